This design comes from an exercise in tuning for small area and a short achievable clock period on the open sky130 flow, not from production work. RTL that was checked went through simulation tests only; none was proved equivalent to the original. The runs stand in the order in which they began. Some may have run side by side, so a run need not build on the results above it, and the first need not be the original design. Some runs may be left out. An edit can pass the tests and still lose a function that they never use. For runs 2 to 13, 25, 26, 28, 29, 31 to 37, 40, 57 and 61 to 66, only the layout was checked, not whether the RTL still works. No activity file was given, so power comes from the tool's default toggle rates.

===== flow/config.mk =====
export PLATFORM = sky130hd
export DESIGN_NAME = VKSA_256_top
export DESIGN_NICKNAME = VKSA_256_top
export VERILOG_FILES = /design/flow/design.v
export SDC_FILE = /design/flow/constraint.sdc
export NUM_CORES = 4
export LEC_CHECK = 0
export CAP_MARGIN = 20
export CORE_MARGIN = 2
export CORE_UTILIZATION = 40
export SLEW_MARGIN = 20

===== flow/constraint.sdc =====
create_clock -name core_clock -period 5.5 [get_ports {in_clk}]
set_input_delay 1.1000 -clock core_clock [delete_from_list [all_inputs] [get_ports {in_clk}]]
set_output_delay 1.1000 -clock core_clock [all_outputs]
set_load 0.01 [all_outputs]

===== flow/design.v =====
module VKSA_256 (in_A, in_B, in_CI, out_S, out_CO);
  input [255:0] in_A, in_B;
  input in_CI;
  output [255:0] out_S;
  output out_CO;
  assign nG_0_0 = in_A[0] & in_B[0];
  assign nP_0_0 = in_A[0] ^ in_B[0];
  assign nG_1_1 = in_A[1] & in_B[1];
  assign nP_1_1 = in_A[1] ^ in_B[1];
  assign nG_2_2 = in_A[2] & in_B[2];
  assign nP_2_2 = in_A[2] ^ in_B[2];
  assign nG_3_3 = in_A[3] & in_B[3];
  assign nP_3_3 = in_A[3] ^ in_B[3];
  assign nG_4_4 = in_A[4] & in_B[4];
  assign nP_4_4 = in_A[4] ^ in_B[4];
  assign nG_5_5 = in_A[5] & in_B[5];
  assign nP_5_5 = in_A[5] ^ in_B[5];
  assign nG_6_6 = in_A[6] & in_B[6];
  assign nP_6_6 = in_A[6] ^ in_B[6];
  assign nG_7_7 = in_A[7] & in_B[7];
  assign nP_7_7 = in_A[7] ^ in_B[7];
  assign nG_8_8 = in_A[8] & in_B[8];
  assign nP_8_8 = in_A[8] ^ in_B[8];
  assign nG_9_9 = in_A[9] & in_B[9];
  assign nP_9_9 = in_A[9] ^ in_B[9];
  assign nG_10_10 = in_A[10] & in_B[10];
  assign nP_10_10 = in_A[10] ^ in_B[10];
  assign nG_11_11 = in_A[11] & in_B[11];
  assign nP_11_11 = in_A[11] ^ in_B[11];
  assign nG_12_12 = in_A[12] & in_B[12];
  assign nP_12_12 = in_A[12] ^ in_B[12];
  assign nG_13_13 = in_A[13] & in_B[13];
  assign nP_13_13 = in_A[13] ^ in_B[13];
  assign nG_14_14 = in_A[14] & in_B[14];
  assign nP_14_14 = in_A[14] ^ in_B[14];
  assign nG_15_15 = in_A[15] & in_B[15];
  assign nP_15_15 = in_A[15] ^ in_B[15];
  assign nG_16_16 = in_A[16] & in_B[16];
  assign nP_16_16 = in_A[16] ^ in_B[16];
  assign nG_17_17 = in_A[17] & in_B[17];
  assign nP_17_17 = in_A[17] ^ in_B[17];
  assign nG_18_18 = in_A[18] & in_B[18];
  assign nP_18_18 = in_A[18] ^ in_B[18];
  assign nG_19_19 = in_A[19] & in_B[19];
  assign nP_19_19 = in_A[19] ^ in_B[19];
  assign nG_20_20 = in_A[20] & in_B[20];
  assign nP_20_20 = in_A[20] ^ in_B[20];
  assign nG_21_21 = in_A[21] & in_B[21];
  assign nP_21_21 = in_A[21] ^ in_B[21];
  assign nG_22_22 = in_A[22] & in_B[22];
  assign nP_22_22 = in_A[22] ^ in_B[22];
  assign nG_23_23 = in_A[23] & in_B[23];
  assign nP_23_23 = in_A[23] ^ in_B[23];
  assign nG_24_24 = in_A[24] & in_B[24];
  assign nP_24_24 = in_A[24] ^ in_B[24];
  assign nG_25_25 = in_A[25] & in_B[25];
  assign nP_25_25 = in_A[25] ^ in_B[25];
  assign nG_26_26 = in_A[26] & in_B[26];
  assign nP_26_26 = in_A[26] ^ in_B[26];
  assign nG_27_27 = in_A[27] & in_B[27];
  assign nP_27_27 = in_A[27] ^ in_B[27];
  assign nG_28_28 = in_A[28] & in_B[28];
  assign nP_28_28 = in_A[28] ^ in_B[28];
  assign nG_29_29 = in_A[29] & in_B[29];
  assign nP_29_29 = in_A[29] ^ in_B[29];
  assign nG_30_30 = in_A[30] & in_B[30];
  assign nP_30_30 = in_A[30] ^ in_B[30];
  assign nG_31_31 = in_A[31] & in_B[31];
  assign nP_31_31 = in_A[31] ^ in_B[31];
  assign nG_32_32 = in_A[32] & in_B[32];
  assign nP_32_32 = in_A[32] ^ in_B[32];
  assign nG_33_33 = in_A[33] & in_B[33];
  assign nP_33_33 = in_A[33] ^ in_B[33];
  assign nG_34_34 = in_A[34] & in_B[34];
  assign nP_34_34 = in_A[34] ^ in_B[34];
  assign nG_35_35 = in_A[35] & in_B[35];
  assign nP_35_35 = in_A[35] ^ in_B[35];
  assign nG_36_36 = in_A[36] & in_B[36];
  assign nP_36_36 = in_A[36] ^ in_B[36];
  assign nG_37_37 = in_A[37] & in_B[37];
  assign nP_37_37 = in_A[37] ^ in_B[37];
  assign nG_38_38 = in_A[38] & in_B[38];
  assign nP_38_38 = in_A[38] ^ in_B[38];
  assign nG_39_39 = in_A[39] & in_B[39];
  assign nP_39_39 = in_A[39] ^ in_B[39];
  assign nG_40_40 = in_A[40] & in_B[40];
  assign nP_40_40 = in_A[40] ^ in_B[40];
  assign nG_41_41 = in_A[41] & in_B[41];
  assign nP_41_41 = in_A[41] ^ in_B[41];
  assign nG_42_42 = in_A[42] & in_B[42];
  assign nP_42_42 = in_A[42] ^ in_B[42];
  assign nG_43_43 = in_A[43] & in_B[43];
  assign nP_43_43 = in_A[43] ^ in_B[43];
  assign nG_44_44 = in_A[44] & in_B[44];
  assign nP_44_44 = in_A[44] ^ in_B[44];
  assign nG_45_45 = in_A[45] & in_B[45];
  assign nP_45_45 = in_A[45] ^ in_B[45];
  assign nG_46_46 = in_A[46] & in_B[46];
  assign nP_46_46 = in_A[46] ^ in_B[46];
  assign nG_47_47 = in_A[47] & in_B[47];
  assign nP_47_47 = in_A[47] ^ in_B[47];
  assign nG_48_48 = in_A[48] & in_B[48];
  assign nP_48_48 = in_A[48] ^ in_B[48];
  assign nG_49_49 = in_A[49] & in_B[49];
  assign nP_49_49 = in_A[49] ^ in_B[49];
  assign nG_50_50 = in_A[50] & in_B[50];
  assign nP_50_50 = in_A[50] ^ in_B[50];
  assign nG_51_51 = in_A[51] & in_B[51];
  assign nP_51_51 = in_A[51] ^ in_B[51];
  assign nG_52_52 = in_A[52] & in_B[52];
  assign nP_52_52 = in_A[52] ^ in_B[52];
  assign nG_53_53 = in_A[53] & in_B[53];
  assign nP_53_53 = in_A[53] ^ in_B[53];
  assign nG_54_54 = in_A[54] & in_B[54];
  assign nP_54_54 = in_A[54] ^ in_B[54];
  assign nG_55_55 = in_A[55] & in_B[55];
  assign nP_55_55 = in_A[55] ^ in_B[55];
  assign nG_56_56 = in_A[56] & in_B[56];
  assign nP_56_56 = in_A[56] ^ in_B[56];
  assign nG_57_57 = in_A[57] & in_B[57];
  assign nP_57_57 = in_A[57] ^ in_B[57];
  assign nG_58_58 = in_A[58] & in_B[58];
  assign nP_58_58 = in_A[58] ^ in_B[58];
  assign nG_59_59 = in_A[59] & in_B[59];
  assign nP_59_59 = in_A[59] ^ in_B[59];
  assign nG_60_60 = in_A[60] & in_B[60];
  assign nP_60_60 = in_A[60] ^ in_B[60];
  assign nG_61_61 = in_A[61] & in_B[61];
  assign nP_61_61 = in_A[61] ^ in_B[61];
  assign nG_62_62 = in_A[62] & in_B[62];
  assign nP_62_62 = in_A[62] ^ in_B[62];
  assign nG_63_63 = in_A[63] & in_B[63];
  assign nP_63_63 = in_A[63] ^ in_B[63];
  assign nG_64_64 = in_A[64] & in_B[64];
  assign nP_64_64 = in_A[64] ^ in_B[64];
  assign nG_65_65 = in_A[65] & in_B[65];
  assign nP_65_65 = in_A[65] ^ in_B[65];
  assign nG_66_66 = in_A[66] & in_B[66];
  assign nP_66_66 = in_A[66] ^ in_B[66];
  assign nG_67_67 = in_A[67] & in_B[67];
  assign nP_67_67 = in_A[67] ^ in_B[67];
  assign nG_68_68 = in_A[68] & in_B[68];
  assign nP_68_68 = in_A[68] ^ in_B[68];
  assign nG_69_69 = in_A[69] & in_B[69];
  assign nP_69_69 = in_A[69] ^ in_B[69];
  assign nG_70_70 = in_A[70] & in_B[70];
  assign nP_70_70 = in_A[70] ^ in_B[70];
  assign nG_71_71 = in_A[71] & in_B[71];
  assign nP_71_71 = in_A[71] ^ in_B[71];
  assign nG_72_72 = in_A[72] & in_B[72];
  assign nP_72_72 = in_A[72] ^ in_B[72];
  assign nG_73_73 = in_A[73] & in_B[73];
  assign nP_73_73 = in_A[73] ^ in_B[73];
  assign nG_74_74 = in_A[74] & in_B[74];
  assign nP_74_74 = in_A[74] ^ in_B[74];
  assign nG_75_75 = in_A[75] & in_B[75];
  assign nP_75_75 = in_A[75] ^ in_B[75];
  assign nG_76_76 = in_A[76] & in_B[76];
  assign nP_76_76 = in_A[76] ^ in_B[76];
  assign nG_77_77 = in_A[77] & in_B[77];
  assign nP_77_77 = in_A[77] ^ in_B[77];
  assign nG_78_78 = in_A[78] & in_B[78];
  assign nP_78_78 = in_A[78] ^ in_B[78];
  assign nG_79_79 = in_A[79] & in_B[79];
  assign nP_79_79 = in_A[79] ^ in_B[79];
  assign nG_80_80 = in_A[80] & in_B[80];
  assign nP_80_80 = in_A[80] ^ in_B[80];
  assign nG_81_81 = in_A[81] & in_B[81];
  assign nP_81_81 = in_A[81] ^ in_B[81];
  assign nG_82_82 = in_A[82] & in_B[82];
  assign nP_82_82 = in_A[82] ^ in_B[82];
  assign nG_83_83 = in_A[83] & in_B[83];
  assign nP_83_83 = in_A[83] ^ in_B[83];
  assign nG_84_84 = in_A[84] & in_B[84];
  assign nP_84_84 = in_A[84] ^ in_B[84];
  assign nG_85_85 = in_A[85] & in_B[85];
  assign nP_85_85 = in_A[85] ^ in_B[85];
  assign nG_86_86 = in_A[86] & in_B[86];
  assign nP_86_86 = in_A[86] ^ in_B[86];
  assign nG_87_87 = in_A[87] & in_B[87];
  assign nP_87_87 = in_A[87] ^ in_B[87];
  assign nG_88_88 = in_A[88] & in_B[88];
  assign nP_88_88 = in_A[88] ^ in_B[88];
  assign nG_89_89 = in_A[89] & in_B[89];
  assign nP_89_89 = in_A[89] ^ in_B[89];
  assign nG_90_90 = in_A[90] & in_B[90];
  assign nP_90_90 = in_A[90] ^ in_B[90];
  assign nG_91_91 = in_A[91] & in_B[91];
  assign nP_91_91 = in_A[91] ^ in_B[91];
  assign nG_92_92 = in_A[92] & in_B[92];
  assign nP_92_92 = in_A[92] ^ in_B[92];
  assign nG_93_93 = in_A[93] & in_B[93];
  assign nP_93_93 = in_A[93] ^ in_B[93];
  assign nG_94_94 = in_A[94] & in_B[94];
  assign nP_94_94 = in_A[94] ^ in_B[94];
  assign nG_95_95 = in_A[95] & in_B[95];
  assign nP_95_95 = in_A[95] ^ in_B[95];
  assign nG_96_96 = in_A[96] & in_B[96];
  assign nP_96_96 = in_A[96] ^ in_B[96];
  assign nG_97_97 = in_A[97] & in_B[97];
  assign nP_97_97 = in_A[97] ^ in_B[97];
  assign nG_98_98 = in_A[98] & in_B[98];
  assign nP_98_98 = in_A[98] ^ in_B[98];
  assign nG_99_99 = in_A[99] & in_B[99];
  assign nP_99_99 = in_A[99] ^ in_B[99];
  assign nG_100_100 = in_A[100] & in_B[100];
  assign nP_100_100 = in_A[100] ^ in_B[100];
  assign nG_101_101 = in_A[101] & in_B[101];
  assign nP_101_101 = in_A[101] ^ in_B[101];
  assign nG_102_102 = in_A[102] & in_B[102];
  assign nP_102_102 = in_A[102] ^ in_B[102];
  assign nG_103_103 = in_A[103] & in_B[103];
  assign nP_103_103 = in_A[103] ^ in_B[103];
  assign nG_104_104 = in_A[104] & in_B[104];
  assign nP_104_104 = in_A[104] ^ in_B[104];
  assign nG_105_105 = in_A[105] & in_B[105];
  assign nP_105_105 = in_A[105] ^ in_B[105];
  assign nG_106_106 = in_A[106] & in_B[106];
  assign nP_106_106 = in_A[106] ^ in_B[106];
  assign nG_107_107 = in_A[107] & in_B[107];
  assign nP_107_107 = in_A[107] ^ in_B[107];
  assign nG_108_108 = in_A[108] & in_B[108];
  assign nP_108_108 = in_A[108] ^ in_B[108];
  assign nG_109_109 = in_A[109] & in_B[109];
  assign nP_109_109 = in_A[109] ^ in_B[109];
  assign nG_110_110 = in_A[110] & in_B[110];
  assign nP_110_110 = in_A[110] ^ in_B[110];
  assign nG_111_111 = in_A[111] & in_B[111];
  assign nP_111_111 = in_A[111] ^ in_B[111];
  assign nG_112_112 = in_A[112] & in_B[112];
  assign nP_112_112 = in_A[112] ^ in_B[112];
  assign nG_113_113 = in_A[113] & in_B[113];
  assign nP_113_113 = in_A[113] ^ in_B[113];
  assign nG_114_114 = in_A[114] & in_B[114];
  assign nP_114_114 = in_A[114] ^ in_B[114];
  assign nG_115_115 = in_A[115] & in_B[115];
  assign nP_115_115 = in_A[115] ^ in_B[115];
  assign nG_116_116 = in_A[116] & in_B[116];
  assign nP_116_116 = in_A[116] ^ in_B[116];
  assign nG_117_117 = in_A[117] & in_B[117];
  assign nP_117_117 = in_A[117] ^ in_B[117];
  assign nG_118_118 = in_A[118] & in_B[118];
  assign nP_118_118 = in_A[118] ^ in_B[118];
  assign nG_119_119 = in_A[119] & in_B[119];
  assign nP_119_119 = in_A[119] ^ in_B[119];
  assign nG_120_120 = in_A[120] & in_B[120];
  assign nP_120_120 = in_A[120] ^ in_B[120];
  assign nG_121_121 = in_A[121] & in_B[121];
  assign nP_121_121 = in_A[121] ^ in_B[121];
  assign nG_122_122 = in_A[122] & in_B[122];
  assign nP_122_122 = in_A[122] ^ in_B[122];
  assign nG_123_123 = in_A[123] & in_B[123];
  assign nP_123_123 = in_A[123] ^ in_B[123];
  assign nG_124_124 = in_A[124] & in_B[124];
  assign nP_124_124 = in_A[124] ^ in_B[124];
  assign nG_125_125 = in_A[125] & in_B[125];
  assign nP_125_125 = in_A[125] ^ in_B[125];
  assign nG_126_126 = in_A[126] & in_B[126];
  assign nP_126_126 = in_A[126] ^ in_B[126];
  assign nG_127_127 = in_A[127] & in_B[127];
  assign nP_127_127 = in_A[127] ^ in_B[127];
  assign nG_128_128 = in_A[128] & in_B[128];
  assign nP_128_128 = in_A[128] ^ in_B[128];
  assign nG_129_129 = in_A[129] & in_B[129];
  assign nP_129_129 = in_A[129] ^ in_B[129];
  assign nG_130_130 = in_A[130] & in_B[130];
  assign nP_130_130 = in_A[130] ^ in_B[130];
  assign nG_131_131 = in_A[131] & in_B[131];
  assign nP_131_131 = in_A[131] ^ in_B[131];
  assign nG_132_132 = in_A[132] & in_B[132];
  assign nP_132_132 = in_A[132] ^ in_B[132];
  assign nG_133_133 = in_A[133] & in_B[133];
  assign nP_133_133 = in_A[133] ^ in_B[133];
  assign nG_134_134 = in_A[134] & in_B[134];
  assign nP_134_134 = in_A[134] ^ in_B[134];
  assign nG_135_135 = in_A[135] & in_B[135];
  assign nP_135_135 = in_A[135] ^ in_B[135];
  assign nG_136_136 = in_A[136] & in_B[136];
  assign nP_136_136 = in_A[136] ^ in_B[136];
  assign nG_137_137 = in_A[137] & in_B[137];
  assign nP_137_137 = in_A[137] ^ in_B[137];
  assign nG_138_138 = in_A[138] & in_B[138];
  assign nP_138_138 = in_A[138] ^ in_B[138];
  assign nG_139_139 = in_A[139] & in_B[139];
  assign nP_139_139 = in_A[139] ^ in_B[139];
  assign nG_140_140 = in_A[140] & in_B[140];
  assign nP_140_140 = in_A[140] ^ in_B[140];
  assign nG_141_141 = in_A[141] & in_B[141];
  assign nP_141_141 = in_A[141] ^ in_B[141];
  assign nG_142_142 = in_A[142] & in_B[142];
  assign nP_142_142 = in_A[142] ^ in_B[142];
  assign nG_143_143 = in_A[143] & in_B[143];
  assign nP_143_143 = in_A[143] ^ in_B[143];
  assign nG_144_144 = in_A[144] & in_B[144];
  assign nP_144_144 = in_A[144] ^ in_B[144];
  assign nG_145_145 = in_A[145] & in_B[145];
  assign nP_145_145 = in_A[145] ^ in_B[145];
  assign nG_146_146 = in_A[146] & in_B[146];
  assign nP_146_146 = in_A[146] ^ in_B[146];
  assign nG_147_147 = in_A[147] & in_B[147];
  assign nP_147_147 = in_A[147] ^ in_B[147];
  assign nG_148_148 = in_A[148] & in_B[148];
  assign nP_148_148 = in_A[148] ^ in_B[148];
  assign nG_149_149 = in_A[149] & in_B[149];
  assign nP_149_149 = in_A[149] ^ in_B[149];
  assign nG_150_150 = in_A[150] & in_B[150];
  assign nP_150_150 = in_A[150] ^ in_B[150];
  assign nG_151_151 = in_A[151] & in_B[151];
  assign nP_151_151 = in_A[151] ^ in_B[151];
  assign nG_152_152 = in_A[152] & in_B[152];
  assign nP_152_152 = in_A[152] ^ in_B[152];
  assign nG_153_153 = in_A[153] & in_B[153];
  assign nP_153_153 = in_A[153] ^ in_B[153];
  assign nG_154_154 = in_A[154] & in_B[154];
  assign nP_154_154 = in_A[154] ^ in_B[154];
  assign nG_155_155 = in_A[155] & in_B[155];
  assign nP_155_155 = in_A[155] ^ in_B[155];
  assign nG_156_156 = in_A[156] & in_B[156];
  assign nP_156_156 = in_A[156] ^ in_B[156];
  assign nG_157_157 = in_A[157] & in_B[157];
  assign nP_157_157 = in_A[157] ^ in_B[157];
  assign nG_158_158 = in_A[158] & in_B[158];
  assign nP_158_158 = in_A[158] ^ in_B[158];
  assign nG_159_159 = in_A[159] & in_B[159];
  assign nP_159_159 = in_A[159] ^ in_B[159];
  assign nG_160_160 = in_A[160] & in_B[160];
  assign nP_160_160 = in_A[160] ^ in_B[160];
  assign nG_161_161 = in_A[161] & in_B[161];
  assign nP_161_161 = in_A[161] ^ in_B[161];
  assign nG_162_162 = in_A[162] & in_B[162];
  assign nP_162_162 = in_A[162] ^ in_B[162];
  assign nG_163_163 = in_A[163] & in_B[163];
  assign nP_163_163 = in_A[163] ^ in_B[163];
  assign nG_164_164 = in_A[164] & in_B[164];
  assign nP_164_164 = in_A[164] ^ in_B[164];
  assign nG_165_165 = in_A[165] & in_B[165];
  assign nP_165_165 = in_A[165] ^ in_B[165];
  assign nG_166_166 = in_A[166] & in_B[166];
  assign nP_166_166 = in_A[166] ^ in_B[166];
  assign nG_167_167 = in_A[167] & in_B[167];
  assign nP_167_167 = in_A[167] ^ in_B[167];
  assign nG_168_168 = in_A[168] & in_B[168];
  assign nP_168_168 = in_A[168] ^ in_B[168];
  assign nG_169_169 = in_A[169] & in_B[169];
  assign nP_169_169 = in_A[169] ^ in_B[169];
  assign nG_170_170 = in_A[170] & in_B[170];
  assign nP_170_170 = in_A[170] ^ in_B[170];
  assign nG_171_171 = in_A[171] & in_B[171];
  assign nP_171_171 = in_A[171] ^ in_B[171];
  assign nG_172_172 = in_A[172] & in_B[172];
  assign nP_172_172 = in_A[172] ^ in_B[172];
  assign nG_173_173 = in_A[173] & in_B[173];
  assign nP_173_173 = in_A[173] ^ in_B[173];
  assign nG_174_174 = in_A[174] & in_B[174];
  assign nP_174_174 = in_A[174] ^ in_B[174];
  assign nG_175_175 = in_A[175] & in_B[175];
  assign nP_175_175 = in_A[175] ^ in_B[175];
  assign nG_176_176 = in_A[176] & in_B[176];
  assign nP_176_176 = in_A[176] ^ in_B[176];
  assign nG_177_177 = in_A[177] & in_B[177];
  assign nP_177_177 = in_A[177] ^ in_B[177];
  assign nG_178_178 = in_A[178] & in_B[178];
  assign nP_178_178 = in_A[178] ^ in_B[178];
  assign nG_179_179 = in_A[179] & in_B[179];
  assign nP_179_179 = in_A[179] ^ in_B[179];
  assign nG_180_180 = in_A[180] & in_B[180];
  assign nP_180_180 = in_A[180] ^ in_B[180];
  assign nG_181_181 = in_A[181] & in_B[181];
  assign nP_181_181 = in_A[181] ^ in_B[181];
  assign nG_182_182 = in_A[182] & in_B[182];
  assign nP_182_182 = in_A[182] ^ in_B[182];
  assign nG_183_183 = in_A[183] & in_B[183];
  assign nP_183_183 = in_A[183] ^ in_B[183];
  assign nG_184_184 = in_A[184] & in_B[184];
  assign nP_184_184 = in_A[184] ^ in_B[184];
  assign nG_185_185 = in_A[185] & in_B[185];
  assign nP_185_185 = in_A[185] ^ in_B[185];
  assign nG_186_186 = in_A[186] & in_B[186];
  assign nP_186_186 = in_A[186] ^ in_B[186];
  assign nG_187_187 = in_A[187] & in_B[187];
  assign nP_187_187 = in_A[187] ^ in_B[187];
  assign nG_188_188 = in_A[188] & in_B[188];
  assign nP_188_188 = in_A[188] ^ in_B[188];
  assign nG_189_189 = in_A[189] & in_B[189];
  assign nP_189_189 = in_A[189] ^ in_B[189];
  assign nG_190_190 = in_A[190] & in_B[190];
  assign nP_190_190 = in_A[190] ^ in_B[190];
  assign nG_191_191 = in_A[191] & in_B[191];
  assign nP_191_191 = in_A[191] ^ in_B[191];
  assign nG_192_192 = in_A[192] & in_B[192];
  assign nP_192_192 = in_A[192] ^ in_B[192];
  assign nG_193_193 = in_A[193] & in_B[193];
  assign nP_193_193 = in_A[193] ^ in_B[193];
  assign nG_194_194 = in_A[194] & in_B[194];
  assign nP_194_194 = in_A[194] ^ in_B[194];
  assign nG_195_195 = in_A[195] & in_B[195];
  assign nP_195_195 = in_A[195] ^ in_B[195];
  assign nG_196_196 = in_A[196] & in_B[196];
  assign nP_196_196 = in_A[196] ^ in_B[196];
  assign nG_197_197 = in_A[197] & in_B[197];
  assign nP_197_197 = in_A[197] ^ in_B[197];
  assign nG_198_198 = in_A[198] & in_B[198];
  assign nP_198_198 = in_A[198] ^ in_B[198];
  assign nG_199_199 = in_A[199] & in_B[199];
  assign nP_199_199 = in_A[199] ^ in_B[199];
  assign nG_200_200 = in_A[200] & in_B[200];
  assign nP_200_200 = in_A[200] ^ in_B[200];
  assign nG_201_201 = in_A[201] & in_B[201];
  assign nP_201_201 = in_A[201] ^ in_B[201];
  assign nG_202_202 = in_A[202] & in_B[202];
  assign nP_202_202 = in_A[202] ^ in_B[202];
  assign nG_203_203 = in_A[203] & in_B[203];
  assign nP_203_203 = in_A[203] ^ in_B[203];
  assign nG_204_204 = in_A[204] & in_B[204];
  assign nP_204_204 = in_A[204] ^ in_B[204];
  assign nG_205_205 = in_A[205] & in_B[205];
  assign nP_205_205 = in_A[205] ^ in_B[205];
  assign nG_206_206 = in_A[206] & in_B[206];
  assign nP_206_206 = in_A[206] ^ in_B[206];
  assign nG_207_207 = in_A[207] & in_B[207];
  assign nP_207_207 = in_A[207] ^ in_B[207];
  assign nG_208_208 = in_A[208] & in_B[208];
  assign nP_208_208 = in_A[208] ^ in_B[208];
  assign nG_209_209 = in_A[209] & in_B[209];
  assign nP_209_209 = in_A[209] ^ in_B[209];
  assign nG_210_210 = in_A[210] & in_B[210];
  assign nP_210_210 = in_A[210] ^ in_B[210];
  assign nG_211_211 = in_A[211] & in_B[211];
  assign nP_211_211 = in_A[211] ^ in_B[211];
  assign nG_212_212 = in_A[212] & in_B[212];
  assign nP_212_212 = in_A[212] ^ in_B[212];
  assign nG_213_213 = in_A[213] & in_B[213];
  assign nP_213_213 = in_A[213] ^ in_B[213];
  assign nG_214_214 = in_A[214] & in_B[214];
  assign nP_214_214 = in_A[214] ^ in_B[214];
  assign nG_215_215 = in_A[215] & in_B[215];
  assign nP_215_215 = in_A[215] ^ in_B[215];
  assign nG_216_216 = in_A[216] & in_B[216];
  assign nP_216_216 = in_A[216] ^ in_B[216];
  assign nG_217_217 = in_A[217] & in_B[217];
  assign nP_217_217 = in_A[217] ^ in_B[217];
  assign nG_218_218 = in_A[218] & in_B[218];
  assign nP_218_218 = in_A[218] ^ in_B[218];
  assign nG_219_219 = in_A[219] & in_B[219];
  assign nP_219_219 = in_A[219] ^ in_B[219];
  assign nG_220_220 = in_A[220] & in_B[220];
  assign nP_220_220 = in_A[220] ^ in_B[220];
  assign nG_221_221 = in_A[221] & in_B[221];
  assign nP_221_221 = in_A[221] ^ in_B[221];
  assign nG_222_222 = in_A[222] & in_B[222];
  assign nP_222_222 = in_A[222] ^ in_B[222];
  assign nG_223_223 = in_A[223] & in_B[223];
  assign nP_223_223 = in_A[223] ^ in_B[223];
  assign nG_224_224 = in_A[224] & in_B[224];
  assign nP_224_224 = in_A[224] ^ in_B[224];
  assign nG_225_225 = in_A[225] & in_B[225];
  assign nP_225_225 = in_A[225] ^ in_B[225];
  assign nG_226_226 = in_A[226] & in_B[226];
  assign nP_226_226 = in_A[226] ^ in_B[226];
  assign nG_227_227 = in_A[227] & in_B[227];
  assign nP_227_227 = in_A[227] ^ in_B[227];
  assign nG_228_228 = in_A[228] & in_B[228];
  assign nP_228_228 = in_A[228] ^ in_B[228];
  assign nG_229_229 = in_A[229] & in_B[229];
  assign nP_229_229 = in_A[229] ^ in_B[229];
  assign nG_230_230 = in_A[230] & in_B[230];
  assign nP_230_230 = in_A[230] ^ in_B[230];
  assign nG_231_231 = in_A[231] & in_B[231];
  assign nP_231_231 = in_A[231] ^ in_B[231];
  assign nG_232_232 = in_A[232] & in_B[232];
  assign nP_232_232 = in_A[232] ^ in_B[232];
  assign nG_233_233 = in_A[233] & in_B[233];
  assign nP_233_233 = in_A[233] ^ in_B[233];
  assign nG_234_234 = in_A[234] & in_B[234];
  assign nP_234_234 = in_A[234] ^ in_B[234];
  assign nG_235_235 = in_A[235] & in_B[235];
  assign nP_235_235 = in_A[235] ^ in_B[235];
  assign nG_236_236 = in_A[236] & in_B[236];
  assign nP_236_236 = in_A[236] ^ in_B[236];
  assign nG_237_237 = in_A[237] & in_B[237];
  assign nP_237_237 = in_A[237] ^ in_B[237];
  assign nG_238_238 = in_A[238] & in_B[238];
  assign nP_238_238 = in_A[238] ^ in_B[238];
  assign nG_239_239 = in_A[239] & in_B[239];
  assign nP_239_239 = in_A[239] ^ in_B[239];
  assign nG_240_240 = in_A[240] & in_B[240];
  assign nP_240_240 = in_A[240] ^ in_B[240];
  assign nG_241_241 = in_A[241] & in_B[241];
  assign nP_241_241 = in_A[241] ^ in_B[241];
  assign nG_242_242 = in_A[242] & in_B[242];
  assign nP_242_242 = in_A[242] ^ in_B[242];
  assign nG_243_243 = in_A[243] & in_B[243];
  assign nP_243_243 = in_A[243] ^ in_B[243];
  assign nG_244_244 = in_A[244] & in_B[244];
  assign nP_244_244 = in_A[244] ^ in_B[244];
  assign nG_245_245 = in_A[245] & in_B[245];
  assign nP_245_245 = in_A[245] ^ in_B[245];
  assign nG_246_246 = in_A[246] & in_B[246];
  assign nP_246_246 = in_A[246] ^ in_B[246];
  assign nG_247_247 = in_A[247] & in_B[247];
  assign nP_247_247 = in_A[247] ^ in_B[247];
  assign nG_248_248 = in_A[248] & in_B[248];
  assign nP_248_248 = in_A[248] ^ in_B[248];
  assign nG_249_249 = in_A[249] & in_B[249];
  assign nP_249_249 = in_A[249] ^ in_B[249];
  assign nG_250_250 = in_A[250] & in_B[250];
  assign nP_250_250 = in_A[250] ^ in_B[250];
  assign nG_251_251 = in_A[251] & in_B[251];
  assign nP_251_251 = in_A[251] ^ in_B[251];
  assign nG_252_252 = in_A[252] & in_B[252];
  assign nP_252_252 = in_A[252] ^ in_B[252];
  assign nG_253_253 = in_A[253] & in_B[253];
  assign nP_253_253 = in_A[253] ^ in_B[253];
  assign nG_254_254 = in_A[254] & in_B[254];
  assign nP_254_254 = in_A[254] ^ in_B[254];
  assign nG_255_255 = in_A[255] & in_B[255];
  assign nP_255_255 = in_A[255] ^ in_B[255];
  assign nG_255_254 = nG_255_255 | (nP_255_255 & nG_254_254);
  assign nP_255_254 = nP_255_255 & nP_254_254;
  assign nG_254_253 = nG_254_254 | (nP_254_254 & nG_253_253);
  assign nP_254_253 = nP_254_254 & nP_253_253;
  assign nG_253_252 = nG_253_253 | (nP_253_253 & nG_252_252);
  assign nP_253_252 = nP_253_253 & nP_252_252;
  assign nG_252_251 = nG_252_252 | (nP_252_252 & nG_251_251);
  assign nP_252_251 = nP_252_252 & nP_251_251;
  assign nG_251_250 = nG_251_251 | (nP_251_251 & nG_250_250);
  assign nP_251_250 = nP_251_251 & nP_250_250;
  assign nG_250_249 = nG_250_250 | (nP_250_250 & nG_249_249);
  assign nP_250_249 = nP_250_250 & nP_249_249;
  assign nG_249_248 = nG_249_249 | (nP_249_249 & nG_248_248);
  assign nP_249_248 = nP_249_249 & nP_248_248;
  assign nG_248_247 = nG_248_248 | (nP_248_248 & nG_247_247);
  assign nP_248_247 = nP_248_248 & nP_247_247;
  assign nG_247_246 = nG_247_247 | (nP_247_247 & nG_246_246);
  assign nP_247_246 = nP_247_247 & nP_246_246;
  assign nG_246_245 = nG_246_246 | (nP_246_246 & nG_245_245);
  assign nP_246_245 = nP_246_246 & nP_245_245;
  assign nG_245_244 = nG_245_245 | (nP_245_245 & nG_244_244);
  assign nP_245_244 = nP_245_245 & nP_244_244;
  assign nG_244_243 = nG_244_244 | (nP_244_244 & nG_243_243);
  assign nP_244_243 = nP_244_244 & nP_243_243;
  assign nG_243_242 = nG_243_243 | (nP_243_243 & nG_242_242);
  assign nP_243_242 = nP_243_243 & nP_242_242;
  assign nG_242_241 = nG_242_242 | (nP_242_242 & nG_241_241);
  assign nP_242_241 = nP_242_242 & nP_241_241;
  assign nG_241_240 = nG_241_241 | (nP_241_241 & nG_240_240);
  assign nP_241_240 = nP_241_241 & nP_240_240;
  assign nG_240_239 = nG_240_240 | (nP_240_240 & nG_239_239);
  assign nP_240_239 = nP_240_240 & nP_239_239;
  assign nG_239_238 = nG_239_239 | (nP_239_239 & nG_238_238);
  assign nP_239_238 = nP_239_239 & nP_238_238;
  assign nG_238_237 = nG_238_238 | (nP_238_238 & nG_237_237);
  assign nP_238_237 = nP_238_238 & nP_237_237;
  assign nG_237_236 = nG_237_237 | (nP_237_237 & nG_236_236);
  assign nP_237_236 = nP_237_237 & nP_236_236;
  assign nG_236_235 = nG_236_236 | (nP_236_236 & nG_235_235);
  assign nP_236_235 = nP_236_236 & nP_235_235;
  assign nG_235_234 = nG_235_235 | (nP_235_235 & nG_234_234);
  assign nP_235_234 = nP_235_235 & nP_234_234;
  assign nG_234_233 = nG_234_234 | (nP_234_234 & nG_233_233);
  assign nP_234_233 = nP_234_234 & nP_233_233;
  assign nG_233_232 = nG_233_233 | (nP_233_233 & nG_232_232);
  assign nP_233_232 = nP_233_233 & nP_232_232;
  assign nG_232_231 = nG_232_232 | (nP_232_232 & nG_231_231);
  assign nP_232_231 = nP_232_232 & nP_231_231;
  assign nG_231_230 = nG_231_231 | (nP_231_231 & nG_230_230);
  assign nP_231_230 = nP_231_231 & nP_230_230;
  assign nG_230_229 = nG_230_230 | (nP_230_230 & nG_229_229);
  assign nP_230_229 = nP_230_230 & nP_229_229;
  assign nG_229_228 = nG_229_229 | (nP_229_229 & nG_228_228);
  assign nP_229_228 = nP_229_229 & nP_228_228;
  assign nG_228_227 = nG_228_228 | (nP_228_228 & nG_227_227);
  assign nP_228_227 = nP_228_228 & nP_227_227;
  assign nG_227_226 = nG_227_227 | (nP_227_227 & nG_226_226);
  assign nP_227_226 = nP_227_227 & nP_226_226;
  assign nG_226_225 = nG_226_226 | (nP_226_226 & nG_225_225);
  assign nP_226_225 = nP_226_226 & nP_225_225;
  assign nG_225_224 = nG_225_225 | (nP_225_225 & nG_224_224);
  assign nP_225_224 = nP_225_225 & nP_224_224;
  assign nG_224_223 = nG_224_224 | (nP_224_224 & nG_223_223);
  assign nP_224_223 = nP_224_224 & nP_223_223;
  assign nG_223_222 = nG_223_223 | (nP_223_223 & nG_222_222);
  assign nP_223_222 = nP_223_223 & nP_222_222;
  assign nG_222_221 = nG_222_222 | (nP_222_222 & nG_221_221);
  assign nP_222_221 = nP_222_222 & nP_221_221;
  assign nG_221_220 = nG_221_221 | (nP_221_221 & nG_220_220);
  assign nP_221_220 = nP_221_221 & nP_220_220;
  assign nG_220_219 = nG_220_220 | (nP_220_220 & nG_219_219);
  assign nP_220_219 = nP_220_220 & nP_219_219;
  assign nG_219_218 = nG_219_219 | (nP_219_219 & nG_218_218);
  assign nP_219_218 = nP_219_219 & nP_218_218;
  assign nG_218_217 = nG_218_218 | (nP_218_218 & nG_217_217);
  assign nP_218_217 = nP_218_218 & nP_217_217;
  assign nG_217_216 = nG_217_217 | (nP_217_217 & nG_216_216);
  assign nP_217_216 = nP_217_217 & nP_216_216;
  assign nG_216_215 = nG_216_216 | (nP_216_216 & nG_215_215);
  assign nP_216_215 = nP_216_216 & nP_215_215;
  assign nG_215_214 = nG_215_215 | (nP_215_215 & nG_214_214);
  assign nP_215_214 = nP_215_215 & nP_214_214;
  assign nG_214_213 = nG_214_214 | (nP_214_214 & nG_213_213);
  assign nP_214_213 = nP_214_214 & nP_213_213;
  assign nG_213_212 = nG_213_213 | (nP_213_213 & nG_212_212);
  assign nP_213_212 = nP_213_213 & nP_212_212;
  assign nG_212_211 = nG_212_212 | (nP_212_212 & nG_211_211);
  assign nP_212_211 = nP_212_212 & nP_211_211;
  assign nG_211_210 = nG_211_211 | (nP_211_211 & nG_210_210);
  assign nP_211_210 = nP_211_211 & nP_210_210;
  assign nG_210_209 = nG_210_210 | (nP_210_210 & nG_209_209);
  assign nP_210_209 = nP_210_210 & nP_209_209;
  assign nG_209_208 = nG_209_209 | (nP_209_209 & nG_208_208);
  assign nP_209_208 = nP_209_209 & nP_208_208;
  assign nG_208_207 = nG_208_208 | (nP_208_208 & nG_207_207);
  assign nP_208_207 = nP_208_208 & nP_207_207;
  assign nG_207_206 = nG_207_207 | (nP_207_207 & nG_206_206);
  assign nP_207_206 = nP_207_207 & nP_206_206;
  assign nG_206_205 = nG_206_206 | (nP_206_206 & nG_205_205);
  assign nP_206_205 = nP_206_206 & nP_205_205;
  assign nG_205_204 = nG_205_205 | (nP_205_205 & nG_204_204);
  assign nP_205_204 = nP_205_205 & nP_204_204;
  assign nG_204_203 = nG_204_204 | (nP_204_204 & nG_203_203);
  assign nP_204_203 = nP_204_204 & nP_203_203;
  assign nG_203_202 = nG_203_203 | (nP_203_203 & nG_202_202);
  assign nP_203_202 = nP_203_203 & nP_202_202;
  assign nG_202_201 = nG_202_202 | (nP_202_202 & nG_201_201);
  assign nP_202_201 = nP_202_202 & nP_201_201;
  assign nG_201_200 = nG_201_201 | (nP_201_201 & nG_200_200);
  assign nP_201_200 = nP_201_201 & nP_200_200;
  assign nG_200_199 = nG_200_200 | (nP_200_200 & nG_199_199);
  assign nP_200_199 = nP_200_200 & nP_199_199;
  assign nG_199_198 = nG_199_199 | (nP_199_199 & nG_198_198);
  assign nP_199_198 = nP_199_199 & nP_198_198;
  assign nG_198_197 = nG_198_198 | (nP_198_198 & nG_197_197);
  assign nP_198_197 = nP_198_198 & nP_197_197;
  assign nG_197_196 = nG_197_197 | (nP_197_197 & nG_196_196);
  assign nP_197_196 = nP_197_197 & nP_196_196;
  assign nG_196_195 = nG_196_196 | (nP_196_196 & nG_195_195);
  assign nP_196_195 = nP_196_196 & nP_195_195;
  assign nG_195_194 = nG_195_195 | (nP_195_195 & nG_194_194);
  assign nP_195_194 = nP_195_195 & nP_194_194;
  assign nG_194_193 = nG_194_194 | (nP_194_194 & nG_193_193);
  assign nP_194_193 = nP_194_194 & nP_193_193;
  assign nG_193_192 = nG_193_193 | (nP_193_193 & nG_192_192);
  assign nP_193_192 = nP_193_193 & nP_192_192;
  assign nG_192_191 = nG_192_192 | (nP_192_192 & nG_191_191);
  assign nP_192_191 = nP_192_192 & nP_191_191;
  assign nG_191_190 = nG_191_191 | (nP_191_191 & nG_190_190);
  assign nP_191_190 = nP_191_191 & nP_190_190;
  assign nG_190_189 = nG_190_190 | (nP_190_190 & nG_189_189);
  assign nP_190_189 = nP_190_190 & nP_189_189;
  assign nG_189_188 = nG_189_189 | (nP_189_189 & nG_188_188);
  assign nP_189_188 = nP_189_189 & nP_188_188;
  assign nG_188_187 = nG_188_188 | (nP_188_188 & nG_187_187);
  assign nP_188_187 = nP_188_188 & nP_187_187;
  assign nG_187_186 = nG_187_187 | (nP_187_187 & nG_186_186);
  assign nP_187_186 = nP_187_187 & nP_186_186;
  assign nG_186_185 = nG_186_186 | (nP_186_186 & nG_185_185);
  assign nP_186_185 = nP_186_186 & nP_185_185;
  assign nG_185_184 = nG_185_185 | (nP_185_185 & nG_184_184);
  assign nP_185_184 = nP_185_185 & nP_184_184;
  assign nG_184_183 = nG_184_184 | (nP_184_184 & nG_183_183);
  assign nP_184_183 = nP_184_184 & nP_183_183;
  assign nG_183_182 = nG_183_183 | (nP_183_183 & nG_182_182);
  assign nP_183_182 = nP_183_183 & nP_182_182;
  assign nG_182_181 = nG_182_182 | (nP_182_182 & nG_181_181);
  assign nP_182_181 = nP_182_182 & nP_181_181;
  assign nG_181_180 = nG_181_181 | (nP_181_181 & nG_180_180);
  assign nP_181_180 = nP_181_181 & nP_180_180;
  assign nG_180_179 = nG_180_180 | (nP_180_180 & nG_179_179);
  assign nP_180_179 = nP_180_180 & nP_179_179;
  assign nG_179_178 = nG_179_179 | (nP_179_179 & nG_178_178);
  assign nP_179_178 = nP_179_179 & nP_178_178;
  assign nG_178_177 = nG_178_178 | (nP_178_178 & nG_177_177);
  assign nP_178_177 = nP_178_178 & nP_177_177;
  assign nG_177_176 = nG_177_177 | (nP_177_177 & nG_176_176);
  assign nP_177_176 = nP_177_177 & nP_176_176;
  assign nG_176_175 = nG_176_176 | (nP_176_176 & nG_175_175);
  assign nP_176_175 = nP_176_176 & nP_175_175;
  assign nG_175_174 = nG_175_175 | (nP_175_175 & nG_174_174);
  assign nP_175_174 = nP_175_175 & nP_174_174;
  assign nG_174_173 = nG_174_174 | (nP_174_174 & nG_173_173);
  assign nP_174_173 = nP_174_174 & nP_173_173;
  assign nG_173_172 = nG_173_173 | (nP_173_173 & nG_172_172);
  assign nP_173_172 = nP_173_173 & nP_172_172;
  assign nG_172_171 = nG_172_172 | (nP_172_172 & nG_171_171);
  assign nP_172_171 = nP_172_172 & nP_171_171;
  assign nG_171_170 = nG_171_171 | (nP_171_171 & nG_170_170);
  assign nP_171_170 = nP_171_171 & nP_170_170;
  assign nG_170_169 = nG_170_170 | (nP_170_170 & nG_169_169);
  assign nP_170_169 = nP_170_170 & nP_169_169;
  assign nG_169_168 = nG_169_169 | (nP_169_169 & nG_168_168);
  assign nP_169_168 = nP_169_169 & nP_168_168;
  assign nG_168_167 = nG_168_168 | (nP_168_168 & nG_167_167);
  assign nP_168_167 = nP_168_168 & nP_167_167;
  assign nG_167_166 = nG_167_167 | (nP_167_167 & nG_166_166);
  assign nP_167_166 = nP_167_167 & nP_166_166;
  assign nG_166_165 = nG_166_166 | (nP_166_166 & nG_165_165);
  assign nP_166_165 = nP_166_166 & nP_165_165;
  assign nG_165_164 = nG_165_165 | (nP_165_165 & nG_164_164);
  assign nP_165_164 = nP_165_165 & nP_164_164;
  assign nG_164_163 = nG_164_164 | (nP_164_164 & nG_163_163);
  assign nP_164_163 = nP_164_164 & nP_163_163;
  assign nG_163_162 = nG_163_163 | (nP_163_163 & nG_162_162);
  assign nP_163_162 = nP_163_163 & nP_162_162;
  assign nG_162_161 = nG_162_162 | (nP_162_162 & nG_161_161);
  assign nP_162_161 = nP_162_162 & nP_161_161;
  assign nG_161_160 = nG_161_161 | (nP_161_161 & nG_160_160);
  assign nP_161_160 = nP_161_161 & nP_160_160;
  assign nG_160_159 = nG_160_160 | (nP_160_160 & nG_159_159);
  assign nP_160_159 = nP_160_160 & nP_159_159;
  assign nG_159_158 = nG_159_159 | (nP_159_159 & nG_158_158);
  assign nP_159_158 = nP_159_159 & nP_158_158;
  assign nG_158_157 = nG_158_158 | (nP_158_158 & nG_157_157);
  assign nP_158_157 = nP_158_158 & nP_157_157;
  assign nG_157_156 = nG_157_157 | (nP_157_157 & nG_156_156);
  assign nP_157_156 = nP_157_157 & nP_156_156;
  assign nG_156_155 = nG_156_156 | (nP_156_156 & nG_155_155);
  assign nP_156_155 = nP_156_156 & nP_155_155;
  assign nG_155_154 = nG_155_155 | (nP_155_155 & nG_154_154);
  assign nP_155_154 = nP_155_155 & nP_154_154;
  assign nG_154_153 = nG_154_154 | (nP_154_154 & nG_153_153);
  assign nP_154_153 = nP_154_154 & nP_153_153;
  assign nG_153_152 = nG_153_153 | (nP_153_153 & nG_152_152);
  assign nP_153_152 = nP_153_153 & nP_152_152;
  assign nG_152_151 = nG_152_152 | (nP_152_152 & nG_151_151);
  assign nP_152_151 = nP_152_152 & nP_151_151;
  assign nG_151_150 = nG_151_151 | (nP_151_151 & nG_150_150);
  assign nP_151_150 = nP_151_151 & nP_150_150;
  assign nG_150_149 = nG_150_150 | (nP_150_150 & nG_149_149);
  assign nP_150_149 = nP_150_150 & nP_149_149;
  assign nG_149_148 = nG_149_149 | (nP_149_149 & nG_148_148);
  assign nP_149_148 = nP_149_149 & nP_148_148;
  assign nG_148_147 = nG_148_148 | (nP_148_148 & nG_147_147);
  assign nP_148_147 = nP_148_148 & nP_147_147;
  assign nG_147_146 = nG_147_147 | (nP_147_147 & nG_146_146);
  assign nP_147_146 = nP_147_147 & nP_146_146;
  assign nG_146_145 = nG_146_146 | (nP_146_146 & nG_145_145);
  assign nP_146_145 = nP_146_146 & nP_145_145;
  assign nG_145_144 = nG_145_145 | (nP_145_145 & nG_144_144);
  assign nP_145_144 = nP_145_145 & nP_144_144;
  assign nG_144_143 = nG_144_144 | (nP_144_144 & nG_143_143);
  assign nP_144_143 = nP_144_144 & nP_143_143;
  assign nG_143_142 = nG_143_143 | (nP_143_143 & nG_142_142);
  assign nP_143_142 = nP_143_143 & nP_142_142;
  assign nG_142_141 = nG_142_142 | (nP_142_142 & nG_141_141);
  assign nP_142_141 = nP_142_142 & nP_141_141;
  assign nG_141_140 = nG_141_141 | (nP_141_141 & nG_140_140);
  assign nP_141_140 = nP_141_141 & nP_140_140;
  assign nG_140_139 = nG_140_140 | (nP_140_140 & nG_139_139);
  assign nP_140_139 = nP_140_140 & nP_139_139;
  assign nG_139_138 = nG_139_139 | (nP_139_139 & nG_138_138);
  assign nP_139_138 = nP_139_139 & nP_138_138;
  assign nG_138_137 = nG_138_138 | (nP_138_138 & nG_137_137);
  assign nP_138_137 = nP_138_138 & nP_137_137;
  assign nG_137_136 = nG_137_137 | (nP_137_137 & nG_136_136);
  assign nP_137_136 = nP_137_137 & nP_136_136;
  assign nG_136_135 = nG_136_136 | (nP_136_136 & nG_135_135);
  assign nP_136_135 = nP_136_136 & nP_135_135;
  assign nG_135_134 = nG_135_135 | (nP_135_135 & nG_134_134);
  assign nP_135_134 = nP_135_135 & nP_134_134;
  assign nG_134_133 = nG_134_134 | (nP_134_134 & nG_133_133);
  assign nP_134_133 = nP_134_134 & nP_133_133;
  assign nG_133_132 = nG_133_133 | (nP_133_133 & nG_132_132);
  assign nP_133_132 = nP_133_133 & nP_132_132;
  assign nG_132_131 = nG_132_132 | (nP_132_132 & nG_131_131);
  assign nP_132_131 = nP_132_132 & nP_131_131;
  assign nG_131_130 = nG_131_131 | (nP_131_131 & nG_130_130);
  assign nP_131_130 = nP_131_131 & nP_130_130;
  assign nG_130_129 = nG_130_130 | (nP_130_130 & nG_129_129);
  assign nP_130_129 = nP_130_130 & nP_129_129;
  assign nG_129_128 = nG_129_129 | (nP_129_129 & nG_128_128);
  assign nP_129_128 = nP_129_129 & nP_128_128;
  assign nG_128_127 = nG_128_128 | (nP_128_128 & nG_127_127);
  assign nP_128_127 = nP_128_128 & nP_127_127;
  assign nG_127_126 = nG_127_127 | (nP_127_127 & nG_126_126);
  assign nP_127_126 = nP_127_127 & nP_126_126;
  assign nG_126_125 = nG_126_126 | (nP_126_126 & nG_125_125);
  assign nP_126_125 = nP_126_126 & nP_125_125;
  assign nG_125_124 = nG_125_125 | (nP_125_125 & nG_124_124);
  assign nP_125_124 = nP_125_125 & nP_124_124;
  assign nG_124_123 = nG_124_124 | (nP_124_124 & nG_123_123);
  assign nP_124_123 = nP_124_124 & nP_123_123;
  assign nG_123_122 = nG_123_123 | (nP_123_123 & nG_122_122);
  assign nP_123_122 = nP_123_123 & nP_122_122;
  assign nG_122_121 = nG_122_122 | (nP_122_122 & nG_121_121);
  assign nP_122_121 = nP_122_122 & nP_121_121;
  assign nG_121_120 = nG_121_121 | (nP_121_121 & nG_120_120);
  assign nP_121_120 = nP_121_121 & nP_120_120;
  assign nG_120_119 = nG_120_120 | (nP_120_120 & nG_119_119);
  assign nP_120_119 = nP_120_120 & nP_119_119;
  assign nG_119_118 = nG_119_119 | (nP_119_119 & nG_118_118);
  assign nP_119_118 = nP_119_119 & nP_118_118;
  assign nG_118_117 = nG_118_118 | (nP_118_118 & nG_117_117);
  assign nP_118_117 = nP_118_118 & nP_117_117;
  assign nG_117_116 = nG_117_117 | (nP_117_117 & nG_116_116);
  assign nP_117_116 = nP_117_117 & nP_116_116;
  assign nG_116_115 = nG_116_116 | (nP_116_116 & nG_115_115);
  assign nP_116_115 = nP_116_116 & nP_115_115;
  assign nG_115_114 = nG_115_115 | (nP_115_115 & nG_114_114);
  assign nP_115_114 = nP_115_115 & nP_114_114;
  assign nG_114_113 = nG_114_114 | (nP_114_114 & nG_113_113);
  assign nP_114_113 = nP_114_114 & nP_113_113;
  assign nG_113_112 = nG_113_113 | (nP_113_113 & nG_112_112);
  assign nP_113_112 = nP_113_113 & nP_112_112;
  assign nG_112_111 = nG_112_112 | (nP_112_112 & nG_111_111);
  assign nP_112_111 = nP_112_112 & nP_111_111;
  assign nG_111_110 = nG_111_111 | (nP_111_111 & nG_110_110);
  assign nP_111_110 = nP_111_111 & nP_110_110;
  assign nG_110_109 = nG_110_110 | (nP_110_110 & nG_109_109);
  assign nP_110_109 = nP_110_110 & nP_109_109;
  assign nG_109_108 = nG_109_109 | (nP_109_109 & nG_108_108);
  assign nP_109_108 = nP_109_109 & nP_108_108;
  assign nG_108_107 = nG_108_108 | (nP_108_108 & nG_107_107);
  assign nP_108_107 = nP_108_108 & nP_107_107;
  assign nG_107_106 = nG_107_107 | (nP_107_107 & nG_106_106);
  assign nP_107_106 = nP_107_107 & nP_106_106;
  assign nG_106_105 = nG_106_106 | (nP_106_106 & nG_105_105);
  assign nP_106_105 = nP_106_106 & nP_105_105;
  assign nG_105_104 = nG_105_105 | (nP_105_105 & nG_104_104);
  assign nP_105_104 = nP_105_105 & nP_104_104;
  assign nG_104_103 = nG_104_104 | (nP_104_104 & nG_103_103);
  assign nP_104_103 = nP_104_104 & nP_103_103;
  assign nG_103_102 = nG_103_103 | (nP_103_103 & nG_102_102);
  assign nP_103_102 = nP_103_103 & nP_102_102;
  assign nG_102_101 = nG_102_102 | (nP_102_102 & nG_101_101);
  assign nP_102_101 = nP_102_102 & nP_101_101;
  assign nG_101_100 = nG_101_101 | (nP_101_101 & nG_100_100);
  assign nP_101_100 = nP_101_101 & nP_100_100;
  assign nG_100_99 = nG_100_100 | (nP_100_100 & nG_99_99);
  assign nP_100_99 = nP_100_100 & nP_99_99;
  assign nG_99_98 = nG_99_99 | (nP_99_99 & nG_98_98);
  assign nP_99_98 = nP_99_99 & nP_98_98;
  assign nG_98_97 = nG_98_98 | (nP_98_98 & nG_97_97);
  assign nP_98_97 = nP_98_98 & nP_97_97;
  assign nG_97_96 = nG_97_97 | (nP_97_97 & nG_96_96);
  assign nP_97_96 = nP_97_97 & nP_96_96;
  assign nG_96_95 = nG_96_96 | (nP_96_96 & nG_95_95);
  assign nP_96_95 = nP_96_96 & nP_95_95;
  assign nG_95_94 = nG_95_95 | (nP_95_95 & nG_94_94);
  assign nP_95_94 = nP_95_95 & nP_94_94;
  assign nG_94_93 = nG_94_94 | (nP_94_94 & nG_93_93);
  assign nP_94_93 = nP_94_94 & nP_93_93;
  assign nG_93_92 = nG_93_93 | (nP_93_93 & nG_92_92);
  assign nP_93_92 = nP_93_93 & nP_92_92;
  assign nG_92_91 = nG_92_92 | (nP_92_92 & nG_91_91);
  assign nP_92_91 = nP_92_92 & nP_91_91;
  assign nG_91_90 = nG_91_91 | (nP_91_91 & nG_90_90);
  assign nP_91_90 = nP_91_91 & nP_90_90;
  assign nG_90_89 = nG_90_90 | (nP_90_90 & nG_89_89);
  assign nP_90_89 = nP_90_90 & nP_89_89;
  assign nG_89_88 = nG_89_89 | (nP_89_89 & nG_88_88);
  assign nP_89_88 = nP_89_89 & nP_88_88;
  assign nG_88_87 = nG_88_88 | (nP_88_88 & nG_87_87);
  assign nP_88_87 = nP_88_88 & nP_87_87;
  assign nG_87_86 = nG_87_87 | (nP_87_87 & nG_86_86);
  assign nP_87_86 = nP_87_87 & nP_86_86;
  assign nG_86_85 = nG_86_86 | (nP_86_86 & nG_85_85);
  assign nP_86_85 = nP_86_86 & nP_85_85;
  assign nG_85_84 = nG_85_85 | (nP_85_85 & nG_84_84);
  assign nP_85_84 = nP_85_85 & nP_84_84;
  assign nG_84_83 = nG_84_84 | (nP_84_84 & nG_83_83);
  assign nP_84_83 = nP_84_84 & nP_83_83;
  assign nG_83_82 = nG_83_83 | (nP_83_83 & nG_82_82);
  assign nP_83_82 = nP_83_83 & nP_82_82;
  assign nG_82_81 = nG_82_82 | (nP_82_82 & nG_81_81);
  assign nP_82_81 = nP_82_82 & nP_81_81;
  assign nG_81_80 = nG_81_81 | (nP_81_81 & nG_80_80);
  assign nP_81_80 = nP_81_81 & nP_80_80;
  assign nG_80_79 = nG_80_80 | (nP_80_80 & nG_79_79);
  assign nP_80_79 = nP_80_80 & nP_79_79;
  assign nG_79_78 = nG_79_79 | (nP_79_79 & nG_78_78);
  assign nP_79_78 = nP_79_79 & nP_78_78;
  assign nG_78_77 = nG_78_78 | (nP_78_78 & nG_77_77);
  assign nP_78_77 = nP_78_78 & nP_77_77;
  assign nG_77_76 = nG_77_77 | (nP_77_77 & nG_76_76);
  assign nP_77_76 = nP_77_77 & nP_76_76;
  assign nG_76_75 = nG_76_76 | (nP_76_76 & nG_75_75);
  assign nP_76_75 = nP_76_76 & nP_75_75;
  assign nG_75_74 = nG_75_75 | (nP_75_75 & nG_74_74);
  assign nP_75_74 = nP_75_75 & nP_74_74;
  assign nG_74_73 = nG_74_74 | (nP_74_74 & nG_73_73);
  assign nP_74_73 = nP_74_74 & nP_73_73;
  assign nG_73_72 = nG_73_73 | (nP_73_73 & nG_72_72);
  assign nP_73_72 = nP_73_73 & nP_72_72;
  assign nG_72_71 = nG_72_72 | (nP_72_72 & nG_71_71);
  assign nP_72_71 = nP_72_72 & nP_71_71;
  assign nG_71_70 = nG_71_71 | (nP_71_71 & nG_70_70);
  assign nP_71_70 = nP_71_71 & nP_70_70;
  assign nG_70_69 = nG_70_70 | (nP_70_70 & nG_69_69);
  assign nP_70_69 = nP_70_70 & nP_69_69;
  assign nG_69_68 = nG_69_69 | (nP_69_69 & nG_68_68);
  assign nP_69_68 = nP_69_69 & nP_68_68;
  assign nG_68_67 = nG_68_68 | (nP_68_68 & nG_67_67);
  assign nP_68_67 = nP_68_68 & nP_67_67;
  assign nG_67_66 = nG_67_67 | (nP_67_67 & nG_66_66);
  assign nP_67_66 = nP_67_67 & nP_66_66;
  assign nG_66_65 = nG_66_66 | (nP_66_66 & nG_65_65);
  assign nP_66_65 = nP_66_66 & nP_65_65;
  assign nG_65_64 = nG_65_65 | (nP_65_65 & nG_64_64);
  assign nP_65_64 = nP_65_65 & nP_64_64;
  assign nG_64_63 = nG_64_64 | (nP_64_64 & nG_63_63);
  assign nP_64_63 = nP_64_64 & nP_63_63;
  assign nG_63_62 = nG_63_63 | (nP_63_63 & nG_62_62);
  assign nP_63_62 = nP_63_63 & nP_62_62;
  assign nG_62_61 = nG_62_62 | (nP_62_62 & nG_61_61);
  assign nP_62_61 = nP_62_62 & nP_61_61;
  assign nG_61_60 = nG_61_61 | (nP_61_61 & nG_60_60);
  assign nP_61_60 = nP_61_61 & nP_60_60;
  assign nG_60_59 = nG_60_60 | (nP_60_60 & nG_59_59);
  assign nP_60_59 = nP_60_60 & nP_59_59;
  assign nG_59_58 = nG_59_59 | (nP_59_59 & nG_58_58);
  assign nP_59_58 = nP_59_59 & nP_58_58;
  assign nG_58_57 = nG_58_58 | (nP_58_58 & nG_57_57);
  assign nP_58_57 = nP_58_58 & nP_57_57;
  assign nG_57_56 = nG_57_57 | (nP_57_57 & nG_56_56);
  assign nP_57_56 = nP_57_57 & nP_56_56;
  assign nG_56_55 = nG_56_56 | (nP_56_56 & nG_55_55);
  assign nP_56_55 = nP_56_56 & nP_55_55;
  assign nG_55_54 = nG_55_55 | (nP_55_55 & nG_54_54);
  assign nP_55_54 = nP_55_55 & nP_54_54;
  assign nG_54_53 = nG_54_54 | (nP_54_54 & nG_53_53);
  assign nP_54_53 = nP_54_54 & nP_53_53;
  assign nG_53_52 = nG_53_53 | (nP_53_53 & nG_52_52);
  assign nP_53_52 = nP_53_53 & nP_52_52;
  assign nG_52_51 = nG_52_52 | (nP_52_52 & nG_51_51);
  assign nP_52_51 = nP_52_52 & nP_51_51;
  assign nG_51_50 = nG_51_51 | (nP_51_51 & nG_50_50);
  assign nP_51_50 = nP_51_51 & nP_50_50;
  assign nG_50_49 = nG_50_50 | (nP_50_50 & nG_49_49);
  assign nP_50_49 = nP_50_50 & nP_49_49;
  assign nG_49_48 = nG_49_49 | (nP_49_49 & nG_48_48);
  assign nP_49_48 = nP_49_49 & nP_48_48;
  assign nG_48_47 = nG_48_48 | (nP_48_48 & nG_47_47);
  assign nP_48_47 = nP_48_48 & nP_47_47;
  assign nG_47_46 = nG_47_47 | (nP_47_47 & nG_46_46);
  assign nP_47_46 = nP_47_47 & nP_46_46;
  assign nG_46_45 = nG_46_46 | (nP_46_46 & nG_45_45);
  assign nP_46_45 = nP_46_46 & nP_45_45;
  assign nG_45_44 = nG_45_45 | (nP_45_45 & nG_44_44);
  assign nP_45_44 = nP_45_45 & nP_44_44;
  assign nG_44_43 = nG_44_44 | (nP_44_44 & nG_43_43);
  assign nP_44_43 = nP_44_44 & nP_43_43;
  assign nG_43_42 = nG_43_43 | (nP_43_43 & nG_42_42);
  assign nP_43_42 = nP_43_43 & nP_42_42;
  assign nG_42_41 = nG_42_42 | (nP_42_42 & nG_41_41);
  assign nP_42_41 = nP_42_42 & nP_41_41;
  assign nG_41_40 = nG_41_41 | (nP_41_41 & nG_40_40);
  assign nP_41_40 = nP_41_41 & nP_40_40;
  assign nG_40_39 = nG_40_40 | (nP_40_40 & nG_39_39);
  assign nP_40_39 = nP_40_40 & nP_39_39;
  assign nG_39_38 = nG_39_39 | (nP_39_39 & nG_38_38);
  assign nP_39_38 = nP_39_39 & nP_38_38;
  assign nG_38_37 = nG_38_38 | (nP_38_38 & nG_37_37);
  assign nP_38_37 = nP_38_38 & nP_37_37;
  assign nG_37_36 = nG_37_37 | (nP_37_37 & nG_36_36);
  assign nP_37_36 = nP_37_37 & nP_36_36;
  assign nG_36_35 = nG_36_36 | (nP_36_36 & nG_35_35);
  assign nP_36_35 = nP_36_36 & nP_35_35;
  assign nG_35_34 = nG_35_35 | (nP_35_35 & nG_34_34);
  assign nP_35_34 = nP_35_35 & nP_34_34;
  assign nG_34_33 = nG_34_34 | (nP_34_34 & nG_33_33);
  assign nP_34_33 = nP_34_34 & nP_33_33;
  assign nG_33_32 = nG_33_33 | (nP_33_33 & nG_32_32);
  assign nP_33_32 = nP_33_33 & nP_32_32;
  assign nG_32_31 = nG_32_32 | (nP_32_32 & nG_31_31);
  assign nP_32_31 = nP_32_32 & nP_31_31;
  assign nG_31_30 = nG_31_31 | (nP_31_31 & nG_30_30);
  assign nP_31_30 = nP_31_31 & nP_30_30;
  assign nG_30_29 = nG_30_30 | (nP_30_30 & nG_29_29);
  assign nP_30_29 = nP_30_30 & nP_29_29;
  assign nG_29_28 = nG_29_29 | (nP_29_29 & nG_28_28);
  assign nP_29_28 = nP_29_29 & nP_28_28;
  assign nG_28_27 = nG_28_28 | (nP_28_28 & nG_27_27);
  assign nP_28_27 = nP_28_28 & nP_27_27;
  assign nG_27_26 = nG_27_27 | (nP_27_27 & nG_26_26);
  assign nP_27_26 = nP_27_27 & nP_26_26;
  assign nG_26_25 = nG_26_26 | (nP_26_26 & nG_25_25);
  assign nP_26_25 = nP_26_26 & nP_25_25;
  assign nG_25_24 = nG_25_25 | (nP_25_25 & nG_24_24);
  assign nP_25_24 = nP_25_25 & nP_24_24;
  assign nG_24_23 = nG_24_24 | (nP_24_24 & nG_23_23);
  assign nP_24_23 = nP_24_24 & nP_23_23;
  assign nG_23_22 = nG_23_23 | (nP_23_23 & nG_22_22);
  assign nP_23_22 = nP_23_23 & nP_22_22;
  assign nG_22_21 = nG_22_22 | (nP_22_22 & nG_21_21);
  assign nP_22_21 = nP_22_22 & nP_21_21;
  assign nG_21_20 = nG_21_21 | (nP_21_21 & nG_20_20);
  assign nP_21_20 = nP_21_21 & nP_20_20;
  assign nG_20_19 = nG_20_20 | (nP_20_20 & nG_19_19);
  assign nP_20_19 = nP_20_20 & nP_19_19;
  assign nG_19_18 = nG_19_19 | (nP_19_19 & nG_18_18);
  assign nP_19_18 = nP_19_19 & nP_18_18;
  assign nG_18_17 = nG_18_18 | (nP_18_18 & nG_17_17);
  assign nP_18_17 = nP_18_18 & nP_17_17;
  assign nG_17_16 = nG_17_17 | (nP_17_17 & nG_16_16);
  assign nP_17_16 = nP_17_17 & nP_16_16;
  assign nG_16_15 = nG_16_16 | (nP_16_16 & nG_15_15);
  assign nP_16_15 = nP_16_16 & nP_15_15;
  assign nG_15_14 = nG_15_15 | (nP_15_15 & nG_14_14);
  assign nP_15_14 = nP_15_15 & nP_14_14;
  assign nG_14_13 = nG_14_14 | (nP_14_14 & nG_13_13);
  assign nP_14_13 = nP_14_14 & nP_13_13;
  assign nG_13_12 = nG_13_13 | (nP_13_13 & nG_12_12);
  assign nP_13_12 = nP_13_13 & nP_12_12;
  assign nG_12_11 = nG_12_12 | (nP_12_12 & nG_11_11);
  assign nP_12_11 = nP_12_12 & nP_11_11;
  assign nG_11_10 = nG_11_11 | (nP_11_11 & nG_10_10);
  assign nP_11_10 = nP_11_11 & nP_10_10;
  assign nG_10_9 = nG_10_10 | (nP_10_10 & nG_9_9);
  assign nP_10_9 = nP_10_10 & nP_9_9;
  assign nG_9_8 = nG_9_9 | (nP_9_9 & nG_8_8);
  assign nP_9_8 = nP_9_9 & nP_8_8;
  assign nG_8_7 = nG_8_8 | (nP_8_8 & nG_7_7);
  assign nP_8_7 = nP_8_8 & nP_7_7;
  assign nG_7_6 = nG_7_7 | (nP_7_7 & nG_6_6);
  assign nP_7_6 = nP_7_7 & nP_6_6;
  assign nG_6_5 = nG_6_6 | (nP_6_6 & nG_5_5);
  assign nP_6_5 = nP_6_6 & nP_5_5;
  assign nG_5_4 = nG_5_5 | (nP_5_5 & nG_4_4);
  assign nP_5_4 = nP_5_5 & nP_4_4;
  assign nG_4_3 = nG_4_4 | (nP_4_4 & nG_3_3);
  assign nP_4_3 = nP_4_4 & nP_3_3;
  assign nG_3_2 = nG_3_3 | (nP_3_3 & nG_2_2);
  assign nP_3_2 = nP_3_3 & nP_2_2;
  assign nG_2_1 = nG_2_2 | (nP_2_2 & nG_1_1);
  assign nP_2_1 = nP_2_2 & nP_1_1;
  assign nG_1_0 = nG_1_1 | (nP_1_1 & nG_0_0);
  assign nP_1_0 = nP_1_1 & nP_0_0;
  assign nG_255_252 = nG_255_254 | (nP_255_254 & nG_253_252);
  assign nP_255_252 = nP_255_254 & nP_253_252;
  assign nG_254_251 = nG_254_253 | (nP_254_253 & nG_252_251);
  assign nP_254_251 = nP_254_253 & nP_252_251;
  assign nG_253_250 = nG_253_252 | (nP_253_252 & nG_251_250);
  assign nP_253_250 = nP_253_252 & nP_251_250;
  assign nG_252_249 = nG_252_251 | (nP_252_251 & nG_250_249);
  assign nP_252_249 = nP_252_251 & nP_250_249;
  assign nG_251_248 = nG_251_250 | (nP_251_250 & nG_249_248);
  assign nP_251_248 = nP_251_250 & nP_249_248;
  assign nG_250_247 = nG_250_249 | (nP_250_249 & nG_248_247);
  assign nP_250_247 = nP_250_249 & nP_248_247;
  assign nG_249_246 = nG_249_248 | (nP_249_248 & nG_247_246);
  assign nP_249_246 = nP_249_248 & nP_247_246;
  assign nG_248_245 = nG_248_247 | (nP_248_247 & nG_246_245);
  assign nP_248_245 = nP_248_247 & nP_246_245;
  assign nG_247_244 = nG_247_246 | (nP_247_246 & nG_245_244);
  assign nP_247_244 = nP_247_246 & nP_245_244;
  assign nG_246_243 = nG_246_245 | (nP_246_245 & nG_244_243);
  assign nP_246_243 = nP_246_245 & nP_244_243;
  assign nG_245_242 = nG_245_244 | (nP_245_244 & nG_243_242);
  assign nP_245_242 = nP_245_244 & nP_243_242;
  assign nG_244_241 = nG_244_243 | (nP_244_243 & nG_242_241);
  assign nP_244_241 = nP_244_243 & nP_242_241;
  assign nG_243_240 = nG_243_242 | (nP_243_242 & nG_241_240);
  assign nP_243_240 = nP_243_242 & nP_241_240;
  assign nG_242_239 = nG_242_241 | (nP_242_241 & nG_240_239);
  assign nP_242_239 = nP_242_241 & nP_240_239;
  assign nG_241_238 = nG_241_240 | (nP_241_240 & nG_239_238);
  assign nP_241_238 = nP_241_240 & nP_239_238;
  assign nG_240_237 = nG_240_239 | (nP_240_239 & nG_238_237);
  assign nP_240_237 = nP_240_239 & nP_238_237;
  assign nG_239_236 = nG_239_238 | (nP_239_238 & nG_237_236);
  assign nP_239_236 = nP_239_238 & nP_237_236;
  assign nG_238_235 = nG_238_237 | (nP_238_237 & nG_236_235);
  assign nP_238_235 = nP_238_237 & nP_236_235;
  assign nG_237_234 = nG_237_236 | (nP_237_236 & nG_235_234);
  assign nP_237_234 = nP_237_236 & nP_235_234;
  assign nG_236_233 = nG_236_235 | (nP_236_235 & nG_234_233);
  assign nP_236_233 = nP_236_235 & nP_234_233;
  assign nG_235_232 = nG_235_234 | (nP_235_234 & nG_233_232);
  assign nP_235_232 = nP_235_234 & nP_233_232;
  assign nG_234_231 = nG_234_233 | (nP_234_233 & nG_232_231);
  assign nP_234_231 = nP_234_233 & nP_232_231;
  assign nG_233_230 = nG_233_232 | (nP_233_232 & nG_231_230);
  assign nP_233_230 = nP_233_232 & nP_231_230;
  assign nG_232_229 = nG_232_231 | (nP_232_231 & nG_230_229);
  assign nP_232_229 = nP_232_231 & nP_230_229;
  assign nG_231_228 = nG_231_230 | (nP_231_230 & nG_229_228);
  assign nP_231_228 = nP_231_230 & nP_229_228;
  assign nG_230_227 = nG_230_229 | (nP_230_229 & nG_228_227);
  assign nP_230_227 = nP_230_229 & nP_228_227;
  assign nG_229_226 = nG_229_228 | (nP_229_228 & nG_227_226);
  assign nP_229_226 = nP_229_228 & nP_227_226;
  assign nG_228_225 = nG_228_227 | (nP_228_227 & nG_226_225);
  assign nP_228_225 = nP_228_227 & nP_226_225;
  assign nG_227_224 = nG_227_226 | (nP_227_226 & nG_225_224);
  assign nP_227_224 = nP_227_226 & nP_225_224;
  assign nG_226_223 = nG_226_225 | (nP_226_225 & nG_224_223);
  assign nP_226_223 = nP_226_225 & nP_224_223;
  assign nG_225_222 = nG_225_224 | (nP_225_224 & nG_223_222);
  assign nP_225_222 = nP_225_224 & nP_223_222;
  assign nG_224_221 = nG_224_223 | (nP_224_223 & nG_222_221);
  assign nP_224_221 = nP_224_223 & nP_222_221;
  assign nG_223_220 = nG_223_222 | (nP_223_222 & nG_221_220);
  assign nP_223_220 = nP_223_222 & nP_221_220;
  assign nG_222_219 = nG_222_221 | (nP_222_221 & nG_220_219);
  assign nP_222_219 = nP_222_221 & nP_220_219;
  assign nG_221_218 = nG_221_220 | (nP_221_220 & nG_219_218);
  assign nP_221_218 = nP_221_220 & nP_219_218;
  assign nG_220_217 = nG_220_219 | (nP_220_219 & nG_218_217);
  assign nP_220_217 = nP_220_219 & nP_218_217;
  assign nG_219_216 = nG_219_218 | (nP_219_218 & nG_217_216);
  assign nP_219_216 = nP_219_218 & nP_217_216;
  assign nG_218_215 = nG_218_217 | (nP_218_217 & nG_216_215);
  assign nP_218_215 = nP_218_217 & nP_216_215;
  assign nG_217_214 = nG_217_216 | (nP_217_216 & nG_215_214);
  assign nP_217_214 = nP_217_216 & nP_215_214;
  assign nG_216_213 = nG_216_215 | (nP_216_215 & nG_214_213);
  assign nP_216_213 = nP_216_215 & nP_214_213;
  assign nG_215_212 = nG_215_214 | (nP_215_214 & nG_213_212);
  assign nP_215_212 = nP_215_214 & nP_213_212;
  assign nG_214_211 = nG_214_213 | (nP_214_213 & nG_212_211);
  assign nP_214_211 = nP_214_213 & nP_212_211;
  assign nG_213_210 = nG_213_212 | (nP_213_212 & nG_211_210);
  assign nP_213_210 = nP_213_212 & nP_211_210;
  assign nG_212_209 = nG_212_211 | (nP_212_211 & nG_210_209);
  assign nP_212_209 = nP_212_211 & nP_210_209;
  assign nG_211_208 = nG_211_210 | (nP_211_210 & nG_209_208);
  assign nP_211_208 = nP_211_210 & nP_209_208;
  assign nG_210_207 = nG_210_209 | (nP_210_209 & nG_208_207);
  assign nP_210_207 = nP_210_209 & nP_208_207;
  assign nG_209_206 = nG_209_208 | (nP_209_208 & nG_207_206);
  assign nP_209_206 = nP_209_208 & nP_207_206;
  assign nG_208_205 = nG_208_207 | (nP_208_207 & nG_206_205);
  assign nP_208_205 = nP_208_207 & nP_206_205;
  assign nG_207_204 = nG_207_206 | (nP_207_206 & nG_205_204);
  assign nP_207_204 = nP_207_206 & nP_205_204;
  assign nG_206_203 = nG_206_205 | (nP_206_205 & nG_204_203);
  assign nP_206_203 = nP_206_205 & nP_204_203;
  assign nG_205_202 = nG_205_204 | (nP_205_204 & nG_203_202);
  assign nP_205_202 = nP_205_204 & nP_203_202;
  assign nG_204_201 = nG_204_203 | (nP_204_203 & nG_202_201);
  assign nP_204_201 = nP_204_203 & nP_202_201;
  assign nG_203_200 = nG_203_202 | (nP_203_202 & nG_201_200);
  assign nP_203_200 = nP_203_202 & nP_201_200;
  assign nG_202_199 = nG_202_201 | (nP_202_201 & nG_200_199);
  assign nP_202_199 = nP_202_201 & nP_200_199;
  assign nG_201_198 = nG_201_200 | (nP_201_200 & nG_199_198);
  assign nP_201_198 = nP_201_200 & nP_199_198;
  assign nG_200_197 = nG_200_199 | (nP_200_199 & nG_198_197);
  assign nP_200_197 = nP_200_199 & nP_198_197;
  assign nG_199_196 = nG_199_198 | (nP_199_198 & nG_197_196);
  assign nP_199_196 = nP_199_198 & nP_197_196;
  assign nG_198_195 = nG_198_197 | (nP_198_197 & nG_196_195);
  assign nP_198_195 = nP_198_197 & nP_196_195;
  assign nG_197_194 = nG_197_196 | (nP_197_196 & nG_195_194);
  assign nP_197_194 = nP_197_196 & nP_195_194;
  assign nG_196_193 = nG_196_195 | (nP_196_195 & nG_194_193);
  assign nP_196_193 = nP_196_195 & nP_194_193;
  assign nG_195_192 = nG_195_194 | (nP_195_194 & nG_193_192);
  assign nP_195_192 = nP_195_194 & nP_193_192;
  assign nG_194_191 = nG_194_193 | (nP_194_193 & nG_192_191);
  assign nP_194_191 = nP_194_193 & nP_192_191;
  assign nG_193_190 = nG_193_192 | (nP_193_192 & nG_191_190);
  assign nP_193_190 = nP_193_192 & nP_191_190;
  assign nG_192_189 = nG_192_191 | (nP_192_191 & nG_190_189);
  assign nP_192_189 = nP_192_191 & nP_190_189;
  assign nG_191_188 = nG_191_190 | (nP_191_190 & nG_189_188);
  assign nP_191_188 = nP_191_190 & nP_189_188;
  assign nG_190_187 = nG_190_189 | (nP_190_189 & nG_188_187);
  assign nP_190_187 = nP_190_189 & nP_188_187;
  assign nG_189_186 = nG_189_188 | (nP_189_188 & nG_187_186);
  assign nP_189_186 = nP_189_188 & nP_187_186;
  assign nG_188_185 = nG_188_187 | (nP_188_187 & nG_186_185);
  assign nP_188_185 = nP_188_187 & nP_186_185;
  assign nG_187_184 = nG_187_186 | (nP_187_186 & nG_185_184);
  assign nP_187_184 = nP_187_186 & nP_185_184;
  assign nG_186_183 = nG_186_185 | (nP_186_185 & nG_184_183);
  assign nP_186_183 = nP_186_185 & nP_184_183;
  assign nG_185_182 = nG_185_184 | (nP_185_184 & nG_183_182);
  assign nP_185_182 = nP_185_184 & nP_183_182;
  assign nG_184_181 = nG_184_183 | (nP_184_183 & nG_182_181);
  assign nP_184_181 = nP_184_183 & nP_182_181;
  assign nG_183_180 = nG_183_182 | (nP_183_182 & nG_181_180);
  assign nP_183_180 = nP_183_182 & nP_181_180;
  assign nG_182_179 = nG_182_181 | (nP_182_181 & nG_180_179);
  assign nP_182_179 = nP_182_181 & nP_180_179;
  assign nG_181_178 = nG_181_180 | (nP_181_180 & nG_179_178);
  assign nP_181_178 = nP_181_180 & nP_179_178;
  assign nG_180_177 = nG_180_179 | (nP_180_179 & nG_178_177);
  assign nP_180_177 = nP_180_179 & nP_178_177;
  assign nG_179_176 = nG_179_178 | (nP_179_178 & nG_177_176);
  assign nP_179_176 = nP_179_178 & nP_177_176;
  assign nG_178_175 = nG_178_177 | (nP_178_177 & nG_176_175);
  assign nP_178_175 = nP_178_177 & nP_176_175;
  assign nG_177_174 = nG_177_176 | (nP_177_176 & nG_175_174);
  assign nP_177_174 = nP_177_176 & nP_175_174;
  assign nG_176_173 = nG_176_175 | (nP_176_175 & nG_174_173);
  assign nP_176_173 = nP_176_175 & nP_174_173;
  assign nG_175_172 = nG_175_174 | (nP_175_174 & nG_173_172);
  assign nP_175_172 = nP_175_174 & nP_173_172;
  assign nG_174_171 = nG_174_173 | (nP_174_173 & nG_172_171);
  assign nP_174_171 = nP_174_173 & nP_172_171;
  assign nG_173_170 = nG_173_172 | (nP_173_172 & nG_171_170);
  assign nP_173_170 = nP_173_172 & nP_171_170;
  assign nG_172_169 = nG_172_171 | (nP_172_171 & nG_170_169);
  assign nP_172_169 = nP_172_171 & nP_170_169;
  assign nG_171_168 = nG_171_170 | (nP_171_170 & nG_169_168);
  assign nP_171_168 = nP_171_170 & nP_169_168;
  assign nG_170_167 = nG_170_169 | (nP_170_169 & nG_168_167);
  assign nP_170_167 = nP_170_169 & nP_168_167;
  assign nG_169_166 = nG_169_168 | (nP_169_168 & nG_167_166);
  assign nP_169_166 = nP_169_168 & nP_167_166;
  assign nG_168_165 = nG_168_167 | (nP_168_167 & nG_166_165);
  assign nP_168_165 = nP_168_167 & nP_166_165;
  assign nG_167_164 = nG_167_166 | (nP_167_166 & nG_165_164);
  assign nP_167_164 = nP_167_166 & nP_165_164;
  assign nG_166_163 = nG_166_165 | (nP_166_165 & nG_164_163);
  assign nP_166_163 = nP_166_165 & nP_164_163;
  assign nG_165_162 = nG_165_164 | (nP_165_164 & nG_163_162);
  assign nP_165_162 = nP_165_164 & nP_163_162;
  assign nG_164_161 = nG_164_163 | (nP_164_163 & nG_162_161);
  assign nP_164_161 = nP_164_163 & nP_162_161;
  assign nG_163_160 = nG_163_162 | (nP_163_162 & nG_161_160);
  assign nP_163_160 = nP_163_162 & nP_161_160;
  assign nG_162_159 = nG_162_161 | (nP_162_161 & nG_160_159);
  assign nP_162_159 = nP_162_161 & nP_160_159;
  assign nG_161_158 = nG_161_160 | (nP_161_160 & nG_159_158);
  assign nP_161_158 = nP_161_160 & nP_159_158;
  assign nG_160_157 = nG_160_159 | (nP_160_159 & nG_158_157);
  assign nP_160_157 = nP_160_159 & nP_158_157;
  assign nG_159_156 = nG_159_158 | (nP_159_158 & nG_157_156);
  assign nP_159_156 = nP_159_158 & nP_157_156;
  assign nG_158_155 = nG_158_157 | (nP_158_157 & nG_156_155);
  assign nP_158_155 = nP_158_157 & nP_156_155;
  assign nG_157_154 = nG_157_156 | (nP_157_156 & nG_155_154);
  assign nP_157_154 = nP_157_156 & nP_155_154;
  assign nG_156_153 = nG_156_155 | (nP_156_155 & nG_154_153);
  assign nP_156_153 = nP_156_155 & nP_154_153;
  assign nG_155_152 = nG_155_154 | (nP_155_154 & nG_153_152);
  assign nP_155_152 = nP_155_154 & nP_153_152;
  assign nG_154_151 = nG_154_153 | (nP_154_153 & nG_152_151);
  assign nP_154_151 = nP_154_153 & nP_152_151;
  assign nG_153_150 = nG_153_152 | (nP_153_152 & nG_151_150);
  assign nP_153_150 = nP_153_152 & nP_151_150;
  assign nG_152_149 = nG_152_151 | (nP_152_151 & nG_150_149);
  assign nP_152_149 = nP_152_151 & nP_150_149;
  assign nG_151_148 = nG_151_150 | (nP_151_150 & nG_149_148);
  assign nP_151_148 = nP_151_150 & nP_149_148;
  assign nG_150_147 = nG_150_149 | (nP_150_149 & nG_148_147);
  assign nP_150_147 = nP_150_149 & nP_148_147;
  assign nG_149_146 = nG_149_148 | (nP_149_148 & nG_147_146);
  assign nP_149_146 = nP_149_148 & nP_147_146;
  assign nG_148_145 = nG_148_147 | (nP_148_147 & nG_146_145);
  assign nP_148_145 = nP_148_147 & nP_146_145;
  assign nG_147_144 = nG_147_146 | (nP_147_146 & nG_145_144);
  assign nP_147_144 = nP_147_146 & nP_145_144;
  assign nG_146_143 = nG_146_145 | (nP_146_145 & nG_144_143);
  assign nP_146_143 = nP_146_145 & nP_144_143;
  assign nG_145_142 = nG_145_144 | (nP_145_144 & nG_143_142);
  assign nP_145_142 = nP_145_144 & nP_143_142;
  assign nG_144_141 = nG_144_143 | (nP_144_143 & nG_142_141);
  assign nP_144_141 = nP_144_143 & nP_142_141;
  assign nG_143_140 = nG_143_142 | (nP_143_142 & nG_141_140);
  assign nP_143_140 = nP_143_142 & nP_141_140;
  assign nG_142_139 = nG_142_141 | (nP_142_141 & nG_140_139);
  assign nP_142_139 = nP_142_141 & nP_140_139;
  assign nG_141_138 = nG_141_140 | (nP_141_140 & nG_139_138);
  assign nP_141_138 = nP_141_140 & nP_139_138;
  assign nG_140_137 = nG_140_139 | (nP_140_139 & nG_138_137);
  assign nP_140_137 = nP_140_139 & nP_138_137;
  assign nG_139_136 = nG_139_138 | (nP_139_138 & nG_137_136);
  assign nP_139_136 = nP_139_138 & nP_137_136;
  assign nG_138_135 = nG_138_137 | (nP_138_137 & nG_136_135);
  assign nP_138_135 = nP_138_137 & nP_136_135;
  assign nG_137_134 = nG_137_136 | (nP_137_136 & nG_135_134);
  assign nP_137_134 = nP_137_136 & nP_135_134;
  assign nG_136_133 = nG_136_135 | (nP_136_135 & nG_134_133);
  assign nP_136_133 = nP_136_135 & nP_134_133;
  assign nG_135_132 = nG_135_134 | (nP_135_134 & nG_133_132);
  assign nP_135_132 = nP_135_134 & nP_133_132;
  assign nG_134_131 = nG_134_133 | (nP_134_133 & nG_132_131);
  assign nP_134_131 = nP_134_133 & nP_132_131;
  assign nG_133_130 = nG_133_132 | (nP_133_132 & nG_131_130);
  assign nP_133_130 = nP_133_132 & nP_131_130;
  assign nG_132_129 = nG_132_131 | (nP_132_131 & nG_130_129);
  assign nP_132_129 = nP_132_131 & nP_130_129;
  assign nG_131_128 = nG_131_130 | (nP_131_130 & nG_129_128);
  assign nP_131_128 = nP_131_130 & nP_129_128;
  assign nG_130_127 = nG_130_129 | (nP_130_129 & nG_128_127);
  assign nP_130_127 = nP_130_129 & nP_128_127;
  assign nG_129_126 = nG_129_128 | (nP_129_128 & nG_127_126);
  assign nP_129_126 = nP_129_128 & nP_127_126;
  assign nG_128_125 = nG_128_127 | (nP_128_127 & nG_126_125);
  assign nP_128_125 = nP_128_127 & nP_126_125;
  assign nG_127_124 = nG_127_126 | (nP_127_126 & nG_125_124);
  assign nP_127_124 = nP_127_126 & nP_125_124;
  assign nG_126_123 = nG_126_125 | (nP_126_125 & nG_124_123);
  assign nP_126_123 = nP_126_125 & nP_124_123;
  assign nG_125_122 = nG_125_124 | (nP_125_124 & nG_123_122);
  assign nP_125_122 = nP_125_124 & nP_123_122;
  assign nG_124_121 = nG_124_123 | (nP_124_123 & nG_122_121);
  assign nP_124_121 = nP_124_123 & nP_122_121;
  assign nG_123_120 = nG_123_122 | (nP_123_122 & nG_121_120);
  assign nP_123_120 = nP_123_122 & nP_121_120;
  assign nG_122_119 = nG_122_121 | (nP_122_121 & nG_120_119);
  assign nP_122_119 = nP_122_121 & nP_120_119;
  assign nG_121_118 = nG_121_120 | (nP_121_120 & nG_119_118);
  assign nP_121_118 = nP_121_120 & nP_119_118;
  assign nG_120_117 = nG_120_119 | (nP_120_119 & nG_118_117);
  assign nP_120_117 = nP_120_119 & nP_118_117;
  assign nG_119_116 = nG_119_118 | (nP_119_118 & nG_117_116);
  assign nP_119_116 = nP_119_118 & nP_117_116;
  assign nG_118_115 = nG_118_117 | (nP_118_117 & nG_116_115);
  assign nP_118_115 = nP_118_117 & nP_116_115;
  assign nG_117_114 = nG_117_116 | (nP_117_116 & nG_115_114);
  assign nP_117_114 = nP_117_116 & nP_115_114;
  assign nG_116_113 = nG_116_115 | (nP_116_115 & nG_114_113);
  assign nP_116_113 = nP_116_115 & nP_114_113;
  assign nG_115_112 = nG_115_114 | (nP_115_114 & nG_113_112);
  assign nP_115_112 = nP_115_114 & nP_113_112;
  assign nG_114_111 = nG_114_113 | (nP_114_113 & nG_112_111);
  assign nP_114_111 = nP_114_113 & nP_112_111;
  assign nG_113_110 = nG_113_112 | (nP_113_112 & nG_111_110);
  assign nP_113_110 = nP_113_112 & nP_111_110;
  assign nG_112_109 = nG_112_111 | (nP_112_111 & nG_110_109);
  assign nP_112_109 = nP_112_111 & nP_110_109;
  assign nG_111_108 = nG_111_110 | (nP_111_110 & nG_109_108);
  assign nP_111_108 = nP_111_110 & nP_109_108;
  assign nG_110_107 = nG_110_109 | (nP_110_109 & nG_108_107);
  assign nP_110_107 = nP_110_109 & nP_108_107;
  assign nG_109_106 = nG_109_108 | (nP_109_108 & nG_107_106);
  assign nP_109_106 = nP_109_108 & nP_107_106;
  assign nG_108_105 = nG_108_107 | (nP_108_107 & nG_106_105);
  assign nP_108_105 = nP_108_107 & nP_106_105;
  assign nG_107_104 = nG_107_106 | (nP_107_106 & nG_105_104);
  assign nP_107_104 = nP_107_106 & nP_105_104;
  assign nG_106_103 = nG_106_105 | (nP_106_105 & nG_104_103);
  assign nP_106_103 = nP_106_105 & nP_104_103;
  assign nG_105_102 = nG_105_104 | (nP_105_104 & nG_103_102);
  assign nP_105_102 = nP_105_104 & nP_103_102;
  assign nG_104_101 = nG_104_103 | (nP_104_103 & nG_102_101);
  assign nP_104_101 = nP_104_103 & nP_102_101;
  assign nG_103_100 = nG_103_102 | (nP_103_102 & nG_101_100);
  assign nP_103_100 = nP_103_102 & nP_101_100;
  assign nG_102_99 = nG_102_101 | (nP_102_101 & nG_100_99);
  assign nP_102_99 = nP_102_101 & nP_100_99;
  assign nG_101_98 = nG_101_100 | (nP_101_100 & nG_99_98);
  assign nP_101_98 = nP_101_100 & nP_99_98;
  assign nG_100_97 = nG_100_99 | (nP_100_99 & nG_98_97);
  assign nP_100_97 = nP_100_99 & nP_98_97;
  assign nG_99_96 = nG_99_98 | (nP_99_98 & nG_97_96);
  assign nP_99_96 = nP_99_98 & nP_97_96;
  assign nG_98_95 = nG_98_97 | (nP_98_97 & nG_96_95);
  assign nP_98_95 = nP_98_97 & nP_96_95;
  assign nG_97_94 = nG_97_96 | (nP_97_96 & nG_95_94);
  assign nP_97_94 = nP_97_96 & nP_95_94;
  assign nG_96_93 = nG_96_95 | (nP_96_95 & nG_94_93);
  assign nP_96_93 = nP_96_95 & nP_94_93;
  assign nG_95_92 = nG_95_94 | (nP_95_94 & nG_93_92);
  assign nP_95_92 = nP_95_94 & nP_93_92;
  assign nG_94_91 = nG_94_93 | (nP_94_93 & nG_92_91);
  assign nP_94_91 = nP_94_93 & nP_92_91;
  assign nG_93_90 = nG_93_92 | (nP_93_92 & nG_91_90);
  assign nP_93_90 = nP_93_92 & nP_91_90;
  assign nG_92_89 = nG_92_91 | (nP_92_91 & nG_90_89);
  assign nP_92_89 = nP_92_91 & nP_90_89;
  assign nG_91_88 = nG_91_90 | (nP_91_90 & nG_89_88);
  assign nP_91_88 = nP_91_90 & nP_89_88;
  assign nG_90_87 = nG_90_89 | (nP_90_89 & nG_88_87);
  assign nP_90_87 = nP_90_89 & nP_88_87;
  assign nG_89_86 = nG_89_88 | (nP_89_88 & nG_87_86);
  assign nP_89_86 = nP_89_88 & nP_87_86;
  assign nG_88_85 = nG_88_87 | (nP_88_87 & nG_86_85);
  assign nP_88_85 = nP_88_87 & nP_86_85;
  assign nG_87_84 = nG_87_86 | (nP_87_86 & nG_85_84);
  assign nP_87_84 = nP_87_86 & nP_85_84;
  assign nG_86_83 = nG_86_85 | (nP_86_85 & nG_84_83);
  assign nP_86_83 = nP_86_85 & nP_84_83;
  assign nG_85_82 = nG_85_84 | (nP_85_84 & nG_83_82);
  assign nP_85_82 = nP_85_84 & nP_83_82;
  assign nG_84_81 = nG_84_83 | (nP_84_83 & nG_82_81);
  assign nP_84_81 = nP_84_83 & nP_82_81;
  assign nG_83_80 = nG_83_82 | (nP_83_82 & nG_81_80);
  assign nP_83_80 = nP_83_82 & nP_81_80;
  assign nG_82_79 = nG_82_81 | (nP_82_81 & nG_80_79);
  assign nP_82_79 = nP_82_81 & nP_80_79;
  assign nG_81_78 = nG_81_80 | (nP_81_80 & nG_79_78);
  assign nP_81_78 = nP_81_80 & nP_79_78;
  assign nG_80_77 = nG_80_79 | (nP_80_79 & nG_78_77);
  assign nP_80_77 = nP_80_79 & nP_78_77;
  assign nG_79_76 = nG_79_78 | (nP_79_78 & nG_77_76);
  assign nP_79_76 = nP_79_78 & nP_77_76;
  assign nG_78_75 = nG_78_77 | (nP_78_77 & nG_76_75);
  assign nP_78_75 = nP_78_77 & nP_76_75;
  assign nG_77_74 = nG_77_76 | (nP_77_76 & nG_75_74);
  assign nP_77_74 = nP_77_76 & nP_75_74;
  assign nG_76_73 = nG_76_75 | (nP_76_75 & nG_74_73);
  assign nP_76_73 = nP_76_75 & nP_74_73;
  assign nG_75_72 = nG_75_74 | (nP_75_74 & nG_73_72);
  assign nP_75_72 = nP_75_74 & nP_73_72;
  assign nG_74_71 = nG_74_73 | (nP_74_73 & nG_72_71);
  assign nP_74_71 = nP_74_73 & nP_72_71;
  assign nG_73_70 = nG_73_72 | (nP_73_72 & nG_71_70);
  assign nP_73_70 = nP_73_72 & nP_71_70;
  assign nG_72_69 = nG_72_71 | (nP_72_71 & nG_70_69);
  assign nP_72_69 = nP_72_71 & nP_70_69;
  assign nG_71_68 = nG_71_70 | (nP_71_70 & nG_69_68);
  assign nP_71_68 = nP_71_70 & nP_69_68;
  assign nG_70_67 = nG_70_69 | (nP_70_69 & nG_68_67);
  assign nP_70_67 = nP_70_69 & nP_68_67;
  assign nG_69_66 = nG_69_68 | (nP_69_68 & nG_67_66);
  assign nP_69_66 = nP_69_68 & nP_67_66;
  assign nG_68_65 = nG_68_67 | (nP_68_67 & nG_66_65);
  assign nP_68_65 = nP_68_67 & nP_66_65;
  assign nG_67_64 = nG_67_66 | (nP_67_66 & nG_65_64);
  assign nP_67_64 = nP_67_66 & nP_65_64;
  assign nG_66_63 = nG_66_65 | (nP_66_65 & nG_64_63);
  assign nP_66_63 = nP_66_65 & nP_64_63;
  assign nG_65_62 = nG_65_64 | (nP_65_64 & nG_63_62);
  assign nP_65_62 = nP_65_64 & nP_63_62;
  assign nG_64_61 = nG_64_63 | (nP_64_63 & nG_62_61);
  assign nP_64_61 = nP_64_63 & nP_62_61;
  assign nG_63_60 = nG_63_62 | (nP_63_62 & nG_61_60);
  assign nP_63_60 = nP_63_62 & nP_61_60;
  assign nG_62_59 = nG_62_61 | (nP_62_61 & nG_60_59);
  assign nP_62_59 = nP_62_61 & nP_60_59;
  assign nG_61_58 = nG_61_60 | (nP_61_60 & nG_59_58);
  assign nP_61_58 = nP_61_60 & nP_59_58;
  assign nG_60_57 = nG_60_59 | (nP_60_59 & nG_58_57);
  assign nP_60_57 = nP_60_59 & nP_58_57;
  assign nG_59_56 = nG_59_58 | (nP_59_58 & nG_57_56);
  assign nP_59_56 = nP_59_58 & nP_57_56;
  assign nG_58_55 = nG_58_57 | (nP_58_57 & nG_56_55);
  assign nP_58_55 = nP_58_57 & nP_56_55;
  assign nG_57_54 = nG_57_56 | (nP_57_56 & nG_55_54);
  assign nP_57_54 = nP_57_56 & nP_55_54;
  assign nG_56_53 = nG_56_55 | (nP_56_55 & nG_54_53);
  assign nP_56_53 = nP_56_55 & nP_54_53;
  assign nG_55_52 = nG_55_54 | (nP_55_54 & nG_53_52);
  assign nP_55_52 = nP_55_54 & nP_53_52;
  assign nG_54_51 = nG_54_53 | (nP_54_53 & nG_52_51);
  assign nP_54_51 = nP_54_53 & nP_52_51;
  assign nG_53_50 = nG_53_52 | (nP_53_52 & nG_51_50);
  assign nP_53_50 = nP_53_52 & nP_51_50;
  assign nG_52_49 = nG_52_51 | (nP_52_51 & nG_50_49);
  assign nP_52_49 = nP_52_51 & nP_50_49;
  assign nG_51_48 = nG_51_50 | (nP_51_50 & nG_49_48);
  assign nP_51_48 = nP_51_50 & nP_49_48;
  assign nG_50_47 = nG_50_49 | (nP_50_49 & nG_48_47);
  assign nP_50_47 = nP_50_49 & nP_48_47;
  assign nG_49_46 = nG_49_48 | (nP_49_48 & nG_47_46);
  assign nP_49_46 = nP_49_48 & nP_47_46;
  assign nG_48_45 = nG_48_47 | (nP_48_47 & nG_46_45);
  assign nP_48_45 = nP_48_47 & nP_46_45;
  assign nG_47_44 = nG_47_46 | (nP_47_46 & nG_45_44);
  assign nP_47_44 = nP_47_46 & nP_45_44;
  assign nG_46_43 = nG_46_45 | (nP_46_45 & nG_44_43);
  assign nP_46_43 = nP_46_45 & nP_44_43;
  assign nG_45_42 = nG_45_44 | (nP_45_44 & nG_43_42);
  assign nP_45_42 = nP_45_44 & nP_43_42;
  assign nG_44_41 = nG_44_43 | (nP_44_43 & nG_42_41);
  assign nP_44_41 = nP_44_43 & nP_42_41;
  assign nG_43_40 = nG_43_42 | (nP_43_42 & nG_41_40);
  assign nP_43_40 = nP_43_42 & nP_41_40;
  assign nG_42_39 = nG_42_41 | (nP_42_41 & nG_40_39);
  assign nP_42_39 = nP_42_41 & nP_40_39;
  assign nG_41_38 = nG_41_40 | (nP_41_40 & nG_39_38);
  assign nP_41_38 = nP_41_40 & nP_39_38;
  assign nG_40_37 = nG_40_39 | (nP_40_39 & nG_38_37);
  assign nP_40_37 = nP_40_39 & nP_38_37;
  assign nG_39_36 = nG_39_38 | (nP_39_38 & nG_37_36);
  assign nP_39_36 = nP_39_38 & nP_37_36;
  assign nG_38_35 = nG_38_37 | (nP_38_37 & nG_36_35);
  assign nP_38_35 = nP_38_37 & nP_36_35;
  assign nG_37_34 = nG_37_36 | (nP_37_36 & nG_35_34);
  assign nP_37_34 = nP_37_36 & nP_35_34;
  assign nG_36_33 = nG_36_35 | (nP_36_35 & nG_34_33);
  assign nP_36_33 = nP_36_35 & nP_34_33;
  assign nG_35_32 = nG_35_34 | (nP_35_34 & nG_33_32);
  assign nP_35_32 = nP_35_34 & nP_33_32;
  assign nG_34_31 = nG_34_33 | (nP_34_33 & nG_32_31);
  assign nP_34_31 = nP_34_33 & nP_32_31;
  assign nG_33_30 = nG_33_32 | (nP_33_32 & nG_31_30);
  assign nP_33_30 = nP_33_32 & nP_31_30;
  assign nG_32_29 = nG_32_31 | (nP_32_31 & nG_30_29);
  assign nP_32_29 = nP_32_31 & nP_30_29;
  assign nG_31_28 = nG_31_30 | (nP_31_30 & nG_29_28);
  assign nP_31_28 = nP_31_30 & nP_29_28;
  assign nG_30_27 = nG_30_29 | (nP_30_29 & nG_28_27);
  assign nP_30_27 = nP_30_29 & nP_28_27;
  assign nG_29_26 = nG_29_28 | (nP_29_28 & nG_27_26);
  assign nP_29_26 = nP_29_28 & nP_27_26;
  assign nG_28_25 = nG_28_27 | (nP_28_27 & nG_26_25);
  assign nP_28_25 = nP_28_27 & nP_26_25;
  assign nG_27_24 = nG_27_26 | (nP_27_26 & nG_25_24);
  assign nP_27_24 = nP_27_26 & nP_25_24;
  assign nG_26_23 = nG_26_25 | (nP_26_25 & nG_24_23);
  assign nP_26_23 = nP_26_25 & nP_24_23;
  assign nG_25_22 = nG_25_24 | (nP_25_24 & nG_23_22);
  assign nP_25_22 = nP_25_24 & nP_23_22;
  assign nG_24_21 = nG_24_23 | (nP_24_23 & nG_22_21);
  assign nP_24_21 = nP_24_23 & nP_22_21;
  assign nG_23_20 = nG_23_22 | (nP_23_22 & nG_21_20);
  assign nP_23_20 = nP_23_22 & nP_21_20;
  assign nG_22_19 = nG_22_21 | (nP_22_21 & nG_20_19);
  assign nP_22_19 = nP_22_21 & nP_20_19;
  assign nG_21_18 = nG_21_20 | (nP_21_20 & nG_19_18);
  assign nP_21_18 = nP_21_20 & nP_19_18;
  assign nG_20_17 = nG_20_19 | (nP_20_19 & nG_18_17);
  assign nP_20_17 = nP_20_19 & nP_18_17;
  assign nG_19_16 = nG_19_18 | (nP_19_18 & nG_17_16);
  assign nP_19_16 = nP_19_18 & nP_17_16;
  assign nG_18_15 = nG_18_17 | (nP_18_17 & nG_16_15);
  assign nP_18_15 = nP_18_17 & nP_16_15;
  assign nG_17_14 = nG_17_16 | (nP_17_16 & nG_15_14);
  assign nP_17_14 = nP_17_16 & nP_15_14;
  assign nG_16_13 = nG_16_15 | (nP_16_15 & nG_14_13);
  assign nP_16_13 = nP_16_15 & nP_14_13;
  assign nG_15_12 = nG_15_14 | (nP_15_14 & nG_13_12);
  assign nP_15_12 = nP_15_14 & nP_13_12;
  assign nG_14_11 = nG_14_13 | (nP_14_13 & nG_12_11);
  assign nP_14_11 = nP_14_13 & nP_12_11;
  assign nG_13_10 = nG_13_12 | (nP_13_12 & nG_11_10);
  assign nP_13_10 = nP_13_12 & nP_11_10;
  assign nG_12_9 = nG_12_11 | (nP_12_11 & nG_10_9);
  assign nP_12_9 = nP_12_11 & nP_10_9;
  assign nG_11_8 = nG_11_10 | (nP_11_10 & nG_9_8);
  assign nP_11_8 = nP_11_10 & nP_9_8;
  assign nG_10_7 = nG_10_9 | (nP_10_9 & nG_8_7);
  assign nP_10_7 = nP_10_9 & nP_8_7;
  assign nG_9_6 = nG_9_8 | (nP_9_8 & nG_7_6);
  assign nP_9_6 = nP_9_8 & nP_7_6;
  assign nG_8_5 = nG_8_7 | (nP_8_7 & nG_6_5);
  assign nP_8_5 = nP_8_7 & nP_6_5;
  assign nG_7_4 = nG_7_6 | (nP_7_6 & nG_5_4);
  assign nP_7_4 = nP_7_6 & nP_5_4;
  assign nG_6_3 = nG_6_5 | (nP_6_5 & nG_4_3);
  assign nP_6_3 = nP_6_5 & nP_4_3;
  assign nG_5_2 = nG_5_4 | (nP_5_4 & nG_3_2);
  assign nP_5_2 = nP_5_4 & nP_3_2;
  assign nG_4_1 = nG_4_3 | (nP_4_3 & nG_2_1);
  assign nP_4_1 = nP_4_3 & nP_2_1;
  assign nG_3_0 = nG_3_2 | (nP_3_2 & nG_1_0);
  assign nP_3_0 = nP_3_2 & nP_1_0;
  assign nG_2_0 = nG_2_1 | (nP_2_1 & nG_0_0);
  assign nP_2_0 = nP_2_1 & nP_0_0;
  assign nG_255_248 = nG_255_252 | (nP_255_252 & nG_251_248);
  assign nP_255_248 = nP_255_252 & nP_251_248;
  assign nG_254_247 = nG_254_251 | (nP_254_251 & nG_250_247);
  assign nP_254_247 = nP_254_251 & nP_250_247;
  assign nG_253_246 = nG_253_250 | (nP_253_250 & nG_249_246);
  assign nP_253_246 = nP_253_250 & nP_249_246;
  assign nG_252_245 = nG_252_249 | (nP_252_249 & nG_248_245);
  assign nP_252_245 = nP_252_249 & nP_248_245;
  assign nG_251_244 = nG_251_248 | (nP_251_248 & nG_247_244);
  assign nP_251_244 = nP_251_248 & nP_247_244;
  assign nG_250_243 = nG_250_247 | (nP_250_247 & nG_246_243);
  assign nP_250_243 = nP_250_247 & nP_246_243;
  assign nG_249_242 = nG_249_246 | (nP_249_246 & nG_245_242);
  assign nP_249_242 = nP_249_246 & nP_245_242;
  assign nG_248_241 = nG_248_245 | (nP_248_245 & nG_244_241);
  assign nP_248_241 = nP_248_245 & nP_244_241;
  assign nG_247_240 = nG_247_244 | (nP_247_244 & nG_243_240);
  assign nP_247_240 = nP_247_244 & nP_243_240;
  assign nG_246_239 = nG_246_243 | (nP_246_243 & nG_242_239);
  assign nP_246_239 = nP_246_243 & nP_242_239;
  assign nG_245_238 = nG_245_242 | (nP_245_242 & nG_241_238);
  assign nP_245_238 = nP_245_242 & nP_241_238;
  assign nG_244_237 = nG_244_241 | (nP_244_241 & nG_240_237);
  assign nP_244_237 = nP_244_241 & nP_240_237;
  assign nG_243_236 = nG_243_240 | (nP_243_240 & nG_239_236);
  assign nP_243_236 = nP_243_240 & nP_239_236;
  assign nG_242_235 = nG_242_239 | (nP_242_239 & nG_238_235);
  assign nP_242_235 = nP_242_239 & nP_238_235;
  assign nG_241_234 = nG_241_238 | (nP_241_238 & nG_237_234);
  assign nP_241_234 = nP_241_238 & nP_237_234;
  assign nG_240_233 = nG_240_237 | (nP_240_237 & nG_236_233);
  assign nP_240_233 = nP_240_237 & nP_236_233;
  assign nG_239_232 = nG_239_236 | (nP_239_236 & nG_235_232);
  assign nP_239_232 = nP_239_236 & nP_235_232;
  assign nG_238_231 = nG_238_235 | (nP_238_235 & nG_234_231);
  assign nP_238_231 = nP_238_235 & nP_234_231;
  assign nG_237_230 = nG_237_234 | (nP_237_234 & nG_233_230);
  assign nP_237_230 = nP_237_234 & nP_233_230;
  assign nG_236_229 = nG_236_233 | (nP_236_233 & nG_232_229);
  assign nP_236_229 = nP_236_233 & nP_232_229;
  assign nG_235_228 = nG_235_232 | (nP_235_232 & nG_231_228);
  assign nP_235_228 = nP_235_232 & nP_231_228;
  assign nG_234_227 = nG_234_231 | (nP_234_231 & nG_230_227);
  assign nP_234_227 = nP_234_231 & nP_230_227;
  assign nG_233_226 = nG_233_230 | (nP_233_230 & nG_229_226);
  assign nP_233_226 = nP_233_230 & nP_229_226;
  assign nG_232_225 = nG_232_229 | (nP_232_229 & nG_228_225);
  assign nP_232_225 = nP_232_229 & nP_228_225;
  assign nG_231_224 = nG_231_228 | (nP_231_228 & nG_227_224);
  assign nP_231_224 = nP_231_228 & nP_227_224;
  assign nG_230_223 = nG_230_227 | (nP_230_227 & nG_226_223);
  assign nP_230_223 = nP_230_227 & nP_226_223;
  assign nG_229_222 = nG_229_226 | (nP_229_226 & nG_225_222);
  assign nP_229_222 = nP_229_226 & nP_225_222;
  assign nG_228_221 = nG_228_225 | (nP_228_225 & nG_224_221);
  assign nP_228_221 = nP_228_225 & nP_224_221;
  assign nG_227_220 = nG_227_224 | (nP_227_224 & nG_223_220);
  assign nP_227_220 = nP_227_224 & nP_223_220;
  assign nG_226_219 = nG_226_223 | (nP_226_223 & nG_222_219);
  assign nP_226_219 = nP_226_223 & nP_222_219;
  assign nG_225_218 = nG_225_222 | (nP_225_222 & nG_221_218);
  assign nP_225_218 = nP_225_222 & nP_221_218;
  assign nG_224_217 = nG_224_221 | (nP_224_221 & nG_220_217);
  assign nP_224_217 = nP_224_221 & nP_220_217;
  assign nG_223_216 = nG_223_220 | (nP_223_220 & nG_219_216);
  assign nP_223_216 = nP_223_220 & nP_219_216;
  assign nG_222_215 = nG_222_219 | (nP_222_219 & nG_218_215);
  assign nP_222_215 = nP_222_219 & nP_218_215;
  assign nG_221_214 = nG_221_218 | (nP_221_218 & nG_217_214);
  assign nP_221_214 = nP_221_218 & nP_217_214;
  assign nG_220_213 = nG_220_217 | (nP_220_217 & nG_216_213);
  assign nP_220_213 = nP_220_217 & nP_216_213;
  assign nG_219_212 = nG_219_216 | (nP_219_216 & nG_215_212);
  assign nP_219_212 = nP_219_216 & nP_215_212;
  assign nG_218_211 = nG_218_215 | (nP_218_215 & nG_214_211);
  assign nP_218_211 = nP_218_215 & nP_214_211;
  assign nG_217_210 = nG_217_214 | (nP_217_214 & nG_213_210);
  assign nP_217_210 = nP_217_214 & nP_213_210;
  assign nG_216_209 = nG_216_213 | (nP_216_213 & nG_212_209);
  assign nP_216_209 = nP_216_213 & nP_212_209;
  assign nG_215_208 = nG_215_212 | (nP_215_212 & nG_211_208);
  assign nP_215_208 = nP_215_212 & nP_211_208;
  assign nG_214_207 = nG_214_211 | (nP_214_211 & nG_210_207);
  assign nP_214_207 = nP_214_211 & nP_210_207;
  assign nG_213_206 = nG_213_210 | (nP_213_210 & nG_209_206);
  assign nP_213_206 = nP_213_210 & nP_209_206;
  assign nG_212_205 = nG_212_209 | (nP_212_209 & nG_208_205);
  assign nP_212_205 = nP_212_209 & nP_208_205;
  assign nG_211_204 = nG_211_208 | (nP_211_208 & nG_207_204);
  assign nP_211_204 = nP_211_208 & nP_207_204;
  assign nG_210_203 = nG_210_207 | (nP_210_207 & nG_206_203);
  assign nP_210_203 = nP_210_207 & nP_206_203;
  assign nG_209_202 = nG_209_206 | (nP_209_206 & nG_205_202);
  assign nP_209_202 = nP_209_206 & nP_205_202;
  assign nG_208_201 = nG_208_205 | (nP_208_205 & nG_204_201);
  assign nP_208_201 = nP_208_205 & nP_204_201;
  assign nG_207_200 = nG_207_204 | (nP_207_204 & nG_203_200);
  assign nP_207_200 = nP_207_204 & nP_203_200;
  assign nG_206_199 = nG_206_203 | (nP_206_203 & nG_202_199);
  assign nP_206_199 = nP_206_203 & nP_202_199;
  assign nG_205_198 = nG_205_202 | (nP_205_202 & nG_201_198);
  assign nP_205_198 = nP_205_202 & nP_201_198;
  assign nG_204_197 = nG_204_201 | (nP_204_201 & nG_200_197);
  assign nP_204_197 = nP_204_201 & nP_200_197;
  assign nG_203_196 = nG_203_200 | (nP_203_200 & nG_199_196);
  assign nP_203_196 = nP_203_200 & nP_199_196;
  assign nG_202_195 = nG_202_199 | (nP_202_199 & nG_198_195);
  assign nP_202_195 = nP_202_199 & nP_198_195;
  assign nG_201_194 = nG_201_198 | (nP_201_198 & nG_197_194);
  assign nP_201_194 = nP_201_198 & nP_197_194;
  assign nG_200_193 = nG_200_197 | (nP_200_197 & nG_196_193);
  assign nP_200_193 = nP_200_197 & nP_196_193;
  assign nG_199_192 = nG_199_196 | (nP_199_196 & nG_195_192);
  assign nP_199_192 = nP_199_196 & nP_195_192;
  assign nG_198_191 = nG_198_195 | (nP_198_195 & nG_194_191);
  assign nP_198_191 = nP_198_195 & nP_194_191;
  assign nG_197_190 = nG_197_194 | (nP_197_194 & nG_193_190);
  assign nP_197_190 = nP_197_194 & nP_193_190;
  assign nG_196_189 = nG_196_193 | (nP_196_193 & nG_192_189);
  assign nP_196_189 = nP_196_193 & nP_192_189;
  assign nG_195_188 = nG_195_192 | (nP_195_192 & nG_191_188);
  assign nP_195_188 = nP_195_192 & nP_191_188;
  assign nG_194_187 = nG_194_191 | (nP_194_191 & nG_190_187);
  assign nP_194_187 = nP_194_191 & nP_190_187;
  assign nG_193_186 = nG_193_190 | (nP_193_190 & nG_189_186);
  assign nP_193_186 = nP_193_190 & nP_189_186;
  assign nG_192_185 = nG_192_189 | (nP_192_189 & nG_188_185);
  assign nP_192_185 = nP_192_189 & nP_188_185;
  assign nG_191_184 = nG_191_188 | (nP_191_188 & nG_187_184);
  assign nP_191_184 = nP_191_188 & nP_187_184;
  assign nG_190_183 = nG_190_187 | (nP_190_187 & nG_186_183);
  assign nP_190_183 = nP_190_187 & nP_186_183;
  assign nG_189_182 = nG_189_186 | (nP_189_186 & nG_185_182);
  assign nP_189_182 = nP_189_186 & nP_185_182;
  assign nG_188_181 = nG_188_185 | (nP_188_185 & nG_184_181);
  assign nP_188_181 = nP_188_185 & nP_184_181;
  assign nG_187_180 = nG_187_184 | (nP_187_184 & nG_183_180);
  assign nP_187_180 = nP_187_184 & nP_183_180;
  assign nG_186_179 = nG_186_183 | (nP_186_183 & nG_182_179);
  assign nP_186_179 = nP_186_183 & nP_182_179;
  assign nG_185_178 = nG_185_182 | (nP_185_182 & nG_181_178);
  assign nP_185_178 = nP_185_182 & nP_181_178;
  assign nG_184_177 = nG_184_181 | (nP_184_181 & nG_180_177);
  assign nP_184_177 = nP_184_181 & nP_180_177;
  assign nG_183_176 = nG_183_180 | (nP_183_180 & nG_179_176);
  assign nP_183_176 = nP_183_180 & nP_179_176;
  assign nG_182_175 = nG_182_179 | (nP_182_179 & nG_178_175);
  assign nP_182_175 = nP_182_179 & nP_178_175;
  assign nG_181_174 = nG_181_178 | (nP_181_178 & nG_177_174);
  assign nP_181_174 = nP_181_178 & nP_177_174;
  assign nG_180_173 = nG_180_177 | (nP_180_177 & nG_176_173);
  assign nP_180_173 = nP_180_177 & nP_176_173;
  assign nG_179_172 = nG_179_176 | (nP_179_176 & nG_175_172);
  assign nP_179_172 = nP_179_176 & nP_175_172;
  assign nG_178_171 = nG_178_175 | (nP_178_175 & nG_174_171);
  assign nP_178_171 = nP_178_175 & nP_174_171;
  assign nG_177_170 = nG_177_174 | (nP_177_174 & nG_173_170);
  assign nP_177_170 = nP_177_174 & nP_173_170;
  assign nG_176_169 = nG_176_173 | (nP_176_173 & nG_172_169);
  assign nP_176_169 = nP_176_173 & nP_172_169;
  assign nG_175_168 = nG_175_172 | (nP_175_172 & nG_171_168);
  assign nP_175_168 = nP_175_172 & nP_171_168;
  assign nG_174_167 = nG_174_171 | (nP_174_171 & nG_170_167);
  assign nP_174_167 = nP_174_171 & nP_170_167;
  assign nG_173_166 = nG_173_170 | (nP_173_170 & nG_169_166);
  assign nP_173_166 = nP_173_170 & nP_169_166;
  assign nG_172_165 = nG_172_169 | (nP_172_169 & nG_168_165);
  assign nP_172_165 = nP_172_169 & nP_168_165;
  assign nG_171_164 = nG_171_168 | (nP_171_168 & nG_167_164);
  assign nP_171_164 = nP_171_168 & nP_167_164;
  assign nG_170_163 = nG_170_167 | (nP_170_167 & nG_166_163);
  assign nP_170_163 = nP_170_167 & nP_166_163;
  assign nG_169_162 = nG_169_166 | (nP_169_166 & nG_165_162);
  assign nP_169_162 = nP_169_166 & nP_165_162;
  assign nG_168_161 = nG_168_165 | (nP_168_165 & nG_164_161);
  assign nP_168_161 = nP_168_165 & nP_164_161;
  assign nG_167_160 = nG_167_164 | (nP_167_164 & nG_163_160);
  assign nP_167_160 = nP_167_164 & nP_163_160;
  assign nG_166_159 = nG_166_163 | (nP_166_163 & nG_162_159);
  assign nP_166_159 = nP_166_163 & nP_162_159;
  assign nG_165_158 = nG_165_162 | (nP_165_162 & nG_161_158);
  assign nP_165_158 = nP_165_162 & nP_161_158;
  assign nG_164_157 = nG_164_161 | (nP_164_161 & nG_160_157);
  assign nP_164_157 = nP_164_161 & nP_160_157;
  assign nG_163_156 = nG_163_160 | (nP_163_160 & nG_159_156);
  assign nP_163_156 = nP_163_160 & nP_159_156;
  assign nG_162_155 = nG_162_159 | (nP_162_159 & nG_158_155);
  assign nP_162_155 = nP_162_159 & nP_158_155;
  assign nG_161_154 = nG_161_158 | (nP_161_158 & nG_157_154);
  assign nP_161_154 = nP_161_158 & nP_157_154;
  assign nG_160_153 = nG_160_157 | (nP_160_157 & nG_156_153);
  assign nP_160_153 = nP_160_157 & nP_156_153;
  assign nG_159_152 = nG_159_156 | (nP_159_156 & nG_155_152);
  assign nP_159_152 = nP_159_156 & nP_155_152;
  assign nG_158_151 = nG_158_155 | (nP_158_155 & nG_154_151);
  assign nP_158_151 = nP_158_155 & nP_154_151;
  assign nG_157_150 = nG_157_154 | (nP_157_154 & nG_153_150);
  assign nP_157_150 = nP_157_154 & nP_153_150;
  assign nG_156_149 = nG_156_153 | (nP_156_153 & nG_152_149);
  assign nP_156_149 = nP_156_153 & nP_152_149;
  assign nG_155_148 = nG_155_152 | (nP_155_152 & nG_151_148);
  assign nP_155_148 = nP_155_152 & nP_151_148;
  assign nG_154_147 = nG_154_151 | (nP_154_151 & nG_150_147);
  assign nP_154_147 = nP_154_151 & nP_150_147;
  assign nG_153_146 = nG_153_150 | (nP_153_150 & nG_149_146);
  assign nP_153_146 = nP_153_150 & nP_149_146;
  assign nG_152_145 = nG_152_149 | (nP_152_149 & nG_148_145);
  assign nP_152_145 = nP_152_149 & nP_148_145;
  assign nG_151_144 = nG_151_148 | (nP_151_148 & nG_147_144);
  assign nP_151_144 = nP_151_148 & nP_147_144;
  assign nG_150_143 = nG_150_147 | (nP_150_147 & nG_146_143);
  assign nP_150_143 = nP_150_147 & nP_146_143;
  assign nG_149_142 = nG_149_146 | (nP_149_146 & nG_145_142);
  assign nP_149_142 = nP_149_146 & nP_145_142;
  assign nG_148_141 = nG_148_145 | (nP_148_145 & nG_144_141);
  assign nP_148_141 = nP_148_145 & nP_144_141;
  assign nG_147_140 = nG_147_144 | (nP_147_144 & nG_143_140);
  assign nP_147_140 = nP_147_144 & nP_143_140;
  assign nG_146_139 = nG_146_143 | (nP_146_143 & nG_142_139);
  assign nP_146_139 = nP_146_143 & nP_142_139;
  assign nG_145_138 = nG_145_142 | (nP_145_142 & nG_141_138);
  assign nP_145_138 = nP_145_142 & nP_141_138;
  assign nG_144_137 = nG_144_141 | (nP_144_141 & nG_140_137);
  assign nP_144_137 = nP_144_141 & nP_140_137;
  assign nG_143_136 = nG_143_140 | (nP_143_140 & nG_139_136);
  assign nP_143_136 = nP_143_140 & nP_139_136;
  assign nG_142_135 = nG_142_139 | (nP_142_139 & nG_138_135);
  assign nP_142_135 = nP_142_139 & nP_138_135;
  assign nG_141_134 = nG_141_138 | (nP_141_138 & nG_137_134);
  assign nP_141_134 = nP_141_138 & nP_137_134;
  assign nG_140_133 = nG_140_137 | (nP_140_137 & nG_136_133);
  assign nP_140_133 = nP_140_137 & nP_136_133;
  assign nG_139_132 = nG_139_136 | (nP_139_136 & nG_135_132);
  assign nP_139_132 = nP_139_136 & nP_135_132;
  assign nG_138_131 = nG_138_135 | (nP_138_135 & nG_134_131);
  assign nP_138_131 = nP_138_135 & nP_134_131;
  assign nG_137_130 = nG_137_134 | (nP_137_134 & nG_133_130);
  assign nP_137_130 = nP_137_134 & nP_133_130;
  assign nG_136_129 = nG_136_133 | (nP_136_133 & nG_132_129);
  assign nP_136_129 = nP_136_133 & nP_132_129;
  assign nG_135_128 = nG_135_132 | (nP_135_132 & nG_131_128);
  assign nP_135_128 = nP_135_132 & nP_131_128;
  assign nG_134_127 = nG_134_131 | (nP_134_131 & nG_130_127);
  assign nP_134_127 = nP_134_131 & nP_130_127;
  assign nG_133_126 = nG_133_130 | (nP_133_130 & nG_129_126);
  assign nP_133_126 = nP_133_130 & nP_129_126;
  assign nG_132_125 = nG_132_129 | (nP_132_129 & nG_128_125);
  assign nP_132_125 = nP_132_129 & nP_128_125;
  assign nG_131_124 = nG_131_128 | (nP_131_128 & nG_127_124);
  assign nP_131_124 = nP_131_128 & nP_127_124;
  assign nG_130_123 = nG_130_127 | (nP_130_127 & nG_126_123);
  assign nP_130_123 = nP_130_127 & nP_126_123;
  assign nG_129_122 = nG_129_126 | (nP_129_126 & nG_125_122);
  assign nP_129_122 = nP_129_126 & nP_125_122;
  assign nG_128_121 = nG_128_125 | (nP_128_125 & nG_124_121);
  assign nP_128_121 = nP_128_125 & nP_124_121;
  assign nG_127_120 = nG_127_124 | (nP_127_124 & nG_123_120);
  assign nP_127_120 = nP_127_124 & nP_123_120;
  assign nG_126_119 = nG_126_123 | (nP_126_123 & nG_122_119);
  assign nP_126_119 = nP_126_123 & nP_122_119;
  assign nG_125_118 = nG_125_122 | (nP_125_122 & nG_121_118);
  assign nP_125_118 = nP_125_122 & nP_121_118;
  assign nG_124_117 = nG_124_121 | (nP_124_121 & nG_120_117);
  assign nP_124_117 = nP_124_121 & nP_120_117;
  assign nG_123_116 = nG_123_120 | (nP_123_120 & nG_119_116);
  assign nP_123_116 = nP_123_120 & nP_119_116;
  assign nG_122_115 = nG_122_119 | (nP_122_119 & nG_118_115);
  assign nP_122_115 = nP_122_119 & nP_118_115;
  assign nG_121_114 = nG_121_118 | (nP_121_118 & nG_117_114);
  assign nP_121_114 = nP_121_118 & nP_117_114;
  assign nG_120_113 = nG_120_117 | (nP_120_117 & nG_116_113);
  assign nP_120_113 = nP_120_117 & nP_116_113;
  assign nG_119_112 = nG_119_116 | (nP_119_116 & nG_115_112);
  assign nP_119_112 = nP_119_116 & nP_115_112;
  assign nG_118_111 = nG_118_115 | (nP_118_115 & nG_114_111);
  assign nP_118_111 = nP_118_115 & nP_114_111;
  assign nG_117_110 = nG_117_114 | (nP_117_114 & nG_113_110);
  assign nP_117_110 = nP_117_114 & nP_113_110;
  assign nG_116_109 = nG_116_113 | (nP_116_113 & nG_112_109);
  assign nP_116_109 = nP_116_113 & nP_112_109;
  assign nG_115_108 = nG_115_112 | (nP_115_112 & nG_111_108);
  assign nP_115_108 = nP_115_112 & nP_111_108;
  assign nG_114_107 = nG_114_111 | (nP_114_111 & nG_110_107);
  assign nP_114_107 = nP_114_111 & nP_110_107;
  assign nG_113_106 = nG_113_110 | (nP_113_110 & nG_109_106);
  assign nP_113_106 = nP_113_110 & nP_109_106;
  assign nG_112_105 = nG_112_109 | (nP_112_109 & nG_108_105);
  assign nP_112_105 = nP_112_109 & nP_108_105;
  assign nG_111_104 = nG_111_108 | (nP_111_108 & nG_107_104);
  assign nP_111_104 = nP_111_108 & nP_107_104;
  assign nG_110_103 = nG_110_107 | (nP_110_107 & nG_106_103);
  assign nP_110_103 = nP_110_107 & nP_106_103;
  assign nG_109_102 = nG_109_106 | (nP_109_106 & nG_105_102);
  assign nP_109_102 = nP_109_106 & nP_105_102;
  assign nG_108_101 = nG_108_105 | (nP_108_105 & nG_104_101);
  assign nP_108_101 = nP_108_105 & nP_104_101;
  assign nG_107_100 = nG_107_104 | (nP_107_104 & nG_103_100);
  assign nP_107_100 = nP_107_104 & nP_103_100;
  assign nG_106_99 = nG_106_103 | (nP_106_103 & nG_102_99);
  assign nP_106_99 = nP_106_103 & nP_102_99;
  assign nG_105_98 = nG_105_102 | (nP_105_102 & nG_101_98);
  assign nP_105_98 = nP_105_102 & nP_101_98;
  assign nG_104_97 = nG_104_101 | (nP_104_101 & nG_100_97);
  assign nP_104_97 = nP_104_101 & nP_100_97;
  assign nG_103_96 = nG_103_100 | (nP_103_100 & nG_99_96);
  assign nP_103_96 = nP_103_100 & nP_99_96;
  assign nG_102_95 = nG_102_99 | (nP_102_99 & nG_98_95);
  assign nP_102_95 = nP_102_99 & nP_98_95;
  assign nG_101_94 = nG_101_98 | (nP_101_98 & nG_97_94);
  assign nP_101_94 = nP_101_98 & nP_97_94;
  assign nG_100_93 = nG_100_97 | (nP_100_97 & nG_96_93);
  assign nP_100_93 = nP_100_97 & nP_96_93;
  assign nG_99_92 = nG_99_96 | (nP_99_96 & nG_95_92);
  assign nP_99_92 = nP_99_96 & nP_95_92;
  assign nG_98_91 = nG_98_95 | (nP_98_95 & nG_94_91);
  assign nP_98_91 = nP_98_95 & nP_94_91;
  assign nG_97_90 = nG_97_94 | (nP_97_94 & nG_93_90);
  assign nP_97_90 = nP_97_94 & nP_93_90;
  assign nG_96_89 = nG_96_93 | (nP_96_93 & nG_92_89);
  assign nP_96_89 = nP_96_93 & nP_92_89;
  assign nG_95_88 = nG_95_92 | (nP_95_92 & nG_91_88);
  assign nP_95_88 = nP_95_92 & nP_91_88;
  assign nG_94_87 = nG_94_91 | (nP_94_91 & nG_90_87);
  assign nP_94_87 = nP_94_91 & nP_90_87;
  assign nG_93_86 = nG_93_90 | (nP_93_90 & nG_89_86);
  assign nP_93_86 = nP_93_90 & nP_89_86;
  assign nG_92_85 = nG_92_89 | (nP_92_89 & nG_88_85);
  assign nP_92_85 = nP_92_89 & nP_88_85;
  assign nG_91_84 = nG_91_88 | (nP_91_88 & nG_87_84);
  assign nP_91_84 = nP_91_88 & nP_87_84;
  assign nG_90_83 = nG_90_87 | (nP_90_87 & nG_86_83);
  assign nP_90_83 = nP_90_87 & nP_86_83;
  assign nG_89_82 = nG_89_86 | (nP_89_86 & nG_85_82);
  assign nP_89_82 = nP_89_86 & nP_85_82;
  assign nG_88_81 = nG_88_85 | (nP_88_85 & nG_84_81);
  assign nP_88_81 = nP_88_85 & nP_84_81;
  assign nG_87_80 = nG_87_84 | (nP_87_84 & nG_83_80);
  assign nP_87_80 = nP_87_84 & nP_83_80;
  assign nG_86_79 = nG_86_83 | (nP_86_83 & nG_82_79);
  assign nP_86_79 = nP_86_83 & nP_82_79;
  assign nG_85_78 = nG_85_82 | (nP_85_82 & nG_81_78);
  assign nP_85_78 = nP_85_82 & nP_81_78;
  assign nG_84_77 = nG_84_81 | (nP_84_81 & nG_80_77);
  assign nP_84_77 = nP_84_81 & nP_80_77;
  assign nG_83_76 = nG_83_80 | (nP_83_80 & nG_79_76);
  assign nP_83_76 = nP_83_80 & nP_79_76;
  assign nG_82_75 = nG_82_79 | (nP_82_79 & nG_78_75);
  assign nP_82_75 = nP_82_79 & nP_78_75;
  assign nG_81_74 = nG_81_78 | (nP_81_78 & nG_77_74);
  assign nP_81_74 = nP_81_78 & nP_77_74;
  assign nG_80_73 = nG_80_77 | (nP_80_77 & nG_76_73);
  assign nP_80_73 = nP_80_77 & nP_76_73;
  assign nG_79_72 = nG_79_76 | (nP_79_76 & nG_75_72);
  assign nP_79_72 = nP_79_76 & nP_75_72;
  assign nG_78_71 = nG_78_75 | (nP_78_75 & nG_74_71);
  assign nP_78_71 = nP_78_75 & nP_74_71;
  assign nG_77_70 = nG_77_74 | (nP_77_74 & nG_73_70);
  assign nP_77_70 = nP_77_74 & nP_73_70;
  assign nG_76_69 = nG_76_73 | (nP_76_73 & nG_72_69);
  assign nP_76_69 = nP_76_73 & nP_72_69;
  assign nG_75_68 = nG_75_72 | (nP_75_72 & nG_71_68);
  assign nP_75_68 = nP_75_72 & nP_71_68;
  assign nG_74_67 = nG_74_71 | (nP_74_71 & nG_70_67);
  assign nP_74_67 = nP_74_71 & nP_70_67;
  assign nG_73_66 = nG_73_70 | (nP_73_70 & nG_69_66);
  assign nP_73_66 = nP_73_70 & nP_69_66;
  assign nG_72_65 = nG_72_69 | (nP_72_69 & nG_68_65);
  assign nP_72_65 = nP_72_69 & nP_68_65;
  assign nG_71_64 = nG_71_68 | (nP_71_68 & nG_67_64);
  assign nP_71_64 = nP_71_68 & nP_67_64;
  assign nG_70_63 = nG_70_67 | (nP_70_67 & nG_66_63);
  assign nP_70_63 = nP_70_67 & nP_66_63;
  assign nG_69_62 = nG_69_66 | (nP_69_66 & nG_65_62);
  assign nP_69_62 = nP_69_66 & nP_65_62;
  assign nG_68_61 = nG_68_65 | (nP_68_65 & nG_64_61);
  assign nP_68_61 = nP_68_65 & nP_64_61;
  assign nG_67_60 = nG_67_64 | (nP_67_64 & nG_63_60);
  assign nP_67_60 = nP_67_64 & nP_63_60;
  assign nG_66_59 = nG_66_63 | (nP_66_63 & nG_62_59);
  assign nP_66_59 = nP_66_63 & nP_62_59;
  assign nG_65_58 = nG_65_62 | (nP_65_62 & nG_61_58);
  assign nP_65_58 = nP_65_62 & nP_61_58;
  assign nG_64_57 = nG_64_61 | (nP_64_61 & nG_60_57);
  assign nP_64_57 = nP_64_61 & nP_60_57;
  assign nG_63_56 = nG_63_60 | (nP_63_60 & nG_59_56);
  assign nP_63_56 = nP_63_60 & nP_59_56;
  assign nG_62_55 = nG_62_59 | (nP_62_59 & nG_58_55);
  assign nP_62_55 = nP_62_59 & nP_58_55;
  assign nG_61_54 = nG_61_58 | (nP_61_58 & nG_57_54);
  assign nP_61_54 = nP_61_58 & nP_57_54;
  assign nG_60_53 = nG_60_57 | (nP_60_57 & nG_56_53);
  assign nP_60_53 = nP_60_57 & nP_56_53;
  assign nG_59_52 = nG_59_56 | (nP_59_56 & nG_55_52);
  assign nP_59_52 = nP_59_56 & nP_55_52;
  assign nG_58_51 = nG_58_55 | (nP_58_55 & nG_54_51);
  assign nP_58_51 = nP_58_55 & nP_54_51;
  assign nG_57_50 = nG_57_54 | (nP_57_54 & nG_53_50);
  assign nP_57_50 = nP_57_54 & nP_53_50;
  assign nG_56_49 = nG_56_53 | (nP_56_53 & nG_52_49);
  assign nP_56_49 = nP_56_53 & nP_52_49;
  assign nG_55_48 = nG_55_52 | (nP_55_52 & nG_51_48);
  assign nP_55_48 = nP_55_52 & nP_51_48;
  assign nG_54_47 = nG_54_51 | (nP_54_51 & nG_50_47);
  assign nP_54_47 = nP_54_51 & nP_50_47;
  assign nG_53_46 = nG_53_50 | (nP_53_50 & nG_49_46);
  assign nP_53_46 = nP_53_50 & nP_49_46;
  assign nG_52_45 = nG_52_49 | (nP_52_49 & nG_48_45);
  assign nP_52_45 = nP_52_49 & nP_48_45;
  assign nG_51_44 = nG_51_48 | (nP_51_48 & nG_47_44);
  assign nP_51_44 = nP_51_48 & nP_47_44;
  assign nG_50_43 = nG_50_47 | (nP_50_47 & nG_46_43);
  assign nP_50_43 = nP_50_47 & nP_46_43;
  assign nG_49_42 = nG_49_46 | (nP_49_46 & nG_45_42);
  assign nP_49_42 = nP_49_46 & nP_45_42;
  assign nG_48_41 = nG_48_45 | (nP_48_45 & nG_44_41);
  assign nP_48_41 = nP_48_45 & nP_44_41;
  assign nG_47_40 = nG_47_44 | (nP_47_44 & nG_43_40);
  assign nP_47_40 = nP_47_44 & nP_43_40;
  assign nG_46_39 = nG_46_43 | (nP_46_43 & nG_42_39);
  assign nP_46_39 = nP_46_43 & nP_42_39;
  assign nG_45_38 = nG_45_42 | (nP_45_42 & nG_41_38);
  assign nP_45_38 = nP_45_42 & nP_41_38;
  assign nG_44_37 = nG_44_41 | (nP_44_41 & nG_40_37);
  assign nP_44_37 = nP_44_41 & nP_40_37;
  assign nG_43_36 = nG_43_40 | (nP_43_40 & nG_39_36);
  assign nP_43_36 = nP_43_40 & nP_39_36;
  assign nG_42_35 = nG_42_39 | (nP_42_39 & nG_38_35);
  assign nP_42_35 = nP_42_39 & nP_38_35;
  assign nG_41_34 = nG_41_38 | (nP_41_38 & nG_37_34);
  assign nP_41_34 = nP_41_38 & nP_37_34;
  assign nG_40_33 = nG_40_37 | (nP_40_37 & nG_36_33);
  assign nP_40_33 = nP_40_37 & nP_36_33;
  assign nG_39_32 = nG_39_36 | (nP_39_36 & nG_35_32);
  assign nP_39_32 = nP_39_36 & nP_35_32;
  assign nG_38_31 = nG_38_35 | (nP_38_35 & nG_34_31);
  assign nP_38_31 = nP_38_35 & nP_34_31;
  assign nG_37_30 = nG_37_34 | (nP_37_34 & nG_33_30);
  assign nP_37_30 = nP_37_34 & nP_33_30;
  assign nG_36_29 = nG_36_33 | (nP_36_33 & nG_32_29);
  assign nP_36_29 = nP_36_33 & nP_32_29;
  assign nG_35_28 = nG_35_32 | (nP_35_32 & nG_31_28);
  assign nP_35_28 = nP_35_32 & nP_31_28;
  assign nG_34_27 = nG_34_31 | (nP_34_31 & nG_30_27);
  assign nP_34_27 = nP_34_31 & nP_30_27;
  assign nG_33_26 = nG_33_30 | (nP_33_30 & nG_29_26);
  assign nP_33_26 = nP_33_30 & nP_29_26;
  assign nG_32_25 = nG_32_29 | (nP_32_29 & nG_28_25);
  assign nP_32_25 = nP_32_29 & nP_28_25;
  assign nG_31_24 = nG_31_28 | (nP_31_28 & nG_27_24);
  assign nP_31_24 = nP_31_28 & nP_27_24;
  assign nG_30_23 = nG_30_27 | (nP_30_27 & nG_26_23);
  assign nP_30_23 = nP_30_27 & nP_26_23;
  assign nG_29_22 = nG_29_26 | (nP_29_26 & nG_25_22);
  assign nP_29_22 = nP_29_26 & nP_25_22;
  assign nG_28_21 = nG_28_25 | (nP_28_25 & nG_24_21);
  assign nP_28_21 = nP_28_25 & nP_24_21;
  assign nG_27_20 = nG_27_24 | (nP_27_24 & nG_23_20);
  assign nP_27_20 = nP_27_24 & nP_23_20;
  assign nG_26_19 = nG_26_23 | (nP_26_23 & nG_22_19);
  assign nP_26_19 = nP_26_23 & nP_22_19;
  assign nG_25_18 = nG_25_22 | (nP_25_22 & nG_21_18);
  assign nP_25_18 = nP_25_22 & nP_21_18;
  assign nG_24_17 = nG_24_21 | (nP_24_21 & nG_20_17);
  assign nP_24_17 = nP_24_21 & nP_20_17;
  assign nG_23_16 = nG_23_20 | (nP_23_20 & nG_19_16);
  assign nP_23_16 = nP_23_20 & nP_19_16;
  assign nG_22_15 = nG_22_19 | (nP_22_19 & nG_18_15);
  assign nP_22_15 = nP_22_19 & nP_18_15;
  assign nG_21_14 = nG_21_18 | (nP_21_18 & nG_17_14);
  assign nP_21_14 = nP_21_18 & nP_17_14;
  assign nG_20_13 = nG_20_17 | (nP_20_17 & nG_16_13);
  assign nP_20_13 = nP_20_17 & nP_16_13;
  assign nG_19_12 = nG_19_16 | (nP_19_16 & nG_15_12);
  assign nP_19_12 = nP_19_16 & nP_15_12;
  assign nG_18_11 = nG_18_15 | (nP_18_15 & nG_14_11);
  assign nP_18_11 = nP_18_15 & nP_14_11;
  assign nG_17_10 = nG_17_14 | (nP_17_14 & nG_13_10);
  assign nP_17_10 = nP_17_14 & nP_13_10;
  assign nG_16_9 = nG_16_13 | (nP_16_13 & nG_12_9);
  assign nP_16_9 = nP_16_13 & nP_12_9;
  assign nG_15_8 = nG_15_12 | (nP_15_12 & nG_11_8);
  assign nP_15_8 = nP_15_12 & nP_11_8;
  assign nG_14_7 = nG_14_11 | (nP_14_11 & nG_10_7);
  assign nP_14_7 = nP_14_11 & nP_10_7;
  assign nG_13_6 = nG_13_10 | (nP_13_10 & nG_9_6);
  assign nP_13_6 = nP_13_10 & nP_9_6;
  assign nG_12_5 = nG_12_9 | (nP_12_9 & nG_8_5);
  assign nP_12_5 = nP_12_9 & nP_8_5;
  assign nG_11_4 = nG_11_8 | (nP_11_8 & nG_7_4);
  assign nP_11_4 = nP_11_8 & nP_7_4;
  assign nG_10_3 = nG_10_7 | (nP_10_7 & nG_6_3);
  assign nP_10_3 = nP_10_7 & nP_6_3;
  assign nG_9_2 = nG_9_6 | (nP_9_6 & nG_5_2);
  assign nP_9_2 = nP_9_6 & nP_5_2;
  assign nG_8_1 = nG_8_5 | (nP_8_5 & nG_4_1);
  assign nP_8_1 = nP_8_5 & nP_4_1;
  assign nG_7_0 = nG_7_4 | (nP_7_4 & nG_3_0);
  assign nP_7_0 = nP_7_4 & nP_3_0;
  assign nG_6_0 = nG_6_3 | (nP_6_3 & nG_2_0);
  assign nP_6_0 = nP_6_3 & nP_2_0;
  assign nG_5_0 = nG_5_2 | (nP_5_2 & nG_1_0);
  assign nP_5_0 = nP_5_2 & nP_1_0;
  assign nG_4_0 = nG_4_1 | (nP_4_1 & nG_0_0);
  assign nP_4_0 = nP_4_1 & nP_0_0;
  assign nG_255_240 = nG_255_248 | (nP_255_248 & nG_247_240);
  assign nP_255_240 = nP_255_248 & nP_247_240;
  assign nG_254_239 = nG_254_247 | (nP_254_247 & nG_246_239);
  assign nP_254_239 = nP_254_247 & nP_246_239;
  assign nG_253_238 = nG_253_246 | (nP_253_246 & nG_245_238);
  assign nP_253_238 = nP_253_246 & nP_245_238;
  assign nG_252_237 = nG_252_245 | (nP_252_245 & nG_244_237);
  assign nP_252_237 = nP_252_245 & nP_244_237;
  assign nG_251_236 = nG_251_244 | (nP_251_244 & nG_243_236);
  assign nP_251_236 = nP_251_244 & nP_243_236;
  assign nG_250_235 = nG_250_243 | (nP_250_243 & nG_242_235);
  assign nP_250_235 = nP_250_243 & nP_242_235;
  assign nG_249_234 = nG_249_242 | (nP_249_242 & nG_241_234);
  assign nP_249_234 = nP_249_242 & nP_241_234;
  assign nG_248_233 = nG_248_241 | (nP_248_241 & nG_240_233);
  assign nP_248_233 = nP_248_241 & nP_240_233;
  assign nG_247_232 = nG_247_240 | (nP_247_240 & nG_239_232);
  assign nP_247_232 = nP_247_240 & nP_239_232;
  assign nG_246_231 = nG_246_239 | (nP_246_239 & nG_238_231);
  assign nP_246_231 = nP_246_239 & nP_238_231;
  assign nG_245_230 = nG_245_238 | (nP_245_238 & nG_237_230);
  assign nP_245_230 = nP_245_238 & nP_237_230;
  assign nG_244_229 = nG_244_237 | (nP_244_237 & nG_236_229);
  assign nP_244_229 = nP_244_237 & nP_236_229;
  assign nG_243_228 = nG_243_236 | (nP_243_236 & nG_235_228);
  assign nP_243_228 = nP_243_236 & nP_235_228;
  assign nG_242_227 = nG_242_235 | (nP_242_235 & nG_234_227);
  assign nP_242_227 = nP_242_235 & nP_234_227;
  assign nG_241_226 = nG_241_234 | (nP_241_234 & nG_233_226);
  assign nP_241_226 = nP_241_234 & nP_233_226;
  assign nG_240_225 = nG_240_233 | (nP_240_233 & nG_232_225);
  assign nP_240_225 = nP_240_233 & nP_232_225;
  assign nG_239_224 = nG_239_232 | (nP_239_232 & nG_231_224);
  assign nP_239_224 = nP_239_232 & nP_231_224;
  assign nG_238_223 = nG_238_231 | (nP_238_231 & nG_230_223);
  assign nP_238_223 = nP_238_231 & nP_230_223;
  assign nG_237_222 = nG_237_230 | (nP_237_230 & nG_229_222);
  assign nP_237_222 = nP_237_230 & nP_229_222;
  assign nG_236_221 = nG_236_229 | (nP_236_229 & nG_228_221);
  assign nP_236_221 = nP_236_229 & nP_228_221;
  assign nG_235_220 = nG_235_228 | (nP_235_228 & nG_227_220);
  assign nP_235_220 = nP_235_228 & nP_227_220;
  assign nG_234_219 = nG_234_227 | (nP_234_227 & nG_226_219);
  assign nP_234_219 = nP_234_227 & nP_226_219;
  assign nG_233_218 = nG_233_226 | (nP_233_226 & nG_225_218);
  assign nP_233_218 = nP_233_226 & nP_225_218;
  assign nG_232_217 = nG_232_225 | (nP_232_225 & nG_224_217);
  assign nP_232_217 = nP_232_225 & nP_224_217;
  assign nG_231_216 = nG_231_224 | (nP_231_224 & nG_223_216);
  assign nP_231_216 = nP_231_224 & nP_223_216;
  assign nG_230_215 = nG_230_223 | (nP_230_223 & nG_222_215);
  assign nP_230_215 = nP_230_223 & nP_222_215;
  assign nG_229_214 = nG_229_222 | (nP_229_222 & nG_221_214);
  assign nP_229_214 = nP_229_222 & nP_221_214;
  assign nG_228_213 = nG_228_221 | (nP_228_221 & nG_220_213);
  assign nP_228_213 = nP_228_221 & nP_220_213;
  assign nG_227_212 = nG_227_220 | (nP_227_220 & nG_219_212);
  assign nP_227_212 = nP_227_220 & nP_219_212;
  assign nG_226_211 = nG_226_219 | (nP_226_219 & nG_218_211);
  assign nP_226_211 = nP_226_219 & nP_218_211;
  assign nG_225_210 = nG_225_218 | (nP_225_218 & nG_217_210);
  assign nP_225_210 = nP_225_218 & nP_217_210;
  assign nG_224_209 = nG_224_217 | (nP_224_217 & nG_216_209);
  assign nP_224_209 = nP_224_217 & nP_216_209;
  assign nG_223_208 = nG_223_216 | (nP_223_216 & nG_215_208);
  assign nP_223_208 = nP_223_216 & nP_215_208;
  assign nG_222_207 = nG_222_215 | (nP_222_215 & nG_214_207);
  assign nP_222_207 = nP_222_215 & nP_214_207;
  assign nG_221_206 = nG_221_214 | (nP_221_214 & nG_213_206);
  assign nP_221_206 = nP_221_214 & nP_213_206;
  assign nG_220_205 = nG_220_213 | (nP_220_213 & nG_212_205);
  assign nP_220_205 = nP_220_213 & nP_212_205;
  assign nG_219_204 = nG_219_212 | (nP_219_212 & nG_211_204);
  assign nP_219_204 = nP_219_212 & nP_211_204;
  assign nG_218_203 = nG_218_211 | (nP_218_211 & nG_210_203);
  assign nP_218_203 = nP_218_211 & nP_210_203;
  assign nG_217_202 = nG_217_210 | (nP_217_210 & nG_209_202);
  assign nP_217_202 = nP_217_210 & nP_209_202;
  assign nG_216_201 = nG_216_209 | (nP_216_209 & nG_208_201);
  assign nP_216_201 = nP_216_209 & nP_208_201;
  assign nG_215_200 = nG_215_208 | (nP_215_208 & nG_207_200);
  assign nP_215_200 = nP_215_208 & nP_207_200;
  assign nG_214_199 = nG_214_207 | (nP_214_207 & nG_206_199);
  assign nP_214_199 = nP_214_207 & nP_206_199;
  assign nG_213_198 = nG_213_206 | (nP_213_206 & nG_205_198);
  assign nP_213_198 = nP_213_206 & nP_205_198;
  assign nG_212_197 = nG_212_205 | (nP_212_205 & nG_204_197);
  assign nP_212_197 = nP_212_205 & nP_204_197;
  assign nG_211_196 = nG_211_204 | (nP_211_204 & nG_203_196);
  assign nP_211_196 = nP_211_204 & nP_203_196;
  assign nG_210_195 = nG_210_203 | (nP_210_203 & nG_202_195);
  assign nP_210_195 = nP_210_203 & nP_202_195;
  assign nG_209_194 = nG_209_202 | (nP_209_202 & nG_201_194);
  assign nP_209_194 = nP_209_202 & nP_201_194;
  assign nG_208_193 = nG_208_201 | (nP_208_201 & nG_200_193);
  assign nP_208_193 = nP_208_201 & nP_200_193;
  assign nG_207_192 = nG_207_200 | (nP_207_200 & nG_199_192);
  assign nP_207_192 = nP_207_200 & nP_199_192;
  assign nG_206_191 = nG_206_199 | (nP_206_199 & nG_198_191);
  assign nP_206_191 = nP_206_199 & nP_198_191;
  assign nG_205_190 = nG_205_198 | (nP_205_198 & nG_197_190);
  assign nP_205_190 = nP_205_198 & nP_197_190;
  assign nG_204_189 = nG_204_197 | (nP_204_197 & nG_196_189);
  assign nP_204_189 = nP_204_197 & nP_196_189;
  assign nG_203_188 = nG_203_196 | (nP_203_196 & nG_195_188);
  assign nP_203_188 = nP_203_196 & nP_195_188;
  assign nG_202_187 = nG_202_195 | (nP_202_195 & nG_194_187);
  assign nP_202_187 = nP_202_195 & nP_194_187;
  assign nG_201_186 = nG_201_194 | (nP_201_194 & nG_193_186);
  assign nP_201_186 = nP_201_194 & nP_193_186;
  assign nG_200_185 = nG_200_193 | (nP_200_193 & nG_192_185);
  assign nP_200_185 = nP_200_193 & nP_192_185;
  assign nG_199_184 = nG_199_192 | (nP_199_192 & nG_191_184);
  assign nP_199_184 = nP_199_192 & nP_191_184;
  assign nG_198_183 = nG_198_191 | (nP_198_191 & nG_190_183);
  assign nP_198_183 = nP_198_191 & nP_190_183;
  assign nG_197_182 = nG_197_190 | (nP_197_190 & nG_189_182);
  assign nP_197_182 = nP_197_190 & nP_189_182;
  assign nG_196_181 = nG_196_189 | (nP_196_189 & nG_188_181);
  assign nP_196_181 = nP_196_189 & nP_188_181;
  assign nG_195_180 = nG_195_188 | (nP_195_188 & nG_187_180);
  assign nP_195_180 = nP_195_188 & nP_187_180;
  assign nG_194_179 = nG_194_187 | (nP_194_187 & nG_186_179);
  assign nP_194_179 = nP_194_187 & nP_186_179;
  assign nG_193_178 = nG_193_186 | (nP_193_186 & nG_185_178);
  assign nP_193_178 = nP_193_186 & nP_185_178;
  assign nG_192_177 = nG_192_185 | (nP_192_185 & nG_184_177);
  assign nP_192_177 = nP_192_185 & nP_184_177;
  assign nG_191_176 = nG_191_184 | (nP_191_184 & nG_183_176);
  assign nP_191_176 = nP_191_184 & nP_183_176;
  assign nG_190_175 = nG_190_183 | (nP_190_183 & nG_182_175);
  assign nP_190_175 = nP_190_183 & nP_182_175;
  assign nG_189_174 = nG_189_182 | (nP_189_182 & nG_181_174);
  assign nP_189_174 = nP_189_182 & nP_181_174;
  assign nG_188_173 = nG_188_181 | (nP_188_181 & nG_180_173);
  assign nP_188_173 = nP_188_181 & nP_180_173;
  assign nG_187_172 = nG_187_180 | (nP_187_180 & nG_179_172);
  assign nP_187_172 = nP_187_180 & nP_179_172;
  assign nG_186_171 = nG_186_179 | (nP_186_179 & nG_178_171);
  assign nP_186_171 = nP_186_179 & nP_178_171;
  assign nG_185_170 = nG_185_178 | (nP_185_178 & nG_177_170);
  assign nP_185_170 = nP_185_178 & nP_177_170;
  assign nG_184_169 = nG_184_177 | (nP_184_177 & nG_176_169);
  assign nP_184_169 = nP_184_177 & nP_176_169;
  assign nG_183_168 = nG_183_176 | (nP_183_176 & nG_175_168);
  assign nP_183_168 = nP_183_176 & nP_175_168;
  assign nG_182_167 = nG_182_175 | (nP_182_175 & nG_174_167);
  assign nP_182_167 = nP_182_175 & nP_174_167;
  assign nG_181_166 = nG_181_174 | (nP_181_174 & nG_173_166);
  assign nP_181_166 = nP_181_174 & nP_173_166;
  assign nG_180_165 = nG_180_173 | (nP_180_173 & nG_172_165);
  assign nP_180_165 = nP_180_173 & nP_172_165;
  assign nG_179_164 = nG_179_172 | (nP_179_172 & nG_171_164);
  assign nP_179_164 = nP_179_172 & nP_171_164;
  assign nG_178_163 = nG_178_171 | (nP_178_171 & nG_170_163);
  assign nP_178_163 = nP_178_171 & nP_170_163;
  assign nG_177_162 = nG_177_170 | (nP_177_170 & nG_169_162);
  assign nP_177_162 = nP_177_170 & nP_169_162;
  assign nG_176_161 = nG_176_169 | (nP_176_169 & nG_168_161);
  assign nP_176_161 = nP_176_169 & nP_168_161;
  assign nG_175_160 = nG_175_168 | (nP_175_168 & nG_167_160);
  assign nP_175_160 = nP_175_168 & nP_167_160;
  assign nG_174_159 = nG_174_167 | (nP_174_167 & nG_166_159);
  assign nP_174_159 = nP_174_167 & nP_166_159;
  assign nG_173_158 = nG_173_166 | (nP_173_166 & nG_165_158);
  assign nP_173_158 = nP_173_166 & nP_165_158;
  assign nG_172_157 = nG_172_165 | (nP_172_165 & nG_164_157);
  assign nP_172_157 = nP_172_165 & nP_164_157;
  assign nG_171_156 = nG_171_164 | (nP_171_164 & nG_163_156);
  assign nP_171_156 = nP_171_164 & nP_163_156;
  assign nG_170_155 = nG_170_163 | (nP_170_163 & nG_162_155);
  assign nP_170_155 = nP_170_163 & nP_162_155;
  assign nG_169_154 = nG_169_162 | (nP_169_162 & nG_161_154);
  assign nP_169_154 = nP_169_162 & nP_161_154;
  assign nG_168_153 = nG_168_161 | (nP_168_161 & nG_160_153);
  assign nP_168_153 = nP_168_161 & nP_160_153;
  assign nG_167_152 = nG_167_160 | (nP_167_160 & nG_159_152);
  assign nP_167_152 = nP_167_160 & nP_159_152;
  assign nG_166_151 = nG_166_159 | (nP_166_159 & nG_158_151);
  assign nP_166_151 = nP_166_159 & nP_158_151;
  assign nG_165_150 = nG_165_158 | (nP_165_158 & nG_157_150);
  assign nP_165_150 = nP_165_158 & nP_157_150;
  assign nG_164_149 = nG_164_157 | (nP_164_157 & nG_156_149);
  assign nP_164_149 = nP_164_157 & nP_156_149;
  assign nG_163_148 = nG_163_156 | (nP_163_156 & nG_155_148);
  assign nP_163_148 = nP_163_156 & nP_155_148;
  assign nG_162_147 = nG_162_155 | (nP_162_155 & nG_154_147);
  assign nP_162_147 = nP_162_155 & nP_154_147;
  assign nG_161_146 = nG_161_154 | (nP_161_154 & nG_153_146);
  assign nP_161_146 = nP_161_154 & nP_153_146;
  assign nG_160_145 = nG_160_153 | (nP_160_153 & nG_152_145);
  assign nP_160_145 = nP_160_153 & nP_152_145;
  assign nG_159_144 = nG_159_152 | (nP_159_152 & nG_151_144);
  assign nP_159_144 = nP_159_152 & nP_151_144;
  assign nG_158_143 = nG_158_151 | (nP_158_151 & nG_150_143);
  assign nP_158_143 = nP_158_151 & nP_150_143;
  assign nG_157_142 = nG_157_150 | (nP_157_150 & nG_149_142);
  assign nP_157_142 = nP_157_150 & nP_149_142;
  assign nG_156_141 = nG_156_149 | (nP_156_149 & nG_148_141);
  assign nP_156_141 = nP_156_149 & nP_148_141;
  assign nG_155_140 = nG_155_148 | (nP_155_148 & nG_147_140);
  assign nP_155_140 = nP_155_148 & nP_147_140;
  assign nG_154_139 = nG_154_147 | (nP_154_147 & nG_146_139);
  assign nP_154_139 = nP_154_147 & nP_146_139;
  assign nG_153_138 = nG_153_146 | (nP_153_146 & nG_145_138);
  assign nP_153_138 = nP_153_146 & nP_145_138;
  assign nG_152_137 = nG_152_145 | (nP_152_145 & nG_144_137);
  assign nP_152_137 = nP_152_145 & nP_144_137;
  assign nG_151_136 = nG_151_144 | (nP_151_144 & nG_143_136);
  assign nP_151_136 = nP_151_144 & nP_143_136;
  assign nG_150_135 = nG_150_143 | (nP_150_143 & nG_142_135);
  assign nP_150_135 = nP_150_143 & nP_142_135;
  assign nG_149_134 = nG_149_142 | (nP_149_142 & nG_141_134);
  assign nP_149_134 = nP_149_142 & nP_141_134;
  assign nG_148_133 = nG_148_141 | (nP_148_141 & nG_140_133);
  assign nP_148_133 = nP_148_141 & nP_140_133;
  assign nG_147_132 = nG_147_140 | (nP_147_140 & nG_139_132);
  assign nP_147_132 = nP_147_140 & nP_139_132;
  assign nG_146_131 = nG_146_139 | (nP_146_139 & nG_138_131);
  assign nP_146_131 = nP_146_139 & nP_138_131;
  assign nG_145_130 = nG_145_138 | (nP_145_138 & nG_137_130);
  assign nP_145_130 = nP_145_138 & nP_137_130;
  assign nG_144_129 = nG_144_137 | (nP_144_137 & nG_136_129);
  assign nP_144_129 = nP_144_137 & nP_136_129;
  assign nG_143_128 = nG_143_136 | (nP_143_136 & nG_135_128);
  assign nP_143_128 = nP_143_136 & nP_135_128;
  assign nG_142_127 = nG_142_135 | (nP_142_135 & nG_134_127);
  assign nP_142_127 = nP_142_135 & nP_134_127;
  assign nG_141_126 = nG_141_134 | (nP_141_134 & nG_133_126);
  assign nP_141_126 = nP_141_134 & nP_133_126;
  assign nG_140_125 = nG_140_133 | (nP_140_133 & nG_132_125);
  assign nP_140_125 = nP_140_133 & nP_132_125;
  assign nG_139_124 = nG_139_132 | (nP_139_132 & nG_131_124);
  assign nP_139_124 = nP_139_132 & nP_131_124;
  assign nG_138_123 = nG_138_131 | (nP_138_131 & nG_130_123);
  assign nP_138_123 = nP_138_131 & nP_130_123;
  assign nG_137_122 = nG_137_130 | (nP_137_130 & nG_129_122);
  assign nP_137_122 = nP_137_130 & nP_129_122;
  assign nG_136_121 = nG_136_129 | (nP_136_129 & nG_128_121);
  assign nP_136_121 = nP_136_129 & nP_128_121;
  assign nG_135_120 = nG_135_128 | (nP_135_128 & nG_127_120);
  assign nP_135_120 = nP_135_128 & nP_127_120;
  assign nG_134_119 = nG_134_127 | (nP_134_127 & nG_126_119);
  assign nP_134_119 = nP_134_127 & nP_126_119;
  assign nG_133_118 = nG_133_126 | (nP_133_126 & nG_125_118);
  assign nP_133_118 = nP_133_126 & nP_125_118;
  assign nG_132_117 = nG_132_125 | (nP_132_125 & nG_124_117);
  assign nP_132_117 = nP_132_125 & nP_124_117;
  assign nG_131_116 = nG_131_124 | (nP_131_124 & nG_123_116);
  assign nP_131_116 = nP_131_124 & nP_123_116;
  assign nG_130_115 = nG_130_123 | (nP_130_123 & nG_122_115);
  assign nP_130_115 = nP_130_123 & nP_122_115;
  assign nG_129_114 = nG_129_122 | (nP_129_122 & nG_121_114);
  assign nP_129_114 = nP_129_122 & nP_121_114;
  assign nG_128_113 = nG_128_121 | (nP_128_121 & nG_120_113);
  assign nP_128_113 = nP_128_121 & nP_120_113;
  assign nG_127_112 = nG_127_120 | (nP_127_120 & nG_119_112);
  assign nP_127_112 = nP_127_120 & nP_119_112;
  assign nG_126_111 = nG_126_119 | (nP_126_119 & nG_118_111);
  assign nP_126_111 = nP_126_119 & nP_118_111;
  assign nG_125_110 = nG_125_118 | (nP_125_118 & nG_117_110);
  assign nP_125_110 = nP_125_118 & nP_117_110;
  assign nG_124_109 = nG_124_117 | (nP_124_117 & nG_116_109);
  assign nP_124_109 = nP_124_117 & nP_116_109;
  assign nG_123_108 = nG_123_116 | (nP_123_116 & nG_115_108);
  assign nP_123_108 = nP_123_116 & nP_115_108;
  assign nG_122_107 = nG_122_115 | (nP_122_115 & nG_114_107);
  assign nP_122_107 = nP_122_115 & nP_114_107;
  assign nG_121_106 = nG_121_114 | (nP_121_114 & nG_113_106);
  assign nP_121_106 = nP_121_114 & nP_113_106;
  assign nG_120_105 = nG_120_113 | (nP_120_113 & nG_112_105);
  assign nP_120_105 = nP_120_113 & nP_112_105;
  assign nG_119_104 = nG_119_112 | (nP_119_112 & nG_111_104);
  assign nP_119_104 = nP_119_112 & nP_111_104;
  assign nG_118_103 = nG_118_111 | (nP_118_111 & nG_110_103);
  assign nP_118_103 = nP_118_111 & nP_110_103;
  assign nG_117_102 = nG_117_110 | (nP_117_110 & nG_109_102);
  assign nP_117_102 = nP_117_110 & nP_109_102;
  assign nG_116_101 = nG_116_109 | (nP_116_109 & nG_108_101);
  assign nP_116_101 = nP_116_109 & nP_108_101;
  assign nG_115_100 = nG_115_108 | (nP_115_108 & nG_107_100);
  assign nP_115_100 = nP_115_108 & nP_107_100;
  assign nG_114_99 = nG_114_107 | (nP_114_107 & nG_106_99);
  assign nP_114_99 = nP_114_107 & nP_106_99;
  assign nG_113_98 = nG_113_106 | (nP_113_106 & nG_105_98);
  assign nP_113_98 = nP_113_106 & nP_105_98;
  assign nG_112_97 = nG_112_105 | (nP_112_105 & nG_104_97);
  assign nP_112_97 = nP_112_105 & nP_104_97;
  assign nG_111_96 = nG_111_104 | (nP_111_104 & nG_103_96);
  assign nP_111_96 = nP_111_104 & nP_103_96;
  assign nG_110_95 = nG_110_103 | (nP_110_103 & nG_102_95);
  assign nP_110_95 = nP_110_103 & nP_102_95;
  assign nG_109_94 = nG_109_102 | (nP_109_102 & nG_101_94);
  assign nP_109_94 = nP_109_102 & nP_101_94;
  assign nG_108_93 = nG_108_101 | (nP_108_101 & nG_100_93);
  assign nP_108_93 = nP_108_101 & nP_100_93;
  assign nG_107_92 = nG_107_100 | (nP_107_100 & nG_99_92);
  assign nP_107_92 = nP_107_100 & nP_99_92;
  assign nG_106_91 = nG_106_99 | (nP_106_99 & nG_98_91);
  assign nP_106_91 = nP_106_99 & nP_98_91;
  assign nG_105_90 = nG_105_98 | (nP_105_98 & nG_97_90);
  assign nP_105_90 = nP_105_98 & nP_97_90;
  assign nG_104_89 = nG_104_97 | (nP_104_97 & nG_96_89);
  assign nP_104_89 = nP_104_97 & nP_96_89;
  assign nG_103_88 = nG_103_96 | (nP_103_96 & nG_95_88);
  assign nP_103_88 = nP_103_96 & nP_95_88;
  assign nG_102_87 = nG_102_95 | (nP_102_95 & nG_94_87);
  assign nP_102_87 = nP_102_95 & nP_94_87;
  assign nG_101_86 = nG_101_94 | (nP_101_94 & nG_93_86);
  assign nP_101_86 = nP_101_94 & nP_93_86;
  assign nG_100_85 = nG_100_93 | (nP_100_93 & nG_92_85);
  assign nP_100_85 = nP_100_93 & nP_92_85;
  assign nG_99_84 = nG_99_92 | (nP_99_92 & nG_91_84);
  assign nP_99_84 = nP_99_92 & nP_91_84;
  assign nG_98_83 = nG_98_91 | (nP_98_91 & nG_90_83);
  assign nP_98_83 = nP_98_91 & nP_90_83;
  assign nG_97_82 = nG_97_90 | (nP_97_90 & nG_89_82);
  assign nP_97_82 = nP_97_90 & nP_89_82;
  assign nG_96_81 = nG_96_89 | (nP_96_89 & nG_88_81);
  assign nP_96_81 = nP_96_89 & nP_88_81;
  assign nG_95_80 = nG_95_88 | (nP_95_88 & nG_87_80);
  assign nP_95_80 = nP_95_88 & nP_87_80;
  assign nG_94_79 = nG_94_87 | (nP_94_87 & nG_86_79);
  assign nP_94_79 = nP_94_87 & nP_86_79;
  assign nG_93_78 = nG_93_86 | (nP_93_86 & nG_85_78);
  assign nP_93_78 = nP_93_86 & nP_85_78;
  assign nG_92_77 = nG_92_85 | (nP_92_85 & nG_84_77);
  assign nP_92_77 = nP_92_85 & nP_84_77;
  assign nG_91_76 = nG_91_84 | (nP_91_84 & nG_83_76);
  assign nP_91_76 = nP_91_84 & nP_83_76;
  assign nG_90_75 = nG_90_83 | (nP_90_83 & nG_82_75);
  assign nP_90_75 = nP_90_83 & nP_82_75;
  assign nG_89_74 = nG_89_82 | (nP_89_82 & nG_81_74);
  assign nP_89_74 = nP_89_82 & nP_81_74;
  assign nG_88_73 = nG_88_81 | (nP_88_81 & nG_80_73);
  assign nP_88_73 = nP_88_81 & nP_80_73;
  assign nG_87_72 = nG_87_80 | (nP_87_80 & nG_79_72);
  assign nP_87_72 = nP_87_80 & nP_79_72;
  assign nG_86_71 = nG_86_79 | (nP_86_79 & nG_78_71);
  assign nP_86_71 = nP_86_79 & nP_78_71;
  assign nG_85_70 = nG_85_78 | (nP_85_78 & nG_77_70);
  assign nP_85_70 = nP_85_78 & nP_77_70;
  assign nG_84_69 = nG_84_77 | (nP_84_77 & nG_76_69);
  assign nP_84_69 = nP_84_77 & nP_76_69;
  assign nG_83_68 = nG_83_76 | (nP_83_76 & nG_75_68);
  assign nP_83_68 = nP_83_76 & nP_75_68;
  assign nG_82_67 = nG_82_75 | (nP_82_75 & nG_74_67);
  assign nP_82_67 = nP_82_75 & nP_74_67;
  assign nG_81_66 = nG_81_74 | (nP_81_74 & nG_73_66);
  assign nP_81_66 = nP_81_74 & nP_73_66;
  assign nG_80_65 = nG_80_73 | (nP_80_73 & nG_72_65);
  assign nP_80_65 = nP_80_73 & nP_72_65;
  assign nG_79_64 = nG_79_72 | (nP_79_72 & nG_71_64);
  assign nP_79_64 = nP_79_72 & nP_71_64;
  assign nG_78_63 = nG_78_71 | (nP_78_71 & nG_70_63);
  assign nP_78_63 = nP_78_71 & nP_70_63;
  assign nG_77_62 = nG_77_70 | (nP_77_70 & nG_69_62);
  assign nP_77_62 = nP_77_70 & nP_69_62;
  assign nG_76_61 = nG_76_69 | (nP_76_69 & nG_68_61);
  assign nP_76_61 = nP_76_69 & nP_68_61;
  assign nG_75_60 = nG_75_68 | (nP_75_68 & nG_67_60);
  assign nP_75_60 = nP_75_68 & nP_67_60;
  assign nG_74_59 = nG_74_67 | (nP_74_67 & nG_66_59);
  assign nP_74_59 = nP_74_67 & nP_66_59;
  assign nG_73_58 = nG_73_66 | (nP_73_66 & nG_65_58);
  assign nP_73_58 = nP_73_66 & nP_65_58;
  assign nG_72_57 = nG_72_65 | (nP_72_65 & nG_64_57);
  assign nP_72_57 = nP_72_65 & nP_64_57;
  assign nG_71_56 = nG_71_64 | (nP_71_64 & nG_63_56);
  assign nP_71_56 = nP_71_64 & nP_63_56;
  assign nG_70_55 = nG_70_63 | (nP_70_63 & nG_62_55);
  assign nP_70_55 = nP_70_63 & nP_62_55;
  assign nG_69_54 = nG_69_62 | (nP_69_62 & nG_61_54);
  assign nP_69_54 = nP_69_62 & nP_61_54;
  assign nG_68_53 = nG_68_61 | (nP_68_61 & nG_60_53);
  assign nP_68_53 = nP_68_61 & nP_60_53;
  assign nG_67_52 = nG_67_60 | (nP_67_60 & nG_59_52);
  assign nP_67_52 = nP_67_60 & nP_59_52;
  assign nG_66_51 = nG_66_59 | (nP_66_59 & nG_58_51);
  assign nP_66_51 = nP_66_59 & nP_58_51;
  assign nG_65_50 = nG_65_58 | (nP_65_58 & nG_57_50);
  assign nP_65_50 = nP_65_58 & nP_57_50;
  assign nG_64_49 = nG_64_57 | (nP_64_57 & nG_56_49);
  assign nP_64_49 = nP_64_57 & nP_56_49;
  assign nG_63_48 = nG_63_56 | (nP_63_56 & nG_55_48);
  assign nP_63_48 = nP_63_56 & nP_55_48;
  assign nG_62_47 = nG_62_55 | (nP_62_55 & nG_54_47);
  assign nP_62_47 = nP_62_55 & nP_54_47;
  assign nG_61_46 = nG_61_54 | (nP_61_54 & nG_53_46);
  assign nP_61_46 = nP_61_54 & nP_53_46;
  assign nG_60_45 = nG_60_53 | (nP_60_53 & nG_52_45);
  assign nP_60_45 = nP_60_53 & nP_52_45;
  assign nG_59_44 = nG_59_52 | (nP_59_52 & nG_51_44);
  assign nP_59_44 = nP_59_52 & nP_51_44;
  assign nG_58_43 = nG_58_51 | (nP_58_51 & nG_50_43);
  assign nP_58_43 = nP_58_51 & nP_50_43;
  assign nG_57_42 = nG_57_50 | (nP_57_50 & nG_49_42);
  assign nP_57_42 = nP_57_50 & nP_49_42;
  assign nG_56_41 = nG_56_49 | (nP_56_49 & nG_48_41);
  assign nP_56_41 = nP_56_49 & nP_48_41;
  assign nG_55_40 = nG_55_48 | (nP_55_48 & nG_47_40);
  assign nP_55_40 = nP_55_48 & nP_47_40;
  assign nG_54_39 = nG_54_47 | (nP_54_47 & nG_46_39);
  assign nP_54_39 = nP_54_47 & nP_46_39;
  assign nG_53_38 = nG_53_46 | (nP_53_46 & nG_45_38);
  assign nP_53_38 = nP_53_46 & nP_45_38;
  assign nG_52_37 = nG_52_45 | (nP_52_45 & nG_44_37);
  assign nP_52_37 = nP_52_45 & nP_44_37;
  assign nG_51_36 = nG_51_44 | (nP_51_44 & nG_43_36);
  assign nP_51_36 = nP_51_44 & nP_43_36;
  assign nG_50_35 = nG_50_43 | (nP_50_43 & nG_42_35);
  assign nP_50_35 = nP_50_43 & nP_42_35;
  assign nG_49_34 = nG_49_42 | (nP_49_42 & nG_41_34);
  assign nP_49_34 = nP_49_42 & nP_41_34;
  assign nG_48_33 = nG_48_41 | (nP_48_41 & nG_40_33);
  assign nP_48_33 = nP_48_41 & nP_40_33;
  assign nG_47_32 = nG_47_40 | (nP_47_40 & nG_39_32);
  assign nP_47_32 = nP_47_40 & nP_39_32;
  assign nG_46_31 = nG_46_39 | (nP_46_39 & nG_38_31);
  assign nP_46_31 = nP_46_39 & nP_38_31;
  assign nG_45_30 = nG_45_38 | (nP_45_38 & nG_37_30);
  assign nP_45_30 = nP_45_38 & nP_37_30;
  assign nG_44_29 = nG_44_37 | (nP_44_37 & nG_36_29);
  assign nP_44_29 = nP_44_37 & nP_36_29;
  assign nG_43_28 = nG_43_36 | (nP_43_36 & nG_35_28);
  assign nP_43_28 = nP_43_36 & nP_35_28;
  assign nG_42_27 = nG_42_35 | (nP_42_35 & nG_34_27);
  assign nP_42_27 = nP_42_35 & nP_34_27;
  assign nG_41_26 = nG_41_34 | (nP_41_34 & nG_33_26);
  assign nP_41_26 = nP_41_34 & nP_33_26;
  assign nG_40_25 = nG_40_33 | (nP_40_33 & nG_32_25);
  assign nP_40_25 = nP_40_33 & nP_32_25;
  assign nG_39_24 = nG_39_32 | (nP_39_32 & nG_31_24);
  assign nP_39_24 = nP_39_32 & nP_31_24;
  assign nG_38_23 = nG_38_31 | (nP_38_31 & nG_30_23);
  assign nP_38_23 = nP_38_31 & nP_30_23;
  assign nG_37_22 = nG_37_30 | (nP_37_30 & nG_29_22);
  assign nP_37_22 = nP_37_30 & nP_29_22;
  assign nG_36_21 = nG_36_29 | (nP_36_29 & nG_28_21);
  assign nP_36_21 = nP_36_29 & nP_28_21;
  assign nG_35_20 = nG_35_28 | (nP_35_28 & nG_27_20);
  assign nP_35_20 = nP_35_28 & nP_27_20;
  assign nG_34_19 = nG_34_27 | (nP_34_27 & nG_26_19);
  assign nP_34_19 = nP_34_27 & nP_26_19;
  assign nG_33_18 = nG_33_26 | (nP_33_26 & nG_25_18);
  assign nP_33_18 = nP_33_26 & nP_25_18;
  assign nG_32_17 = nG_32_25 | (nP_32_25 & nG_24_17);
  assign nP_32_17 = nP_32_25 & nP_24_17;
  assign nG_31_16 = nG_31_24 | (nP_31_24 & nG_23_16);
  assign nP_31_16 = nP_31_24 & nP_23_16;
  assign nG_30_15 = nG_30_23 | (nP_30_23 & nG_22_15);
  assign nP_30_15 = nP_30_23 & nP_22_15;
  assign nG_29_14 = nG_29_22 | (nP_29_22 & nG_21_14);
  assign nP_29_14 = nP_29_22 & nP_21_14;
  assign nG_28_13 = nG_28_21 | (nP_28_21 & nG_20_13);
  assign nP_28_13 = nP_28_21 & nP_20_13;
  assign nG_27_12 = nG_27_20 | (nP_27_20 & nG_19_12);
  assign nP_27_12 = nP_27_20 & nP_19_12;
  assign nG_26_11 = nG_26_19 | (nP_26_19 & nG_18_11);
  assign nP_26_11 = nP_26_19 & nP_18_11;
  assign nG_25_10 = nG_25_18 | (nP_25_18 & nG_17_10);
  assign nP_25_10 = nP_25_18 & nP_17_10;
  assign nG_24_9 = nG_24_17 | (nP_24_17 & nG_16_9);
  assign nP_24_9 = nP_24_17 & nP_16_9;
  assign nG_23_8 = nG_23_16 | (nP_23_16 & nG_15_8);
  assign nP_23_8 = nP_23_16 & nP_15_8;
  assign nG_22_7 = nG_22_15 | (nP_22_15 & nG_14_7);
  assign nP_22_7 = nP_22_15 & nP_14_7;
  assign nG_21_6 = nG_21_14 | (nP_21_14 & nG_13_6);
  assign nP_21_6 = nP_21_14 & nP_13_6;
  assign nG_20_5 = nG_20_13 | (nP_20_13 & nG_12_5);
  assign nP_20_5 = nP_20_13 & nP_12_5;
  assign nG_19_4 = nG_19_12 | (nP_19_12 & nG_11_4);
  assign nP_19_4 = nP_19_12 & nP_11_4;
  assign nG_18_3 = nG_18_11 | (nP_18_11 & nG_10_3);
  assign nP_18_3 = nP_18_11 & nP_10_3;
  assign nG_17_2 = nG_17_10 | (nP_17_10 & nG_9_2);
  assign nP_17_2 = nP_17_10 & nP_9_2;
  assign nG_16_1 = nG_16_9 | (nP_16_9 & nG_8_1);
  assign nP_16_1 = nP_16_9 & nP_8_1;
  assign nG_15_0 = nG_15_8 | (nP_15_8 & nG_7_0);
  assign nP_15_0 = nP_15_8 & nP_7_0;
  assign nG_14_0 = nG_14_7 | (nP_14_7 & nG_6_0);
  assign nP_14_0 = nP_14_7 & nP_6_0;
  assign nG_13_0 = nG_13_6 | (nP_13_6 & nG_5_0);
  assign nP_13_0 = nP_13_6 & nP_5_0;
  assign nG_12_0 = nG_12_5 | (nP_12_5 & nG_4_0);
  assign nP_12_0 = nP_12_5 & nP_4_0;
  assign nG_11_0 = nG_11_4 | (nP_11_4 & nG_3_0);
  assign nP_11_0 = nP_11_4 & nP_3_0;
  assign nG_10_0 = nG_10_3 | (nP_10_3 & nG_2_0);
  assign nP_10_0 = nP_10_3 & nP_2_0;
  assign nG_9_0 = nG_9_2 | (nP_9_2 & nG_1_0);
  assign nP_9_0 = nP_9_2 & nP_1_0;
  assign nG_8_0 = nG_8_1 | (nP_8_1 & nG_0_0);
  assign nP_8_0 = nP_8_1 & nP_0_0;
  assign nG_255_224 = nG_255_240 | (nP_255_240 & nG_239_224);
  assign nP_255_224 = nP_255_240 & nP_239_224;
  assign nG_254_223 = nG_254_239 | (nP_254_239 & nG_238_223);
  assign nP_254_223 = nP_254_239 & nP_238_223;
  assign nG_253_222 = nG_253_238 | (nP_253_238 & nG_237_222);
  assign nP_253_222 = nP_253_238 & nP_237_222;
  assign nG_252_221 = nG_252_237 | (nP_252_237 & nG_236_221);
  assign nP_252_221 = nP_252_237 & nP_236_221;
  assign nG_251_220 = nG_251_236 | (nP_251_236 & nG_235_220);
  assign nP_251_220 = nP_251_236 & nP_235_220;
  assign nG_250_219 = nG_250_235 | (nP_250_235 & nG_234_219);
  assign nP_250_219 = nP_250_235 & nP_234_219;
  assign nG_249_218 = nG_249_234 | (nP_249_234 & nG_233_218);
  assign nP_249_218 = nP_249_234 & nP_233_218;
  assign nG_248_217 = nG_248_233 | (nP_248_233 & nG_232_217);
  assign nP_248_217 = nP_248_233 & nP_232_217;
  assign nG_247_216 = nG_247_232 | (nP_247_232 & nG_231_216);
  assign nP_247_216 = nP_247_232 & nP_231_216;
  assign nG_246_215 = nG_246_231 | (nP_246_231 & nG_230_215);
  assign nP_246_215 = nP_246_231 & nP_230_215;
  assign nG_245_214 = nG_245_230 | (nP_245_230 & nG_229_214);
  assign nP_245_214 = nP_245_230 & nP_229_214;
  assign nG_244_213 = nG_244_229 | (nP_244_229 & nG_228_213);
  assign nP_244_213 = nP_244_229 & nP_228_213;
  assign nG_243_212 = nG_243_228 | (nP_243_228 & nG_227_212);
  assign nP_243_212 = nP_243_228 & nP_227_212;
  assign nG_242_211 = nG_242_227 | (nP_242_227 & nG_226_211);
  assign nP_242_211 = nP_242_227 & nP_226_211;
  assign nG_241_210 = nG_241_226 | (nP_241_226 & nG_225_210);
  assign nP_241_210 = nP_241_226 & nP_225_210;
  assign nG_240_209 = nG_240_225 | (nP_240_225 & nG_224_209);
  assign nP_240_209 = nP_240_225 & nP_224_209;
  assign nG_239_208 = nG_239_224 | (nP_239_224 & nG_223_208);
  assign nP_239_208 = nP_239_224 & nP_223_208;
  assign nG_238_207 = nG_238_223 | (nP_238_223 & nG_222_207);
  assign nP_238_207 = nP_238_223 & nP_222_207;
  assign nG_237_206 = nG_237_222 | (nP_237_222 & nG_221_206);
  assign nP_237_206 = nP_237_222 & nP_221_206;
  assign nG_236_205 = nG_236_221 | (nP_236_221 & nG_220_205);
  assign nP_236_205 = nP_236_221 & nP_220_205;
  assign nG_235_204 = nG_235_220 | (nP_235_220 & nG_219_204);
  assign nP_235_204 = nP_235_220 & nP_219_204;
  assign nG_234_203 = nG_234_219 | (nP_234_219 & nG_218_203);
  assign nP_234_203 = nP_234_219 & nP_218_203;
  assign nG_233_202 = nG_233_218 | (nP_233_218 & nG_217_202);
  assign nP_233_202 = nP_233_218 & nP_217_202;
  assign nG_232_201 = nG_232_217 | (nP_232_217 & nG_216_201);
  assign nP_232_201 = nP_232_217 & nP_216_201;
  assign nG_231_200 = nG_231_216 | (nP_231_216 & nG_215_200);
  assign nP_231_200 = nP_231_216 & nP_215_200;
  assign nG_230_199 = nG_230_215 | (nP_230_215 & nG_214_199);
  assign nP_230_199 = nP_230_215 & nP_214_199;
  assign nG_229_198 = nG_229_214 | (nP_229_214 & nG_213_198);
  assign nP_229_198 = nP_229_214 & nP_213_198;
  assign nG_228_197 = nG_228_213 | (nP_228_213 & nG_212_197);
  assign nP_228_197 = nP_228_213 & nP_212_197;
  assign nG_227_196 = nG_227_212 | (nP_227_212 & nG_211_196);
  assign nP_227_196 = nP_227_212 & nP_211_196;
  assign nG_226_195 = nG_226_211 | (nP_226_211 & nG_210_195);
  assign nP_226_195 = nP_226_211 & nP_210_195;
  assign nG_225_194 = nG_225_210 | (nP_225_210 & nG_209_194);
  assign nP_225_194 = nP_225_210 & nP_209_194;
  assign nG_224_193 = nG_224_209 | (nP_224_209 & nG_208_193);
  assign nP_224_193 = nP_224_209 & nP_208_193;
  assign nG_223_192 = nG_223_208 | (nP_223_208 & nG_207_192);
  assign nP_223_192 = nP_223_208 & nP_207_192;
  assign nG_222_191 = nG_222_207 | (nP_222_207 & nG_206_191);
  assign nP_222_191 = nP_222_207 & nP_206_191;
  assign nG_221_190 = nG_221_206 | (nP_221_206 & nG_205_190);
  assign nP_221_190 = nP_221_206 & nP_205_190;
  assign nG_220_189 = nG_220_205 | (nP_220_205 & nG_204_189);
  assign nP_220_189 = nP_220_205 & nP_204_189;
  assign nG_219_188 = nG_219_204 | (nP_219_204 & nG_203_188);
  assign nP_219_188 = nP_219_204 & nP_203_188;
  assign nG_218_187 = nG_218_203 | (nP_218_203 & nG_202_187);
  assign nP_218_187 = nP_218_203 & nP_202_187;
  assign nG_217_186 = nG_217_202 | (nP_217_202 & nG_201_186);
  assign nP_217_186 = nP_217_202 & nP_201_186;
  assign nG_216_185 = nG_216_201 | (nP_216_201 & nG_200_185);
  assign nP_216_185 = nP_216_201 & nP_200_185;
  assign nG_215_184 = nG_215_200 | (nP_215_200 & nG_199_184);
  assign nP_215_184 = nP_215_200 & nP_199_184;
  assign nG_214_183 = nG_214_199 | (nP_214_199 & nG_198_183);
  assign nP_214_183 = nP_214_199 & nP_198_183;
  assign nG_213_182 = nG_213_198 | (nP_213_198 & nG_197_182);
  assign nP_213_182 = nP_213_198 & nP_197_182;
  assign nG_212_181 = nG_212_197 | (nP_212_197 & nG_196_181);
  assign nP_212_181 = nP_212_197 & nP_196_181;
  assign nG_211_180 = nG_211_196 | (nP_211_196 & nG_195_180);
  assign nP_211_180 = nP_211_196 & nP_195_180;
  assign nG_210_179 = nG_210_195 | (nP_210_195 & nG_194_179);
  assign nP_210_179 = nP_210_195 & nP_194_179;
  assign nG_209_178 = nG_209_194 | (nP_209_194 & nG_193_178);
  assign nP_209_178 = nP_209_194 & nP_193_178;
  assign nG_208_177 = nG_208_193 | (nP_208_193 & nG_192_177);
  assign nP_208_177 = nP_208_193 & nP_192_177;
  assign nG_207_176 = nG_207_192 | (nP_207_192 & nG_191_176);
  assign nP_207_176 = nP_207_192 & nP_191_176;
  assign nG_206_175 = nG_206_191 | (nP_206_191 & nG_190_175);
  assign nP_206_175 = nP_206_191 & nP_190_175;
  assign nG_205_174 = nG_205_190 | (nP_205_190 & nG_189_174);
  assign nP_205_174 = nP_205_190 & nP_189_174;
  assign nG_204_173 = nG_204_189 | (nP_204_189 & nG_188_173);
  assign nP_204_173 = nP_204_189 & nP_188_173;
  assign nG_203_172 = nG_203_188 | (nP_203_188 & nG_187_172);
  assign nP_203_172 = nP_203_188 & nP_187_172;
  assign nG_202_171 = nG_202_187 | (nP_202_187 & nG_186_171);
  assign nP_202_171 = nP_202_187 & nP_186_171;
  assign nG_201_170 = nG_201_186 | (nP_201_186 & nG_185_170);
  assign nP_201_170 = nP_201_186 & nP_185_170;
  assign nG_200_169 = nG_200_185 | (nP_200_185 & nG_184_169);
  assign nP_200_169 = nP_200_185 & nP_184_169;
  assign nG_199_168 = nG_199_184 | (nP_199_184 & nG_183_168);
  assign nP_199_168 = nP_199_184 & nP_183_168;
  assign nG_198_167 = nG_198_183 | (nP_198_183 & nG_182_167);
  assign nP_198_167 = nP_198_183 & nP_182_167;
  assign nG_197_166 = nG_197_182 | (nP_197_182 & nG_181_166);
  assign nP_197_166 = nP_197_182 & nP_181_166;
  assign nG_196_165 = nG_196_181 | (nP_196_181 & nG_180_165);
  assign nP_196_165 = nP_196_181 & nP_180_165;
  assign nG_195_164 = nG_195_180 | (nP_195_180 & nG_179_164);
  assign nP_195_164 = nP_195_180 & nP_179_164;
  assign nG_194_163 = nG_194_179 | (nP_194_179 & nG_178_163);
  assign nP_194_163 = nP_194_179 & nP_178_163;
  assign nG_193_162 = nG_193_178 | (nP_193_178 & nG_177_162);
  assign nP_193_162 = nP_193_178 & nP_177_162;
  assign nG_192_161 = nG_192_177 | (nP_192_177 & nG_176_161);
  assign nP_192_161 = nP_192_177 & nP_176_161;
  assign nG_191_160 = nG_191_176 | (nP_191_176 & nG_175_160);
  assign nP_191_160 = nP_191_176 & nP_175_160;
  assign nG_190_159 = nG_190_175 | (nP_190_175 & nG_174_159);
  assign nP_190_159 = nP_190_175 & nP_174_159;
  assign nG_189_158 = nG_189_174 | (nP_189_174 & nG_173_158);
  assign nP_189_158 = nP_189_174 & nP_173_158;
  assign nG_188_157 = nG_188_173 | (nP_188_173 & nG_172_157);
  assign nP_188_157 = nP_188_173 & nP_172_157;
  assign nG_187_156 = nG_187_172 | (nP_187_172 & nG_171_156);
  assign nP_187_156 = nP_187_172 & nP_171_156;
  assign nG_186_155 = nG_186_171 | (nP_186_171 & nG_170_155);
  assign nP_186_155 = nP_186_171 & nP_170_155;
  assign nG_185_154 = nG_185_170 | (nP_185_170 & nG_169_154);
  assign nP_185_154 = nP_185_170 & nP_169_154;
  assign nG_184_153 = nG_184_169 | (nP_184_169 & nG_168_153);
  assign nP_184_153 = nP_184_169 & nP_168_153;
  assign nG_183_152 = nG_183_168 | (nP_183_168 & nG_167_152);
  assign nP_183_152 = nP_183_168 & nP_167_152;
  assign nG_182_151 = nG_182_167 | (nP_182_167 & nG_166_151);
  assign nP_182_151 = nP_182_167 & nP_166_151;
  assign nG_181_150 = nG_181_166 | (nP_181_166 & nG_165_150);
  assign nP_181_150 = nP_181_166 & nP_165_150;
  assign nG_180_149 = nG_180_165 | (nP_180_165 & nG_164_149);
  assign nP_180_149 = nP_180_165 & nP_164_149;
  assign nG_179_148 = nG_179_164 | (nP_179_164 & nG_163_148);
  assign nP_179_148 = nP_179_164 & nP_163_148;
  assign nG_178_147 = nG_178_163 | (nP_178_163 & nG_162_147);
  assign nP_178_147 = nP_178_163 & nP_162_147;
  assign nG_177_146 = nG_177_162 | (nP_177_162 & nG_161_146);
  assign nP_177_146 = nP_177_162 & nP_161_146;
  assign nG_176_145 = nG_176_161 | (nP_176_161 & nG_160_145);
  assign nP_176_145 = nP_176_161 & nP_160_145;
  assign nG_175_144 = nG_175_160 | (nP_175_160 & nG_159_144);
  assign nP_175_144 = nP_175_160 & nP_159_144;
  assign nG_174_143 = nG_174_159 | (nP_174_159 & nG_158_143);
  assign nP_174_143 = nP_174_159 & nP_158_143;
  assign nG_173_142 = nG_173_158 | (nP_173_158 & nG_157_142);
  assign nP_173_142 = nP_173_158 & nP_157_142;
  assign nG_172_141 = nG_172_157 | (nP_172_157 & nG_156_141);
  assign nP_172_141 = nP_172_157 & nP_156_141;
  assign nG_171_140 = nG_171_156 | (nP_171_156 & nG_155_140);
  assign nP_171_140 = nP_171_156 & nP_155_140;
  assign nG_170_139 = nG_170_155 | (nP_170_155 & nG_154_139);
  assign nP_170_139 = nP_170_155 & nP_154_139;
  assign nG_169_138 = nG_169_154 | (nP_169_154 & nG_153_138);
  assign nP_169_138 = nP_169_154 & nP_153_138;
  assign nG_168_137 = nG_168_153 | (nP_168_153 & nG_152_137);
  assign nP_168_137 = nP_168_153 & nP_152_137;
  assign nG_167_136 = nG_167_152 | (nP_167_152 & nG_151_136);
  assign nP_167_136 = nP_167_152 & nP_151_136;
  assign nG_166_135 = nG_166_151 | (nP_166_151 & nG_150_135);
  assign nP_166_135 = nP_166_151 & nP_150_135;
  assign nG_165_134 = nG_165_150 | (nP_165_150 & nG_149_134);
  assign nP_165_134 = nP_165_150 & nP_149_134;
  assign nG_164_133 = nG_164_149 | (nP_164_149 & nG_148_133);
  assign nP_164_133 = nP_164_149 & nP_148_133;
  assign nG_163_132 = nG_163_148 | (nP_163_148 & nG_147_132);
  assign nP_163_132 = nP_163_148 & nP_147_132;
  assign nG_162_131 = nG_162_147 | (nP_162_147 & nG_146_131);
  assign nP_162_131 = nP_162_147 & nP_146_131;
  assign nG_161_130 = nG_161_146 | (nP_161_146 & nG_145_130);
  assign nP_161_130 = nP_161_146 & nP_145_130;
  assign nG_160_129 = nG_160_145 | (nP_160_145 & nG_144_129);
  assign nP_160_129 = nP_160_145 & nP_144_129;
  assign nG_159_128 = nG_159_144 | (nP_159_144 & nG_143_128);
  assign nP_159_128 = nP_159_144 & nP_143_128;
  assign nG_158_127 = nG_158_143 | (nP_158_143 & nG_142_127);
  assign nP_158_127 = nP_158_143 & nP_142_127;
  assign nG_157_126 = nG_157_142 | (nP_157_142 & nG_141_126);
  assign nP_157_126 = nP_157_142 & nP_141_126;
  assign nG_156_125 = nG_156_141 | (nP_156_141 & nG_140_125);
  assign nP_156_125 = nP_156_141 & nP_140_125;
  assign nG_155_124 = nG_155_140 | (nP_155_140 & nG_139_124);
  assign nP_155_124 = nP_155_140 & nP_139_124;
  assign nG_154_123 = nG_154_139 | (nP_154_139 & nG_138_123);
  assign nP_154_123 = nP_154_139 & nP_138_123;
  assign nG_153_122 = nG_153_138 | (nP_153_138 & nG_137_122);
  assign nP_153_122 = nP_153_138 & nP_137_122;
  assign nG_152_121 = nG_152_137 | (nP_152_137 & nG_136_121);
  assign nP_152_121 = nP_152_137 & nP_136_121;
  assign nG_151_120 = nG_151_136 | (nP_151_136 & nG_135_120);
  assign nP_151_120 = nP_151_136 & nP_135_120;
  assign nG_150_119 = nG_150_135 | (nP_150_135 & nG_134_119);
  assign nP_150_119 = nP_150_135 & nP_134_119;
  assign nG_149_118 = nG_149_134 | (nP_149_134 & nG_133_118);
  assign nP_149_118 = nP_149_134 & nP_133_118;
  assign nG_148_117 = nG_148_133 | (nP_148_133 & nG_132_117);
  assign nP_148_117 = nP_148_133 & nP_132_117;
  assign nG_147_116 = nG_147_132 | (nP_147_132 & nG_131_116);
  assign nP_147_116 = nP_147_132 & nP_131_116;
  assign nG_146_115 = nG_146_131 | (nP_146_131 & nG_130_115);
  assign nP_146_115 = nP_146_131 & nP_130_115;
  assign nG_145_114 = nG_145_130 | (nP_145_130 & nG_129_114);
  assign nP_145_114 = nP_145_130 & nP_129_114;
  assign nG_144_113 = nG_144_129 | (nP_144_129 & nG_128_113);
  assign nP_144_113 = nP_144_129 & nP_128_113;
  assign nG_143_112 = nG_143_128 | (nP_143_128 & nG_127_112);
  assign nP_143_112 = nP_143_128 & nP_127_112;
  assign nG_142_111 = nG_142_127 | (nP_142_127 & nG_126_111);
  assign nP_142_111 = nP_142_127 & nP_126_111;
  assign nG_141_110 = nG_141_126 | (nP_141_126 & nG_125_110);
  assign nP_141_110 = nP_141_126 & nP_125_110;
  assign nG_140_109 = nG_140_125 | (nP_140_125 & nG_124_109);
  assign nP_140_109 = nP_140_125 & nP_124_109;
  assign nG_139_108 = nG_139_124 | (nP_139_124 & nG_123_108);
  assign nP_139_108 = nP_139_124 & nP_123_108;
  assign nG_138_107 = nG_138_123 | (nP_138_123 & nG_122_107);
  assign nP_138_107 = nP_138_123 & nP_122_107;
  assign nG_137_106 = nG_137_122 | (nP_137_122 & nG_121_106);
  assign nP_137_106 = nP_137_122 & nP_121_106;
  assign nG_136_105 = nG_136_121 | (nP_136_121 & nG_120_105);
  assign nP_136_105 = nP_136_121 & nP_120_105;
  assign nG_135_104 = nG_135_120 | (nP_135_120 & nG_119_104);
  assign nP_135_104 = nP_135_120 & nP_119_104;
  assign nG_134_103 = nG_134_119 | (nP_134_119 & nG_118_103);
  assign nP_134_103 = nP_134_119 & nP_118_103;
  assign nG_133_102 = nG_133_118 | (nP_133_118 & nG_117_102);
  assign nP_133_102 = nP_133_118 & nP_117_102;
  assign nG_132_101 = nG_132_117 | (nP_132_117 & nG_116_101);
  assign nP_132_101 = nP_132_117 & nP_116_101;
  assign nG_131_100 = nG_131_116 | (nP_131_116 & nG_115_100);
  assign nP_131_100 = nP_131_116 & nP_115_100;
  assign nG_130_99 = nG_130_115 | (nP_130_115 & nG_114_99);
  assign nP_130_99 = nP_130_115 & nP_114_99;
  assign nG_129_98 = nG_129_114 | (nP_129_114 & nG_113_98);
  assign nP_129_98 = nP_129_114 & nP_113_98;
  assign nG_128_97 = nG_128_113 | (nP_128_113 & nG_112_97);
  assign nP_128_97 = nP_128_113 & nP_112_97;
  assign nG_127_96 = nG_127_112 | (nP_127_112 & nG_111_96);
  assign nP_127_96 = nP_127_112 & nP_111_96;
  assign nG_126_95 = nG_126_111 | (nP_126_111 & nG_110_95);
  assign nP_126_95 = nP_126_111 & nP_110_95;
  assign nG_125_94 = nG_125_110 | (nP_125_110 & nG_109_94);
  assign nP_125_94 = nP_125_110 & nP_109_94;
  assign nG_124_93 = nG_124_109 | (nP_124_109 & nG_108_93);
  assign nP_124_93 = nP_124_109 & nP_108_93;
  assign nG_123_92 = nG_123_108 | (nP_123_108 & nG_107_92);
  assign nP_123_92 = nP_123_108 & nP_107_92;
  assign nG_122_91 = nG_122_107 | (nP_122_107 & nG_106_91);
  assign nP_122_91 = nP_122_107 & nP_106_91;
  assign nG_121_90 = nG_121_106 | (nP_121_106 & nG_105_90);
  assign nP_121_90 = nP_121_106 & nP_105_90;
  assign nG_120_89 = nG_120_105 | (nP_120_105 & nG_104_89);
  assign nP_120_89 = nP_120_105 & nP_104_89;
  assign nG_119_88 = nG_119_104 | (nP_119_104 & nG_103_88);
  assign nP_119_88 = nP_119_104 & nP_103_88;
  assign nG_118_87 = nG_118_103 | (nP_118_103 & nG_102_87);
  assign nP_118_87 = nP_118_103 & nP_102_87;
  assign nG_117_86 = nG_117_102 | (nP_117_102 & nG_101_86);
  assign nP_117_86 = nP_117_102 & nP_101_86;
  assign nG_116_85 = nG_116_101 | (nP_116_101 & nG_100_85);
  assign nP_116_85 = nP_116_101 & nP_100_85;
  assign nG_115_84 = nG_115_100 | (nP_115_100 & nG_99_84);
  assign nP_115_84 = nP_115_100 & nP_99_84;
  assign nG_114_83 = nG_114_99 | (nP_114_99 & nG_98_83);
  assign nP_114_83 = nP_114_99 & nP_98_83;
  assign nG_113_82 = nG_113_98 | (nP_113_98 & nG_97_82);
  assign nP_113_82 = nP_113_98 & nP_97_82;
  assign nG_112_81 = nG_112_97 | (nP_112_97 & nG_96_81);
  assign nP_112_81 = nP_112_97 & nP_96_81;
  assign nG_111_80 = nG_111_96 | (nP_111_96 & nG_95_80);
  assign nP_111_80 = nP_111_96 & nP_95_80;
  assign nG_110_79 = nG_110_95 | (nP_110_95 & nG_94_79);
  assign nP_110_79 = nP_110_95 & nP_94_79;
  assign nG_109_78 = nG_109_94 | (nP_109_94 & nG_93_78);
  assign nP_109_78 = nP_109_94 & nP_93_78;
  assign nG_108_77 = nG_108_93 | (nP_108_93 & nG_92_77);
  assign nP_108_77 = nP_108_93 & nP_92_77;
  assign nG_107_76 = nG_107_92 | (nP_107_92 & nG_91_76);
  assign nP_107_76 = nP_107_92 & nP_91_76;
  assign nG_106_75 = nG_106_91 | (nP_106_91 & nG_90_75);
  assign nP_106_75 = nP_106_91 & nP_90_75;
  assign nG_105_74 = nG_105_90 | (nP_105_90 & nG_89_74);
  assign nP_105_74 = nP_105_90 & nP_89_74;
  assign nG_104_73 = nG_104_89 | (nP_104_89 & nG_88_73);
  assign nP_104_73 = nP_104_89 & nP_88_73;
  assign nG_103_72 = nG_103_88 | (nP_103_88 & nG_87_72);
  assign nP_103_72 = nP_103_88 & nP_87_72;
  assign nG_102_71 = nG_102_87 | (nP_102_87 & nG_86_71);
  assign nP_102_71 = nP_102_87 & nP_86_71;
  assign nG_101_70 = nG_101_86 | (nP_101_86 & nG_85_70);
  assign nP_101_70 = nP_101_86 & nP_85_70;
  assign nG_100_69 = nG_100_85 | (nP_100_85 & nG_84_69);
  assign nP_100_69 = nP_100_85 & nP_84_69;
  assign nG_99_68 = nG_99_84 | (nP_99_84 & nG_83_68);
  assign nP_99_68 = nP_99_84 & nP_83_68;
  assign nG_98_67 = nG_98_83 | (nP_98_83 & nG_82_67);
  assign nP_98_67 = nP_98_83 & nP_82_67;
  assign nG_97_66 = nG_97_82 | (nP_97_82 & nG_81_66);
  assign nP_97_66 = nP_97_82 & nP_81_66;
  assign nG_96_65 = nG_96_81 | (nP_96_81 & nG_80_65);
  assign nP_96_65 = nP_96_81 & nP_80_65;
  assign nG_95_64 = nG_95_80 | (nP_95_80 & nG_79_64);
  assign nP_95_64 = nP_95_80 & nP_79_64;
  assign nG_94_63 = nG_94_79 | (nP_94_79 & nG_78_63);
  assign nP_94_63 = nP_94_79 & nP_78_63;
  assign nG_93_62 = nG_93_78 | (nP_93_78 & nG_77_62);
  assign nP_93_62 = nP_93_78 & nP_77_62;
  assign nG_92_61 = nG_92_77 | (nP_92_77 & nG_76_61);
  assign nP_92_61 = nP_92_77 & nP_76_61;
  assign nG_91_60 = nG_91_76 | (nP_91_76 & nG_75_60);
  assign nP_91_60 = nP_91_76 & nP_75_60;
  assign nG_90_59 = nG_90_75 | (nP_90_75 & nG_74_59);
  assign nP_90_59 = nP_90_75 & nP_74_59;
  assign nG_89_58 = nG_89_74 | (nP_89_74 & nG_73_58);
  assign nP_89_58 = nP_89_74 & nP_73_58;
  assign nG_88_57 = nG_88_73 | (nP_88_73 & nG_72_57);
  assign nP_88_57 = nP_88_73 & nP_72_57;
  assign nG_87_56 = nG_87_72 | (nP_87_72 & nG_71_56);
  assign nP_87_56 = nP_87_72 & nP_71_56;
  assign nG_86_55 = nG_86_71 | (nP_86_71 & nG_70_55);
  assign nP_86_55 = nP_86_71 & nP_70_55;
  assign nG_85_54 = nG_85_70 | (nP_85_70 & nG_69_54);
  assign nP_85_54 = nP_85_70 & nP_69_54;
  assign nG_84_53 = nG_84_69 | (nP_84_69 & nG_68_53);
  assign nP_84_53 = nP_84_69 & nP_68_53;
  assign nG_83_52 = nG_83_68 | (nP_83_68 & nG_67_52);
  assign nP_83_52 = nP_83_68 & nP_67_52;
  assign nG_82_51 = nG_82_67 | (nP_82_67 & nG_66_51);
  assign nP_82_51 = nP_82_67 & nP_66_51;
  assign nG_81_50 = nG_81_66 | (nP_81_66 & nG_65_50);
  assign nP_81_50 = nP_81_66 & nP_65_50;
  assign nG_80_49 = nG_80_65 | (nP_80_65 & nG_64_49);
  assign nP_80_49 = nP_80_65 & nP_64_49;
  assign nG_79_48 = nG_79_64 | (nP_79_64 & nG_63_48);
  assign nP_79_48 = nP_79_64 & nP_63_48;
  assign nG_78_47 = nG_78_63 | (nP_78_63 & nG_62_47);
  assign nP_78_47 = nP_78_63 & nP_62_47;
  assign nG_77_46 = nG_77_62 | (nP_77_62 & nG_61_46);
  assign nP_77_46 = nP_77_62 & nP_61_46;
  assign nG_76_45 = nG_76_61 | (nP_76_61 & nG_60_45);
  assign nP_76_45 = nP_76_61 & nP_60_45;
  assign nG_75_44 = nG_75_60 | (nP_75_60 & nG_59_44);
  assign nP_75_44 = nP_75_60 & nP_59_44;
  assign nG_74_43 = nG_74_59 | (nP_74_59 & nG_58_43);
  assign nP_74_43 = nP_74_59 & nP_58_43;
  assign nG_73_42 = nG_73_58 | (nP_73_58 & nG_57_42);
  assign nP_73_42 = nP_73_58 & nP_57_42;
  assign nG_72_41 = nG_72_57 | (nP_72_57 & nG_56_41);
  assign nP_72_41 = nP_72_57 & nP_56_41;
  assign nG_71_40 = nG_71_56 | (nP_71_56 & nG_55_40);
  assign nP_71_40 = nP_71_56 & nP_55_40;
  assign nG_70_39 = nG_70_55 | (nP_70_55 & nG_54_39);
  assign nP_70_39 = nP_70_55 & nP_54_39;
  assign nG_69_38 = nG_69_54 | (nP_69_54 & nG_53_38);
  assign nP_69_38 = nP_69_54 & nP_53_38;
  assign nG_68_37 = nG_68_53 | (nP_68_53 & nG_52_37);
  assign nP_68_37 = nP_68_53 & nP_52_37;
  assign nG_67_36 = nG_67_52 | (nP_67_52 & nG_51_36);
  assign nP_67_36 = nP_67_52 & nP_51_36;
  assign nG_66_35 = nG_66_51 | (nP_66_51 & nG_50_35);
  assign nP_66_35 = nP_66_51 & nP_50_35;
  assign nG_65_34 = nG_65_50 | (nP_65_50 & nG_49_34);
  assign nP_65_34 = nP_65_50 & nP_49_34;
  assign nG_64_33 = nG_64_49 | (nP_64_49 & nG_48_33);
  assign nP_64_33 = nP_64_49 & nP_48_33;
  assign nG_63_32 = nG_63_48 | (nP_63_48 & nG_47_32);
  assign nP_63_32 = nP_63_48 & nP_47_32;
  assign nG_62_31 = nG_62_47 | (nP_62_47 & nG_46_31);
  assign nP_62_31 = nP_62_47 & nP_46_31;
  assign nG_61_30 = nG_61_46 | (nP_61_46 & nG_45_30);
  assign nP_61_30 = nP_61_46 & nP_45_30;
  assign nG_60_29 = nG_60_45 | (nP_60_45 & nG_44_29);
  assign nP_60_29 = nP_60_45 & nP_44_29;
  assign nG_59_28 = nG_59_44 | (nP_59_44 & nG_43_28);
  assign nP_59_28 = nP_59_44 & nP_43_28;
  assign nG_58_27 = nG_58_43 | (nP_58_43 & nG_42_27);
  assign nP_58_27 = nP_58_43 & nP_42_27;
  assign nG_57_26 = nG_57_42 | (nP_57_42 & nG_41_26);
  assign nP_57_26 = nP_57_42 & nP_41_26;
  assign nG_56_25 = nG_56_41 | (nP_56_41 & nG_40_25);
  assign nP_56_25 = nP_56_41 & nP_40_25;
  assign nG_55_24 = nG_55_40 | (nP_55_40 & nG_39_24);
  assign nP_55_24 = nP_55_40 & nP_39_24;
  assign nG_54_23 = nG_54_39 | (nP_54_39 & nG_38_23);
  assign nP_54_23 = nP_54_39 & nP_38_23;
  assign nG_53_22 = nG_53_38 | (nP_53_38 & nG_37_22);
  assign nP_53_22 = nP_53_38 & nP_37_22;
  assign nG_52_21 = nG_52_37 | (nP_52_37 & nG_36_21);
  assign nP_52_21 = nP_52_37 & nP_36_21;
  assign nG_51_20 = nG_51_36 | (nP_51_36 & nG_35_20);
  assign nP_51_20 = nP_51_36 & nP_35_20;
  assign nG_50_19 = nG_50_35 | (nP_50_35 & nG_34_19);
  assign nP_50_19 = nP_50_35 & nP_34_19;
  assign nG_49_18 = nG_49_34 | (nP_49_34 & nG_33_18);
  assign nP_49_18 = nP_49_34 & nP_33_18;
  assign nG_48_17 = nG_48_33 | (nP_48_33 & nG_32_17);
  assign nP_48_17 = nP_48_33 & nP_32_17;
  assign nG_47_16 = nG_47_32 | (nP_47_32 & nG_31_16);
  assign nP_47_16 = nP_47_32 & nP_31_16;
  assign nG_46_15 = nG_46_31 | (nP_46_31 & nG_30_15);
  assign nP_46_15 = nP_46_31 & nP_30_15;
  assign nG_45_14 = nG_45_30 | (nP_45_30 & nG_29_14);
  assign nP_45_14 = nP_45_30 & nP_29_14;
  assign nG_44_13 = nG_44_29 | (nP_44_29 & nG_28_13);
  assign nP_44_13 = nP_44_29 & nP_28_13;
  assign nG_43_12 = nG_43_28 | (nP_43_28 & nG_27_12);
  assign nP_43_12 = nP_43_28 & nP_27_12;
  assign nG_42_11 = nG_42_27 | (nP_42_27 & nG_26_11);
  assign nP_42_11 = nP_42_27 & nP_26_11;
  assign nG_41_10 = nG_41_26 | (nP_41_26 & nG_25_10);
  assign nP_41_10 = nP_41_26 & nP_25_10;
  assign nG_40_9 = nG_40_25 | (nP_40_25 & nG_24_9);
  assign nP_40_9 = nP_40_25 & nP_24_9;
  assign nG_39_8 = nG_39_24 | (nP_39_24 & nG_23_8);
  assign nP_39_8 = nP_39_24 & nP_23_8;
  assign nG_38_7 = nG_38_23 | (nP_38_23 & nG_22_7);
  assign nP_38_7 = nP_38_23 & nP_22_7;
  assign nG_37_6 = nG_37_22 | (nP_37_22 & nG_21_6);
  assign nP_37_6 = nP_37_22 & nP_21_6;
  assign nG_36_5 = nG_36_21 | (nP_36_21 & nG_20_5);
  assign nP_36_5 = nP_36_21 & nP_20_5;
  assign nG_35_4 = nG_35_20 | (nP_35_20 & nG_19_4);
  assign nP_35_4 = nP_35_20 & nP_19_4;
  assign nG_34_3 = nG_34_19 | (nP_34_19 & nG_18_3);
  assign nP_34_3 = nP_34_19 & nP_18_3;
  assign nG_33_2 = nG_33_18 | (nP_33_18 & nG_17_2);
  assign nP_33_2 = nP_33_18 & nP_17_2;
  assign nG_32_1 = nG_32_17 | (nP_32_17 & nG_16_1);
  assign nP_32_1 = nP_32_17 & nP_16_1;
  assign nG_31_0 = nG_31_16 | (nP_31_16 & nG_15_0);
  assign nP_31_0 = nP_31_16 & nP_15_0;
  assign nG_30_0 = nG_30_15 | (nP_30_15 & nG_14_0);
  assign nP_30_0 = nP_30_15 & nP_14_0;
  assign nG_29_0 = nG_29_14 | (nP_29_14 & nG_13_0);
  assign nP_29_0 = nP_29_14 & nP_13_0;
  assign nG_28_0 = nG_28_13 | (nP_28_13 & nG_12_0);
  assign nP_28_0 = nP_28_13 & nP_12_0;
  assign nG_27_0 = nG_27_12 | (nP_27_12 & nG_11_0);
  assign nP_27_0 = nP_27_12 & nP_11_0;
  assign nG_26_0 = nG_26_11 | (nP_26_11 & nG_10_0);
  assign nP_26_0 = nP_26_11 & nP_10_0;
  assign nG_25_0 = nG_25_10 | (nP_25_10 & nG_9_0);
  assign nP_25_0 = nP_25_10 & nP_9_0;
  assign nG_24_0 = nG_24_9 | (nP_24_9 & nG_8_0);
  assign nP_24_0 = nP_24_9 & nP_8_0;
  assign nG_23_0 = nG_23_8 | (nP_23_8 & nG_7_0);
  assign nP_23_0 = nP_23_8 & nP_7_0;
  assign nG_22_0 = nG_22_7 | (nP_22_7 & nG_6_0);
  assign nP_22_0 = nP_22_7 & nP_6_0;
  assign nG_21_0 = nG_21_6 | (nP_21_6 & nG_5_0);
  assign nP_21_0 = nP_21_6 & nP_5_0;
  assign nG_20_0 = nG_20_5 | (nP_20_5 & nG_4_0);
  assign nP_20_0 = nP_20_5 & nP_4_0;
  assign nG_19_0 = nG_19_4 | (nP_19_4 & nG_3_0);
  assign nP_19_0 = nP_19_4 & nP_3_0;
  assign nG_18_0 = nG_18_3 | (nP_18_3 & nG_2_0);
  assign nP_18_0 = nP_18_3 & nP_2_0;
  assign nG_17_0 = nG_17_2 | (nP_17_2 & nG_1_0);
  assign nP_17_0 = nP_17_2 & nP_1_0;
  assign nG_16_0 = nG_16_1 | (nP_16_1 & nG_0_0);
  assign nP_16_0 = nP_16_1 & nP_0_0;
  assign nG_255_192 = nG_255_224 | (nP_255_224 & nG_223_192);
  assign nP_255_192 = nP_255_224 & nP_223_192;
  assign nG_254_191 = nG_254_223 | (nP_254_223 & nG_222_191);
  assign nP_254_191 = nP_254_223 & nP_222_191;
  assign nG_253_190 = nG_253_222 | (nP_253_222 & nG_221_190);
  assign nP_253_190 = nP_253_222 & nP_221_190;
  assign nG_252_189 = nG_252_221 | (nP_252_221 & nG_220_189);
  assign nP_252_189 = nP_252_221 & nP_220_189;
  assign nG_251_188 = nG_251_220 | (nP_251_220 & nG_219_188);
  assign nP_251_188 = nP_251_220 & nP_219_188;
  assign nG_250_187 = nG_250_219 | (nP_250_219 & nG_218_187);
  assign nP_250_187 = nP_250_219 & nP_218_187;
  assign nG_249_186 = nG_249_218 | (nP_249_218 & nG_217_186);
  assign nP_249_186 = nP_249_218 & nP_217_186;
  assign nG_248_185 = nG_248_217 | (nP_248_217 & nG_216_185);
  assign nP_248_185 = nP_248_217 & nP_216_185;
  assign nG_247_184 = nG_247_216 | (nP_247_216 & nG_215_184);
  assign nP_247_184 = nP_247_216 & nP_215_184;
  assign nG_246_183 = nG_246_215 | (nP_246_215 & nG_214_183);
  assign nP_246_183 = nP_246_215 & nP_214_183;
  assign nG_245_182 = nG_245_214 | (nP_245_214 & nG_213_182);
  assign nP_245_182 = nP_245_214 & nP_213_182;
  assign nG_244_181 = nG_244_213 | (nP_244_213 & nG_212_181);
  assign nP_244_181 = nP_244_213 & nP_212_181;
  assign nG_243_180 = nG_243_212 | (nP_243_212 & nG_211_180);
  assign nP_243_180 = nP_243_212 & nP_211_180;
  assign nG_242_179 = nG_242_211 | (nP_242_211 & nG_210_179);
  assign nP_242_179 = nP_242_211 & nP_210_179;
  assign nG_241_178 = nG_241_210 | (nP_241_210 & nG_209_178);
  assign nP_241_178 = nP_241_210 & nP_209_178;
  assign nG_240_177 = nG_240_209 | (nP_240_209 & nG_208_177);
  assign nP_240_177 = nP_240_209 & nP_208_177;
  assign nG_239_176 = nG_239_208 | (nP_239_208 & nG_207_176);
  assign nP_239_176 = nP_239_208 & nP_207_176;
  assign nG_238_175 = nG_238_207 | (nP_238_207 & nG_206_175);
  assign nP_238_175 = nP_238_207 & nP_206_175;
  assign nG_237_174 = nG_237_206 | (nP_237_206 & nG_205_174);
  assign nP_237_174 = nP_237_206 & nP_205_174;
  assign nG_236_173 = nG_236_205 | (nP_236_205 & nG_204_173);
  assign nP_236_173 = nP_236_205 & nP_204_173;
  assign nG_235_172 = nG_235_204 | (nP_235_204 & nG_203_172);
  assign nP_235_172 = nP_235_204 & nP_203_172;
  assign nG_234_171 = nG_234_203 | (nP_234_203 & nG_202_171);
  assign nP_234_171 = nP_234_203 & nP_202_171;
  assign nG_233_170 = nG_233_202 | (nP_233_202 & nG_201_170);
  assign nP_233_170 = nP_233_202 & nP_201_170;
  assign nG_232_169 = nG_232_201 | (nP_232_201 & nG_200_169);
  assign nP_232_169 = nP_232_201 & nP_200_169;
  assign nG_231_168 = nG_231_200 | (nP_231_200 & nG_199_168);
  assign nP_231_168 = nP_231_200 & nP_199_168;
  assign nG_230_167 = nG_230_199 | (nP_230_199 & nG_198_167);
  assign nP_230_167 = nP_230_199 & nP_198_167;
  assign nG_229_166 = nG_229_198 | (nP_229_198 & nG_197_166);
  assign nP_229_166 = nP_229_198 & nP_197_166;
  assign nG_228_165 = nG_228_197 | (nP_228_197 & nG_196_165);
  assign nP_228_165 = nP_228_197 & nP_196_165;
  assign nG_227_164 = nG_227_196 | (nP_227_196 & nG_195_164);
  assign nP_227_164 = nP_227_196 & nP_195_164;
  assign nG_226_163 = nG_226_195 | (nP_226_195 & nG_194_163);
  assign nP_226_163 = nP_226_195 & nP_194_163;
  assign nG_225_162 = nG_225_194 | (nP_225_194 & nG_193_162);
  assign nP_225_162 = nP_225_194 & nP_193_162;
  assign nG_224_161 = nG_224_193 | (nP_224_193 & nG_192_161);
  assign nP_224_161 = nP_224_193 & nP_192_161;
  assign nG_223_160 = nG_223_192 | (nP_223_192 & nG_191_160);
  assign nP_223_160 = nP_223_192 & nP_191_160;
  assign nG_222_159 = nG_222_191 | (nP_222_191 & nG_190_159);
  assign nP_222_159 = nP_222_191 & nP_190_159;
  assign nG_221_158 = nG_221_190 | (nP_221_190 & nG_189_158);
  assign nP_221_158 = nP_221_190 & nP_189_158;
  assign nG_220_157 = nG_220_189 | (nP_220_189 & nG_188_157);
  assign nP_220_157 = nP_220_189 & nP_188_157;
  assign nG_219_156 = nG_219_188 | (nP_219_188 & nG_187_156);
  assign nP_219_156 = nP_219_188 & nP_187_156;
  assign nG_218_155 = nG_218_187 | (nP_218_187 & nG_186_155);
  assign nP_218_155 = nP_218_187 & nP_186_155;
  assign nG_217_154 = nG_217_186 | (nP_217_186 & nG_185_154);
  assign nP_217_154 = nP_217_186 & nP_185_154;
  assign nG_216_153 = nG_216_185 | (nP_216_185 & nG_184_153);
  assign nP_216_153 = nP_216_185 & nP_184_153;
  assign nG_215_152 = nG_215_184 | (nP_215_184 & nG_183_152);
  assign nP_215_152 = nP_215_184 & nP_183_152;
  assign nG_214_151 = nG_214_183 | (nP_214_183 & nG_182_151);
  assign nP_214_151 = nP_214_183 & nP_182_151;
  assign nG_213_150 = nG_213_182 | (nP_213_182 & nG_181_150);
  assign nP_213_150 = nP_213_182 & nP_181_150;
  assign nG_212_149 = nG_212_181 | (nP_212_181 & nG_180_149);
  assign nP_212_149 = nP_212_181 & nP_180_149;
  assign nG_211_148 = nG_211_180 | (nP_211_180 & nG_179_148);
  assign nP_211_148 = nP_211_180 & nP_179_148;
  assign nG_210_147 = nG_210_179 | (nP_210_179 & nG_178_147);
  assign nP_210_147 = nP_210_179 & nP_178_147;
  assign nG_209_146 = nG_209_178 | (nP_209_178 & nG_177_146);
  assign nP_209_146 = nP_209_178 & nP_177_146;
  assign nG_208_145 = nG_208_177 | (nP_208_177 & nG_176_145);
  assign nP_208_145 = nP_208_177 & nP_176_145;
  assign nG_207_144 = nG_207_176 | (nP_207_176 & nG_175_144);
  assign nP_207_144 = nP_207_176 & nP_175_144;
  assign nG_206_143 = nG_206_175 | (nP_206_175 & nG_174_143);
  assign nP_206_143 = nP_206_175 & nP_174_143;
  assign nG_205_142 = nG_205_174 | (nP_205_174 & nG_173_142);
  assign nP_205_142 = nP_205_174 & nP_173_142;
  assign nG_204_141 = nG_204_173 | (nP_204_173 & nG_172_141);
  assign nP_204_141 = nP_204_173 & nP_172_141;
  assign nG_203_140 = nG_203_172 | (nP_203_172 & nG_171_140);
  assign nP_203_140 = nP_203_172 & nP_171_140;
  assign nG_202_139 = nG_202_171 | (nP_202_171 & nG_170_139);
  assign nP_202_139 = nP_202_171 & nP_170_139;
  assign nG_201_138 = nG_201_170 | (nP_201_170 & nG_169_138);
  assign nP_201_138 = nP_201_170 & nP_169_138;
  assign nG_200_137 = nG_200_169 | (nP_200_169 & nG_168_137);
  assign nP_200_137 = nP_200_169 & nP_168_137;
  assign nG_199_136 = nG_199_168 | (nP_199_168 & nG_167_136);
  assign nP_199_136 = nP_199_168 & nP_167_136;
  assign nG_198_135 = nG_198_167 | (nP_198_167 & nG_166_135);
  assign nP_198_135 = nP_198_167 & nP_166_135;
  assign nG_197_134 = nG_197_166 | (nP_197_166 & nG_165_134);
  assign nP_197_134 = nP_197_166 & nP_165_134;
  assign nG_196_133 = nG_196_165 | (nP_196_165 & nG_164_133);
  assign nP_196_133 = nP_196_165 & nP_164_133;
  assign nG_195_132 = nG_195_164 | (nP_195_164 & nG_163_132);
  assign nP_195_132 = nP_195_164 & nP_163_132;
  assign nG_194_131 = nG_194_163 | (nP_194_163 & nG_162_131);
  assign nP_194_131 = nP_194_163 & nP_162_131;
  assign nG_193_130 = nG_193_162 | (nP_193_162 & nG_161_130);
  assign nP_193_130 = nP_193_162 & nP_161_130;
  assign nG_192_129 = nG_192_161 | (nP_192_161 & nG_160_129);
  assign nP_192_129 = nP_192_161 & nP_160_129;
  assign nG_191_128 = nG_191_160 | (nP_191_160 & nG_159_128);
  assign nP_191_128 = nP_191_160 & nP_159_128;
  assign nG_190_127 = nG_190_159 | (nP_190_159 & nG_158_127);
  assign nP_190_127 = nP_190_159 & nP_158_127;
  assign nG_189_126 = nG_189_158 | (nP_189_158 & nG_157_126);
  assign nP_189_126 = nP_189_158 & nP_157_126;
  assign nG_188_125 = nG_188_157 | (nP_188_157 & nG_156_125);
  assign nP_188_125 = nP_188_157 & nP_156_125;
  assign nG_187_124 = nG_187_156 | (nP_187_156 & nG_155_124);
  assign nP_187_124 = nP_187_156 & nP_155_124;
  assign nG_186_123 = nG_186_155 | (nP_186_155 & nG_154_123);
  assign nP_186_123 = nP_186_155 & nP_154_123;
  assign nG_185_122 = nG_185_154 | (nP_185_154 & nG_153_122);
  assign nP_185_122 = nP_185_154 & nP_153_122;
  assign nG_184_121 = nG_184_153 | (nP_184_153 & nG_152_121);
  assign nP_184_121 = nP_184_153 & nP_152_121;
  assign nG_183_120 = nG_183_152 | (nP_183_152 & nG_151_120);
  assign nP_183_120 = nP_183_152 & nP_151_120;
  assign nG_182_119 = nG_182_151 | (nP_182_151 & nG_150_119);
  assign nP_182_119 = nP_182_151 & nP_150_119;
  assign nG_181_118 = nG_181_150 | (nP_181_150 & nG_149_118);
  assign nP_181_118 = nP_181_150 & nP_149_118;
  assign nG_180_117 = nG_180_149 | (nP_180_149 & nG_148_117);
  assign nP_180_117 = nP_180_149 & nP_148_117;
  assign nG_179_116 = nG_179_148 | (nP_179_148 & nG_147_116);
  assign nP_179_116 = nP_179_148 & nP_147_116;
  assign nG_178_115 = nG_178_147 | (nP_178_147 & nG_146_115);
  assign nP_178_115 = nP_178_147 & nP_146_115;
  assign nG_177_114 = nG_177_146 | (nP_177_146 & nG_145_114);
  assign nP_177_114 = nP_177_146 & nP_145_114;
  assign nG_176_113 = nG_176_145 | (nP_176_145 & nG_144_113);
  assign nP_176_113 = nP_176_145 & nP_144_113;
  assign nG_175_112 = nG_175_144 | (nP_175_144 & nG_143_112);
  assign nP_175_112 = nP_175_144 & nP_143_112;
  assign nG_174_111 = nG_174_143 | (nP_174_143 & nG_142_111);
  assign nP_174_111 = nP_174_143 & nP_142_111;
  assign nG_173_110 = nG_173_142 | (nP_173_142 & nG_141_110);
  assign nP_173_110 = nP_173_142 & nP_141_110;
  assign nG_172_109 = nG_172_141 | (nP_172_141 & nG_140_109);
  assign nP_172_109 = nP_172_141 & nP_140_109;
  assign nG_171_108 = nG_171_140 | (nP_171_140 & nG_139_108);
  assign nP_171_108 = nP_171_140 & nP_139_108;
  assign nG_170_107 = nG_170_139 | (nP_170_139 & nG_138_107);
  assign nP_170_107 = nP_170_139 & nP_138_107;
  assign nG_169_106 = nG_169_138 | (nP_169_138 & nG_137_106);
  assign nP_169_106 = nP_169_138 & nP_137_106;
  assign nG_168_105 = nG_168_137 | (nP_168_137 & nG_136_105);
  assign nP_168_105 = nP_168_137 & nP_136_105;
  assign nG_167_104 = nG_167_136 | (nP_167_136 & nG_135_104);
  assign nP_167_104 = nP_167_136 & nP_135_104;
  assign nG_166_103 = nG_166_135 | (nP_166_135 & nG_134_103);
  assign nP_166_103 = nP_166_135 & nP_134_103;
  assign nG_165_102 = nG_165_134 | (nP_165_134 & nG_133_102);
  assign nP_165_102 = nP_165_134 & nP_133_102;
  assign nG_164_101 = nG_164_133 | (nP_164_133 & nG_132_101);
  assign nP_164_101 = nP_164_133 & nP_132_101;
  assign nG_163_100 = nG_163_132 | (nP_163_132 & nG_131_100);
  assign nP_163_100 = nP_163_132 & nP_131_100;
  assign nG_162_99 = nG_162_131 | (nP_162_131 & nG_130_99);
  assign nP_162_99 = nP_162_131 & nP_130_99;
  assign nG_161_98 = nG_161_130 | (nP_161_130 & nG_129_98);
  assign nP_161_98 = nP_161_130 & nP_129_98;
  assign nG_160_97 = nG_160_129 | (nP_160_129 & nG_128_97);
  assign nP_160_97 = nP_160_129 & nP_128_97;
  assign nG_159_96 = nG_159_128 | (nP_159_128 & nG_127_96);
  assign nP_159_96 = nP_159_128 & nP_127_96;
  assign nG_158_95 = nG_158_127 | (nP_158_127 & nG_126_95);
  assign nP_158_95 = nP_158_127 & nP_126_95;
  assign nG_157_94 = nG_157_126 | (nP_157_126 & nG_125_94);
  assign nP_157_94 = nP_157_126 & nP_125_94;
  assign nG_156_93 = nG_156_125 | (nP_156_125 & nG_124_93);
  assign nP_156_93 = nP_156_125 & nP_124_93;
  assign nG_155_92 = nG_155_124 | (nP_155_124 & nG_123_92);
  assign nP_155_92 = nP_155_124 & nP_123_92;
  assign nG_154_91 = nG_154_123 | (nP_154_123 & nG_122_91);
  assign nP_154_91 = nP_154_123 & nP_122_91;
  assign nG_153_90 = nG_153_122 | (nP_153_122 & nG_121_90);
  assign nP_153_90 = nP_153_122 & nP_121_90;
  assign nG_152_89 = nG_152_121 | (nP_152_121 & nG_120_89);
  assign nP_152_89 = nP_152_121 & nP_120_89;
  assign nG_151_88 = nG_151_120 | (nP_151_120 & nG_119_88);
  assign nP_151_88 = nP_151_120 & nP_119_88;
  assign nG_150_87 = nG_150_119 | (nP_150_119 & nG_118_87);
  assign nP_150_87 = nP_150_119 & nP_118_87;
  assign nG_149_86 = nG_149_118 | (nP_149_118 & nG_117_86);
  assign nP_149_86 = nP_149_118 & nP_117_86;
  assign nG_148_85 = nG_148_117 | (nP_148_117 & nG_116_85);
  assign nP_148_85 = nP_148_117 & nP_116_85;
  assign nG_147_84 = nG_147_116 | (nP_147_116 & nG_115_84);
  assign nP_147_84 = nP_147_116 & nP_115_84;
  assign nG_146_83 = nG_146_115 | (nP_146_115 & nG_114_83);
  assign nP_146_83 = nP_146_115 & nP_114_83;
  assign nG_145_82 = nG_145_114 | (nP_145_114 & nG_113_82);
  assign nP_145_82 = nP_145_114 & nP_113_82;
  assign nG_144_81 = nG_144_113 | (nP_144_113 & nG_112_81);
  assign nP_144_81 = nP_144_113 & nP_112_81;
  assign nG_143_80 = nG_143_112 | (nP_143_112 & nG_111_80);
  assign nP_143_80 = nP_143_112 & nP_111_80;
  assign nG_142_79 = nG_142_111 | (nP_142_111 & nG_110_79);
  assign nP_142_79 = nP_142_111 & nP_110_79;
  assign nG_141_78 = nG_141_110 | (nP_141_110 & nG_109_78);
  assign nP_141_78 = nP_141_110 & nP_109_78;
  assign nG_140_77 = nG_140_109 | (nP_140_109 & nG_108_77);
  assign nP_140_77 = nP_140_109 & nP_108_77;
  assign nG_139_76 = nG_139_108 | (nP_139_108 & nG_107_76);
  assign nP_139_76 = nP_139_108 & nP_107_76;
  assign nG_138_75 = nG_138_107 | (nP_138_107 & nG_106_75);
  assign nP_138_75 = nP_138_107 & nP_106_75;
  assign nG_137_74 = nG_137_106 | (nP_137_106 & nG_105_74);
  assign nP_137_74 = nP_137_106 & nP_105_74;
  assign nG_136_73 = nG_136_105 | (nP_136_105 & nG_104_73);
  assign nP_136_73 = nP_136_105 & nP_104_73;
  assign nG_135_72 = nG_135_104 | (nP_135_104 & nG_103_72);
  assign nP_135_72 = nP_135_104 & nP_103_72;
  assign nG_134_71 = nG_134_103 | (nP_134_103 & nG_102_71);
  assign nP_134_71 = nP_134_103 & nP_102_71;
  assign nG_133_70 = nG_133_102 | (nP_133_102 & nG_101_70);
  assign nP_133_70 = nP_133_102 & nP_101_70;
  assign nG_132_69 = nG_132_101 | (nP_132_101 & nG_100_69);
  assign nP_132_69 = nP_132_101 & nP_100_69;
  assign nG_131_68 = nG_131_100 | (nP_131_100 & nG_99_68);
  assign nP_131_68 = nP_131_100 & nP_99_68;
  assign nG_130_67 = nG_130_99 | (nP_130_99 & nG_98_67);
  assign nP_130_67 = nP_130_99 & nP_98_67;
  assign nG_129_66 = nG_129_98 | (nP_129_98 & nG_97_66);
  assign nP_129_66 = nP_129_98 & nP_97_66;
  assign nG_128_65 = nG_128_97 | (nP_128_97 & nG_96_65);
  assign nP_128_65 = nP_128_97 & nP_96_65;
  assign nG_127_64 = nG_127_96 | (nP_127_96 & nG_95_64);
  assign nP_127_64 = nP_127_96 & nP_95_64;
  assign nG_126_63 = nG_126_95 | (nP_126_95 & nG_94_63);
  assign nP_126_63 = nP_126_95 & nP_94_63;
  assign nG_125_62 = nG_125_94 | (nP_125_94 & nG_93_62);
  assign nP_125_62 = nP_125_94 & nP_93_62;
  assign nG_124_61 = nG_124_93 | (nP_124_93 & nG_92_61);
  assign nP_124_61 = nP_124_93 & nP_92_61;
  assign nG_123_60 = nG_123_92 | (nP_123_92 & nG_91_60);
  assign nP_123_60 = nP_123_92 & nP_91_60;
  assign nG_122_59 = nG_122_91 | (nP_122_91 & nG_90_59);
  assign nP_122_59 = nP_122_91 & nP_90_59;
  assign nG_121_58 = nG_121_90 | (nP_121_90 & nG_89_58);
  assign nP_121_58 = nP_121_90 & nP_89_58;
  assign nG_120_57 = nG_120_89 | (nP_120_89 & nG_88_57);
  assign nP_120_57 = nP_120_89 & nP_88_57;
  assign nG_119_56 = nG_119_88 | (nP_119_88 & nG_87_56);
  assign nP_119_56 = nP_119_88 & nP_87_56;
  assign nG_118_55 = nG_118_87 | (nP_118_87 & nG_86_55);
  assign nP_118_55 = nP_118_87 & nP_86_55;
  assign nG_117_54 = nG_117_86 | (nP_117_86 & nG_85_54);
  assign nP_117_54 = nP_117_86 & nP_85_54;
  assign nG_116_53 = nG_116_85 | (nP_116_85 & nG_84_53);
  assign nP_116_53 = nP_116_85 & nP_84_53;
  assign nG_115_52 = nG_115_84 | (nP_115_84 & nG_83_52);
  assign nP_115_52 = nP_115_84 & nP_83_52;
  assign nG_114_51 = nG_114_83 | (nP_114_83 & nG_82_51);
  assign nP_114_51 = nP_114_83 & nP_82_51;
  assign nG_113_50 = nG_113_82 | (nP_113_82 & nG_81_50);
  assign nP_113_50 = nP_113_82 & nP_81_50;
  assign nG_112_49 = nG_112_81 | (nP_112_81 & nG_80_49);
  assign nP_112_49 = nP_112_81 & nP_80_49;
  assign nG_111_48 = nG_111_80 | (nP_111_80 & nG_79_48);
  assign nP_111_48 = nP_111_80 & nP_79_48;
  assign nG_110_47 = nG_110_79 | (nP_110_79 & nG_78_47);
  assign nP_110_47 = nP_110_79 & nP_78_47;
  assign nG_109_46 = nG_109_78 | (nP_109_78 & nG_77_46);
  assign nP_109_46 = nP_109_78 & nP_77_46;
  assign nG_108_45 = nG_108_77 | (nP_108_77 & nG_76_45);
  assign nP_108_45 = nP_108_77 & nP_76_45;
  assign nG_107_44 = nG_107_76 | (nP_107_76 & nG_75_44);
  assign nP_107_44 = nP_107_76 & nP_75_44;
  assign nG_106_43 = nG_106_75 | (nP_106_75 & nG_74_43);
  assign nP_106_43 = nP_106_75 & nP_74_43;
  assign nG_105_42 = nG_105_74 | (nP_105_74 & nG_73_42);
  assign nP_105_42 = nP_105_74 & nP_73_42;
  assign nG_104_41 = nG_104_73 | (nP_104_73 & nG_72_41);
  assign nP_104_41 = nP_104_73 & nP_72_41;
  assign nG_103_40 = nG_103_72 | (nP_103_72 & nG_71_40);
  assign nP_103_40 = nP_103_72 & nP_71_40;
  assign nG_102_39 = nG_102_71 | (nP_102_71 & nG_70_39);
  assign nP_102_39 = nP_102_71 & nP_70_39;
  assign nG_101_38 = nG_101_70 | (nP_101_70 & nG_69_38);
  assign nP_101_38 = nP_101_70 & nP_69_38;
  assign nG_100_37 = nG_100_69 | (nP_100_69 & nG_68_37);
  assign nP_100_37 = nP_100_69 & nP_68_37;
  assign nG_99_36 = nG_99_68 | (nP_99_68 & nG_67_36);
  assign nP_99_36 = nP_99_68 & nP_67_36;
  assign nG_98_35 = nG_98_67 | (nP_98_67 & nG_66_35);
  assign nP_98_35 = nP_98_67 & nP_66_35;
  assign nG_97_34 = nG_97_66 | (nP_97_66 & nG_65_34);
  assign nP_97_34 = nP_97_66 & nP_65_34;
  assign nG_96_33 = nG_96_65 | (nP_96_65 & nG_64_33);
  assign nP_96_33 = nP_96_65 & nP_64_33;
  assign nG_95_32 = nG_95_64 | (nP_95_64 & nG_63_32);
  assign nP_95_32 = nP_95_64 & nP_63_32;
  assign nG_94_31 = nG_94_63 | (nP_94_63 & nG_62_31);
  assign nP_94_31 = nP_94_63 & nP_62_31;
  assign nG_93_30 = nG_93_62 | (nP_93_62 & nG_61_30);
  assign nP_93_30 = nP_93_62 & nP_61_30;
  assign nG_92_29 = nG_92_61 | (nP_92_61 & nG_60_29);
  assign nP_92_29 = nP_92_61 & nP_60_29;
  assign nG_91_28 = nG_91_60 | (nP_91_60 & nG_59_28);
  assign nP_91_28 = nP_91_60 & nP_59_28;
  assign nG_90_27 = nG_90_59 | (nP_90_59 & nG_58_27);
  assign nP_90_27 = nP_90_59 & nP_58_27;
  assign nG_89_26 = nG_89_58 | (nP_89_58 & nG_57_26);
  assign nP_89_26 = nP_89_58 & nP_57_26;
  assign nG_88_25 = nG_88_57 | (nP_88_57 & nG_56_25);
  assign nP_88_25 = nP_88_57 & nP_56_25;
  assign nG_87_24 = nG_87_56 | (nP_87_56 & nG_55_24);
  assign nP_87_24 = nP_87_56 & nP_55_24;
  assign nG_86_23 = nG_86_55 | (nP_86_55 & nG_54_23);
  assign nP_86_23 = nP_86_55 & nP_54_23;
  assign nG_85_22 = nG_85_54 | (nP_85_54 & nG_53_22);
  assign nP_85_22 = nP_85_54 & nP_53_22;
  assign nG_84_21 = nG_84_53 | (nP_84_53 & nG_52_21);
  assign nP_84_21 = nP_84_53 & nP_52_21;
  assign nG_83_20 = nG_83_52 | (nP_83_52 & nG_51_20);
  assign nP_83_20 = nP_83_52 & nP_51_20;
  assign nG_82_19 = nG_82_51 | (nP_82_51 & nG_50_19);
  assign nP_82_19 = nP_82_51 & nP_50_19;
  assign nG_81_18 = nG_81_50 | (nP_81_50 & nG_49_18);
  assign nP_81_18 = nP_81_50 & nP_49_18;
  assign nG_80_17 = nG_80_49 | (nP_80_49 & nG_48_17);
  assign nP_80_17 = nP_80_49 & nP_48_17;
  assign nG_79_16 = nG_79_48 | (nP_79_48 & nG_47_16);
  assign nP_79_16 = nP_79_48 & nP_47_16;
  assign nG_78_15 = nG_78_47 | (nP_78_47 & nG_46_15);
  assign nP_78_15 = nP_78_47 & nP_46_15;
  assign nG_77_14 = nG_77_46 | (nP_77_46 & nG_45_14);
  assign nP_77_14 = nP_77_46 & nP_45_14;
  assign nG_76_13 = nG_76_45 | (nP_76_45 & nG_44_13);
  assign nP_76_13 = nP_76_45 & nP_44_13;
  assign nG_75_12 = nG_75_44 | (nP_75_44 & nG_43_12);
  assign nP_75_12 = nP_75_44 & nP_43_12;
  assign nG_74_11 = nG_74_43 | (nP_74_43 & nG_42_11);
  assign nP_74_11 = nP_74_43 & nP_42_11;
  assign nG_73_10 = nG_73_42 | (nP_73_42 & nG_41_10);
  assign nP_73_10 = nP_73_42 & nP_41_10;
  assign nG_72_9 = nG_72_41 | (nP_72_41 & nG_40_9);
  assign nP_72_9 = nP_72_41 & nP_40_9;
  assign nG_71_8 = nG_71_40 | (nP_71_40 & nG_39_8);
  assign nP_71_8 = nP_71_40 & nP_39_8;
  assign nG_70_7 = nG_70_39 | (nP_70_39 & nG_38_7);
  assign nP_70_7 = nP_70_39 & nP_38_7;
  assign nG_69_6 = nG_69_38 | (nP_69_38 & nG_37_6);
  assign nP_69_6 = nP_69_38 & nP_37_6;
  assign nG_68_5 = nG_68_37 | (nP_68_37 & nG_36_5);
  assign nP_68_5 = nP_68_37 & nP_36_5;
  assign nG_67_4 = nG_67_36 | (nP_67_36 & nG_35_4);
  assign nP_67_4 = nP_67_36 & nP_35_4;
  assign nG_66_3 = nG_66_35 | (nP_66_35 & nG_34_3);
  assign nP_66_3 = nP_66_35 & nP_34_3;
  assign nG_65_2 = nG_65_34 | (nP_65_34 & nG_33_2);
  assign nP_65_2 = nP_65_34 & nP_33_2;
  assign nG_64_1 = nG_64_33 | (nP_64_33 & nG_32_1);
  assign nP_64_1 = nP_64_33 & nP_32_1;
  assign nG_63_0 = nG_63_32 | (nP_63_32 & nG_31_0);
  assign nP_63_0 = nP_63_32 & nP_31_0;
  assign nG_62_0 = nG_62_31 | (nP_62_31 & nG_30_0);
  assign nP_62_0 = nP_62_31 & nP_30_0;
  assign nG_61_0 = nG_61_30 | (nP_61_30 & nG_29_0);
  assign nP_61_0 = nP_61_30 & nP_29_0;
  assign nG_60_0 = nG_60_29 | (nP_60_29 & nG_28_0);
  assign nP_60_0 = nP_60_29 & nP_28_0;
  assign nG_59_0 = nG_59_28 | (nP_59_28 & nG_27_0);
  assign nP_59_0 = nP_59_28 & nP_27_0;
  assign nG_58_0 = nG_58_27 | (nP_58_27 & nG_26_0);
  assign nP_58_0 = nP_58_27 & nP_26_0;
  assign nG_57_0 = nG_57_26 | (nP_57_26 & nG_25_0);
  assign nP_57_0 = nP_57_26 & nP_25_0;
  assign nG_56_0 = nG_56_25 | (nP_56_25 & nG_24_0);
  assign nP_56_0 = nP_56_25 & nP_24_0;
  assign nG_55_0 = nG_55_24 | (nP_55_24 & nG_23_0);
  assign nP_55_0 = nP_55_24 & nP_23_0;
  assign nG_54_0 = nG_54_23 | (nP_54_23 & nG_22_0);
  assign nP_54_0 = nP_54_23 & nP_22_0;
  assign nG_53_0 = nG_53_22 | (nP_53_22 & nG_21_0);
  assign nP_53_0 = nP_53_22 & nP_21_0;
  assign nG_52_0 = nG_52_21 | (nP_52_21 & nG_20_0);
  assign nP_52_0 = nP_52_21 & nP_20_0;
  assign nG_51_0 = nG_51_20 | (nP_51_20 & nG_19_0);
  assign nP_51_0 = nP_51_20 & nP_19_0;
  assign nG_50_0 = nG_50_19 | (nP_50_19 & nG_18_0);
  assign nP_50_0 = nP_50_19 & nP_18_0;
  assign nG_49_0 = nG_49_18 | (nP_49_18 & nG_17_0);
  assign nP_49_0 = nP_49_18 & nP_17_0;
  assign nG_48_0 = nG_48_17 | (nP_48_17 & nG_16_0);
  assign nP_48_0 = nP_48_17 & nP_16_0;
  assign nG_47_0 = nG_47_16 | (nP_47_16 & nG_15_0);
  assign nP_47_0 = nP_47_16 & nP_15_0;
  assign nG_46_0 = nG_46_15 | (nP_46_15 & nG_14_0);
  assign nP_46_0 = nP_46_15 & nP_14_0;
  assign nG_45_0 = nG_45_14 | (nP_45_14 & nG_13_0);
  assign nP_45_0 = nP_45_14 & nP_13_0;
  assign nG_44_0 = nG_44_13 | (nP_44_13 & nG_12_0);
  assign nP_44_0 = nP_44_13 & nP_12_0;
  assign nG_43_0 = nG_43_12 | (nP_43_12 & nG_11_0);
  assign nP_43_0 = nP_43_12 & nP_11_0;
  assign nG_42_0 = nG_42_11 | (nP_42_11 & nG_10_0);
  assign nP_42_0 = nP_42_11 & nP_10_0;
  assign nG_41_0 = nG_41_10 | (nP_41_10 & nG_9_0);
  assign nP_41_0 = nP_41_10 & nP_9_0;
  assign nG_40_0 = nG_40_9 | (nP_40_9 & nG_8_0);
  assign nP_40_0 = nP_40_9 & nP_8_0;
  assign nG_39_0 = nG_39_8 | (nP_39_8 & nG_7_0);
  assign nP_39_0 = nP_39_8 & nP_7_0;
  assign nG_38_0 = nG_38_7 | (nP_38_7 & nG_6_0);
  assign nP_38_0 = nP_38_7 & nP_6_0;
  assign nG_37_0 = nG_37_6 | (nP_37_6 & nG_5_0);
  assign nP_37_0 = nP_37_6 & nP_5_0;
  assign nG_36_0 = nG_36_5 | (nP_36_5 & nG_4_0);
  assign nP_36_0 = nP_36_5 & nP_4_0;
  assign nG_35_0 = nG_35_4 | (nP_35_4 & nG_3_0);
  assign nP_35_0 = nP_35_4 & nP_3_0;
  assign nG_34_0 = nG_34_3 | (nP_34_3 & nG_2_0);
  assign nP_34_0 = nP_34_3 & nP_2_0;
  assign nG_33_0 = nG_33_2 | (nP_33_2 & nG_1_0);
  assign nP_33_0 = nP_33_2 & nP_1_0;
  assign nG_32_0 = nG_32_1 | (nP_32_1 & nG_0_0);
  assign nP_32_0 = nP_32_1 & nP_0_0;
  assign nG_255_128 = nG_255_192 | (nP_255_192 & nG_191_128);
  assign nP_255_128 = nP_255_192 & nP_191_128;
  assign nG_254_127 = nG_254_191 | (nP_254_191 & nG_190_127);
  assign nP_254_127 = nP_254_191 & nP_190_127;
  assign nG_253_126 = nG_253_190 | (nP_253_190 & nG_189_126);
  assign nP_253_126 = nP_253_190 & nP_189_126;
  assign nG_252_125 = nG_252_189 | (nP_252_189 & nG_188_125);
  assign nP_252_125 = nP_252_189 & nP_188_125;
  assign nG_251_124 = nG_251_188 | (nP_251_188 & nG_187_124);
  assign nP_251_124 = nP_251_188 & nP_187_124;
  assign nG_250_123 = nG_250_187 | (nP_250_187 & nG_186_123);
  assign nP_250_123 = nP_250_187 & nP_186_123;
  assign nG_249_122 = nG_249_186 | (nP_249_186 & nG_185_122);
  assign nP_249_122 = nP_249_186 & nP_185_122;
  assign nG_248_121 = nG_248_185 | (nP_248_185 & nG_184_121);
  assign nP_248_121 = nP_248_185 & nP_184_121;
  assign nG_247_120 = nG_247_184 | (nP_247_184 & nG_183_120);
  assign nP_247_120 = nP_247_184 & nP_183_120;
  assign nG_246_119 = nG_246_183 | (nP_246_183 & nG_182_119);
  assign nP_246_119 = nP_246_183 & nP_182_119;
  assign nG_245_118 = nG_245_182 | (nP_245_182 & nG_181_118);
  assign nP_245_118 = nP_245_182 & nP_181_118;
  assign nG_244_117 = nG_244_181 | (nP_244_181 & nG_180_117);
  assign nP_244_117 = nP_244_181 & nP_180_117;
  assign nG_243_116 = nG_243_180 | (nP_243_180 & nG_179_116);
  assign nP_243_116 = nP_243_180 & nP_179_116;
  assign nG_242_115 = nG_242_179 | (nP_242_179 & nG_178_115);
  assign nP_242_115 = nP_242_179 & nP_178_115;
  assign nG_241_114 = nG_241_178 | (nP_241_178 & nG_177_114);
  assign nP_241_114 = nP_241_178 & nP_177_114;
  assign nG_240_113 = nG_240_177 | (nP_240_177 & nG_176_113);
  assign nP_240_113 = nP_240_177 & nP_176_113;
  assign nG_239_112 = nG_239_176 | (nP_239_176 & nG_175_112);
  assign nP_239_112 = nP_239_176 & nP_175_112;
  assign nG_238_111 = nG_238_175 | (nP_238_175 & nG_174_111);
  assign nP_238_111 = nP_238_175 & nP_174_111;
  assign nG_237_110 = nG_237_174 | (nP_237_174 & nG_173_110);
  assign nP_237_110 = nP_237_174 & nP_173_110;
  assign nG_236_109 = nG_236_173 | (nP_236_173 & nG_172_109);
  assign nP_236_109 = nP_236_173 & nP_172_109;
  assign nG_235_108 = nG_235_172 | (nP_235_172 & nG_171_108);
  assign nP_235_108 = nP_235_172 & nP_171_108;
  assign nG_234_107 = nG_234_171 | (nP_234_171 & nG_170_107);
  assign nP_234_107 = nP_234_171 & nP_170_107;
  assign nG_233_106 = nG_233_170 | (nP_233_170 & nG_169_106);
  assign nP_233_106 = nP_233_170 & nP_169_106;
  assign nG_232_105 = nG_232_169 | (nP_232_169 & nG_168_105);
  assign nP_232_105 = nP_232_169 & nP_168_105;
  assign nG_231_104 = nG_231_168 | (nP_231_168 & nG_167_104);
  assign nP_231_104 = nP_231_168 & nP_167_104;
  assign nG_230_103 = nG_230_167 | (nP_230_167 & nG_166_103);
  assign nP_230_103 = nP_230_167 & nP_166_103;
  assign nG_229_102 = nG_229_166 | (nP_229_166 & nG_165_102);
  assign nP_229_102 = nP_229_166 & nP_165_102;
  assign nG_228_101 = nG_228_165 | (nP_228_165 & nG_164_101);
  assign nP_228_101 = nP_228_165 & nP_164_101;
  assign nG_227_100 = nG_227_164 | (nP_227_164 & nG_163_100);
  assign nP_227_100 = nP_227_164 & nP_163_100;
  assign nG_226_99 = nG_226_163 | (nP_226_163 & nG_162_99);
  assign nP_226_99 = nP_226_163 & nP_162_99;
  assign nG_225_98 = nG_225_162 | (nP_225_162 & nG_161_98);
  assign nP_225_98 = nP_225_162 & nP_161_98;
  assign nG_224_97 = nG_224_161 | (nP_224_161 & nG_160_97);
  assign nP_224_97 = nP_224_161 & nP_160_97;
  assign nG_223_96 = nG_223_160 | (nP_223_160 & nG_159_96);
  assign nP_223_96 = nP_223_160 & nP_159_96;
  assign nG_222_95 = nG_222_159 | (nP_222_159 & nG_158_95);
  assign nP_222_95 = nP_222_159 & nP_158_95;
  assign nG_221_94 = nG_221_158 | (nP_221_158 & nG_157_94);
  assign nP_221_94 = nP_221_158 & nP_157_94;
  assign nG_220_93 = nG_220_157 | (nP_220_157 & nG_156_93);
  assign nP_220_93 = nP_220_157 & nP_156_93;
  assign nG_219_92 = nG_219_156 | (nP_219_156 & nG_155_92);
  assign nP_219_92 = nP_219_156 & nP_155_92;
  assign nG_218_91 = nG_218_155 | (nP_218_155 & nG_154_91);
  assign nP_218_91 = nP_218_155 & nP_154_91;
  assign nG_217_90 = nG_217_154 | (nP_217_154 & nG_153_90);
  assign nP_217_90 = nP_217_154 & nP_153_90;
  assign nG_216_89 = nG_216_153 | (nP_216_153 & nG_152_89);
  assign nP_216_89 = nP_216_153 & nP_152_89;
  assign nG_215_88 = nG_215_152 | (nP_215_152 & nG_151_88);
  assign nP_215_88 = nP_215_152 & nP_151_88;
  assign nG_214_87 = nG_214_151 | (nP_214_151 & nG_150_87);
  assign nP_214_87 = nP_214_151 & nP_150_87;
  assign nG_213_86 = nG_213_150 | (nP_213_150 & nG_149_86);
  assign nP_213_86 = nP_213_150 & nP_149_86;
  assign nG_212_85 = nG_212_149 | (nP_212_149 & nG_148_85);
  assign nP_212_85 = nP_212_149 & nP_148_85;
  assign nG_211_84 = nG_211_148 | (nP_211_148 & nG_147_84);
  assign nP_211_84 = nP_211_148 & nP_147_84;
  assign nG_210_83 = nG_210_147 | (nP_210_147 & nG_146_83);
  assign nP_210_83 = nP_210_147 & nP_146_83;
  assign nG_209_82 = nG_209_146 | (nP_209_146 & nG_145_82);
  assign nP_209_82 = nP_209_146 & nP_145_82;
  assign nG_208_81 = nG_208_145 | (nP_208_145 & nG_144_81);
  assign nP_208_81 = nP_208_145 & nP_144_81;
  assign nG_207_80 = nG_207_144 | (nP_207_144 & nG_143_80);
  assign nP_207_80 = nP_207_144 & nP_143_80;
  assign nG_206_79 = nG_206_143 | (nP_206_143 & nG_142_79);
  assign nP_206_79 = nP_206_143 & nP_142_79;
  assign nG_205_78 = nG_205_142 | (nP_205_142 & nG_141_78);
  assign nP_205_78 = nP_205_142 & nP_141_78;
  assign nG_204_77 = nG_204_141 | (nP_204_141 & nG_140_77);
  assign nP_204_77 = nP_204_141 & nP_140_77;
  assign nG_203_76 = nG_203_140 | (nP_203_140 & nG_139_76);
  assign nP_203_76 = nP_203_140 & nP_139_76;
  assign nG_202_75 = nG_202_139 | (nP_202_139 & nG_138_75);
  assign nP_202_75 = nP_202_139 & nP_138_75;
  assign nG_201_74 = nG_201_138 | (nP_201_138 & nG_137_74);
  assign nP_201_74 = nP_201_138 & nP_137_74;
  assign nG_200_73 = nG_200_137 | (nP_200_137 & nG_136_73);
  assign nP_200_73 = nP_200_137 & nP_136_73;
  assign nG_199_72 = nG_199_136 | (nP_199_136 & nG_135_72);
  assign nP_199_72 = nP_199_136 & nP_135_72;
  assign nG_198_71 = nG_198_135 | (nP_198_135 & nG_134_71);
  assign nP_198_71 = nP_198_135 & nP_134_71;
  assign nG_197_70 = nG_197_134 | (nP_197_134 & nG_133_70);
  assign nP_197_70 = nP_197_134 & nP_133_70;
  assign nG_196_69 = nG_196_133 | (nP_196_133 & nG_132_69);
  assign nP_196_69 = nP_196_133 & nP_132_69;
  assign nG_195_68 = nG_195_132 | (nP_195_132 & nG_131_68);
  assign nP_195_68 = nP_195_132 & nP_131_68;
  assign nG_194_67 = nG_194_131 | (nP_194_131 & nG_130_67);
  assign nP_194_67 = nP_194_131 & nP_130_67;
  assign nG_193_66 = nG_193_130 | (nP_193_130 & nG_129_66);
  assign nP_193_66 = nP_193_130 & nP_129_66;
  assign nG_192_65 = nG_192_129 | (nP_192_129 & nG_128_65);
  assign nP_192_65 = nP_192_129 & nP_128_65;
  assign nG_191_64 = nG_191_128 | (nP_191_128 & nG_127_64);
  assign nP_191_64 = nP_191_128 & nP_127_64;
  assign nG_190_63 = nG_190_127 | (nP_190_127 & nG_126_63);
  assign nP_190_63 = nP_190_127 & nP_126_63;
  assign nG_189_62 = nG_189_126 | (nP_189_126 & nG_125_62);
  assign nP_189_62 = nP_189_126 & nP_125_62;
  assign nG_188_61 = nG_188_125 | (nP_188_125 & nG_124_61);
  assign nP_188_61 = nP_188_125 & nP_124_61;
  assign nG_187_60 = nG_187_124 | (nP_187_124 & nG_123_60);
  assign nP_187_60 = nP_187_124 & nP_123_60;
  assign nG_186_59 = nG_186_123 | (nP_186_123 & nG_122_59);
  assign nP_186_59 = nP_186_123 & nP_122_59;
  assign nG_185_58 = nG_185_122 | (nP_185_122 & nG_121_58);
  assign nP_185_58 = nP_185_122 & nP_121_58;
  assign nG_184_57 = nG_184_121 | (nP_184_121 & nG_120_57);
  assign nP_184_57 = nP_184_121 & nP_120_57;
  assign nG_183_56 = nG_183_120 | (nP_183_120 & nG_119_56);
  assign nP_183_56 = nP_183_120 & nP_119_56;
  assign nG_182_55 = nG_182_119 | (nP_182_119 & nG_118_55);
  assign nP_182_55 = nP_182_119 & nP_118_55;
  assign nG_181_54 = nG_181_118 | (nP_181_118 & nG_117_54);
  assign nP_181_54 = nP_181_118 & nP_117_54;
  assign nG_180_53 = nG_180_117 | (nP_180_117 & nG_116_53);
  assign nP_180_53 = nP_180_117 & nP_116_53;
  assign nG_179_52 = nG_179_116 | (nP_179_116 & nG_115_52);
  assign nP_179_52 = nP_179_116 & nP_115_52;
  assign nG_178_51 = nG_178_115 | (nP_178_115 & nG_114_51);
  assign nP_178_51 = nP_178_115 & nP_114_51;
  assign nG_177_50 = nG_177_114 | (nP_177_114 & nG_113_50);
  assign nP_177_50 = nP_177_114 & nP_113_50;
  assign nG_176_49 = nG_176_113 | (nP_176_113 & nG_112_49);
  assign nP_176_49 = nP_176_113 & nP_112_49;
  assign nG_175_48 = nG_175_112 | (nP_175_112 & nG_111_48);
  assign nP_175_48 = nP_175_112 & nP_111_48;
  assign nG_174_47 = nG_174_111 | (nP_174_111 & nG_110_47);
  assign nP_174_47 = nP_174_111 & nP_110_47;
  assign nG_173_46 = nG_173_110 | (nP_173_110 & nG_109_46);
  assign nP_173_46 = nP_173_110 & nP_109_46;
  assign nG_172_45 = nG_172_109 | (nP_172_109 & nG_108_45);
  assign nP_172_45 = nP_172_109 & nP_108_45;
  assign nG_171_44 = nG_171_108 | (nP_171_108 & nG_107_44);
  assign nP_171_44 = nP_171_108 & nP_107_44;
  assign nG_170_43 = nG_170_107 | (nP_170_107 & nG_106_43);
  assign nP_170_43 = nP_170_107 & nP_106_43;
  assign nG_169_42 = nG_169_106 | (nP_169_106 & nG_105_42);
  assign nP_169_42 = nP_169_106 & nP_105_42;
  assign nG_168_41 = nG_168_105 | (nP_168_105 & nG_104_41);
  assign nP_168_41 = nP_168_105 & nP_104_41;
  assign nG_167_40 = nG_167_104 | (nP_167_104 & nG_103_40);
  assign nP_167_40 = nP_167_104 & nP_103_40;
  assign nG_166_39 = nG_166_103 | (nP_166_103 & nG_102_39);
  assign nP_166_39 = nP_166_103 & nP_102_39;
  assign nG_165_38 = nG_165_102 | (nP_165_102 & nG_101_38);
  assign nP_165_38 = nP_165_102 & nP_101_38;
  assign nG_164_37 = nG_164_101 | (nP_164_101 & nG_100_37);
  assign nP_164_37 = nP_164_101 & nP_100_37;
  assign nG_163_36 = nG_163_100 | (nP_163_100 & nG_99_36);
  assign nP_163_36 = nP_163_100 & nP_99_36;
  assign nG_162_35 = nG_162_99 | (nP_162_99 & nG_98_35);
  assign nP_162_35 = nP_162_99 & nP_98_35;
  assign nG_161_34 = nG_161_98 | (nP_161_98 & nG_97_34);
  assign nP_161_34 = nP_161_98 & nP_97_34;
  assign nG_160_33 = nG_160_97 | (nP_160_97 & nG_96_33);
  assign nP_160_33 = nP_160_97 & nP_96_33;
  assign nG_159_32 = nG_159_96 | (nP_159_96 & nG_95_32);
  assign nP_159_32 = nP_159_96 & nP_95_32;
  assign nG_158_31 = nG_158_95 | (nP_158_95 & nG_94_31);
  assign nP_158_31 = nP_158_95 & nP_94_31;
  assign nG_157_30 = nG_157_94 | (nP_157_94 & nG_93_30);
  assign nP_157_30 = nP_157_94 & nP_93_30;
  assign nG_156_29 = nG_156_93 | (nP_156_93 & nG_92_29);
  assign nP_156_29 = nP_156_93 & nP_92_29;
  assign nG_155_28 = nG_155_92 | (nP_155_92 & nG_91_28);
  assign nP_155_28 = nP_155_92 & nP_91_28;
  assign nG_154_27 = nG_154_91 | (nP_154_91 & nG_90_27);
  assign nP_154_27 = nP_154_91 & nP_90_27;
  assign nG_153_26 = nG_153_90 | (nP_153_90 & nG_89_26);
  assign nP_153_26 = nP_153_90 & nP_89_26;
  assign nG_152_25 = nG_152_89 | (nP_152_89 & nG_88_25);
  assign nP_152_25 = nP_152_89 & nP_88_25;
  assign nG_151_24 = nG_151_88 | (nP_151_88 & nG_87_24);
  assign nP_151_24 = nP_151_88 & nP_87_24;
  assign nG_150_23 = nG_150_87 | (nP_150_87 & nG_86_23);
  assign nP_150_23 = nP_150_87 & nP_86_23;
  assign nG_149_22 = nG_149_86 | (nP_149_86 & nG_85_22);
  assign nP_149_22 = nP_149_86 & nP_85_22;
  assign nG_148_21 = nG_148_85 | (nP_148_85 & nG_84_21);
  assign nP_148_21 = nP_148_85 & nP_84_21;
  assign nG_147_20 = nG_147_84 | (nP_147_84 & nG_83_20);
  assign nP_147_20 = nP_147_84 & nP_83_20;
  assign nG_146_19 = nG_146_83 | (nP_146_83 & nG_82_19);
  assign nP_146_19 = nP_146_83 & nP_82_19;
  assign nG_145_18 = nG_145_82 | (nP_145_82 & nG_81_18);
  assign nP_145_18 = nP_145_82 & nP_81_18;
  assign nG_144_17 = nG_144_81 | (nP_144_81 & nG_80_17);
  assign nP_144_17 = nP_144_81 & nP_80_17;
  assign nG_143_16 = nG_143_80 | (nP_143_80 & nG_79_16);
  assign nP_143_16 = nP_143_80 & nP_79_16;
  assign nG_142_15 = nG_142_79 | (nP_142_79 & nG_78_15);
  assign nP_142_15 = nP_142_79 & nP_78_15;
  assign nG_141_14 = nG_141_78 | (nP_141_78 & nG_77_14);
  assign nP_141_14 = nP_141_78 & nP_77_14;
  assign nG_140_13 = nG_140_77 | (nP_140_77 & nG_76_13);
  assign nP_140_13 = nP_140_77 & nP_76_13;
  assign nG_139_12 = nG_139_76 | (nP_139_76 & nG_75_12);
  assign nP_139_12 = nP_139_76 & nP_75_12;
  assign nG_138_11 = nG_138_75 | (nP_138_75 & nG_74_11);
  assign nP_138_11 = nP_138_75 & nP_74_11;
  assign nG_137_10 = nG_137_74 | (nP_137_74 & nG_73_10);
  assign nP_137_10 = nP_137_74 & nP_73_10;
  assign nG_136_9 = nG_136_73 | (nP_136_73 & nG_72_9);
  assign nP_136_9 = nP_136_73 & nP_72_9;
  assign nG_135_8 = nG_135_72 | (nP_135_72 & nG_71_8);
  assign nP_135_8 = nP_135_72 & nP_71_8;
  assign nG_134_7 = nG_134_71 | (nP_134_71 & nG_70_7);
  assign nP_134_7 = nP_134_71 & nP_70_7;
  assign nG_133_6 = nG_133_70 | (nP_133_70 & nG_69_6);
  assign nP_133_6 = nP_133_70 & nP_69_6;
  assign nG_132_5 = nG_132_69 | (nP_132_69 & nG_68_5);
  assign nP_132_5 = nP_132_69 & nP_68_5;
  assign nG_131_4 = nG_131_68 | (nP_131_68 & nG_67_4);
  assign nP_131_4 = nP_131_68 & nP_67_4;
  assign nG_130_3 = nG_130_67 | (nP_130_67 & nG_66_3);
  assign nP_130_3 = nP_130_67 & nP_66_3;
  assign nG_129_2 = nG_129_66 | (nP_129_66 & nG_65_2);
  assign nP_129_2 = nP_129_66 & nP_65_2;
  assign nG_128_1 = nG_128_65 | (nP_128_65 & nG_64_1);
  assign nP_128_1 = nP_128_65 & nP_64_1;
  assign nG_127_0 = nG_127_64 | (nP_127_64 & nG_63_0);
  assign nP_127_0 = nP_127_64 & nP_63_0;
  assign nG_126_0 = nG_126_63 | (nP_126_63 & nG_62_0);
  assign nP_126_0 = nP_126_63 & nP_62_0;
  assign nG_125_0 = nG_125_62 | (nP_125_62 & nG_61_0);
  assign nP_125_0 = nP_125_62 & nP_61_0;
  assign nG_124_0 = nG_124_61 | (nP_124_61 & nG_60_0);
  assign nP_124_0 = nP_124_61 & nP_60_0;
  assign nG_123_0 = nG_123_60 | (nP_123_60 & nG_59_0);
  assign nP_123_0 = nP_123_60 & nP_59_0;
  assign nG_122_0 = nG_122_59 | (nP_122_59 & nG_58_0);
  assign nP_122_0 = nP_122_59 & nP_58_0;
  assign nG_121_0 = nG_121_58 | (nP_121_58 & nG_57_0);
  assign nP_121_0 = nP_121_58 & nP_57_0;
  assign nG_120_0 = nG_120_57 | (nP_120_57 & nG_56_0);
  assign nP_120_0 = nP_120_57 & nP_56_0;
  assign nG_119_0 = nG_119_56 | (nP_119_56 & nG_55_0);
  assign nP_119_0 = nP_119_56 & nP_55_0;
  assign nG_118_0 = nG_118_55 | (nP_118_55 & nG_54_0);
  assign nP_118_0 = nP_118_55 & nP_54_0;
  assign nG_117_0 = nG_117_54 | (nP_117_54 & nG_53_0);
  assign nP_117_0 = nP_117_54 & nP_53_0;
  assign nG_116_0 = nG_116_53 | (nP_116_53 & nG_52_0);
  assign nP_116_0 = nP_116_53 & nP_52_0;
  assign nG_115_0 = nG_115_52 | (nP_115_52 & nG_51_0);
  assign nP_115_0 = nP_115_52 & nP_51_0;
  assign nG_114_0 = nG_114_51 | (nP_114_51 & nG_50_0);
  assign nP_114_0 = nP_114_51 & nP_50_0;
  assign nG_113_0 = nG_113_50 | (nP_113_50 & nG_49_0);
  assign nP_113_0 = nP_113_50 & nP_49_0;
  assign nG_112_0 = nG_112_49 | (nP_112_49 & nG_48_0);
  assign nP_112_0 = nP_112_49 & nP_48_0;
  assign nG_111_0 = nG_111_48 | (nP_111_48 & nG_47_0);
  assign nP_111_0 = nP_111_48 & nP_47_0;
  assign nG_110_0 = nG_110_47 | (nP_110_47 & nG_46_0);
  assign nP_110_0 = nP_110_47 & nP_46_0;
  assign nG_109_0 = nG_109_46 | (nP_109_46 & nG_45_0);
  assign nP_109_0 = nP_109_46 & nP_45_0;
  assign nG_108_0 = nG_108_45 | (nP_108_45 & nG_44_0);
  assign nP_108_0 = nP_108_45 & nP_44_0;
  assign nG_107_0 = nG_107_44 | (nP_107_44 & nG_43_0);
  assign nP_107_0 = nP_107_44 & nP_43_0;
  assign nG_106_0 = nG_106_43 | (nP_106_43 & nG_42_0);
  assign nP_106_0 = nP_106_43 & nP_42_0;
  assign nG_105_0 = nG_105_42 | (nP_105_42 & nG_41_0);
  assign nP_105_0 = nP_105_42 & nP_41_0;
  assign nG_104_0 = nG_104_41 | (nP_104_41 & nG_40_0);
  assign nP_104_0 = nP_104_41 & nP_40_0;
  assign nG_103_0 = nG_103_40 | (nP_103_40 & nG_39_0);
  assign nP_103_0 = nP_103_40 & nP_39_0;
  assign nG_102_0 = nG_102_39 | (nP_102_39 & nG_38_0);
  assign nP_102_0 = nP_102_39 & nP_38_0;
  assign nG_101_0 = nG_101_38 | (nP_101_38 & nG_37_0);
  assign nP_101_0 = nP_101_38 & nP_37_0;
  assign nG_100_0 = nG_100_37 | (nP_100_37 & nG_36_0);
  assign nP_100_0 = nP_100_37 & nP_36_0;
  assign nG_99_0 = nG_99_36 | (nP_99_36 & nG_35_0);
  assign nP_99_0 = nP_99_36 & nP_35_0;
  assign nG_98_0 = nG_98_35 | (nP_98_35 & nG_34_0);
  assign nP_98_0 = nP_98_35 & nP_34_0;
  assign nG_97_0 = nG_97_34 | (nP_97_34 & nG_33_0);
  assign nP_97_0 = nP_97_34 & nP_33_0;
  assign nG_96_0 = nG_96_33 | (nP_96_33 & nG_32_0);
  assign nP_96_0 = nP_96_33 & nP_32_0;
  assign nG_95_0 = nG_95_32 | (nP_95_32 & nG_31_0);
  assign nP_95_0 = nP_95_32 & nP_31_0;
  assign nG_94_0 = nG_94_31 | (nP_94_31 & nG_30_0);
  assign nP_94_0 = nP_94_31 & nP_30_0;
  assign nG_93_0 = nG_93_30 | (nP_93_30 & nG_29_0);
  assign nP_93_0 = nP_93_30 & nP_29_0;
  assign nG_92_0 = nG_92_29 | (nP_92_29 & nG_28_0);
  assign nP_92_0 = nP_92_29 & nP_28_0;
  assign nG_91_0 = nG_91_28 | (nP_91_28 & nG_27_0);
  assign nP_91_0 = nP_91_28 & nP_27_0;
  assign nG_90_0 = nG_90_27 | (nP_90_27 & nG_26_0);
  assign nP_90_0 = nP_90_27 & nP_26_0;
  assign nG_89_0 = nG_89_26 | (nP_89_26 & nG_25_0);
  assign nP_89_0 = nP_89_26 & nP_25_0;
  assign nG_88_0 = nG_88_25 | (nP_88_25 & nG_24_0);
  assign nP_88_0 = nP_88_25 & nP_24_0;
  assign nG_87_0 = nG_87_24 | (nP_87_24 & nG_23_0);
  assign nP_87_0 = nP_87_24 & nP_23_0;
  assign nG_86_0 = nG_86_23 | (nP_86_23 & nG_22_0);
  assign nP_86_0 = nP_86_23 & nP_22_0;
  assign nG_85_0 = nG_85_22 | (nP_85_22 & nG_21_0);
  assign nP_85_0 = nP_85_22 & nP_21_0;
  assign nG_84_0 = nG_84_21 | (nP_84_21 & nG_20_0);
  assign nP_84_0 = nP_84_21 & nP_20_0;
  assign nG_83_0 = nG_83_20 | (nP_83_20 & nG_19_0);
  assign nP_83_0 = nP_83_20 & nP_19_0;
  assign nG_82_0 = nG_82_19 | (nP_82_19 & nG_18_0);
  assign nP_82_0 = nP_82_19 & nP_18_0;
  assign nG_81_0 = nG_81_18 | (nP_81_18 & nG_17_0);
  assign nP_81_0 = nP_81_18 & nP_17_0;
  assign nG_80_0 = nG_80_17 | (nP_80_17 & nG_16_0);
  assign nP_80_0 = nP_80_17 & nP_16_0;
  assign nG_79_0 = nG_79_16 | (nP_79_16 & nG_15_0);
  assign nP_79_0 = nP_79_16 & nP_15_0;
  assign nG_78_0 = nG_78_15 | (nP_78_15 & nG_14_0);
  assign nP_78_0 = nP_78_15 & nP_14_0;
  assign nG_77_0 = nG_77_14 | (nP_77_14 & nG_13_0);
  assign nP_77_0 = nP_77_14 & nP_13_0;
  assign nG_76_0 = nG_76_13 | (nP_76_13 & nG_12_0);
  assign nP_76_0 = nP_76_13 & nP_12_0;
  assign nG_75_0 = nG_75_12 | (nP_75_12 & nG_11_0);
  assign nP_75_0 = nP_75_12 & nP_11_0;
  assign nG_74_0 = nG_74_11 | (nP_74_11 & nG_10_0);
  assign nP_74_0 = nP_74_11 & nP_10_0;
  assign nG_73_0 = nG_73_10 | (nP_73_10 & nG_9_0);
  assign nP_73_0 = nP_73_10 & nP_9_0;
  assign nG_72_0 = nG_72_9 | (nP_72_9 & nG_8_0);
  assign nP_72_0 = nP_72_9 & nP_8_0;
  assign nG_71_0 = nG_71_8 | (nP_71_8 & nG_7_0);
  assign nP_71_0 = nP_71_8 & nP_7_0;
  assign nG_70_0 = nG_70_7 | (nP_70_7 & nG_6_0);
  assign nP_70_0 = nP_70_7 & nP_6_0;
  assign nG_69_0 = nG_69_6 | (nP_69_6 & nG_5_0);
  assign nP_69_0 = nP_69_6 & nP_5_0;
  assign nG_68_0 = nG_68_5 | (nP_68_5 & nG_4_0);
  assign nP_68_0 = nP_68_5 & nP_4_0;
  assign nG_67_0 = nG_67_4 | (nP_67_4 & nG_3_0);
  assign nP_67_0 = nP_67_4 & nP_3_0;
  assign nG_66_0 = nG_66_3 | (nP_66_3 & nG_2_0);
  assign nP_66_0 = nP_66_3 & nP_2_0;
  assign nG_65_0 = nG_65_2 | (nP_65_2 & nG_1_0);
  assign nP_65_0 = nP_65_2 & nP_1_0;
  assign nG_64_0 = nG_64_1 | (nP_64_1 & nG_0_0);
  assign nP_64_0 = nP_64_1 & nP_0_0;
  assign nG_255_0 = nG_255_128 | (nP_255_128 & nG_127_0);
  assign nP_255_0 = nP_255_128 & nP_127_0;
  assign nG_254_0 = nG_254_127 | (nP_254_127 & nG_126_0);
  assign nP_254_0 = nP_254_127 & nP_126_0;
  assign nG_253_0 = nG_253_126 | (nP_253_126 & nG_125_0);
  assign nP_253_0 = nP_253_126 & nP_125_0;
  assign nG_252_0 = nG_252_125 | (nP_252_125 & nG_124_0);
  assign nP_252_0 = nP_252_125 & nP_124_0;
  assign nG_251_0 = nG_251_124 | (nP_251_124 & nG_123_0);
  assign nP_251_0 = nP_251_124 & nP_123_0;
  assign nG_250_0 = nG_250_123 | (nP_250_123 & nG_122_0);
  assign nP_250_0 = nP_250_123 & nP_122_0;
  assign nG_249_0 = nG_249_122 | (nP_249_122 & nG_121_0);
  assign nP_249_0 = nP_249_122 & nP_121_0;
  assign nG_248_0 = nG_248_121 | (nP_248_121 & nG_120_0);
  assign nP_248_0 = nP_248_121 & nP_120_0;
  assign nG_247_0 = nG_247_120 | (nP_247_120 & nG_119_0);
  assign nP_247_0 = nP_247_120 & nP_119_0;
  assign nG_246_0 = nG_246_119 | (nP_246_119 & nG_118_0);
  assign nP_246_0 = nP_246_119 & nP_118_0;
  assign nG_245_0 = nG_245_118 | (nP_245_118 & nG_117_0);
  assign nP_245_0 = nP_245_118 & nP_117_0;
  assign nG_244_0 = nG_244_117 | (nP_244_117 & nG_116_0);
  assign nP_244_0 = nP_244_117 & nP_116_0;
  assign nG_243_0 = nG_243_116 | (nP_243_116 & nG_115_0);
  assign nP_243_0 = nP_243_116 & nP_115_0;
  assign nG_242_0 = nG_242_115 | (nP_242_115 & nG_114_0);
  assign nP_242_0 = nP_242_115 & nP_114_0;
  assign nG_241_0 = nG_241_114 | (nP_241_114 & nG_113_0);
  assign nP_241_0 = nP_241_114 & nP_113_0;
  assign nG_240_0 = nG_240_113 | (nP_240_113 & nG_112_0);
  assign nP_240_0 = nP_240_113 & nP_112_0;
  assign nG_239_0 = nG_239_112 | (nP_239_112 & nG_111_0);
  assign nP_239_0 = nP_239_112 & nP_111_0;
  assign nG_238_0 = nG_238_111 | (nP_238_111 & nG_110_0);
  assign nP_238_0 = nP_238_111 & nP_110_0;
  assign nG_237_0 = nG_237_110 | (nP_237_110 & nG_109_0);
  assign nP_237_0 = nP_237_110 & nP_109_0;
  assign nG_236_0 = nG_236_109 | (nP_236_109 & nG_108_0);
  assign nP_236_0 = nP_236_109 & nP_108_0;
  assign nG_235_0 = nG_235_108 | (nP_235_108 & nG_107_0);
  assign nP_235_0 = nP_235_108 & nP_107_0;
  assign nG_234_0 = nG_234_107 | (nP_234_107 & nG_106_0);
  assign nP_234_0 = nP_234_107 & nP_106_0;
  assign nG_233_0 = nG_233_106 | (nP_233_106 & nG_105_0);
  assign nP_233_0 = nP_233_106 & nP_105_0;
  assign nG_232_0 = nG_232_105 | (nP_232_105 & nG_104_0);
  assign nP_232_0 = nP_232_105 & nP_104_0;
  assign nG_231_0 = nG_231_104 | (nP_231_104 & nG_103_0);
  assign nP_231_0 = nP_231_104 & nP_103_0;
  assign nG_230_0 = nG_230_103 | (nP_230_103 & nG_102_0);
  assign nP_230_0 = nP_230_103 & nP_102_0;
  assign nG_229_0 = nG_229_102 | (nP_229_102 & nG_101_0);
  assign nP_229_0 = nP_229_102 & nP_101_0;
  assign nG_228_0 = nG_228_101 | (nP_228_101 & nG_100_0);
  assign nP_228_0 = nP_228_101 & nP_100_0;
  assign nG_227_0 = nG_227_100 | (nP_227_100 & nG_99_0);
  assign nP_227_0 = nP_227_100 & nP_99_0;
  assign nG_226_0 = nG_226_99 | (nP_226_99 & nG_98_0);
  assign nP_226_0 = nP_226_99 & nP_98_0;
  assign nG_225_0 = nG_225_98 | (nP_225_98 & nG_97_0);
  assign nP_225_0 = nP_225_98 & nP_97_0;
  assign nG_224_0 = nG_224_97 | (nP_224_97 & nG_96_0);
  assign nP_224_0 = nP_224_97 & nP_96_0;
  assign nG_223_0 = nG_223_96 | (nP_223_96 & nG_95_0);
  assign nP_223_0 = nP_223_96 & nP_95_0;
  assign nG_222_0 = nG_222_95 | (nP_222_95 & nG_94_0);
  assign nP_222_0 = nP_222_95 & nP_94_0;
  assign nG_221_0 = nG_221_94 | (nP_221_94 & nG_93_0);
  assign nP_221_0 = nP_221_94 & nP_93_0;
  assign nG_220_0 = nG_220_93 | (nP_220_93 & nG_92_0);
  assign nP_220_0 = nP_220_93 & nP_92_0;
  assign nG_219_0 = nG_219_92 | (nP_219_92 & nG_91_0);
  assign nP_219_0 = nP_219_92 & nP_91_0;
  assign nG_218_0 = nG_218_91 | (nP_218_91 & nG_90_0);
  assign nP_218_0 = nP_218_91 & nP_90_0;
  assign nG_217_0 = nG_217_90 | (nP_217_90 & nG_89_0);
  assign nP_217_0 = nP_217_90 & nP_89_0;
  assign nG_216_0 = nG_216_89 | (nP_216_89 & nG_88_0);
  assign nP_216_0 = nP_216_89 & nP_88_0;
  assign nG_215_0 = nG_215_88 | (nP_215_88 & nG_87_0);
  assign nP_215_0 = nP_215_88 & nP_87_0;
  assign nG_214_0 = nG_214_87 | (nP_214_87 & nG_86_0);
  assign nP_214_0 = nP_214_87 & nP_86_0;
  assign nG_213_0 = nG_213_86 | (nP_213_86 & nG_85_0);
  assign nP_213_0 = nP_213_86 & nP_85_0;
  assign nG_212_0 = nG_212_85 | (nP_212_85 & nG_84_0);
  assign nP_212_0 = nP_212_85 & nP_84_0;
  assign nG_211_0 = nG_211_84 | (nP_211_84 & nG_83_0);
  assign nP_211_0 = nP_211_84 & nP_83_0;
  assign nG_210_0 = nG_210_83 | (nP_210_83 & nG_82_0);
  assign nP_210_0 = nP_210_83 & nP_82_0;
  assign nG_209_0 = nG_209_82 | (nP_209_82 & nG_81_0);
  assign nP_209_0 = nP_209_82 & nP_81_0;
  assign nG_208_0 = nG_208_81 | (nP_208_81 & nG_80_0);
  assign nP_208_0 = nP_208_81 & nP_80_0;
  assign nG_207_0 = nG_207_80 | (nP_207_80 & nG_79_0);
  assign nP_207_0 = nP_207_80 & nP_79_0;
  assign nG_206_0 = nG_206_79 | (nP_206_79 & nG_78_0);
  assign nP_206_0 = nP_206_79 & nP_78_0;
  assign nG_205_0 = nG_205_78 | (nP_205_78 & nG_77_0);
  assign nP_205_0 = nP_205_78 & nP_77_0;
  assign nG_204_0 = nG_204_77 | (nP_204_77 & nG_76_0);
  assign nP_204_0 = nP_204_77 & nP_76_0;
  assign nG_203_0 = nG_203_76 | (nP_203_76 & nG_75_0);
  assign nP_203_0 = nP_203_76 & nP_75_0;
  assign nG_202_0 = nG_202_75 | (nP_202_75 & nG_74_0);
  assign nP_202_0 = nP_202_75 & nP_74_0;
  assign nG_201_0 = nG_201_74 | (nP_201_74 & nG_73_0);
  assign nP_201_0 = nP_201_74 & nP_73_0;
  assign nG_200_0 = nG_200_73 | (nP_200_73 & nG_72_0);
  assign nP_200_0 = nP_200_73 & nP_72_0;
  assign nG_199_0 = nG_199_72 | (nP_199_72 & nG_71_0);
  assign nP_199_0 = nP_199_72 & nP_71_0;
  assign nG_198_0 = nG_198_71 | (nP_198_71 & nG_70_0);
  assign nP_198_0 = nP_198_71 & nP_70_0;
  assign nG_197_0 = nG_197_70 | (nP_197_70 & nG_69_0);
  assign nP_197_0 = nP_197_70 & nP_69_0;
  assign nG_196_0 = nG_196_69 | (nP_196_69 & nG_68_0);
  assign nP_196_0 = nP_196_69 & nP_68_0;
  assign nG_195_0 = nG_195_68 | (nP_195_68 & nG_67_0);
  assign nP_195_0 = nP_195_68 & nP_67_0;
  assign nG_194_0 = nG_194_67 | (nP_194_67 & nG_66_0);
  assign nP_194_0 = nP_194_67 & nP_66_0;
  assign nG_193_0 = nG_193_66 | (nP_193_66 & nG_65_0);
  assign nP_193_0 = nP_193_66 & nP_65_0;
  assign nG_192_0 = nG_192_65 | (nP_192_65 & nG_64_0);
  assign nP_192_0 = nP_192_65 & nP_64_0;
  assign nG_191_0 = nG_191_64 | (nP_191_64 & nG_63_0);
  assign nP_191_0 = nP_191_64 & nP_63_0;
  assign nG_190_0 = nG_190_63 | (nP_190_63 & nG_62_0);
  assign nP_190_0 = nP_190_63 & nP_62_0;
  assign nG_189_0 = nG_189_62 | (nP_189_62 & nG_61_0);
  assign nP_189_0 = nP_189_62 & nP_61_0;
  assign nG_188_0 = nG_188_61 | (nP_188_61 & nG_60_0);
  assign nP_188_0 = nP_188_61 & nP_60_0;
  assign nG_187_0 = nG_187_60 | (nP_187_60 & nG_59_0);
  assign nP_187_0 = nP_187_60 & nP_59_0;
  assign nG_186_0 = nG_186_59 | (nP_186_59 & nG_58_0);
  assign nP_186_0 = nP_186_59 & nP_58_0;
  assign nG_185_0 = nG_185_58 | (nP_185_58 & nG_57_0);
  assign nP_185_0 = nP_185_58 & nP_57_0;
  assign nG_184_0 = nG_184_57 | (nP_184_57 & nG_56_0);
  assign nP_184_0 = nP_184_57 & nP_56_0;
  assign nG_183_0 = nG_183_56 | (nP_183_56 & nG_55_0);
  assign nP_183_0 = nP_183_56 & nP_55_0;
  assign nG_182_0 = nG_182_55 | (nP_182_55 & nG_54_0);
  assign nP_182_0 = nP_182_55 & nP_54_0;
  assign nG_181_0 = nG_181_54 | (nP_181_54 & nG_53_0);
  assign nP_181_0 = nP_181_54 & nP_53_0;
  assign nG_180_0 = nG_180_53 | (nP_180_53 & nG_52_0);
  assign nP_180_0 = nP_180_53 & nP_52_0;
  assign nG_179_0 = nG_179_52 | (nP_179_52 & nG_51_0);
  assign nP_179_0 = nP_179_52 & nP_51_0;
  assign nG_178_0 = nG_178_51 | (nP_178_51 & nG_50_0);
  assign nP_178_0 = nP_178_51 & nP_50_0;
  assign nG_177_0 = nG_177_50 | (nP_177_50 & nG_49_0);
  assign nP_177_0 = nP_177_50 & nP_49_0;
  assign nG_176_0 = nG_176_49 | (nP_176_49 & nG_48_0);
  assign nP_176_0 = nP_176_49 & nP_48_0;
  assign nG_175_0 = nG_175_48 | (nP_175_48 & nG_47_0);
  assign nP_175_0 = nP_175_48 & nP_47_0;
  assign nG_174_0 = nG_174_47 | (nP_174_47 & nG_46_0);
  assign nP_174_0 = nP_174_47 & nP_46_0;
  assign nG_173_0 = nG_173_46 | (nP_173_46 & nG_45_0);
  assign nP_173_0 = nP_173_46 & nP_45_0;
  assign nG_172_0 = nG_172_45 | (nP_172_45 & nG_44_0);
  assign nP_172_0 = nP_172_45 & nP_44_0;
  assign nG_171_0 = nG_171_44 | (nP_171_44 & nG_43_0);
  assign nP_171_0 = nP_171_44 & nP_43_0;
  assign nG_170_0 = nG_170_43 | (nP_170_43 & nG_42_0);
  assign nP_170_0 = nP_170_43 & nP_42_0;
  assign nG_169_0 = nG_169_42 | (nP_169_42 & nG_41_0);
  assign nP_169_0 = nP_169_42 & nP_41_0;
  assign nG_168_0 = nG_168_41 | (nP_168_41 & nG_40_0);
  assign nP_168_0 = nP_168_41 & nP_40_0;
  assign nG_167_0 = nG_167_40 | (nP_167_40 & nG_39_0);
  assign nP_167_0 = nP_167_40 & nP_39_0;
  assign nG_166_0 = nG_166_39 | (nP_166_39 & nG_38_0);
  assign nP_166_0 = nP_166_39 & nP_38_0;
  assign nG_165_0 = nG_165_38 | (nP_165_38 & nG_37_0);
  assign nP_165_0 = nP_165_38 & nP_37_0;
  assign nG_164_0 = nG_164_37 | (nP_164_37 & nG_36_0);
  assign nP_164_0 = nP_164_37 & nP_36_0;
  assign nG_163_0 = nG_163_36 | (nP_163_36 & nG_35_0);
  assign nP_163_0 = nP_163_36 & nP_35_0;
  assign nG_162_0 = nG_162_35 | (nP_162_35 & nG_34_0);
  assign nP_162_0 = nP_162_35 & nP_34_0;
  assign nG_161_0 = nG_161_34 | (nP_161_34 & nG_33_0);
  assign nP_161_0 = nP_161_34 & nP_33_0;
  assign nG_160_0 = nG_160_33 | (nP_160_33 & nG_32_0);
  assign nP_160_0 = nP_160_33 & nP_32_0;
  assign nG_159_0 = nG_159_32 | (nP_159_32 & nG_31_0);
  assign nP_159_0 = nP_159_32 & nP_31_0;
  assign nG_158_0 = nG_158_31 | (nP_158_31 & nG_30_0);
  assign nP_158_0 = nP_158_31 & nP_30_0;
  assign nG_157_0 = nG_157_30 | (nP_157_30 & nG_29_0);
  assign nP_157_0 = nP_157_30 & nP_29_0;
  assign nG_156_0 = nG_156_29 | (nP_156_29 & nG_28_0);
  assign nP_156_0 = nP_156_29 & nP_28_0;
  assign nG_155_0 = nG_155_28 | (nP_155_28 & nG_27_0);
  assign nP_155_0 = nP_155_28 & nP_27_0;
  assign nG_154_0 = nG_154_27 | (nP_154_27 & nG_26_0);
  assign nP_154_0 = nP_154_27 & nP_26_0;
  assign nG_153_0 = nG_153_26 | (nP_153_26 & nG_25_0);
  assign nP_153_0 = nP_153_26 & nP_25_0;
  assign nG_152_0 = nG_152_25 | (nP_152_25 & nG_24_0);
  assign nP_152_0 = nP_152_25 & nP_24_0;
  assign nG_151_0 = nG_151_24 | (nP_151_24 & nG_23_0);
  assign nP_151_0 = nP_151_24 & nP_23_0;
  assign nG_150_0 = nG_150_23 | (nP_150_23 & nG_22_0);
  assign nP_150_0 = nP_150_23 & nP_22_0;
  assign nG_149_0 = nG_149_22 | (nP_149_22 & nG_21_0);
  assign nP_149_0 = nP_149_22 & nP_21_0;
  assign nG_148_0 = nG_148_21 | (nP_148_21 & nG_20_0);
  assign nP_148_0 = nP_148_21 & nP_20_0;
  assign nG_147_0 = nG_147_20 | (nP_147_20 & nG_19_0);
  assign nP_147_0 = nP_147_20 & nP_19_0;
  assign nG_146_0 = nG_146_19 | (nP_146_19 & nG_18_0);
  assign nP_146_0 = nP_146_19 & nP_18_0;
  assign nG_145_0 = nG_145_18 | (nP_145_18 & nG_17_0);
  assign nP_145_0 = nP_145_18 & nP_17_0;
  assign nG_144_0 = nG_144_17 | (nP_144_17 & nG_16_0);
  assign nP_144_0 = nP_144_17 & nP_16_0;
  assign nG_143_0 = nG_143_16 | (nP_143_16 & nG_15_0);
  assign nP_143_0 = nP_143_16 & nP_15_0;
  assign nG_142_0 = nG_142_15 | (nP_142_15 & nG_14_0);
  assign nP_142_0 = nP_142_15 & nP_14_0;
  assign nG_141_0 = nG_141_14 | (nP_141_14 & nG_13_0);
  assign nP_141_0 = nP_141_14 & nP_13_0;
  assign nG_140_0 = nG_140_13 | (nP_140_13 & nG_12_0);
  assign nP_140_0 = nP_140_13 & nP_12_0;
  assign nG_139_0 = nG_139_12 | (nP_139_12 & nG_11_0);
  assign nP_139_0 = nP_139_12 & nP_11_0;
  assign nG_138_0 = nG_138_11 | (nP_138_11 & nG_10_0);
  assign nP_138_0 = nP_138_11 & nP_10_0;
  assign nG_137_0 = nG_137_10 | (nP_137_10 & nG_9_0);
  assign nP_137_0 = nP_137_10 & nP_9_0;
  assign nG_136_0 = nG_136_9 | (nP_136_9 & nG_8_0);
  assign nP_136_0 = nP_136_9 & nP_8_0;
  assign nG_135_0 = nG_135_8 | (nP_135_8 & nG_7_0);
  assign nP_135_0 = nP_135_8 & nP_7_0;
  assign nG_134_0 = nG_134_7 | (nP_134_7 & nG_6_0);
  assign nP_134_0 = nP_134_7 & nP_6_0;
  assign nG_133_0 = nG_133_6 | (nP_133_6 & nG_5_0);
  assign nP_133_0 = nP_133_6 & nP_5_0;
  assign nG_132_0 = nG_132_5 | (nP_132_5 & nG_4_0);
  assign nP_132_0 = nP_132_5 & nP_4_0;
  assign nG_131_0 = nG_131_4 | (nP_131_4 & nG_3_0);
  assign nP_131_0 = nP_131_4 & nP_3_0;
  assign nG_130_0 = nG_130_3 | (nP_130_3 & nG_2_0);
  assign nP_130_0 = nP_130_3 & nP_2_0;
  assign nG_129_0 = nG_129_2 | (nP_129_2 & nG_1_0);
  assign nP_129_0 = nP_129_2 & nP_1_0;
  assign nG_128_0 = nG_128_1 | (nP_128_1 & nG_0_0);
  assign nP_128_0 = nP_128_1 & nP_0_0;
  assign nC_0 = in_CI;
  assign nC_1 = nG_0_0 | (nP_0_0 & in_CI);
  assign nC_2 = nG_1_0 | (nP_1_0 & in_CI);
  assign nC_3 = nG_2_0 | (nP_2_0 & in_CI);
  assign nC_4 = nG_3_0 | (nP_3_0 & in_CI);
  assign nC_5 = nG_4_0 | (nP_4_0 & in_CI);
  assign nC_6 = nG_5_0 | (nP_5_0 & in_CI);
  assign nC_7 = nG_6_0 | (nP_6_0 & in_CI);
  assign nC_8 = nG_7_0 | (nP_7_0 & in_CI);
  assign nC_9 = nG_8_0 | (nP_8_0 & in_CI);
  assign nC_10 = nG_9_0 | (nP_9_0 & in_CI);
  assign nC_11 = nG_10_0 | (nP_10_0 & in_CI);
  assign nC_12 = nG_11_0 | (nP_11_0 & in_CI);
  assign nC_13 = nG_12_0 | (nP_12_0 & in_CI);
  assign nC_14 = nG_13_0 | (nP_13_0 & in_CI);
  assign nC_15 = nG_14_0 | (nP_14_0 & in_CI);
  assign nC_16 = nG_15_0 | (nP_15_0 & in_CI);
  assign nC_17 = nG_16_0 | (nP_16_0 & in_CI);
  assign nC_18 = nG_17_0 | (nP_17_0 & in_CI);
  assign nC_19 = nG_18_0 | (nP_18_0 & in_CI);
  assign nC_20 = nG_19_0 | (nP_19_0 & in_CI);
  assign nC_21 = nG_20_0 | (nP_20_0 & in_CI);
  assign nC_22 = nG_21_0 | (nP_21_0 & in_CI);
  assign nC_23 = nG_22_0 | (nP_22_0 & in_CI);
  assign nC_24 = nG_23_0 | (nP_23_0 & in_CI);
  assign nC_25 = nG_24_0 | (nP_24_0 & in_CI);
  assign nC_26 = nG_25_0 | (nP_25_0 & in_CI);
  assign nC_27 = nG_26_0 | (nP_26_0 & in_CI);
  assign nC_28 = nG_27_0 | (nP_27_0 & in_CI);
  assign nC_29 = nG_28_0 | (nP_28_0 & in_CI);
  assign nC_30 = nG_29_0 | (nP_29_0 & in_CI);
  assign nC_31 = nG_30_0 | (nP_30_0 & in_CI);
  assign nC_32 = nG_31_0 | (nP_31_0 & in_CI);
  assign nC_33 = nG_32_0 | (nP_32_0 & in_CI);
  assign nC_34 = nG_33_0 | (nP_33_0 & in_CI);
  assign nC_35 = nG_34_0 | (nP_34_0 & in_CI);
  assign nC_36 = nG_35_0 | (nP_35_0 & in_CI);
  assign nC_37 = nG_36_0 | (nP_36_0 & in_CI);
  assign nC_38 = nG_37_0 | (nP_37_0 & in_CI);
  assign nC_39 = nG_38_0 | (nP_38_0 & in_CI);
  assign nC_40 = nG_39_0 | (nP_39_0 & in_CI);
  assign nC_41 = nG_40_0 | (nP_40_0 & in_CI);
  assign nC_42 = nG_41_0 | (nP_41_0 & in_CI);
  assign nC_43 = nG_42_0 | (nP_42_0 & in_CI);
  assign nC_44 = nG_43_0 | (nP_43_0 & in_CI);
  assign nC_45 = nG_44_0 | (nP_44_0 & in_CI);
  assign nC_46 = nG_45_0 | (nP_45_0 & in_CI);
  assign nC_47 = nG_46_0 | (nP_46_0 & in_CI);
  assign nC_48 = nG_47_0 | (nP_47_0 & in_CI);
  assign nC_49 = nG_48_0 | (nP_48_0 & in_CI);
  assign nC_50 = nG_49_0 | (nP_49_0 & in_CI);
  assign nC_51 = nG_50_0 | (nP_50_0 & in_CI);
  assign nC_52 = nG_51_0 | (nP_51_0 & in_CI);
  assign nC_53 = nG_52_0 | (nP_52_0 & in_CI);
  assign nC_54 = nG_53_0 | (nP_53_0 & in_CI);
  assign nC_55 = nG_54_0 | (nP_54_0 & in_CI);
  assign nC_56 = nG_55_0 | (nP_55_0 & in_CI);
  assign nC_57 = nG_56_0 | (nP_56_0 & in_CI);
  assign nC_58 = nG_57_0 | (nP_57_0 & in_CI);
  assign nC_59 = nG_58_0 | (nP_58_0 & in_CI);
  assign nC_60 = nG_59_0 | (nP_59_0 & in_CI);
  assign nC_61 = nG_60_0 | (nP_60_0 & in_CI);
  assign nC_62 = nG_61_0 | (nP_61_0 & in_CI);
  assign nC_63 = nG_62_0 | (nP_62_0 & in_CI);
  assign nC_64 = nG_63_0 | (nP_63_0 & in_CI);
  assign nC_65 = nG_64_0 | (nP_64_0 & in_CI);
  assign nC_66 = nG_65_0 | (nP_65_0 & in_CI);
  assign nC_67 = nG_66_0 | (nP_66_0 & in_CI);
  assign nC_68 = nG_67_0 | (nP_67_0 & in_CI);
  assign nC_69 = nG_68_0 | (nP_68_0 & in_CI);
  assign nC_70 = nG_69_0 | (nP_69_0 & in_CI);
  assign nC_71 = nG_70_0 | (nP_70_0 & in_CI);
  assign nC_72 = nG_71_0 | (nP_71_0 & in_CI);
  assign nC_73 = nG_72_0 | (nP_72_0 & in_CI);
  assign nC_74 = nG_73_0 | (nP_73_0 & in_CI);
  assign nC_75 = nG_74_0 | (nP_74_0 & in_CI);
  assign nC_76 = nG_75_0 | (nP_75_0 & in_CI);
  assign nC_77 = nG_76_0 | (nP_76_0 & in_CI);
  assign nC_78 = nG_77_0 | (nP_77_0 & in_CI);
  assign nC_79 = nG_78_0 | (nP_78_0 & in_CI);
  assign nC_80 = nG_79_0 | (nP_79_0 & in_CI);
  assign nC_81 = nG_80_0 | (nP_80_0 & in_CI);
  assign nC_82 = nG_81_0 | (nP_81_0 & in_CI);
  assign nC_83 = nG_82_0 | (nP_82_0 & in_CI);
  assign nC_84 = nG_83_0 | (nP_83_0 & in_CI);
  assign nC_85 = nG_84_0 | (nP_84_0 & in_CI);
  assign nC_86 = nG_85_0 | (nP_85_0 & in_CI);
  assign nC_87 = nG_86_0 | (nP_86_0 & in_CI);
  assign nC_88 = nG_87_0 | (nP_87_0 & in_CI);
  assign nC_89 = nG_88_0 | (nP_88_0 & in_CI);
  assign nC_90 = nG_89_0 | (nP_89_0 & in_CI);
  assign nC_91 = nG_90_0 | (nP_90_0 & in_CI);
  assign nC_92 = nG_91_0 | (nP_91_0 & in_CI);
  assign nC_93 = nG_92_0 | (nP_92_0 & in_CI);
  assign nC_94 = nG_93_0 | (nP_93_0 & in_CI);
  assign nC_95 = nG_94_0 | (nP_94_0 & in_CI);
  assign nC_96 = nG_95_0 | (nP_95_0 & in_CI);
  assign nC_97 = nG_96_0 | (nP_96_0 & in_CI);
  assign nC_98 = nG_97_0 | (nP_97_0 & in_CI);
  assign nC_99 = nG_98_0 | (nP_98_0 & in_CI);
  assign nC_100 = nG_99_0 | (nP_99_0 & in_CI);
  assign nC_101 = nG_100_0 | (nP_100_0 & in_CI);
  assign nC_102 = nG_101_0 | (nP_101_0 & in_CI);
  assign nC_103 = nG_102_0 | (nP_102_0 & in_CI);
  assign nC_104 = nG_103_0 | (nP_103_0 & in_CI);
  assign nC_105 = nG_104_0 | (nP_104_0 & in_CI);
  assign nC_106 = nG_105_0 | (nP_105_0 & in_CI);
  assign nC_107 = nG_106_0 | (nP_106_0 & in_CI);
  assign nC_108 = nG_107_0 | (nP_107_0 & in_CI);
  assign nC_109 = nG_108_0 | (nP_108_0 & in_CI);
  assign nC_110 = nG_109_0 | (nP_109_0 & in_CI);
  assign nC_111 = nG_110_0 | (nP_110_0 & in_CI);
  assign nC_112 = nG_111_0 | (nP_111_0 & in_CI);
  assign nC_113 = nG_112_0 | (nP_112_0 & in_CI);
  assign nC_114 = nG_113_0 | (nP_113_0 & in_CI);
  assign nC_115 = nG_114_0 | (nP_114_0 & in_CI);
  assign nC_116 = nG_115_0 | (nP_115_0 & in_CI);
  assign nC_117 = nG_116_0 | (nP_116_0 & in_CI);
  assign nC_118 = nG_117_0 | (nP_117_0 & in_CI);
  assign nC_119 = nG_118_0 | (nP_118_0 & in_CI);
  assign nC_120 = nG_119_0 | (nP_119_0 & in_CI);
  assign nC_121 = nG_120_0 | (nP_120_0 & in_CI);
  assign nC_122 = nG_121_0 | (nP_121_0 & in_CI);
  assign nC_123 = nG_122_0 | (nP_122_0 & in_CI);
  assign nC_124 = nG_123_0 | (nP_123_0 & in_CI);
  assign nC_125 = nG_124_0 | (nP_124_0 & in_CI);
  assign nC_126 = nG_125_0 | (nP_125_0 & in_CI);
  assign nC_127 = nG_126_0 | (nP_126_0 & in_CI);
  assign nC_128 = nG_127_0 | (nP_127_0 & in_CI);
  assign nC_129 = nG_128_0 | (nP_128_0 & in_CI);
  assign nC_130 = nG_129_0 | (nP_129_0 & in_CI);
  assign nC_131 = nG_130_0 | (nP_130_0 & in_CI);
  assign nC_132 = nG_131_0 | (nP_131_0 & in_CI);
  assign nC_133 = nG_132_0 | (nP_132_0 & in_CI);
  assign nC_134 = nG_133_0 | (nP_133_0 & in_CI);
  assign nC_135 = nG_134_0 | (nP_134_0 & in_CI);
  assign nC_136 = nG_135_0 | (nP_135_0 & in_CI);
  assign nC_137 = nG_136_0 | (nP_136_0 & in_CI);
  assign nC_138 = nG_137_0 | (nP_137_0 & in_CI);
  assign nC_139 = nG_138_0 | (nP_138_0 & in_CI);
  assign nC_140 = nG_139_0 | (nP_139_0 & in_CI);
  assign nC_141 = nG_140_0 | (nP_140_0 & in_CI);
  assign nC_142 = nG_141_0 | (nP_141_0 & in_CI);
  assign nC_143 = nG_142_0 | (nP_142_0 & in_CI);
  assign nC_144 = nG_143_0 | (nP_143_0 & in_CI);
  assign nC_145 = nG_144_0 | (nP_144_0 & in_CI);
  assign nC_146 = nG_145_0 | (nP_145_0 & in_CI);
  assign nC_147 = nG_146_0 | (nP_146_0 & in_CI);
  assign nC_148 = nG_147_0 | (nP_147_0 & in_CI);
  assign nC_149 = nG_148_0 | (nP_148_0 & in_CI);
  assign nC_150 = nG_149_0 | (nP_149_0 & in_CI);
  assign nC_151 = nG_150_0 | (nP_150_0 & in_CI);
  assign nC_152 = nG_151_0 | (nP_151_0 & in_CI);
  assign nC_153 = nG_152_0 | (nP_152_0 & in_CI);
  assign nC_154 = nG_153_0 | (nP_153_0 & in_CI);
  assign nC_155 = nG_154_0 | (nP_154_0 & in_CI);
  assign nC_156 = nG_155_0 | (nP_155_0 & in_CI);
  assign nC_157 = nG_156_0 | (nP_156_0 & in_CI);
  assign nC_158 = nG_157_0 | (nP_157_0 & in_CI);
  assign nC_159 = nG_158_0 | (nP_158_0 & in_CI);
  assign nC_160 = nG_159_0 | (nP_159_0 & in_CI);
  assign nC_161 = nG_160_0 | (nP_160_0 & in_CI);
  assign nC_162 = nG_161_0 | (nP_161_0 & in_CI);
  assign nC_163 = nG_162_0 | (nP_162_0 & in_CI);
  assign nC_164 = nG_163_0 | (nP_163_0 & in_CI);
  assign nC_165 = nG_164_0 | (nP_164_0 & in_CI);
  assign nC_166 = nG_165_0 | (nP_165_0 & in_CI);
  assign nC_167 = nG_166_0 | (nP_166_0 & in_CI);
  assign nC_168 = nG_167_0 | (nP_167_0 & in_CI);
  assign nC_169 = nG_168_0 | (nP_168_0 & in_CI);
  assign nC_170 = nG_169_0 | (nP_169_0 & in_CI);
  assign nC_171 = nG_170_0 | (nP_170_0 & in_CI);
  assign nC_172 = nG_171_0 | (nP_171_0 & in_CI);
  assign nC_173 = nG_172_0 | (nP_172_0 & in_CI);
  assign nC_174 = nG_173_0 | (nP_173_0 & in_CI);
  assign nC_175 = nG_174_0 | (nP_174_0 & in_CI);
  assign nC_176 = nG_175_0 | (nP_175_0 & in_CI);
  assign nC_177 = nG_176_0 | (nP_176_0 & in_CI);
  assign nC_178 = nG_177_0 | (nP_177_0 & in_CI);
  assign nC_179 = nG_178_0 | (nP_178_0 & in_CI);
  assign nC_180 = nG_179_0 | (nP_179_0 & in_CI);
  assign nC_181 = nG_180_0 | (nP_180_0 & in_CI);
  assign nC_182 = nG_181_0 | (nP_181_0 & in_CI);
  assign nC_183 = nG_182_0 | (nP_182_0 & in_CI);
  assign nC_184 = nG_183_0 | (nP_183_0 & in_CI);
  assign nC_185 = nG_184_0 | (nP_184_0 & in_CI);
  assign nC_186 = nG_185_0 | (nP_185_0 & in_CI);
  assign nC_187 = nG_186_0 | (nP_186_0 & in_CI);
  assign nC_188 = nG_187_0 | (nP_187_0 & in_CI);
  assign nC_189 = nG_188_0 | (nP_188_0 & in_CI);
  assign nC_190 = nG_189_0 | (nP_189_0 & in_CI);
  assign nC_191 = nG_190_0 | (nP_190_0 & in_CI);
  assign nC_192 = nG_191_0 | (nP_191_0 & in_CI);
  assign nC_193 = nG_192_0 | (nP_192_0 & in_CI);
  assign nC_194 = nG_193_0 | (nP_193_0 & in_CI);
  assign nC_195 = nG_194_0 | (nP_194_0 & in_CI);
  assign nC_196 = nG_195_0 | (nP_195_0 & in_CI);
  assign nC_197 = nG_196_0 | (nP_196_0 & in_CI);
  assign nC_198 = nG_197_0 | (nP_197_0 & in_CI);
  assign nC_199 = nG_198_0 | (nP_198_0 & in_CI);
  assign nC_200 = nG_199_0 | (nP_199_0 & in_CI);
  assign nC_201 = nG_200_0 | (nP_200_0 & in_CI);
  assign nC_202 = nG_201_0 | (nP_201_0 & in_CI);
  assign nC_203 = nG_202_0 | (nP_202_0 & in_CI);
  assign nC_204 = nG_203_0 | (nP_203_0 & in_CI);
  assign nC_205 = nG_204_0 | (nP_204_0 & in_CI);
  assign nC_206 = nG_205_0 | (nP_205_0 & in_CI);
  assign nC_207 = nG_206_0 | (nP_206_0 & in_CI);
  assign nC_208 = nG_207_0 | (nP_207_0 & in_CI);
  assign nC_209 = nG_208_0 | (nP_208_0 & in_CI);
  assign nC_210 = nG_209_0 | (nP_209_0 & in_CI);
  assign nC_211 = nG_210_0 | (nP_210_0 & in_CI);
  assign nC_212 = nG_211_0 | (nP_211_0 & in_CI);
  assign nC_213 = nG_212_0 | (nP_212_0 & in_CI);
  assign nC_214 = nG_213_0 | (nP_213_0 & in_CI);
  assign nC_215 = nG_214_0 | (nP_214_0 & in_CI);
  assign nC_216 = nG_215_0 | (nP_215_0 & in_CI);
  assign nC_217 = nG_216_0 | (nP_216_0 & in_CI);
  assign nC_218 = nG_217_0 | (nP_217_0 & in_CI);
  assign nC_219 = nG_218_0 | (nP_218_0 & in_CI);
  assign nC_220 = nG_219_0 | (nP_219_0 & in_CI);
  assign nC_221 = nG_220_0 | (nP_220_0 & in_CI);
  assign nC_222 = nG_221_0 | (nP_221_0 & in_CI);
  assign nC_223 = nG_222_0 | (nP_222_0 & in_CI);
  assign nC_224 = nG_223_0 | (nP_223_0 & in_CI);
  assign nC_225 = nG_224_0 | (nP_224_0 & in_CI);
  assign nC_226 = nG_225_0 | (nP_225_0 & in_CI);
  assign nC_227 = nG_226_0 | (nP_226_0 & in_CI);
  assign nC_228 = nG_227_0 | (nP_227_0 & in_CI);
  assign nC_229 = nG_228_0 | (nP_228_0 & in_CI);
  assign nC_230 = nG_229_0 | (nP_229_0 & in_CI);
  assign nC_231 = nG_230_0 | (nP_230_0 & in_CI);
  assign nC_232 = nG_231_0 | (nP_231_0 & in_CI);
  assign nC_233 = nG_232_0 | (nP_232_0 & in_CI);
  assign nC_234 = nG_233_0 | (nP_233_0 & in_CI);
  assign nC_235 = nG_234_0 | (nP_234_0 & in_CI);
  assign nC_236 = nG_235_0 | (nP_235_0 & in_CI);
  assign nC_237 = nG_236_0 | (nP_236_0 & in_CI);
  assign nC_238 = nG_237_0 | (nP_237_0 & in_CI);
  assign nC_239 = nG_238_0 | (nP_238_0 & in_CI);
  assign nC_240 = nG_239_0 | (nP_239_0 & in_CI);
  assign nC_241 = nG_240_0 | (nP_240_0 & in_CI);
  assign nC_242 = nG_241_0 | (nP_241_0 & in_CI);
  assign nC_243 = nG_242_0 | (nP_242_0 & in_CI);
  assign nC_244 = nG_243_0 | (nP_243_0 & in_CI);
  assign nC_245 = nG_244_0 | (nP_244_0 & in_CI);
  assign nC_246 = nG_245_0 | (nP_245_0 & in_CI);
  assign nC_247 = nG_246_0 | (nP_246_0 & in_CI);
  assign nC_248 = nG_247_0 | (nP_247_0 & in_CI);
  assign nC_249 = nG_248_0 | (nP_248_0 & in_CI);
  assign nC_250 = nG_249_0 | (nP_249_0 & in_CI);
  assign nC_251 = nG_250_0 | (nP_250_0 & in_CI);
  assign nC_252 = nG_251_0 | (nP_251_0 & in_CI);
  assign nC_253 = nG_252_0 | (nP_252_0 & in_CI);
  assign nC_254 = nG_253_0 | (nP_253_0 & in_CI);
  assign nC_255 = nG_254_0 | (nP_254_0 & in_CI);
  assign out_S[0] = nP_0_0 ^ nC_0;
  assign out_S[1] = nP_1_1 ^ nC_1;
  assign out_S[2] = nP_2_2 ^ nC_2;
  assign out_S[3] = nP_3_3 ^ nC_3;
  assign out_S[4] = nP_4_4 ^ nC_4;
  assign out_S[5] = nP_5_5 ^ nC_5;
  assign out_S[6] = nP_6_6 ^ nC_6;
  assign out_S[7] = nP_7_7 ^ nC_7;
  assign out_S[8] = nP_8_8 ^ nC_8;
  assign out_S[9] = nP_9_9 ^ nC_9;
  assign out_S[10] = nP_10_10 ^ nC_10;
  assign out_S[11] = nP_11_11 ^ nC_11;
  assign out_S[12] = nP_12_12 ^ nC_12;
  assign out_S[13] = nP_13_13 ^ nC_13;
  assign out_S[14] = nP_14_14 ^ nC_14;
  assign out_S[15] = nP_15_15 ^ nC_15;
  assign out_S[16] = nP_16_16 ^ nC_16;
  assign out_S[17] = nP_17_17 ^ nC_17;
  assign out_S[18] = nP_18_18 ^ nC_18;
  assign out_S[19] = nP_19_19 ^ nC_19;
  assign out_S[20] = nP_20_20 ^ nC_20;
  assign out_S[21] = nP_21_21 ^ nC_21;
  assign out_S[22] = nP_22_22 ^ nC_22;
  assign out_S[23] = nP_23_23 ^ nC_23;
  assign out_S[24] = nP_24_24 ^ nC_24;
  assign out_S[25] = nP_25_25 ^ nC_25;
  assign out_S[26] = nP_26_26 ^ nC_26;
  assign out_S[27] = nP_27_27 ^ nC_27;
  assign out_S[28] = nP_28_28 ^ nC_28;
  assign out_S[29] = nP_29_29 ^ nC_29;
  assign out_S[30] = nP_30_30 ^ nC_30;
  assign out_S[31] = nP_31_31 ^ nC_31;
  assign out_S[32] = nP_32_32 ^ nC_32;
  assign out_S[33] = nP_33_33 ^ nC_33;
  assign out_S[34] = nP_34_34 ^ nC_34;
  assign out_S[35] = nP_35_35 ^ nC_35;
  assign out_S[36] = nP_36_36 ^ nC_36;
  assign out_S[37] = nP_37_37 ^ nC_37;
  assign out_S[38] = nP_38_38 ^ nC_38;
  assign out_S[39] = nP_39_39 ^ nC_39;
  assign out_S[40] = nP_40_40 ^ nC_40;
  assign out_S[41] = nP_41_41 ^ nC_41;
  assign out_S[42] = nP_42_42 ^ nC_42;
  assign out_S[43] = nP_43_43 ^ nC_43;
  assign out_S[44] = nP_44_44 ^ nC_44;
  assign out_S[45] = nP_45_45 ^ nC_45;
  assign out_S[46] = nP_46_46 ^ nC_46;
  assign out_S[47] = nP_47_47 ^ nC_47;
  assign out_S[48] = nP_48_48 ^ nC_48;
  assign out_S[49] = nP_49_49 ^ nC_49;
  assign out_S[50] = nP_50_50 ^ nC_50;
  assign out_S[51] = nP_51_51 ^ nC_51;
  assign out_S[52] = nP_52_52 ^ nC_52;
  assign out_S[53] = nP_53_53 ^ nC_53;
  assign out_S[54] = nP_54_54 ^ nC_54;
  assign out_S[55] = nP_55_55 ^ nC_55;
  assign out_S[56] = nP_56_56 ^ nC_56;
  assign out_S[57] = nP_57_57 ^ nC_57;
  assign out_S[58] = nP_58_58 ^ nC_58;
  assign out_S[59] = nP_59_59 ^ nC_59;
  assign out_S[60] = nP_60_60 ^ nC_60;
  assign out_S[61] = nP_61_61 ^ nC_61;
  assign out_S[62] = nP_62_62 ^ nC_62;
  assign out_S[63] = nP_63_63 ^ nC_63;
  assign out_S[64] = nP_64_64 ^ nC_64;
  assign out_S[65] = nP_65_65 ^ nC_65;
  assign out_S[66] = nP_66_66 ^ nC_66;
  assign out_S[67] = nP_67_67 ^ nC_67;
  assign out_S[68] = nP_68_68 ^ nC_68;
  assign out_S[69] = nP_69_69 ^ nC_69;
  assign out_S[70] = nP_70_70 ^ nC_70;
  assign out_S[71] = nP_71_71 ^ nC_71;
  assign out_S[72] = nP_72_72 ^ nC_72;
  assign out_S[73] = nP_73_73 ^ nC_73;
  assign out_S[74] = nP_74_74 ^ nC_74;
  assign out_S[75] = nP_75_75 ^ nC_75;
  assign out_S[76] = nP_76_76 ^ nC_76;
  assign out_S[77] = nP_77_77 ^ nC_77;
  assign out_S[78] = nP_78_78 ^ nC_78;
  assign out_S[79] = nP_79_79 ^ nC_79;
  assign out_S[80] = nP_80_80 ^ nC_80;
  assign out_S[81] = nP_81_81 ^ nC_81;
  assign out_S[82] = nP_82_82 ^ nC_82;
  assign out_S[83] = nP_83_83 ^ nC_83;
  assign out_S[84] = nP_84_84 ^ nC_84;
  assign out_S[85] = nP_85_85 ^ nC_85;
  assign out_S[86] = nP_86_86 ^ nC_86;
  assign out_S[87] = nP_87_87 ^ nC_87;
  assign out_S[88] = nP_88_88 ^ nC_88;
  assign out_S[89] = nP_89_89 ^ nC_89;
  assign out_S[90] = nP_90_90 ^ nC_90;
  assign out_S[91] = nP_91_91 ^ nC_91;
  assign out_S[92] = nP_92_92 ^ nC_92;
  assign out_S[93] = nP_93_93 ^ nC_93;
  assign out_S[94] = nP_94_94 ^ nC_94;
  assign out_S[95] = nP_95_95 ^ nC_95;
  assign out_S[96] = nP_96_96 ^ nC_96;
  assign out_S[97] = nP_97_97 ^ nC_97;
  assign out_S[98] = nP_98_98 ^ nC_98;
  assign out_S[99] = nP_99_99 ^ nC_99;
  assign out_S[100] = nP_100_100 ^ nC_100;
  assign out_S[101] = nP_101_101 ^ nC_101;
  assign out_S[102] = nP_102_102 ^ nC_102;
  assign out_S[103] = nP_103_103 ^ nC_103;
  assign out_S[104] = nP_104_104 ^ nC_104;
  assign out_S[105] = nP_105_105 ^ nC_105;
  assign out_S[106] = nP_106_106 ^ nC_106;
  assign out_S[107] = nP_107_107 ^ nC_107;
  assign out_S[108] = nP_108_108 ^ nC_108;
  assign out_S[109] = nP_109_109 ^ nC_109;
  assign out_S[110] = nP_110_110 ^ nC_110;
  assign out_S[111] = nP_111_111 ^ nC_111;
  assign out_S[112] = nP_112_112 ^ nC_112;
  assign out_S[113] = nP_113_113 ^ nC_113;
  assign out_S[114] = nP_114_114 ^ nC_114;
  assign out_S[115] = nP_115_115 ^ nC_115;
  assign out_S[116] = nP_116_116 ^ nC_116;
  assign out_S[117] = nP_117_117 ^ nC_117;
  assign out_S[118] = nP_118_118 ^ nC_118;
  assign out_S[119] = nP_119_119 ^ nC_119;
  assign out_S[120] = nP_120_120 ^ nC_120;
  assign out_S[121] = nP_121_121 ^ nC_121;
  assign out_S[122] = nP_122_122 ^ nC_122;
  assign out_S[123] = nP_123_123 ^ nC_123;
  assign out_S[124] = nP_124_124 ^ nC_124;
  assign out_S[125] = nP_125_125 ^ nC_125;
  assign out_S[126] = nP_126_126 ^ nC_126;
  assign out_S[127] = nP_127_127 ^ nC_127;
  assign out_S[128] = nP_128_128 ^ nC_128;
  assign out_S[129] = nP_129_129 ^ nC_129;
  assign out_S[130] = nP_130_130 ^ nC_130;
  assign out_S[131] = nP_131_131 ^ nC_131;
  assign out_S[132] = nP_132_132 ^ nC_132;
  assign out_S[133] = nP_133_133 ^ nC_133;
  assign out_S[134] = nP_134_134 ^ nC_134;
  assign out_S[135] = nP_135_135 ^ nC_135;
  assign out_S[136] = nP_136_136 ^ nC_136;
  assign out_S[137] = nP_137_137 ^ nC_137;
  assign out_S[138] = nP_138_138 ^ nC_138;
  assign out_S[139] = nP_139_139 ^ nC_139;
  assign out_S[140] = nP_140_140 ^ nC_140;
  assign out_S[141] = nP_141_141 ^ nC_141;
  assign out_S[142] = nP_142_142 ^ nC_142;
  assign out_S[143] = nP_143_143 ^ nC_143;
  assign out_S[144] = nP_144_144 ^ nC_144;
  assign out_S[145] = nP_145_145 ^ nC_145;
  assign out_S[146] = nP_146_146 ^ nC_146;
  assign out_S[147] = nP_147_147 ^ nC_147;
  assign out_S[148] = nP_148_148 ^ nC_148;
  assign out_S[149] = nP_149_149 ^ nC_149;
  assign out_S[150] = nP_150_150 ^ nC_150;
  assign out_S[151] = nP_151_151 ^ nC_151;
  assign out_S[152] = nP_152_152 ^ nC_152;
  assign out_S[153] = nP_153_153 ^ nC_153;
  assign out_S[154] = nP_154_154 ^ nC_154;
  assign out_S[155] = nP_155_155 ^ nC_155;
  assign out_S[156] = nP_156_156 ^ nC_156;
  assign out_S[157] = nP_157_157 ^ nC_157;
  assign out_S[158] = nP_158_158 ^ nC_158;
  assign out_S[159] = nP_159_159 ^ nC_159;
  assign out_S[160] = nP_160_160 ^ nC_160;
  assign out_S[161] = nP_161_161 ^ nC_161;
  assign out_S[162] = nP_162_162 ^ nC_162;
  assign out_S[163] = nP_163_163 ^ nC_163;
  assign out_S[164] = nP_164_164 ^ nC_164;
  assign out_S[165] = nP_165_165 ^ nC_165;
  assign out_S[166] = nP_166_166 ^ nC_166;
  assign out_S[167] = nP_167_167 ^ nC_167;
  assign out_S[168] = nP_168_168 ^ nC_168;
  assign out_S[169] = nP_169_169 ^ nC_169;
  assign out_S[170] = nP_170_170 ^ nC_170;
  assign out_S[171] = nP_171_171 ^ nC_171;
  assign out_S[172] = nP_172_172 ^ nC_172;
  assign out_S[173] = nP_173_173 ^ nC_173;
  assign out_S[174] = nP_174_174 ^ nC_174;
  assign out_S[175] = nP_175_175 ^ nC_175;
  assign out_S[176] = nP_176_176 ^ nC_176;
  assign out_S[177] = nP_177_177 ^ nC_177;
  assign out_S[178] = nP_178_178 ^ nC_178;
  assign out_S[179] = nP_179_179 ^ nC_179;
  assign out_S[180] = nP_180_180 ^ nC_180;
  assign out_S[181] = nP_181_181 ^ nC_181;
  assign out_S[182] = nP_182_182 ^ nC_182;
  assign out_S[183] = nP_183_183 ^ nC_183;
  assign out_S[184] = nP_184_184 ^ nC_184;
  assign out_S[185] = nP_185_185 ^ nC_185;
  assign out_S[186] = nP_186_186 ^ nC_186;
  assign out_S[187] = nP_187_187 ^ nC_187;
  assign out_S[188] = nP_188_188 ^ nC_188;
  assign out_S[189] = nP_189_189 ^ nC_189;
  assign out_S[190] = nP_190_190 ^ nC_190;
  assign out_S[191] = nP_191_191 ^ nC_191;
  assign out_S[192] = nP_192_192 ^ nC_192;
  assign out_S[193] = nP_193_193 ^ nC_193;
  assign out_S[194] = nP_194_194 ^ nC_194;
  assign out_S[195] = nP_195_195 ^ nC_195;
  assign out_S[196] = nP_196_196 ^ nC_196;
  assign out_S[197] = nP_197_197 ^ nC_197;
  assign out_S[198] = nP_198_198 ^ nC_198;
  assign out_S[199] = nP_199_199 ^ nC_199;
  assign out_S[200] = nP_200_200 ^ nC_200;
  assign out_S[201] = nP_201_201 ^ nC_201;
  assign out_S[202] = nP_202_202 ^ nC_202;
  assign out_S[203] = nP_203_203 ^ nC_203;
  assign out_S[204] = nP_204_204 ^ nC_204;
  assign out_S[205] = nP_205_205 ^ nC_205;
  assign out_S[206] = nP_206_206 ^ nC_206;
  assign out_S[207] = nP_207_207 ^ nC_207;
  assign out_S[208] = nP_208_208 ^ nC_208;
  assign out_S[209] = nP_209_209 ^ nC_209;
  assign out_S[210] = nP_210_210 ^ nC_210;
  assign out_S[211] = nP_211_211 ^ nC_211;
  assign out_S[212] = nP_212_212 ^ nC_212;
  assign out_S[213] = nP_213_213 ^ nC_213;
  assign out_S[214] = nP_214_214 ^ nC_214;
  assign out_S[215] = nP_215_215 ^ nC_215;
  assign out_S[216] = nP_216_216 ^ nC_216;
  assign out_S[217] = nP_217_217 ^ nC_217;
  assign out_S[218] = nP_218_218 ^ nC_218;
  assign out_S[219] = nP_219_219 ^ nC_219;
  assign out_S[220] = nP_220_220 ^ nC_220;
  assign out_S[221] = nP_221_221 ^ nC_221;
  assign out_S[222] = nP_222_222 ^ nC_222;
  assign out_S[223] = nP_223_223 ^ nC_223;
  assign out_S[224] = nP_224_224 ^ nC_224;
  assign out_S[225] = nP_225_225 ^ nC_225;
  assign out_S[226] = nP_226_226 ^ nC_226;
  assign out_S[227] = nP_227_227 ^ nC_227;
  assign out_S[228] = nP_228_228 ^ nC_228;
  assign out_S[229] = nP_229_229 ^ nC_229;
  assign out_S[230] = nP_230_230 ^ nC_230;
  assign out_S[231] = nP_231_231 ^ nC_231;
  assign out_S[232] = nP_232_232 ^ nC_232;
  assign out_S[233] = nP_233_233 ^ nC_233;
  assign out_S[234] = nP_234_234 ^ nC_234;
  assign out_S[235] = nP_235_235 ^ nC_235;
  assign out_S[236] = nP_236_236 ^ nC_236;
  assign out_S[237] = nP_237_237 ^ nC_237;
  assign out_S[238] = nP_238_238 ^ nC_238;
  assign out_S[239] = nP_239_239 ^ nC_239;
  assign out_S[240] = nP_240_240 ^ nC_240;
  assign out_S[241] = nP_241_241 ^ nC_241;
  assign out_S[242] = nP_242_242 ^ nC_242;
  assign out_S[243] = nP_243_243 ^ nC_243;
  assign out_S[244] = nP_244_244 ^ nC_244;
  assign out_S[245] = nP_245_245 ^ nC_245;
  assign out_S[246] = nP_246_246 ^ nC_246;
  assign out_S[247] = nP_247_247 ^ nC_247;
  assign out_S[248] = nP_248_248 ^ nC_248;
  assign out_S[249] = nP_249_249 ^ nC_249;
  assign out_S[250] = nP_250_250 ^ nC_250;
  assign out_S[251] = nP_251_251 ^ nC_251;
  assign out_S[252] = nP_252_252 ^ nC_252;
  assign out_S[253] = nP_253_253 ^ nC_253;
  assign out_S[254] = nP_254_254 ^ nC_254;
  assign out_S[255] = nP_255_255 ^ nC_255;
  assign out_CO = nG_255_0 | (nP_255_0 & in_CI);
endmodule
module VKSA_256_top (in_clk, in_A, in_B, in_CI, out_S, out_CO);
  input in_clk;
  input [255:0] in_A, in_B;
  input in_CI;
  output reg [255:0] out_S;
  output reg out_CO;
  reg [255:0] r_A, r_B;
  reg r_CI;
  wire [255:0] w_S;
  wire w_CO;
  always @(posedge in_clk) begin
    r_A <= in_A;
    r_B <= in_B;
    r_CI <= in_CI;
    out_S <= w_S;
    out_CO <= w_CO;
  end
  VKSA_256 U1 ( .in_A(r_A), .in_B(r_B), .in_CI(r_CI), .out_S(w_S), .out_CO(w_CO) );
endmodule

===== flow/run.sh =====
#!/bin/bash
# synth_recipe.tcl (not shown) runs the flow's synth.tcl, then flattens the netlist and writes it again
# the make line also repeats each setting of config.mk as NAME=value (left out here)
make -C /OpenROAD-flow-scripts/flow DESIGN_CONFIG=/design/flow/config.mk WORK_HOME=/design/flow/orfs CLKGATE_MAP_FILE= SYNTH_SCRIPT=/design/flow/synth_recipe.tcl finish

==> impl_metrics.csv, run 1 <==
group,metric,value,unit
run_status,status,"complete, no violations",
detailed_routing,avgViaCountPerCell,5.66,
yosys,yosysSeqAreaShare,45.7,%
critical_path,setup.worst_path.end_class,"flop",
timing,hold-worst-slack,625,ps
placement,port_buffers,770,
finish,n_fill_cell,7718,
clock_tree,clock_sinks,770,
min_path,holdCritStartpoint,"r_B[0]",
placement,dp_hpwl,127,mm
timing,hold_violations,0,
yosys,yosys_register_bits,770,
timing,worst_pin_slew,1080,ps
timing,fmax,189,MHz
timing,final.setup.tns,0,ps
timing,rsz0062_at_grt,"false",
yosys,yosysUniqueCellTypes,78,
detailed_routing,drt_iter0_drc,2978,
floorplan,fp.coreArea,83600,sq um
detailed_routing,ant_nets,0,
clock_tree,cts_root_buffer,"clkbuf_16",
yosys,async_flop_share,0,%
yosys,ys.flop_type,"dfxtp_1",
clock_tree,numCtsBuffers,84,
critical_path,required,6040,ps
min_path,min_path_cells,3,
clock_tree,cts_tree,"done",
timing,layout_min_cycle_time,5290,ps
critical_path,cp-start-kind,"flop",
critical_path,rr_endpoint,"out_S[249]",
power_and_ir_drop,vdd_drop_max,0.000246,V
yosys,synth.net_count,4500,
min_path,worstHoldEndpoint,"out_S[0]",
global_route,grt_pass1_vias,31600,
finish,stdcell_area,45400,sq um
floorplan,rows,106,
yosys,synthCells,3729,
yosys,syn_area,33700,sq um
floorplan,dieArea,86600,sq um
power_and_ir_drop,power,16.5,mW
detailed_routing,drt-total-wl,150,mm
yosys,synth.avg_cell_area,9.04,sq um
finish,fin_nets,5268,
global_route,grt_antenna_before_repair,32,
critical_path,criticalPathCategory,"flop to flop",
detailed_routing,firstDrtPassIters,7,
floorplan,die_y,294,um
min_path,hp-class,"flop to flop",
critical_path,cp.arrival,5840,ps
clock_tree,clk_pin_slew,60,ps
flow_run,drv_cap,0,
clock_tree,clockBufferDepth,3,
global_route,track_usage,33.4,%
placement,placed_cell_area,42600,sq um
critical_path,ff2ff_setup_slack,210,ps
floorplan,ios,771,
yosys,synth_warnings,4355,
timing,slew-limit-headroom,28.1,%
floorplan,fp.dieW,294,um
finish,final_util,54.3,%
finish,syn_to_final_growth,34.5,%
detailed_routing,drc_errors,0,
detailed_routing,wire_per_inst,26.5,um
power_and_ir_drop,power_per_cell_area,364,nW/um^2
clock_tree,h-tree-depth,3,
timing,finalSetupViolCount,0,
global_route,grt_pass1_wl,213,mm
power_and_ir_drop,p_leak,18.3,nW
global_route,grt_overflow,0,
timing,post-route-period-util,96.3,%
detailed_routing,num_vias,32000,
critical_path,path_max_fanout,8,
critical_path,r2r.worst_path.cells,16,
clock_tree,clk_latency,650,ps
global_route,grt_max_degree,16,
yosys,synth_enable_flop_cells,0,
critical_path,r2r_start,"r_A[100]",
placement,place.gp.congestion,0.982,
floorplan,start_util,40.4,%
timing,maxSlewViolCount,0,
finish,final_layout_size_suffix_gt1_share,4.73,%
timing,fin_worst_skew,31.4,ps
-- power by group --
group	leakage, nW	internal (mW)	switching, mW
Clock	1.33	3.20	2.45
Sequential	6.50	6.23	0.302
Combinational	10.4	1.93	2.40
-- layout make-up --
cell class / instances / area [sq um] / share of cell area, %
Antenna cell: 18 / 45.0 / 0.0993
Clock buffer: 111 / 2280 / 5.03
Clock inverter: 42 / 432 / 0.952
Inverter: 91 / 342 / 0.753
Multi-Input combinational cell: 2739 / 17500 / 38.5
Sequential cell: 770 / 15400 / 34.0
Tap cell: 1080 / 1350 / 2.98
Timing Repair Buffer: 811 / 8020 / 17.7
-- critical path, stage by stage (launching register included) --
cell and delay, ps:
dfxtp_1 320, ha_1 490, nand2_1 230, nor2_1 410
nand2_1 170, nor4_2 590, nand2_1 110, o211a_1 370
nand4b_1 320, o21ai_1 420, nand3_1 290, o211ai_1 240
buf_4 170, a21boi_1 120, o21a_1 280, o41ai_2 430
xnor2_1 210
-- cell usage after synthesis (5+ instances only) --
master | n | area (sq um)
a211o_1 | 7 | 61.3
a211oi_1 | 9 | 67.6
a21boi_0 | 29 | 218
a21o_1 | 103 | 773
a21oi_1 | 483 | 2420
a221o_1 | 10 | 100
a221oi_1 | 9 | 78.8
a31o_2 | 6 | 52.6
a31oi_1 | 30 | 188
a41oi_1 | 7 | 61.3
and2_1 | 10 | 62.6
and3_1 | 13 | 81.3
buf_2 | 6 | 30.0
clkbuf_1 | 123 | 462
dfxtp_1 | 770 | 15400
ha_1 | 256 | 3200
inv_1 | 91 | 342
nand2_1 | 367 | 1380
nand2b_1 | 13 | 81.3
nand3_1 | 33 | 165
nand4_1 | 154 | 963
nor2_1 | 282 | 1060
nor2b_1 | 16 | 100
nor3_1 | 59 | 295
nor4_1 | 27 | 169
o211a_1 | 5 | 50.1
o211ai_1 | 19 | 143
o21a_1 | 33 | 248
o21ai_0 | 278 | 1390
o21ai_1 | 9 | 45.0
o21bai_1 | 92 | 691
o221ai_1 | 9 | 78.8
o31ai_1 | 23 | 173
o41ai_1 | 5 | 43.8
or2_2 | 13 | 81.3
or3_1 | 12 | 75.1
or4_1 | 5 | 37.5
xnor2_1 | 155 | 1360
xor2_1 | 100 | 876
-- per-stage QoR --
step	std cells	setup slack, ps
2_1_floorplan	3729	1670
3_3_place_gp	5489	-1.69
3_5_place_dp	5489	36.8
4_1_cts	5642	90.9
5_1_grt	5657	60.7
6_report	5662	205
-- logic make-up after synthesis --
| logic type | synth area share, % |
|---|---|
| adder cells (fa/ha/maj) | 9.56 |
| flip-flops | 45.7 |
| buffers and inverters | 2.47 |
| AO/OA/AOI/OAI | 21.8 |
| XOR/XNOR | 6.62 |
| AND/OR/NAND/NOR | 13.9 |
-- registers in the layout (all words and copies together) (netlist names) --
register,count
r_A,256
out_S,256
r_CI,1
out_CO,1
r_B,256
-- cell usage in the layout (no fill, tap or decap), types with 33 or more instances in the layout --
| cell type | Yosys | final |
|---|---|---|
| o21a_1 | 33 | 33 |
| nand4_1 | 154 | 154 |
| nand2_1 | 367 | 367 |
| a21oi_1 | 483 | 483 |
| ha_1 | 256 | 256 |
| o21ai_0 | 278 | 278 |
| buf_4 | 0 | 41 |
| clkbuf_16 | 0 | 84 |
| dfxtp_1 | 770 | 770 |
| nand3_1 | 33 | 33 |
| nor3_1 | 59 | 58 |
| a21o_1 | 103 | 103 |
| nor2_1 | 282 | 282 |
| clkdlybuf4s50_1 | 0 | 770 |
| inv_1 | 91 | 91 |
| o21bai_1 | 92 | 92 |
| xor2_1 | 100 | 100 |
| xnor2_1 | 155 | 155 |
-- timing repair --
action                                  CTS  global route
pin swaps                                 0             1
hold buffers                              0             0
gates resized for setup                   1             1
buffers inserted                          0             2
endpoints found under the setup margin    1             3
-- per-layer routing --
layer | track usage [%] | vias up | part of all wire [%] | routed length, um
met4 | 12.8 | 14 | 4.0 | 5970
met3 | 7.71 | 264 | 8.4 | 12600
li1 | - | 14900 | - | -
met5 | 0 | - | 0.061 | 92
met2 | 55.8 | 1445 | 47 | 70600
met1 | 41.7 | 15400 | 41 | 61000
-- how the worst max path moves through the flow --
stage	from	end	slack, ps	cells after the start
final	r_A[100]	out_S[249]	210	16
after global routing	r_B[97]	out_S[249]	60	16
after floorplan	r_B[1]	out_S[253]	1670	15
after CTS	r_B[19]	out_S[244]	90	16
after detailed placement	r_A[100]	out_S[249]	40	15
after global placement	r_B[99]	out_S[249]	-2	15
==> run 2: too many edits to list; what changed since run 1 <==
flow/design.v: 4636 -> 758 lines; modules unchanged: 0
  VKSA_blocks: new, 25 lines, not shown
  VKSA_256: edited, 4617 -> 712 lines, not shown
  VKSA_256_top: edited, 19 -> 21 lines, not shown
--- a/flow/config.mk
+++ b/flow/config.mk
@@ -7,5 +7,6 @@
 export LEC_CHECK = 0
+export ABC_AREA = 1
 export CAP_MARGIN = 20
 export CORE_MARGIN = 2
-export CORE_UTILIZATION = 40
+export CORE_UTILIZATION = 60
 export SLEW_MARGIN = 20
==> impl_metrics.csv, run 2 <==
group,metric,value,unit
floorplan,start_util,60.7,%
run_status,first-error,"[ERROR PPL-0024] Number of IO pins (771) exceeds maximum number of available positions (742). Increase the die perimeter from 828.16um to 1048.56um.",
yosys,synth_enable_flop_cells,0,
yosys,async_flop_share,0,%
yosys,syn_area,24700,sq um
yosys,ys.flop_type,"dfxtp_1",
run_status,haltStage,"3_2_place_iop",
floorplan,rows,74,
yosys,yosysTopAreaCellShare,46.7,%
floorplan,die_y,207,um
yosys,synthCells,2556,
yosys,yosysMostFrequentCell,"dfxtp_1",
yosys,ys_top_cells_by_count,"dfxtp_1 (577), inv_1 (561), nand2_1 (521)",
yosys,synth_warnings,1,
yosys,synth.avg_cell_area,9.68,sq um
yosys,yosysTopAreaCell,"dfxtp_1",
run_status,status,"stopped before the end",
floorplan,fp.dieW,207,um
yosys,yosysSeqAreaShare,46.7,%
yosys,yosys_register_bits,577,
yosys,yosysUniqueCellTypes,38,
yosys,synth.net_count,3389,
yosys,synth_area_leaders,"dfxtp_1 (47%), fa_1 (16%), inv_1 (8.5%)",
[run 2: cell count changes after synthesis, moves of 143 or more]
cell     delta
nand4_1   -143
o21ai_0   -277
nor2_1    -156
nand2_1   +154
dfxtp_1   -193
inv_1     +470
fa_1      +192
a21oi_1   -423
[run 2: cells by family after synthesis]
logic type,after synthesis,share of synthesized area (%)
flip-flops,577,46.7
AO/OA/AOI/OAI,88,2.07
buffers and inverters,573,8.92
XOR/XNOR,97,3.43
AND/OR/NAND/NOR,902,16.9
adder cells (fa/ha/maj),319,22.0
==> run 3: changes to the inputs <==
--- a/flow/config.mk
+++ b/flow/config.mk
@@ -7,6 +7,5 @@
 export LEC_CHECK = 0
-export ABC_AREA = 1
 export CAP_MARGIN = 20
 export CORE_MARGIN = 2
-export CORE_UTILIZATION = 60
+export CORE_UTILIZATION = 40
 export SLEW_MARGIN = 20
==> impl_metrics.csv, run 3 <==
group,metric,value,unit
global_route,grt_util_met3,6.58,%
timing,final.setup.tns,0,ps
run_status,status,"complete, no violations",
critical_path,required,5990,ps
global_route,grtUsageMet1,26.5,%
yosys,yosysSeqAreaShare,49.7,%
yosys,synth.net_count,2830,
finish,stdcell_area,33900,sq um
yosys,syn_area,23200,sq um
finish,reg.largest.list,"out_S: 256 flops, r_bs: 256 flops, r_bg: 64 flops",
global_route,grt_pass1_vias,17900,
global_route,grt_util_met2,46.7,%
yosys,synth-xor-area-share,6.83,%
detailed_routing,wl_met2,39.7,mm
critical_path,ff2ff_setup_slack,1790,ps
floorplan,rows,88,
timing,rsz0062_at_grt,"false",
power_and_ir_drop,intPower,9.22,mW
finish,final_common_cell,"clkdlybuf4s50_1",
floorplan,fp.dieW,245,um
critical_path,crit_top_cell,"nand2_1",
timing,hold_violations,0,
clock_tree,h-tree-depth,2,
global_route,grt_pass1_wl,108,mm
detailed_routing,num_vias,16900,
yosys,yosysTopAreaCellShare,49.7,%
detailed_routing,routed.top_layer,"met5",
floorplan,dieArea,60000,sq um
yosys,ys_top_cells_by_count,"dfxtp_1 (577), inv_1 (370), fa_1 (193)",
critical_path,criticalPathCategory,"flop to flop",
clock_tree,cts_tree,"done",
detailed_routing,drt-total-wl,75.1,mm
detailed_routing,wl_met3,5.55,mm
yosys,synth_warnings,1,
finish,instances_no_fill,3638,
clock_tree,cts_hold_buf,0,
floorplan,die_y,245,um
placement,dp_hpwl,65.1,mm
finish,fin_nets,3658,
clock_tree,post_cts_buffers,0,
power_and_ir_drop,p_switching,3.55,mW
critical_path,path_max_fanout,13,
yosys,synth_enable_flop_cells,0,
power_and_ir_drop,power_per_cell_area,376,nW/um^2
clock_tree,cts-resized-gates,0,
clock_tree,numCtsBuffers,59,
global_route,grt_overflow,0,
power_and_ir_drop,clkPwrFrac,32.3,%
finish,mostFrequentLayoutCells,"clkdlybuf4s50_1 (770), dfxtp_1 (577), inv_1 (370), fa_1 (193), ha_1 (126)",
run 3: final timing paths:
path              startpoint          to  depth (start not counted)
setup / recovery    r_bs[38]  out_S[217]                         13
hold / removal       r_bs[1]    out_S[1]                          0
setup reg to reg    r_bs[38]  out_S[217]                         13
hold reg to reg      r_bs[1]    out_S[1]                          0
run 3: power by group through the flow:
stage                     logic (mW)  registers [mW]  clock network, mW
after floorplan                0.844            5.75                  0
after global placement          3.16            5.59                  0
after detailed placement        3.16            5.61                  0
after CTS                       3.19            5.53               4.20
after global routing            3.37            5.62               4.37
final                           3.13            5.52               4.12
run 3: cell type report:
class | count | area (sq um)
Antenna cell | 2 | 5.00
Clock buffer | 89 | 1810
Clock inverter | 18 | 223
Fill cell | 4795 | 23700
Inverter | 373 | 1400
Multi-Input combinational cell | 1044 | 10300
Sequential cell | 577 | 11600
Tap cell | 765 | 957
Timing Repair Buffer | 770 | 7710
==> run 4: too many edits to list; what changed since run 3 <==
flow/design.v: 758 -> 914 lines; modules unchanged: 0
  VKSA_blocks: edited, 25 -> 25 lines, not shown
  VKSA_256: edited, 712 -> 868 lines, not shown
  VKSA_256_top: edited, 21 -> 21 lines, not shown
removed: flow/run.sh
==> flow/flow/run.sh (new file) <==
#!/bin/bash
# Standard synthesis and layout, but with plain buffers on the ports
# (buffer_ports would otherwise pick clkdlybuf4s50_1, a slow delay cell).
set -euo pipefail
bash standard.sh synth > synth.log 2>&1
bash standard.sh "BUFFER_PORTS_ARGS=-buffer_cell ${PORT_BUF:-sky130_fd_sc_hd__buf_1}" finish > layout.log 2>&1
==> flow/standard.sh (new file) <==
#!/bin/bash
# synth_recipe.tcl (not shown) runs the flow's synth.tcl, then flattens the netlist and writes it again
# the make line also repeats each setting of config.mk as NAME=value (left out here)
make -C /OpenROAD-flow-scripts/flow DESIGN_CONFIG=/design/flow/config.mk WORK_HOME=/design/flow/orfs CLKGATE_MAP_FILE= SYNTH_SCRIPT=/design/flow/synth_recipe.tcl "${@:-finish}"
--- a/flow/config.mk
+++ b/flow/config.mk
@@ -7,2 +7,3 @@
 export LEC_CHECK = 0
+export ABC_CLOCK_PERIOD_IN_PS = 1500
 export CAP_MARGIN = 20
@@ -10,2 +11,3 @@
 export CORE_UTILIZATION = 40
+export SETUP_SLACK_MARGIN = 3.3
 export SLEW_MARGIN = 20
==> impl_metrics.csv, run 4 <==
group,metric,value,unit
detailed_routing,met1_length,28.9,mm
finish,syn_to_final_growth,46.4,%
critical_path,required,5980,ps
yosys,ys_top_cells_by_count,"dfxtp_1 (599), inv_1 (452), fa_1 (171)",
placement,placed_cell_area,28400,sq um
floorplan,ios,771,
detailed_routing,ant_nets,0,
yosys,synth.avg_cell_area,11.6,sq um
timing,rsz0062_at_grt,"true",
timing,maxSlewViolCount,0,
clock_tree,clk_pin_slew,60,ps
yosys,synth_warnings,1,
run_status,status,"complete, no violations",
power_and_ir_drop,pg_comb,3.01,mW
finish,diodes,0,
clock_tree,clockBufferDepth,3,
finish,final_layout_size_suffix_gt1_share,32.9,%
detailed_routing,routed.top_layer,"met5",
detailed_routing,drc_errors,0,
global_route,grt_util_met3,4.27,%
floorplan,start_util,40.4,%
timing,fin_worst_skew,12.7,ps
global_route,grt_pass1_wl,105,mm
finish,reg.largest.list,"out_S: 256 flops, r_bs: 256 flops, r_bg: 86 flops",
critical_path,path_buf_inv,0,
detailed_routing,wire_per_inst,19.0,um
finish,final_util,59.2,%
placement,place.gp.congestion,1.05,
power_and_ir_drop,power_per_cell_area,381,nW/um^2
floorplan,fp.coreArea,59000,sq um
critical_path,path_max_fanout,4,
yosys,yosysMostFrequentCell,"dfxtp_1",
power_and_ir_drop,p_switching,3.86,mW
yosys,async_flop_share,0,%
run 4: changes by cell type after synthesis, sizes merged, moves of 17 or more:
cell / delta
a41o: +25
a41oi: +23
and3: +18
and4: -17
dfxtp: +22
fa: -22
ha: +43
inv: +80
nand2: -20
nand3: +49
nand4: -55
xnor2: -17
run 4: final cells by class:
cell class,count,area (sq um)
clock buffers,83,1760
clock inverters,29,444
fillers,4865,24100
inverters,453,1710
multi-input cells,1005,12800
flip-flops and latches,599,12300
well taps,773,967
repair buffers,926,5010
run 4: repair_timing:
item	4_1_cts	5_1_grt
hold buffers	0	0
setup buffers	108	48
gates cloned	0	0
resized for setup	658	282
endpoints found under the setup margin	458	313
pin swaps	135	105
run 4: cells by family after synthesis:
group | after synthesis | share of synthesized area, %
adders and majority gates | 340 | 23.2
AOI/OAI and AO/OA | 193 | 6.49
xor gates and xnor gates | 166 | 6.09
DFF | 599 | 50.2
muxes | 1 | 0.0419
and+or+nand+nor | 305 | 6.80
buffers and inverters | 454 | 7.14
==> run 5: changes to the inputs <==
--- a/flow/config.mk
+++ b/flow/config.mk
@@ -7,3 +7,2 @@
 export LEC_CHECK = 0
-export ABC_CLOCK_PERIOD_IN_PS = 1500
 export CAP_MARGIN = 20
@@ -11,3 +10,2 @@
 export CORE_UTILIZATION = 40
-export SETUP_SLACK_MARGIN = 3.3
 export SLEW_MARGIN = 20
==> impl_metrics.csv, run 5 <==
group,metric,value,unit
detailed_routing,drc_errors,0,
critical_path,cp.arrival,4000,ps
detailed_routing,drt-total-wl,70.7,mm
timing,fin_worst_skew,32.4,ps
flow_run,drv_cap,0,
timing,final.setup.tns,0,ps
timing,finalSetupViolCount,0,
power_and_ir_drop,clkPwrFrac,34.7,%
power_and_ir_drop,intPower,8.51,mW
min_path,min_path_cells,0,
clock_tree,clk_latency,620,ps
detailed_routing,ant_nets,0,
yosys,ys.flop_type,"dfxtp_1",
power_and_ir_drop,power,12.1,mW
critical_path,r2r_start,"r_bs[159]",
clock_tree,cts_tree,"done",
power_and_ir_drop,switching_share,29.6,%
finish,final_layout_size_suffix_gt1_share,4.66,%
floorplan,fp.dieW,248,um
global_route,grt_max_degree,16,
timing,slew-limit-headroom,45.4,%
floorplan,ios,771,
finish,mostFrequentLayoutCells,"buf_1 (770), dfxtp_1 (599), inv_1 (452), fa_1 (171), ha_1 (169)",
floorplan,dieArea,61600,sq um
finish,stdcell_area,29800,sq um
clock_tree,cts_root_buffer,"clkbuf_16",
power_and_ir_drop,power_per_cell_area,406,nW/um^2
critical_path,crit_start,"r_bs[159]",
critical_path,path_max_fanout,5,
run_status,status,"complete, no violations",
critical_path,setup.worst_path.end_class,"flop",
finish,fin_nets,3744,
finish,final_common_cell,"buf_1",
yosys,synth_top_family_by_area,"adder cells",
## run 5: metal layers
metal	track usage (%)	vias to the layer above	part of all wire, %	wire (um)
li1	-	8235	-	-
met1	25.1	8224	38	27000
met2	39.2	604	50	35300
met3	5.47	136	7.1	5030
met4	10.3	10	4.6	3270
met5	0	-	0.098	69
## run 5: power by group through the flow
stage	registers [mW]	clock network [mW]	logic, mW
global route	5.76	4.47	2.47
global placement	5.73	0	2.25
floorplan	5.89	0	0.854
detailed placement	5.76	0	2.25
finish	5.67	4.19	2.23
CTS	5.67	4.29	2.27
## run 5: area by class of cell
| class | count | area (sq um) | share of cell area [%] |
|---|---|---|---|
| clock inverter | 28 | 325 | 1.09 |
| clock buffer | 85 | 1730 | 5.80 |
| inverter | 453 | 1700 | 5.71 |
| multi-input combinational | 1005 | 10200 | 34.2 |
| tap | 773 | 967 | 3.25 |
| sequential | 599 | 12000 | 40.3 |
| antenna | 1 | 2.50 | 0.00840 |
| timing repair buffer | 770 | 2890 | 9.71 |
==> run 6: too many edits to list; what changed since run 5 <==
flow/design.v: 914 -> 759 lines; modules unchanged: 0
  VKSA_blocks: edited, 25 -> 26 lines, not shown
  VKSA_256: edited, 868 -> 712 lines, not shown
  VKSA_256_top: edited, 21 -> 21 lines
==> module VKSA_256_top, changes in run 6 <==
@@ -7,5 +7,5 @@
   wire [255:0] w_bs;
-  wire [85:0] w_bg;
+  wire [63:0] w_bg;
   reg [255:0] r_bs;
-  reg [85:0] r_bg;
+  reg [63:0] r_bg;
   wire [255:0] w_S;
--- a/flow/config.mk
+++ b/flow/config.mk
@@ -7,2 +7,3 @@
 export LEC_CHECK = 0
+export ABC_AREA = 1
 export CAP_MARGIN = 20
==> impl_metrics.csv, run 6 <==
group,metric,value,unit
run_status,status,"complete, no violations",
yosys,yosysMostFrequentCell,"dfxtp_1",
finish,syn_to_final_growth,24.7,%
timing,fmax,370,MHz
yosys,synth.avg_cell_area,10.5,sq um
yosys,async_flop_share,0,%
yosys,yosys_register_bits,577,
critical_path,setup.worst_path.end_class,"flop",
detailed_routing,avgViaCountPerCell,4.56,
critical_path,rr_endpoint,"out_S[217]",
detailed_routing,ant_nets,0,
critical_path,crit_start,"r_bs[32]",
timing,hold-worst-slack,327,ps
finish,fin_nets,3897,
clock_tree,post_cts_buffers,0,
yosys,yosysTopAreaCellShare,49.3,%
clock_tree,clk_latency,610,ps
yosys,synth_mux_area_share,0,%
yosys,syn_area,23400,sq um
detailed_routing,drt-total-wl,68.1,mm
power_and_ir_drop,p_switching,3.51,mW
detailed_routing,drt_iter0_drc,607,
detailed_routing,num_vias,17700,
min_path,min_path_cells,0,
clock_tree,cts_hold_buf,0,
power_and_ir_drop,p_seq,5.41,mW
clock_tree,numCtsBuffers,58,
clock_tree,clockBufferDepth,3,
floorplan,start_util,40.6,%
placement,place.gp.congestion,0.946,
power_and_ir_drop,power,11.8,mW
global_route,grt_overflow,0,
yosys,ys_top_cells_by_count,"dfxtp_1 (577), nand2_1 (530), inv_1 (211)",
finish,mostFrequentLayoutCells,"buf_1 (770), dfxtp_1 (577), nand2_1 (530), inv_1 (211), fa_1 (193)",
[run 6: changes by cell type after synthesis, sizes merged, moves of 25 or more]
cell | previous run | this run
ha | 169 | 126
nor2 | 38 | 156
a41o | 25 | 0
and3 | 39 | 1
nand2 | 55 | 582
a21oi | 39 | 67
inv | 453 | 257
xnor2 | 51 | 18
xor2 | 115 | 81
[run 6: metal layers]
metal  share of wire (%)  up-vias  GRT usage, %
met5               0.019        -             0
met4                 2.8        2          7.17
li1                    -     8598             -
met3                 6.3      108          4.29
met1                  37     8434          24.3
met2                  53      557          42.0
[run 6: cell type report]
class / instances / area share (%)
inverter: 257 / 3.30
clock inverter: 25 / 1.08
antenna: 3 / 0.0257
sequential: 577 / 39.5
timing repair buffer: 770 / 9.88
tap: 765 / 3.27
multi-input combinational: 1400 / 37.1
clock buffer: 83 / 5.84
## Run 7: large edit since run 6, in outline
flow/design.v: 759 -> 915 lines; modules unchanged: 0
  VKSA_blocks: edited, 26 -> 26 lines, not shown
  VKSA_256: edited, 712 -> 868 lines, not shown
  VKSA_256_top: edited, 21 -> 21 lines
==> module VKSA_256_top, changes in run 7 <==
@@ -7,5 +7,5 @@
   wire [255:0] w_bs;
-  wire [63:0] w_bg;
+  wire [85:0] w_bg;
   reg [255:0] r_bs;
-  reg [63:0] r_bg;
+  reg [85:0] r_bg;
   wire [255:0] w_S;
==> impl_metrics.csv, run 7 <==
group,metric,value,unit
yosys,synthSimpleGateAreaFrac,14.7,%
clock_tree,cts_root_buffer,"clkbuf_16",
critical_path,r2r.worst_path.cells,15,
floorplan,rows,89,
timing,finalSetupViolCount,0,
finish,instances_no_fill,3770,
finish,final_util,50.6,%
power_and_ir_drop,p_clk,4.67,mW
floorplan,ios,771,
detailed_routing,routed.top_layer,"met5",
timing,slew-limit-headroom,55.9,%
clock_tree,clock_sinks,599,
detailed_routing,firstDrtPassIters,5,
power_and_ir_drop,p_switching,3.63,mW
critical_path,r2r_start,"r_bs[21]",
clock_tree,clk_latency,590,ps
critical_path,cp-start-kind,"flop",
floorplan,start_util,40.2,%
timing,rsz0062_at_grt,"false",
detailed_routing,num_vias,17100,
power_and_ir_drop,p_leak,13.4,nW
yosys,synthCells,2113,
timing,final.setup.tns,0,ps
yosys,synth_top_family_by_area,"adder cells",
finish,fin_nets,3800,
finish,final_common_cell,"buf_1",
clock_tree,cts_tree,"done",
floorplan,fp.dieW,247,um
clock_tree,post_cts_buffers,0,
yosys,synthAdderAreaFrac,23.4,%
global_route,grt_pass1_wl,98.8,mm
critical_path,crit_top_cell,"nand2_2",
floorplan,dieArea,61100,sq um
detailed_routing,wl_met2,33.5,mm
power_and_ir_drop,power,12.5,mW
timing,layout_min_cycle_time,2880,ps
power_and_ir_drop,switching_share,29.1,%
detailed_routing,wl_met3,4.91,mm
detailed_routing,drc_errors,0,
critical_path,crit_start,"r_bs[21]",
run_status,status,"complete, no violations",
detailed_routing,ant_nets,0,
clock_tree,cts-resized-gates,0,
min_path,holdCritStartpoint,"r_bs[0]",
detailed_routing,drt_iter0_drc,556,
power_and_ir_drop,power_frac_comb,17.8,%
power_and_ir_drop,sequentialPowerShare,44.8,%
detailed_routing,met1_length,27.6,mm
timing,fin_worst_skew,23.7,ps
## run 7: changes by cell type in the layout (fill, tap and decap cells not counted), sizes merged, moves of 9 or more
cell    before  now
nand3      119  137
a21oi       67   56
inv        261  236
a31oi        5   14
nand2      582  422
dfxtp      577  599
clkbuf      83   94
xor2        81   92
o21ai        2   15
fa         193  171
nor2       156  111
ha         126  169
o21bai       7   22
## run 7: layout make-up
cell class,instances,share of cell area (%)
Timing Repair Buffer,770,9.71
Sequential cell,599,40.3
Antenna cell,1,0.00840
Clock buffer,94,6.58
Multi-Input combinational cell,1278,36.0
Tap cell,773,3.25
Inverter,231,2.91
Clock inverter,24,1.26
## run 7: layer usage
| metal | vias up | track usage [%] |
|---|---|---|
| li1 | 8366 | - |
| met3 | 153 | 6.27 |
| met5 | - | 0 |
| met1 | 8043 | 25.7 |
| met4 | 16 | 9.86 |
| met2 | 540 | 37.4 |
## Run 8: large edit since run 7, in outline
flow/design.v: 915 -> 1017 lines; modules unchanged: 0
  VKSA_blocks: edited, 26 -> 26 lines, not shown
  VKSA_256: edited, 868 -> 970 lines, not shown
  VKSA_256_top: edited, 21 -> 21 lines
==> module VKSA_256_top, changes in run 8 <==
@@ -7,5 +7,5 @@
   wire [255:0] w_bs;
-  wire [85:0] w_bg;
+  wire [63:0] w_bg;
   reg [255:0] r_bs;
-  reg [85:0] r_bg;
+  reg [63:0] r_bg;
   wire [255:0] w_S;
==> impl_metrics.csv, run 8 <==
group,metric,value,unit
run_status,status,"complete, no violations",
critical_path,required,6020,ps
critical_path,cp-start-kind,"flop",
finish,final_layout_size_suffix_gt1_share,7.56,%
global_route,busiest_layer,"met2",
yosys,synth_enable_flop_cells,0,
timing,finalSetupViolCount,0,
finish,instances_no_fill,4500,
clock_tree,cts_root_buffer,"clkbuf_16",
critical_path,criticalPathCategory,"flop to flop",
power_and_ir_drop,power,11.7,mW
power_and_ir_drop,p_leak,15.0,nW
yosys,synth_area_leaders,"dfxtp_1 (45%), fa_1 (15%), nand2_1 (12%)",
detailed_routing,wl_met2,38.1,mm
yosys,yosysUniqueCellTypes,34,
yosys,yosysTopAreaCell,"dfxtp_1",
yosys,synth-xor-area-share,3.73,%
finish,final_common_cell,"nand2_1",
power_and_ir_drop,sequentialPowerShare,46.2,%
yosys,synth_compound_area_share,1.65,%
yosys,synth.avg_cell_area,9.22,sq um
timing,slew-limit-headroom,63.8,%
power_and_ir_drop,switching_share,30.6,%
detailed_routing,met1_length,33.7,mm
detailed_routing,firstDrtPassIters,5,
detailed_routing,drt_iter0_drc,935,
clock_tree,cts-resized-gates,0,
finish,syn_to_final_growth,22.8,%
flow_run,drv_cap,0,
global_route,track_usage,23.5,%
timing,fin_worst_skew,20.4,ps
critical_path,ff2ff_setup_slack,2960,ps
global_route,grt_pass1_wl,116,mm
floorplan,rows,92,
yosys,synth_warnings,1,
global_route,grtUsageMet1,29.6,%
clock_tree,clockBufferDepth,3,
yosys,synth_top_family_by_area,"simple AND/OR/NAND/NOR gates",
global_route,grt_overflow,0,
detailed_routing,wire_per_inst,17.5,um
critical_path,crit_family,"simple AND/OR/NAND/NOR gates",
timing,hold-worst-slack,329,ps
min_path,hp-class,"flop to flop",
power_and_ir_drop,p_clk,3.90,mW
floorplan,die_y,257,um
yosys,yosysMostFrequentCell,"nand2_1",
detailed_routing,drt-total-wl,78.5,mm
yosys,synth.net_count,3612,
yosys,synthAdderAreaFrac,21.2,%
[run 8: worst paths after layout]
| check | cells after the start | startpoint | to |
|---|---|---|---|
| max | 12 | r_bs[109] | out_S[253] |
| min | 0 | r_bs[2] | out_S[2] |
| max reg2reg | 12 | r_bs[109] | out_S[253] |
| min reg2reg | 0 | r_bs[2] | out_S[2] |
[run 8: cells by family after synthesis]
group | count (synthesis)
AOI/OAI and AO/OA | 77
xor gates and xnor gates | 109
adders and majority gates | 319
buffers and inverters | 434
DFF | 577
and+or+nand+nor | 1263
[run 8: area by class of cell]
| type | count | area (sq um) | share of cell area (%) |
|---|---|---|---|
| clock inverters | 28 | 289 | 0.919 |
| well taps | 846 | 1060 | 3.36 |
| flip-flops and latches | 577 | 11600 | 36.7 |
| diodes | 1 | 2.50 | 0.00795 |
| inverters | 434 | 1630 | 5.18 |
| clock buffers | 76 | 1600 | 5.08 |
| repair buffers | 770 | 2890 | 9.19 |
| multi-input cells | 1768 | 12400 | 39.6 |
--- run 9: outline of the changes from run 8 ---
flow/design.v: 1017 -> 2731 lines; modules unchanged: 1
  ksa_inv: new, 5 lines, not shown
  ksa_nand2: new, 5 lines, not shown
  ksa_nor2: new, 5 lines, not shown
  ksa_nand3: new, 5 lines, not shown
  ksa_nand4: new, 5 lines, not shown
  ksa_and2: new, 5 lines, not shown
  ksa_and3: new, 5 lines, not shown
  ksa_xor2: new, 5 lines, not shown
  ksa_xnor2: new, 5 lines, not shown
  ksa_aoi21: new, 5 lines, not shown
  ksa_oai21: new, 5 lines, not shown
  ksa_fa: new, 7 lines, not shown
  ksa_ha: new, 6 lines, not shown
  VKSA_blocks: edited, 26 -> 263 lines, not shown
  and 1 more new or edited module, 0 of them shown
--- a/flow/config.mk
+++ b/flow/config.mk
@@ -7,3 +7,2 @@
 export LEC_CHECK = 0
-export ABC_AREA = 1
 export CAP_MARGIN = 20
@@ -12 +11,2 @@
 export SLEW_MARGIN = 20
+export SYNTH_HIERARCHICAL = 1
==> impl_metrics.csv, run 9 <==
group,metric,value,unit
yosys,synth_enable_flop_cells,0,
critical_path,crit_start,"r_bs[8]",
detailed_routing,routed.top_layer,"met5",
finish,final_common_cell,"buf_1",
power_and_ir_drop,p_seq,5.54,mW
min_path,holdCritStartpoint,"r_bs[1]",
finish,reg.largest.list,"out_S: 256 flops, r_bs: 256 flops, r_bg: 64 flops",
power_and_ir_drop,p_clk,3.84,mW
timing,slew-limit-headroom,29.2,%
global_route,grt_util_met2,45.8,%
finish,mostFrequentLayoutCells,"buf_1 (770), dfxtp_1 (577), nand2_1 (297), fa_1 (193)",
critical_path,critical_path.slowest_cell,"o21ai_1",
run_status,status,"complete, no violations",
yosys,synth.avg_cell_area,11.1,sq um
detailed_routing,wl_met2,41.5,mm
global_route,grt_pass1_vias,18600,
power_and_ir_drop,switching_share,30.6,%
detailed_routing,wire_per_inst,21.3,um
yosys,ys_top_cells_by_count,"dfxtp_1 (577), nand2_1 (297), fa_1 (193)",
critical_path,slowest_delay,680,ps
min_path,worstHoldEndpoint,"out_S[1]",
min_path,hp-class,"flop to flop",
finish,fin_nets,3744,
power_and_ir_drop,vdd_drop_max,0.000230,V
yosys,synthAdderAreaFrac,19.5,%
timing,fin_worst_skew,17.3,ps
detailed_routing,avgViaCountPerCell,4.78,
yosys,synth_compound_area_share,9.43,%
timing,final.setup.tns,0,ps
timing,fmax,300,MHz
detailed_routing,met1_length,31.8,mm
placement,dp_hpwl,70.5,mm
critical_path,cp.arrival,3820,ps
floorplan,fp.dieW,248,um
run 9: cell types whose count changed after synthesis, sizes merged, moves of 51 or more:
cell	before	now
a21oi	63	171
nor2	230	171
nand3	87	21
inv	432	100
ha	126	63
xnor2	33	147
nand4	12	63
o21ai	4	150
nand2	892	297
run 9: through the flow:
| step | utilization, % | instances | setup slack [ps] | area [sq um] | hold WS (ps) |
|---|---|---|---|---|---|
| after floorplan | - | 2146 | 2680 | 23800 | 400 |
| after global placement | 46.9 | 3686 | 2210 | 27700 | 313 |
| after detailed placement | 46.9 | 3686 | 2150 | 27700 | 312 |
| after CTS | 50.1 | 3793 | 2120 | 29600 | 326 |
| after global routing | 50.1 | 3794 | 1930 | 29600 | 345 |
| final | 50.1 | 3795 | 2160 | 29600 | 326 |
run 9: cell type report:
cell class                 count  share of cell area (%)
clock buffer                  87                    5.90
inverter                     100                    1.27
clock inverter                20                   0.478
tap                          773                    3.27
multi-input combinational   1465                    40.2
antenna                        2                  0.0169
timing repair buffer         771                    9.80
sequential                   577                    39.1
--- run 10: outline of the changes from run 9 ---
flow/design.v: 2731 -> 2257 lines; modules unchanged: 15
  VKSA_256: edited, 2379 -> 1905 lines, not shown
==> impl_metrics.csv, run 10 <==
group,metric,value,unit
floorplan,tap-cell-count,748,
timing,maxSlewViolCount,0,
floorplan,fp.coreArea,55400,sq um
finish,multi_input_area,10500,sq um
finish,reg.largest.list,"out_S: 256 flops, r_bs: 256 flops, r_bg: 64 flops",
detailed_routing,avgViaCountPerCell,4.62,
critical_path,r2r.worst_path.cells,11,
finish,fin_nets,3506,
critical_path,path_buf_inv,2,
floorplan,ios,771,
detailed_routing,drt_iter0_drc,637,
power_and_ir_drop,power_per_cell_area,419,nW/um^2
finish,nFlopsAndLatches,577,
yosys,synthCells,1909,
clock_tree,post_cts_buffers,0,
clock_tree,clk_latency,600,ps
power_and_ir_drop,power,11.9,mW
timing,layout_min_cycle_time,3690,ps
run_status,status,"complete, no violations",
critical_path,rr_endpoint,"out_S[245]",
finish,final_common_cell,"buf_1",
finish,nNonClkInverters,121,
power_and_ir_drop,p_switching,3.54,mW
yosys,yosysTopAreaCell,"dfxtp_1",
yosys,yosys_register_bits,577,
detailed_routing,wire_per_inst,19.9,um
placement,port_buffers,770,
floorplan,rows,86,
yosys,yosysUniqueCellTypes,15,
timing,final.setup.tns,0,ps
critical_path,r2r_start,"r_bs[4]",
global_route,grt_overflow,0,
finish,buf_share,10.2,%
power_and_ir_drop,p_seq,5.56,mW
-- run 10: cell types whose count changed after synthesis, sizes merged --
cell	before	now
nand2	297	180
o21ai	150	75
nor2	171	180
xor2	105	147
a21oi	171	117
xnor2	147	105
and3	42	21
inv	100	121
and2	42	21
nand3	21	42
-- run 10: per-module statistics from Yosys (local to each module, per instance), a selection --
module        area, sq um  cells inside
ksa_nand2            3.75             1
ksa_xnor2            8.76             1
ksa_nand3            5.00             1
ksa_and3             6.26             1
ksa_ha               12.5             1
VKSA_256_top        11600           577
ksa_nor2             3.75             1
ksa_and2             6.26             1
VKSA_256             30.0             4
ksa_xor2             8.76             1
ksa_inv              3.75             1
ksa_oai21            5.00             1
ksa_nand4            6.26             1
ksa_aoi21            8.76             1
-- run 10: per-layer routing --
layer | share of wire (%) | up-vias | track usage [%]
met5 | 0.038 | - | 0
met4 | 4.0 | 4 | 9.69
met3 | 7.0 | 134 | 6.10
met2 | 51 | 582 | 42.5
met1 | 38 | 7795 | 26.5
li1 | - | 7804 | -
==> run 11: changes to the inputs <==
==> flow/design.v: back to that of run 9 <==
--- a/flow/config.mk
+++ b/flow/config.mk
@@ -10,2 +10,3 @@
 export CORE_UTILIZATION = 40
+export SETUP_SLACK_MARGIN = 3.2
 export SLEW_MARGIN = 20
==> impl_metrics.csv, run 11 <==
group,metric,value,unit
global_route,grt_pass1_vias,19300,
critical_path,cp_cell_sequence,"nand4_1 -> inv_2 -> nand2_2 -> nor2_4 -> nand2_1 -> o21ai_4 -> a21oi_4 -> o21ai_4 -> buf_12 -> nand2_1 -> xnor2_1",
timing,finalSetupViolCount,0,
run_status,status,"complete, no violations",
finish,final_layout_size_suffix_gt1_share,29.4,%
yosys,yosys_register_bits,577,
power_and_ir_drop,power_frac_comb,22.0,%
detailed_routing,drt_iter0_drc,660,
critical_path,criticalPathCategory,"flop to flop",
timing,post-route-period-util,41.8,%
clock_tree,numCtsBuffers,59,
timing,hold_violations,0,
power_and_ir_drop,power_leader,"registers",
clock_tree,clk_pin_slew,60,ps
finish,mostFrequentLayoutCells,"buf_1 (760), dfxtp_1 (549), nand2_1 (228), fa_2 (193), a21oi_2 (151)",
yosys,synth_warnings,7,
yosys,synth_top_family_by_area,"adder cells",
clock_tree,clk_latency,610,ps
floorplan,fp.dieW,248,um
clock_tree,cts_tree,"done",
detailed_routing,drt-total-wl,82.3,mm
yosys,ys.flop_type,"dfxtp_1",
power_and_ir_drop,clkPwrFrac,33.4,%
yosys,synth_enable_flop_cells,0,
power_and_ir_drop,switching_share,30.4,%
timing,layout_min_cycle_time,2300,ps
detailed_routing,wl_met2,42.8,mm
power_and_ir_drop,pg_comb,2.74,mW
yosys,yosysMostFrequentCell,"dfxtp_1",
critical_path,path_buf_inv,2,
timing,fmax,435,MHz
floorplan,die_y,248,um
placement,dp.cells,3686,
floorplan,start_util,40.4,%
[run 11: changes by cell type in the layout (fill, tap and decap cells not counted), sizes merged, moves of 3 or more]
| cell | previous run | this run |
|---|---|---|
| nand2 | 180 | 297 |
| o21ai | 75 | 150 |
| a21oi | 117 | 171 |
| buf | 771 | 813 |
| xnor2 | 105 | 147 |
| xor2 | 147 | 105 |
| inv | 124 | 101 |
| and2 | 21 | 42 |
| and3 | 21 | 42 |
| nand3 | 42 | 21 |
| clkbuf | 75 | 84 |
| nor2 | 180 | 171 |
| clkinv | 17 | 14 |
[run 11: layout make-up]
class	count	area [sq um]	share of cell area, %
clock buffer	79	1670	5.05
clock inverter	28	364	1.10
inverter	100	375	1.13
multi-input combinational	1465	14900	44.9
sequential	577	11600	35.0
tap	773	967	2.92
timing repair buffer	818	3300	9.97
[run 11: cell families after synthesis]
family	after synthesis
xor gates and xnor gates	252
buffers and inverters	104
AOI/OAI and AO/OA	321
adders and majority gates	256
DFF	577
and+or+nand+nor	636
==> run 12: changes to the inputs <==
==> flow/design.v: back to that of run 10 <==
==> impl_metrics.csv, run 12 <==
group,metric,value,unit
floorplan,fp.dieW,241,um
global_route,grt_max_degree,15,
timing,setup_slack,3220,ps
timing,hold_violations,0,
run_status,status,"complete, no violations",
critical_path,ff2ff_setup_slack,3220,ps
power_and_ir_drop,power_per_cell_area,393,nW/um^2
detailed_routing,num_vias,16500,
power_and_ir_drop,clkPwrFrac,34.3,%
critical_path,path_buf_inv,3,
yosys,syn_area,22500,sq um
global_route,grt_pass1_vias,17600,
clock_tree,numCtsBuffers,58,
timing,fmax,439,MHz
timing,final.setup.tns,0,ps
finish,largest_cell_class,"multi-input gates",
power_and_ir_drop,power,12.4,mW
yosys,yosysSeqAreaShare,51.3,%
yosys,async_flop_share,0,%
placement,dpl_worst_slack,2240,ps
finish,nNonClkBuffers,830,
critical_path,criticalPathCategory,"flop to flop",
min_path,holdCritStartpoint,"r_bs[2]",
finish,diodes,0,
yosys,yosysMostFrequentCell,"dfxtp_1",
power_and_ir_drop,power_frac_comb,21.1,%
floorplan,fp.coreArea,55400,sq um
finish,clk_share,6.65,%
critical_path,rr_endpoint,"out_S[166]",
critical_path,cp.depth,13,
power_and_ir_drop,p_leak,12.3,nW
yosys,synth_enable_flop_cells,0,
detailed_routing,drt_iter0_drc,455,
clock_tree,clockBufferDepth,3,
yosys,yosysTopAreaCellShare,51.3,%
finish,clkbuf_count,77,
yosys,synthAdderAreaFrac,20.7,%
power_and_ir_drop,pg_comb,2.62,mW
finish,final_layout_size_suffix_gt1_share,28.4,%
global_route,grt_pass1_wl,103,mm
finish,multi_input_area_share,41.3,%
finish,regArea,11600,sq um
timing,fin_worst_skew,12.5,ps
timing,rsz0062_at_grt,"true",
critical_path,required,5990,ps
finish,mostFrequentLayoutCells,"buf_1 (727), dfxtp_1 (527), fa_2 (192), xor2_1 (147), nand2_1 (137)",
power_and_ir_drop,p_seq,5.55,mW
yosys,ys_top_cells_by_count,"dfxtp_1 (577), fa_1 (193), nand2_1 (180), nor2_1 (180), xor2_1 (147)",
finish,nNonClkInverters,121,
-- run 12: per-layer routing --
| layer | vias to the layer above | GRT usage [%] | wire length, um |
|---|---|---|---|
| li1 | 7919 | - | - |
| met4 | 0 | 7.54 | 2100 |
| met2 | 503 | 46.3 | 39400 |
| met1 | 7995 | 27.1 | 27800 |
| met3 | 106 | 5.21 | 4310 |
| met5 | - | 0 | 0 |
-- run 12: worst max-delay path by stage --
stage | slack, ps | to | start
after global placement | 2360 | out_S[239] | r_bs[12]
after global routing | 3080 | out_S[191] | r_bs[68]
after detailed placement | 2240 | out_S[239] | r_bs[8]
after CTS | 3140 | out_S[245] | r_bs[80]
after floorplan | 2780 | r_bs[3] | in_A[0]
final | 3220 | out_S[166] | r_bs[68]
-- run 12: what timing repair did --
item	in CTS	in global routing
pin swaps	30	55
resized for setup	162	244
setup buffers	38	22
endpoints found under the setup margin	215	168
gates cloned	0	0
==> run 13: changes to the inputs <==
==> flow/design.v: back to that of run 8 <==
--- a/flow/config.mk
+++ b/flow/config.mk
@@ -7,2 +7,3 @@
 export LEC_CHECK = 0
+export ABC_AREA = 1
 export CAP_MARGIN = 20
@@ -12,2 +13 @@
 export SLEW_MARGIN = 20
-export SYNTH_HIERARCHICAL = 1
==> impl_metrics.csv, run 13 <==
group,metric,value,unit
run_status,status,"complete, no violations",
min_path,hp-class,"flop to flop",
timing,maxSlewViolCount,0,
min_path,holdCritStartpoint,"r_bs[1]",
placement,placed_cell_area,30800,sq um
power_and_ir_drop,power,12.3,mW
critical_path,criticalPathCategory,"flop to output port",
floorplan,ios,771,
yosys,yosysTopAreaCell,"dfxtp_1",
power_and_ir_drop,p_leak,15.1,nW
finish,stdcell_area,33700,sq um
detailed_routing,drt-total-wl,81.2,mm
detailed_routing,ant_nets,0,
power_and_ir_drop,pg_comb,2.65,mW
placement,dp.cells,4395,
yosys,synth_warnings,1,
global_route,grt_overflow,0,
global_route,grt_antenna_before_repair,7,
yosys,synth_area_leaders,"dfxtp_1 (45%), fa_1 (15%), nand2_1 (12%)",
yosys,synth.net_count,3612,
timing,hold-worst-slack,329,ps
power_and_ir_drop,switching_share,30.6,%
power_and_ir_drop,vdd_drop_max,0.000237,V
clock_tree,clockBufferDepth,3,
critical_path,required,4400,ps
yosys,async_flop_share,0,%
floorplan,start_util,40.6,%
yosys,syn_area,25600,sq um
critical_path,setup.worst_path.end_class,"output port",
finish,regArea,11600,sq um
critical_path,r2r_start,"r_bs[75]",
power_and_ir_drop,p_switching,3.78,mW
timing,setup_slack,3250,ps
critical_path,slowest_delay,310,ps
clock_tree,cts_tree,"done",
detailed_routing,drt_iter0_drc,897,
clock_tree,h-tree-depth,2,
floorplan,fp.coreArea,63200,sq um
global_route,grt_pass1_vias,20400,
global_route,grt_pass1_wl,119,mm
flow_run,drv_cap,0,
floorplan,rows,92,
clock_tree,cts_root_buffer,"clkbuf_16",
finish,final_common_cell,"nand2_1",
detailed_routing,wire_per_inst,18.0,um
timing,post-route-period-util,41.0,%
finish,multi_input_area,14300,sq um
power_and_ir_drop,sequentialPowerShare,43.8,%
critical_path,crit_end,"out_S[93]",
-- run 13: kinds of logic (layout without fill, tap and decap cells) --
logic type	after synthesis	in the layout	synth area share, %
fa+ha+maj	319	319	21.2
compound gates	77	77	1.65
xor+xnor	109	109	3.73
other cells	0	4	0
simple gates	1263	1263	22.0
flops	577	577	45.1
buf+inv	434	1326	6.36
-- run 13: timing repair --
item | in CTS | in global routing
resized for setup | 38 | 132
endpoints found under the setup margin | 105 | 117
setup buffers | 2 | 8
pin swaps | 1 | 18
-- run 13: layout make-up --
class                      instances  share of cell area (%)
sequential                       577                    34.3
inverter                         434                    4.84
clock buffer                      79                    4.97
multi-input combinational       1768                    42.5
clock inverter                    33                    1.33
timing repair buffer             780                    8.87
tap                              846                    3.14
antenna                            4                  0.0297
-- run 13: metal layers --
metal / global-route usage (%) / share of wire (%) / vias to the layer above
li1: - / - / 10100
met1: 30.1 / 43 / 9241
met2: 41.4 / 48 / 579
met3: 5.05 / 6.0 / 145
met4: 9.38 / 3.8 / 2
met5: 0 / 0.016 / -
--- run 14: outline of the changes from run 13 ---
flow/design.v: 1017 -> 2358 lines; modules unchanged: 0
  ksa_inv: new, 5 lines, not shown
  ksa_nand2: new, 5 lines, not shown
  ksa_nor2: new, 5 lines, not shown
  ksa_nand3: new, 5 lines, not shown
  ksa_nand4: new, 5 lines, not shown
  ksa_and2: new, 5 lines, not shown
  ksa_and3: new, 5 lines, not shown
  ksa_xor2: new, 5 lines, not shown
  ksa_xnor2: new, 5 lines, not shown
  ksa_aoi21: new, 5 lines, not shown
  ksa_a21boi: new, 5 lines, not shown
  ksa_oai21: new, 5 lines, not shown
  ksa_fa: new, 7 lines, not shown
  ksa_ha: new, 6 lines, not shown
  and 3 more new or edited modules, 0 of them shown
--- a/flow/config.mk
+++ b/flow/config.mk
@@ -7,3 +7,2 @@
 export LEC_CHECK = 0
-export ABC_AREA = 1
 export CAP_MARGIN = 20
@@ -13 +12,2 @@
 export SLEW_MARGIN = 20
+export SYNTH_HIERARCHICAL = 1
==> impl_metrics.csv, run 14 <==
group,metric,value,unit
power_and_ir_drop,p_seq,5.60,mW
floorplan,fp.dieW,244,um
clock_tree,clk_latency,600,ps
global_route,grt_pass1_vias,18100,
finish,instances_no_fill,3742,
timing,fin_worst_skew,16.5,ps
power_and_ir_drop,p_switching,3.75,mW
critical_path,required,6010,ps
power_and_ir_drop,power_per_cell_area,391,nW/um^2
run_status,status,"complete, no violations",
placement,dp_hpwl,62.5,mm
critical_path,critical_path.slowest_cell,"dfxtp_2",
placement,place.gp.congestion,1.02,
yosys,synthSimpleGateAreaFrac,11.1,%
placement,port_buffers,770,
timing,post-route-period-util,42.1,%
timing,worst_pin_slew,573,ps
timing,slew-limit-headroom,61.5,%
detailed_routing,num_vias,17600,
critical_path,cp.arrival,2820,ps
finish,mostFrequentLayoutCells,"buf_1 (745), dfxtp_1 (471), xor2_1 (232), nand2_1 (217), xnor2_1 (143)",
critical_path,slowest_delay,370,ps
power_and_ir_drop,p_leak,12.3,nW
power_and_ir_drop,intPower,8.66,mW
yosys,yosysTopAreaCell,"dfxtp_1",
global_route,grt_antenna_before_repair,2,
detailed_routing,avgViaCountPerCell,4.71,
min_path,hp-class,"flop to flop",
timing,setup_slack,3180,ps
critical_path,r2r.worst_path.cells,12,
global_route,track_usage,23.9,%
yosys,synth.net_count,2729,
yosys,ys_top_cells_by_count,"dfxtp_1 (578), nand2_1 (265), xor2_1 (233)",
power_and_ir_drop,pg_comb,2.71,mW
yosys,synthAdderAreaFrac,14.7,%
yosys,synth.avg_cell_area,11.3,sq um
floorplan,fp.coreArea,56600,sq um
critical_path,path_buf_inv,3,
timing,final.setup.tns,0,ps
timing,hold_violations,0,
yosys,synth_warnings,7,
power_and_ir_drop,p_clk,4.10,mW
timing,layout_min_cycle_time,2320,ps
clock_tree,clock_sinks,578,
yosys,synth_top_family_by_area,"adder cells",
critical_path,path_max_fanout,6,
placement,dp.cells,3546,
yosys,async_flop_share,0,%
timing,fmax,432,MHz
[run 14: changes by cell type after synthesis, moves of 64 or more]
cell	before	now
a21boi_2	0	64
a21oi_2	0	76
fa_1	193	128
inv_1	424	41
nand2_1	813	265
o21ai_1	0	117
xnor2_1	33	148
xor2_1	76	233
[run 14: path summary, 6_finish.rpt]
path	slack [ps]	endpoint	startpoint
min reg2reg	330	out_S[2]	r_bs[2]
max	3180	out_S[102]	r_bs[51]
max reg2reg	3180	out_S[102]	r_bs[51]
min	330	out_S[2]	r_bs[2]
[run 14: cell type report]
type / instances / area [sq um]
diodes: 2 / 5.00
repair buffers: 860 / 3680
inverters: 41 / 156
clock buffers: 78 / 1690
flip-flops and latches: 578 / 11700
clock inverters: 26 / 320
well taps: 756 / 946
fillers: 4966 / 24900
multi-input cells: 1401 / 13200
[run 14: routing by layer]
layer  wire (um)  up-vias  GRT usage (%)
li1            -     8488              -
met1       28600     8475           26.8
met2       39700      553           45.2
met3        4610      112           5.39
met4        1960        0           6.24
met5           0        -              0
==> run 15: changes to the inputs <==
--- a/flow/config.mk
+++ b/flow/config.mk
@@ -10,3 +10,4 @@
 export CORE_UTILIZATION = 40
-export SETUP_SLACK_MARGIN = 3.2
+export CTS_BUF_LIST = sky130_fd_sc_hd__clkbuf_8
+export SETUP_SLACK_MARGIN = 3.3
 export SLEW_MARGIN = 20
==> impl_metrics.csv, run 15 <==
group,metric,value,unit
clock_tree,cts_tree,"done",
clock_tree,cts_root_buffer,"clkbuf_8",
yosys,syn_area,23000,sq um
critical_path,crit_end,"out_S[94]",
critical_path,r2r.worst_path.cells,12,
floorplan,dieArea,59300,sq um
global_route,grt_pass1_wl,111,mm
power_and_ir_drop,power_leader,"registers",
detailed_routing,met1_length,29.3,mm
detailed_routing,drt_iter0_drc,599,
clock_tree,clk_pin_slew,70,ps
run_status,status,"complete, no violations",
clock_tree,cts_hold_buf,0,
timing,maxSlewViolCount,0,
clock_tree,numCtsBuffers,93,
yosys,ys.flop_type,"dfxtp_1",
placement,dp_hpwl,63.8,mm
power_and_ir_drop,power_frac_comb,26.9,%
critical_path,path_buf_inv,3,
finish,multi_input_area,14100,sq um
floorplan,rows,87,
yosys,synth_compound_area_share,8.59,%
floorplan,fp.coreArea,56600,sq um
critical_path,setup.worst_path.end_class,"flop",
critical_path,critical_path.slowest_cell,"dfxtp_1",
finish,n_fill_cell,4562,
critical_path,cp.depth,12,
finish,syn_to_final_growth,52.0,%
critical_path,cp.arrival,2870,ps
flow_run,drv_cap,0,
power_and_ir_drop,clkPwrFrac,28.2,%
power_and_ir_drop,pg_comb,3.47,mW
clock_tree,post_cts_buffers,61,
placement,dp.cells,3546,
timing,layout_min_cycle_time,2290,ps
power_and_ir_drop,vdd_drop_max,0.000210,V
finish,clkbuf_count,119,
yosys,synth-xor-area-share,14.5,%
timing,post-route-period-util,41.6,%
placement,port_buffers,770,
clock_tree,clk_latency,690,ps
timing,setup_slack,3210,ps
finish,buf_share,16.6,%
global_route,busiest_layer,"met2",
finish,final_util,61.6,%
timing,final.setup.tns,0,ps
timing,rsz0062_at_grt,"true",
finish,nNonClkBuffers,904,
finish,regArea,12000,sq um
## run 15: cell counts after synthesis
No cell type changed its count.
## run 15: modules after synthesis, one instance, submodules excluded, excerpt
module / times used / cells inside / cell area, sq um / flops+latches
VKSA_256: 1 / 3 / 22.5 / 0
ksa_a21boi: 64 / 1 / 11.3 / 0
ksa_and2: 42 / 1 / 6.26 / 0
ksa_and3: 42 / 1 / 6.26 / 0
ksa_aoi21: 76 / 1 / 8.76 / 0
ksa_fa: 128 / 1 / 20.0 / 0
ksa_ha: 64 / 1 / 12.5 / 0
ksa_nand2: 265 / 1 / 3.75 / 0
ksa_nand3: 21 / 1 / 5.00 / 0
ksa_nor2: 138 / 1 / 3.75 / 0
ksa_oai21: 117 / 1 / 5.00 / 0
ksa_xnor2: 148 / 1 / 8.76 / 0
ksa_xor2: 233 / 1 / 8.76 / 0
==> run 16: changes to the inputs <==
--- a/flow/config.mk
+++ b/flow/config.mk
@@ -10,4 +10,3 @@
 export CORE_UTILIZATION = 40
-export CTS_BUF_LIST = sky130_fd_sc_hd__clkbuf_8
-export SETUP_SLACK_MARGIN = 3.3
+export SETUP_SLACK_MARGIN = 2.9
 export SLEW_MARGIN = 20
==> impl_metrics.csv, run 16 <==
group,metric,value,unit
clock_tree,clk_latency,600,ps
clock_tree,cts_tree,"done",
finish,multi_input_cells,1401,
finish,fin_nets,3578,
timing,hold_violations,0,
run_status,status,"complete, no violations",
global_route,grt_overflow,0,
global_route,grt_max_degree,15,
critical_path,crit_end,"out_S[198]",
finish,seq_share,39.2,%
finish,multi_input_area_share,39.8,%
power_and_ir_drop,p_clk,4.11,mW
placement,place.gp.congestion,0.990,
power_and_ir_drop,power_frac_comb,20.2,%
yosys,yosysTopAreaCellShare,50.4,%
power_and_ir_drop,intPower,8.48,mW
critical_path,criticalPathCategory,"flop to flop",
power_and_ir_drop,pg_comb,2.45,mW
clock_tree,clockBufferDepth,3,
floorplan,ios,771,
floorplan,start_util,40.6,%
clock_tree,numCtsBuffers,58,
critical_path,cp-start-kind,"flop",
critical_path,crit_family,"simple AND/OR/NAND/NOR gates",
power_and_ir_drop,vdd_drop_max,0.000237,V
yosys,yosysMostFrequentCell,"dfxtp_1",
critical_path,crit_top_cell,"nand2_1",
finish,nNonClkBuffers,792,
finish,multi_input_area,11700,sq um
global_route,grt_pass1_vias,17800,
yosys,synthSimpleGateAreaFrac,11.1,%
yosys,synth_warnings,7,
finish,mostFrequentLayoutCells,"buf_1 (770), dfxtp_1 (576), nand2_1 (265), xor2_1 (233), xnor2_1 (148)",
critical_path,crit_start,"r_bs[67]",
run 16: per-module statistics from Yosys (local to each module, per instance), a selection:
module	cell area [sq um]	times used	cells inside
ksa_aoi21	8.76	76	1
ksa_nand3	5.00	21	1
ksa_inv	3.75	41	1
VKSA_256	22.5	1	3
ksa_and2	6.26	42	1
ksa_oai21	5.00	117	1
ksa_ha	12.5	64	1
ksa_nand2	3.75	265	1
ksa_a21boi	11.3	64	1
run 16: per-layer routing:
metal / up-vias / global-route usage, % / part of all wire [%]
met5: - / 0 / 0
met4: 0 / 6.78 / 2.5
met3: 89 / 4.73 / 5.6
met2: 523 / 45.2 / 53
met1: 8250 / 27.5 / 39
li1: 8354 / - / -
run 16: stage by stage:
step	hold WS, ps	cell area, sq um	power, mW	setup WS (ps)	cells
finish	328	29500	12.1	2980	3679
global route	339	29500	12.7	2810	3678
CTS	329	29100	12.2	2860	3658
detailed placement	314	26800	8.02	2020	3546
global placement	312	26800	7.99	2150	3546
floorplan	392	23000	6.76	2910	2023
==> run 17: changes to the inputs <==
--- a/flow/config.mk
+++ b/flow/config.mk
@@ -10,4 +10,5 @@
 export CORE_UTILIZATION = 40
-export SETUP_SLACK_MARGIN = 2.9
+export SETUP_SLACK_MARGIN = 3.1
 export SLEW_MARGIN = 20
 export SYNTH_HIERARCHICAL = 1
+export TNS_END_PERCENT = 5
==> impl_metrics.csv, run 17 <==
group,metric,value,unit
detailed_routing,firstDrtPassIters,5,
finish,multi_input_area,12200,sq um
timing,maxSlewViolCount,0,
timing,layout_min_cycle_time,2410,ps
floorplan,ios,771,
flow_run,drv_cap,0,
run_status,status,"complete, no violations",
min_path,min_path_cells,0,
critical_path,cp.arrival,2930,ps
finish,instances_no_fill,3710,
critical_path,crit_start,"r_bs[91]",
timing,fin_worst_skew,25.7,ps
detailed_routing,drt_iter0_drc,669,
floorplan,fp.dieW,244,um
detailed_routing,ant_nets,0,
placement,placed_cell_area,26800,sq um
global_route,grt_pass1_wl,104,mm
critical_path,crit_end,"out_S[182]",
finish,n_fill_cell,5148,
clock_tree,cts_hold_buf,0,
detailed_routing,wire_per_inst,19.8,um
global_route,grt_max_degree,15,
floorplan,rows,87,
clock_tree,h-tree-depth,2,
clock_tree,clock_sinks,578,
timing,hold_violations,0,
placement,dp_hpwl,62.7,mm
power_and_ir_drop,vdd_drop_max,0.000248,V
finish,regArea,11600,sq um
timing,fmax,414,MHz
timing,rsz0062_at_grt,"true",
critical_path,setup.worst_path.end_class,"flop",
detailed_routing,drc_errors,0,
global_route,grt_antenna_before_repair,5,
run 17: cell counts after synthesis:
No cell type changed its count.
run 17: cell type report:
cell class	instances	area share (%)
Timing Repair Buffer	822	10.9
Inverter	41	0.510
Sequential cell	578	38.4
Antenna cell	4	0.0332
Multi-Input combinational cell	1401	40.6
Clock inverter	20	0.701
Clock buffer	88	5.73
Tap cell	756	3.14
run 17: layer usage:
layer  routed length, um  share of wire (%)  vias up
met1               28000                 38     8209
met5                   0                  0        -
met2               38100                 52      557
met3                4530                6.2      129
met4                2800                3.8        0
li1                    -                  -     8428
run 17: where the power goes:
| group | internal [mW] | total, mW | switching (mW) |
|---|---|---|---|
| logic | 0.987 | 2.51 | 1.52 |
| registers | 5.06 | 5.57 | 0.513 |
| clock network | 2.35 | 3.95 | 1.61 |
run 17: cells by family after synthesis:
family | count (synthesis) | synth area share [%]
compound gates | 257 | 8.59
xor+xnor | 381 | 14.5
fa+ha+maj | 192 | 14.7
buf+inv | 44 | 0.768
flops | 578 | 50.4
simple gates | 571 | 11.1
==> run 18: changes to the inputs <==
--- a/flow/config.mk
+++ b/flow/config.mk
@@ -10,3 +10,3 @@
 export CORE_UTILIZATION = 40
-export SETUP_SLACK_MARGIN = 3.1
+export SETUP_SLACK_MARGIN = 3.25
 export SLEW_MARGIN = 20
==> impl_metrics.csv, run 18 <==
group,metric,value,unit
timing,hold_violations,0,
yosys,ys_top_cells_by_count,"dfxtp_1 (578), nand2_1 (265), xor2_1 (233)",
placement,place.gp.congestion,1.04,
yosys,synth_top_family_by_area,"adder cells",
power_and_ir_drop,p_leak,12.1,nW
detailed_routing,ant_nets,0,
global_route,track_usage,24.2,%
floorplan,start_util,40.6,%
run_status,status,"complete, no violations",
floorplan,ios,771,
power_and_ir_drop,pg_comb,2.59,mW
floorplan,dieArea,59300,sq um
power_and_ir_drop,switching_share,30.5,%
power_and_ir_drop,power_leader,"registers",
timing,rsz0062_at_grt,"true",
power_and_ir_drop,p_switching,3.69,mW
global_route,grt_pass1_vias,18300,
timing,fin_worst_skew,17.7,ps
critical_path,criticalPathCategory,"flop to flop",
critical_path,crit_family,"compound AO/OA/AOI/OAI gates",
power_and_ir_drop,power_per_cell_area,392,nW/um^2
critical_path,rr_endpoint,"out_S[230]",
critical_path,required,6020,ps
clock_tree,clk_pin_slew,60,ps
yosys,yosysSeqAreaShare,50.4,%
yosys,yosysTopAreaCell,"dfxtp_1",
timing,finalSetupViolCount,0,
timing,post-route-period-util,41.9,%
critical_path,cp.arrival,2820,ps
timing,setup_slack,3200,ps
detailed_routing,routed.top_layer,"met5",
clock_tree,numCtsBuffers,58,
detailed_routing,wl_met3,4.37,mm
finish,syn_to_final_growth,34.3,%
global_route,grtUsageMet1,27.6,%
power_and_ir_drop,intPower,8.41,mW
detailed_routing,met1_length,28.9,mm
timing,fmax,434,MHz
global_route,grt_antenna_before_repair,6,
global_route,busiest_layer,"met2",
yosys,synth.net_count,2729,
critical_path,path_buf_inv,2,
placement,port_buffers,770,
clock_tree,cts_root_buffer,"clkbuf_16",
clock_tree,cts-resized-gates,228,
power_and_ir_drop,power_frac_comb,21.4,%
critical_path,critical_path.slowest_cell,"dfxtp_4",
clock_tree,h-tree-depth,2,
power_and_ir_drop,power,12.1,mW
[run 18: cell counts after synthesis]
No cell type changed its count.
[run 18: layout make-up]
class                           instances  area (sq um)  share of cell area, %
Tap cell                              756           946                   3.07
Antenna cell                            3          7.51                 0.0244
Timing Repair Buffer                  845          3510                   11.4
Multi-Input combinational cell       1401         12600                   41.0
Sequential cell                       578         11700                   37.8
Clock inverter                         24           245                  0.796
Inverter                               41           156                  0.507
Clock buffer                           81          1670                   5.41
[run 18: worst min path at each step]
stage / start / to / slack [ps] / cells past startpoint
4_1_cts: r_bs[2] / out_S[2] / 330 / 0
2_1_floorplan: r_bg[64] / out_CO / 390 / 2
3_5_place_dp: r_bs[0] / out_S[0] / 320 / 0
5_1_grt: r_bs[0] / out_S[0] / 330 / 0
6_report: r_bs[2] / out_S[2] / 330 / 0
3_3_place_gp: r_bs[2] / out_S[2] / 310 / 0
--- run 19: outline of the changes from run 18 ---
flow/design.v: 2358 -> 2096 lines; modules unchanged: 16
  VKSA_256: edited, 1745 -> 1483 lines, not shown
==> impl_metrics.csv, run 19 <==
group,metric,value,unit
yosys,synthCells,1892,
power_and_ir_drop,power_leader,"registers",
floorplan,dieArea,58100,sq um
yosys,async_flop_share,0,%
power_and_ir_drop,p_leak,11.6,nW
critical_path,rr_endpoint,"out_S[251]",
timing,setup_slack,3120,ps
yosys,synth-xor-area-share,14.9,%
detailed_routing,drt-total-wl,75.9,mm
finish,final_util,55.4,%
placement,dpl_worst_slack,2420,ps
global_route,track_usage,24.8,%
timing,layout_min_cycle_time,2380,ps
yosys,ys.flop_type,"dfxtp_1",
global_route,grt_antenna_before_repair,2,
yosys,synth_area_leaders,"dfxtp_1 (52%), fa_1 (11%), xnor2_1 (8.2%)",
power_and_ir_drop,p_seq,5.61,mW
detailed_routing,num_vias,17200,
clock_tree,clk_pin_slew,60,ps
power_and_ir_drop,power_frac_comb,21.5,%
yosys,yosysMostFrequentCell,"dfxtp_1",
critical_path,setup.worst_path.end_class,"flop",
yosys,yosysUniqueCellTypes,14,
global_route,grt_pass1_wl,105,mm
run_status,status,"complete, no violations",
finish,stdcell_area,30600,sq um
power_and_ir_drop,power,12.2,mW
timing,rsz0062_at_grt,"true",
placement,placed_cell_area,26300,sq um
timing,worst_pin_slew,523,ps
finish,fin_nets,3521,
timing,hold_violations,0,
floorplan,start_util,40.6,%
clock_tree,clock_sinks,578,
==> run 19: layout make-up <==
| type | instances | area, sq um | share of cell area [%] |
|---|---|---|---|
| Inverter | 36 | 143 | 0.466 |
| Multi-Input combinational cell | 1275 | 12200 | 39.8 |
| Clock inverter | 28 | 313 | 1.02 |
| Antenna cell | 2 | 5.00 | 0.0163 |
| Tap cell | 748 | 936 | 3.05 |
| Timing Repair Buffer | 868 | 3710 | 12.1 |
| Clock buffer | 78 | 1660 | 5.40 |
| Sequential cell | 578 | 11700 | 38.1 |
==> run 19: routing by layer <==
metal,routed length (um),up-vias,track usage (%)
li1,-,8241,-
met1,29000,8234,27.8
met2,39800,566,46.5
met3,4620,115,5.49
met4,2420,2,7.65
met5,11,-,0
==> run 19: worst max-delay path, stage by stage (launching register included) <==
cell and delay (ps):
dfxtp_4 350, nand4_1 210, nor2_4 80, buf_6 140
a21oi_2 260, o21ai_4 120, a21oi_4 300, o21ai_4 150
a21oi_4 260, o21ai_4 90, buf_4 140, xor2_1 150
==> run 20: changes to the inputs <==
--- a/flow/config.mk
+++ b/flow/config.mk
@@ -10,2 +10,4 @@
 export CORE_UTILIZATION = 40
+export CTS_CLUSTER_DIAMETER = 150
+export CTS_CLUSTER_SIZE = 30
 export SETUP_SLACK_MARGIN = 3.25
==> impl_metrics.csv, run 20 <==
group,metric,value,unit
clock_tree,cts_hold_buf,0,
global_route,grtUsageMet1,27.7,%
power_and_ir_drop,p_leak,10.8,nW
yosys,synth.net_count,2598,
power_and_ir_drop,vdd_drop_max,0.000218,V
timing,slew-limit-headroom,67.5,%
detailed_routing,drt-total-wl,74.6,mm
clock_tree,cts_tree,"done",
finish,multi_input_area_share,41.4,%
placement,dp.cells,3407,
yosys,synth_warnings,7,
finish,seq_share,40.1,%
finish,fin_nets,3486,
power_and_ir_drop,power_per_cell_area,350,nW/um^2
finish,clkbuf_count,23,
yosys,syn_area,22500,sq um
timing,fin_worst_skew,32.7,ps
power_and_ir_drop,clkPwrFrac,19.8,%
power_and_ir_drop,p_clk,2.02,mW
placement,dpl_worst_slack,2420,ps
detailed_routing,ant_nets,0,
finish,diodes,1,
clock_tree,clock_sinks,578,
floorplan,start_util,40.6,%
timing,worst_pin_slew,485,ps
timing,post-route-period-util,43.6,%
min_path,hp-class,"flop to flop",
global_route,busiest_layer,"met2",
yosys,yosysSeqAreaShare,51.5,%
placement,place.gp.congestion,1.06,
critical_path,cp_cell_sequence,"nand4_1 -> o21ai_2 -> a21oi_4 -> o21ai_4 -> a21oi_4 -> o21ai_4 -> inv_1 -> o21ai_2 -> nand4_1 -> xnor2_1",
clock_tree,cts-resized-gates,285,
yosys,yosysTopAreaCellShare,51.5,%
timing,rsz0062_at_grt,"true",
finish,n_fill_cell,4980,
global_route,grt_util_met3,4.66,%
clock_tree,clk_pin_slew,110,ps
global_route,grt_util_met2,46.0,%
critical_path,setup.worst_path.end_class,"flop",
timing,setup_slack,3100,ps
global_route,grt_pass1_wl,104,mm
critical_path,critical_path.slowest_cell,"dfxtp_2",
floorplan,tap-cell-count,748,
detailed_routing,firstDrtPassIters,5,
run_status,status,"complete, no violations",
finish,nNonClkBuffers,866,
global_route,grt_max_degree,31,
finish,instances_no_fill,3529,
timing,fmax,417,MHz
-- run 20: cell counts after synthesis --
No cell type changed its count.
-- run 20: path summary, 6_finish.rpt --
| check | startpoint | end | slack [ps] | cells after the start |
|---|---|---|---|---|
| max reg2reg | r_bs[28] | out_S[126] | 3100 | 10 |
| min | r_bs[2] | out_S[2] | 340 | 0 |
| max | r_bs[28] | out_S[126] | 3100 | 10 |
| min reg2reg | r_bs[2] | out_S[2] | 340 | 0 |
-- run 20: cells by family after synthesis --
family	after synthesis	synth area share, %
xor gates and xnor gates	381	14.9
DFF	578	51.5
and+or+nand+nor	445	9.19
buffers and inverters	39	0.702
AOI/OAI and AO/OA	257	8.78
adders and majority gates	192	15.0
-- run 20: worst register-to-register path: stages (launching register included) --
cell and delay [ps]:
dfxtp_2 360, nand4_1 230, o21ai_2 340, a21oi_4 130, o21ai_4 220, a21oi_4 90, o21ai_4 280, inv_1 110
o21ai_2 230, nand4_1 150, xnor2_1 150
==> run 21: changes to the inputs <==
--- a/flow/config.mk
+++ b/flow/config.mk
@@ -8,6 +8,4 @@
 export CAP_MARGIN = 20
-export CORE_MARGIN = 2
-export CORE_UTILIZATION = 40
-export CTS_CLUSTER_DIAMETER = 150
-export CTS_CLUSTER_SIZE = 30
+export CORE_AREA = 17 17 227 227
+export DIE_AREA = 0 0 244 244
 export SETUP_SLACK_MARGIN = 3.25
==> impl_metrics.csv, run 21 <==
group,metric,value,unit
yosys,synth_enable_flop_cells,0,
timing,finalSetupViolCount,0,
yosys,synth.net_count,2598,
finish,reg.largest.list,"out_S: 256 flops, r_bs: 256 flops, r_bg: 65 flops",
finish,final_util,68.4,%
min_path,holdCritStartpoint,"r_bs[1]",
finish,fin_nets,3492,
clock_tree,clockBufferDepth,3,
placement,port_buffers,770,
min_path,hp-class,"flop to flop",
global_route,busiest_layer,"met2",
clock_tree,numCtsBuffers,56,
floorplan,ios,771,
clock_tree,clock_sinks,578,
detailed_routing,wl_met2,43.5,mm
power_and_ir_drop,power,12.0,mW
critical_path,r2r.worst_path.cells,11,
power_and_ir_drop,clkPwrFrac,31.4,%
floorplan,dieArea,59500,sq um
detailed_routing,met1_length,30.9,mm
power_and_ir_drop,p_leak,11.2,nW
finish,final_layout_size_suffix_gt1_share,19.0,%
critical_path,criticalPathCategory,"flop to flop",
global_route,grt_max_degree,15,
floorplan,fp.dieW,244,um
finish,nNonClkInverters,36,
power_and_ir_drop,power_leader,"registers",
power_and_ir_drop,power_frac_comb,21.2,%
finish,buf_share,11.6,%
finish,clkbuf_count,85,
yosys,yosysUniqueCellTypes,14,
finish,mostFrequentLayoutCells,"buf_1 (764), dfxtp_1 (529), xnor2_1 (211), xor2_1 (170), nand2_1 (154)",
power_and_ir_drop,power_per_cell_area,404,nW/um^2
finish,final_common_cell,"buf_1",
placement,place.gp.congestion,0.926,
yosys,synth.avg_cell_area,11.9,sq um
yosys,synthCells,1892,
detailed_routing,routed.top_layer,"met5",
yosys,yosysMostFrequentCell,"dfxtp_1",
global_route,grt_util_met3,8.01,%
yosys,yosysSeqAreaShare,51.5,%
global_route,grt_pass1_vias,17700,
critical_path,cp-start-kind,"flop",
detailed_routing,num_vias,17100,
power_and_ir_drop,switching_share,30.9,%
run_status,status,"complete, no violations",
timing,final.setup.tns,0,ps
floorplan,fp.coreArea,43400,sq um
timing,post-route-period-util,43.0,%
==> run 21: cell counts after synthesis <==
Identical to the previous run, type by type.
==> run 21: kinds of logic (layout without fill, tap and decap cells) <==
logic type	Yosys count	after routing	synth area share [%]
xor gates and xnor gates	381	381	14.9
and+or+nand+nor	445	445	9.19
adders and majority gates	192	192	15.0
other	0	6	0
DFF	578	578	51.5
AOI/OAI and AO/OA	257	257	8.78
buffers and inverters	39	977	0.702
==> run 21: timing repair <==
item / 4_1_cts / 5_1_grt
gates cloned: 0 / 0
endpoints found under the setup margin: 323 / 318
pin swaps: 45 / 91
setup buffers: 25 / 44
resized for setup: 169 / 151
==> run 21: worst max-delay path by stage <==
stage / slack (ps) / to / cells past startpoint
global route: 3060 / out_S[222] / 11
CTS: 3150 / out_S[84] / 1
detailed placement: 2480 / out_S[246] / 10
floorplan: 3140 / r_bs[106] / 4
global placement: 2640 / out_S[246] / 10
finish: 3130 / out_S[222] / 11
==> run 22: changes to the inputs <==
--- a/flow/config.mk
+++ b/flow/config.mk
@@ -9,2 +9,4 @@
 export CORE_AREA = 17 17 227 227
+export CTS_CLUSTER_DIAMETER = 150
+export CTS_CLUSTER_SIZE = 30
 export DIE_AREA = 0 0 244 244
==> impl_metrics.csv, run 22 <==
group,metric,value,unit
yosys,synth.avg_cell_area,11.9,sq um
power_and_ir_drop,p_clk,2.00,mW
floorplan,ios,771,
critical_path,crit_family,"compound AO/OA/AOI/OAI gates",
clock_tree,cts_root_buffer,"clkbuf_16",
global_route,grt_antenna_before_repair,5,
timing,hold_violations,0,
power_and_ir_drop,p_seq,5.66,mW
yosys,synth_warnings,7,
global_route,grt_max_degree,31,
detailed_routing,ant_nets,0,
critical_path,r2r.worst_path.cells,10,
timing,hold-worst-slack,335,ps
floorplan,die_y,244,um
placement,place.gp.congestion,0.926,
power_and_ir_drop,intPower,6.84,mW
power_and_ir_drop,power_per_cell_area,359,nW/um^2
critical_path,criticalPathCategory,"flop to flop",
min_path,min_path_cells,0,
detailed_routing,wire_per_inst,24.7,um
timing,finalSetupViolCount,0,
global_route,grt_overflow,0,
placement,dpl_worst_slack,2480,ps
clock_tree,cts-resized-gates,185,
clock_tree,h-tree-depth,1,
clock_tree,cts_tree,"done",
timing,rsz0062_at_grt,"true",
clock_tree,clk_pin_slew,110,ps
finish,stdcell_area,28400,sq um
floorplan,fp.dieW,244,um
placement,port_buffers,770,
power_and_ir_drop,power,10.2,mW
power_and_ir_drop,power_leader,"registers",
critical_path,ff2ff_setup_slack,3150,ps
finish,n_fill_cell,3701,
detailed_routing,firstDrtPassIters,5,
critical_path,slowest_delay,370,ps
yosys,async_flop_share,0,%
yosys,synth_mux_area_share,0,%
critical_path,crit_start,"r_bs[94]",
timing,fmax,426,MHz
detailed_routing,drc_errors,0,
run_status,status,"complete, no violations",
clock_tree,cts_hold_buf,0,
finish,instances_no_fill,3329,
power_and_ir_drop,power_frac_comb,24.8,%
global_route,grt_pass1_vias,17400,
critical_path,cp.depth,10,
finish,final_layout_size_suffix_gt1_share,17.8,%
## run 22: cell types whose count changed in the layout (fill, tap and decap cells not counted), sizes merged
| cell | previous run | this run |
|---|---|---|
| clkinvlp | 3 | 1 |
| inv | 36 | 35 |
| buf | 839 | 829 |
| bufinv | 1 | 0 |
| clkinv | 13 | 1 |
| diode | 6 | 2 |
| clkbuf | 85 | 23 |
## run 22: layer usage
metal | wire, um | vias to the layer above | GRT usage, %
met4 | 1700 | 6 | 5.31
met2 | 44600 | 481 | 48.9
met1 | 31300 | 8105 | 28.4
li1 | - | 8060 | -
met3 | 4800 | 82 | 5.76
met5 | 42 | - | 0
## run 22: area by class of cell
type                       instances  share of cell area (%)
clock inverter                     1                   0.106
antenna                            2                  0.0176
clock buffer                      23                    2.03
timing repair buffer             829                    11.8
tap                              585                    2.58
sequential                       578                    41.2
inverter                          36                   0.507
multi-input combinational       1275                    41.8
==> run 23: changes to the inputs <==
==> flow/flow/run.sh (replaced) <==
#!/bin/bash
# Standard synthesis and layout, with plain buffers on the ports (buffer_ports
# would otherwise pick clkdlybuf4s50_1, a slow delay cell): minimum-size
# buffers on the inputs, and larger ones on the outputs, which drive the
# output load.
set -euo pipefail
bash standard.sh synth > synth.log 2>&1
bash standard.sh "BUFFER_PORTS_ARGS=-buffer_cell sky130_fd_sc_hd__buf_1" \
  "POST_GLOBAL_PLACE_TCL=$PWD/flow/outbuf.tcl" \
  "OUT_BUF_CELL=${OUT_BUF_CELL:-sky130_fd_sc_hd__buf_4}" finish > layout.log 2>&1
==> flow/flow/outbuf.tcl (new file) <==
# Upsize the output-port buffers that buffer_ports inserted (all outputs get
# the cell named in OUT_BUF_CELL); the input-port buffers stay minimum size.
set block [ord::get_db_block]
set n 0
foreach bterm [$block getBTerms] {
  if {[$bterm getIoType] ne "OUTPUT"} { continue }
  set net [$bterm getNet]
  foreach iterm [$net getITerms] {
    if {[$iterm isOutputSignal]} {
      set inst [$iterm getInst]
      if {[string match "*buf*" [[$inst getMaster] getName]]} {
        replace_cell $inst $::env(OUT_BUF_CELL)
        incr n
      }
    }
  }
}
puts "outbuf.tcl: resized $n output buffers to $::env(OUT_BUF_CELL)"
--- a/flow/config.mk
+++ b/flow/config.mk
@@ -9,4 +9,4 @@
 export CORE_AREA = 17 17 227 227
-export CTS_CLUSTER_DIAMETER = 150
-export CTS_CLUSTER_SIZE = 30
+export CTS_CLUSTER_DIAMETER = 120
+export CTS_CLUSTER_SIZE = 24
 export DIE_AREA = 0 0 244 244
==> impl_metrics.csv, run 23 <==
group,metric,value,unit
yosys,ys_top_cells_by_count,"dfxtp_1 (578), xnor2_1 (211), nand2_1 (181)",
run_status,status,"stopped before the end",
yosys,synth_enable_flop_cells,0,
floorplan,die_y,244,um
yosys,yosysSeqAreaShare,51.5,%
run_status,first-error,"[ERROR STA-0124] instance type 'odb__dbInst' is not an instance.",
yosys,synth_warnings,7,
yosys,synthCells,1892,
floorplan,start_util,51.8,%
yosys,yosys_register_bits,578,
floorplan,fp.dieW,244,um
yosys,synth_area_leaders,"dfxtp_1 (52%), fa_1 (11%), xnor2_1 (8.2%)",
yosys,yosysTopAreaCellShare,51.5,%
yosys,syn_area,22500,sq um
yosys,yosysMostFrequentCell,"dfxtp_1",
placement,port_buffers,770,
yosys,yosysUniqueCellTypes,14,
run_status,haltStage,"3_3_place_gp",
floorplan,rows,76,
yosys,ys.flop_type,"dfxtp_1",
yosys,synth.net_count,2598,
yosys,synth.avg_cell_area,11.9,sq um
yosys,async_flop_share,0,%
floorplan,ios,771,
yosys,yosysTopAreaCell,"dfxtp_1",
-- run 23: cell counts after synthesis --
No cell type changed its count.
-- run 23: kinds of logic after synthesis --
family / share of synthesized area [%]
DFF: 51.5
and+or+nand+nor: 9.19
xor gates and xnor gates: 14.9
AOI/OAI and AO/OA: 8.78
adders and majority gates: 15.0
buffers and inverters: 0.702
==> run 24: changes to the inputs <==
--- a/flow/flow/run.sh
+++ b/flow/flow/run.sh
@@ -9,2 +9,2 @@
   "POST_GLOBAL_PLACE_TCL=$PWD/flow/outbuf.tcl" \
-  "OUT_BUF_CELL=${OUT_BUF_CELL:-sky130_fd_sc_hd__buf_4}" finish > layout.log 2>&1
+  "OUT_BUF_CELL=${OUT_BUF_CELL:-sky130_fd_sc_hd__buf_2}" finish > layout.log 2>&1
==> impl_metrics.csv, run 24 <==
group,metric,value,unit
yosys,synth_enable_flop_cells,0,
run_status,haltStage,"3_3_place_gp",
yosys,async_flop_share,0,%
yosys,synth_warnings,7,
floorplan,start_util,51.8,%
yosys,yosysSeqAreaShare,51.5,%
floorplan,ios,771,
yosys,yosysTopAreaCell,"dfxtp_1",
yosys,ys.flop_type,"dfxtp_1",
run_status,status,"stopped before the end",
placement,port_buffers,770,
yosys,synth_area_leaders,"dfxtp_1 (52%), fa_1 (11%), xnor2_1 (8.2%)",
yosys,yosys_register_bits,578,
floorplan,die_y,244,um
yosys,synth.avg_cell_area,11.9,sq um
yosys,yosysUniqueCellTypes,14,
floorplan,rows,76,
yosys,synth.net_count,2598,
yosys,syn_area,22500,sq um
yosys,synthCells,1892,
yosys,yosysMostFrequentCell,"dfxtp_1",
yosys,ys_top_cells_by_count,"dfxtp_1 (578), xnor2_1 (211), nand2_1 (181)",
run_status,first-error,"[ERROR STA-0124] instance type 'odb__dbInst' is not an instance.",
yosys,yosysTopAreaCellShare,51.5,%
floorplan,fp.dieW,244,um
-- run 24: modules after synthesis, one instance, submodules excluded, excerpt --
| module | area, sq um | times used |
|---|---|---|
| ksa_nor2 | 3.75 | 75 |
| ksa_nand2 | 3.75 | 181 |
| ksa_a21boi | 11.3 | 64 |
| ksa_oai21 | 5.00 | 117 |
| ksa_xor2 | 8.76 | 170 |
| VKSA_256_top | 11600 | 1 |
| ksa_inv | 3.75 | 36 |
| ksa_aoi21 | 8.76 | 76 |
| ksa_nand4 | 6.26 | 126 |
| ksa_ha | 12.5 | 64 |
| VKSA_256 | 22.5 | 1 |
| ksa_fa | 20.0 | 128 |
| ksa_xnor2 | 8.76 | 211 |
| ksa_nand3 | 5.00 | 63 |
-- run 24: logic make-up after synthesis --
kind of cell,share of synthesized area (%)
xor+xnor,14.9
simple gates,9.19
fa+ha+maj,15.0
flops,51.5
compound gates,8.78
buf+inv,0.702
## Run 25: large edit since run 24, in outline
flow/design.v: 2096 -> 2190 lines; modules unchanged: 16
  VKSA_256: edited, 1483 -> 1577 lines, not shown
--- a/flow/flow/run.sh
+++ b/flow/flow/run.sh
@@ -9,2 +9,2 @@
   "POST_GLOBAL_PLACE_TCL=$PWD/flow/outbuf.tcl" \
-  "OUT_BUF_CELL=${OUT_BUF_CELL:-sky130_fd_sc_hd__buf_2}" finish > layout.log 2>&1
+  "OUT_BUF_CELL=${OUT_BUF_CELL:-sky130_fd_sc_hd__buf_4}" finish > layout.log 2>&1
--- a/flow/flow/outbuf.tcl
+++ b/flow/flow/outbuf.tcl
@@ -11,3 +11,3 @@
       if {[string match "*buf*" [[$inst getMaster] getName]]} {
-        replace_cell $inst $::env(OUT_BUF_CELL)
+        replace_cell [get_cells [$inst getName]] [get_lib_cells $::env(OUT_BUF_CELL)]
         incr n
==> impl_metrics.csv, run 25 <==
group,metric,value,unit
run_status,status,"complete, no violations",
yosys,synthCells,1939,
power_and_ir_drop,p_switching,3.45,mW
timing,post-route-period-util,42.0,%
detailed_routing,drt-total-wl,83.4,mm
timing,slew-limit-headroom,69.9,%
finish,final_layout_size_suffix_gt1_share,28.7,%
critical_path,critical_path.slowest_cell,"dfxtp_1",
finish,syn_to_final_growth,33.7,%
floorplan,rows,76,
clock_tree,clockBufferDepth,3,
yosys,yosysTopAreaCellShare,51.2,%
placement,port_buffers,770,
critical_path,rr_endpoint,"out_S[230]",
finish,fin_nets,3535,
finish,regArea,11700,sq um
global_route,grt_max_degree,25,
critical_path,crit_end,"out_S[72]",
critical_path,cp.depth,1,
power_and_ir_drop,vdd_drop_max,0.000248,V
yosys,yosysMostFrequentCell,"dfxtp_1",
power_and_ir_drop,power_leader,"registers",
clock_tree,clock_sinks,578,
placement,dp_hpwl,72.0,mm
global_route,grtUsageMet1,27.3,%
critical_path,cp.arrival,1210,ps
finish,instances_no_fill,3424,
detailed_routing,firstDrtPassIters,5,
power_and_ir_drop,sequentialPowerShare,52.2,%
yosys,ys.flop_type,"dfxtp_1",
detailed_routing,avgViaCountPerCell,5.02,
global_route,grt_antenna_before_repair,11,
critical_path,cp_cell_sequence,"buf_4",
clock_tree,clk_latency,590,ps
timing,worst_pin_slew,448,ps
timing,fin_worst_skew,20.5,ps
timing,finalSetupViolCount,0,
critical_path,ff2ff_setup_slack,3210,ps
yosys,yosysUniqueCellTypes,14,
clock_tree,cts_hold_buf,0,
min_path,worstHoldEndpoint,"out_S[1]",
detailed_routing,wire_per_inst,24.3,um
global_route,grt_util_met2,47.0,%
clock_tree,cts_tree,"done",
clock_tree,clk_pin_slew,100,ps
min_path,holdCritStartpoint,"r_bs[1]",
global_route,grt_pass1_vias,17900,
floorplan,fp.coreArea,43400,sq um
finish,n_fill_cell,3417,
-- run 25: per-layer routing --
| layer | wire length (um) | up-vias |
|---|---|---|
| li1 | - | 8232 |
| met1 | 30100 | 8276 |
| met2 | 43700 | 544 |
| met3 | 6310 | 122 |
| met4 | 3250 | 2 |
| met5 | 20 | - |
-- run 25: cell type report --
cell class,count,share of cell area (%)
sequential,578,38.9
inverter,41,0.518
clock inverter,1,0.0994
antenna,10,0.0828
multi-input combinational,1317,40.4
timing repair buffer,863,15.2
tap,585,2.42
clock buffer,29,2.40
-- run 25: kinds of logic after synthesis --
kind of cell | synth area share, %
adders and majority gates | 14.9
AOI/OAI and AO/OA | 8.73
DFF | 51.2
buffers and inverters | 0.781
xor gates and xnor gates | 14.8
and+or+nand+nor | 9.60
-- run 25: stage by stage --
stage               util [%]  setup slack [ps]  cell area, sq um
finish                  69.7              3190             30200
global route            69.6              3120             30200
CTS                     66.7              3180             28900
detailed placement      62.8              2490             27200
global placement        60.5              2580             26300
floorplan                  -              3140             22700
==> run 26: changes to the inputs <==
--- a/flow/flow/run.sh
+++ b/flow/flow/run.sh
@@ -9,2 +9,2 @@
   "POST_GLOBAL_PLACE_TCL=$PWD/flow/outbuf.tcl" \
-  "OUT_BUF_CELL=${OUT_BUF_CELL:-sky130_fd_sc_hd__buf_4}" finish > layout.log 2>&1
+  "OUT_BUF_CELL=${OUT_BUF_CELL:-sky130_fd_sc_hd__buf_2}" finish > layout.log 2>&1
==> impl_metrics.csv, run 26 <==
group,metric,value,unit
flow_run,drv_cap,0,
yosys,yosysTopAreaCell,"dfxtp_1",
power_and_ir_drop,power_per_cell_area,360,nW/um^2
global_route,grt_max_degree,25,
timing,setup_slack,3190,ps
clock_tree,numCtsBuffers,28,
yosys,synth.net_count,2645,
finish,final_util,67.7,%
placement,port_buffers,770,
yosys,async_flop_share,0,%
timing,post-route-period-util,42.0,%
floorplan,fp.coreArea,43400,sq um
clock_tree,cts_root_buffer,"clkbuf_16",
global_route,grtUsageMet1,27.6,%
finish,nFlopsAndLatches,578,
detailed_routing,avgViaCountPerCell,4.99,
clock_tree,h-tree-depth,1,
critical_path,path_max_fanout,5,
yosys,synth.avg_cell_area,11.6,sq um
critical_path,ff2ff_setup_slack,3190,ps
yosys,yosysMostFrequentCell,"dfxtp_1",
yosys,synth_area_leaders,"dfxtp_1 (51%), fa_1 (11%), xor2_1 (9.0%)",
timing,maxSlewViolCount,0,
placement,dp_hpwl,72.0,mm
floorplan,start_util,52.1,%
floorplan,tap-cell-count,585,
finish,buf_share,13.1,%
global_route,busiest_layer,"met2",
critical_path,required,5980,ps
timing,fmax,433,MHz
yosys,synth_top_family_by_area,"adder cells",
clock_tree,clock_sinks,578,
global_route,track_usage,25.5,%
finish,syn_to_final_growth,29.9,%
clock_tree,clk_pin_slew,90,ps
finish,n_fill_cell,3493,
critical_path,critical_path.slowest_cell,"dfxtp_2",
critical_path,criticalPathCategory,"flop to flop",
run_status,status,"complete, no violations",
finish,multi_input_area,12100,sq um
power_and_ir_drop,vdd_drop_max,0.000262,V
timing,fin_worst_skew,28.1,ps
critical_path,cp.arrival,2790,ps
yosys,synth_compound_area_share,8.73,%
global_route,grt_antenna_before_repair,10,
finish,multi_input_cells,1317,
timing,final.setup.tns,0,ps
critical_path,crit_family,"simple AND/OR/NAND/NOR gates",
yosys,syn_area,22600,sq um
[run 26: report_power, final]
group | internal, mW | switching (mW)
logic | 1.14 | 1.55
registers | 5.07 | 0.587
clock network | 0.949 | 1.28
[run 26: worst paths after layout]
kind                               start          to  depth (start not counted)
worst min register to register   r_bs[1]    out_S[1]                          0
worst max-delay path            r_bs[29]  out_S[238]                         11
worst max register to register  r_bs[29]  out_S[238]                         11
worst min-delay path             r_bs[1]    out_S[1]                          0
[run 26: routing by layer]
metal  vias to the layer above  wire length [um]  part of all wire (%)
li1                       8201                 -                     -
met1                      8146             30500                    37
met2                       535             43300                    52
met3                       116              5870                   7.1
met4                         4              2870                   3.5
met5                         -                27                 0.033
[run 26: cell families after synthesis]
kind of cell,Yosys count
buf+inv,44
flops,578
simple gates,487
fa+ha+maj,192
xor+xnor,381
compound gates,257
[run 26: repair_timing]
item                                    in CTS  in global routing
endpoints found under the setup margin     219                193
pin swaps                                   57                130
setup buffers                               27                 53
gates resized for setup                    199                189
==> run 27: changes to the inputs <==
==> flow/design.v: back to that of run 19 <==
==> flow/flow/run.sh (replaced) <==
#!/bin/bash
# Standard synthesis and layout, but with plain buffers on the ports
# (buffer_ports would otherwise pick clkdlybuf4s50_1, a slow delay cell).
set -euo pipefail
bash standard.sh synth > synth.log 2>&1
bash standard.sh "BUFFER_PORTS_ARGS=-buffer_cell ${PORT_BUF:-sky130_fd_sc_hd__buf_1}" finish > layout.log 2>&1
removed: flow/flow/outbuf.tcl
==> impl_metrics.csv, run 27 <==
group,metric,value,unit
critical_path,setup.worst_path.end_class,"flop",
detailed_routing,wl_met2,43.2,mm
clock_tree,h-tree-depth,1,
placement,dp_hpwl,72.7,mm
detailed_routing,firstDrtPassIters,5,
min_path,min_path_cells,0,
timing,slew-limit-headroom,71.8,%
yosys,synth.avg_cell_area,11.9,sq um
detailed_routing,ant_nets,0,
timing,setup_slack,3170,ps
detailed_routing,routed.top_layer,"met5",
placement,place.gp.congestion,0.926,
finish,clkbuf_count,29,
clock_tree,cts-resized-gates,171,
critical_path,r2r.worst_path.cells,11,
critical_path,criticalPathCategory,"flop to flop",
finish,regArea,11700,sq um
yosys,yosysMostFrequentCell,"dfxtp_1",
flow_run,drv_cap,0,
yosys,synth_area_leaders,"dfxtp_1 (52%), fa_1 (11%), xnor2_1 (8.2%)",
global_route,grt_antenna_before_repair,12,
finish,multi_input_area,11900,sq um
run_status,status,"complete, no violations",
detailed_routing,drt_iter0_drc,817,
critical_path,cp.depth,11,
detailed_routing,num_vias,16800,
critical_path,ff2ff_setup_slack,3170,ps
clock_tree,clk_latency,590,ps
finish,buf_share,11.6,%
power_and_ir_drop,vdd_drop_max,0.000262,V
finish,multi_input_cells,1275,
global_route,grt_pass1_vias,17500,
power_and_ir_drop,intPower,7.01,mW
timing,final.setup.tns,0,ps
min_path,hp-class,"flop to flop",
floorplan,fp.coreArea,43400,sq um
global_route,grt_pass1_wl,116,mm
floorplan,rows,76,
power_and_ir_drop,p_switching,3.39,mW
clock_tree,clockBufferDepth,3,
finish,syn_to_final_growth,26.8,%
global_route,grt_util_met3,6.81,%
placement,port_buffers,770,
critical_path,cp-start-kind,"flop",
detailed_routing,drt-total-wl,82.7,mm
finish,clk_share,2.65,%
finish,instances_no_fill,3334,
finish,diodes,8,
critical_path,crit_start,"r_bs[75]",
-- run 27: cell count changes in the layout (fill, tap and decap cells not counted), sizes merged --
| cell | change |
|---|---|
| buf | -28 |
| clkinvlp | +1 |
| inv | -6 |
| nand4 | +21 |
| nor2 | -63 |
| xnor2 | +63 |
| xor2 | -63 |
-- run 27: power by group through the flow --
| stage | logic [mW] | registers, mW | clock network [mW] |
|---|---|---|---|
| 6_report | 2.53 | 5.66 | 2.22 |
| 5_1_grt | 2.73 | 5.74 | 2.43 |
| 4_1_cts | 2.50 | 5.64 | 2.27 |
| 3_5_place_dp | 2.38 | 5.72 | 0 |
| 3_3_place_gp | 2.37 | 5.70 | 0 |
| 2_1_floorplan | 0.977 | 5.78 | 0 |
-- run 27: logic make-up after synthesis --
kind of cell,count (synthesis),share of synthesized area [%]
AO/OA/AOI/OAI,257,8.78
XOR/XNOR,381,14.9
adder cells (fa/ha/maj),192,15.0
buffers and inverters,39,0.702
flip-flops,578,51.5
AND/OR/NAND/NOR,445,9.19
==> run 28: changes to the inputs <==
==> flow/design.v: back to that of run 25 <==
--- a/flow/config.mk
+++ b/flow/config.mk
@@ -8,3 +8,3 @@
 export CAP_MARGIN = 20
-export CORE_AREA = 17 17 227 227
+export CORE_AREA = 22 22 222 222
 export CTS_CLUSTER_DIAMETER = 120
==> impl_metrics.csv, run 28 <==
group,metric,value,unit
timing,rsz0062_at_grt,"true",
run_status,status,"complete, no violations",
power_and_ir_drop,power_per_cell_area,365,nW/um^2
placement,place.gp.congestion,0.879,
yosys,synth.net_count,2645,
finish,final_layout_size_suffix_gt1_share,16.0,%
clock_tree,post_cts_buffers,30,
global_route,grt_pass1_wl,120,mm
critical_path,setup.worst_path.end_class,"flop",
critical_path,cp-start-kind,"flop",
yosys,yosysMostFrequentCell,"dfxtp_1",
floorplan,start_util,57.8,%
yosys,synth_warnings,7,
clock_tree,clk_latency,570,ps
critical_path,cp.depth,11,
timing,layout_min_cycle_time,2360,ps
yosys,async_flop_share,0,%
power_and_ir_drop,power_leader,"registers",
timing,finalSetupViolCount,0,
critical_path,r2r_start,"r_bs[155]",
clock_tree,clock_sinks,578,
timing,fmax,424,MHz
critical_path,crit_start,"r_bs[155]",
clock_tree,cts_tree,"done",
min_path,hp-class,"flop to flop",
detailed_routing,drt-total-wl,86.6,mm
power_and_ir_drop,intPower,6.99,mW
critical_path,path_buf_inv,1,
power_and_ir_drop,power,10.4,mW
power_and_ir_drop,power_frac_comb,25.1,%
floorplan,dieArea,59500,sq um
finish,regArea,11600,sq um
yosys,yosysTopAreaCell,"dfxtp_1",
detailed_routing,wire_per_inst,26.1,um
timing,maxSlewViolCount,0,
yosys,syn_area,22600,sq um
clock_tree,cts-resized-gates,165,
power_and_ir_drop,p_seq,5.58,mW
finish,final_common_cell,"buf_1",
floorplan,die_y,244,um
floorplan,fp.coreArea,39100,sq um
clock_tree,numCtsBuffers,28,
yosys,yosysSeqAreaShare,51.2,%
global_route,grt_max_degree,25,
timing,fin_worst_skew,18.3,ps
detailed_routing,drt_iter0_drc,864,
critical_path,r2r.worst_path.cells,11,
finish,stdcell_area,28500,sq um
finish,reg.largest.list,"out_S: 256 flops, r_bs: 256 flops, r_bg: 65 flops",
run 28: per-layer routing:
metal,wire length [um],up-vias,GRT usage [%]
li1,-,8157,-
met1,31000,8384,27.2
met2,46800,574,50.9
met3,6320,115,7.76
met4,2440,2,6.38
met5,20,-,0
run 28: cell families (layout without fill, tap and decap cells):
family	Yosys count	after routing	synth area share, %
simple gates	487	487	9.60
other cells	0	3	0
flops	578	578	51.2
fa+ha+maj	192	192	14.9
compound gates	257	257	8.73
buf+inv	44	906	0.781
xor+xnor	381	381	14.8
run 28: cell type report:
type / instances / share of cell area [%]
clock inverter: 1 / 0.105
multi-input combinational: 1317 / 41.8
clock buffer: 29 / 2.55
tap: 518 / 2.28
inverter: 41 / 0.549
antenna: 3 / 0.0264
timing repair buffer: 835 / 11.9
sequential: 578 / 40.8
run 28: per-stage QoR:
stage	utilization (%)	setup slack (ps)	hold WS, ps
floorplan	-	3140	392
global placement	66.9	2650	311
global route	72.8	3000	350
detailed placement	66.9	2470	312
finish	72.8	3140	333
CTS	71.0	3140	334
## Run 29: large edit since run 28, in outline
flow/design.v: 2190 -> 2878 lines; modules unchanged: 16
  VKSA_256: edited, 1577 -> 2265 lines, not shown
--- a/flow/config.mk
+++ b/flow/config.mk
@@ -8,3 +8,3 @@
 export CAP_MARGIN = 20
-export CORE_AREA = 22 22 222 222
+export CORE_AREA = 17 17 227 227
 export CTS_CLUSTER_DIAMETER = 120
==> impl_metrics.csv, run 29 <==
group,metric,value,unit
run_status,status,"complete, no violations",
yosys,synth.net_count,2989,
timing,hold_violations,0,
yosys,synthSimpleGateAreaFrac,11.5,%
clock_tree,h-tree-depth,1,
min_path,holdCritStartpoint,"r_bs[0]",
flow_run,drv_cap,0,
timing,finalSetupViolCount,0,
detailed_routing,avgViaCountPerCell,5.15,
min_path,min_path_cells,0,
power_and_ir_drop,intPower,7.03,mW
timing,post-route-period-util,41.7,%
yosys,yosysTopAreaCellShare,47.6,%
yosys,ys_top_cells_by_count,"dfxtp_1 (578), nor2_1 (279), xor2_1 (275)",
power_and_ir_drop,power_frac_comb,25.9,%
finish,reg.largest.list,"out_S: 256 flops, r_bs: 256 flops, r_bg: 65 flops",
critical_path,critical_path.slowest_cell,"dfxtp_1",
finish,final_common_cell,"buf_1",
critical_path,rr_endpoint,"out_S[110]",
global_route,grt_overflow,0,
clock_tree,numCtsBuffers,28,
critical_path,required,4400,ps
power_and_ir_drop,p_switching,3.49,mW
finish,syn_to_final_growth,24.7,%
power_and_ir_drop,p_leak,11.6,nW
finish,final_util,69.8,%
floorplan,start_util,56.0,%
critical_path,crit_end,"out_S[69]",
timing,final.setup.tns,0,ps
power_and_ir_drop,sequentialPowerShare,53.2,%
yosys,yosysMostFrequentCell,"dfxtp_1",
floorplan,die_y,244,um
yosys,syn_area,24300,sq um
detailed_routing,num_vias,19300,
floorplan,fp.coreArea,43400,sq um
global_route,grt_max_degree,25,
detailed_routing,firstDrtPassIters,7,
power_and_ir_drop,clkPwrFrac,20.9,%
power_and_ir_drop,switching_share,33.2,%
yosys,yosysUniqueCellTypes,14,
clock_tree,cts_root_buffer,"clkbuf_16",
critical_path,r2r_start,"r_bs[55]",
power_and_ir_drop,p_seq,5.59,mW
critical_path,setup.worst_path.end_class,"output port",
timing,hold-worst-slack,333,ps
critical_path,ff2ff_setup_slack,3240,ps
yosys,synthAdderAreaFrac,13.8,%
yosys,synth_top_family_by_area,"adder cells",
timing,fmax,436,MHz
==> run 29: stage by stage <==
step           area, sq um  setup WS, ps  cells
5_1_grt              30300          3150   3737
6_report             30300          3210   3738
4_1_cts              29400          3170   3696
2_1_floorplan        24300          3140   2283
3_5_place_dp         27900          2470   3635
3_3_place_gp         27900          2580   3635
==> run 29: cell type report <==
cell class,instances,area (sq um)
diodes,1,2.50
clock buffers,29,726
clock inverters,1,30.0
fillers,3460,13100
inverters,73,274
multi-input cells,1629,13400
flip-flops and latches,578,11600
well taps,585,732
repair buffers,842,3500
==> run 29: what timing repair did <==
action,CTS,global route
gates cloned,0,0
hold endpoints to repair,0,0
resized for setup,112,157
pin swaps,31,67
hold buffers,0,0
buffers inserted,31,41
endpoints found under the setup margin,262,301
==> run 29: metal layers <==
metal,up-vias,routed length [um],GRT usage (%)
li1,9281,-,-
met1,9189,32100,29.2
met3,146,6120,7.43
met4,6,2960,8.33
met5,-,48,0.318
met2,637,46500,51.7
--- run 30: outline of the changes from run 29 ---
flow/design.v: 2878 -> 2184 lines; modules unchanged: 15
  VKSA_blocks: edited, 519 -> 263 lines, not shown
  VKSA_256: edited, 2265 -> 1827 lines, not shown
==> impl_metrics.csv, run 30 <==
group,metric,value,unit
timing,fmax,427,MHz
power_and_ir_drop,clkPwrFrac,21.6,%
timing,finalSetupViolCount,0,
placement,port_buffers,770,
critical_path,cp.depth,13,
timing,maxSlewViolCount,0,
critical_path,r2r.worst_path.cells,13,
yosys,synth_mux_area_share,0,%
yosys,synthSimpleGateAreaFrac,9.10,%
detailed_routing,avgViaCountPerCell,4.90,
clock_tree,cts_tree,"done",
power_and_ir_drop,power_leader,"registers",
clock_tree,numCtsBuffers,28,
finish,n_fill_cell,3595,
timing,layout_min_cycle_time,2340,ps
yosys,synth-xor-area-share,9.91,%
min_path,min_path_cells,0,
finish,fin_nets,3493,
yosys,yosys_register_bits,578,
yosys,synth_top_family_by_area,"adder cells",
critical_path,ff2ff_setup_slack,3160,ps
global_route,grt_antenna_before_repair,3,
yosys,synth_area_leaders,"dfxtp_1 (52%), fa_1 (17%), xor2_1 (5.8%)",
critical_path,crit_family,"compound AO/OA/AOI/OAI gates",
global_route,grt_max_degree,25,
yosys,ys.flop_type,"dfxtp_1",
critical_path,cp.arrival,2820,ps
run_status,status,"complete, no violations",
min_path,hp-class,"flop to flop",
clock_tree,post_cts_buffers,33,
detailed_routing,ant_nets,0,
clock_tree,clock_sinks,578,
power_and_ir_drop,p_clk,2.22,mW
clock_tree,clk_pin_slew,90,ps
critical_path,slowest_delay,370,ps
timing,setup_slack,3160,ps
yosys,yosysMostFrequentCell,"dfxtp_1",
placement,placed_cell_area,26100,sq um
floorplan,fp.coreArea,43400,sq um
critical_path,crit_top_cell,"a21oi_4",
clock_tree,cts_root_buffer,"clkbuf_16",
placement,dpl_worst_slack,1820,ps
power_and_ir_drop,sequentialPowerShare,54.6,%
finish,final_util,65.7,%
yosys,yosysSeqAreaShare,51.7,%
power_and_ir_drop,vdd_drop_max,0.000220,V
floorplan,start_util,51.6,%
yosys,yosysTopAreaCellShare,51.7,%
critical_path,required,5970,ps
run 30: cell count changes in the layout (fill, tap and decap cells not counted), moves of 20 or more:
| cell | delta |
|---|---|
| dfxtp_1 | -47 |
| nand2_1 | -123 |
| xor2_1 | -127 |
| nor2_1 | -48 |
| dfxtp_2 | +46 |
| inv_1 | +43 |
| nor2_2 | -59 |
| a21oi_2 | -50 |
| o21ai_1 | -80 |
| fa_1 | +49 |
| buf_4 | -20 |
| o21ai_2 | -25 |
| a21boi_2 | -64 |
run 30: layout make-up:
class                           instances  area [sq um]  area share (%)
Clock inverter                          1          30.0           0.105
Timing Repair Buffer                  824          3350            11.8
Tap cell                              585           732            2.57
Multi-Input combinational cell       1167         11500            40.5
Sequential cell                       578         11600            40.9
Inverter                              124           470            1.65
Clock buffer                           29           726            2.55
Antenna cell                            4          10.0          0.0351
run 30: per-layer routing:
layer / track usage [%] / routed length, um
met5: 0 / 0
met4: 8.53 / 3060
met3: 8.28 / 6290
met2: 47.5 / 43000
met1: 27.4 / 29700
==> run 31: changes to the inputs <==
==> flow/design.v: back to that of run 25 <==
--- a/flow/config.mk
+++ b/flow/config.mk
@@ -12,3 +12,3 @@
 export DIE_AREA = 0 0 244 244
-export SETUP_SLACK_MARGIN = 3.25
+export SETUP_SLACK_MARGIN = 3.35
 export SLEW_MARGIN = 20
==> impl_metrics.csv, run 31 <==
group,metric,value,unit
clock_tree,post_cts_buffers,94,
timing,setup_slack,3200,ps
critical_path,r2r_start,"r_bs[83]",
placement,dp.cells,3291,
detailed_routing,firstDrtPassIters,5,
finish,nNonClkInverters,41,
floorplan,rows,76,
power_and_ir_drop,vdd_drop_max,0.000242,V
finish,nNonClkBuffers,900,
finish,instances_no_fill,3463,
timing,maxSlewViolCount,0,
finish,diodes,12,
yosys,synth_warnings,7,
timing,worst_pin_slew,446,ps
power_and_ir_drop,power,10.7,mW
detailed_routing,routed.top_layer,"met5",
critical_path,crit_end,"out_S[219]",
detailed_routing,drc_errors,0,
yosys,yosysTopAreaCell,"dfxtp_1",
global_route,grt_util_met3,7.88,%
power_and_ir_drop,pg_comb,2.79,mW
critical_path,criticalPathCategory,"flop to flop",
finish,mostFrequentLayoutCells,"buf_1 (574), dfxtp_1 (402), xor2_1 (233), buf_2 (176), dfxtp_2 (165)",
placement,placed_cell_area,26300,sq um
power_and_ir_drop,p_clk,2.21,mW
yosys,syn_area,22600,sq um
flow_run,drv_cap,0,
power_and_ir_drop,p_switching,3.44,mW
critical_path,r2r.worst_path.cells,12,
critical_path,required,5960,ps
timing,slew-limit-headroom,70.1,%
critical_path,crit_family,"compound AO/OA/AOI/OAI gates",
timing,finalSetupViolCount,0,
floorplan,tap-cell-count,585,
timing,rsz0062_at_grt,"true",
power_and_ir_drop,switching_share,32.2,%
finish,largest_cell_class,"multi-input gates",
yosys,yosys_register_bits,578,
detailed_routing,avgViaCountPerCell,5.02,
placement,port_buffers,770,
finish,multi_input_area,12200,sq um
critical_path,slowest_delay,330,ps
floorplan,fp.coreArea,43400,sq um
clock_tree,cts_hold_buf,0,
floorplan,ios,771,
clock_tree,clock_sinks,578,
run_status,status,"complete, no violations",
yosys,ys.flop_type,"dfxtp_1",
yosys,synthCells,1939,
==> run 31: cell count changes after synthesis, sizes merged <==
cell	before	now
a21oi	118	76
fa	192	128
nor2	180	138
nand2	138	181
inv	124	41
nand4	84	105
o21ai	75	117
xor2	148	233
a21boi	0	64
xnor2	105	148
==> run 31: Yosys stat by module, one instance, submodules excluded, excerpt <==
module	cell area [sq um]	cells	flops+latches
VKSA_256	22.5	3	0
ksa_a21boi	11.3	1	0
ksa_ha	12.5	1	0
ksa_inv	3.75	1	0
ksa_nand3	5.00	1	0
ksa_xnor2	8.76	1	0
==> run 31: logic make-up (layout without fill, tap and decap cells) <==
family	Yosys count	after routing	synth area share [%]
and+or+nand+nor	487	487	9.60
AOI/OAI and AO/OA	257	257	8.73
xor gates and xnor gates	381	381	14.8
buffers and inverters	44	971	0.781
other	0	12	0
adders and majority gates	192	192	14.9
DFF	578	578	51.2
==> run 32: changes to the inputs <==
--- a/flow/config.mk
+++ b/flow/config.mk
@@ -12,3 +12,4 @@
 export DIE_AREA = 0 0 244 244
-export SETUP_SLACK_MARGIN = 3.35
+export PLACE_DENSITY = 0.75
+export SETUP_SLACK_MARGIN = 3.25
 export SLEW_MARGIN = 20
==> impl_metrics.csv, run 32 <==
group,metric,value,unit
floorplan,fp.dieW,244,um
global_route,grt_util_met2,50.6,%
critical_path,slowest_delay,380,ps
detailed_routing,wire_per_inst,25.0,um
detailed_routing,ant_nets,0,
finish,n_fill_cell,3324,
finish,diodes,4,
yosys,ys_top_cells_by_count,"dfxtp_1 (578), xor2_1 (233), nand2_1 (181)",
critical_path,setup.worst_path.end_class,"flop",
detailed_routing,met1_length,30.4,mm
clock_tree,clockBufferDepth,3,
floorplan,dieArea,59500,sq um
timing,fmax,419,MHz
finish,reg.largest.list,"out_S: 256 flops, r_bs: 256 flops, r_bg: 65 flops",
critical_path,crit_end,"out_S[77]",
finish,nFlopsAndLatches,578,
critical_path,rr_endpoint,"out_S[77]",
timing,fin_worst_skew,22.8,ps
yosys,synthCells,1939,
finish,multi_input_area_share,41.9,%
global_route,grt_pass1_vias,18700,
timing,hold_violations,0,
finish,regArea,11700,sq um
floorplan,rows,76,
timing,post-route-period-util,43.4,%
global_route,busiest_layer,"met2",
floorplan,ios,771,
global_route,grt_antenna_before_repair,4,
finish,buf_share,12.2,%
floorplan,tap-cell-count,585,
yosys,synth.net_count,2645,
finish,final_layout_size_suffix_gt1_share,18.3,%
critical_path,crit_family,"simple AND/OR/NAND/NOR gates",
detailed_routing,avgViaCountPerCell,5.12,
power_and_ir_drop,p_clk,2.22,mW
yosys,synth_area_leaders,"dfxtp_1 (51%), fa_1 (11%), xor2_1 (9.0%)",
detailed_routing,drt_iter0_drc,945,
finish,final_common_cell,"buf_1",
yosys,synth_warnings,7,
clock_tree,cts_tree,"done",
clock_tree,clk_pin_slew,100,ps
critical_path,criticalPathCategory,"flop to flop",
finish,syn_to_final_growth,28.3,%
yosys,yosysMostFrequentCell,"dfxtp_1",
timing,layout_min_cycle_time,2380,ps
run_status,status,"complete, no violations",
min_path,min_path_cells,0,
power_and_ir_drop,power_per_cell_area,361,nW/um^2
min_path,holdCritStartpoint,"r_bs[1]",
-- run 32: cell counts after synthesis --
No cell type changed its count.
-- run 32: cell families after synthesis --
kind of cell	share of synthesized area (%)
AOI/OAI and AO/OA	8.73
xor gates and xnor gates	14.8
adders and majority gates	14.9
buffers and inverters	0.781
DFF	51.2
and+or+nand+nor	9.60
-- run 32: timing repair --
action                                  4_1_cts  5_1_grt
endpoints found under the setup margin      298      321
gates resized for setup                     234      135
setup buffers                                33       46
pin swaps                                    67      104
-- run 32: metrics by stage --
stage | hold WS, ps | total power [mW] | std cells | setup WS (ps) | util, %
2_1_floorplan | 392 | 6.74 | 1939 | 3140 | -
3_3_place_gp | 311 | 8.02 | 3291 | 2560 | 60.5
3_5_place_dp | 316 | 8.08 | 3291 | 2440 | 60.5
4_1_cts | 338 | 10.4 | 3354 | 3180 | 64.9
5_1_grt | 343 | 10.9 | 3401 | 3010 | 66.8
6_report | 338 | 10.5 | 3404 | 3120 | 66.8
==> run 33: changes to the inputs <==
--- a/flow/config.mk
+++ b/flow/config.mk
@@ -12,3 +12,2 @@
 export DIE_AREA = 0 0 244 244
-export PLACE_DENSITY = 0.75
 export SETUP_SLACK_MARGIN = 3.25
@@ -16,2 +15,2 @@
 export SYNTH_HIERARCHICAL = 1
-export TNS_END_PERCENT = 5
+export TNS_END_PERCENT = 20
==> impl_metrics.csv, run 33 <==
group,metric,value,unit
run_status,status,"complete, no violations",
clock_tree,post_cts_buffers,41,
yosys,synth.avg_cell_area,11.6,sq um
yosys,synthCells,1939,
clock_tree,numCtsBuffers,28,
critical_path,path_max_fanout,4,
power_and_ir_drop,p_switching,3.43,mW
global_route,grt_util_met3,7.68,%
power_and_ir_drop,power_per_cell_area,357,nW/um^2
yosys,synth-xor-area-share,14.8,%
timing,final.setup.tns,0,ps
finish,reg.largest.list,"out_S: 256 flops, r_bs: 256 flops, r_bg: 65 flops",
detailed_routing,routed.top_layer,"met5",
power_and_ir_drop,sequentialPowerShare,54.0,%
floorplan,fp.coreArea,43400,sq um
clock_tree,clk_latency,590,ps
detailed_routing,drt_iter0_drc,885,
floorplan,die_y,244,um
floorplan,dieArea,59500,sq um
detailed_routing,drt-total-wl,84.4,mm
global_route,grt_pass1_vias,18100,
finish,syn_to_final_growth,30.1,%
floorplan,ios,771,
yosys,yosysSeqAreaShare,51.2,%
yosys,synth_top_family_by_area,"adder cells",
power_and_ir_drop,power_leader,"registers",
finish,stdcell_area,29400,sq um
floorplan,start_util,52.1,%
min_path,hp-class,"flop to flop",
power_and_ir_drop,vdd_drop_max,0.000245,V
global_route,grt_util_met2,48.7,%
yosys,synth_enable_flop_cells,0,
yosys,yosys_register_bits,578,
yosys,ys.flop_type,"dfxtp_1",
timing,rsz0062_at_grt,"true",
yosys,yosysMostFrequentCell,"dfxtp_1",
global_route,busiest_layer,"met2",
yosys,yosysUniqueCellTypes,14,
detailed_routing,wl_met3,5.87,mm
detailed_routing,drc_errors,0,
placement,dp_hpwl,73.0,mm
yosys,synth.net_count,2645,
yosys,yosysTopAreaCellShare,51.2,%
power_and_ir_drop,p_clk,2.20,mW
timing,layout_min_cycle_time,2330,ps
timing,hold-worst-slack,335,ps
global_route,track_usage,25.8,%
critical_path,cp.arrival,2800,ps
detailed_routing,num_vias,17200,
[run 33: cell counts after synthesis]
No cell type changed its count.
[run 33: final timing paths]
| check | slack [ps] | cells after the start | from | end |
|---|---|---|---|---|
| setup / recovery | 3170 | 12 | r_bs[79] | out_S[235] |
| setup reg to reg | 3170 | 12 | r_bs[79] | out_S[235] |
| hold reg to reg | 330 | 0 | r_bs[2] | out_S[2] |
| hold / removal | 330 | 0 | r_bs[2] | out_S[2] |
[run 33: final cells by class]
type                            count  area [sq um]  share of cell area (%)
Clock buffer                       29           726                    2.47
Sequential cell                   578         11700                    39.8
Tap cell                          585           732                    2.49
Timing Repair Buffer              878          3740                    12.7
Multi-Input combinational cell   1317         12300                    41.8
Inverter                           41           154                   0.524
Antenna cell                        9          22.5                  0.0766
Clock inverter                      1          30.0                   0.102
## Run 34: large edit since run 33, in outline
flow/design.v: 2190 -> 2244 lines; modules unchanged: 16
  VKSA_256: edited, 1577 -> 1631 lines, not shown
--- a/flow/config.mk
+++ b/flow/config.mk
@@ -15,2 +15,2 @@
 export SYNTH_HIERARCHICAL = 1
-export TNS_END_PERCENT = 20
+export TNS_END_PERCENT = 5
==> impl_metrics.csv, run 34 <==
group,metric,value,unit
yosys,yosysMostFrequentCell,"dfxtp_1",
finish,reg.largest.list,"out_S: 256 flops, r_bs: 256 flops, r_bg: 65 flops",
finish,nNonClkInverters,84,
yosys,yosysUniqueCellTypes,14,
critical_path,cp.arrival,2830,ps
power_and_ir_drop,p_clk,2.22,mW
critical_path,r2r.worst_path.cells,12,
detailed_routing,drt-total-wl,82.4,mm
clock_tree,cts_hold_buf,0,
yosys,synth_area_leaders,"dfxtp_1 (51%), fa_1 (11%), xor2_1 (9.5%)",
run_status,status,"complete, no violations",
timing,setup_slack,3140,ps
power_and_ir_drop,switching_share,32.6,%
critical_path,setup.worst_path.end_class,"flop",
power_and_ir_drop,power_frac_comb,24.6,%
yosys,syn_area,22600,sq um
placement,dp_hpwl,71.6,mm
critical_path,cp.depth,12,
power_and_ir_drop,p_switching,3.40,mW
finish,largest_cell_class,"registers",
finish,multi_input_area,11600,sq um
yosys,ys.flop_type,"dfxtp_1",
clock_tree,h-tree-depth,1,
global_route,grt_pass1_vias,17700,
global_route,track_usage,25.4,%
power_and_ir_drop,clkPwrFrac,21.3,%
power_and_ir_drop,p_leak,11.5,nW
flow_run,drv_cap,0,
finish,n_fill_cell,3624,
finish,syn_to_final_growth,27.4,%
floorplan,start_util,52.2,%
power_and_ir_drop,vdd_drop_max,0.000222,V
finish,instances_no_fill,3466,
timing,finalSetupViolCount,0,
critical_path,required,5980,ps
clock_tree,cts_tree,"done",
finish,final_common_cell,"buf_1",
clock_tree,numCtsBuffers,28,
finish,clkbuf_count,29,
finish,clk_share,2.62,%
critical_path,slowest_delay,370,ps
timing,hold-worst-slack,336,ps
timing,layout_min_cycle_time,2360,ps
yosys,ys_top_cells_by_count,"dfxtp_1 (578), xor2_1 (245), nand2_1 (171)",
timing,fin_worst_skew,30.7,ps
floorplan,die_y,244,um
detailed_routing,drc_errors,0,
yosys,synth.avg_cell_area,11.5,sq um
clock_tree,cts-resized-gates,108,
==> run 34: path summary, 6_finish.rpt <==
kind / from / to / slack, ps
setup / recovery: r_bs[43] / out_S[249] / 3140
setup reg to reg: r_bs[43] / out_S[249] / 3140
hold reg to reg: r_bs[2] / out_S[2] / 340
hold / removal: r_bs[2] / out_S[2] / 340
==> run 34: metal layers <==
| metal | track usage [%] | share of wire [%] | vias to the layer above |
|---|---|---|---|
| li1 | - | - | 8263 |
| met3 | 9.01 | 8.3 | 150 |
| met1 | 26.2 | 35 | 8151 |
| met5 | 0 | 0.056 | - |
| met2 | 46.4 | 52 | 556 |
| met4 | 10.3 | 4.5 | 8 |
==> run 34: cells by family after synthesis <==
kind of cell | count (synthesis) | synth area share [%]
flip-flops | 578 | 51.1
AND/OR/NAND/NOR | 485 | 9.48
XOR/XNOR | 381 | 14.7
AO/OA/AOI/OAI | 243 | 8.33
adder cells (fa/ha/maj) | 192 | 14.9
buffers and inverters | 87 | 1.49
==> run 35: too many edits to list; what changed since run 34 <==
flow/design.v: 2244 -> 2366 lines; modules unchanged: 16
  VKSA_256: edited, 1631 -> 1753 lines, not shown
==> impl_metrics.csv, run 35 <==
group,metric,value,unit
clock_tree,clock_sinks,578,
finish,nNonClkBuffers,882,
min_path,hp-class,"flop to flop",
finish,multi_input_area_share,40.5,%
finish,instances_no_fill,3526,
timing,setup_slack,3130,ps
flow_run,drv_cap,0,
global_route,track_usage,25.8,%
timing,slew-limit-headroom,70.6,%
floorplan,start_util,52.9,%
clock_tree,clk_latency,590,ps
global_route,grt_antenna_before_repair,9,
timing,worst_pin_slew,439,ps
power_and_ir_drop,p_leak,11.5,nW
run_status,status,"complete, no violations",
power_and_ir_drop,intPower,7.02,mW
finish,fin_nets,3641,
clock_tree,clockBufferDepth,3,
yosys,async_flop_share,0,%
finish,nNonClkInverters,74,
timing,final.setup.tns,0,ps
finish,reg.largest.list,"out_S: 256 flops, r_bs: 256 flops, r_bg: 65 flops",
finish,clk_share,2.60,%
yosys,synth.net_count,2732,
yosys,synth_warnings,7,
critical_path,cp.arrival,2850,ps
floorplan,dieArea,59500,sq um
critical_path,path_buf_inv,1,
detailed_routing,drt_iter0_drc,825,
finish,nFlopsAndLatches,578,
yosys,synth_enable_flop_cells,0,
yosys,synth.avg_cell_area,11.3,sq um
critical_path,setup.worst_path.end_class,"flop",
clock_tree,numCtsBuffers,28,
finish,multi_input_cells,1371,
yosys,ys.flop_type,"dfxtp_1",
critical_path,cp_cell_sequence,"nand4_1 -> nor2_2 -> nand2_2 -> nor2_4 -> nand2_1 -> nor2_2 -> a21oi_4 -> buf_6 -> o21ai_4 -> nand4_1 -> xnor2_1",
floorplan,tap-cell-count,585,
detailed_routing,wl_met2,44.6,mm
timing,post-route-period-util,43.1,%
finish,syn_to_final_growth,26.5,%
finish,regArea,11700,sq um
detailed_routing,num_vias,17600,
floorplan,die_y,244,um
finish,clkbuf_count,29,
floorplan,rows,76,
finish,seq_share,40.2,%
global_route,grt_max_degree,25,
detailed_routing,routed.top_layer,"met5",
run 35: changes by cell type after synthesis, sizes merged:
cell / change
nand4: -8
nor2: +41
inv: -10
xnor2: -16
xor2: +16
o21ai: +10
nand2: +10
a21oi: +17
run 35: repair_timing:
item                                    in CTS  in global routing
gates cloned                                 0                  0
endpoints found under the setup margin     333                361
pin swaps                                   56                101
hold buffers                                 0                  0
setup buffers                               54                 58
gates resized for setup                    117                102
run 35: worst paths after layout:
path / startpoint / end / slack, ps / cells after the start
worst min-delay path: r_bs[1] / out_S[1] / 340 / 0
worst max register to register: r_bs[141] / out_S[238] / 3130 / 11
worst min register to register: r_bs[1] / out_S[1] / 340 / 0
worst max-delay path: r_bs[141] / out_S[238] / 3130 / 11
run 35: cells by family (layout without fill, tap and decap cells):
logic type      count (synthesis)  count (layout)  synth area share [%]
compound gates                270             270                  9.09
simple gates                  528             528                  9.97
fa+ha+maj                     192             192                  14.7
other cells                     0               6                     0
flops                         578             578                  50.4
buf+inv                        77             986                  1.31
xor+xnor                      381             381                  14.5
==> run 36: changes to the inputs <==
==> flow/design.v: back to that of run 25 <==
==> flow/flow/run.sh (replaced) <==
#!/bin/bash
# Standard synthesis and layout, with plain minimum-size buffers on the ports
# (buffer_ports would otherwise pick clkdlybuf4s50_1, a slow delay cell), and
# power/area recovery (downsizing gates off the critical paths) after global
# routing.
set -euo pipefail
bash standard.sh synth > synth.log 2>&1
bash standard.sh "BUFFER_PORTS_ARGS=-buffer_cell sky130_fd_sc_hd__buf_1" \
  "RECOVER_POWER=${RECOVER_POWER:-100}" finish > layout.log 2>&1
==> impl_metrics.csv, run 36 <==
group,metric,value,unit
run_status,status,"complete, no violations",
timing,fin_worst_skew,26.9,ps
floorplan,die_y,244,um
clock_tree,clockBufferDepth,3,
finish,final_common_cell,"buf_1",
timing,setup_slack,1820,ps
clock_tree,post_cts_buffers,21,
yosys,synth_mux_area_share,0,%
yosys,synth_top_family_by_area,"adder cells",
yosys,yosys_register_bits,578,
global_route,grt_antenna_before_repair,7,
finish,seq_share,41.7,%
placement,place.gp.congestion,0.928,
finish,final_util,64.5,%
clock_tree,cts_root_buffer,"clkbuf_16",
floorplan,start_util,52.1,%
critical_path,cp.arrival,4200,ps
power_and_ir_drop,power,10.3,mW
detailed_routing,drc_errors,0,
clock_tree,clk_latency,590,ps
placement,placed_cell_area,26300,sq um
yosys,synth_warnings,7,
timing,rsz0062_at_grt,"true",
finish,stdcell_area,28000,sq um
finish,buf_share,11.9,%
finish,multi_input_area_share,40.5,%
detailed_routing,ant_nets,0,
yosys,syn_area,22600,sq um
power_and_ir_drop,sequentialPowerShare,55.1,%
placement,port_buffers,770,
finish,fin_nets,3510,
power_and_ir_drop,power_per_cell_area,367,nW/um^2
power_and_ir_drop,intPower,6.92,mW
detailed_routing,firstDrtPassIters,5,
detailed_routing,drt_iter0_drc,809,
critical_path,cp_cell_sequence,"nand4_1 -> o21ai_0 -> a21oi_1 -> o21ai_0 -> a21oi_1 -> o21ai_0 -> a21oi_1 -> o21ai_0 -> nand4_1 -> xnor2_1",
yosys,yosysSeqAreaShare,51.2,%
clock_tree,cts_hold_buf,0,
yosys,yosysTopAreaCellShare,51.2,%
clock_tree,h-tree-depth,1,
finish,syn_to_final_growth,23.8,%
critical_path,path_max_fanout,7,
timing,post-route-period-util,66.9,%
yosys,synth-xor-area-share,14.8,%
floorplan,ios,771,
critical_path,path_buf_inv,0,
flow_run,drv_cap,0,
critical_path,setup.worst_path.end_class,"flop",
global_route,grt_pass1_vias,17800,
-- run 36: changes by cell type in the layout (fill, tap and decap cells not counted), sizes merged, moves of 13 or more --
cell / delta
nand4: +14
inv: -35
a21oi: -13
clkbuf: +45
buf: -90
xnor2: +28
xor2: -28
nor2: -55
-- run 36: power groups by stage --
stage,Sequential (mW),Combinational [mW],Clock [mW]
6_report,5.65,2.39,2.23
5_1_grt,5.74,2.60,2.43
4_1_cts,5.64,2.48,2.27
3_5_place_dp,5.71,2.37,0
3_3_place_gp,5.70,2.36,0
2_1_floorplan,5.78,0.962,0
-- run 36: final timing paths --
kind,startpoint,to,slack (ps),depth (start not counted)
setup / recovery,r_bs[27],out_S[238],1820,10
hold / removal,r_bs[1],out_S[1],340,0
hold reg to reg,r_bs[1],out_S[1],340,0
setup reg to reg,r_bs[27],out_S[238],1820,10
-- run 36: layer usage --
layer | vias up | GRT usage, %
li1 | 8160 | -
met1 | 8251 | 28.6
met2 | 521 | 48.9
met3 | 92 | 6.04
met4 | 2 | 5.86
met5 | - | 0
==> run 37: changes to the inputs <==
==> flow/flow/run.sh (replaced) <==
#!/bin/bash
# Standard synthesis and layout, with plain minimum-size buffers on the ports
# (buffer_ports would otherwise pick clkdlybuf4s50_1, a slow delay cell), and
# with every gate reset to its smallest drive strength after global placement
# (flow/downsize.tcl), so that timing repair upsizes only what it needs.
set -euo pipefail
bash standard.sh synth > synth.log 2>&1
bash standard.sh "BUFFER_PORTS_ARGS=-buffer_cell sky130_fd_sc_hd__buf_1" \
  "POST_GLOBAL_PLACE_TCL=$PWD/flow/downsize.tcl" finish > layout.log 2>&1
==> flow/flow/downsize.tcl (new file) <==
# Start timing repair from minimum-size gates: every combinational cell that
# synthesis mapped to a larger drive strength is swapped for the smallest cell
# of the same function (same name but for the drive-strength suffix). The
# resizer then upsizes only the gates that timing needs.
set n 0
set saved 0.0
foreach inst [get_cells *] {
  set lc [get_lib_cells -of_objects $inst]
  if {$lc eq "" || $lc eq "NULL"} { continue }
  set name [get_name $lc]
  if {![regexp {^(sky130_fd_sc_hd__[a-z0-9]+)_([0-9]+)$} $name -> base drive]} { continue }
  if {[string match "*df*" $base] || [string match "*clk*" $base] || [string match "*tap*" $base]} { continue }
  set best $name
  set best_area [get_property $lc area]
  foreach cand [get_lib_cells ${base}_*] {
    set cname [get_name $cand]
    if {![regexp "^${base}_\[0-9\]+\$" $cname]} { continue }
    if {[get_property $cand dont_use]} { continue }
    set a [get_property $cand area]
    if {$a < $best_area} { set best $cname; set best_area $a }
  }
  if {$best ne $name} {
    set saved [expr {$saved + [get_property $lc area] - $best_area}]
    replace_cell $inst [get_lib_cells $best]
    incr n
  }
}
puts "downsize.tcl: downsized $n cells, [format %.1f $saved] um2"
==> impl_metrics.csv, run 37 <==
group,metric,value,unit
critical_path,cp_cell_sequence,"buf_1",
detailed_routing,drt-total-wl,81.9,mm
yosys,synth_area_leaders,"dfxtp_1 (51%), fa_1 (11%), xor2_1 (9.0%)",
finish,final_util,65.2,%
finish,reg.largest.list,"out_S: 256 flops, r_bs: 256 flops, r_bg: 65 flops",
critical_path,critical_path.slowest_cell,"dfxtp_1",
power_and_ir_drop,power_leader,"registers",
power_and_ir_drop,power,10.3,mW
placement,dp.cells,3291,
floorplan,fp.dieW,244,um
yosys,yosysTopAreaCell,"dfxtp_1",
yosys,yosysUniqueCellTypes,14,
clock_tree,clockBufferDepth,3,
global_route,grt_max_degree,25,
critical_path,setup.worst_path.end_class,"output port",
detailed_routing,firstDrtPassIters,5,
clock_tree,cts_root_buffer,"clkbuf_16",
yosys,synth.net_count,2645,
timing,maxSlewViolCount,0,
finish,mostFrequentLayoutCells,"buf_1 (766), dfxtp_1 (508), xor2_1 (233), nand2_1 (156), xnor2_1 (147)",
run_status,status,"complete, no violations",
placement,dpl_worst_slack,306,ps
clock_tree,clk_pin_slew,90,ps
power_and_ir_drop,p_switching,3.34,mW
critical_path,rr_endpoint,"out_S[238]",
detailed_routing,met1_length,30.7,mm
timing,rsz0062_at_grt,"true",
placement,port_buffers,770,
clock_tree,numCtsBuffers,28,
yosys,synthCells,1939,
yosys,syn_area,22600,sq um
clock_tree,cts_hold_buf,0,
critical_path,path_buf_inv,1,
clock_tree,clock_sinks,578,
detailed_routing,wl_met3,5.33,mm
critical_path,crit_family,"flip-flops",
critical_path,cp.arrival,1220,ps
critical_path,path_max_fanout,1,
power_and_ir_drop,vdd_drop_max,0.000234,V
yosys,async_flop_share,0,%
clock_tree,post_cts_buffers,26,
clock_tree,h-tree-depth,1,
global_route,grt_pass1_vias,17900,
timing,setup_slack,3180,ps
power_and_ir_drop,power_frac_comb,23.7,%
finish,instances_no_fill,3381,
clock_tree,cts_tree,"done",
min_path,hp-class,"flop to flop",
detailed_routing,routed.top_layer,"met5",
[run 37: how the worst max path moves through the flow]
| stage | startpoint | endpoint | slack (ps) |
|---|---|---|---|
| floorplan | in_A[103] | r_bs[106] | 3140 |
| global placement | r_bs[63] | out_S[214] | 2580 |
| detailed placement | r_bs[3] | out_S[229] | 310 |
| CTS | out_S[111] | out_S[111] | 3130 |
| global route | r_bs[84] | out_S[221] | 3080 |
| finish | out_S[161] | out_S[161] | 3180 |
[run 37: kinds of logic after synthesis]
logic type	after synthesis	synth area share (%)
simple gates	487	9.60
compound gates	257	8.73
buf+inv	44	0.781
xor+xnor	381	14.8
fa+ha+maj	192	14.9
flops	578	51.2
[run 37: area by class of cell]
class	instances	area, sq um
antenna	6	15.0
inverter	41	156
sequential	578	11700
tap	585	732
clock inverter	1	30.0
timing repair buffer	824	3340
clock buffer	29	726
multi-input combinational	1317	11600
fill	3662	15100
==> run 38: changes to the inputs <==
==> flow/design.v: back to that of run 30 <==
==> impl_metrics.csv, run 38 <==
group,metric,value,unit
run_status,status,"complete, no violations",
global_route,grt_overflow,0,
yosys,async_flop_share,0,%
yosys,yosysSeqAreaShare,51.7,%
detailed_routing,firstDrtPassIters,7,
detailed_routing,wire_per_inst,24.9,um
critical_path,slowest_delay,420,ps
detailed_routing,num_vias,16400,
global_route,grt_util_met3,6.72,%
yosys,yosysTopAreaCellShare,51.7,%
yosys,synth_mux_area_share,0,%
yosys,synth_enable_flop_cells,0,
yosys,synth_warnings,7,
power_and_ir_drop,power,10.3,mW
critical_path,ff2ff_setup_slack,3200,ps
yosys,syn_area,22400,sq um
power_and_ir_drop,power_leader,"registers",
critical_path,setup.worst_path.end_class,"output port",
power_and_ir_drop,power_frac_comb,23.5,%
detailed_routing,drc_errors,0,
floorplan,start_util,51.6,%
critical_path,crit_family,"flip-flops",
power_and_ir_drop,p_switching,3.34,mW
floorplan,die_y,244,um
critical_path,path_max_fanout,1,
min_path,holdCritStartpoint,"r_bs[1]",
finish,instances_no_fill,3310,
global_route,track_usage,25.7,%
critical_path,rr_endpoint,"out_S[210]",
critical_path,cp.arrival,1210,ps
floorplan,dieArea,59500,sq um
timing,hold_violations,0,
floorplan,fp.dieW,244,um
floorplan,fp.coreArea,43400,sq um
## run 38: cell types whose count changed in the layout (fill, tap and decap cells not counted), sizes merged, moves of 43 or more
cell	before	now
xor2	233	148
xnor2	148	105
inv	41	124
a21boi	64	0
fa	128	192
nand2	181	138
## run 38: final cells by class
cell class / instances / area, sq um / share of cell area, %
Sequential cell: 578 / 11700 / 41.2
Multi-Input combinational cell: 1167 / 11300 / 40.1
Inverter: 124 / 465 / 1.65
Clock buffer: 29 / 726 / 2.57
Tap cell: 585 / 732 / 2.59
Clock inverter: 1 / 30.0 / 0.106
Timing Repair Buffer: 826 / 3340 / 11.8
## run 38: routing by layer
metal	routed length [um]	part of all wire [%]
met5	0	0
met4	1620	2.0
met3	5470	6.7
met2	44500	54
met1	30700	37
## run 38: what timing repair did
action | CTS | global route
gates resized for setup | 181 | 248
setup buffers | 32 | 23
pin swaps | 26 | 45
hold buffers | 0 | 0
setup endpoints to repair | 361 | 345
==> run 39: changes to the inputs <==
==> flow/flow/run.sh (replaced) <==
#!/bin/bash
# Standard synthesis and layout, with:
# - plain minimum-size buffers on the ports (buffer_ports would otherwise pick
#   clkdlybuf4s50_1, a slow delay cell);
# - the pins in bit order around the die (flow/pins.tcl);
# - every gate reset to its smallest drive strength after global placement
#   (flow/downsize.tcl), so that timing repair upsizes only what it needs.
set -euo pipefail
bash standard.sh synth > synth.log 2>&1
bash standard.sh "BUFFER_PORTS_ARGS=-buffer_cell sky130_fd_sc_hd__buf_1" \
  "PRE_IO_PLACEMENT_TCL=$PWD/flow/pins.tcl" \
  "POST_GLOBAL_PLACE_TCL=$PWD/flow/downsize.tcl" finish > layout.log 2>&1
==> flow/flow/pins.tcl (new file) <==
# Pin order: the adder's bit slices follow each other around the die, each
# bit's in_A, in_B and out_S pins side by side, so that the carry network runs
# around a ring of bit slices: bits 0-79 on the bottom edge, 80-127 on the
# right, 128-207 on the top and 208-255 on the left (the top and bottom edges
# have the finer pin pitch).
set edges {bottom right top left}
set bounds {0 80 128 208 256}
for {set q 0} {$q < 4} {incr q} {
  set names {}
  if {$q == 0} { lappend names in_CI }
  for {set i [lindex $bounds $q]} {$i < [lindex $bounds [expr {$q + 1}]]} {incr i} {
    lappend names "in_A\[$i\]" "in_B\[$i\]" "out_S\[$i\]"
  }
  if {$q == 3} { lappend names out_CO }
  if {$q >= 2} { set names [lreverse $names] }
  set_io_pin_constraint -pin_names $names -region [lindex $edges $q]:* -group -order
}
==> impl_metrics.csv, run 39 <==
group,metric,value,unit
flow_run,drv_cap,0,
clock_tree,clock_sinks,578,
critical_path,path_buf_inv,1,
critical_path,crit_end,"out_S[215]",
timing,setup_slack,3130,ps
min_path,holdCritStartpoint,"r_bs[0]",
run_status,status,"complete, no violations",
yosys,synth_enable_flop_cells,0,
critical_path,cp.depth,1,
finish,clk_share,2.67,%
detailed_routing,wl_met3,4.72,mm
clock_tree,clockBufferDepth,3,
finish,final_layout_size_suffix_gt1_share,14.7,%
finish,buf_share,11.9,%
timing,post-route-period-util,43.1,%
finish,syn_to_final_growth,26.3,%
yosys,synthCells,1872,
clock_tree,cts_tree,"done",
detailed_routing,drt_iter0_drc,786,
detailed_routing,wire_per_inst,24.1,um
detailed_routing,wl_met2,43.5,mm
timing,worst_pin_slew,503,ps
detailed_routing,num_vias,16400,
floorplan,fp.dieW,244,um
finish,instances_no_fill,3306,
global_route,track_usage,24.8,%
global_route,grt_pass1_wl,114,mm
detailed_routing,firstDrtPassIters,5,
critical_path,ff2ff_setup_slack,3150,ps
clock_tree,cts-resized-gates,134,
critical_path,crit_start,"out_S[215]",
timing,slew-limit-headroom,66.4,%
critical_path,required,4400,ps
floorplan,fp.coreArea,43400,sq um
timing,finalSetupViolCount,0,
floorplan,ios,771,
clock_tree,numCtsBuffers,28,
power_and_ir_drop,sequentialPowerShare,54.6,%
yosys,ys_top_cells_by_count,"dfxtp_1 (578), fa_1 (192), nor2_1 (180)",
timing,hold-worst-slack,337,ps
timing,final.setup.tns,0,ps
floorplan,die_y,244,um
yosys,yosysMostFrequentCell,"dfxtp_1",
critical_path,r2r.worst_path.cells,13,
global_route,grt_util_met3,5.52,%
finish,stdcell_area,28300,sq um
detailed_routing,ant_nets,0,
yosys,yosysUniqueCellTypes,13,
clock_tree,clk_latency,590,ps
## run 39: cell count changes in the layout (fill, tap and decap cells not counted), sizes merged
cell	change
clkbuf	-3
buf	-1
## run 39: cell families after synthesis
family | Yosys count | share of synthesized area [%]
compound gates | 193 | 6.30
xor+xnor | 253 | 9.91
flops | 578 | 51.7
simple gates | 465 | 9.10
fa+ha+maj | 256 | 20.8
buf+inv | 127 | 2.18
## run 39: per-module statistics from Yosys (local to each module, per instance), a selection
module	cells	flops+latches
VKSA_256	3	0
ksa_ha	1	0
ksa_nand2	1	0
ksa_nand4	1	0
ksa_nor2	1	0
ksa_xor2	1	0
## run 39: power groups by stage
stage | Combinational (mW) | Sequential [mW] | Clock (mW)
after detailed placement | 2.29 | 5.68 | 0
after global routing | 2.69 | 5.72 | 2.41
after global placement | 2.36 | 5.68 | 0
after CTS | 2.43 | 5.60 | 2.26
after floorplan | 0.831 | 5.78 | 0
final | 2.48 | 5.63 | 2.21
==> run 40: changes to the inputs <==
==> flow/design.v: back to that of run 25 <==
==> impl_metrics.csv, run 40 <==
group,metric,value,unit
placement,placed_cell_area,25700,sq um
power_and_ir_drop,p_clk,2.21,mW
power_and_ir_drop,switching_share,33.0,%
finish,fin_nets,3511,
yosys,synth_enable_flop_cells,0,
min_path,holdCritStartpoint,"r_bs[1]",
yosys,synth.net_count,2645,
clock_tree,clk_pin_slew,90,ps
clock_tree,clockBufferDepth,3,
min_path,worstHoldEndpoint,"out_S[1]",
global_route,grt_pass1_vias,18200,
power_and_ir_drop,power_leader,"registers",
finish,stdcell_area,28400,sq um
yosys,synth_warnings,7,
finish,reg.largest.list,"out_S: 256 flops, r_bs: 256 flops, r_bg: 65 flops",
detailed_routing,avgViaCountPerCell,5.05,
min_path,min_path_cells,0,
global_route,grt_antenna_before_repair,1,
floorplan,start_util,52.1,%
critical_path,required,4400,ps
placement,port_buffers,770,
timing,rsz0062_at_grt,"true",
floorplan,ios,771,
timing,layout_min_cycle_time,2350,ps
global_route,busiest_layer,"met2",
yosys,syn_area,22600,sq um
yosys,yosysMostFrequentCell,"dfxtp_1",
detailed_routing,routed.top_layer,"met5",
critical_path,path_buf_inv,1,
clock_tree,numCtsBuffers,28,
finish,diodes,0,
global_route,track_usage,25.4,%
timing,hold-worst-slack,308,ps
clock_tree,cts_tree,"done",
critical_path,cp-start-kind,"flop",
placement,dp_hpwl,71.0,mm
finish,final_layout_size_suffix_gt1_share,13.7,%
timing,finalSetupViolCount,0,
critical_path,critical_path.slowest_cell,"buf_1",
placement,dp.cells,3291,
run_status,status,"complete, no violations",
clock_tree,h-tree-depth,1,
floorplan,die_y,244,um
min_path,hp-class,"flop to flop",
timing,setup_slack,3150,ps
global_route,grt_max_degree,25,
timing,post-route-period-util,42.8,%
global_route,grtUsageMet1,26.7,%
detailed_routing,wl_met2,45.0,mm
run 40: changes by cell type after synthesis, sizes merged, moves of 43 or more:
cell	change
a21boi	+64
fa	-64
inv	-83
nand2	+43
xnor2	+43
xor2	+85
run 40: final cells by class:
class / count / area [sq um] / share of cell area, %
Clock buffer: 29 / 726 / 2.55
Multi-Input combinational cell: 1317 / 11600 / 41.0
Clock inverter: 1 / 30.0 / 0.106
Inverter: 41 / 156 / 0.551
Tap cell: 585 / 732 / 2.58
Timing Repair Buffer: 839 / 3460 / 12.2
Sequential cell: 578 / 11700 / 41.1
run 40: kinds of logic (layout without fill, tap and decap cells):
family	after synthesis	in the layout	share of synthesized area (%)
compound gates	257	257	8.73
flops	578	578	51.2
xor+xnor	381	381	14.8
fa+ha+maj	192	192	14.9
simple gates	487	487	9.60
buf+inv	44	910	0.781
run 40: repair_timing:
item	CTS	global route
setup endpoints to repair	373	358
setup buffers	27	42
pin swaps	45	121
gates resized for setup	164	236
==> run 41: changes to the inputs <==
==> flow/design.v: back to that of run 30 <==
==> flow/flow/run.sh (replaced) <==
#!/bin/bash
# Standard synthesis and layout, with plain minimum-size buffers on the ports
# (buffer_ports would otherwise pick clkdlybuf4s50_1, a slow delay cell), and
# with every gate reset to its smallest drive strength after global placement
# (flow/downsize.tcl), so that timing repair upsizes only what it needs.
set -euo pipefail
bash standard.sh synth > synth.log 2>&1
bash standard.sh "BUFFER_PORTS_ARGS=-buffer_cell sky130_fd_sc_hd__buf_1" \
  "POST_GLOBAL_PLACE_TCL=$PWD/flow/downsize.tcl" finish > layout.log 2>&1
--- a/flow/config.mk
+++ b/flow/config.mk
@@ -12,3 +12,3 @@
 export DIE_AREA = 0 0 244 244
-export SETUP_SLACK_MARGIN = 3.25
+export SETUP_SLACK_MARGIN = 3.3
 export SLEW_MARGIN = 20
removed: flow/flow/pins.tcl
==> impl_metrics.csv, run 41 <==
group,metric,value,unit
floorplan,fp.coreArea,43400,sq um
finish,instances_no_fill,3320,
critical_path,ff2ff_setup_slack,3250,ps
detailed_routing,firstDrtPassIters,5,
yosys,synth-xor-area-share,9.91,%
placement,dpl_worst_slack,1320,ps
critical_path,critical_path.slowest_cell,"fa_1",
run_status,status,"complete, no violations",
min_path,holdCritStartpoint,"r_bs[2]",
critical_path,path_buf_inv,1,
yosys,syn_area,22400,sq um
critical_path,slowest_delay,470,ps
critical_path,crit_start,"in_A[131]",
placement,port_buffers,770,
critical_path,criticalPathCategory,"input pin to flop",
flow_run,drv_cap,0,
yosys,ys.flop_type,"dfxtp_1",
critical_path,path_max_fanout,1,
finish,final_util,65.9,%
timing,fmax,439,MHz
finish,buf_share,12.2,%
floorplan,die_y,244,um
timing,fin_worst_skew,26.2,ps
finish,multi_input_area,11400,sq um
clock_tree,cts_root_buffer,"clkbuf_16",
clock_tree,clk_latency,590,ps
min_path,worstHoldEndpoint,"out_S[2]",
clock_tree,cts_tree,"done",
finish,multi_input_area_share,40.0,%
critical_path,crit_top_cell,"fa_1",
floorplan,rows,76,
timing,hold-worst-slack,344,ps
power_and_ir_drop,p_leak,11.7,nW
placement,placed_cell_area,25500,sq um
yosys,synth_mux_area_share,0,%
global_route,track_usage,25.7,%
detailed_routing,wire_per_inst,25.0,um
timing,hold_violations,0,
floorplan,dieArea,59500,sq um
detailed_routing,routed.top_layer,"met5",
critical_path,cp-start-kind,"input pin",
global_route,grt_overflow,0,
detailed_routing,avgViaCountPerCell,4.95,
power_and_ir_drop,power,10.3,mW
finish,regArea,11700,sq um
yosys,synth_warnings,7,
yosys,synthSimpleGateAreaFrac,9.10,%
detailed_routing,drc_errors,0,
yosys,yosys_register_bits,578,
run 41: cell count changes after synthesis, sizes merged:
cell,delta
xor2,-85
inv,+83
a21boi,-64
fa,+64
nand2,-43
xnor2,-43
a21oi,+42
nor2,+42
o21ai,-42
nand4,-21
run 41: cells by family after synthesis:
| family | after synthesis |
|---|---|
| flip-flops | 578 |
| AND/OR/NAND/NOR | 465 |
| adder cells (fa/ha/maj) | 256 |
| XOR/XNOR | 253 |
| AO/OA/AOI/OAI | 193 |
| buffers and inverters | 127 |
run 41: what timing repair did:
action	4_1_cts	5_1_grt
endpoints found under the hold margin	0	0
pin swaps	24	59
buffers inserted	27	37
gates resized for setup	289	268
setup endpoints to repair	497	463
run 41: power by group through the flow:
stage	clock, mW	combinational, mW	sequential [mW]
CTS	2.27	2.40	5.63
global placement	0	2.28	5.71
detailed placement	0	2.22	5.70
floorplan	0	0.835	5.78
finish	2.21	2.48	5.65
global route	2.42	2.68	5.74
==> run 42: changes to the inputs <==
--- a/flow/config.mk
+++ b/flow/config.mk
@@ -12,3 +12,4 @@
 export DIE_AREA = 0 0 244 244
-export SETUP_SLACK_MARGIN = 3.3
+export GPL_ROUTABILITY_DRIVEN = 0
+export SETUP_SLACK_MARGIN = 3.25
 export SLEW_MARGIN = 20
==> impl_metrics.csv, run 42 <==
group,metric,value,unit
global_route,grt_pass1_vias,17300,
clock_tree,numCtsBuffers,28,
detailed_routing,wire_per_inst,24.8,um
floorplan,ios,771,
yosys,synth_warnings,7,
run_status,status,"complete, no violations",
global_route,track_usage,25.6,%
global_route,grt_max_degree,25,
clock_tree,clockBufferDepth,3,
placement,dp.cells,3225,
floorplan,dieArea,59500,sq um
timing,post-route-period-util,42.5,%
critical_path,setup.worst_path.end_class,"flop",
detailed_routing,routed.top_layer,"met4",
yosys,synth_mux_area_share,0,%
finish,n_fill_cell,3654,
floorplan,fp.coreArea,43400,sq um
finish,instances_no_fill,3303,
floorplan,rows,76,
yosys,synth_compound_area_share,6.30,%
finish,fin_nets,3488,
finish,clkbuf_count,29,
critical_path,cp.arrival,2820,ps
global_route,grt_overflow,0,
clock_tree,post_cts_buffers,28,
floorplan,die_y,244,um
detailed_routing,drc_errors,0,
power_and_ir_drop,intPower,6.92,mW
critical_path,r2r.worst_path.cells,11,
timing,finalSetupViolCount,0,
finish,final_common_cell,"buf_1",
finish,largest_cell_class,"registers",
timing,hold_violations,0,
critical_path,required,5980,ps
finish,diodes,0,
placement,placed_cell_area,25500,sq um
timing,worst_pin_slew,488,ps
yosys,synth.net_count,2642,
critical_path,ff2ff_setup_slack,3160,ps
yosys,synthCells,1872,
finish,regArea,11600,sq um
detailed_routing,drt-total-wl,81.8,mm
timing,slew-limit-headroom,67.4,%
global_route,busiest_layer,"met2",
yosys,yosysTopAreaCellShare,51.7,%
power_and_ir_drop,power,10.2,mW
flow_run,drv_cap,0,
critical_path,cp-start-kind,"flop",
yosys,yosysUniqueCellTypes,13,
## run 42: critical path, cell delays in order (launching register included)
cell and delay, ps:
dfxtp_4 380, nand4_1 240, inv_2 180, nand2_4 100, nor2_4 210, nand2_4 110, o21ai_4 210, a21oi_4 90
o21ai_4 310, buf_6 160, nand3_1 90, xnor2_1 140
## run 42: worst min-delay path by stage
stage | to | start | cells past startpoint
2_1_floorplan | out_CO | r_bg[64] | 2
3_3_place_gp | out_S[0] | r_bs[0] | 0
3_5_place_dp | out_S[2] | r_bs[2] | 0
4_1_cts | out_S[2] | r_bs[2] | 0
5_1_grt | out_S[2] | r_bs[2] | 0
6_report | out_S[2] | r_bs[2] | 0
## run 42: power groups by stage
stage	sequential [mW]	clock [mW]	combinational (mW)
detailed placement	5.68	0	2.22
CTS	5.60	2.27	2.37
finish	5.62	2.23	2.40
global route	5.70	2.42	2.61
floorplan	5.78	0	0.831
global placement	5.68	0	2.28
==> run 43: changes to the inputs <==
--- a/flow/config.mk
+++ b/flow/config.mk
@@ -12,4 +12,4 @@
 export DIE_AREA = 0 0 244 244
-export GPL_ROUTABILITY_DRIVEN = 0
-export SETUP_SLACK_MARGIN = 3.25
+export PLACE_DENSITY = 0.5
+export SETUP_SLACK_MARGIN = 3.3
 export SLEW_MARGIN = 20
==> impl_metrics.csv, run 43 <==
group,metric,value,unit
run_status,status,"complete, no violations",
critical_path,cp-start-kind,"input pin",
power_and_ir_drop,vdd_drop_max,0.000204,V
timing,setup_slack,3200,ps
yosys,ys.flop_type,"dfxtp_1",
timing,finalSetupViolCount,0,
timing,rsz0062_at_grt,"true",
clock_tree,clk_latency,590,ps
global_route,grtUsageMet1,27.9,%
placement,dpl_worst_slack,1550,ps
finish,diodes,2,
critical_path,r2r.worst_path.cells,12,
finish,clk_share,2.65,%
power_and_ir_drop,p_switching,3.33,mW
yosys,yosysMostFrequentCell,"dfxtp_1",
floorplan,ios,771,
global_route,grt_overflow,0,
placement,dp_hpwl,71.7,mm
floorplan,rows,76,
critical_path,criticalPathCategory,"input pin to flop",
finish,fin_nets,3496,
yosys,yosysTopAreaCell,"dfxtp_1",
finish,multi_input_area_share,40.3,%
detailed_routing,avgViaCountPerCell,4.96,
finish,stdcell_area,28500,sq um
global_route,grt_util_met2,49.0,%
detailed_routing,met1_length,30.1,mm
placement,dp.cells,3224,
clock_tree,cts_root_buffer,"clkbuf_16",
yosys,synth_compound_area_share,6.30,%
detailed_routing,drt_iter0_drc,803,
critical_path,cp.arrival,2750,ps
power_and_ir_drop,p_leak,11.6,nW
min_path,hp-class,"flop to flop",
critical_path,required,5950,ps
global_route,grt_max_degree,25,
clock_tree,numCtsBuffers,28,
detailed_routing,drt-total-wl,81.9,mm
finish,nNonClkInverters,124,
floorplan,dieArea,59500,sq um
global_route,track_usage,25.6,%
finish,nNonClkBuffers,827,
yosys,yosysUniqueCellTypes,13,
timing,hold_violations,0,
critical_path,path_max_fanout,1,
yosys,synth_enable_flop_cells,0,
finish,reg.largest.list,"out_S: 256 flops, r_bs: 256 flops, r_bg: 65 flops",
critical_path,crit_end,"r_bs[114]",
critical_path,rr_endpoint,"out_S[86]",
[run 43: how the worst min path moves through the flow]
stage	slack (ps)	start	cells past startpoint	to
after global placement	310	r_bs[0]	0	out_S[0]
after global routing	340	r_bs[0]	0	out_S[0]
after floorplan	390	r_bg[64]	2	out_CO
final	330	r_bs[1]	0	out_S[1]
after detailed placement	310	r_bs[1]	0	out_S[1]
after CTS	340	r_bs[1]	0	out_S[1]
[run 43: power by group through the flow]
stage	registers, mW	logic [mW]	clock network, mW
floorplan	5.78	0.835	0
detailed placement	5.68	2.21	0
global route	5.72	2.66	2.40
CTS	5.61	2.37	2.24
finish	5.63	2.44	2.21
global placement	5.69	2.27	0
[run 43: critical path, stage by stage]
cell	delay [ps]
buf_1	80
ha_1	210
fa_1	410
fa_1	420
fa_1	520
[run 43: timing repair]
action / in CTS / in global routing
setup buffers: 27 / 30
setup endpoints to repair: 467 / 482
gates resized for setup: 237 / 275
pin swaps: 28 / 73
==> run 44: changes to the inputs <==
--- a/flow/config.mk
+++ b/flow/config.mk
@@ -12,4 +12,4 @@
 export DIE_AREA = 0 0 244 244
-export PLACE_DENSITY = 0.5
-export SETUP_SLACK_MARGIN = 3.3
+export PLACE_DENSITY = 0.4
+export SETUP_SLACK_MARGIN = 3.25
 export SLEW_MARGIN = 20
==> impl_metrics.csv, run 44 <==
group,metric,value,unit
run_status,status,"complete, no violations",
finish,syn_to_final_growth,24.9,%
detailed_routing,firstDrtPassIters,5,
power_and_ir_drop,vdd_drop_max,0.000250,V
clock_tree,cts-resized-gates,142,
critical_path,required,4400,ps
finish,clkbuf_count,29,
global_route,grt_pass1_vias,17200,
critical_path,crit_family,"flip-flops",
yosys,synth_enable_flop_cells,0,
global_route,grt_pass1_wl,113,mm
yosys,ys.flop_type,"dfxtp_1",
yosys,yosysSeqAreaShare,51.7,%
finish,nNonClkInverters,124,
yosys,synth_top_family_by_area,"adder cells",
clock_tree,clk_pin_slew,90,ps
yosys,synth.avg_cell_area,11.9,sq um
finish,mostFrequentLayoutCells,"buf_1 (764), dfxtp_1 (514), fa_1 (192), xor2_1 (148), nor2_1 (132)",
finish,multi_input_area_share,39.6,%
timing,fin_worst_skew,24.6,ps
finish,multi_input_cells,1167,
finish,clk_share,2.70,%
critical_path,criticalPathCategory,"flop to output port",
floorplan,start_util,51.6,%
finish,reg.largest.list,"out_S: 256 flops, r_bs: 256 flops, r_bg: 65 flops",
power_and_ir_drop,power_per_cell_area,364,nW/um^2
critical_path,path_buf_inv,1,
clock_tree,numCtsBuffers,28,
floorplan,ios,771,
yosys,yosys_register_bits,578,
yosys,synth_warnings,7,
yosys,synth.net_count,2642,
floorplan,tap-cell-count,585,
detailed_routing,num_vias,16200,
finish,largest_cell_class,"registers",
detailed_routing,avgViaCountPerCell,4.91,
yosys,async_flop_share,0,%
global_route,grt_overflow,0,
finish,n_fill_cell,3667,
detailed_routing,met1_length,29.1,mm
timing,worst_pin_slew,404,ps
clock_tree,h-tree-depth,1,
placement,dp.cells,3225,
critical_path,slowest_delay,320,ps
timing,post-route-period-util,42.0,%
yosys,syn_area,22400,sq um
critical_path,cp-start-kind,"flop",
yosys,synthSimpleGateAreaFrac,9.10,%
yosys,ys_top_cells_by_count,"dfxtp_1 (578), fa_1 (192), nor2_1 (180)",
[run 44: cell counts after synthesis]
No cell type changed its count.
[run 44: power by group]
part	internal, mW	switching (mW)
Clock	0.949	1.26
Sequential	5.05	0.544
Combinational	0.913	1.45
[run 44: per-module statistics from Yosys (local to each module, per instance), excerpt]
module     cells  flip-flops and latches  times used
ksa_aoi21      1                       0         118
ksa_inv        1                       0         124
ksa_nand2      1                       0         138
ksa_xnor2      1                       0         105
ksa_xor2       1                       0         148
ksa_fa         1                       0         192
ksa_ha         1                       0          64
[run 44: final timing paths]
| kind | to | slack, ps | cells after the start |
|---|---|---|---|
| max | out_S[52] | 3190 | 1 |
| min | out_S[2] | 330 | 0 |
| max reg2reg | out_S[142] | 3220 | 11 |
| min reg2reg | out_S[2] | 330 | 0 |
[run 44: through the flow]
step / hold WS [ps] / cell area, sq um
3_3_place_gp: 311 / 26100
2_1_floorplan: 392 / 22500
4_1_cts: 334 / 27100
3_5_place_dp: 312 / 25500
5_1_grt: 352 / 27900
6_report: 334 / 27900
==> run 45: changes to the inputs <==
--- a/flow/config.mk
+++ b/flow/config.mk
@@ -12,3 +12,3 @@
 export DIE_AREA = 0 0 244 244
-export PLACE_DENSITY = 0.4
+export PLACE_DENSITY = 0.45
 export SETUP_SLACK_MARGIN = 3.25
==> impl_metrics.csv, run 45 <==
group,metric,value,unit
detailed_routing,drt-total-wl,79.4,mm
yosys,yosysTopAreaCell,"dfxtp_1",
placement,dpl_worst_slack,1350,ps
power_and_ir_drop,p_switching,3.25,mW
yosys,synthCells,1872,
timing,hold-worst-slack,334,ps
power_and_ir_drop,vdd_drop_max,0.000250,V
run_status,status,"complete, no violations",
yosys,async_flop_share,0,%
power_and_ir_drop,sequentialPowerShare,55.1,%
critical_path,required,4400,ps
global_route,grt_util_met2,47.4,%
timing,layout_min_cycle_time,2310,ps
power_and_ir_drop,pg_comb,2.36,mW
clock_tree,cts_hold_buf,0,
yosys,synth_enable_flop_cells,0,
power_and_ir_drop,p_leak,11.3,nW
yosys,yosysSeqAreaShare,51.7,%
timing,rsz0062_at_grt,"true",
critical_path,criticalPathCategory,"flop to output port",
detailed_routing,ant_nets,0,
detailed_routing,num_vias,16200,
floorplan,ios,771,
finish,instances_no_fill,3302,
detailed_routing,drc_errors,0,
yosys,synth_warnings,7,
placement,placed_cell_area,25500,sq um
global_route,busiest_layer,"met2",
clock_tree,numCtsBuffers,28,
power_and_ir_drop,intPower,6.92,mW
clock_tree,h-tree-depth,1,
detailed_routing,drt_iter0_drc,761,
critical_path,setup.worst_path.end_class,"output port",
power_and_ir_drop,p_seq,5.60,mW
detailed_routing,met1_length,29.1,mm
timing,final.setup.tns,0,ps
clock_tree,cts-resized-gates,142,
timing,maxSlewViolCount,0,
global_route,grt_pass1_wl,113,mm
critical_path,path_buf_inv,1,
floorplan,die_y,244,um
critical_path,cp.arrival,1210,ps
yosys,syn_area,22400,sq um
yosys,ys_top_cells_by_count,"dfxtp_1 (578), fa_1 (192), nor2_1 (180)",
global_route,grt_util_met3,7.08,%
timing,slew-limit-headroom,73.1,%
yosys,yosys_register_bits,578,
yosys,yosysUniqueCellTypes,13,
timing,fmax,433,MHz
## run 45: cell counts after synthesis
Identical to the previous run, type by type.
## run 45: cell families after synthesis
family | count (synthesis) | synth area share (%)
fa+ha+maj | 256 | 20.8
flops | 578 | 51.7
compound gates | 193 | 6.30
simple gates | 465 | 9.10
buf+inv | 127 | 2.18
xor+xnor | 253 | 9.91
## run 45: worst paths after layout
| kind | startpoint | endpoint | slack, ps | cells after the start |
|---|---|---|---|---|
| worst max-delay path | out_S[52] | out_S[52] | 3190 | 1 |
| worst min-delay path | r_bs[2] | out_S[2] | 330 | 0 |
| worst max register to register | r_bs[69] | out_S[142] | 3220 | 11 |
| worst min register to register | r_bs[2] | out_S[2] | 330 | 0 |
## run 45: cell type report
type	count	area, sq um
Inverter	124	465
Clock inverter	1	30.0
Antenna cell	2	5.00
Sequential cell	578	11700
Fill cell	3667	15400
Multi-Input combinational cell	1167	11100
Tap cell	585	732
Clock buffer	29	726
Timing Repair Buffer	816	3280
==> run 46: changes to the inputs <==
--- a/flow/config.mk
+++ b/flow/config.mk
@@ -12,3 +12,3 @@
 export DIE_AREA = 0 0 244 244
-export PLACE_DENSITY = 0.45
+export PLACE_DENSITY = 0.5
 export SETUP_SLACK_MARGIN = 3.25
==> impl_metrics.csv, run 46 <==
group,metric,value,unit
yosys,synth.net_count,2642,
placement,placed_cell_area,25500,sq um
global_route,grt_max_degree,25,
global_route,grt_util_met3,7.08,%
critical_path,r2r.worst_path.cells,11,
clock_tree,cts-resized-gates,142,
placement,port_buffers,770,
timing,maxSlewViolCount,0,
run_status,status,"complete, no violations",
critical_path,rr_endpoint,"out_S[142]",
global_route,grt_util_met2,47.4,%
global_route,grt_pass1_vias,17200,
critical_path,criticalPathCategory,"flop to output port",
detailed_routing,num_vias,16200,
power_and_ir_drop,p_leak,11.3,nW
detailed_routing,drc_errors,0,
critical_path,cp.depth,1,
yosys,synth_enable_flop_cells,0,
detailed_routing,wire_per_inst,24.0,um
timing,rsz0062_at_grt,"true",
yosys,yosysMostFrequentCell,"dfxtp_1",
min_path,worstHoldEndpoint,"out_S[2]",
yosys,synthAdderAreaFrac,20.8,%
timing,fmax,433,MHz
power_and_ir_drop,p_clk,2.21,mW
yosys,yosysTopAreaCell,"dfxtp_1",
global_route,grt_overflow,0,
timing,layout_min_cycle_time,2310,ps
yosys,synth_top_family_by_area,"adder cells",
yosys,yosysTopAreaCellShare,51.7,%
power_and_ir_drop,sequentialPowerShare,55.1,%
timing,hold-worst-slack,334,ps
power_and_ir_drop,vdd_drop_max,0.000250,V
yosys,ys.flop_type,"dfxtp_1",
min_path,holdCritStartpoint,"r_bs[2]",
critical_path,slowest_delay,320,ps
floorplan,dieArea,59500,sq um
yosys,synthCells,1872,
global_route,grt_pass1_wl,113,mm
yosys,synth-xor-area-share,9.91,%
yosys,yosysSeqAreaShare,51.7,%
yosys,syn_area,22400,sq um
critical_path,cp.arrival,1210,ps
power_and_ir_drop,clkPwrFrac,21.7,%
power_and_ir_drop,power_per_cell_area,364,nW/um^2
detailed_routing,met1_length,29.1,mm
clock_tree,cts_root_buffer,"clkbuf_16",
finish,instances_no_fill,3302,
floorplan,fp.coreArea,43400,sq um
-- run 46: cell type report --
cell class              count  area [sq um]
flip-flops and latches    578         11700
fillers                  3667         15400
well taps                 585           732
multi-input cells        1167         11100
clock buffers              29           726
clock inverters             1          30.0
inverters                 124           465
diodes                      2          5.00
repair buffers            816          3280
-- run 46: worst max-delay path by stage --
stage                      end       from
CTS                 out_S[149]   r_bs[20]
global placement    out_S[246]    r_bs[3]
floorplan            r_bs[130]  in_A[127]
global route        out_S[205]  r_bs[107]
finish               out_S[52]  out_S[52]
detailed placement  out_S[254]    r_bs[3]
-- run 46: Yosys stat by module, one instance, submodules excluded, excerpt --
module	copies in the design	flops+latches	cells
VKSA_256_top	1	578	578
VKSA_256	1	0	3
ksa_ha	64	0	1
ksa_xor2	148	0	1
ksa_aoi21	118	0	1
ksa_xnor2	105	0	1
ksa_nand4	84	0	1
ksa_oai21	75	0	1
ksa_nand3	63	0	1
ksa_inv	124	0	1
ksa_nor2	180	0	1
==> run 47: changes to the inputs <==
--- a/flow/config.mk
+++ b/flow/config.mk
@@ -16,2 +16,2 @@
 export SYNTH_HIERARCHICAL = 1
-export TNS_END_PERCENT = 5
+export TNS_END_PERCENT = 10
==> impl_metrics.csv, run 47 <==
group,metric,value,unit
clock_tree,numCtsBuffers,28,
detailed_routing,wl_met3,5.98,mm
timing,rsz0062_at_grt,"true",
detailed_routing,wire_per_inst,24.8,um
clock_tree,cts-resized-gates,161,
timing,fin_worst_skew,28.5,ps
min_path,worstHoldEndpoint,"out_S[1]",
critical_path,required,5960,ps
yosys,synth_top_family_by_area,"adder cells",
yosys,synthSimpleGateAreaFrac,9.10,%
finish,fin_nets,3483,
run_status,status,"complete, no violations",
clock_tree,clockBufferDepth,3,
timing,layout_min_cycle_time,2330,ps
detailed_routing,drt_iter0_drc,786,
critical_path,criticalPathCategory,"input pin to flop",
yosys,synth_enable_flop_cells,0,
critical_path,r2r.worst_path.cells,12,
timing,finalSetupViolCount,0,
critical_path,cp-start-kind,"input pin",
critical_path,rr_endpoint,"out_S[141]",
yosys,yosysUniqueCellTypes,13,
placement,dp.cells,3224,
yosys,synthAdderAreaFrac,20.8,%
critical_path,path_max_fanout,1,
global_route,grtUsageMet1,28.2,%
yosys,synth_warnings,7,
floorplan,ios,771,
global_route,track_usage,25.5,%
yosys,synth.net_count,2642,
finish,stdcell_area,28400,sq um
clock_tree,clock_sinks,578,
critical_path,cp.arrival,2790,ps
placement,dpl_worst_slack,1560,ps
power_and_ir_drop,power,10.3,mW
timing,slew-limit-headroom,65.7,%
power_and_ir_drop,p_leak,11.6,nW
yosys,synth.avg_cell_area,11.9,sq um
min_path,holdCritStartpoint,"r_bs[1]",
min_path,hp-class,"flop to flop",
critical_path,crit_family,"adder cells",
critical_path,crit_start,"in_A[119]",
power_and_ir_drop,vdd_drop_max,0.000359,V
finish,final_layout_size_suffix_gt1_share,17.4,%
critical_path,slowest_delay,460,ps
global_route,busiest_layer,"met2",
detailed_routing,avgViaCountPerCell,4.95,
detailed_routing,num_vias,16300,
yosys,yosysTopAreaCellShare,51.7,%
[run 47: cell counts after synthesis]
Identical to the previous run, type by type.
[run 47: final cells by class]
class | instances | area share [%]
Sequential cell | 578 | 41.3
Multi-Input combinational cell | 1167 | 40.4
Timing Repair Buffer | 814 | 11.4
Tap cell | 585 | 2.57
Clock buffer | 29 | 2.55
Inverter | 124 | 1.64
Clock inverter | 1 | 0.106
Antenna cell | 1 | 0.00880
[run 47: per-module statistics from Yosys (local to each module, per instance), a selection]
module	cell area, sq um	copies in the design	flops+latches
ksa_nand4	6.26	84	0
ksa_nand3	5.00	63	0
ksa_oai21	5.00	75	0
ksa_nand2	3.75	138	0
ksa_fa	20.0	192	0
ksa_xor2	8.76	148	0
VKSA_256	22.5	1	0
VKSA_256_top	11600	1	578
ksa_inv	3.75	124	0
[run 47: where the power goes]
part           internal (mW)  switching (mW)
logic                  0.926            1.48
registers               5.07           0.569
clock network          0.949            1.26
total                   6.94            3.31
==> run 48: changes to the inputs <==
--- a/flow/config.mk
+++ b/flow/config.mk
@@ -8,3 +8,3 @@
 export CAP_MARGIN = 20
-export CORE_AREA = 17 17 227 227
+export CORE_AREA = 10 10 234 234
 export CTS_CLUSTER_DIAMETER = 120
@@ -16,2 +16,2 @@
 export SYNTH_HIERARCHICAL = 1
-export TNS_END_PERCENT = 10
+export TNS_END_PERCENT = 5
==> impl_metrics.csv, run 48 <==
group,metric,value,unit
detailed_routing,firstDrtPassIters,4,
detailed_routing,wl_met3,4.58,mm
clock_tree,cts_tree,"done",
critical_path,setup.worst_path.end_class,"flop",
detailed_routing,met1_length,28.8,mm
detailed_routing,drt-total-wl,75.1,mm
critical_path,cp-start-kind,"flop",
timing,rsz0062_at_grt,"true",
power_and_ir_drop,switching_share,32.1,%
placement,dpl_worst_slack,1020,ps
yosys,ys.flop_type,"dfxtp_1",
run_status,status,"complete, no violations",
yosys,syn_area,22400,sq um
finish,nNonClkBuffers,822,
power_and_ir_drop,p_switching,3.28,mW
timing,finalSetupViolCount,0,
power_and_ir_drop,intPower,6.94,mW
timing,final.setup.tns,0,ps
critical_path,slowest_delay,370,ps
timing,fmax,425,MHz
floorplan,fp.dieW,244,um
critical_path,criticalPathCategory,"flop to flop",
finish,clk_share,2.66,%
detailed_routing,wire_per_inst,22.1,um
critical_path,crit_top_cell,"a21oi_4",
clock_tree,numCtsBuffers,28,
critical_path,path_buf_inv,4,
timing,worst_pin_slew,438,ps
yosys,yosysUniqueCellTypes,13,
global_route,grt_pass1_vias,17200,
power_and_ir_drop,power,10.2,mW
critical_path,required,5990,ps
finish,nNonClkInverters,124,
finish,multi_input_area,11300,sq um
yosys,synth_enable_flop_cells,0,
global_route,busiest_layer,"met2",
finish,multi_input_area_share,39.8,%
global_route,grt_overflow,0,
critical_path,crit_start,"r_bs[11]",
timing,hold-worst-slack,335,ps
yosys,synth.avg_cell_area,11.9,sq um
clock_tree,h-tree-depth,1,
clock_tree,cts_root_buffer,"clkbuf_16",
timing,fin_worst_skew,27.7,ps
finish,buf_share,11.7,%
finish,final_layout_size_suffix_gt1_share,15.6,%
detailed_routing,wl_met2,38.9,mm
placement,dp_hpwl,65.0,mm
critical_path,cp.arrival,2840,ps
-- run 48: cell counts after synthesis --
No cell type changed its count.
-- run 48: path summary, 6_finish.rpt --
check / end / slack [ps]
setup / recovery: out_S[228] / 3150
hold / removal: out_S[2] / 330
setup reg to reg: out_S[228] / 3150
hold reg to reg: out_S[2] / 330
-- run 48: what timing repair did --
item,4_1_cts,5_1_grt
gates resized for setup,182,282
endpoints found under the setup margin,349,330
pin swaps,24,60
setup buffers,27,24
-- run 48: power by group through the flow --
stage | clock, mW | sequential [mW] | combinational [mW]
global placement | 0 | 5.67 | 2.25
CTS | 2.30 | 5.59 | 2.33
global route | 2.46 | 5.71 | 2.59
floorplan | 0 | 5.78 | 0.831
detailed placement | 0 | 5.67 | 2.19
finish | 2.24 | 5.61 | 2.37
-- run 48: cell families after synthesis --
family	synth area share, %
AO/OA/AOI/OAI	6.30
XOR/XNOR	9.91
adder cells (fa/ha/maj)	20.8
buffers and inverters	2.18
flip-flops	51.7
AND/OR/NAND/NOR	9.10
==> run 49: changes to the inputs <==
--- a/flow/config.mk
+++ b/flow/config.mk
@@ -8,3 +8,3 @@
 export CAP_MARGIN = 20
-export CORE_AREA = 10 10 234 234
+export CORE_AREA = 17 17 227 227
 export CTS_CLUSTER_DIAMETER = 120
@@ -13,3 +13,3 @@
 export PLACE_DENSITY = 0.5
-export SETUP_SLACK_MARGIN = 3.25
+export SETUP_SLACK_MARGIN = 3.1
 export SLEW_MARGIN = 20
==> impl_metrics.csv, run 49 <==
group,metric,value,unit
clock_tree,clk_pin_slew,90,ps
finish,regArea,11600,sq um
yosys,yosysMostFrequentCell,"dfxtp_1",
yosys,synth_mux_area_share,0,%
timing,fmax,419,MHz
clock_tree,clockBufferDepth,3,
clock_tree,cts-resized-gates,93,
min_path,hp-class,"flop to flop",
finish,final_common_cell,"buf_1",
timing,finalSetupViolCount,0,
finish,multi_input_area,10800,sq um
power_and_ir_drop,power_leader,"registers",
placement,dp_hpwl,71.1,mm
detailed_routing,wl_met2,41.8,mm
power_and_ir_drop,pg_comb,2.35,mW
power_and_ir_drop,intPower,6.88,mW
global_route,track_usage,25.2,%
clock_tree,cts_tree,"done",
yosys,synth-xor-area-share,9.91,%
finish,final_layout_size_suffix_gt1_share,8.84,%
floorplan,ios,771,
finish,final_util,63.6,%
yosys,synth_top_family_by_area,"adder cells",
global_route,grt_antenna_before_repair,6,
yosys,syn_area,22400,sq um
timing,final.setup.tns,0,ps
detailed_routing,ant_nets,0,
floorplan,dieArea,59500,sq um
global_route,grtUsageMet1,26.6,%
power_and_ir_drop,power_per_cell_area,368,nW/um^2
yosys,yosysSeqAreaShare,51.7,%
critical_path,required,4400,ps
yosys,yosysTopAreaCell,"dfxtp_1",
finish,syn_to_final_growth,23.2,%
yosys,synth.avg_cell_area,11.9,sq um
timing,setup_slack,3110,ps
yosys,synth_compound_area_share,6.30,%
yosys,synthCells,1872,
finish,instances_no_fill,3293,
timing,maxSlewViolCount,0,
yosys,synth_area_leaders,"dfxtp_1 (52%), fa_1 (17%), xor2_1 (5.8%)",
timing,hold_violations,0,
power_and_ir_drop,clkPwrFrac,21.7,%
run_status,status,"complete, no violations",
clock_tree,cts_root_buffer,"clkbuf_16",
timing,post-route-period-util,43.4,%
power_and_ir_drop,p_switching,3.24,mW
detailed_routing,met1_length,28.7,mm
power_and_ir_drop,power,10.1,mW
## run 49: modules after synthesis, one instance, submodules excluded, a selection
module / flip-flops and latches / copies in the design
VKSA_256: 0 / 1
ksa_fa: 0 / 192
ksa_ha: 0 / 64
ksa_nand2: 0 / 138
ksa_nand4: 0 / 84
ksa_oai21: 0 / 75
ksa_xor2: 0 / 148
VKSA_256_top: 578 / 1
## run 49: cell type report
class,instances,share of cell area [%]
Sequential cell,578,42.0
Multi-Input combinational cell,1167,39.2
Timing Repair Buffer,805,11.6
Tap cell,585,2.66
Clock buffer,29,2.63
Inverter,124,1.69
Clock inverter,1,0.109
Antenna cell,4,0.0363
## run 49: worst paths after layout
| check | from | end | slack (ps) | depth (start not counted) |
|---|---|---|---|---|
| worst max-delay path | out_S[81] | out_S[81] | 3110 | 1 |
| worst min-delay path | r_bs[2] | out_S[2] | 330 | 0 |
| worst max register to register | r_bs[59] | out_S[202] | 3130 | 11 |
| worst min register to register | r_bs[2] | out_S[2] | 330 | 0 |
==> run 50: changes to the inputs <==
--- a/flow/config.mk
+++ b/flow/config.mk
@@ -13,3 +13,3 @@
 export PLACE_DENSITY = 0.5
-export SETUP_SLACK_MARGIN = 3.1
+export SETUP_SLACK_MARGIN = 3.15
 export SLEW_MARGIN = 20
==> impl_metrics.csv, run 50 <==
group,metric,value,unit
min_path,worstHoldEndpoint,"out_S[2]",
finish,clkbuf_count,29,
floorplan,dieArea,59500,sq um
run_status,status,"complete, no violations",
finish,final_util,63.8,%
global_route,track_usage,25.3,%
placement,port_buffers,770,
timing,hold_violations,0,
floorplan,start_util,51.6,%
min_path,min_path_cells,0,
yosys,syn_area,22400,sq um
finish,clk_share,2.73,%
finish,n_fill_cell,3671,
yosys,ys.flop_type,"dfxtp_1",
global_route,grt_pass1_vias,17200,
power_and_ir_drop,intPower,6.89,mW
finish,syn_to_final_growth,23.7,%
power_and_ir_drop,pg_comb,2.36,mW
yosys,ys_top_cells_by_count,"dfxtp_1 (578), fa_1 (192), nor2_1 (180)",
clock_tree,cts_tree,"done",
finish,seq_share,41.9,%
finish,final_layout_size_suffix_gt1_share,10.2,%
clock_tree,clk_latency,590,ps
floorplan,ios,771,
yosys,yosysUniqueCellTypes,13,
yosys,synth.avg_cell_area,11.9,sq um
finish,multi_input_area_share,39.3,%
yosys,yosys_register_bits,578,
detailed_routing,avgViaCountPerCell,4.87,
yosys,yosysTopAreaCellShare,51.7,%
critical_path,path_max_fanout,1,
min_path,hp-class,"flop to flop",
finish,instances_no_fill,3296,
critical_path,r2r_start,"r_bs[59]",
floorplan,tap-cell-count,585,
timing,fmax,419,MHz
yosys,async_flop_share,0,%
timing,hold-worst-slack,334,ps
critical_path,crit_family,"flip-flops",
global_route,grt_overflow,0,
yosys,synth_area_leaders,"dfxtp_1 (52%), fa_1 (17%), xor2_1 (5.8%)",
power_and_ir_drop,switching_share,32.1,%
finish,fin_nets,3477,
global_route,grt_antenna_before_repair,6,
critical_path,required,4400,ps
critical_path,cp.depth,1,
yosys,synthCells,1872,
floorplan,fp.dieW,244,um
critical_path,cp_cell_sequence,"buf_1",
## run 50: cell counts after synthesis
Identical to the previous run, type by type.
## run 50: layer usage
| layer | wire length (um) | part of all wire (%) | vias up | track usage [%] |
|---|---|---|---|---|
| met4 | 3010 | 3.8 | 4 | 8.65 |
| li1 | - | - | 7712 | - |
| met2 | 41900 | 52 | 522 | 46.6 |
| met5 | 22 | 0.027 | - | 0 |
| met1 | 28500 | 36 | 7710 | 26.5 |
| met3 | 6740 | 8.4 | 115 | 8.70 |
## run 50: cells by family after synthesis
| group | Yosys count | synth area share (%) |
|---|---|---|
| adders and majority gates | 256 | 20.8 |
| DFF | 578 | 51.7 |
| buffers and inverters | 127 | 2.18 |
| xor gates and xnor gates | 253 | 9.91 |
| and+or+nand+nor | 465 | 9.10 |
| AOI/OAI and AO/OA | 193 | 6.30 |
## run 50: timing repair
item | 4_1_cts | 5_1_grt
setup buffers | 18 | 20
endpoints found under the setup margin | 228 | 169
pin swaps | 9 | 21
hold buffers | 0 | 0
gates resized for setup | 114 | 160
==> run 51: changes to the inputs <==
--- a/flow/config.mk
+++ b/flow/config.mk
@@ -13,5 +13,5 @@
 export PLACE_DENSITY = 0.5
-export SETUP_SLACK_MARGIN = 3.15
+export SETUP_SLACK_MARGIN = 3.2
 export SLEW_MARGIN = 20
 export SYNTH_HIERARCHICAL = 1
-export TNS_END_PERCENT = 5
+export TNS_END_PERCENT = 2
==> impl_metrics.csv, run 51 <==
group,metric,value,unit
yosys,async_flop_share,0,%
run_status,status,"complete, no violations",
global_route,busiest_layer,"met2",
finish,seq_share,41.7,%
floorplan,ios,771,
timing,layout_min_cycle_time,2340,ps
detailed_routing,drc_errors,0,
detailed_routing,wl_met3,5.73,mm
detailed_routing,met1_length,29.4,mm
yosys,yosys_register_bits,578,
floorplan,die_y,244,um
yosys,ys_top_cells_by_count,"dfxtp_1 (578), fa_1 (192), nor2_1 (180)",
timing,fmax,428,MHz
floorplan,dieArea,59500,sq um
yosys,ys.flop_type,"dfxtp_1",
detailed_routing,wire_per_inst,24.2,um
detailed_routing,routed.top_layer,"met4",
timing,hold_violations,0,
clock_tree,clock_sinks,578,
finish,syn_to_final_growth,24.6,%
finish,final_layout_size_suffix_gt1_share,11.2,%
finish,regArea,11600,sq um
critical_path,setup.worst_path.end_class,"output port",
critical_path,slowest_delay,390,ps
clock_tree,clk_pin_slew,90,ps
finish,multi_input_cells,1167,
finish,diodes,1,
power_and_ir_drop,vdd_drop_max,0.000299,V
detailed_routing,wl_met2,43.0,mm
min_path,holdCritStartpoint,"r_bs[2]",
finish,mostFrequentLayoutCells,"buf_1 (769), dfxtp_1 (547), fa_1 (192), xor2_1 (148), nor2_1 (131)",
placement,dp_hpwl,70.6,mm
timing,finalSetupViolCount,0,
floorplan,fp.coreArea,43400,sq um
detailed_routing,avgViaCountPerCell,4.91,
power_and_ir_drop,p_seq,5.58,mW
critical_path,cp_cell_sequence,"buf_1",
power_and_ir_drop,sequentialPowerShare,54.9,%
finish,nNonClkBuffers,816,
min_path,min_path_cells,0,
power_and_ir_drop,power_frac_comb,23.3,%
detailed_routing,ant_nets,0,
global_route,track_usage,25.0,%
timing,final.setup.tns,0,ps
power_and_ir_drop,switching_share,32.0,%
critical_path,criticalPathCategory,"flop to output port",
power_and_ir_drop,p_leak,11.3,nW
floorplan,fp.dieW,244,um
min_path,hp-class,"flop to flop",
## run 51: cells by family after synthesis
family,after synthesis,share of synthesized area [%]
flops,578,51.7
simple gates,465,9.10
fa+ha+maj,256,20.8
xor+xnor,253,9.91
compound gates,193,6.30
buf+inv,127,2.18
## run 51: worst max path at each step
stage,to,start
after CTS,out_S[157],r_bs[131]
after global routing,out_S[181],r_bs[36]
after detailed placement,out_S[252],r_bs[3]
after floorplan,r_bs[110],in_A[107]
final,out_S[177],out_S[177]
after global placement,out_S[196],r_bs[3]
## run 51: metrics by stage
step	worst slack (ps)	cell area (sq um)	cells	power, mW
2_1_floorplan	2920	22400	1872	6.61
3_3_place_gp	2050	26000	3224	7.93
3_5_place_dp	1390	25500	3224	7.89
4_1_cts	3120	27000	3276	10.2
5_1_grt	3100	27900	3300	10.7
6_report	3160	27900	3301	10.2
==> run 52: changes to the inputs <==
--- a/flow/config.mk
+++ b/flow/config.mk
@@ -16,2 +16,2 @@
 export SYNTH_HIERARCHICAL = 1
-export TNS_END_PERCENT = 2
+export TNS_END_PERCENT = 5
==> impl_metrics.csv, run 52 <==
group,metric,value,unit
clock_tree,h-tree-depth,1,
finish,stdcell_area,27700,sq um
detailed_routing,wl_met3,5.58,mm
floorplan,fp.coreArea,43400,sq um
min_path,min_path_cells,0,
placement,dp.cells,3225,
finish,regArea,11600,sq um
critical_path,crit_end,"out_S[104]",
timing,layout_min_cycle_time,2310,ps
power_and_ir_drop,intPower,6.90,mW
flow_run,drv_cap,0,
power_and_ir_drop,power,10.1,mW
clock_tree,clock_sinks,578,
detailed_routing,ant_nets,0,
finish,multi_input_area,10900,sq um
detailed_routing,drt_iter0_drc,749,
finish,syn_to_final_growth,23.7,%
min_path,holdCritStartpoint,"r_bs[2]",
timing,maxSlewViolCount,0,
detailed_routing,firstDrtPassIters,5,
yosys,synth_warnings,7,
yosys,async_flop_share,0,%
yosys,yosysMostFrequentCell,"dfxtp_1",
yosys,yosysUniqueCellTypes,13,
floorplan,ios,771,
timing,setup_slack,3190,ps
finish,instances_no_fill,3293,
detailed_routing,avgViaCountPerCell,4.90,
yosys,yosysTopAreaCellShare,51.7,%
run_status,status,"complete, no violations",
power_and_ir_drop,p_leak,11.2,nW
power_and_ir_drop,p_clk,2.20,mW
detailed_routing,met1_length,29.4,mm
power_and_ir_drop,p_switching,3.23,mW
placement,dpl_worst_slack,1350,ps
clock_tree,cts_tree,"done",
finish,mostFrequentLayoutCells,"buf_1 (767), dfxtp_1 (535), fa_1 (192), xor2_1 (148), nor2_1 (136)",
yosys,ys.flop_type,"dfxtp_1",
power_and_ir_drop,vdd_drop_max,0.000250,V
critical_path,cp-start-kind,"flop",
floorplan,start_util,51.6,%
finish,final_common_cell,"buf_1",
finish,final_util,63.8,%
clock_tree,numCtsBuffers,28,
detailed_routing,routed.top_layer,"met4",
global_route,grt_pass1_vias,17100,
timing,hold_violations,0,
detailed_routing,num_vias,16100,
critical_path,path_max_fanout,1,
[run 52: Yosys stat by module (local to each module, per instance), a selection]
module        copies in the design  cell area, sq um
VKSA_256_top                     1             11600
ksa_ha                          64              12.5
ksa_xor2                       148              8.76
ksa_inv                        124              3.75
ksa_aoi21                      118              8.76
ksa_nand2                      138              3.75
ksa_nand4                       84              6.26
ksa_nand3                       63              5.00
ksa_nor2                       180              3.75
[run 52: cell type report]
type,count,area share (%)
antenna,2,0.0181
clock buffer,29,2.62
clock inverter,1,0.109
inverter,124,1.68
multi-input combinational,1167,39.3
sequential,578,42.0
tap,585,2.65
timing repair buffer,807,11.6
[run 52: cell families after synthesis]
kind of cell | synth area share, %
flops | 51.7
buf+inv | 2.18
xor+xnor | 9.91
compound gates | 6.30
simple gates | 9.10
fa+ha+maj | 20.8
[run 52: per-layer routing]
layer	vias to the layer above	GRT usage (%)
met3	75	7.08
li1	7688	-
met5	-	0
met1	7893	27.0
met4	0	4.66
met2	486	47.3
==> run 53: changes to the inputs <==
==> flow/flow/run.sh (replaced) <==
#!/bin/bash
# Standard synthesis and layout, with:
# - plain buffers on the ports (buffer_ports would otherwise pick
#   clkdlybuf4s50_1, a slow delay cell): minimum size on the inputs, and
#   OUT_BUF_CELL on the outputs, which drive the output load;
# - every gate reset to its smallest drive strength after global placement
#   (flow/downsize.tcl), so that timing repair upsizes only what it needs.
set -euo pipefail
bash standard.sh synth > synth.log 2>&1
bash standard.sh "BUFFER_PORTS_ARGS=-buffer_cell sky130_fd_sc_hd__buf_1" \
  "POST_GLOBAL_PLACE_TCL=$PWD/flow/downsize.tcl" \
  "OUT_BUF_CELL=${OUT_BUF_CELL:-sky130_fd_sc_hd__buf_2}" finish > layout.log 2>&1
--- a/flow/flow/downsize.tcl
+++ b/flow/flow/downsize.tcl
@@ -28 +28,19 @@
 puts "downsize.tcl: downsized $n cells, [format %.1f $saved] um2"
+# The output-port buffers drive the output load and the wire to the pin: give
+# them the cell named in OUT_BUF_CELL.
+if {[info exists ::env(OUT_BUF_CELL)]} {
+  set n 0
+  foreach bterm [[ord::get_db_block] getBTerms] {
+    if {[$bterm getIoType] ne "OUTPUT"} { continue }
+    foreach iterm [[$bterm getNet] getITerms] {
+      if {[$iterm isOutputSignal]} {
+        set inst [$iterm getInst]
+        if {[string match "*buf*" [[$inst getMaster] getName]]} {
+          replace_cell [get_cells [$inst getName]] [get_lib_cells $::env(OUT_BUF_CELL)]
+          incr n
+        }
+      }
+    }
+  }
+  puts "downsize.tcl: set $n output buffers to $::env(OUT_BUF_CELL)"
+}
==> impl_metrics.csv, run 53 <==
group,metric,value,unit
run_status,status,"complete, no violations",
finish,diodes,8,
critical_path,r2r_start,"r_bs[67]",
critical_path,crit_end,"out_S[165]",
floorplan,tap-cell-count,585,
flow_run,drv_cap,0,
clock_tree,cts-resized-gates,160,
finish,nNonClkBuffers,809,
power_and_ir_drop,p_leak,11.9,nW
detailed_routing,avgViaCountPerCell,4.88,
yosys,yosysTopAreaCell,"dfxtp_1",
yosys,yosysUniqueCellTypes,13,
placement,port_buffers,770,
finish,stdcell_area,27900,sq um
placement,dp_hpwl,70.0,mm
finish,clkbuf_count,29,
global_route,grt_pass1_vias,17300,
critical_path,cp-start-kind,"flop",
timing,fmax,423,MHz
global_route,grt_antenna_before_repair,8,
floorplan,start_util,51.6,%
power_and_ir_drop,p_switching,3.21,mW
finish,final_layout_size_suffix_gt1_share,18.9,%
floorplan,rows,76,
timing,rsz0062_at_grt,"true",
finish,buf_share,12.7,%
yosys,yosysTopAreaCellShare,51.7,%
power_and_ir_drop,sequentialPowerShare,54.5,%
clock_tree,clockBufferDepth,3,
clock_tree,h-tree-depth,1,
placement,dpl_worst_slack,1350,ps
detailed_routing,firstDrtPassIters,5,
min_path,worstHoldEndpoint,"out_S[2]",
critical_path,r2r.worst_path.cells,13,
timing,hold_violations,0,
finish,final_common_cell,"dfxtp_1",
finish,nFlopsAndLatches,578,
yosys,synth.avg_cell_area,11.9,sq um
detailed_routing,num_vias,16100,
power_and_ir_drop,power_frac_comb,24.0,%
critical_path,cp.depth,13,
detailed_routing,drc_errors,0,
timing,worst_pin_slew,414,ps
critical_path,cp.arrival,2840,ps
finish,clk_share,2.71,%
yosys,yosysMostFrequentCell,"dfxtp_1",
clock_tree,numCtsBuffers,28,
floorplan,fp.dieW,244,um
yosys,synth_area_leaders,"dfxtp_1 (52%), fa_1 (17%), xor2_1 (5.8%)",
-- run 53: per-layer routing --
layer  wire [um]  up-vias  part of all wire [%]  global-route usage (%)
met3        6110      111                   7.7                    8.05
met1       28800     7784                    36                    26.7
met2       41300      525                    52                    45.6
met5           0        -                     0                       0
met4        2850        0                   3.6                    8.98
li1            -     7704                     -                       -
-- run 53: cells by family (layout without fill, tap and decap cells) --
family,after synthesis,after routing,share of synthesized area [%]
flip-flops,578,578,51.7
AND/OR/NAND/NOR,465,465,9.10
adder cells (fa/ha/maj),256,256,20.8
XOR/XNOR,253,253,9.91
AO/OA/AOI/OAI,193,193,6.30
buffers and inverters,127,963,2.18
other,0,8,0
-- run 53: power by group through the flow --
stage / Combinational (mW) / Sequential, mW / Clock (mW)
after global placement: 2.26 / 5.66 / 0
after CTS: 2.47 / 5.56 / 2.26
final: 2.46 / 5.57 / 2.20
after floorplan: 0.831 / 5.78 / 0
after detailed placement: 2.34 / 5.64 / 0
after global routing: 2.68 / 5.67 / 2.40
==> run 54: changes to the inputs <==
--- a/flow/config.mk
+++ b/flow/config.mk
@@ -13,3 +13,3 @@
 export PLACE_DENSITY = 0.5
-export SETUP_SLACK_MARGIN = 3.2
+export SETUP_SLACK_MARGIN = 3.25
 export SLEW_MARGIN = 20
==> impl_metrics.csv, run 54 <==
group,metric,value,unit
power_and_ir_drop,intPower,7.06,mW
power_and_ir_drop,power_frac_comb,24.5,%
min_path,hp-class,"flop to flop",
yosys,yosysUniqueCellTypes,13,
yosys,synth_mux_area_share,0,%
yosys,synthCells,1872,
yosys,synth_enable_flop_cells,0,
run_status,status,"complete, no violations",
detailed_routing,drc_errors,0,
yosys,synth.avg_cell_area,11.9,sq um
timing,slew-limit-headroom,73.1,%
finish,final_layout_size_suffix_gt1_share,23.5,%
critical_path,path_buf_inv,1,
power_and_ir_drop,switching_share,31.5,%
power_and_ir_drop,p_seq,5.59,mW
min_path,holdCritStartpoint,"r_bs[2]",
timing,finalSetupViolCount,0,
clock_tree,cts_hold_buf,0,
finish,fin_nets,3493,
global_route,grt_max_degree,25,
global_route,grt_pass1_wl,113,mm
timing,worst_pin_slew,403,ps
detailed_routing,drt-total-wl,79.8,mm
critical_path,cp-start-kind,"flop",
clock_tree,cts-resized-gates,195,
power_and_ir_drop,sequentialPowerShare,54.1,%
detailed_routing,wire_per_inst,24.1,um
power_and_ir_drop,pg_comb,2.53,mW
floorplan,rows,76,
power_and_ir_drop,vdd_drop_max,0.000225,V
power_and_ir_drop,power_leader,"registers",
timing,hold_violations,0,
floorplan,dieArea,59500,sq um
yosys,syn_area,22400,sq um
placement,dp_hpwl,70.0,mm
critical_path,cp_cell_sequence,"buf_2",
critical_path,required,4400,ps
clock_tree,clockBufferDepth,3,
power_and_ir_drop,p_leak,12.2,nW
finish,instances_no_fill,3315,
critical_path,crit_family,"flip-flops",
power_and_ir_drop,clkPwrFrac,21.4,%
critical_path,criticalPathCategory,"flop to output port",
yosys,synthAdderAreaFrac,20.8,%
timing,layout_min_cycle_time,2280,ps
critical_path,crit_start,"out_S[32]",
detailed_routing,firstDrtPassIters,5,
finish,syn_to_final_growth,27.8,%
critical_path,setup.worst_path.end_class,"output port",
-- run 54: layout make-up --
type	instances	area, sq um
diodes	7	17.5
clock buffers	29	726
clock inverters	1	30.0
fillers	3535	14800
inverters	124	468
multi-input cells	1167	11300
flip-flops and latches	578	11700
well taps	585	732
repair buffers	824	3660
-- run 54: metal layers --
metal,GRT usage [%],up-vias,wire length (um)
met3,8.06,113,6090
met4,8.78,0,2850
li1,-,7734,-
met1,26.7,7857,28900
met2,45.7,504,42000
met5,0,-,0
-- run 54: worst min-delay path by stage --
stage,slack [ps],to
floorplan,390,out_CO
global placement,310,out_S[1]
detailed placement,310,out_S[2]
CTS,340,out_S[2]
global route,350,out_S[1]
finish,330,out_S[2]
-- run 54: per-stage QoR --
stage               setup WS, ps  util, %
floorplan                   2920        -
global placement            2240     60.2
detailed placement          1350     59.6
CTS                         3220     63.8
global route                3140     65.9
finish                      3220     65.9
==> run 55: changes to the inputs <==
==> flow/flow/run.sh (replaced) <==
#!/bin/bash
# Standard synthesis and layout, with plain minimum-size buffers on the ports
# (buffer_ports would otherwise pick clkdlybuf4s50_1, a slow delay cell), and
# with every gate reset to its smallest drive strength after global placement
# (flow/downsize.tcl), so that timing repair upsizes only what it needs.
set -euo pipefail
bash standard.sh synth > synth.log 2>&1
bash standard.sh "BUFFER_PORTS_ARGS=-buffer_cell sky130_fd_sc_hd__buf_1" \
  "POST_GLOBAL_PLACE_TCL=$PWD/flow/downsize.tcl" finish > layout.log 2>&1
--- a/flow/flow/downsize.tcl
+++ b/flow/flow/downsize.tcl
@@ -28,19 +28 @@
 puts "downsize.tcl: downsized $n cells, [format %.1f $saved] um2"
-# The output-port buffers drive the output load and the wire to the pin: give
-# them the cell named in OUT_BUF_CELL.
-if {[info exists ::env(OUT_BUF_CELL)]} {
-  set n 0
-  foreach bterm [[ord::get_db_block] getBTerms] {
-    if {[$bterm getIoType] ne "OUTPUT"} { continue }
-    foreach iterm [[$bterm getNet] getITerms] {
-      if {[$iterm isOutputSignal]} {
-        set inst [$iterm getInst]
-        if {[string match "*buf*" [[$inst getMaster] getName]]} {
-          replace_cell [get_cells [$inst getName]] [get_lib_cells $::env(OUT_BUF_CELL)]
-          incr n
-        }
-      }
-    }
-  }
-  puts "downsize.tcl: set $n output buffers to $::env(OUT_BUF_CELL)"
-}
--- a/flow/config.mk
+++ b/flow/config.mk
@@ -9,7 +9,7 @@
 export CORE_AREA = 17 17 227 227
-export CTS_CLUSTER_DIAMETER = 120
-export CTS_CLUSTER_SIZE = 24
+export CTS_CLUSTER_DIAMETER = 150
+export CTS_CLUSTER_SIZE = 30
 export DIE_AREA = 0 0 244 244
 export PLACE_DENSITY = 0.5
-export SETUP_SLACK_MARGIN = 3.25
+export SETUP_SLACK_MARGIN = 3.2
 export SLEW_MARGIN = 20
==> impl_metrics.csv, run 55 <==
group,metric,value,unit
run_status,status,"complete, no violations",
yosys,synthCells,1872,
yosys,synth.avg_cell_area,11.9,sq um
floorplan,dieArea,59500,sq um
yosys,ys.flop_type,"dfxtp_1",
global_route,busiest_layer,"met2",
critical_path,crit_start,"out_S[81]",
clock_tree,cts_hold_buf,0,
global_route,grt_overflow,0,
power_and_ir_drop,clkPwrFrac,20.1,%
floorplan,ios,771,
yosys,yosysUniqueCellTypes,13,
power_and_ir_drop,power_per_cell_area,360,nW/um^2
global_route,grt_util_met3,7.06,%
floorplan,fp.coreArea,43400,sq um
detailed_routing,met1_length,29.2,mm
clock_tree,clk_pin_slew,110,ps
timing,setup_slack,3160,ps
clock_tree,cts_tree,"done",
power_and_ir_drop,power_frac_comb,23.5,%
power_and_ir_drop,vdd_drop_max,0.000266,V
timing,fin_worst_skew,23.6,ps
finish,fin_nets,3472,
clock_tree,clockBufferDepth,3,
clock_tree,cts-resized-gates,123,
power_and_ir_drop,p_switching,3.19,mW
clock_tree,cts_root_buffer,"clkbuf_16",
yosys,async_flop_share,0,%
yosys,yosysSeqAreaShare,51.7,%
yosys,yosysTopAreaCellShare,51.7,%
detailed_routing,wl_met3,5.47,mm
finish,final_layout_size_suffix_gt1_share,11.1,%
critical_path,crit_end,"out_S[81]",
detailed_routing,avgViaCountPerCell,4.90,
critical_path,ff2ff_setup_slack,3210,ps
critical_path,cp.depth,1,
placement,dp_hpwl,69.9,mm
floorplan,start_util,51.6,%
timing,finalSetupViolCount,0,
detailed_routing,firstDrtPassIters,5,
timing,worst_pin_slew,433,ps
clock_tree,clock_sinks,578,
finish,stdcell_area,27500,sq um
critical_path,rr_endpoint,"out_S[166]",
power_and_ir_drop,power_leader,"registers",
critical_path,cp.arrival,1240,ps
timing,rsz0062_at_grt,"true",
placement,dp.cells,3225,
yosys,ys_top_cells_by_count,"dfxtp_1 (578), fa_1 (192), nor2_1 (180)",
run 55: cell counts after synthesis:
No cell type changed its count.
run 55: logic make-up (layout without fill, tap and decap cells):
family	count (synthesis)	count (layout)	share of synthesized area, %
flip-flops	578	578	51.7
XOR/XNOR	253	253	9.91
other	0	2	0
AO/OA/AOI/OAI	193	193	6.30
buffers and inverters	127	956	2.18
AND/OR/NAND/NOR	465	465	9.10
adder cells (fa/ha/maj)	256	256	20.8
run 55: layout make-up:
class | count | area, sq um
antenna | 2 | 5.00
clock buffer | 23 | 576
clock inverter | 1 | 30.0
fill | 3717 | 15800
inverter | 124 | 465
multi-input combinational | 1167 | 10900
sequential | 578 | 11600
tap | 585 | 732
timing repair buffer | 808 | 3210
run 55: how the worst min path moves through the flow:
stage                   from        to
detailed placement   r_bs[2]  out_S[2]
global route         r_bs[1]  out_S[1]
CTS                  r_bs[2]  out_S[2]
global placement     r_bs[1]  out_S[1]
floorplan           r_bg[64]    out_CO
finish               r_bs[2]  out_S[2]
==> run 56: changes to the inputs <==
--- a/flow/config.mk
+++ b/flow/config.mk
@@ -9,4 +9,4 @@
 export CORE_AREA = 17 17 227 227
-export CTS_CLUSTER_DIAMETER = 150
-export CTS_CLUSTER_SIZE = 30
+export CTS_CLUSTER_DIAMETER = 100
+export CTS_CLUSTER_SIZE = 20
 export DIE_AREA = 0 0 244 244
==> impl_metrics.csv, run 56 <==
group,metric,value,unit
yosys,yosysTopAreaCell,"dfxtp_1",
clock_tree,clk_latency,550,ps
floorplan,fp.coreArea,43400,sq um
critical_path,r2r.worst_path.cells,13,
global_route,grt_pass1_wl,113,mm
yosys,synthAdderAreaFrac,20.8,%
timing,fin_worst_skew,13.5,ps
power_and_ir_drop,switching_share,31.4,%
floorplan,tap-cell-count,585,
timing,post-route-period-util,42.4,%
power_and_ir_drop,vdd_drop_max,0.000232,V
yosys,synthCells,1872,
run_status,status,"complete, no violations",
detailed_routing,drc_errors,0,
finish,syn_to_final_growth,24.8,%
global_route,grt_antenna_before_repair,2,
placement,placed_cell_area,25500,sq um
min_path,worstHoldEndpoint,"out_S[2]",
clock_tree,clockBufferDepth,3,
power_and_ir_drop,sequentialPowerShare,53.6,%
critical_path,slowest_delay,350,ps
clock_tree,cts_hold_buf,0,
finish,clkbuf_count,38,
floorplan,start_util,51.6,%
min_path,hp-class,"flop to flop",
clock_tree,numCtsBuffers,34,
timing,fmax,429,MHz
yosys,synth.net_count,2642,
finish,stdcell_area,27900,sq um
min_path,holdCritStartpoint,"r_bs[2]",
yosys,async_flop_share,0,%
detailed_routing,ant_nets,0,
clock_tree,cts_root_buffer,"clkbuf_16",
detailed_routing,drt-total-wl,79.6,mm
-- run 56: cell counts after synthesis --
No cell type changed its count.
-- run 56: repair_timing --
item	in CTS	in global routing
buffers inserted	25	15
pin swaps	14	29
resized for setup	139	162
endpoints found under the setup margin	235	170
cloned	0	0
-- run 56: through the flow --
| step | total power, mW | setup WS (ps) | util, % | cells | hold slack, ps |
|---|---|---|---|---|---|
| finish | 10.4 | 3170 | 64.4 | 3305 | 330 |
| global route | 11.0 | 3070 | 64.4 | 3305 | 349 |
| CTS | 10.5 | 3140 | 63.0 | 3288 | 331 |
| detailed placement | 7.86 | 1350 | 58.9 | 3225 | 312 |
| global placement | 7.92 | 2240 | 60.2 | 3225 | 311 |
| floorplan | 6.61 | 2920 | - | 1872 | 392 |
-- run 56: routing by layer --
| metal | share of wire [%] | GRT usage (%) |
|---|---|---|
| met5 | 0 | 0 |
| met4 | 2.3 | 6.00 |
| met3 | 7.1 | 7.12 |
| met2 | 54 | 47.7 |
| met1 | 37 | 27.0 |
==> run 57: changes to the inputs <==
==> flow/design.v: back to that of run 25 <==
--- a/flow/config.mk
+++ b/flow/config.mk
@@ -9,4 +9,4 @@
 export CORE_AREA = 17 17 227 227
-export CTS_CLUSTER_DIAMETER = 100
-export CTS_CLUSTER_SIZE = 20
+export CTS_CLUSTER_DIAMETER = 120
+export CTS_CLUSTER_SIZE = 24
 export DIE_AREA = 0 0 244 244
==> impl_metrics.csv, run 57 <==
group,metric,value,unit
clock_tree,cts-resized-gates,154,
global_route,grt_pass1_wl,115,mm
timing,final.setup.tns,0,ps
clock_tree,numCtsBuffers,28,
critical_path,path_max_fanout,7,
finish,stdcell_area,28200,sq um
critical_path,rr_endpoint,"out_S[246]",
finish,reg.largest.list,"out_S: 256 flops, r_bs: 256 flops, r_bg: 65 flops",
detailed_routing,drt_iter0_drc,868,
floorplan,die_y,244,um
detailed_routing,drt-total-wl,81.4,mm
timing,hold-worst-slack,334,ps
critical_path,setup.worst_path.end_class,"flop",
finish,final_util,65.0,%
global_route,grt_overflow,0,
placement,dp_hpwl,71.3,mm
yosys,synthSimpleGateAreaFrac,9.60,%
global_route,grt_max_degree,25,
timing,slew-limit-headroom,69.1,%
yosys,ys.flop_type,"dfxtp_1",
timing,fin_worst_skew,22.0,ps
clock_tree,clock_sinks,578,
finish,final_layout_size_suffix_gt1_share,13.1,%
min_path,hp-class,"flop to flop",
clock_tree,clk_latency,580,ps
min_path,min_path_cells,0,
power_and_ir_drop,power_per_cell_area,365,nW/um^2
critical_path,cp.arrival,2870,ps
critical_path,cp_cell_sequence,"nand4_1 -> nor2_2 -> buf_4 -> a21oi_2 -> o21ai_2 -> a21oi_4 -> o21ai_4 -> a21oi_4 -> o21ai_4 -> nand4_1 -> xnor2_1",
critical_path,path_buf_inv,1,
timing,setup_slack,3140,ps
yosys,yosysTopAreaCellShare,51.2,%
detailed_routing,drc_errors,0,
run_status,status,"complete, no violations",
-- run 57: metal layers --
layer	vias to the layer above	wire length, um	GRT usage, %
li1	8132	-	-
met1	8091	30100	27.5
met2	538	43900	48.1
met3	87	5380	6.43
met4	4	1870	5.71
met5	-	34	0
-- run 57: area by class of cell --
cell class | count | area [sq um]
Sequential cell | 578 | 11700
Timing Repair Buffer | 826 | 3370
Antenna cell | 7 | 17.5
Clock inverter | 1 | 30.0
Multi-Input combinational cell | 1317 | 11500
Inverter | 41 | 154
Tap cell | 585 | 732
Clock buffer | 29 | 726
Fill cell | 3639 | 15200
-- run 57: per-module statistics from Yosys, one instance, submodules excluded, excerpt --
module	flops+latches	copies in the design
VKSA_256	0	1
VKSA_256_top	578	1
ksa_a21boi	0	64
ksa_aoi21	0	76
ksa_fa	0	128
ksa_ha	0	64
ksa_inv	0	41
ksa_nand2	0	181
ksa_nand3	0	63
ksa_nand4	0	105
ksa_nor2	0	138
ksa_oai21	0	117
ksa_xnor2	0	148
ksa_xor2	0	233
==> run 58: changes to the inputs <==
==> flow/design.v: back to that of run 30 <==
--- a/flow/config.mk
+++ b/flow/config.mk
@@ -12,2 +12,3 @@
 export DIE_AREA = 0 0 244 244
+export GPL_TIMING_DRIVEN = 0
 export PLACE_DENSITY = 0.5
==> impl_metrics.csv, run 58 <==
group,metric,value,unit
run_status,status,"complete, no violations",
yosys,synthCells,1872,
yosys,yosysTopAreaCellShare,51.7,%
critical_path,crit_family,"flip-flops",
floorplan,ios,771,
detailed_routing,avgViaCountPerCell,4.90,
finish,diodes,4,
finish,stdcell_area,27900,sq um
yosys,ys_top_cells_by_count,"dfxtp_1 (578), fa_1 (192), nor2_1 (180)",
timing,hold-worst-slack,409,ps
timing,setup_slack,3180,ps
placement,dp_hpwl,69.9,mm
finish,n_fill_cell,3705,
placement,placed_cell_area,25500,sq um
yosys,synth.avg_cell_area,11.9,sq um
power_and_ir_drop,power,10.1,mW
finish,reg.largest.list,"out_S: 256 flops, r_bs: 256 flops, r_bg: 65 flops",
detailed_routing,met1_length,28.6,mm
timing,layout_min_cycle_time,2320,ps
power_and_ir_drop,p_clk,2.19,mW
yosys,synth_warnings,7,
min_path,hp-class,"flop to flop",
flow_run,drv_cap,0,
finish,final_layout_size_suffix_gt1_share,11.8,%
critical_path,ff2ff_setup_slack,3210,ps
timing,finalSetupViolCount,0,
power_and_ir_drop,vdd_drop_max,0.000223,V
detailed_routing,wl_met2,42.6,mm
finish,clkbuf_count,29,
finish,multi_input_area_share,39.6,%
clock_tree,clk_latency,580,ps
placement,dpl_worst_slack,1070,ps
floorplan,fp.coreArea,43400,sq um
power_and_ir_drop,pg_comb,2.36,mW
==> run 58: logic make-up (layout without fill, tap and decap cells) <==
logic type      after synthesis  count (layout)  share of synthesized area (%)
compound gates              193             193                           6.30
xor+xnor                    253             253                           9.91
fa+ha+maj                   256             256                           20.8
buf+inv                     127             968                           2.18
flops                       578             578                           51.7
other cells                   0               4                              0
simple gates                465             465                           9.10
==> run 58: timing repair <==
item                                   in CTS  in global routing
setup endpoints to repair                 254                196
buffers inserted                           23                 18
gates resized for setup                   113                218
pin swaps                                  15                 25
endpoints found under the hold margin       0                  0
==> run 58: layer usage <==
metal | GRT usage, % | vias up
met5 | 0 | -
met2 | 47.8 | 480
met4 | 4.58 | 10
met1 | 26.5 | 7907
met3 | 7.97 | 93
li1 | - | 7706
==> run 58: worst paths after layout <==
check / endpoint / cells past startpoint / from
setup / recovery: out_S[53] / 1 / out_S[53]
hold / removal: out_S[1] / 1 / r_bs[1]
setup reg to reg: out_S[194] / 12 / r_bs[9]
hold reg to reg: out_S[1] / 1 / r_bs[1]
==> run 59: changes to the inputs <==
--- a/flow/config.mk
+++ b/flow/config.mk
@@ -8,2 +8,4 @@
 export CAP_MARGIN = 20
+export CELL_PAD_IN_SITES_DETAIL_PLACEMENT = 1
+export CELL_PAD_IN_SITES_GLOBAL_PLACEMENT = 1
 export CORE_AREA = 17 17 227 227
@@ -12,3 +14,2 @@
 export DIE_AREA = 0 0 244 244
-export GPL_TIMING_DRIVEN = 0
 export PLACE_DENSITY = 0.5
==> impl_metrics.csv, run 59 <==
group,metric,value,unit
clock_tree,cts-resized-gates,155,
floorplan,tap-cell-count,585,
clock_tree,post_cts_buffers,24,
floorplan,dieArea,59500,sq um
global_route,track_usage,27.9,%
detailed_routing,drc_errors,0,
detailed_routing,num_vias,16900,
detailed_routing,wl_met3,5.69,mm
global_route,grt_util_met3,7.96,%
finish,seq_share,41.4,%
min_path,holdCritStartpoint,"r_bs[2]",
run_status,status,"complete, no violations",
critical_path,ff2ff_setup_slack,3140,ps
detailed_routing,routed.top_layer,"met5",
finish,diodes,2,
finish,mostFrequentLayoutCells,"buf_1 (768), dfxtp_1 (515), fa_1 (192), xor2_1 (148), nor2_1 (132)",
yosys,yosys_register_bits,578,
flow_run,drv_cap,0,
power_and_ir_drop,p_leak,11.4,nW
critical_path,cp_cell_sequence,"nand4_1 -> inv_1 -> a21oi_2 -> o21ai_1 -> a21oi_1 -> o21ai_1 -> a21oi_2 -> o21ai_4 -> a21oi_4 -> nor2_1 -> xor2_1",
global_route,grt_pass1_vias,19200,
critical_path,required,5970,ps
finish,n_fill_cell,4787,
finish,clkbuf_count,29,
global_route,grt_pass1_wl,127,mm
critical_path,r2r_start,"r_bs[139]",
finish,reg.largest.list,"out_S: 256 flops, r_bs: 256 flops, r_bg: 65 flops",
critical_path,rr_endpoint,"out_S[237]",
detailed_routing,firstDrtPassIters,5,
timing,rsz0062_at_grt,"true",
power_and_ir_drop,power_leader,"registers",
global_route,grtUsageMet1,27.8,%
floorplan,ios,771,
detailed_routing,drt_iter0_drc,728,
[run 59: cell types whose count changed in the layout (fill, tap and decap cells not counted), moves of 3 or more]
| cell | delta |
|---|---|
| o21ai_2 | -6 |
| dfxtp_1 | -14 |
| a21oi_1 | -4 |
| buf_1 | -3 |
| o21ai_4 | +5 |
| inv_2 | +4 |
| nand2_1 | -12 |
| buf_4 | +13 |
| inv_1 | -5 |
| nand2_2 | +9 |
| nor2_4 | +10 |
| nor2_2 | -10 |
| nand2_4 | +3 |
| dfxtp_2 | +14 |
[run 59: metrics by stage]
step	setup slack [ps]	std cells	power [mW]	area (sq um)	hold WS, ps
after floorplan	2920	1872	6.61	22500	392
after global placement	2110	3225	7.91	26100	311
after detailed placement	1320	3225	7.95	25500	313
after CTS	3110	3279	10.3	27100	357
after global routing	3030	3308	10.8	28100	361
final	3140	3309	10.4	28100	352
[run 59: logic make-up after synthesis]
kind of cell | count (synthesis)
flops | 578
simple gates | 465
fa+ha+maj | 256
compound gates | 193
xor+xnor | 253
buf+inv | 127
==> run 60: changes to the inputs <==
--- a/flow/config.mk
+++ b/flow/config.mk
@@ -8,8 +8,6 @@
 export CAP_MARGIN = 20
-export CELL_PAD_IN_SITES_DETAIL_PLACEMENT = 1
-export CELL_PAD_IN_SITES_GLOBAL_PLACEMENT = 1
-export CORE_AREA = 17 17 227 227
+export CORE_AREA = 20 20 230 230
 export CTS_CLUSTER_DIAMETER = 120
 export CTS_CLUSTER_SIZE = 24
-export DIE_AREA = 0 0 244 244
+export DIE_AREA = 0 0 250 250
 export PLACE_DENSITY = 0.5
==> impl_metrics.csv, run 60 <==
group,metric,value,unit
yosys,async_flop_share,0,%
floorplan,tap-cell-count,585,
run_status,status,"complete, no violations",
yosys,yosysSeqAreaShare,51.7,%
yosys,yosys_register_bits,578,
clock_tree,clockBufferDepth,3,
clock_tree,h-tree-depth,1,
global_route,grt_antenna_before_repair,3,
global_route,grt_overflow,0,
critical_path,cp.depth,1,
floorplan,fp.coreArea,43400,sq um
power_and_ir_drop,clkPwrFrac,21.7,%
timing,hold-worst-slack,333,ps
yosys,yosysMostFrequentCell,"dfxtp_1",
power_and_ir_drop,power_leader,"registers",
global_route,grtUsageMet1,25.3,%
finish,instances_no_fill,3294,
global_route,grt_util_met2,45.3,%
placement,dp_hpwl,73.1,mm
timing,fin_worst_skew,23.5,ps
timing,setup_slack,3180,ps
critical_path,path_buf_inv,1,
finish,stdcell_area,27900,sq um
timing,rsz0062_at_grt,"true",
placement,dpl_worst_slack,1400,ps
finish,n_fill_cell,3666,
detailed_routing,drt-total-wl,82.4,mm
yosys,synthAdderAreaFrac,20.8,%
min_path,holdCritStartpoint,"r_bs[1]",
timing,slew-limit-headroom,71.2,%
clock_tree,cts_root_buffer,"clkbuf_16",
power_and_ir_drop,switching_share,32.2,%
global_route,busiest_layer,"met2",
global_route,grt_util_met3,8.53,%
finish,final_util,64.4,%
critical_path,critical_path.slowest_cell,"dfxtp_1",
placement,port_buffers,770,
floorplan,fp.dieW,250,um
finish,syn_to_final_growth,24.8,%
detailed_routing,num_vias,16200,
finish,nNonClkInverters,124,
yosys,yosysTopAreaCellShare,51.7,%
placement,placed_cell_area,25500,sq um
global_route,grt_max_degree,25,
yosys,synth.avg_cell_area,11.9,sq um
finish,regArea,11600,sq um
yosys,synth-xor-area-share,9.91,%
global_route,grt_pass1_wl,116,mm
yosys,synth_enable_flop_cells,0,
[run 60: cell counts after synthesis]
Identical to the previous run, type by type.
[run 60: what timing repair did]
action	in CTS	in global routing
hold endpoints to repair	0	0
hold buffers	0	0
resized for setup	147	211
gates cloned	0	0
setup endpoints to repair	270	206
pin swaps	17	25
setup buffers	22	14
[run 60: Yosys stat by module (local to each module, per instance), a selection]
| module | cells | copies in the design |
|---|---|---|
| ksa_aoi21 | 1 | 118 |
| ksa_nand4 | 1 | 84 |
| VKSA_256_top | 578 | 1 |
| ksa_nor2 | 1 | 180 |
| ksa_inv | 1 | 124 |
| ksa_oai21 | 1 | 75 |
| VKSA_256 | 3 | 1 |
| ksa_ha | 1 | 64 |
| ksa_fa | 1 | 192 |
| ksa_nand2 | 1 | 138 |
| ksa_xor2 | 1 | 148 |
| ksa_xnor2 | 1 | 105 |
| ksa_nand3 | 1 | 63 |
[run 60: routing by layer]
metal  share of wire, %  wire length (um)
met5                  0                 0
met1                 35             28900
met2                 53             43500
met4                3.9              3190
met3                8.2              6770
--- run 61: outline of the changes from run 60 ---
flow/design.v: 2184 -> 2063 lines; modules unchanged: 16
  ksa_and4: new, 5 lines
  VKSA_256: edited, 1827 -> 1701 lines, not shown
==> module ksa_and4 as of run 61 <==
module ksa_and4 (a, b, c, d, y);
  input a, b, c, d;
  output y;
  assign y = a & b & c & d;
endmodule
--- a/flow/config.mk
+++ b/flow/config.mk
@@ -8,6 +8,6 @@
 export CAP_MARGIN = 20
-export CORE_AREA = 20 20 230 230
+export CORE_AREA = 17 17 227 227
 export CTS_CLUSTER_DIAMETER = 120
 export CTS_CLUSTER_SIZE = 24
-export DIE_AREA = 0 0 250 250
+export DIE_AREA = 0 0 244 244
 export PLACE_DENSITY = 0.5
==> impl_metrics.csv, run 61 <==
group,metric,value,unit
run_status,status,"complete, no violations",
timing,worst_pin_slew,386,ps
timing,hold-worst-slack,333,ps
timing,finalSetupViolCount,0,
global_route,track_usage,25.2,%
critical_path,required,5980,ps
timing,final.setup.tns,0,ps
timing,rsz0062_at_grt,"true",
critical_path,cp-start-kind,"flop",
critical_path,path_max_fanout,5,
clock_tree,clk_latency,590,ps
global_route,grt_util_met2,45.5,%
placement,dp_hpwl,70.7,mm
power_and_ir_drop,power,10.2,mW
detailed_routing,drt_iter0_drc,681,
timing,hold_violations,0,
detailed_routing,num_vias,15900,
floorplan,start_util,51.4,%
min_path,worstHoldEndpoint,"out_S[0]",
critical_path,crit_family,"compound AO/OA/AOI/OAI gates",
placement,placed_cell_area,25400,sq um
critical_path,setup.worst_path.end_class,"flop",
critical_path,cp.depth,11,
yosys,synth.avg_cell_area,12.3,sq um
yosys,synth_enable_flop_cells,0,
critical_path,r2r.worst_path.cells,11,
critical_path,path_buf_inv,1,
power_and_ir_drop,power_frac_comb,23.1,%
clock_tree,clk_pin_slew,90,ps
power_and_ir_drop,p_switching,3.24,mW
finish,final_util,64.3,%
finish,fin_nets,3414,
floorplan,rows,76,
finish,mostFrequentLayoutCells,"buf_1 (767), dfxtp_1 (534), fa_1 (192), xor2_1 (148), nor2_1 (134)",
detailed_routing,drc_errors,0,
yosys,synthCells,1809,
power_and_ir_drop,power_per_cell_area,364,nW/um^2
detailed_routing,drt-total-wl,80.4,mm
finish,stdcell_area,27900,sq um
detailed_routing,met1_length,29.0,mm
yosys,yosysMostFrequentCell,"dfxtp_1",
critical_path,ff2ff_setup_slack,3150,ps
timing,slew-limit-headroom,74.3,%
clock_tree,cts_root_buffer,"clkbuf_16",
finish,instances_no_fill,3235,
yosys,yosysTopAreaCellShare,51.9,%
yosys,async_flop_share,0,%
yosys,yosysUniqueCellTypes,14,
clock_tree,cts_tree,"done",
[run 61: cell types whose count changed after synthesis, sizes merged]
cell and change:
inv -63, nand4 -63, and4 +63
[run 61: repair_timing]
item                       4_1_cts  5_1_grt
setup buffers                   17       21
pin swaps                       10       28
gates cloned                     0        0
resized for setup              146      226
setup endpoints to repair      270      215
[run 61: cells by family (layout without fill, tap and decap cells)]
kind of cell               count (synthesis)  after routing  share of synthesized area (%)
and+or+nand+nor                          465            465                           9.84
other                                      0              6                              0
adders and majority gates                256            256                           20.8
DFF                                      578            578                           51.9
buffers and inverters                     64            899                           1.13
xor gates and xnor gates                 253            253                           9.94
AOI/OAI and AO/OA                        193            193                           6.32
[run 61: cell type report]
cell class                      count  share of cell area [%]
Clock buffer                       29                    2.60
Inverter                           61                   0.822
Multi-Input combinational cell   1167                    40.6
Antenna cell                        6                  0.0539
Timing Repair Buffer              808                    11.5
Clock inverter                      1                   0.108
Tap cell                          585                    2.63
Sequential cell                   578                    41.7
==> run 62: changes to the inputs <==
--- a/flow/config.mk
+++ b/flow/config.mk
@@ -9,4 +9,4 @@
 export CORE_AREA = 17 17 227 227
-export CTS_CLUSTER_DIAMETER = 120
-export CTS_CLUSTER_SIZE = 24
+export CTS_CLUSTER_DIAMETER = 150
+export CTS_CLUSTER_SIZE = 30
 export DIE_AREA = 0 0 244 244
==> impl_metrics.csv, run 62 <==
group,metric,value,unit
power_and_ir_drop,clkPwrFrac,19.9,%
detailed_routing,firstDrtPassIters,5,
yosys,async_flop_share,0,%
clock_tree,clk_pin_slew,120,ps
yosys,yosysTopAreaCell,"dfxtp_1",
yosys,synthAdderAreaFrac,20.8,%
critical_path,cp.depth,1,
yosys,yosys_register_bits,578,
run_status,status,"complete, no violations",
timing,hold-worst-slack,337,ps
yosys,synth.avg_cell_area,12.3,sq um
power_and_ir_drop,p_leak,10.8,nW
floorplan,die_y,244,um
yosys,synth_compound_area_share,6.32,%
critical_path,cp-start-kind,"flop",
flow_run,drv_cap,0,
critical_path,path_max_fanout,1,
finish,fin_nets,3410,
min_path,worstHoldEndpoint,"out_S[0]",
global_route,grt_pass1_wl,114,mm
timing,fmax,430,MHz
timing,hold_violations,0,
power_and_ir_drop,p_switching,3.20,mW
power_and_ir_drop,sequentialPowerShare,56.5,%
timing,final.setup.tns,0,ps
timing,layout_min_cycle_time,2330,ps
placement,placed_cell_area,25400,sq um
yosys,yosysTopAreaCellShare,51.9,%
global_route,grt_pass1_vias,16800,
placement,dpl_worst_slack,695,ps
global_route,track_usage,25.1,%
floorplan,start_util,51.4,%
finish,stdcell_area,27800,sq um
power_and_ir_drop,p_seq,5.62,mW
critical_path,path_buf_inv,1,
power_and_ir_drop,power_frac_comb,23.6,%
clock_tree,cts_tree,"done",
critical_path,critical_path.slowest_cell,"dfxtp_1",
floorplan,dieArea,59500,sq um
critical_path,required,4400,ps
timing,maxSlewViolCount,0,
finish,final_common_cell,"buf_1",
timing,finalSetupViolCount,0,
clock_tree,cts_hold_buf,0,
clock_tree,numCtsBuffers,23,
floorplan,fp.dieW,244,um
critical_path,slowest_delay,470,ps
clock_tree,h-tree-depth,1,
power_and_ir_drop,p_clk,1.98,mW
## run 62: cell types whose count changed in the layout (fill, tap and decap cells not counted), sizes merged
cell | before | now
clkbuf | 30 | 26
buf | 807 | 806
diode | 6 | 1
## run 62: metal layers
metal / global-route usage (%) / wire length [um] / share of wire, %
met1: 28.0 / 30000 / 37
met2: 47.9 / 43300 / 54
met3: 6.62 / 5480 / 6.8
met4: 4.33 / 1690 / 2.1
met5: 0 / 0 / 0
## run 62: area by class of cell
| class | count | area, sq um | area share [%] |
|---|---|---|---|
| Sequential cell | 578 | 11700 | 41.9 |
| Timing Repair Buffer | 809 | 3190 | 11.5 |
| Tap cell | 585 | 732 | 2.63 |
| Clock buffer | 23 | 576 | 2.07 |
| Antenna cell | 1 | 2.50 | 0.00899 |
| Inverter | 61 | 229 | 0.823 |
| Multi-Input combinational cell | 1167 | 11400 | 41.0 |
| Clock inverter | 1 | 30.0 | 0.108 |
==> run 63: too many edits to list; what changed since run 62 <==
flow/design.v: 2063 -> 2191 lines; modules unchanged: 16
  VKSA_blocks: edited, 263 -> 263 lines, not shown
  VKSA_256: edited, 1701 -> 1829 lines, not shown
--- a/flow/config.mk
+++ b/flow/config.mk
@@ -9,4 +9,4 @@
 export CORE_AREA = 17 17 227 227
-export CTS_CLUSTER_DIAMETER = 150
-export CTS_CLUSTER_SIZE = 30
+export CTS_CLUSTER_DIAMETER = 120
+export CTS_CLUSTER_SIZE = 24
 export DIE_AREA = 0 0 244 244
==> impl_metrics.csv, run 63 <==
group,metric,value,unit
run_status,status,"complete, no violations",
finish,n_fill_cell,3600,
floorplan,die_y,244,um
power_and_ir_drop,clkPwrFrac,21.7,%
clock_tree,clk_pin_slew,90,ps
critical_path,required,4400,ps
yosys,synth_enable_flop_cells,0,
placement,dpl_worst_slack,1670,ps
global_route,grtUsageMet1,26.9,%
detailed_routing,wl_met3,6.57,mm
timing,worst_pin_slew,431,ps
critical_path,cp-start-kind,"flop",
clock_tree,clockBufferDepth,3,
clock_tree,cts_tree,"done",
global_route,grt_overflow,0,
placement,port_buffers,770,
critical_path,setup.worst_path.end_class,"output port",
finish,fin_nets,3480,
yosys,ys.flop_type,"dfxtp_1",
flow_run,drv_cap,0,
detailed_routing,wl_met2,43.2,mm
clock_tree,cts-resized-gates,158,
power_and_ir_drop,sequentialPowerShare,55.0,%
power_and_ir_drop,p_seq,5.61,mW
critical_path,path_max_fanout,1,
power_and_ir_drop,power_per_cell_area,364,nW/um^2
power_and_ir_drop,switching_share,32.2,%
finish,instances_no_fill,3298,
timing,setup_slack,3140,ps
detailed_routing,avgViaCountPerCell,4.90,
critical_path,r2r.worst_path.cells,12,
finish,stdcell_area,28000,sq um
timing,fin_worst_skew,23.5,ps
yosys,yosysUniqueCellTypes,13,
yosys,yosysTopAreaCell,"dfxtp_1",
detailed_routing,met1_length,29.0,mm
critical_path,cp.depth,1,
clock_tree,cts_root_buffer,"clkbuf_16",
power_and_ir_drop,power_leader,"registers",
timing,hold_violations,0,
power_and_ir_drop,power,10.2,mW
critical_path,cp.arrival,1260,ps
yosys,synthCells,1873,
clock_tree,numCtsBuffers,28,
yosys,yosysSeqAreaShare,51.7,%
global_route,grt_antenna_before_repair,3,
timing,fmax,425,MHz
global_route,busiest_layer,"met2",
placement,dp.cells,3227,
[run 63: cell count changes after synthesis]
cell,before,now
xnor2_1,105,106
buf_4,3,2
inv_1,61,123
nand2_1,138,140
nand4_1,21,84
and4_1,63,0
[run 63: final cells by class]
cell class / instances / area, sq um / area share (%)
inverters: 123 / 462 / 1.65
diodes: 3 / 7.51 / 0.0268
well taps: 585 / 732 / 2.61
flip-flops and latches: 578 / 11600 / 41.6
clock inverters: 1 / 30.0 / 0.107
clock buffers: 29 / 726 / 2.59
multi-input cells: 1170 / 11200 / 40.0
repair buffers: 809 / 3210 / 11.5
[run 63: kinds of logic (layout without fill, tap and decap cells)]
logic type | Yosys count | after routing | share of synthesized area, %
adder cells (fa/ha/maj) | 256 | 256 | 20.8
XOR/XNOR | 254 | 254 | 9.95
AND/OR/NAND/NOR | 467 | 467 | 9.13
other | 0 | 3 | 0
flip-flops | 578 | 578 | 51.7
AO/OA/AOI/OAI | 193 | 193 | 6.30
buffers and inverters | 125 | 962 | 2.13
--- run 64: outline of the changes from run 63 ---
flow/design.v: 2191 -> 1999 lines; modules unchanged: 16
  VKSA_blocks: edited, 263 -> 263 lines, not shown
  VKSA_256: edited, 1829 -> 1637 lines, not shown
==> impl_metrics.csv, run 64 <==
group,metric,value,unit
run_status,status,"complete, no violations",
critical_path,path_buf_inv,1,
clock_tree,clk_pin_slew,90,ps
yosys,ys_top_cells_by_count,"dfxtp_1 (578), xnor2_1 (231), fa_1 (192)",
critical_path,crit_end,"out_S[49]",
clock_tree,cts_root_buffer,"clkbuf_16",
yosys,yosysMostFrequentCell,"dfxtp_1",
yosys,synth_warnings,7,
critical_path,cp.arrival,1260,ps
timing,worst_pin_slew,378,ps
clock_tree,clk_latency,580,ps
finish,final_util,63.7,%
timing,rsz0062_at_grt,"true",
min_path,worstHoldEndpoint,"out_S[1]",
timing,setup_slack,3140,ps
yosys,synth.avg_cell_area,12.4,sq um
finish,clk_share,2.74,%
power_and_ir_drop,sequentialPowerShare,55.0,%
yosys,synth-xor-area-share,10.0,%
placement,dpl_worst_slack,1530,ps
critical_path,ff2ff_setup_slack,3170,ps
power_and_ir_drop,p_seq,5.61,mW
yosys,synth_compound_area_share,6.37,%
finish,buf_share,11.5,%
yosys,ys.flop_type,"dfxtp_1",
global_route,track_usage,25.2,%
detailed_routing,firstDrtPassIters,5,
critical_path,slowest_delay,400,ps
timing,fin_worst_skew,22.1,ps
min_path,hp-class,"flop to flop",
power_and_ir_drop,pg_comb,2.38,mW
clock_tree,post_cts_buffers,22,
detailed_routing,drt-total-wl,80.5,mm
floorplan,die_y,244,um
finish,syn_to_final_growth,24.9,%
timing,layout_min_cycle_time,2360,ps
power_and_ir_drop,clkPwrFrac,21.6,%
global_route,grt_overflow,0,
flow_run,drv_cap,0,
finish,multi_input_cells,1083,
finish,clkbuf_count,29,
clock_tree,clockBufferDepth,3,
timing,slew-limit-headroom,74.9,%
critical_path,cp.depth,1,
finish,n_fill_cell,3665,
detailed_routing,ant_nets,0,
floorplan,dieArea,59500,sq um
finish,regArea,11700,sq um
placement,port_buffers,770,
==> run 64: modules after synthesis, one instance, submodules excluded, excerpt <==
| module | times used | flip-flops and latches | cell area, sq um |
|---|---|---|---|
| VKSA_256 | 1 | 0 | 22.5 |
| VKSA_256_top | 1 | 578 | 11600 |
| ksa_aoi21 | 118 | 0 | 8.76 |
| ksa_fa | 192 | 0 | 20.0 |
| ksa_ha | 64 | 0 | 12.5 |
| ksa_inv | 113 | 0 | 3.75 |
| ksa_nand2 | 138 | 0 | 3.75 |
| ksa_nand3 | 63 | 0 | 5.00 |
| ksa_nand4 | 126 | 0 | 6.26 |
| ksa_nor2 | 54 | 0 | 3.75 |
| ksa_oai21 | 75 | 0 | 5.00 |
| ksa_xnor2 | 231 | 0 | 8.76 |
| ksa_xor2 | 22 | 0 | 8.76 |
==> run 64: metal layers <==
metal  share of wire, %  GRT usage [%]  vias up
li1                   -              -     7518
met1                 37           27.6     7713
met2                 54           48.3      529
met3                7.3           7.26       79
met4                1.9           4.14        0
met5                  0              0        -
==> run 65: too many edits to list; what changed since run 64 <==
flow/design.v: 1999 -> 2273 lines; modules unchanged: 17
  VKSA_256: edited, 1637 -> 1911 lines, not shown
==> impl_metrics.csv, run 65 <==
group,metric,value,unit
run_status,status,"complete, no violations",
placement,placed_cell_area,25700,sq um
global_route,track_usage,25.2,%
critical_path,crit_start,"out_S[31]",
yosys,async_flop_share,0,%
yosys,ys_top_cells_by_count,"dfxtp_1 (578), fa_1 (192), nand2_1 (180), nor2_1 (180), xor2_1 (148)",
critical_path,critical_path.slowest_cell,"buf_1",
floorplan,start_util,52.0,%
critical_path,required,4400,ps
clock_tree,cts_root_buffer,"clkbuf_16",
timing,layout_min_cycle_time,2380,ps
power_and_ir_drop,power_leader,"registers",
timing,setup_slack,3120,ps
yosys,yosysMostFrequentCell,"dfxtp_1",
yosys,yosysTopAreaCellShare,51.3,%
critical_path,cp-start-kind,"flop",
finish,final_util,64.1,%
power_and_ir_drop,pg_comb,2.36,mW
yosys,synth_compound_area_share,6.25,%
yosys,yosysUniqueCellTypes,15,
yosys,synthAdderAreaFrac,20.6,%
detailed_routing,drt_iter0_drc,767,
finish,stdcell_area,27800,sq um
critical_path,setup.worst_path.end_class,"output port",
finish,fin_nets,3517,
yosys,synth_top_family_by_area,"adder cells",
global_route,grt_overflow,0,
clock_tree,clockBufferDepth,3,
timing,post-route-period-util,43.4,%
timing,slew-limit-headroom,69.3,%
yosys,synth_area_leaders,"dfxtp_1 (51%), fa_1 (17%), xor2_1 (5.7%)",
critical_path,rr_endpoint,"out_S[93]",
yosys,yosysTopAreaCell,"dfxtp_1",
timing,fmax,419,MHz
critical_path,path_buf_inv,1,
yosys,synth.avg_cell_area,11.8,sq um
clock_tree,clk_pin_slew,100,ps
yosys,synth.net_count,2684,
clock_tree,h-tree-depth,1,
critical_path,cp_cell_sequence,"buf_1",
critical_path,path_max_fanout,1,
clock_tree,cts_tree,"done",
yosys,yosysSeqAreaShare,51.3,%
power_and_ir_drop,p_leak,11.4,nW
detailed_routing,drt-total-wl,80.2,mm
yosys,synth_mux_area_share,0,%
yosys,yosys_register_bits,578,
timing,hold-worst-slack,335,ps
min_path,worstHoldEndpoint,"out_S[1]",
## run 65: changes by cell type after synthesis, moves of 21 or more
cell,previous run,this run
nand4_1,126,63
nand2_1,138,180
nand3_1,63,42
xor2_1,22,148
and3_1,0,21
and2_1,0,21
nor2_1,54,180
xnor2_1,231,105
## run 65: timing repair
item / in CTS / in global routing
setup endpoints to repair: 252 / 213
hold buffers: 0 / 0
setup buffers: 21 / 15
gates resized for setup: 129 / 121
pin swaps: 15 / 19
cloned: 0 / 0
## run 65: cell type report
class                      count  share of cell area (%)
antenna                        4                  0.0360
clock inverter                 1                   0.108
inverter                     124                    1.67
tap                          585                    2.63
timing repair buffer         806                    11.5
clock buffer                  29                    2.61
sequential                   578                    41.7
multi-input combinational   1209                    39.7
## run 65: metal layers
layer  global-route usage [%]  up-vias  share of wire [%]
li1                         -     7781                  -
met1                     27.5     7884                 36
met2                     46.2      579                 52
met3                     7.22      123                7.6
met4                     8.47        2                3.6
met5                        0        -              0.012
--- run 66: outline of the changes from run 65 ---
flow/design.v: 2273 -> 2189 lines; modules unchanged: 17
  VKSA_256: edited, 1911 -> 1827 lines, not shown
--- a/flow/config.mk
+++ b/flow/config.mk
@@ -9,2 +9,3 @@
 export CORE_AREA = 17 17 227 227
+export CTS_BUF_LIST = sky130_fd_sc_hd__clkbuf_8 sky130_fd_sc_hd__clkbuf_16
 export CTS_CLUSTER_DIAMETER = 120
==> impl_metrics.csv, run 66 <==
group,metric,value,unit
yosys,syn_area,22400,sq um
floorplan,start_util,51.6,%
detailed_routing,num_vias,16100,
yosys,yosysTopAreaCell,"dfxtp_1",
floorplan,ios,771,
critical_path,required,4400,ps
finish,syn_to_final_growth,23.7,%
clock_tree,h-tree-depth,1,
timing,setup_slack,3190,ps
global_route,busiest_layer,"met2",
yosys,async_flop_share,0,%
detailed_routing,ant_nets,0,
timing,post-route-period-util,42.1,%
clock_tree,cts_tree,"done",
power_and_ir_drop,p_leak,11.2,nW
global_route,grtUsageMet1,27.0,%
critical_path,crit_family,"flip-flops",
timing,slew-limit-headroom,73.2,%
global_route,grt_pass1_vias,17100,
critical_path,r2r_start,"r_bs[69]",
global_route,grt_max_degree,25,
finish,stdcell_area,27700,sq um
placement,dpl_worst_slack,1350,ps
power_and_ir_drop,power,10.1,mW
global_route,grt_overflow,0,
finish,final_layout_size_suffix_gt1_share,11.1,%
finish,mostFrequentLayoutCells,"buf_1 (767), dfxtp_1 (535), fa_1 (192), xor2_1 (148), nor2_1 (136)",
power_and_ir_drop,p_clk,2.20,mW
clock_tree,cts_root_buffer,"clkbuf_16",
yosys,yosysMostFrequentCell,"dfxtp_1",
timing,rsz0062_at_grt,"true",
finish,final_common_cell,"buf_1",
clock_tree,clock_sinks,578,
floorplan,rows,76,
run_status,status,"complete, no violations",
critical_path,ff2ff_setup_slack,3230,ps
yosys,yosysTopAreaCellShare,51.7,%
power_and_ir_drop,vdd_drop_max,0.000250,V
power_and_ir_drop,power_frac_comb,23.0,%
power_and_ir_drop,power_leader,"registers",
yosys,ys.flop_type,"dfxtp_1",
yosys,synthAdderAreaFrac,20.8,%
detailed_routing,routed.top_layer,"met4",
clock_tree,cts-resized-gates,138,
clock_tree,clk_latency,580,ps
finish,final_util,63.8,%
detailed_routing,drt-total-wl,79.3,mm
critical_path,r2r.worst_path.cells,11,
critical_path,setup.worst_path.end_class,"output port",
[run 66: changes by cell type after synthesis]
| cell | change |
|---|---|
| nand4_1 | +21 |
| and2_1 | -21 |
| and3_1 | -21 |
| nand2_1 | -42 |
| nand3_1 | +21 |
[run 66: cell type report]
class	count	area (sq um)	share of cell area, %
clock inverter	1	30.0	0.109
timing repair buffer	807	3200	11.6
antenna	2	5.00	0.0181
clock buffer	29	726	2.62
tap	585	732	2.65
inverter	124	465	1.68
multi-input combinational	1167	10900	39.3
sequential	578	11600	42.0
[run 66: per-module statistics from Yosys (local to each module, per instance), a selection]
module,area [sq um],flops+latches,times used
VKSA_256,22.5,0,1
VKSA_256_top,11600,578,1
ksa_aoi21,8.76,0,118
ksa_fa,20.0,0,192
ksa_ha,12.5,0,64
ksa_inv,3.75,0,124
ksa_nand2,3.75,0,138
ksa_nand3,5.00,0,63
ksa_nand4,6.26,0,84
ksa_nor2,3.75,0,180
ksa_oai21,5.00,0,75
ksa_xnor2,8.76,0,105
ksa_xor2,8.76,0,148

-- static timing again, ports no longer ideal --
No port has a modelled driver above. Below, the same layouts with a new extraction and two added sets of constraints. Step 1 assumes that a clkbuf_16 drives the clock port and a buf_2 every other input. Step 2 adds t to the input delays and takes it off the output delays; t is the mean of the earliest and latest rising clock arrival at the registers after step 1. Input paths then give back, and output paths get back, about the clock's delay inside the block. Slacks: no drivers / after step 1 / after step 2; pairs: no drivers / after step 1.
| run | t, ns | setup slack, ns | slew at the worst register clock pin (ns) | cell pins on the clock port's net |
|---|---|---|---|---|
| run 1 | 0.715 | 0.205 / 0.205 / 0.205 | 0.07 / 0.07 | 1 |
| run 3 | 0.657 | 1.787 / 1.787 / 1.787 | 0.06 / 0.06 | 1 |
| run 4 | 0.651 | 2.594 / 2.594 / 2.594 | 0.06 / 0.06 | 1 |
| run 5 | 0.658 | 1.984 / 1.984 / 1.984 | 0.07 / 0.07 | 1 |
| run 6 | 0.661 | 2.799 / 2.799 / 2.470 | 0.07 / 0.07 | 1 |
| run 7 | 0.628 | 2.623 / 2.623 / 2.623 | 0.06 / 0.06 | 1 |
| run 8 | 0.653 | 2.958 / 2.958 / 2.496 | 0.07 / 0.07 | 1 |
| run 9 | 0.663 | 2.163 / 2.163 / 2.163 | 0.07 / 0.07 | 1 |
| run 10 | 0.661 | 1.811 / 1.811 / 1.811 | 0.07 / 0.07 | 1 |
| run 11 | 0.673 | 3.201 / 3.178 / 2.578 | 0.07 / 0.07 | 1 |
| run 12 | 0.668 | 3.221 / 3.174 / 2.619 | 0.06 / 0.06 | 1 |
| run 13 | 0.656 | 3.247 / 3.186 / 2.638 | 0.07 / 0.07 | 1 |
| run 14 | 0.659 | 3.184 / 3.182 / 2.905 | 0.06 / 0.06 | 1 |
| run 15 | 0.733 | 3.213 / 3.169 / 2.874 | 0.07 / 0.07 | 1 |
| run 16 | 0.655 | 2.985 / 2.985 / 2.772 | 0.07 / 0.07 | 1 |
| run 17 | 0.661 | 3.087 / 3.087 / 2.821 | 0.06 / 0.06 | 1 |
| run 18 | 0.662 | 3.196 / 3.155 / 2.853 | 0.06 / 0.06 | 1 |
| run 19 | 0.651 | 3.123 / 3.123 / 2.812 | 0.07 / 0.07 | 1 |
| run 20 | 0.637 | 3.103 / 3.103 / 2.828 | 0.11 / 0.11 | 1 |
| run 21 | 0.643 | 3.132 / 3.110 / 2.846 | 0.07 / 0.07 | 1 |
| run 22 | 0.621 | 3.154 / 3.117 / 2.847 | 0.12 / 0.12 | 1 |
| run 25 | 0.641 | 3.193 / 3.133 / 2.831 | 0.10 / 0.10 | 1 |
| run 26 | 0.646 | 3.190 / 3.152 / 2.853 | 0.10 / 0.10 | 1 |
| run 27 | 0.632 | 3.169 / 3.120 / 2.847 | 0.10 / 0.10 | 1 |
| run 28 | 0.630 | 3.142 / 3.098 / 2.834 | 0.10 / 0.10 | 1 |
| run 29 | 0.639 | 3.208 / 3.145 / 2.854 | 0.10 / 0.10 | 1 |
| run 30 | 0.641 | 3.156 / 3.113 / 2.600 | 0.10 / 0.10 | 1 |
| run 31 | 0.637 | 3.201 / 3.201 / 2.838 | 0.10 / 0.10 | 1 |
| run 32 | 0.639 | 3.115 / 3.115 / 2.816 | 0.10 / 0.10 | 1 |
| run 33 | 0.630 | 3.169 / 3.118 / 2.832 | 0.10 / 0.10 | 1 |
| run 34 | 0.633 | 3.144 / 3.093 / 2.832 | 0.10 / 0.10 | 1 |
| run 35 | 0.640 | 3.131 / 3.096 / 2.813 | 0.10 / 0.10 | 1 |
| run 36 | 0.639 | 1.820 / 1.820 / 1.820 | 0.10 / 0.10 | 1 |
| run 37 | 0.633 | 3.182 / 3.122 / 2.768 | 0.10 / 0.10 | 1 |
| run 38 | 0.634 | 3.189 / 3.128 / 2.600 | 0.10 / 0.10 | 1 |
| run 39 | 0.637 | 3.132 / 3.072 / 2.584 | 0.10 / 0.10 | 1 |
| run 40 | 0.627 | 3.147 / 3.092 / 2.680 | 0.10 / 0.10 | 1 |
| run 41 | 0.636 | 3.221 / 3.171 / 2.611 | 0.10 / 0.10 | 1 |
| run 42 | 0.633 | 3.164 / 3.121 / 2.620 | 0.10 / 0.10 | 1 |
| run 43 | 0.635 | 3.204 / 3.149 / 2.588 | 0.10 / 0.10 | 1 |
| run 44 | 0.627 | 3.191 / 3.131 / 2.624 | 0.09 / 0.09 | 1 |
| run 45 | 0.627 | 3.191 / 3.131 / 2.624 | 0.09 / 0.09 | 1 |
| run 46 | 0.627 | 3.191 / 3.131 / 2.624 | 0.09 / 0.09 | 1 |
| run 47 | 0.633 | 3.168 / 3.131 / 2.568 | 0.10 / 0.10 | 1 |
| run 48 | 0.643 | 3.146 / 3.104 / 2.603 | 0.10 / 0.10 | 1 |
| run 49 | 0.633 | 3.111 / 3.051 / 2.615 | 0.10 / 0.10 | 1 |
| run 50 | 0.634 | 3.113 / 3.053 / 2.613 | 0.10 / 0.10 | 1 |
| run 51 | 0.636 | 3.165 / 3.105 / 2.626 | 0.10 / 0.10 | 1 |
| run 52 | 0.628 | 3.187 / 3.126 / 2.623 | 0.09 / 0.09 | 1 |
| run 53 | 0.631 | 3.136 / 3.136 / 2.622 | 0.10 / 0.10 | 1 |
| run 54 | 0.631 | 3.224 / 3.168 / 2.622 | 0.10 / 0.10 | 1 |
| run 55 | 0.617 | 3.163 / 3.104 / 2.612 | 0.11 / 0.11 | 1 |
| run 56 | 0.597 | 3.170 / 3.139 / 2.608 | 0.08 / 0.08 | 1 |
| run 57 | 0.633 | 3.141 / 3.123 / 2.738 | 0.10 / 0.10 | 1 |
| run 58 | 0.634 | 3.178 / 3.117 / 2.616 | 0.10 / 0.10 | 1 |
| run 59 | 0.649 | 3.140 / 3.082 / 2.591 | 0.10 / 0.10 | 1 |
| run 60 | 0.639 | 3.176 / 3.116 / 2.620 | 0.10 / 0.10 | 1 |
| run 61 | 0.637 | 3.147 / 3.094 / 2.591 | 0.10 / 0.10 | 1 |
| run 62 | 0.611 | 3.172 / 3.110 / 2.599 | 0.12 / 0.12 | 1 |
| run 63 | 0.635 | 3.145 / 3.083 / 2.596 | 0.10 / 0.10 | 1 |
| run 64 | 0.630 | 3.135 / 3.078 / 2.604 | 0.10 / 0.10 | 1 |
| run 65 | 0.635 | 3.115 / 3.052 / 2.606 | 0.10 / 0.10 | 1 |
| run 66 | 0.628 | 3.187 / 3.126 / 2.623 | 0.09 / 0.09 | 1 |
After both steps every run listed still meets setup and hold. For run 11, which loses most, drivers alone change the setup slack by -0.023 ns; drivers and shift together by -0.623 ns.
